From an optimization exercise on the open Yosys and OpenROAD flow, aimed at small area and a short achievable clock period; shortcuts taken in it are not production practice.
RTL that was checked went through simulation tests only; none was proved equivalent to the original.
The runs stand in the order in which they began. Some may have run side by side, so a run need not build on the results above it, and the first need not be the original design.
Not every run is shown, and edits may drop behaviour that the tests do not exercise.
No functional check of the RTL was part of runs 2, 6 and 8.
Power figures rest on the tool's default switching activity, not on a simulated workload. The flow treats the clock pin as an ideal source, which a real chip does not have.

==> flow/design.v <==
module jmb_fifo # (
  parameter pixel_width = 8,
  parameter sl_width = 512
)
(
  enable,
  clock,
  reset_n,
  in,
  out
);
input wire enable;
input wire [pixel_width-1:0] in;
input wire clock;
input wire reset_n;
output wire [pixel_width-1:0] out;
integer i;
reg [pixel_width-1:0] R[sl_width-1:0];
assign out = R[0];
always @(posedge clock) begin
  if(!reset_n) begin
    for(i = 0; i < sl_width; i = i+1) begin
      R[i] <= 0;
    end
  end
  else if(enable) begin
    for(i = 0; i < sl_width-1; i = i+1) begin
      R[i] <= R[i+1];
    end
    R[sl_width-1] <= in;
  end
  else begin
    for(i = 0; i < sl_width; i = i+1) begin
      R[i] <= R[i];
    end
  end
end
endmodule
module jmb_9x9_window #
(
  parameter integer pixel_width = 8,
  parameter integer image_width = 512
)
(
  enable,
  clock,
  reset_n,
  data,
  w00,  w01,  w02,  w03,  w04,  w05,  w06,  w07,  w08,
  w10,  w11,  w12,  w13,  w14,  w15,  w16,  w17,  w18,
  w20,  w21,  w22,  w23,  w24,  w25,  w26,  w27,  w28,
  w30,  w31,  w32,  w33,  w34,  w35,  w36,  w37,  w38,
  w40,  w41,  w42,  w43,  w44,  w45,  w46,  w47,  w48,
  w50,  w51,  w52,  w53,  w54,  w55,  w56,  w57,  w58,
  w60,  w61,  w62,  w63,  w64,  w65,  w66,  w67,  w68,
  w70,  w71,  w72,  w73,  w74,  w75,  w76,  w77,  w78,
  w80,  w81,  w82,  w83,  w84,  w85,  w86,  w87,  w88
);
input wire enable;
input wire clock;
input wire reset_n;
input wire [pixel_width-1:0] data;
output wire [pixel_width-1:0]  w00,  w01,  w02,  w03,  w04,  w05,  w06,  w07,  w08;
output wire [pixel_width-1:0]  w10,  w11,  w12,  w13,  w14,  w15,  w16,  w17,  w18;
output wire [pixel_width-1:0]  w20,  w21,  w22,  w23,  w24,  w25,  w26,  w27,  w28;
output wire [pixel_width-1:0]  w30,  w31,  w32,  w33,  w34,  w35,  w36,  w37,  w38;
output wire [pixel_width-1:0]  w40,  w41,  w42,  w43,  w44,  w45,  w46,  w47,  w48;
output wire [pixel_width-1:0]  w50,  w51,  w52,  w53,  w54,  w55,  w56,  w57,  w58;
output wire [pixel_width-1:0]  w60,  w61,  w62,  w63,  w64,  w65,  w66,  w67,  w68;
output wire [pixel_width-1:0]  w70,  w71,  w72,  w73,  w74,  w75,  w76,  w77,  w78;
output wire [pixel_width-1:0]  w80,  w81,  w82,  w83,  w84,  w85,  w86,  w87,  w88;
reg [pixel_width-1:0] sl0[0:8];
reg [pixel_width-1:0] sl1[0:8];
reg [pixel_width-1:0] sl2[0:8];
reg [pixel_width-1:0] sl3[0:8];
reg [pixel_width-1:0] sl4[0:8];
reg [pixel_width-1:0] sl5[0:8];
reg [pixel_width-1:0] sl6[0:8];
reg [pixel_width-1:0] sl7[0:8];
reg [pixel_width-1:0] sl8[0:8];
wire [pixel_width-1:0] fifo0_out_w;
wire [pixel_width-1:0] fifo1_out_w;
wire [pixel_width-1:0] fifo2_out_w;
wire [pixel_width-1:0] fifo3_out_w;
wire [pixel_width-1:0] fifo4_out_w;
wire [pixel_width-1:0] fifo5_out_w;
wire [pixel_width-1:0] fifo6_out_w;
wire [pixel_width-1:0] fifo7_out_w;
integer i;
assign w00 = sl0[0];
assign w01 = sl0[1];
assign w02 = sl0[2];
assign w03 = sl0[3];
assign w04 = sl0[4];
assign w05 = sl0[5];
assign w06 = sl0[6];
assign w07 = sl0[7];
assign w08 = sl0[8];
assign w10 = sl1[0];
assign w11 = sl1[1];
assign w12 = sl1[2];
assign w13 = sl1[3];
assign w14 = sl1[4];
assign w15 = sl1[5];
assign w16 = sl1[6];
assign w17 = sl1[7];
assign w18 = sl1[8];
assign w20 = sl2[0];
assign w21 = sl2[1];
assign w22 = sl2[2];
assign w23 = sl2[3];
assign w24 = sl2[4];
assign w25 = sl2[5];
assign w26 = sl2[6];
assign w27 = sl2[7];
assign w28 = sl2[8];
assign w30 = sl3[0];
assign w31 = sl3[1];
assign w32 = sl3[2];
assign w33 = sl3[3];
assign w34 = sl3[4];
assign w35 = sl3[5];
assign w36 = sl3[6];
assign w37 = sl3[7];
assign w38 = sl3[8];
assign w40 = sl4[0];
assign w41 = sl4[1];
assign w42 = sl4[2];
assign w43 = sl4[3];
assign w44 = sl4[4];
assign w45 = sl4[5];
assign w46 = sl4[6];
assign w47 = sl4[7];
assign w48 = sl4[8];
assign w50 = sl5[0];
assign w51 = sl5[1];
assign w52 = sl5[2];
assign w53 = sl5[3];
assign w54 = sl5[4];
assign w55 = sl5[5];
assign w56 = sl5[6];
assign w57 = sl5[7];
assign w58 = sl5[8];
assign w60 = sl6[0];
assign w61 = sl6[1];
assign w62 = sl6[2];
assign w63 = sl6[3];
assign w64 = sl6[4];
assign w65 = sl6[5];
assign w66 = sl6[6];
assign w67 = sl6[7];
assign w68 = sl6[8];
assign w70 = sl7[0];
assign w71 = sl7[1];
assign w72 = sl7[2];
assign w73 = sl7[3];
assign w74 = sl7[4];
assign w75 = sl7[5];
assign w76 = sl7[6];
assign w77 = sl7[7];
assign w78 = sl7[8];
assign w80 = sl8[0];
assign w81 = sl8[1];
assign w82 = sl8[2];
assign w83 = sl8[3];
assign w84 = sl8[4];
assign w85 = sl8[5];
assign w86 = sl8[6];
assign w87 = sl8[7];
assign w88 = sl8[8];
jmb_fifo # (
  pixel_width,
  image_width-9
)fifo0( 
  enable,
  clock,
  reset_n,
  w10,
  fifo0_out_w
);
jmb_fifo # (
  pixel_width,
  image_width-9
)fifo1( 
  enable,
  clock,
  reset_n,
  w20,
  fifo1_out_w
);
jmb_fifo # (
  pixel_width,
  image_width-9
)fifo2( 
  enable,
  clock,
  reset_n,
  w30,
  fifo2_out_w
);
jmb_fifo # (
  pixel_width,
  image_width-9
)fifo3( 
  enable,
  clock,
  reset_n,
  w40,
  fifo3_out_w
);
jmb_fifo # (
  pixel_width,
  image_width-9
)fifo4( 
  enable,
  clock,
  reset_n,
  w50,
  fifo4_out_w
);
jmb_fifo # (
  pixel_width,
  image_width-9
)fifo5( 
  enable,
  clock,
  reset_n,
  w60,
  fifo5_out_w
);
jmb_fifo # (
  pixel_width,
  image_width-9
)fifo6( 
  enable,
  clock,
  reset_n,
  w70,
  fifo6_out_w
);
jmb_fifo # (
  pixel_width,
  image_width-9
)fifo7( 
  enable,
  clock,
  reset_n,
  w80,
  fifo7_out_w
);
always @(posedge clock) begin
  if(!reset_n) begin
    for(i = 0; i < 9; i = i+1) begin
      sl0[i] <= 0;
    end
  end
  else if(enable) begin
    for(i = 0; i < 8; i = i+1) begin
      sl0[i] <= sl0[i+1];
    end
    sl0[8] <= fifo0_out_w;
  end
  else begin 
    for(i = 0; i < 9; i = i+1) begin
      sl0[i] <= sl0[i];
    end
  end
end
always @(posedge clock) begin
  if(!reset_n) begin
    for(i = 0; i < 9; i = i+1) begin
      sl1[i] <= 0;
    end
  end
  else if(enable) begin
    for(i = 0; i < 8; i = i+1) begin
      sl1[i] <= sl1[i+1];
    end
    sl1[8] <= fifo1_out_w;
  end
  else begin 
    for(i = 0; i < 9; i = i+1) begin
      sl1[i] <= sl1[i];
    end
  end
end
always @(posedge clock) begin
  if(!reset_n) begin
    for(i = 0; i < 9; i = i+1) begin
      sl2[i] <= 0;
    end
  end
  else if(enable) begin
    for(i = 0; i < 8; i = i+1) begin
      sl2[i] <= sl2[i+1];
    end
    sl2[8] <= fifo2_out_w;
  end
  else begin 
    for(i = 0; i < 9; i = i+1) begin
      sl2[i] <= sl2[i];
    end
  end
end
always @(posedge clock) begin
  if(!reset_n) begin
    for(i = 0; i < 9; i = i+1) begin
      sl3[i] <= 0;
    end
  end
  else if(enable) begin
    for(i = 0; i < 8; i = i+1) begin
      sl3[i] <= sl3[i+1];
    end
    sl3[8] <= fifo3_out_w;
  end
  else begin 
    for(i = 0; i < 9; i = i+1) begin
      sl3[i] <= sl3[i];
    end
  end
end
always @(posedge clock) begin
  if(!reset_n) begin
    for(i = 0; i < 9; i = i+1) begin
      sl4[i] <= 0;
    end
  end
  else if(enable) begin
    for(i = 0; i < 8; i = i+1) begin
      sl4[i] <= sl4[i+1];
    end
    sl4[8] <= fifo4_out_w;
  end
  else begin 
    for(i = 0; i < 9; i = i+1) begin
      sl4[i] <= sl4[i];
    end
  end
end
always @(posedge clock) begin
  if(!reset_n) begin
    for(i = 0; i < 9; i = i+1) begin
      sl5[i] <= 0;
    end
  end
  else if(enable) begin
    for(i = 0; i < 8; i = i+1) begin
      sl5[i] <= sl5[i+1];
    end
    sl5[8] <= fifo5_out_w;
  end
  else begin 
    for(i = 0; i < 9; i = i+1) begin
      sl5[i] <= sl5[i];
    end
  end
end
always @(posedge clock) begin
  if(!reset_n) begin
    for(i = 0; i < 9; i = i+1) begin
      sl6[i] <= 0;
    end
  end
  else if(enable) begin
    for(i = 0; i < 8; i = i+1) begin
      sl6[i] <= sl6[i+1];
    end
    sl6[8] <= fifo6_out_w;
  end
  else begin 
    for(i = 0; i < 9; i = i+1) begin
      sl6[i] <= sl6[i];
    end
  end
end
always @(posedge clock) begin
  if(!reset_n) begin
    for(i = 0; i < 9; i = i+1) begin
      sl7[i] <= 0;
    end
  end
  else if(enable) begin
    for(i = 0; i < 8; i = i+1) begin
      sl7[i] <= sl7[i+1];
    end
    sl7[8] <= fifo7_out_w;
  end
  else begin 
    for(i = 0; i < 9; i = i+1) begin
      sl7[i] <= sl7[i];
    end
  end
end
always @(posedge clock) begin
  if(!reset_n) begin
    for(i = 0; i < 9; i = i+1) begin
      sl8[i] <= 0;
    end
  end
  else if(enable) begin
    for(i = 0; i < 8; i = i+1) begin
      sl8[i] <= sl8[i+1];
    end
    sl8[8] <= data;
  end
  else begin 
    for(i = 0; i < 9; i = i+1) begin
      sl8[i] <= sl8[i];
    end
  end
end
endmodule
module jmb_9x9_filter #
(
  parameter integer pixel_width = 8,
  parameter integer image_width = 64,
  parameter integer signed A = -40,
  parameter integer signed B = -24,
  parameter integer signed C = -12,
  parameter integer signed D = 0,
  parameter integer signed E = 3,
  parameter integer signed F = 5,
  parameter integer signed G = 5,
  parameter integer signed H = 5,
  parameter integer signed I = 4,
  parameter integer signed J = 2,
  parameter integer signed K = 2,
  parameter integer signed L = 2,
  parameter integer signed M = 1,
  parameter integer signed N = 1,
  parameter integer signed O = 0,
  parameter integer shift = 0,
  parameter integer offset = 128
)
(
  valid_in,
  ready_in,
  clock,
  reset_n,
  data_in,
  valid_out,
  ready_out,
  data_out
);
input wire valid_in;
input wire ready_in;
input wire clock;
input wire reset_n;
input [pixel_width-1:0] data_in;
output wire [pixel_width-1:0] data_out;
output wire valid_out;
output wire ready_out;
wire signed [pixel_width:0]  w00,  w01,  w02,  w03,  w04,  w05,  w06,  w07,  w08;
wire signed [pixel_width:0]  w10,  w11,  w12,  w13,  w14,  w15,  w16,  w17,  w18;
wire signed [pixel_width:0]  w20,  w21,  w22,  w23,  w24,  w25,  w26,  w27,  w28;
wire signed [pixel_width:0]  w30,  w31,  w32,  w33,  w34,  w35,  w36,  w37,  w38;
wire signed [pixel_width:0]  w40,  w41,  w42,  w43,  w44,  w45,  w46,  w47,  w48;
wire signed [pixel_width:0]  w50,  w51,  w52,  w53,  w54,  w55,  w56,  w57,  w58;
wire signed [pixel_width:0]  w60,  w61,  w62,  w63,  w64,  w65,  w66,  w67,  w68;
wire signed [pixel_width:0]  w70,  w71,  w72,  w73,  w74,  w75,  w76,  w77,  w78;
wire signed [pixel_width:0]  w80,  w81,  w82,  w83,  w84,  w85,  w86,  w87,  w88;
wire enable;
reg [pixel_width-1:0] data_out_r;
reg valid_out_r;
reg ready_out_r;
integer signed sum_a;
integer signed sum_b;
integer signed sum_c;
integer signed sum_d;
integer signed sum_e;
integer signed sum_f;
integer signed sum_g;
integer signed sum_h;
integer signed sum_i;
integer signed sum_j;
integer signed sum_k;
integer signed sum_l;
integer signed sum_m;
integer signed sum_n;
integer signed sum_o;
reg signed [63:0] sum_total_1;
reg signed [63:0] sum_total_2;
reg signed [63:0] sum_total_3;
reg signed [63:0] sum_total_4;
reg signed [63:0] sum_total_5;
reg signed [63:0] sum_total_6;
assign data_out = data_out_r;
assign valid_out = valid_out_r;
assign ready_out = ready_out_r;
assign enable = ready_in & valid_in;
assign w00[8] = 1'b0;
assign w01[8] = 1'b0;
assign w02[8] = 1'b0;
assign w03[8] = 1'b0;
assign w04[8] = 1'b0;
assign w05[8] = 1'b0;
assign w06[8] = 1'b0;
assign w07[8] = 1'b0;
assign w08[8] = 1'b0;
assign w10[8] = 1'b0;
assign w11[8] = 1'b0;
assign w12[8] = 1'b0;
assign w13[8] = 1'b0;
assign w14[8] = 1'b0;
assign w15[8] = 1'b0;
assign w16[8] = 1'b0;
assign w17[8] = 1'b0;
assign w18[8] = 1'b0;
assign w20[8] = 1'b0;
assign w21[8] = 1'b0;
assign w22[8] = 1'b0;
assign w23[8] = 1'b0;
assign w24[8] = 1'b0;
assign w25[8] = 1'b0;
assign w26[8] = 1'b0;
assign w27[8] = 1'b0;
assign w28[8] = 1'b0;
assign w30[8] = 1'b0;
assign w31[8] = 1'b0;
assign w32[8] = 1'b0;
assign w33[8] = 1'b0;
assign w34[8] = 1'b0;
assign w35[8] = 1'b0;
assign w36[8] = 1'b0;
assign w37[8] = 1'b0;
assign w38[8] = 1'b0;
assign w40[8] = 1'b0;
assign w41[8] = 1'b0;
assign w42[8] = 1'b0;
assign w43[8] = 1'b0;
assign w44[8] = 1'b0;
assign w45[8] = 1'b0;
assign w46[8] = 1'b0;
assign w47[8] = 1'b0;
assign w48[8] = 1'b0;
assign w50[8] = 1'b0;
assign w51[8] = 1'b0;
assign w52[8] = 1'b0;
assign w53[8] = 1'b0;
assign w54[8] = 1'b0;
assign w55[8] = 1'b0;
assign w56[8] = 1'b0;
assign w57[8] = 1'b0;
assign w58[8] = 1'b0;
assign w60[8] = 1'b0;
assign w61[8] = 1'b0;
assign w62[8] = 1'b0;
assign w63[8] = 1'b0;
assign w64[8] = 1'b0;
assign w65[8] = 1'b0;
assign w66[8] = 1'b0;
assign w67[8] = 1'b0;
assign w68[8] = 1'b0;
assign w70[8] = 1'b0;
assign w71[8] = 1'b0;
assign w72[8] = 1'b0;
assign w73[8] = 1'b0;
assign w74[8] = 1'b0;
assign w75[8] = 1'b0;
assign w76[8] = 1'b0;
assign w77[8] = 1'b0;
assign w78[8] = 1'b0;
assign w80[8] = 1'b0;
assign w81[8] = 1'b0;
assign w82[8] = 1'b0;
assign w83[8] = 1'b0;
assign w84[8] = 1'b0;
assign w85[8] = 1'b0;
assign w86[8] = 1'b0;
assign w87[8] = 1'b0;
assign w88[8] = 1'b0;
jmb_9x9_window #(
  pixel_width,
  image_width
) window (
  enable,
  clock,
  reset_n,
  data_in,
  w00[7:0], w01[7:0], w02[7:0], w03[7:0], w04[7:0], w05[7:0], w06[7:0], w07[7:0], w08[7:0],
  w10[7:0], w11[7:0], w12[7:0], w13[7:0], w14[7:0], w15[7:0], w16[7:0], w17[7:0], w18[7:0],
  w20[7:0], w21[7:0], w22[7:0], w23[7:0], w24[7:0], w25[7:0], w26[7:0], w27[7:0], w28[7:0],
  w30[7:0], w31[7:0], w32[7:0], w33[7:0], w34[7:0], w35[7:0], w36[7:0], w37[7:0], w38[7:0],
  w40[7:0], w41[7:0], w42[7:0], w43[7:0], w44[7:0], w45[7:0], w46[7:0], w47[7:0], w48[7:0],
  w50[7:0], w51[7:0], w52[7:0], w53[7:0], w54[7:0], w55[7:0], w56[7:0], w57[7:0], w58[7:0],
  w60[7:0], w61[7:0], w62[7:0], w63[7:0], w64[7:0], w65[7:0], w66[7:0], w67[7:0], w68[7:0],
  w70[7:0], w71[7:0], w72[7:0], w73[7:0], w74[7:0], w75[7:0], w76[7:0], w77[7:0], w78[7:0],
  w80[7:0], w81[7:0], w82[7:0], w83[7:0], w84[7:0], w85[7:0], w86[7:0], w87[7:0], w88[7:0]
);
always @(posedge clock) begin
  if(!reset_n) begin
    valid_out_r <= 0;
  end
  else begin
    valid_out_r <= valid_in;
  end
end
always @(posedge clock) begin
  if(!reset_n) begin
    ready_out_r <= 0;
  end
  else begin
    ready_out_r <= ready_in;
  end
end
always @(posedge clock) begin
  if(!reset_n) begin
    data_out_r = 0;
    sum_a = 0;
    sum_b = 0;
    sum_c = 0;
    sum_d = 0;
    sum_e = 0;
    sum_f = 0;
    sum_g = 0;
    sum_h = 0;
    sum_i = 0;
    sum_j = 0;
    sum_k = 0;
    sum_l = 0;
    sum_m = 0;
    sum_n = 0;
    sum_o = 0;
    sum_total_1 = 0;
    sum_total_2 = 0;
    sum_total_3 = 0;
    sum_total_4 = 0;
    sum_total_5 = 0;
    sum_total_6 = 0;
  end
  else if(valid_in && ready_in) begin
    sum_a = A*(w44);
    sum_b = B*(w34+w43+w45+w54);
    sum_c = C*(w33+w35+w53+w55);
    sum_d = D*(w24+w42+w46+w64);
    sum_e = E*(w23+w25+w32+w36+w52+w56+w63+w65);
    sum_f = F*(w22+w26+w62+w66);
    sum_g = G*(w14+w41+w47+w74);
    sum_h = H*(w13+w15+w31+w37+w51+w57+w73+w75);
    sum_i = I*(w12+w16+w21+w27+w61+w67+w72+w76);
    sum_j = J*(w11+w17+w71+w77);
    sum_k = K*(w04+w40+w48+w84);
    sum_l = L*(w03+w05+w30+w38+w50+w58+w83+w85);
    sum_m = M*(w02+w06+w20+w28+w60+w68+w82+w86);
    sum_n = N*(w01+w07+w10+w18+w70+w78+w81+w87);
    sum_o = O*(w00+w08+w80+w88);
    sum_total_1 = sum_a+sum_b+sum_c+sum_d;
    sum_total_2 = sum_e+sum_f+sum_g+sum_h;
    sum_total_3 = sum_i+sum_j+sum_k+sum_l;
    sum_total_4 = sum_m+sum_n+sum_o;
    sum_total_5 = sum_total_1+sum_total_2+sum_total_3+sum_total_4;
    sum_total_6 = (sum_total_5 >>> shift) + offset;
    if(sum_total_6[63] == 1'b1) begin
      data_out_r = 8'h0;
    end 
    else if(sum_total_6[62:8] && 1) begin
      data_out_r = 8'hFF;
    end
    else begin
      data_out_r = sum_total_6[7:0];
    end
  end
  else begin
    data_out_r = data_out_r;
  end
end
endmodule
==> flow/run.sh <==
#!/bin/bash
# synth_recipe.tcl (not shown) runs the flow's synth.tcl, then flattens the netlist and writes it again
# the make line also repeats each setting of config.mk as NAME=value (left out here)
make -C /OpenROAD-flow-scripts/flow DESIGN_CONFIG=/design/flow/config.mk WORK_HOME=/design/flow/orfs CLKGATE_MAP_FILE= SYNTH_SCRIPT=/design/flow/synth_recipe.tcl finish
==> flow/config.mk <==
export PLATFORM = sky130hd
export DESIGN_NAME = jmb_9x9_filter
export DESIGN_NICKNAME = jmb_9x9_filter
export VERILOG_FILES = /design/flow/design.v
export SDC_FILE = /design/flow/constraint.sdc
export NUM_CORES = 4
export LEC_CHECK = 0
export CAP_MARGIN = 20
export CORE_MARGIN = 2
export CORE_UTILIZATION = 40
export SLEW_MARGIN = 20
==> flow/constraint.sdc <==
create_clock -name core_clock -period 12.5 [get_ports {clock}]
set_input_delay 2.5000 -clock core_clock [delete_from_list [all_inputs] [get_ports {clock}]]
set_output_delay 2.5000 -clock core_clock [all_outputs]
set_load 0.01 [all_outputs]
==> metrics.md, run 1 <==
| Metric | Value |
|---|---|
| Ports | `22` |
| Post-DR wirelength/cell | `13.4 µm` |
| Die Ht | `659 µm` |
| Clock Skew | `0.0520 ns` |
| FF-to-FF End | `data_out_r[7]` |
| Crit path largest cell delay | `0.64 ns` |
| Final Power | `27.2 mW` |
| Vias post-DR | `120555` |
| Starting Density | `40.2%` |
| M2 GR Usage | `24.7%` |
| P_leak | `63.8 nW` |
| Worst R2R Setup Slack | `0.53 ns` |
| Core area | `0.427 mm²` |
| First-pass DRT Iterations | `8` |
| Slowest CP cell | `or4b_2` |
| Cts hold-fix bufs | `0` |
| Clock tree buffer depth | `4` |
| Register Area | `0.0835 mm²` |
| Worst Path Arrival | `12.80 ns` |
| R2R depth | `38` |
| Initial antenna violation count | `1` |
| Final ANT Viol Nets | `0` |
| Final WL | `339 mm` |
| Most frequent cells in the layout | `8358 x nand2_1, 4170 x dfxtp_1, 4169 x a21boi_0, 672 x inv_1, 534 x fa_1` |
| Die width | `659 µm` |
| Multi-input gate area | `0.0804 mm²` |
| Post-CTS Setup Inserts | `0` |
| Residual DRC count | `0` |
| Tmin final | `11.97 ns` |
| Final worst-path cycle share | `95.7%` |
| Area share of the leading cell type in the synthesized netlist | `48.6%` |
| Slew headroom | `23.3%` |
| Achievable frequency | `83.6 MHz` |
| CTS Buf Count | `435` |
| Crit path max fanout | `8` |
| Met1 Usage GRT | `21.2%` |
| Status | `no timing/DRC/antenna violations` |
| Share of layout cells above drive strength 1 | `4.22%` |
| Initial DRC count | `8015` |
| Post-Synthesis Mean Instance Area | `8.55 µm²` |
| Hold Path Depth | `2` |
| Clk latency of the worst-skew pair | `0.98 ns` |
| Number of vias per cell | `4.77` |
| Primary FF master, synth | `dfxtp_1` |
| Hold Path End | `window.fifo2.R[11][5]` |
| Tot GR Track Use | `15.1%` |
| Max H-tree Level | `5` |
| Final Setup Violations | `0` |
| Setup crit end kind | `register` |
| Largest net degree at the start of global routing | `276` |
| Largest area contributor in the netlist | `dfxtp_1` |
| Fin. Hold Viols | `0` |
| Synthesized instance count | `20082` |
| GRT met3 Usage | `1.82%` |
| Min-delay worst type | `register to register` |
| Commonest non-fill, non-tap cell in the layout | `nand2_1` |
| Peak supply drop | `0.000125 V` |
| Startpoint Class | `register` |
| Ranking of synthesized cells by area | `dfxtp_1 49%, nand2_1 18%, a21boi_0 18%, fa_1 6.2%, clkbuf_1 3.0%` |
| Global route hottest layer | `met2` |
| Port Buffers | `21` |
| Clk slew on worst S/H paths | `0.06 ns` |
| RSZ-0062 raised after global routing | `no` |
| Post-synth EDFFs | `0` |
| Gp weighted congestion | `0.820` |
| Critical path class | `register to register` |
| Global-route wire length before repair | `569 mm` |
| CTS tree | `built` |
| Number of max-slew violations in the final report | `0` |
| Area Overhead vs Synth | `10.6%` |
| Die Area | `0.434 mm²` |
| Dpl hpwl | `200 mm` |
| Maxcap violations | `0` |
| Root Driver | `clkbuf_16` |
| Clk sink count | `4170` |
| Ys Warns | `13` |
| Cts repair resizes | `0` |
| Number of global-route vias before repair | `113255` |
| Pin slew with the least headroom to its limit | `1.15 ns` |
| Post-synth cell types | `53` |
| Reg2reg start | `window.sl5[7][2]` |
| Post-Syn Area | `0.172 mm²` |
| Setup TNS | `0 ns` |
| CP Data Required Time | `13.34 ns` |
| Top cell by count, worst path | `fa_1` |
| Fillers | `42456` |
| PwrDens | `143 mW/mm²` |
| Num rows | `240` |
| Overflow after GRT | `0` |
| Flops & latches, synth | `4170` |
| Asr flop ratio synth | `0%` |
| Hold path startpoint | `window.fifo2.R[12][5]` |
| Seq/Total Area, Yosys | `48.6%` |
| Final layout net count | `20096` |
==> stage by stage <==
stage                     instance area, µm²  std cells  util (%)  setup WS, ns  hold WS, ns
after floorplan                       172000      20082         -          1.44        0.441
after global placement                175000      24499      41.0         0.158        0.446
after detailed placement              175000      24499      41.0         0.304        0.456
after CTS                             190000      25294      44.4         0.295        0.427
after global routing                  190000      25295      44.4       0.00598        0.458
final                                 190000      25296      44.4         0.532        0.420
==> cell type report <==
| class | instances | share of cell area, % |
|---|---|---|
| Clock inverter | 154 | 0.943 |
| Inverter | 672 | 1.33 |
| Timing Repair Buffer | 123 | 0.822 |
| Tap cell | 5687 | 3.75 |
| Antenna cell | 2 | 0.00264 |
| Sequential cell | 4170 | 44.0 |
| Clock buffer | 641 | 6.77 |
| Multi-Input combinational cell | 13847 | 42.4 |
==> cells in the mapped netlist, drive strengths merged (8+ instances only) <==
library cell,instances
nand2,8359
dfxtp,4170
a21boi,4169
clkbuf,1380
inv,672
fa,534
ha,301
a21oi,98
xnor2,72
o21ai,43
nor2,41
xor2,40
o21bai,35
a21o,34
nand2b,17
buf,13
nor2b,10
nand3,9
a2bb2oi,8
==> worst max path at each step <==
| stage | from | depth (start not counted) | to |
|---|---|---|---|
| floorplan | window.sl5[7][2] | 38 | data_out_r[0] |
| global placement | window.sl5[7][2] | 40 | data_out_r[5] |
| detailed placement | window.sl5[7][2] | 40 | data_out_r[0] |
| CTS | window.sl5[7][2] | 40 | data_out_r[7] |
| global route | window.sl5[7][3] | 40 | data_out_r[7] |
| finish | window.sl5[7][2] | 38 | data_out_r[7] |
==> worst max-delay path, delay by kind of cell (launching register included) <==
kind / cells / cell delay (ns)
adders and majority gates: 17 / 7.37
DFF: 1 / 0.35
and+or+nand+nor: 5 / 1.60
xor gates and xnor gates: 2 / 0.63
AOI/OAI and AO/OA: 9 / 1.61
buffers and inverters: 5 / 0.30
==> power breakdown <==
group / internal, mW / switching, mW
sequential: 13.3 / 0.00200
combinational: 0.210 / 0.595
clock: 7.66 / 5.41
total: 21.2 / 6.01
==> cells by family (layout without fill, tap and decap cells) <==
family	after synthesis	after routing	synth area share [%]
xor+xnor	112	112	0.572
mux	5	5	0.0292
buf+inv	2065	1590	4.52
fa+ha+maj	835	835	8.42
simple gates	8470	8470	18.6
flops	4170	4170	48.6
compound gates	4425	4425	19.2
other cells	0	2	0
==> state kept, by name, summed over array words and instances, names as in the netlist, 440 cells and up <==
name / count
window.fifo3.R: 440
window.fifo4.R: 440
window.fifo1.R: 440
window.fifo7.R: 440
window.fifo2.R: 440
window.fifo0.R: 440
window.fifo6.R: 440
window.fifo5.R: 440
==> layer usage <==
layer,vias to the layer above,share of wire [%]
met3,486,2.8
met1,57024,49
met2,886,46
met5,-,0
met4,0,2.1
li1,62159,-
## Run 2: large edit since run 1, in outline
flow/design.v: 668 -> 2673 lines; modules unchanged: 0
  jmb_fifo: edited, 38 -> 16 lines
  jmb_9x9_window: edited, 375 -> 86 lines
  jmb_9x9_filter: edited, 255 -> 2571 lines, shown in part
==> module jmb_fifo as of run 2 <==
module jmb_fifo #(
  parameter integer pixel_width = 8,
  parameter integer depth = 55
) (
  input  wire ld,
  input  wire hd,
  input  wire clock,
  input  wire [pixel_width-1:0] in,
  output wire [pixel_width*depth-1:0] taps
);
  reg [pixel_width*depth-1:0] r;
  wire [pixel_width*depth-1:0] d = {r[pixel_width*(depth-1)-1:0], in};
  always @(posedge clock)
    r <= ({pixel_width*depth{ld}} & d) | ({pixel_width*depth{hd}} & r);
  assign taps = r;
endmodule
==> module jmb_9x9_window as of run 2 <==
module jmb_9x9_window #(
  parameter integer pixel_width = 8
) (
  input  wire ld,
  input  wire hd,
  input  wire clock,
  input  wire [pixel_width-1:0] data,
  output wire [pixel_width*73-1:0] taps
);
  wire [pixel_width*519-1:0] q;
  jmb_fifo #(.pixel_width(pixel_width), .depth(519)) line (
    .ld(ld), .hd(hd), .clock(clock), .in(data), .taps(q));
  assign taps[0*pixel_width +: pixel_width] = q[0*pixel_width +: pixel_width];
  assign taps[1*pixel_width +: pixel_width] = q[1*pixel_width +: pixel_width];
  assign taps[2*pixel_width +: pixel_width] = q[2*pixel_width +: pixel_width];
  assign taps[3*pixel_width +: pixel_width] = q[3*pixel_width +: pixel_width];
  assign taps[4*pixel_width +: pixel_width] = q[4*pixel_width +: pixel_width];
  assign taps[5*pixel_width +: pixel_width] = q[5*pixel_width +: pixel_width];
  assign taps[6*pixel_width +: pixel_width] = q[6*pixel_width +: pixel_width];
  assign taps[7*pixel_width +: pixel_width] = q[63*pixel_width +: pixel_width];
  assign taps[8*pixel_width +: pixel_width] = q[64*pixel_width +: pixel_width];
  assign taps[9*pixel_width +: pixel_width] = q[65*pixel_width +: pixel_width];
  assign taps[10*pixel_width +: pixel_width] = q[66*pixel_width +: pixel_width];
  assign taps[11*pixel_width +: pixel_width] = q[67*pixel_width +: pixel_width];
  assign taps[12*pixel_width +: pixel_width] = q[68*pixel_width +: pixel_width];
  assign taps[13*pixel_width +: pixel_width] = q[69*pixel_width +: pixel_width];
  assign taps[14*pixel_width +: pixel_width] = q[70*pixel_width +: pixel_width];
  assign taps[15*pixel_width +: pixel_width] = q[71*pixel_width +: pixel_width];
  assign taps[16*pixel_width +: pixel_width] = q[127*pixel_width +: pixel_width];
  assign taps[17*pixel_width +: pixel_width] = q[128*pixel_width +: pixel_width];
  assign taps[18*pixel_width +: pixel_width] = q[129*pixel_width +: pixel_width];
  assign taps[19*pixel_width +: pixel_width] = q[130*pixel_width +: pixel_width];
  assign taps[20*pixel_width +: pixel_width] = q[132*pixel_width +: pixel_width];
  assign taps[21*pixel_width +: pixel_width] = q[133*pixel_width +: pixel_width];
  assign taps[22*pixel_width +: pixel_width] = q[134*pixel_width +: pixel_width];
  assign taps[23*pixel_width +: pixel_width] = q[135*pixel_width +: pixel_width];
  assign taps[24*pixel_width +: pixel_width] = q[191*pixel_width +: pixel_width];
  assign taps[25*pixel_width +: pixel_width] = q[192*pixel_width +: pixel_width];
  assign taps[26*pixel_width +: pixel_width] = q[193*pixel_width +: pixel_width];
  assign taps[27*pixel_width +: pixel_width] = q[194*pixel_width +: pixel_width];
  assign taps[28*pixel_width +: pixel_width] = q[195*pixel_width +: pixel_width];
  assign taps[29*pixel_width +: pixel_width] = q[196*pixel_width +: pixel_width];
  assign taps[30*pixel_width +: pixel_width] = q[197*pixel_width +: pixel_width];
  assign taps[31*pixel_width +: pixel_width] = q[198*pixel_width +: pixel_width];
  assign taps[32*pixel_width +: pixel_width] = q[199*pixel_width +: pixel_width];
  assign taps[33*pixel_width +: pixel_width] = q[255*pixel_width +: pixel_width];
  assign taps[34*pixel_width +: pixel_width] = q[256*pixel_width +: pixel_width];
  assign taps[35*pixel_width +: pixel_width] = q[258*pixel_width +: pixel_width];
  assign taps[36*pixel_width +: pixel_width] = q[259*pixel_width +: pixel_width];
  assign taps[37*pixel_width +: pixel_width] = q[260*pixel_width +: pixel_width];
  assign taps[38*pixel_width +: pixel_width] = q[262*pixel_width +: pixel_width];
  assign taps[39*pixel_width +: pixel_width] = q[263*pixel_width +: pixel_width];
  assign taps[40*pixel_width +: pixel_width] = q[319*pixel_width +: pixel_width];
  assign taps[41*pixel_width +: pixel_width] = q[320*pixel_width +: pixel_width];
  assign taps[42*pixel_width +: pixel_width] = q[321*pixel_width +: pixel_width];
  assign taps[43*pixel_width +: pixel_width] = q[322*pixel_width +: pixel_width];
  assign taps[44*pixel_width +: pixel_width] = q[323*pixel_width +: pixel_width];
  assign taps[45*pixel_width +: pixel_width] = q[324*pixel_width +: pixel_width];
  assign taps[46*pixel_width +: pixel_width] = q[325*pixel_width +: pixel_width];
  assign taps[47*pixel_width +: pixel_width] = q[326*pixel_width +: pixel_width];
  assign taps[48*pixel_width +: pixel_width] = q[327*pixel_width +: pixel_width];
  assign taps[49*pixel_width +: pixel_width] = q[383*pixel_width +: pixel_width];
  assign taps[50*pixel_width +: pixel_width] = q[384*pixel_width +: pixel_width];
  assign taps[51*pixel_width +: pixel_width] = q[385*pixel_width +: pixel_width];
  assign taps[52*pixel_width +: pixel_width] = q[386*pixel_width +: pixel_width];
  assign taps[53*pixel_width +: pixel_width] = q[388*pixel_width +: pixel_width];
  assign taps[54*pixel_width +: pixel_width] = q[389*pixel_width +: pixel_width];
  assign taps[55*pixel_width +: pixel_width] = q[390*pixel_width +: pixel_width];
  assign taps[56*pixel_width +: pixel_width] = q[391*pixel_width +: pixel_width];
  assign taps[57*pixel_width +: pixel_width] = q[447*pixel_width +: pixel_width];
  assign taps[58*pixel_width +: pixel_width] = q[448*pixel_width +: pixel_width];
  assign taps[59*pixel_width +: pixel_width] = q[449*pixel_width +: pixel_width];
  assign taps[60*pixel_width +: pixel_width] = q[450*pixel_width +: pixel_width];
  assign taps[61*pixel_width +: pixel_width] = q[451*pixel_width +: pixel_width];
  assign taps[62*pixel_width +: pixel_width] = q[452*pixel_width +: pixel_width];
  assign taps[63*pixel_width +: pixel_width] = q[453*pixel_width +: pixel_width];
  assign taps[64*pixel_width +: pixel_width] = q[454*pixel_width +: pixel_width];
  assign taps[65*pixel_width +: pixel_width] = q[455*pixel_width +: pixel_width];
  assign taps[66*pixel_width +: pixel_width] = q[512*pixel_width +: pixel_width];
  assign taps[67*pixel_width +: pixel_width] = q[513*pixel_width +: pixel_width];
  assign taps[68*pixel_width +: pixel_width] = q[514*pixel_width +: pixel_width];
  assign taps[69*pixel_width +: pixel_width] = q[515*pixel_width +: pixel_width];
  assign taps[70*pixel_width +: pixel_width] = q[516*pixel_width +: pixel_width];
  assign taps[71*pixel_width +: pixel_width] = q[517*pixel_width +: pixel_width];
  assign taps[72*pixel_width +: pixel_width] = q[518*pixel_width +: pixel_width];
endmodule
==> module jmb_9x9_filter, changes in run 2, first 57 of 2823 lines <==
@@ -1,255 +1,2571 @@
-module jmb_9x9_filter #
-(
+module jmb_9x9_filter #(
   parameter integer pixel_width = 8,
-  parameter integer image_width = 64,
-  parameter integer signed A = -40,
-  parameter integer signed B = -24,
-  parameter integer signed C = -12,
-  parameter integer signed D = 0,
-  parameter integer signed E = 3,
-  parameter integer signed F = 5,
-  parameter integer signed G = 5,
-  parameter integer signed H = 5,
-  parameter integer signed I = 4,
-  parameter integer signed J = 2,
-  parameter integer signed K = 2,
-  parameter integer signed L = 2,
-  parameter integer signed M = 1,
-  parameter integer signed N = 1,
-  parameter integer signed O = 0,
-  parameter integer shift = 0,
-  parameter integer offset = 128
-)
-(
-  valid_in,
-  ready_in,
-  clock,
-  reset_n,
-  data_in,
-  valid_out,
-  ready_out,
-  data_out
+  parameter integer image_width = 64
+) (
+  input  wire valid_in,
+  input  wire ready_in,
+  input  wire clock,
+  input  wire reset_n,
+  input  wire [pixel_width-1:0] data_in,
+  output wire valid_out,
+  output wire ready_out,
+  output wire [pixel_width-1:0] data_out
 );
-input wire valid_in;
-input wire ready_in;
-input wire clock;
-input wire reset_n;
-input [pixel_width-1:0] data_in;
-output wire [pixel_width-1:0] data_out;
-output wire valid_out;
-output wire ready_out;
-wire signed [pixel_width:0]  w00,  w01,  w02,  w03,  w04,  w05,  w06,  w07,  w08;
-wire signed [pixel_width:0]  w10,  w11,  w12,  w13,  w14,  w15,  w16,  w17,  w18;
-wire signed [pixel_width:0]  w20,  w21,  w22,  w23,  w24,  w25,  w26,  w27,  w28;
-wire signed [pixel_width:0]  w30,  w31,  w32,  w33,  w34,  w35,  w36,  w37,  w38;
-wire signed [pixel_width:0]  w40,  w41,  w42,  w43,  w44,  w45,  w46,  w47,  w48;
==> run 2 against run 1 <==
Net effect: still clean on timing, DRC and antenna; clock power shrank 4%; total power shrank 1.8%; global-route usage grew 0.26 points; routed wire length decreased by 16%; sequential cell count rose by 48; first-iteration DRC count decreased by 26%; setup slack better by 6.2 ns; non-clock buffer count fell by 35; critical path type unchanged.
==> metrics.md, run 2 <==
| Metric | Value |
|---|---|
| Port Buffers | `21 (unchanged)` |
| Slowest CP cell | `fa_1 (was or4b_2)` |
| Final worst-path cycle share | `45.8% (was 95.7%)` |
| Ys Warns | `2 (was 13)` |
| Global-route wire length before repair | `460 mm (was 569 mm)` |
| Reg2reg start | `window.line.r[2074] (was window.sl5[7][2])` |
| P_leak | `62.6 nW (was 63.8 nW)` |
| PwrDens | `167 mW/mm² (was 143 mW/mm²)` |
| Largest delay share family, worst path | `adder cells (unchanged)` |
| Most instantiated cells after synthesis | `4218 x dfxtp_1, 3964 x a22o_1, 899 x clkbuf_1 (was 8359 x nand2_1, 4170 x dfxtp_1, 4169 x a21boi_0)` |
| Tot GR Track Use | `15.4% (was 15.1%)` |
| Final Core Density | `45.2% (was 44.4%)` |
| Maxcap violations | `0 (unchanged)` |
| Pin slew with the least headroom to its limit | `1.11 ns (was 1.15 ns)` |
| Area Overhead vs Synth | `12.4% (was 10.6%)` |
| Final ANT Viol Nets | `0 (unchanged)` |
| Die width | `599 µm (was 659 µm)` |
| Residual DRC count | `0 (unchanged)` |
| First-pass DRT Iterations | `5 (was 8)` |
| Worst hold slack | `0.418 ns (was 0.420 ns)` |
| Flops & latches, synth | `4218 (was 4170)` |
| Setup TNS | `0 ns (unchanged)` |
| Biggest regs | `window.line.r: 4152 flops, p: 56 flops, data_out_r: 8 flops` |
| Initial antenna violation count | `1 (unchanged)` |
| Number of global-route vias before repair | `83480 (was 113255)` |
| CP bufs+invs | `3 (was 5)` |
| Number of max-slew violations in the final report | `0 (unchanged)` |
| Die Area | `0.359 mm² (was 0.434 mm²)` |
| Ports | `22 (unchanged)` |
| Primary FF master, synth | `dfxtp_1 (unchanged)` |
| Setup crit end kind | `register (unchanged)` |
| Final Setup Violations | `0 (unchanged)` |
| Slew headroom | `25.8% (was 23.3%)` |
| R2R depth | `13 (was 38)` |
| Hold Path End | `window.line.r[689] (was window.fifo2.R[11][5])` |
| Vias post-DR | `83704 (was 120555)` |
| Crit path max fanout | `4 (was 8)` |
| Core area | `0.353 mm² (was 0.427 mm²)` |
| Post-CTS Setup Inserts | `0 (unchanged)` |
| Count leader, synth | `dfxtp_1 (was nand2_1)` |
| Post-Synthesis Mean Instance Area | `12.6 µm² (was 8.55 µm²)` |
| Max reg flops | `4152` |
| CTS tree | `built (unchanged)` |
| Die Ht | `599 µm (was 659 µm)` |
| Share of layout cells above drive strength 1 | `6.92% (was 4.22%)` |
| Most flop-heavy register | `window.line.r` |
| Startpoint Class | `register (unchanged)` |
| Pre-CTS setup slack | `6.38 ns (was 0.304 ns)` |
| Largest net degree at the start of global routing | `253 (was 276)` |
| Status | `no timing/DRC/antenna violations (unchanged)` |
| Worst Path Arrival | `6.52 ns (was 12.80 ns)` |
| Gp weighted congestion | `0.870 (was 0.820)` |
| Critical path class | `register to register (unchanged)` |
| Largest area contributor in the netlist | `dfxtp_1 (unchanged)` |
| Crit path largest cell delay | `0.65 ns (was 0.64 ns)` |
| Min-delay worst type | `register to register (unchanged)` |
| Commonest non-fill, non-tap cell in the layout | `dfxtp_1 (was nand2_1)` |
| Achievable frequency | `175 MHz (was 83.6 MHz)` |
| Asr flop ratio synth | `0% (unchanged)` |
| Final layout net count | `11454 (was 20096)` |
| Seq/Total Area, Yosys | `59.6% (was 48.6%)` |
| Cts repair resizes | `0 (unchanged)` |
| Clk latency of the worst-skew pair | `0.95 ns (was 0.98 ns)` |
| Post-synth EDFFs | `0 (unchanged)` |
| Placed Area | `0.145 mm² (was 0.175 mm²)` |
| Design Area, Final | `0.159 mm² (was 0.190 mm²)` |
| Most frequent cells in the layout | `4218 x dfxtp_1, 3964 x a22o_1, 818 x inv_1, 628 x fa_1, 413 x clkbuf_16 (was 8358 x nand2_1, 4170 x dfxtp_1, 4169 x a21boi_0, 672 x inv_1, 534 x fa_1)` |
| Top cell by count, worst path | `fa_1 (unchanged)` |
| RSZ-0062 raised after global routing | `no (unchanged)` |
| Clk sink count | `4218 (was 4170)` |
| Cts hold-fix bufs | `0 (unchanged)` |
| Post-DR wirelength/cell | `17.9 µm (was 13.4 µm)` |
| FF-to-FF End | `p[40] (was data_out_r[7])` |
| Hold Path Depth | `1 (was 2)` |
| Num rows | `218 (was 240)` |
| Initial DRC count | `5966 (was 8015)` |
| Starting Density | `40.2% (about the same)` |
| Ranking of synthesized cells by area | `dfxtp_1 60%, a22o_1 24%, fa_1 8.9%, clkbuf_1 2.4%, inv_1 2.2% (was dfxtp_1 49%, nand2_1 18%, a21boi_0 18%, fa_1 6.2%, clkbuf_1 3.0%)` |
| Area share of the leading cell type in the synthesized netlist | `59.6% (was 48.6%)` |
| Clock Skew | `0.0625 ns (was 0.0520 ns)` |
| CP Data Required Time | `13.30 ns (was 13.34 ns)` |
| Clock tree buffer depth | `4 (unchanged)` |
| CTS Buf Count | `412 (was 435)` |
| Crit path cell chain | `fa_1, inv_1, fa_1, inv_1, fa_1, fa_1, inv_1, fa_1, fa_1, fa_1, fa_1, fa_1, a22o_1` |
| Overflow after GRT | `0 (unchanged)` |
| Max H-tree Level | `5 (unchanged)` |
| Synthesized instance count | `11224 (was 20082)` |
| Number of vias per cell | `5.28 (was 4.77)` |
| Post-synth cell types | `48 (was 53)` |
| Tmin final | `5.72 ns (was 11.97 ns)` |
| Worst R2R Setup Slack | `6.78 ns (was 0.53 ns)` |
| Clk slew on worst S/H paths | `0.06 ns (about the same)` |
| Hold path startpoint | `window.line.r[681] (was window.fifo2.R[12][5])` |
| Dpl hpwl | `172 mm (was 200 mm)` |
| Peak supply drop | `0.000120 V (was 0.000125 V)` |
| Fin. Hold Viols | `0 (unchanged)` |
| Post-Syn Area | `0.142 mm² (was 0.172 mm²)` |
| Root Driver | `clkbuf_16 (unchanged)` |
| Post-layout worst setup margin | `6.78 ns (was 0.532 ns)` |
| Final WL | `284 mm (was 339 mm)` |
run 2: cell count changes in the layout (fill, tap and decap cells not counted), moves of 35 or more:
| cell | change |
|---|---|
| fa_1 | +94 |
| a21oi_1 | -87 |
| o21bai_1 | -35 |
| dfxtp_1 | +48 |
| a21boi_0 | -4169 |
| ha_1 | -270 |
| inv_1 | +146 |
| xnor2_1 | -56 |
| o21ai_0 | +206 |
| xor2_1 | -38 |
| nand2_1 | -8097 |
| a22o_1 | +3964 |
run 2: cell type report:
cell class,instances,area [µm²]
multi-input combinational,5248,50800
inverter,818,3070
antenna,1,2.50
tap,4730,5920
fill,31408,193000
clock inverter,176,2100
timing repair buffer,88,1100
sequential,4218,84400
clock buffer,585,12000
run 2: worst reg2reg max path, cell delays in order (launching register included):
cell and delay [ns]:
dfxtp_1 0.49, fa_1 0.66, inv_1 0.08, fa_1 0.63
inv_1 0.09, fa_1 0.42, fa_1 0.49, inv_1 0.08
fa_1 0.46, fa_1 0.53, fa_1 0.48, fa_1 0.52
fa_1 0.49, a22o_1 0.20
run 2: worst max path at each step:
| stage | to | slack [ns] | cells after the start | startpoint |
|---|---|---|---|---|
| finish | p[40] | 6.78 | 13 | window.line.r[2074] |
| global route | p[43] | 6.58 | 18 | window.line.r[2611] |
| CTS | p[40] | 6.70 | 13 | window.line.r[2074] |
| detailed placement | data_out_r[3] | 6.38 | 9 | valid_in |
| global placement | data_out_r[0] | 6.37 | 8 | valid_in |
| floorplan | p[36] | 7.32 | 16 | window.line.r[4117] |
run 2: logic make-up (layout without fill, tap and decap cells):
group,after synthesis,count (layout),share of synthesized area [%]
AO/OA/AOI/OAI,4261,4261,25.6
flip-flops,4218,4218,59.6
buffers and inverters,1758,1667,4.65
adder cells (fa/ha/maj),660,660,9.14
AND/OR/NAND/NOR,308,308,0.879
XOR/XNOR,18,18,0.111
multiplexers,1,1,0.00706
other,0,1,0
run 2: per-stage QoR:
| stage | total power [mW] | cells |
|---|---|---|
| after floorplan | 14.2 | 11224 |
| after global placement | 14.4 | 15101 |
| after detailed placement | 14.4 | 15101 |
| after CTS | 27.0 | 15862 |
| after global routing | 27.6 | 15864 |
| final | 26.7 | 15864 |
run 2: metal layers:
layer | GRT usage, % | wire [µm]
met1 | 21.8 | 137000
met2 | 24.3 | 130000
met3 | 2.04 | 9380
met4 | 4.70 | 7710
met5 | 0 | 0
run 2: power by group:
part	internal [mW]	switching [mW]	leakage (nW)
clock	7.34	5.27	6.97
sequential	13.5	0.0165	34.0
combinational	0.0967	0.504	21.7
total	20.9	5.79	62.6
## Run 3: large edit since run 2, in outline
flow/design.v: 2673 -> 4290 lines; modules unchanged: 1
  jmb_9x9_window: edited, 86 -> 85 lines
  jmb_9x9_filter: edited, 2571 -> 4189 lines, shown in part
==> module jmb_9x9_window as of run 3 <==
module jmb_9x9_window #(
  parameter integer pixel_width = 8
) (
  input  wire ld,
  input  wire hd,
  input  wire clock,
  input  wire [pixel_width-1:0] data,
  output wire [pixel_width*72-1:0] taps
);
  wire [pixel_width*518-1:0] q;
  jmb_fifo #(.pixel_width(pixel_width), .depth(518)) line (
    .ld(ld), .hd(hd), .clock(clock), .in(data), .taps(q));
  assign taps[0*pixel_width +: pixel_width] = q[0*pixel_width +: pixel_width];
  assign taps[1*pixel_width +: pixel_width] = q[1*pixel_width +: pixel_width];
  assign taps[2*pixel_width +: pixel_width] = q[2*pixel_width +: pixel_width];
  assign taps[3*pixel_width +: pixel_width] = q[3*pixel_width +: pixel_width];
  assign taps[4*pixel_width +: pixel_width] = q[4*pixel_width +: pixel_width];
  assign taps[5*pixel_width +: pixel_width] = q[5*pixel_width +: pixel_width];
  assign taps[6*pixel_width +: pixel_width] = q[62*pixel_width +: pixel_width];
  assign taps[7*pixel_width +: pixel_width] = q[63*pixel_width +: pixel_width];
  assign taps[8*pixel_width +: pixel_width] = q[64*pixel_width +: pixel_width];
  assign taps[9*pixel_width +: pixel_width] = q[65*pixel_width +: pixel_width];
  assign taps[10*pixel_width +: pixel_width] = q[66*pixel_width +: pixel_width];
  assign taps[11*pixel_width +: pixel_width] = q[67*pixel_width +: pixel_width];
  assign taps[12*pixel_width +: pixel_width] = q[68*pixel_width +: pixel_width];
  assign taps[13*pixel_width +: pixel_width] = q[69*pixel_width +: pixel_width];
  assign taps[14*pixel_width +: pixel_width] = q[70*pixel_width +: pixel_width];
  assign taps[15*pixel_width +: pixel_width] = q[126*pixel_width +: pixel_width];
  assign taps[16*pixel_width +: pixel_width] = q[127*pixel_width +: pixel_width];
  assign taps[17*pixel_width +: pixel_width] = q[128*pixel_width +: pixel_width];
  assign taps[18*pixel_width +: pixel_width] = q[129*pixel_width +: pixel_width];
  assign taps[19*pixel_width +: pixel_width] = q[131*pixel_width +: pixel_width];
  assign taps[20*pixel_width +: pixel_width] = q[132*pixel_width +: pixel_width];
  assign taps[21*pixel_width +: pixel_width] = q[133*pixel_width +: pixel_width];
  assign taps[22*pixel_width +: pixel_width] = q[134*pixel_width +: pixel_width];
  assign taps[23*pixel_width +: pixel_width] = q[190*pixel_width +: pixel_width];
  assign taps[24*pixel_width +: pixel_width] = q[191*pixel_width +: pixel_width];
  assign taps[25*pixel_width +: pixel_width] = q[192*pixel_width +: pixel_width];
  assign taps[26*pixel_width +: pixel_width] = q[193*pixel_width +: pixel_width];
  assign taps[27*pixel_width +: pixel_width] = q[194*pixel_width +: pixel_width];
  assign taps[28*pixel_width +: pixel_width] = q[195*pixel_width +: pixel_width];
  assign taps[29*pixel_width +: pixel_width] = q[196*pixel_width +: pixel_width];
  assign taps[30*pixel_width +: pixel_width] = q[197*pixel_width +: pixel_width];
  assign taps[31*pixel_width +: pixel_width] = q[198*pixel_width +: pixel_width];
  assign taps[32*pixel_width +: pixel_width] = q[254*pixel_width +: pixel_width];
  assign taps[33*pixel_width +: pixel_width] = q[255*pixel_width +: pixel_width];
  assign taps[34*pixel_width +: pixel_width] = q[257*pixel_width +: pixel_width];
  assign taps[35*pixel_width +: pixel_width] = q[258*pixel_width +: pixel_width];
  assign taps[36*pixel_width +: pixel_width] = q[259*pixel_width +: pixel_width];
  assign taps[37*pixel_width +: pixel_width] = q[261*pixel_width +: pixel_width];
  assign taps[38*pixel_width +: pixel_width] = q[262*pixel_width +: pixel_width];
  assign taps[39*pixel_width +: pixel_width] = q[318*pixel_width +: pixel_width];
  assign taps[40*pixel_width +: pixel_width] = q[319*pixel_width +: pixel_width];
  assign taps[41*pixel_width +: pixel_width] = q[320*pixel_width +: pixel_width];
  assign taps[42*pixel_width +: pixel_width] = q[321*pixel_width +: pixel_width];
  assign taps[43*pixel_width +: pixel_width] = q[322*pixel_width +: pixel_width];
  assign taps[44*pixel_width +: pixel_width] = q[323*pixel_width +: pixel_width];
  assign taps[45*pixel_width +: pixel_width] = q[324*pixel_width +: pixel_width];
  assign taps[46*pixel_width +: pixel_width] = q[325*pixel_width +: pixel_width];
  assign taps[47*pixel_width +: pixel_width] = q[326*pixel_width +: pixel_width];
  assign taps[48*pixel_width +: pixel_width] = q[382*pixel_width +: pixel_width];
  assign taps[49*pixel_width +: pixel_width] = q[383*pixel_width +: pixel_width];
  assign taps[50*pixel_width +: pixel_width] = q[384*pixel_width +: pixel_width];
  assign taps[51*pixel_width +: pixel_width] = q[385*pixel_width +: pixel_width];
  assign taps[52*pixel_width +: pixel_width] = q[387*pixel_width +: pixel_width];
  assign taps[53*pixel_width +: pixel_width] = q[388*pixel_width +: pixel_width];
  assign taps[54*pixel_width +: pixel_width] = q[389*pixel_width +: pixel_width];
  assign taps[55*pixel_width +: pixel_width] = q[390*pixel_width +: pixel_width];
  assign taps[56*pixel_width +: pixel_width] = q[446*pixel_width +: pixel_width];
  assign taps[57*pixel_width +: pixel_width] = q[447*pixel_width +: pixel_width];
  assign taps[58*pixel_width +: pixel_width] = q[448*pixel_width +: pixel_width];
  assign taps[59*pixel_width +: pixel_width] = q[449*pixel_width +: pixel_width];
  assign taps[60*pixel_width +: pixel_width] = q[450*pixel_width +: pixel_width];
  assign taps[61*pixel_width +: pixel_width] = q[451*pixel_width +: pixel_width];
  assign taps[62*pixel_width +: pixel_width] = q[452*pixel_width +: pixel_width];
  assign taps[63*pixel_width +: pixel_width] = q[453*pixel_width +: pixel_width];
  assign taps[64*pixel_width +: pixel_width] = q[454*pixel_width +: pixel_width];
  assign taps[65*pixel_width +: pixel_width] = q[511*pixel_width +: pixel_width];
  assign taps[66*pixel_width +: pixel_width] = q[512*pixel_width +: pixel_width];
  assign taps[67*pixel_width +: pixel_width] = q[513*pixel_width +: pixel_width];
  assign taps[68*pixel_width +: pixel_width] = q[514*pixel_width +: pixel_width];
  assign taps[69*pixel_width +: pixel_width] = q[515*pixel_width +: pixel_width];
  assign taps[70*pixel_width +: pixel_width] = q[516*pixel_width +: pixel_width];
  assign taps[71*pixel_width +: pixel_width] = q[517*pixel_width +: pixel_width];
endmodule
==> module jmb_9x9_filter, changes in run 3, first 49 of 6529 lines <==
@@ -21,7 +21,7 @@
   end
   assign valid_out = valid_out_r;
   assign ready_out = ready_out_r;
-  wire [pixel_width*73-1:0] taps;
+  wire [pixel_width*72-1:0] taps;
   jmb_9x9_window #(.pixel_width(pixel_width)) window (
     .ld(ld), .hd(hd), .clock(clock), .data(data_in), .taps(taps));
   wire [7:0] q0 = taps[0*8 +: 8];
@@ -30,7 +30,7 @@
   wire [7:0] q3 = taps[3*8 +: 8];
   wire [7:0] q4 = taps[4*8 +: 8];
   wire [7:0] q5 = taps[5*8 +: 8];
-  wire [7:0] q6 = taps[6*8 +: 8];
+  wire [7:0] q62 = taps[6*8 +: 8];
   wire [7:0] q63 = taps[7*8 +: 8];
   wire [7:0] q64 = taps[8*8 +: 8];
   wire [7:0] q65 = taps[9*8 +: 8];
@@ -39,15 +39,15 @@
   wire [7:0] q68 = taps[12*8 +: 8];
   wire [7:0] q69 = taps[13*8 +: 8];
   wire [7:0] q70 = taps[14*8 +: 8];
-  wire [7:0] q71 = taps[15*8 +: 8];
+  wire [7:0] q126 = taps[15*8 +: 8];
   wire [7:0] q127 = taps[16*8 +: 8];
   wire [7:0] q128 = taps[17*8 +: 8];
   wire [7:0] q129 = taps[18*8 +: 8];
-  wire [7:0] q130 = taps[19*8 +: 8];
+  wire [7:0] q131 = taps[19*8 +: 8];
   wire [7:0] q132 = taps[20*8 +: 8];
   wire [7:0] q133 = taps[21*8 +: 8];
   wire [7:0] q134 = taps[22*8 +: 8];
-  wire [7:0] q135 = taps[23*8 +: 8];
+  wire [7:0] q190 = taps[23*8 +: 8];
   wire [7:0] q191 = taps[24*8 +: 8];
   wire [7:0] q192 = taps[25*8 +: 8];
   wire [7:0] q193 = taps[26*8 +: 8];
@@ -56,14 +56,14 @@
   wire [7:0] q196 = taps[29*8 +: 8];
   wire [7:0] q197 = taps[30*8 +: 8];
   wire [7:0] q198 = taps[31*8 +: 8];
-  wire [7:0] q199 = taps[32*8 +: 8];
+  wire [7:0] q254 = taps[32*8 +: 8];
   wire [7:0] q255 = taps[33*8 +: 8];
-  wire [7:0] q256 = taps[34*8 +: 8];
+  wire [7:0] q257 = taps[34*8 +: 8];
   wire [7:0] q258 = taps[35*8 +: 8];
   wire [7:0] q259 = taps[36*8 +: 8];
-  wire [7:0] q260 = taps[37*8 +: 8];
==> run 3 against run 2 <==
Net effect: highest routed layer unchanged; final area up 0.50%; area after synthesis up 0.80%; first-iteration DRC count up 9.8%; still clean; clock power about the same; via count down 1.0%; sequential share of layout area up 0.55 points.
==> metrics.md, run 3 <==
| Metric | Value |
|---|---|
| Tmin final | `5.72 ns (about the same)` |
| Asr flop ratio synth | `0% (unchanged)` |
| CTS Buf Count | `412 (unchanged)` |
| Final ANT Viol Nets | `0 (unchanged)` |
| Seq/Total Area, Yosys | `60.0% (was 59.6%)` |
| Ports | `22 (unchanged)` |
| Most flop-heavy register | `window.line.r (unchanged)` |
| Commonest non-fill, non-tap cell in the layout | `dfxtp_1 (unchanged)` |
| Die Ht | `602 µm (was 599 µm)` |
| Num rows | `219 (was 218)` |
| Number of vias per cell | `5.28 (about the same)` |
| Final layout net count | `11295 (was 11454)` |
| Hold path startpoint | `window.line.r[2405] (was window.line.r[681])` |
| Post-CTS Setup Inserts | `0 (unchanged)` |
| Tot GR Track Use | `13.8% (was 15.4%)` |
| Gp weighted congestion | `0.822 (was 0.870)` |
| CP startpoint | `reset_n (was window.line.r[2074])` |
| Pin slew with the least headroom to its limit | `1.17 ns (was 1.11 ns)` |
| Die Area | `0.362 mm² (was 0.359 mm²)` |
| Setup TNS | `0 ns (unchanged)` |
| Primary FF master, synth | `dfxtp_1 (unchanged)` |
| Number of max-slew violations in the final report | `0 (unchanged)` |
| Fillers | `31784 (was 31408)` |
| Clk slew on worst S/H paths | `0.06 ns (about the same)` |
| Post-DR wirelength/cell | `16.4 µm (was 17.9 µm)` |
| Maxcap violations | `0 (unchanged)` |
| Final Setup Violations | `0 (unchanged)` |
| First-pass DRT Iterations | `5 (unchanged)` |
| Final Power | `26.7 mW (about the same)` |
| Overflow after GRT | `0 (unchanged)` |
| Peak supply drop | `0.000127 V (was 0.000120 V)` |
| CTS tree | `built (unchanged)` |
| PwrDens | `167 mW/mm² (about the same)` |
| Ys Warns | `2 (unchanged)` |
| Post-layout worst setup margin | `6.78 ns (about the same)` |
| Slew headroom | `22.0% (was 25.8%)` |
| Post-Syn Area | `0.143 mm² (was 0.142 mm²)` |
| Area Overhead vs Synth | `12.1% (was 12.4%)` |
| Largest net degree at the start of global routing | `261 (was 253)` |
| Clock Skew | `0.0569 ns (was 0.0625 ns)` |
| Min-delay worst type | `register to register (unchanged)` |
| Critical path class | `input pin to register (was register to register)` |
| Status | `no timing/DRC/antenna violations (unchanged)` |
| Biggest regs | `window.line.r: 4144 flops, p1: 98 flops, p2: 31 flops (was window.line.r: 4152 flops, p: 56 flops, data_out_r: 8 flops)` |
| Port Buffers | `21 (unchanged)` |
| Share of layout cells above drive strength 1 | `6.46% (was 6.92%)` |
| Initial antenna violation count | `3 (was 1)` |
| Cts repair resizes | `0 (unchanged)` |
| Crit path max fanout | `250 (was 4)` |
| Most instantiated cells after synthesis | `4283 x dfxtp_1, 4040 x a22o_1, 899 x clkbuf_1 (was 4218 x dfxtp_1, 3964 x a22o_1, 899 x clkbuf_1)` |
| Post-synth cell types | `47 (was 48)` |
| Final WL | `257 mm (was 284 mm)` |
| Starting Density | `40.2% (about the same)` |
| RSZ-0062 raised after global routing | `no (unchanged)` |
| Post-synth EDFFs | `0 (unchanged)` |
| Core area | `0.356 mm² (was 0.353 mm²)` |
| Fin. Hold Viols | `0 (unchanged)` |
| P_leak | `60.5 nW (was 62.6 nW)` |
| Final Core Density | `45.0% (was 45.2%)` |
| Die width | `602 µm (was 599 µm)` |
| Max reg flops | `4144 (was 4152)` |
| Most frequent cells in the layout | `4283 x dfxtp_1, 4040 x a22o_1, 640 x fa_1, 557 x inv_1, 419 x clkbuf_16 (was 4218 x dfxtp_1, 3964 x a22o_1, 818 x inv_1, 628 x fa_1, 413 x clkbuf_16)` |
| Global-route wire length before repair | `431 mm (was 460 mm)` |
| Clock tree buffer depth | `4 (unchanged)` |
| Reg2reg start | `window.line.r[3] (was window.line.r[2074])` |
| Residual DRC count | `0 (unchanged)` |
| Root Driver | `clkbuf_16 (unchanged)` |
| Cts hold-fix bufs | `0 (unchanged)` |
| Max H-tree Level | `5 (unchanged)` |
| Final worst-path cycle share | `45.8% (about the same)` |
| Dpl hpwl | `148 mm (was 172 mm)` |
| Synthesized instance count | `11057 (was 11224)` |
| Post-Synthesis Mean Instance Area | `12.9 µm² (was 12.6 µm²)` |
| Hold Path Depth | `1 (unchanged)` |
| Initial DRC count | `6551 (was 5966)` |
| Largest area contributor in the netlist | `dfxtp_1 (unchanged)` |
| Pre-CTS setup slack | `5.97 ns (was 6.38 ns)` |
| Number of global-route vias before repair | `81104 (was 83480)` |
| Worst Path Arrival | `6.56 ns (was 6.52 ns)` |
| Vias post-DR | `82846 (was 83704)` |
| CP Data Required Time | `13.34 ns (was 13.30 ns)` |
| R2R depth | `9 (was 13)` |
| Clk sink count | `4283 (was 4218)` |
| Startpoint Class | `input pin (was register)` |
| Achievable frequency | `175 MHz (about the same)` |
| Setup crit end kind | `register (unchanged)` |
| Area share of the leading cell type in the synthesized netlist | `60.0% (was 59.6%)` |
| Count leader, synth | `dfxtp_1 (unchanged)` |
| Ranking of synthesized cells by area | `dfxtp_1 60%, a22o_1 25%, fa_1 9.0%, clkbuf_1 2.4%, inv_1 1.5% (was dfxtp_1 60%, a22o_1 24%, fa_1 8.9%, clkbuf_1 2.4%, inv_1 2.2%)` |
| Flops & latches, synth | `4283 (was 4218)` |
| Clk latency of the worst-skew pair | `0.95 ns (about the same)` |
-- run 3: cell types whose count changed after synthesis, sizes merged, moves of 7 or more --
cell / change
a32oi: -8
inv: -261
o21ai: -63
fa: +12
ha: +15
a22o: +76
o311ai: +7
nand2: -59
buf: +10
o22ai: +46
a21oi: +10
dfxtp: +65
-- run 3: through the flow --
stage          instances  hold WS, ns  area, µm²
2_1_floorplan      11057        0.425     143000
3_3_place_gp       14936        0.434     146000
3_5_place_dp       14936        0.442     146000
4_1_cts            15682        0.424     160000
5_1_grt            15684        0.460     160000
6_report           15684        0.426     160000
-- run 3: area by class of cell --
class / instances / area [µm²] / area share [%]
Sequential cell: 4283 / 85700 / 53.5
Tap cell: 4751 / 5940 / 3.71
Clock buffer: 629 / 12300 / 7.68
Antenna cell: 1 / 2.50 / 0.00156
Timing Repair Buffer: 79 / 1060 / 0.662
Inverter: 557 / 2090 / 1.31
Clock inverter: 117 / 1520 / 0.948
Multi-Input combinational cell: 5267 / 51500 / 32.2
-- run 3: worst paths after layout --
path	slack (ns)	to
worst max-delay path	6.78	window.line.r[3852]
worst min-delay path	0.43	window.line.r[2413]
worst max register to register	8.37	p1[17]
worst min register to register	0.43	window.line.r[2413]
-- run 3: critical path, cell delays in order --
cell and delay, ns:
clkdlybuf4s50_1 0.67, and2_4 0.73, buf_4 0.58, buf_4 0.69, buf_12 0.71, a22o_1 0.27
-- run 3: metal layers --
layer / GRT usage (%) / part of all wire (%) / vias up
met1: 20.2 / 50 / 41379
met4: 3.81 / 2.4 / 0
met5: 0 / 0 / -
met3: 2.08 / 3.3 / 410
li1: - / - / 40035
met2: 20.9 / 44 / 1022
-- run 3: cells by family (layout without fill, tap and decap cells) --
logic type / Yosys count / after routing / synth area share (%)
fa+ha+maj: 683 / 683 / 9.34
compound gates: 4325 / 4325 / 25.9
mux: 3 / 3 / 0.0219
buf+inv: 1507 / 1382 / 3.97
simple gates: 233 / 233 / 0.648
flops: 4283 / 4283 / 60.0
xor+xnor: 23 / 23 / 0.146
other cells: 0 / 1 / 0
-- run 3: power by group --
group          switching (mW)  leakage (nW)  internal (mW)
Clock                    5.14          6.78           7.33
Combinational           0.470          19.2         0.0904
Sequential             0.0161          34.5           13.7
==> inputs of run 4 (changes only) <==
==> flow/flow/run.sh (new file) <==
#!/bin/bash
# The standard layout, with timing repair aimed at a setup slack of 8.5 ns
# (a 4 ns period) instead of 0; the SDC and everything else stay as they are.
set -euo pipefail
bash standard.sh SETUP_SLACK_MARGIN=8.5 finish > make_finish.log 2>&1
==> flow/standard.sh (new file) <==
#!/bin/bash
# synth_recipe.tcl (not shown) runs the flow's synth.tcl, then flattens the netlist and writes it again
# the make line also repeats each setting of config.mk as NAME=value (left out here)
make -C /OpenROAD-flow-scripts/flow DESIGN_CONFIG=/design/flow/config.mk WORK_HOME=/design/flow/orfs CLKGATE_MAP_FILE= SYNTH_SCRIPT=/design/flow/synth_recipe.tcl "${@:-finish}"
removed: flow/run.sh
==> run 4 against run 3 <==
Net effect: hold slack got worse by 0.012 ns; synthesized cell count unchanged; cell count increased by 0.64%; still clean on timing, DRC and antenna; critical path depth unchanged; combinational power increased by 26%; sequential power about the same; clock power about the same; sequential share of layout area decreased by 0.99 points; routed wire length increased by 11%; first-iteration DRC count decreased by 6.6%; sequential cell count unchanged.
==> metrics.md, run 4 <==
| Metric | Value |
|---|---|
| Post-Synthesis Mean Instance Area | `12.9 µm² (unchanged)` |
| Crit path largest cell delay | `0.68 ns (was 0.73 ns)` |
| Primary FF master, synth | `dfxtp_1 (unchanged)` |
| Achievable frequency | `250 MHz (was 175 MHz)` |
| Final Core Density | `45.9% (was 45.0%)` |
| Crit path max fanout | `108 (was 250)` |
| Tmin final | `4.00 ns (was 5.72 ns)` |
| Clock Skew | `0.0710 ns (was 0.0569 ns)` |
| Final worst-path cycle share | `32.0% (was 45.8%)` |
| Largest delay share family, worst path | `buffers and inverters (unchanged)` |
| Placed Area | `0.146 mm² (about the same)` |
| Pin slew with the least headroom to its limit | `0.982 ns (was 1.17 ns)` |
| Max reg flops | `4144 (unchanged)` |
| Starting Density | `40.2% (unchanged)` |
| Final WL | `286 mm (was 257 mm)` |
| Final Setup Violations | `0 (unchanged)` |
| Clk sink count | `4283 (unchanged)` |
| Clk slew on worst S/H paths | `0.06 ns (about the same)` |
| Post-Synth Simple-Gate Area | `0.648% (unchanged)` |
| Dpl hpwl | `153 mm (was 148 mm)` |
| Biggest regs | `window.line.r: 4144 flops, p1: 98 flops, p2: 31 flops (unchanged)` |
| Port Buffers | `21 (unchanged)` |
| Clock tree buffer depth | `4 (unchanged)` |
| Fin. Hold Viols | `0 (unchanged)` |
| Largest family of logic cells by synthesized area | `compound AO/OA/AOI/OAI gates (unchanged)` |
| Root Driver | `clkbuf_16 (unchanged)` |
| Die width | `602 µm (unchanged)` |
| Tot GR Track Use | `15.3% (was 13.8%)` |
| Crit path cell chain | `clkdlybuf4s50_1, and3_4, buf_4, buf_16, clkbuf_16, a22o_1 (was clkdlybuf4s50_1, and2_4, buf_4, buf_4, buf_12, a22o_1)` |
| First-pass DRT Iterations | `7 (was 5)` |
| Area share of the leading cell type in the synthesized netlist | `60.0% (unchanged)` |
| Adder-Cell Fraction of Synth Area | `9.34% (unchanged)` |
| P_leak | `62.0 nW (was 60.5 nW)` |
| Largest area contributor in the netlist | `dfxtp_1 (unchanged)` |
| Final layout net count | `11385 (was 11295)` |
| RSZ-0062 raised after global routing | `yes (was no)` |
| Residual DRC count | `0 (unchanged)` |
| Clk latency of the worst-skew pair | `0.97 ns (was 0.95 ns)` |
| Most frequent cells in the layout | `4265 x dfxtp_1, 4040 x a22o_1, 606 x fa_1, 553 x inv_1, 427 x clkbuf_16 (was 4283 x dfxtp_1, 4040 x a22o_1, 640 x fa_1, 557 x inv_1, 419 x clkbuf_16)` |
| Die Area | `0.362 mm² (unchanged)` |
| Max H-tree Level | `5 (unchanged)` |
| Worst hold slack | `0.414 ns (was 0.426 ns)` |
| Flops & latches, synth | `4283 (unchanged)` |
| Xor and xnor area share after synthesis | `0.146% (unchanged)` |
| Asr flop ratio synth | `0% (unchanged)` |
| Dpl cells | `14943 (was 14936)` |
| Worst Path Arrival | `4.83 ns (was 6.56 ns)` |
| Initial DRC count | `6118 (was 6551)` |
| CP bufs+invs | `4 (unchanged)` |
| Share of layout cells above drive strength 1 | `8.17% (was 6.46%)` |
| CTS Buf Count | `413 (was 412)` |
| CTS tree | `built (unchanged)` |
| Design Area, Final | `0.163 mm² (was 0.160 mm²)` |
| Die Ht | `602 µm (unchanged)` |
| Peak supply drop | `0.000124 V (was 0.000127 V)` |
| CP Data Required Time | `13.34 ns (about the same)` |
| Post-synth EDFFs | `0 (unchanged)` |
| Setup crit end kind | `register (unchanged)` |
| Most flop-heavy register | `window.line.r (unchanged)` |
| Synthesized instance count | `11057 (unchanged)` |
| Startpoint Class | `input pin (unchanged)` |
| Final ANT Viol Nets | `0 (unchanged)` |
| Min-delay worst type | `register to register (unchanged)` |
| Most instantiated cells after synthesis | `4283 x dfxtp_1, 4040 x a22o_1, 899 x clkbuf_1 (unchanged)` |
| Num rows | `219 (unchanged)` |
| Compound-Gate Fraction of Synth Area | `25.9% (unchanged)` |
| Setup TNS | `0 ns (unchanged)` |
| Number of vias per cell | `5.37 (was 5.28)` |
| Mux share of post-synthesis cell area | `0.0219% (unchanged)` |
| Commonest non-fill, non-tap cell in the layout | `dfxtp_1 (unchanged)` |
| Status | `no timing/DRC/antenna violations (unchanged)` |
| Area Overhead vs Synth | `14.2% (was 12.1%)` |
| Maxcap violations | `0 (unchanged)` |
| Ports | `22 (unchanged)` |
| Initial antenna violation count | `1 (was 3)` |
| Seq/Total Area, Yosys | `60.0% (unchanged)` |
| Number of max-slew violations in the final report | `0 (unchanged)` |
| Post-synth cell types | `47 (unchanged)` |
| Global-route wire length before repair | `471 mm (was 431 mm)` |
| Post-DR wirelength/cell | `18.1 µm (was 16.4 µm)` |
| Count leader, synth | `dfxtp_1 (unchanged)` |
| PwrDens | `167 mW/mm² (about the same)` |
| Gp weighted congestion | `0.838 (was 0.822)` |
| Final std cells w/o fill | `15784 (was 15684)` |
| Vias post-DR | `84783 (was 82846)` |
| Slowest CP cell | `clkdlybuf4s50_1 (was and2_4)` |
| Slew headroom | `34.6% (was 22.0%)` |
| Ys Warns | `2 (unchanged)` |
| Post-Syn Area | `0.143 mm² (unchanged)` |
| Ranking of synthesized cells by area | `dfxtp_1 60%, a22o_1 25%, fa_1 9.0%, clkbuf_1 2.4%, inv_1 1.5% (unchanged)` |
| Largest net degree at the start of global routing | `177 (was 261)` |
| Core area | `0.356 mm² (unchanged)` |
| Critical path class | `input pin to register (unchanged)` |
| Overflow after GRT | `0 (unchanged)` |
| Number of global-route vias before repair | `85500 (was 81104)` |
run 4: kinds of logic after synthesis:
logic type	count (synthesis)
DFF	4283
buffers and inverters	1507
muxes	3
adders and majority gates	683
and+or+nand+nor	233
xor gates and xnor gates	23
AOI/OAI and AO/OA	4325
run 4: worst reg2reg max path, cell delays in order (launching register included):
cell        delay (ns)
dfxtp_1           0.36
clkinvlp_4        0.25
fa_1              0.56
inv_1             0.05
fa_1              0.47
fa_2              0.56
fa_1              0.44
fa_1              0.52
fa_1              0.56
o22ai_1           0.08
run 4: final cells by class:
cell class                 count  area (µm²)
fill                       31536      192000
sequential                  4283       85800
multi-input combinational   5271       51600
clock buffer                 599       12200
tap                         4751        5940
timing repair buffer         164        3550
inverter                     557        2100
clock inverter               157        2070
antenna                        2        5.00
run 4: timing repair:
item	in CTS	in global routing
endpoints found under the setup margin	3730	1146
buffers inserted	16	1
pin swaps	10	26
hold buffers	0	0
resized for setup	191	64
hold endpoints to repair	0	0
cloned	59	7
run 4: metal layers:
| layer | vias to the layer above | part of all wire (%) | track usage, % |
|---|---|---|---|
| li1 | 40310 | - | - |
| met1 | 42887 | 49 | 21.9 |
| met2 | 1131 | 46 | 24.2 |
| met3 | 455 | 3.3 | 2.15 |
| met4 | 0 | 2.5 | 4.27 |
| met5 | - | 0 | 0 |
run 4: stage by stage:
step | power [mW] | setup slack [ns]
3_5_place_dp | 14.6 | 6.37
6_report | 27.2 | 8.50
2_1_floorplan | 14.4 | 8.45
3_3_place_gp | 14.5 | 6.46
4_1_cts | 27.6 | 8.46
5_1_grt | 28.2 | 8.42
run 4: report_power, final:
part | switching [mW] | total (mW) | leakage, nW | internal (mW)
registers | 0.0156 | 13.7 | 34.5 | 13.7
logic | 0.534 | 0.708 | 20.5 | 0.174
clock network | 5.24 | 12.8 | 7.04 | 7.60
total | 5.79 | 27.2 | 62.0 | 21.4
run 4: final timing paths:
| path | depth (start not counted) | slack, ns | to | startpoint |
|---|---|---|---|---|
| setup / recovery | 6 | 8.50 | window.line.r[267] | ready_in |
| hold / removal | 1 | 0.41 | window.line.r[2437] | window.line.r[2429] |
| hold reg to reg | 1 | 0.41 | window.line.r[2437] | window.line.r[2429] |
| setup reg to reg | 9 | 8.52 | p1[36] | window.line.r[2065] |
==> inputs of run 5 (changes only) <==
==> flow/flow/run.sh (replaced) <==
#!/bin/bash
# The standard layout (standard.sh: the standard flow's synthesis and ORFS flow, unchanged
# SDC and floorplan settings) with these make-variable overrides:
#  - timing repair aims at a setup slack of 8.7 ns instead of 0,
#  - port buffers are buf_4 (the default pick is a slow delay cell),
#  - CTS without dummy balancing loads, sinks clustered 30 per leaf buffer
#    within 60 um.
# make's full output goes to make_finish.log, each step's to orfs/logs/.
set -euo pipefail
bash standard.sh \
  SETUP_SLACK_MARGIN=8.7 \
  "BUFFER_PORTS_ARGS=-buffer_cell sky130_fd_sc_hd__buf_4" \
  "CTS_ARGS=-sink_clustering_enable -repair_clock_nets -dont_use_dummy_load -sink_clustering_size 30 -sink_clustering_max_diameter 60" \
  finish > make_finish.log 2>&1
==> run 5 against run 4 <==
Net effect: still clean on timing, DRC and antenna; final area down 5.4%; fmax up 1.3%; clock skew up 0.039 ns; routed wire length down 4.0%; die area unchanged; total power down 20%; area after synthesis unchanged; sequential power about the same.
==> metrics.md, run 5 <==
| Metric | Value |
|---|---|
| Status | `no timing/DRC/antenna violations (unchanged)` |
| Most frequent cells in the layout | `4210 x dfxtp_1, 4040 x a22o_1, 524 x inv_1, 484 x fa_1, 248 x clkbuf_16 (was 4265 x dfxtp_1, 4040 x a22o_1, 606 x fa_1, 553 x inv_1, 427 x clkbuf_16)` |
| Tmin final | `3.94 ns (was 4.00 ns)` |
| Crit path max fanout | `4 (was 108)` |
| Flops & latches, synth | `4283 (unchanged)` |
| Crit path cell chain | `clkinvlp_4, fa_1, inv_2, fa_2, fa_2, fa_2, fa_2, fa_1, o22ai_1 (was clkdlybuf4s50_1, and3_4, buf_4, buf_16, clkbuf_16, a22o_1)` |
| Reg2reg start | `window.line.r[2067] (was window.line.r[2065])` |
| Post-synth cell types | `47 (unchanged)` |
| Fillers | `32100 (was 31536)` |
| Global-route wire length before repair | `446 mm (was 471 mm)` |
| Initial DRC count | `6525 (was 6118)` |
| Final Core Density | `43.4% (was 45.9%)` |
| Num rows | `219 (unchanged)` |
| Most flop-heavy register | `window.line.r (unchanged)` |
| Tot GR Track Use | `14.5% (was 15.3%)` |
| Clock tree buffer depth | `4 (unchanged)` |
| Critical path class | `register to register (was input pin to register)` |
| Dpl hpwl | `156 mm (was 153 mm)` |
| Core area | `0.356 mm² (unchanged)` |
| Clk slew on worst S/H paths | `0.10 ns (was 0.06 ns)` |
| Number of vias per cell | `5.41 (was 5.37)` |
| Final layout net count | `11187 (was 11385)` |
| Sw Share | `21.5% (was 21.3%)` |
| Vias post-DR | `82512 (was 84783)` |
| R2R depth | `9 (unchanged)` |
| Achievable frequency | `254 MHz (was 250 MHz)` |
| First-pass DRT Iterations | `17 (was 7)` |
| Asr flop ratio synth | `0% (unchanged)` |
| Root Driver | `clkbuf_16 (unchanged)` |
| Fin. Hold Viols | `0 (unchanged)` |
| Final Setup Violations | `0 (unchanged)` |
| Count leader, synth | `dfxtp_1 (unchanged)` |
| Final worst-path cycle share | `31.5% (was 32.0%)` |
| Final ANT Viol Nets | `0 (unchanged)` |
| Slowest CP cell | `fa_2 (was clkdlybuf4s50_1)` |
| Clock Skew | `0.110 ns (was 0.0710 ns)` |
| Startpoint Class | `register (was input pin)` |
| Starting Density | `40.2% (unchanged)` |
| Clk sink count | `4283 (unchanged)` |
| Die width | `602 µm (unchanged)` |
| Die Ht | `602 µm (unchanged)` |
| Register Area | `0.0859 mm² (was 0.0858 mm²)` |
| Sequential power share | `62.5% (was 50.2%)` |
| Largest net degree at the start of global routing | `232 (was 177)` |
| Setup TNS | `0 ns (unchanged)` |
| Min-delay worst type | `register to register (unchanged)` |
| PwrDens | `142 mW/mm² (was 167 mW/mm²)` |
| Overflow after GRT | `0 (unchanged)` |
| Max reg flops | `4144 (unchanged)` |
| Hold path startpoint | `window.line.r[3364] (was window.line.r[2429])` |
| Largest area contributor in the netlist | `dfxtp_1 (unchanged)` |
| Max H-tree Level | `4 (was 5)` |
| Post-synth EDFFs | `0 (unchanged)` |
| FF-to-FF End | `p1[36] (unchanged)` |
| Post-DR wirelength/cell | `18.0 µm (was 18.1 µm)` |
| Largest delay share family, worst path | `adder cells (was buffers and inverters)` |
| Port Buffers | `21 (unchanged)` |
| Synthesized instance count | `11057 (unchanged)` |
| Slew headroom | `30.3% (was 34.6%)` |
| Crit path largest cell delay | `0.60 ns (was 0.68 ns)` |
| Primary FF master, synth | `dfxtp_1 (unchanged)` |
| RSZ-0062 raised after global routing | `yes (unchanged)` |
| Switching power | `4.69 mW (was 5.79 mW)` |
| Biggest regs | `window.line.r: 4144 flops, p1: 98 flops, p2: 31 flops (unchanged)` |
| Commonest non-fill, non-tap cell in the layout | `dfxtp_1 (unchanged)` |
| Maxcap violations | `0 (unchanged)` |
| Residual DRC count | `0 (unchanged)` |
| Ranking of synthesized cells by area | `dfxtp_1 60%, a22o_1 25%, fa_1 9.0%, clkbuf_1 2.4%, inv_1 1.5% (unchanged)` |
| Setup crit end kind | `register (unchanged)` |
| Ports | `22 (unchanged)` |
| Worst R2R Setup Slack | `8.56 ns (was 8.52 ns)` |
| Top cell by count, worst path | `fa_2` |
| CP bufs+invs | `2 (was 4)` |
| Die Area | `0.362 mm² (unchanged)` |
| Number of max-slew violations in the final report | `0 (unchanged)` |
| CTS Buf Count | `239 (was 413)` |
| Initial antenna violation count | `1 (unchanged)` |
| Int Pwr | `17.2 mW (was 21.4 mW)` |
| Seq/Total Area, Yosys | `60.0% (unchanged)` |
| Area Overhead vs Synth | `8.05% (was 14.2%)` |
| Peak supply drop | `0.000126 V (was 0.000124 V)` |
| Hold Path Depth | `1 (unchanged)` |
| Pin slew with the least headroom to its limit | `1.05 ns (was 0.982 ns)` |
| Clock network fraction of total power | `34.5% (was 47.2%)` |
| Gp weighted congestion | `0.839 (was 0.838)` |
| Most instantiated cells after synthesis | `4283 x dfxtp_1, 4040 x a22o_1, 899 x clkbuf_1 (unchanged)` |
| Clk latency of the worst-skew pair | `0.94 ns (was 0.97 ns)` |
| Worst Path Arrival | `4.67 ns (was 4.83 ns)` |
| Ys Warns | `2 (unchanged)` |
| P_leak | `57.5 nW (was 62.0 nW)` |
| Post-Synthesis Mean Instance Area | `12.9 µm² (unchanged)` |
| Share of layout cells above drive strength 1 | `6.30% (was 8.17%)` |
| Post-Syn Area | `0.143 mm² (unchanged)` |
| Final Power | `21.9 mW (was 27.2 mW)` |
| Final WL | `275 mm (was 286 mm)` |
| Number of global-route vias before repair | `81002 (was 85500)` |
| Area share of the leading cell type in the synthesized netlist | `60.0% (unchanged)` |
| Hold Path End | `window.line.r[3372] (was window.line.r[2437])` |
| Part of the power in combinational logic | `2.9% (was 2.6%)` |
| CP Data Required Time | `13.23 ns (was 13.34 ns)` |
| CTS tree | `built (unchanged)` |
| Multi-input gate area | `0.0520 mm² (was 0.0516 mm²)` |
## run 5: cell counts after synthesis
No cell type changed its count.
## run 5: what timing repair did
action / in CTS / in global routing
gates resized for setup: 235 / 164
endpoints found under the setup margin: 3700 / 1625
hold buffers: 0 / 0
buffers inserted: 22 / 4
gates cloned: 25 / 9
pin swaps: 89 / 105
## run 5: final cells by class
cell class	instances	share of cell area (%)
flip-flops and latches	4283	55.6
multi-input cells	5271	33.7
clock buffers	239	3.87
well taps	4751	3.85
repair buffers	140	1.65
inverters	557	1.36
diodes	1	0.00162
## run 5: how the worst max path moves through the flow
stage / from / to / slack [ns] / cells after the start
5_1_grt: window.line.r[2067] / p1[36] / 8.46 / 9
3_3_place_gp: ready_in / window.line.r[1040] / 6.83 / 8
4_1_cts: window.line.r[2067] / p1[36] / 8.56 / 9
3_5_place_dp: ready_in / window.line.r[3384] / 6.76 / 7
6_report: window.line.r[2067] / p1[36] / 8.56 / 9
2_1_floorplan: ready_in / p2[27] / 8.57 / 6
## run 5: worst register-to-register path, delay by kind of cell (launching register included)
kind | cells | cell delay [ns]
adder cells (fa/ha/maj) | 6 | 3.13
flip-flops | 1 | 0.35
buffers and inverters | 2 | 0.22
AO/OA/AOI/OAI | 1 | 0.08
## run 5: stage by stage
step                      std cells  instance area, µm²  setup WS, ns  hold slack, ns
after global placement        14942              146000          6.83           0.431
after CTS                     15228              154000          8.56           0.399
after detailed placement      14942              146000          6.76           0.444
after floorplan               11057              143000          8.57           0.425
after global routing          15242              154000          8.46           0.403
final                         15242              154000          8.56           0.403
## run 5: metal layers
layer	vias up	share of wire (%)	global-route usage, %
met3	322	4.0	2.20
li1	39520	-	-
met5	-	0	0
met1	41565	51	21.9
met4	0	2.1	3.22
met2	1105	43	21.7
## run 5: cells by family (layout without fill, tap and decap cells)
| logic type | Yosys count | count (layout) | share of synthesized area, % |
|---|---|---|---|
| adders and majority gates | 683 | 683 | 9.34 |
| and+or+nand+nor | 233 | 237 | 0.648 |
| AOI/OAI and AO/OA | 4325 | 4325 | 25.9 |
| muxes | 3 | 3 | 0.0219 |
| buffers and inverters | 1507 | 936 | 3.97 |
| DFF | 4283 | 4283 | 60.0 |
| xor gates and xnor gates | 23 | 23 | 0.146 |
| other | 0 | 1 | 0 |
## run 5: power groups by stage
stage | Clock (mW) | Sequential [mW] | Combinational [mW]
final | 7.55 | 13.7 | 0.645
after global placement | 0 | 14.0 | 0.554
after floorplan | 0 | 14.0 | 0.456
after CTS | 7.84 | 13.7 | 0.634
after global routing | 8.31 | 13.7 | 0.713
after detailed placement | 0 | 14.0 | 0.566
==> inputs of run 6 (changes only) <==
--- a/flow/design.v
+++ b/flow/design.v
@@ -197,8 +197,8 @@
   wire [7:0] q515 = taps[69*8 +: 8];
   wire [7:0] q516 = taps[70*8 +: 8];
   wire [7:0] q517 = taps[71*8 +: 8];
-  reg [97:0] p1;
-  reg [30:0] p2;
+  reg [138:0] p1;
+  reg [35:0] p2;
   wire n1;
   wire n2;
   wire n3;
@@ -1863,378 +1863,354 @@
   wire s1_x1662;
   wire s1_s1663;
   wire s1_c1664;
-  wire s1_s1665;
-  wire s1_c1666;
-  wire s1_x1667;
-  wire s1_s1668;
-  wire s1_c1669;
-  wire s1_s1670;
-  wire s1_c1671;
-  wire s1_x1672;
-  wire s1_s1673;
-  wire s1_c1674;
-  wire s1_x1675;
-  wire s1_s1676;
-  wire s1_c1677;
-  wire s1_x1678;
-  wire s1_s1679;
-  wire s1_c1680;
-  wire s1_x1681;
-  wire s1_s1682;
-  wire s1_c1683;
-  wire s1_x1684;
-  wire s1_s1685;
-  wire s1_c1686;
-  wire s1_x1687;
-  wire s1_s1688;
-  wire s1_c1689;
-  wire s1_x1690;
-  wire s1_s1691;
-  wire s1_c1692;
-  wire s1_x1693;
-  wire s1_s1694;
-  wire s1_c1695;
-  wire s1_x1696;
-  wire s1_s1697;
-  wire s1_c1698;
-  wire s1_x1699;
-  wire s1_s1700;
-  wire s1_c1701;
-  wire s1_x1702;
-  wire s1_s1703;
-  wire s1_c1704;
-  wire s1_x1705;
-  wire s1_s1706;
-  wire s1_c1707;
-  wire s1_x1708;
-  wire s1_s1709;
-  wire s1_c1710;
-  wire s1_x1711;
-  wire s1_s1712;
-  wire s1_c1713;
-  wire s1_x1714;
-  wire s1_s1715;
-  wire s1_c1716;
-  wire s1_x1717;
-  wire s1_s1718;
-  wire s1_c1719;
-  wire s1_x1720;
-  wire s1_s1721;
-  wire s1_c1722;
-  wire s1_x1723;
-  wire s1_s1724;
-  wire s1_c1725;
-  wire s1_x1726;
-  wire s1_s1727;
-  wire s1_c1728;
-  wire s1_x1729;
-  wire s1_s1730;
-  wire s1_c1731;
-  wire s1_x1732;
-  wire s1_s1733;
-  wire s1_c1734;
-  wire s1_x1735;
-  wire s1_s1736;
-  wire s1_c1737;
-  wire s1_x1738;
-  wire s1_s1739;
-  wire s1_c1740;
-  wire s1_x1741;
-  wire s1_s1742;
-  wire s1_c1743;
-  wire s1_x1744;
-  wire s1_s1745;
-  wire s1_c1746;
-  wire s1_x1747;
-  wire s1_s1748;
-  wire s1_c1749;
-  wire s1_x1750;
-  wire s1_s1751;
-  wire s1_c1752;
-  wire s1_x1753;
-  wire s1_s1754;
-  wire s1_c1755;
-  wire s1_x1756;
-  wire s1_s1757;
-  wire s1_c1758;
-  wire s1_x1759;
-  wire s1_s1760;
-  wire s1_c1761;
-  wire s1_x1762;
-  wire s1_s1763;
-  wire s1_c1764;
-  wire s1_x1765;
-  wire s1_s1766;
-  wire s1_c1767;
-  wire s1_x1768;
-  wire s1_s1769;
-  wire s1_c1770;
-  wire s1_x1771;
-  wire s1_s1772;
-  wire s1_c1773;
-  wire s1_x1774;
-  wire s1_s1775;
-  wire s1_c1776;
-  wire s1_x1777;
-  wire s1_s1778;
-  wire s1_c1779;
-  wire s1_x1780;
-  wire s1_s1781;
-  wire s1_c1782;
-  wire s1_x1783;
-  wire s1_s1784;
-  wire s1_c1785;
-  wire s1_x1786;
-  wire s1_s1787;
-  wire s1_c1788;
-  wire s1_x1789;
-  wire s2_s1790;
-  wire s2_c1791;
-  wire s2_x1792;
-  wire s2_s1793;
-  wire s2_c1794;
-  wire s2_x1795;
-  wire s2_s1796;
-  wire s2_c1797;
-  wire s2_x1798;
-  wire s2_s1799;
-  wire s2_c1800;
-  wire s2_x1801;
-  wire s2_s1802;
-  wire s2_c1803;
-  wire s2_x1804;
-  wire s2_s1805;
-  wire s2_c1806;
-  wire s2_x1807;
-  wire s2_s1808;
-  wire s2_c1809;
-  wire s2_x1810;
-  wire s2_s1811;
-  wire s2_c1812;
-  wire s2_x1813;
-  wire s2_s1814;
-  wire s2_c1815;
-  wire s2_x1816;
-  wire s2_s1817;
-  wire s2_c1818;
-  wire s2_x1819;
-  wire s2_s1820;
-  wire s2_c1821;
-  wire s2_x1822;
-  wire s2_s1823;
-  wire s2_c1824;
-  wire s2_x1825;
-  wire s2_s1826;
-  wire s2_c1827;
-  wire s2_x1828;
-  wire s2_s1829;
-  wire s2_c1830;
-  wire s2_x1831;
-  wire s2_s1832;
-  wire s2_c1833;
-  wire s2_x1834;
-  wire s2_s1835;
-  wire s2_c1836;
-  wire s2_x1837;
-  wire s2_s1838;
-  wire s2_c1839;
-  wire s2_x1840;
-  wire s2_s1841;
-  wire s2_c1842;
-  wire s2_x1843;
-  wire s2_s1844;
-  wire s2_c1845;
-  wire s2_x1846;
-  wire s2_s1847;
-  wire s2_c1848;
-  wire s2_x1849;
-  wire s2_s1850;
-  wire s2_c1851;
-  wire s2_x1852;
-  wire s2_s1853;
-  wire s2_c1854;
-  wire s2_x1855;
-  wire s2_s1856;
-  wire s2_c1857;
-  wire s2_x1858;
-  wire s2_s1859;
-  wire s2_c1860;
-  wire s2_x1861;
-  wire s2_s1862;
-  wire s2_c1863;
-  wire s2_x1864;
-  wire s2_s1865;
-  wire s2_c1866;
-  wire s2_x1867;
-  wire s2_s1868;
-  wire s2_c1869;
-  wire s2_x1870;
-  wire s2_s1871;
-  wire s2_c1872;
-  wire s2_x1873;
-  wire s2_s1874;
-  wire s2_c1875;
-  wire s2_x1876;
-  wire s2_s1877;
-  wire s2_c1878;
-  wire s2_s1879;
-  wire s2_c1880;
-  wire s2_x1881;
-  wire s2_s1882;
-  wire s2_c1883;
-  wire s2_x1884;
-  wire s2_s1885;
-  wire s2_c1886;
-  wire s2_x1887;
-  wire s2_s1888;
-  wire s2_c1889;
-  wire s2_x1890;
-  wire s2_s1891;
-  wire s2_c1892;
-  wire s2_x1893;
-  wire s2_s1894;
-  wire s2_c1895;
-  wire s2_x1896;
-  wire s2_s1897;
-  wire s2_c1898;
-  wire s2_x1899;
-  wire s2_s1900;
-  wire s2_c1901;
-  wire s2_x1902;
-  wire s2_s1903;
-  wire s2_c1904;
-  wire s2_x1905;
-  wire s2_s1906;
-  wire s2_c1907;
-  wire s2_x1908;
-  wire s2_s1909;
-  wire s2_c1910;
-  wire s2_x1911;
-  wire s2_s1912;
-  wire s2_c1913;
-  wire s2_x1914;
-  wire s2_s1915;
-  wire s2_c1916;
-  wire s2_x1917;
-  wire s2_s1918;
-  wire s2_c1919;
-  wire s2_x1920;
-  wire s2_s1921;
-  wire s2_c1922;
-  wire s2_x1923;
-  wire s2_s1924;
-  wire s2_c1925;
-  wire s2_x1926;
-  wire s2_s1927;
-  wire s2_c1928;
-  wire s2_x1929;
-  wire s2_s1930;
-  wire s2_c1931;
-  wire s2_x1932;
-  wire s2_s1933;
-  wire s2_c1934;
-  wire s2_x1935;
-  wire s2_s1936;
-  wire s2_c1937;
-  wire s2_x1938;
-  wire s2_s1939;
-  wire s2_c1940;
-  wire s2_s1941;
-  wire s2_c1942;
-  wire s2_x1943;
-  wire s2_s1944;
-  wire s2_c1945;
-  wire s2_x1946;
-  wire s2_s1947;
-  wire s2_c1948;
-  wire s2_x1949;
-  wire s2_s1950;
-  wire s2_c1951;
-  wire s2_x1952;
-  wire s2_s1953;
-  wire s2_c1954;
-  wire s2_x1955;
-  wire s2_s1956;
-  wire s2_c1957;
-  wire s2_x1958;
-  wire s2_s1959;
-  wire s2_c1960;
-  wire s2_x1961;
-  wire s2_s1962;
-  wire s2_c1963;
-  wire s2_x1964;
-  wire s2_s1965;
-  wire s2_c1966;
-  wire s2_x1967;
-  wire s2_s1968;
-  wire s2_c1969;
-  wire s2_x1970;
-  wire s2_s1971;
-  wire s2_c1972;
-  wire s2_x1973;
-  wire s2_s1974;
-  wire s2_c1975;
-  wire s2_s1976;
-  wire s2_c1977;
-  wire s2_s1978;
-  wire s2_c1979;
-  wire s2_s1980;
-  wire s2_c1981;
-  wire s2_x1982;
-  wire s2_s1983;
-  wire s2_c1984;
-  wire s2_x1985;
-  wire s2_s1986;
-  wire s2_c1987;
-  wire s2_x1988;
-  wire s2_s1989;
-  wire s2_c1990;
-  wire s2_x1991;
-  wire s2_s1992;
-  wire s2_c1993;
-  wire s2_x1994;
-  wire s2_s1995;
-  wire s2_c1996;
-  wire s2_x1997;
-  wire s2_s1998;
-  wire s2_c1999;
-  wire s2_x2000;
-  wire s2_s2001;
-  wire s2_c2002;
-  wire s2_x2003;
-  wire s2_s2004;
-  wire s2_c2005;
-  wire s2_s2006;
-  wire s2_c2007;
-  wire s2_s2008;
-  wire s2_c2009;
-  wire s2_s2010;
-  wire s2_c2011;
-  wire s2_s2012;
-  wire s2_c2013;
-  wire s2_x2014;
-  wire s2_s2015;
-  wire s2_c2016;
-  wire s2_x2017;
-  wire s2_s2018;
-  wire s2_c2019;
-  wire s2_x2020;
-  wire s2_s2021;
-  wire s2_c2022;
-  wire s2_x2023;
-  wire s2_s2024;
-  wire s2_c2025;
-  wire s2_s2026;
-  wire s2_c2027;
-  wire s2_x2028;
-  wire s2_s2029;
-  wire s2_c2030;
-  wire s2_s2031;
-  wire s2_c2032;
-  wire s2_s2033;
-  wire s2_c2034;
-  wire s2_s2035;
-  wire s2_c2036;
+  wire s2_s1665;
+  wire s2_c1666;
+  wire s2_x1667;
+  wire s2_s1668;
+  wire s2_c1669;
+  wire s2_x1670;
+  wire s2_s1671;
+  wire s2_c1672;
+  wire s2_x1673;
+  wire s2_s1674;
+  wire s2_c1675;
+  wire s2_x1676;
+  wire s2_s1677;
+  wire s2_c1678;
+  wire s2_x1679;
+  wire s2_s1680;
+  wire s2_c1681;
+  wire s2_x1682;
+  wire s2_s1683;
+  wire s2_c1684;
+  wire s2_x1685;
+  wire s2_s1686;
+  wire s2_c1687;
+  wire s2_x1688;
+  wire s2_s1689;
+  wire s2_c1690;
+  wire s2_x1691;
+  wire s2_s1692;
+  wire s2_c1693;
+  wire s2_x1694;
+  wire s2_s1695;
+  wire s2_c1696;
+  wire s2_x1697;
+  wire s2_s1698;
+  wire s2_c1699;
+  wire s2_x1700;
+  wire s2_s1701;
+  wire s2_c1702;
+  wire s2_x1703;
+  wire s2_s1704;
+  wire s2_c1705;
+  wire s2_x1706;
+  wire s2_s1707;
+  wire s2_c1708;
+  wire s2_x1709;
+  wire s2_s1710;
+  wire s2_c1711;
+  wire s2_x1712;
+  wire s2_s1713;
+  wire s2_c1714;
+  wire s2_x1715;
+  wire s2_s1716;
+  wire s2_c1717;
+  wire s2_x1718;
+  wire s2_s1719;
+  wire s2_c1720;
+  wire s2_x1721;
+  wire s2_s1722;
+  wire s2_c1723;
+  wire s2_x1724;
+  wire s2_s1725;
+  wire s2_c1726;
+  wire s2_x1727;
+  wire s2_s1728;
+  wire s2_c1729;
+  wire s2_x1730;
+  wire s2_s1731;
+  wire s2_c1732;
+  wire s2_x1733;
+  wire s2_s1734;
+  wire s2_c1735;
+  wire s2_x1736;
+  wire s2_s1737;
+  wire s2_c1738;
+  wire s2_x1739;
+  wire s2_s1740;
+  wire s2_c1741;
+  wire s2_x1742;
+  wire s2_s1743;
+  wire s2_c1744;
+  wire s2_x1745;
+  wire s2_s1746;
+  wire s2_c1747;
+  wire s2_x1748;
+  wire s2_s1749;
+  wire s2_c1750;
+  wire s2_x1751;
+  wire s2_s1752;
+  wire s2_c1753;
+  wire s2_x1754;
+  wire s2_s1755;
+  wire s2_c1756;
+  wire s2_x1757;
+  wire s2_s1758;
+  wire s2_c1759;
+  wire s2_x1760;
+  wire s2_s1761;
+  wire s2_c1762;
+  wire s2_x1763;
+  wire s2_s1764;
+  wire s2_c1765;
+  wire s2_x1766;
+  wire s2_s1767;
+  wire s2_c1768;
+  wire s2_x1769;
+  wire s2_s1770;
+  wire s2_c1771;
+  wire s2_x1772;
+  wire s2_s1773;
+  wire s2_c1774;
+  wire s2_x1775;
+  wire s2_s1776;
+  wire s2_c1777;
+  wire s2_x1778;
+  wire s2_s1779;
+  wire s2_c1780;
+  wire s2_x1781;
+  wire s2_s1782;
+  wire s2_c1783;
+  wire s2_x1784;
+  wire s2_s1785;
+  wire s2_c1786;
+  wire s2_x1787;
+  wire s2_s1788;
+  wire s2_c1789;
+  wire s2_x1790;
+  wire s2_s1791;
+  wire s2_c1792;
+  wire s2_x1793;
+  wire s2_s1794;
+  wire s2_c1795;
+  wire s2_x1796;
+  wire s2_s1797;
+  wire s2_c1798;
+  wire s2_x1799;
+  wire s2_s1800;
+  wire s2_c1801;
+  wire s2_x1802;
+  wire s2_s1803;
+  wire s2_c1804;
+  wire s2_x1805;
+  wire s2_s1806;
+  wire s2_c1807;
+  wire s2_x1808;
+  wire s2_s1809;
+  wire s2_c1810;
+  wire s2_x1811;
+  wire s2_s1812;
+  wire s2_c1813;
+  wire s2_x1814;
+  wire s2_s1815;
+  wire s2_c1816;
+  wire s2_x1817;
+  wire s2_s1818;
+  wire s2_c1819;
+  wire s2_x1820;
+  wire s2_s1821;
+  wire s2_c1822;
+  wire s2_x1823;
+  wire s2_s1824;
+  wire s2_c1825;
+  wire s2_x1826;
+  wire s2_s1827;
+  wire s2_c1828;
+  wire s2_x1829;
+  wire s2_s1830;
+  wire s2_c1831;
+  wire s2_x1832;
+  wire s2_s1833;
+  wire s2_c1834;
+  wire s2_x1835;
+  wire s2_s1836;
+  wire s2_c1837;
+  wire s2_x1838;
+  wire s2_s1839;
+  wire s2_c1840;
+  wire s2_x1841;
+  wire s2_s1842;
+  wire s2_c1843;
+  wire s2_x1844;
+  wire s2_s1845;
+  wire s2_c1846;
+  wire s2_x1847;
+  wire s2_s1848;
+  wire s2_c1849;
+  wire s2_x1850;
+  wire s2_s1851;
+  wire s2_c1852;
+  wire s2_x1853;
+  wire s2_s1854;
+  wire s2_c1855;
+  wire s2_x1856;
+  wire s2_s1857;
+  wire s2_c1858;
+  wire s2_x1859;
+  wire s2_s1860;
+  wire s2_c1861;
+  wire s2_x1862;
+  wire s2_s1863;
+  wire s2_c1864;
+  wire s2_x1865;
+  wire s2_s1866;
+  wire s2_c1867;
+  wire s2_x1868;
+  wire s2_s1869;
+  wire s2_c1870;
+  wire s2_x1871;
+  wire s2_s1872;
+  wire s2_c1873;
+  wire s2_x1874;
+  wire s2_s1875;
+  wire s2_c1876;
+  wire s2_x1877;
+  wire s2_s1878;
+  wire s2_c1879;
+  wire s2_x1880;
+  wire s2_s1881;
+  wire s2_c1882;
+  wire s2_s1883;
+  wire s2_c1884;
+  wire s2_x1885;
+  wire s2_s1886;
+  wire s2_c1887;
+  wire s2_x1888;
+  wire s2_s1889;
+  wire s2_c1890;
+  wire s2_x1891;
+  wire s2_s1892;
+  wire s2_c1893;
+  wire s2_x1894;
+  wire s2_s1895;
+  wire s2_c1896;
+  wire s2_x1897;
+  wire s2_s1898;
+  wire s2_c1899;
+  wire s2_x1900;
+  wire s2_s1901;
+  wire s2_c1902;
+  wire s2_x1903;
+  wire s2_s1904;
+  wire s2_c1905;
+  wire s2_x1906;
+  wire s2_s1907;
+  wire s2_c1908;
+  wire s2_x1909;
+  wire s2_s1910;
+  wire s2_c1911;
+  wire s2_x1912;
+  wire s2_s1913;
+  wire s2_c1914;
+  wire s2_x1915;
+  wire s2_s1916;
+  wire s2_c1917;
+  wire s2_x1918;
+  wire s2_s1919;
+  wire s2_c1920;
+  wire s2_x1921;
+  wire s2_s1922;
+  wire s2_c1923;
+  wire s2_x1924;
+  wire s2_s1925;
+  wire s2_c1926;
+  wire s2_x1927;
+  wire s2_s1928;
+  wire s2_c1929;
+  wire s2_x1930;
+  wire s2_s1931;
+  wire s2_c1932;
+  wire s2_x1933;
+  wire s2_s1934;
+  wire s2_c1935;
+  wire s2_x1936;
+  wire s2_s1937;
+  wire s2_c1938;
+  wire s2_x1939;
+  wire s2_s1940;
+  wire s2_c1941;
+  wire s2_s1942;
+  wire s2_c1943;
+  wire s2_x1944;
+  wire s2_s1945;
+  wire s2_c1946;
+  wire s2_x1947;
+  wire s2_s1948;
+  wire s2_c1949;
+  wire s2_x1950;
+  wire s2_s1951;
+  wire s2_c1952;
+  wire s2_x1953;
+  wire s2_s1954;
+  wire s2_c1955;
+  wire s2_x1956;
+  wire s2_s1957;
+  wire s2_c1958;
+  wire s2_x1959;
+  wire s2_s1960;
+  wire s2_c1961;
+  wire s2_x1962;
+  wire s2_s1963;
+  wire s2_c1964;
+  wire s2_x1965;
+  wire s2_s1966;
+  wire s2_c1967;
+  wire s2_x1968;
+  wire s2_s1969;
+  wire s2_c1970;
+  wire s2_x1971;
+  wire s2_s1972;
+  wire s2_c1973;
+  wire s2_x1974;
+  wire s2_s1975;
+  wire s2_c1976;
+  wire s2_s1977;
+  wire s2_c1978;
+  wire s2_s1979;
+  wire s2_c1980;
+  wire s2_s1981;
+  wire s2_c1982;
+  wire s2_x1983;
+  wire s2_s1984;
+  wire s2_c1985;
+  wire s2_x1986;
+  wire s2_s1987;
+  wire s2_c1988;
+  wire s2_x1989;
+  wire s2_s1990;
+  wire s2_c1991;
+  wire s2_x1992;
+  wire s2_s1993;
+  wire s2_c1994;
+  wire s2_x1995;
+  wire s2_s1996;
+  wire s2_c1997;
+  wire s2_x1998;
+  wire s2_s1999;
+  wire s2_c2000;
+  wire s2_x2001;
+  wire s2_s2002;
+  wire s2_c2003;
+  wire s2_x2004;
+  wire s2_s2005;
+  wire s2_c2006;
+  wire s2_s2007;
+  wire s2_c2008;
+  wire s2_s2009;
+  wire s2_c2010;
+  wire s2_s2011;
+  wire s2_c2012;
   assign n1 = ~q258[0];
   assign n2 = ~q258[1];
   assign n3 = ~q258[2];
@@ -3899,389 +3875,367 @@
   assign s1_c1661 = (s1_s1309 & s1_c1466) | (s1_x1662 & s1_c1469);
   assign s1_s1663 = s1_c1310 ^ s1_c1475;
   assign s1_c1664 = s1_c1310 & s1_c1475;
-  assign s1_x1667 = s1_s1330 ^ s1_c1478;
-  assign s1_s1665 = s1_x1667 ^ s1_s1480;
-  assign s1_c1666 = (s1_s1330 & s1_c1478) | (s1_x1667 & s1_s1480);
-  assign s1_s1668 = s1_s1483 ^ s1_s1486;
-  assign s1_c1669 = s1_s1483 & s1_s1486;
-  assign s1_x1672 = s1_c1481 ^ s1_c1484;
-  assign s1_s1670 = s1_x1672 ^ s1_c1487;
-  assign s1_c1671 = (s1_c1481 & s1_c1484) | (s1_x1672 & s1_c1487);
-  assign s1_x1675 = s1_s1489 ^ s1_s1492;
-  assign s1_s1673 = s1_x1675 ^ s1_s1495;
-  assign s1_c1674 = (s1_s1489 & s1_s1492) | (s1_x1675 & s1_s1495);
-  assign s1_x1678 = s1_s1357 ^ s1_s1360;
-  assign s1_s1676 = s1_x1678 ^ s1_c1490;
-  assign s1_c1677 = (s1_s1357 & s1_s1360) | (s1_x1678 & s1_c1490);
-  assign s1_x1681 = s1_c1493 ^ s1_c1496;
-  assign s1_s1679 = s1_x1681 ^ s1_c1499;
-  assign s1_c1680 = (s1_c1493 & s1_c1496) | (s1_x1681 & s1_c1499);
-  assign s1_x1684 = s1_c1502 ^ s1_s1504;
-  assign s1_s1682 = s1_x1684 ^ s1_s1507;
-  assign s1_c1683 = (s1_c1502 & s1_s1504) | (s1_x1684 & s1_s1507);
-  assign s1_x1687 = s1_s1510 ^ s1_s1513;
-  assign s1_s1685 = s1_x1687 ^ s1_s1516;
-  assign s1_c1686 = (s1_s1510 & s1_s1513) | (s1_x1687 & s1_s1516);
-  assign s1_x1690 = s1_s1375 ^ s1_s1378;
-  assign s1_s1688 = s1_x1690 ^ s1_c1505;
-  assign s1_c1689 = (s1_s1375 & s1_s1378) | (s1_x1690 & s1_c1505);
-  assign s1_x1693 = s1_c1508 ^ s1_c1511;
-  assign s1_s1691 = s1_x1693 ^ s1_c1514;
-  assign s1_c1692 = (s1_c1508 & s1_c1511) | (s1_x1693 & s1_c1514);
-  assign s1_x1696 = s1_c1517 ^ s1_c1520;
-  assign s1_s1694 = s1_x1696 ^ s1_s1522;
-  assign s1_c1695 = (s1_c1517 & s1_c1520) | (s1_x1696 & s1_s1522);
-  assign s1_x1699 = s1_s1525 ^ s1_s1528;
-  assign s1_s1697 = s1_x1699 ^ s1_s1531;
-  assign s1_c1698 = (s1_s1525 & s1_s1528) | (s1_x1699 & s1_s1531);
-  assign s1_x1702 = s1_s1534 ^ s1_s1537;
-  assign s1_s1700 = s1_x1702 ^ s1_s1540;
-  assign s1_c1701 = (s1_s1534 & s1_s1537) | (s1_x1702 & s1_s1540);
-  assign s1_x1705 = s1_c1523 ^ s1_c1526;
-  assign s1_s1703 = s1_x1705 ^ s1_c1529;
-  assign s1_c1704 = (s1_c1523 & s1_c1526) | (s1_x1705 & s1_c1529);
-  assign s1_x1708 = s1_c1532 ^ s1_c1535;
-  assign s1_s1706 = s1_x1708 ^ s1_c1538;
-  assign s1_c1707 = (s1_c1532 & s1_c1535) | (s1_x1708 & s1_c1538);
-  assign s1_x1711 = s1_c1541 ^ s1_s1543;
-  assign s1_s1709 = s1_x1711 ^ s1_s1546;
-  assign s1_c1710 = (s1_c1541 & s1_s1543) | (s1_x1711 & s1_s1546);
-  assign s1_x1714 = s1_s1549 ^ s1_s1552;
-  assign s1_s1712 = s1_x1714 ^ s1_s1555;
-  assign s1_c1713 = (s1_s1549 & s1_s1552) | (s1_x1714 & s1_s1555);
-  assign s1_x1717 = s1_s1558 ^ s1_s1561;
-  assign s1_s1715 = s1_x1717 ^ s1_s1564;
-  assign s1_c1716 = (s1_s1558 & s1_s1561) | (s1_x1717 & s1_s1564);
-  assign s1_x1720 = s1_c1544 ^ s1_c1547;
-  assign s1_s1718 = s1_x1720 ^ s1_c1550;
-  assign s1_c1719 = (s1_c1544 & s1_c1547) | (s1_x1720 & s1_c1550);
-  assign s1_x1723 = s1_c1553 ^ s1_c1556;
-  assign s1_s1721 = s1_x1723 ^ s1_c1559;
-  assign s1_c1722 = (s1_c1553 & s1_c1556) | (s1_x1723 & s1_c1559);
-  assign s1_x1726 = s1_c1562 ^ s1_c1565;
-  assign s1_s1724 = s1_x1726 ^ s1_s1567;
-  assign s1_c1725 = (s1_c1562 & s1_c1565) | (s1_x1726 & s1_s1567);
-  assign s1_x1729 = s1_s1570 ^ s1_s1573;
-  assign s1_s1727 = s1_x1729 ^ s1_s1576;
-  assign s1_c1728 = (s1_s1570 & s1_s1573) | (s1_x1729 & s1_s1576);
-  assign s1_x1732 = s1_s1579 ^ s1_s1582;
-  assign s1_s1730 = s1_x1732 ^ s1_s1585;
-  assign s1_c1731 = (s1_s1579 & s1_s1582) | (s1_x1732 & s1_s1585);
-  assign s1_x1735 = s1_c1568 ^ s1_c1571;
-  assign s1_s1733 = s1_x1735 ^ s1_c1574;
-  assign s1_c1734 = (s1_c1568 & s1_c1571) | (s1_x1735 & s1_c1574);
-  assign s1_x1738 = s1_c1577 ^ s1_c1580;
-  assign s1_s1736 = s1_x1738 ^ s1_c1583;
-  assign s1_c1737 = (s1_c1577 & s1_c1580) | (s1_x1738 & s1_c1583);
-  assign s1_x1741 = s1_c1586 ^ s1_c1589;
-  assign s1_s1739 = s1_x1741 ^ s1_s1591;
-  assign s1_c1740 = (s1_c1586 & s1_c1589) | (s1_x1741 & s1_s1591);
-  assign s1_x1744 = s1_s1594 ^ s1_s1597;
-  assign s1_s1742 = s1_x1744 ^ s1_s1600;
-  assign s1_c1743 = (s1_s1594 & s1_s1597) | (s1_x1744 & s1_s1600);
-  assign s1_x1747 = s1_s1603 ^ s1_s1606;
-  assign s1_s1745 = s1_x1747 ^ s1_s1609;
-  assign s1_c1746 = (s1_s1603 & s1_s1606) | (s1_x1747 & s1_s1609);
-  assign s1_x1750 = s1_s1450 ^ s1_c1592;
-  assign s1_s1748 = s1_x1750 ^ s1_c1595;
-  assign s1_c1749 = (s1_s1450 & s1_c1592) | (s1_x1750 & s1_c1595);
-  assign s1_x1753 = s1_c1598 ^ s1_c1601;
-  assign s1_s1751 = s1_x1753 ^ s1_c1604;
-  assign s1_c1752 = (s1_c1598 & s1_c1601) | (s1_x1753 & s1_c1604);
-  assign s1_x1756 = s1_c1607 ^ s1_c1610;
-  assign s1_s1754 = s1_x1756 ^ s1_c1613;
-  assign s1_c1755 = (s1_c1607 & s1_c1610) | (s1_x1756 & s1_c1613);
-  assign s1_x1759 = s1_s1615 ^ s1_s1618;
-  assign s1_s1757 = s1_x1759 ^ s1_s1621;
-  assign s1_c1758 = (s1_s1615 & s1_s1618) | (s1_x1759 & s1_s1621);
-  assign s1_x1762 = s1_s1624 ^ s1_s1627;
-  assign s1_s1760 = s1_x1762 ^ s1_s1630;
-  assign s1_c1761 = (s1_s1624 & s1_s1627) | (s1_x1762 & s1_s1630);
-  assign s1_x1765 = s1_c1616 ^ s1_c1619;
-  assign s1_s1763 = s1_x1765 ^ s1_c1622;
-  assign s1_c1764 = (s1_c1616 & s1_c1619) | (s1_x1765 & s1_c1622);
-  assign s1_x1768 = s1_c1625 ^ s1_c1628;
-  assign s1_s1766 = s1_x1768 ^ s1_c1631;
-  assign s1_c1767 = (s1_c1625 & s1_c1628) | (s1_x1768 & s1_c1631);
-  assign s1_x1771 = s1_c1634 ^ s1_s1636;
-  assign s1_s1769 = s1_x1771 ^ s1_s1639;
-  assign s1_c1770 = (s1_c1634 & s1_s1636) | (s1_x1771 & s1_s1639);
-  assign s1_x1774 = s1_s1642 ^ s1_s1645;
-  assign s1_s1772 = s1_x1774 ^ s1_s1648;
-  assign s1_c1773 = (s1_s1642 & s1_s1645) | (s1_x1774 & s1_s1648);
-  assign s1_x1777 = s1_s1471 ^ s1_c1637;
-  assign s1_s1775 = s1_x1777 ^ s1_c1640;
-  assign s1_c1776 = (s1_s1471 & s1_c1637) | (s1_x1777 & s1_c1640);
-  assign s1_x1780 = s1_c1643 ^ s1_c1646;
-  assign s1_s1778 = s1_x1780 ^ s1_c1649;
-  assign s1_c1779 = (s1_c1643 & s1_c1646) | (s1_x1780 & s1_c1649);
-  assign s1_x1783 = s1_s1651 ^ s1_s1654;
-  assign s1_s1781 = s1_x1783 ^ s1_s1657;
-  assign s1_c1782 = (s1_s1651 & s1_s1654) | (s1_x1783 & s1_s1657);
-  assign s1_x1786 = s1_c1472 ^ s1_s1474;
-  assign s1_s1784 = s1_x1786 ^ s1_c1652;
-  assign s1_c1785 = (s1_c1472 & s1_s1474) | (s1_x1786 & s1_c1652);
-  assign s1_x1789 = s1_c1655 ^ s1_c1658;
-  assign s1_s1787 = s1_x1789 ^ s1_s1660;
-  assign s1_c1788 = (s1_c1655 & s1_c1658) | (s1_x1789 & s1_s1660);
-  assign s2_x1792 = p1[1] ^ p1[2];
-  assign s2_s1790 = s2_x1792 ^ q0[1];
-  assign s2_c1791 = (p1[1] & p1[2]) | (s2_x1792 & q0[1]);
-  assign s2_x1795 = p1[3] ^ p1[4];
-  assign s2_s1793 = s2_x1795 ^ q0[2];
-  assign s2_c1794 = (p1[3] & p1[4]) | (s2_x1795 & q0[2]);
-  assign s2_x1798 = p1[5] ^ p1[6];
-  assign s2_s1796 = s2_x1798 ^ p1[7];
-  assign s2_c1797 = (p1[5] & p1[6]) | (s2_x1798 & p1[7]);
-  assign s2_x1801 = p1[8] ^ p1[9];
-  assign s2_s1799 = s2_x1801 ^ p1[10];
-  assign s2_c1800 = (p1[8] & p1[9]) | (s2_x1801 & p1[10]);
-  assign s2_x1804 = p1[11] ^ p1[12];
-  assign s2_s1802 = s2_x1804 ^ p1[13];
-  assign s2_c1803 = (p1[11] & p1[12]) | (s2_x1804 & p1[13]);
-  assign s2_x1807 = p1[14] ^ p1[15];
-  assign s2_s1805 = s2_x1807 ^ p1[16];
-  assign s2_c1806 = (p1[14] & p1[15]) | (s2_x1807 & p1[16]);
-  assign s2_x1810 = p1[18] ^ p1[19];
-  assign s2_s1808 = s2_x1810 ^ p1[20];
-  assign s2_c1809 = (p1[18] & p1[19]) | (s2_x1810 & p1[20]);
-  assign s2_x1813 = p1[21] ^ p1[22];
-  assign s2_s1811 = s2_x1813 ^ p1[23];
-  assign s2_c1812 = (p1[21] & p1[22]) | (s2_x1813 & p1[23]);
-  assign s2_x1816 = p1[24] ^ p1[25];
-  assign s2_s1814 = s2_x1816 ^ p1[26];
-  assign s2_c1815 = (p1[24] & p1[25]) | (s2_x1816 & p1[26]);
-  assign s2_x1819 = p1[27] ^ p1[28];
-  assign s2_s1817 = s2_x1819 ^ p1[29];
-  assign s2_c1818 = (p1[27] & p1[28]) | (s2_x1819 & p1[29]);
-  assign s2_x1822 = p1[30] ^ p1[31];
-  assign s2_s1820 = s2_x1822 ^ p1[32];
-  assign s2_c1821 = (p1[30] & p1[31]) | (s2_x1822 & p1[32]);
-  assign s2_x1825 = p1[33] ^ p1[34];
-  assign s2_s1823 = s2_x1825 ^ p1[35];
-  assign s2_c1824 = (p1[33] & p1[34]) | (s2_x1825 & p1[35]);
-  assign s2_x1828 = p1[37] ^ p1[38];
-  assign s2_s1826 = s2_x1828 ^ p1[39];
-  assign s2_c1827 = (p1[37] & p1[38]) | (s2_x1828 & p1[39]);
-  assign s2_x1831 = p1[40] ^ p1[41];
-  assign s2_s1829 = s2_x1831 ^ p1[42];
-  assign s2_c1830 = (p1[40] & p1[41]) | (s2_x1831 & p1[42]);
-  assign s2_x1834 = p1[43] ^ p1[44];
-  assign s2_s1832 = s2_x1834 ^ p1[45];
-  assign s2_c1833 = (p1[43] & p1[44]) | (s2_x1834 & p1[45]);
-  assign s2_x1837 = p1[46] ^ p1[47];
-  assign s2_s1835 = s2_x1837 ^ q0[7];
-  assign s2_c1836 = (p1[46] & p1[47]) | (s2_x1837 & q0[7]);
-  assign s2_x1840 = p1[48] ^ p1[49];
-  assign s2_s1838 = s2_x1840 ^ p1[50];
-  assign s2_c1839 = (p1[48] & p1[49]) | (s2_x1840 & p1[50]);
-  assign s2_x1843 = p1[51] ^ p1[52];
-  assign s2_s1841 = s2_x1843 ^ p1[53];
-  assign s2_c1842 = (p1[51] & p1[52]) | (s2_x1843 & p1[53]);
-  assign s2_x1846 = p1[54] ^ p1[55];
-  assign s2_s1844 = s2_x1846 ^ p1[56];
-  assign s2_c1845 = (p1[54] & p1[55]) | (s2_x1846 & p1[56]);
-  assign s2_x1849 = p1[59] ^ p1[60];
-  assign s2_s1847 = s2_x1849 ^ p1[61];
-  assign s2_c1848 = (p1[59] & p1[60]) | (s2_x1849 & p1[61]);
-  assign s2_x1852 = p1[62] ^ p1[63];
-  assign s2_s1850 = s2_x1852 ^ p1[64];
-  assign s2_c1851 = (p1[62] & p1[63]) | (s2_x1852 & p1[64]);
-  assign s2_x1855 = p1[65] ^ p1[66];
-  assign s2_s1853 = s2_x1855 ^ p1[67];
-  assign s2_c1854 = (p1[65] & p1[66]) | (s2_x1855 & p1[67]);
-  assign s2_x1858 = p1[70] ^ p1[71];
-  assign s2_s1856 = s2_x1858 ^ p1[72];
-  assign s2_c1857 = (p1[70] & p1[71]) | (s2_x1858 & p1[72]);
-  assign s2_x1861 = p1[73] ^ p1[74];
-  assign s2_s1859 = s2_x1861 ^ p1[75];
-  assign s2_c1860 = (p1[73] & p1[74]) | (s2_x1861 & p1[75]);
-  assign s2_x1864 = p1[76] ^ p1[77];
-  assign s2_s1862 = s2_x1864 ^ p1[78];
-  assign s2_c1863 = (p1[76] & p1[77]) | (s2_x1864 & p1[78]);
-  assign s2_x1867 = p1[79] ^ p1[80];
-  assign s2_s1865 = s2_x1867 ^ p1[81];
-  assign s2_c1866 = (p1[79] & p1[80]) | (s2_x1867 & p1[81]);
-  assign s2_x1870 = p1[82] ^ p1[83];
-  assign s2_s1868 = s2_x1870 ^ p1[84];
-  assign s2_c1869 = (p1[82] & p1[83]) | (s2_x1870 & p1[84]);
-  assign s2_x1873 = p1[86] ^ p1[87];
-  assign s2_s1871 = s2_x1873 ^ p1[88];
-  assign s2_c1872 = (p1[86] & p1[87]) | (s2_x1873 & p1[88]);
-  assign s2_x1876 = p1[91] ^ p1[92];
-  assign s2_s1874 = s2_x1876 ^ p1[93];
-  assign s2_c1875 = (p1[91] & p1[92]) | (s2_x1876 & p1[93]);
-  assign s2_s1877 = p1[95] ^ p1[96];
-  assign s2_c1878 = p1[95] & p1[96];
-  assign s2_x1881 = q0[3] ^ s2_c1794;
-  assign s2_s1879 = s2_x1881 ^ s2_s1796;
-  assign s2_c1880 = (q0[3] & s2_c1794) | (s2_x1881 & s2_s1796);
-  assign s2_x1884 = p1[17] ^ q0[4];
-  assign s2_s1882 = s2_x1884 ^ s2_c1797;
-  assign s2_c1883 = (p1[17] & q0[4]) | (s2_x1884 & s2_c1797);
-  assign s2_x1887 = s2_c1800 ^ s2_s1802;
-  assign s2_s1885 = s2_x1887 ^ s2_s1805;
-  assign s2_c1886 = (s2_c1800 & s2_s1802) | (s2_x1887 & s2_s1805);
-  assign s2_x1890 = q0[5] ^ s2_c1803;
-  assign s2_s1888 = s2_x1890 ^ s2_c1806;
-  assign s2_c1889 = (q0[5] & s2_c1803) | (s2_x1890 & s2_c1806);
-  assign s2_x1893 = s2_s1808 ^ s2_s1811;
-  assign s2_s1891 = s2_x1893 ^ s2_s1814;
-  assign s2_c1892 = (s2_s1808 & s2_s1811) | (s2_x1893 & s2_s1814);
-  assign s2_x1896 = p1[36] ^ q0[6];
-  assign s2_s1894 = s2_x1896 ^ s2_c1809;
-  assign s2_c1895 = (p1[36] & q0[6]) | (s2_x1896 & s2_c1809);
-  assign s2_x1899 = s2_c1812 ^ s2_c1815;
-  assign s2_s1897 = s2_x1899 ^ s2_s1817;
-  assign s2_c1898 = (s2_c1812 & s2_c1815) | (s2_x1899 & s2_s1817);
-  assign s2_x1902 = s2_c1818 ^ s2_c1821;
-  assign s2_s1900 = s2_x1902 ^ s2_c1824;
-  assign s2_c1901 = (s2_c1818 & s2_c1821) | (s2_x1902 & s2_c1824);
-  assign s2_x1905 = s2_s1826 ^ s2_s1829;
-  assign s2_s1903 = s2_x1905 ^ s2_s1832;
-  assign s2_c1904 = (s2_s1826 & s2_s1829) | (s2_x1905 & s2_s1832);
-  assign s2_x1908 = p1[57] ^ p1[58];
-  assign s2_s1906 = s2_x1908 ^ s2_c1827;
-  assign s2_c1907 = (p1[57] & p1[58]) | (s2_x1908 & s2_c1827);
-  assign s2_x1911 = s2_c1830 ^ s2_c1833;
-  assign s2_s1909 = s2_x1911 ^ s2_c1836;
-  assign s2_c1910 = (s2_c1830 & s2_c1833) | (s2_x1911 & s2_c1836);
-  assign s2_x1914 = s2_s1838 ^ s2_s1841;
-  assign s2_s1912 = s2_x1914 ^ s2_s1844;
-  assign s2_c1913 = (s2_s1838 & s2_s1841) | (s2_x1914 & s2_s1844);
-  assign s2_x1917 = p1[68] ^ p1[69];
-  assign s2_s1915 = s2_x1917 ^ s2_c1839;
-  assign s2_c1916 = (p1[68] & p1[69]) | (s2_x1917 & s2_c1839);
-  assign s2_x1920 = s2_c1842 ^ s2_c1845;
-  assign s2_s1918 = s2_x1920 ^ s2_s1847;
-  assign s2_c1919 = (s2_c1842 & s2_c1845) | (s2_x1920 & s2_s1847);
-  assign s2_x1923 = s2_c1848 ^ s2_c1851;
-  assign s2_s1921 = s2_x1923 ^ s2_c1854;
-  assign s2_c1922 = (s2_c1848 & s2_c1851) | (s2_x1923 & s2_c1854);
-  assign s2_x1926 = s2_s1856 ^ s2_s1859;
-  assign s2_s1924 = s2_x1926 ^ s2_s1862;
-  assign s2_c1925 = (s2_s1856 & s2_s1859) | (s2_x1926 & s2_s1862);
-  assign s2_x1929 = p1[85] ^ s2_c1857;
-  assign s2_s1927 = s2_x1929 ^ s2_c1860;
-  assign s2_c1928 = (p1[85] & s2_c1857) | (s2_x1929 & s2_c1860);
-  assign s2_x1932 = s2_c1863 ^ s2_s1865;
-  assign s2_s1930 = s2_x1932 ^ s2_s1868;
-  assign s2_c1931 = (s2_c1863 & s2_s1865) | (s2_x1932 & s2_s1868);
-  assign s2_x1935 = p1[89] ^ p1[90];
-  assign s2_s1933 = s2_x1935 ^ s2_c1866;
-  assign s2_c1934 = (p1[89] & p1[90]) | (s2_x1935 & s2_c1866);
-  assign s2_x1938 = p1[94] ^ s2_c1872;
-  assign s2_s1936 = s2_x1938 ^ s2_s1874;
-  assign s2_c1937 = (p1[94] & s2_c1872) | (s2_x1938 & s2_s1874);
-  assign s2_s1939 = s2_c1875 ^ s2_s1877;
-  assign s2_c1940 = s2_c1875 & s2_s1877;
-  assign s2_x1943 = s2_c1880 ^ s2_s1882;
-  assign s2_s1941 = s2_x1943 ^ s2_s1885;
-  assign s2_c1942 = (s2_c1880 & s2_s1882) | (s2_x1943 & s2_s1885);
-  assign s2_x1946 = s2_c1883 ^ s2_c1886;
-  assign s2_s1944 = s2_x1946 ^ s2_s1888;
-  assign s2_c1945 = (s2_c1883 & s2_c1886) | (s2_x1946 & s2_s1888);
-  assign s2_x1949 = s2_s1820 ^ s2_s1823;
-  assign s2_s1947 = s2_x1949 ^ s2_c1889;
-  assign s2_c1948 = (s2_s1820 & s2_s1823) | (s2_x1949 & s2_c1889);
-  assign s2_x1952 = s2_c1892 ^ s2_s1894;
-  assign s2_s1950 = s2_x1952 ^ s2_s1897;
-  assign s2_c1951 = (s2_c1892 & s2_s1894) | (s2_x1952 & s2_s1897);
-  assign s2_x1955 = s2_s1835 ^ s2_c1895;
-  assign s2_s1953 = s2_x1955 ^ s2_c1898;
-  assign s2_c1954 = (s2_s1835 & s2_c1895) | (s2_x1955 & s2_c1898);
-  assign s2_x1958 = s2_c1901 ^ s2_c1904;
-  assign s2_s1956 = s2_x1958 ^ s2_s1906;
-  assign s2_c1957 = (s2_c1901 & s2_c1904) | (s2_x1958 & s2_s1906);
-  assign s2_x1961 = s2_s1850 ^ s2_s1853;
-  assign s2_s1959 = s2_x1961 ^ s2_c1907;
-  assign s2_c1960 = (s2_s1850 & s2_s1853) | (s2_x1961 & s2_c1907);
-  assign s2_x1964 = s2_c1910 ^ s2_c1913;
-  assign s2_s1962 = s2_x1964 ^ s2_s1915;
-  assign s2_c1963 = (s2_c1910 & s2_c1913) | (s2_x1964 & s2_s1915);
-  assign s2_x1967 = s2_c1916 ^ s2_c1919;
-  assign s2_s1965 = s2_x1967 ^ s2_s1921;
-  assign s2_c1966 = (s2_c1916 & s2_c1919) | (s2_x1967 & s2_s1921);
-  assign s2_x1970 = s2_c1922 ^ s2_c1925;
-  assign s2_s1968 = s2_x1970 ^ s2_s1927;
-  assign s2_c1969 = (s2_c1922 & s2_c1925) | (s2_x1970 & s2_s1927);
-  assign s2_x1973 = s2_c1869 ^ s2_s1871;
-  assign s2_s1971 = s2_x1973 ^ s2_c1928;
-  assign s2_c1972 = (s2_c1869 & s2_s1871) | (s2_x1973 & s2_c1928);
-  assign s2_s1974 = s2_c1934 ^ s2_s1936;
-  assign s2_c1975 = s2_c1934 & s2_s1936;
-  assign s2_s1976 = s2_c1937 ^ s2_s1939;
-  assign s2_c1977 = s2_c1937 & s2_s1939;
-  assign s2_s1978 = s2_c1878 ^ s2_c1940;
-  assign s2_c1979 = s2_c1878 & s2_c1940;
-  assign s2_x1982 = s2_s1891 ^ s2_c1942;
-  assign s2_s1980 = s2_x1982 ^ s2_s1944;
-  assign s2_c1981 = (s2_s1891 & s2_c1942) | (s2_x1982 & s2_s1944);
-  assign s2_x1985 = s2_c1945 ^ s2_s1947;
-  assign s2_s1983 = s2_x1985 ^ s2_s1950;
-  assign s2_c1984 = (s2_c1945 & s2_s1947) | (s2_x1985 & s2_s1950);
-  assign s2_x1988 = s2_s1900 ^ s2_s1903;
-  assign s2_s1986 = s2_x1988 ^ s2_c1948;
-  assign s2_c1987 = (s2_s1900 & s2_s1903) | (s2_x1988 & s2_c1948);
-  assign s2_x1991 = s2_s1909 ^ s2_s1912;
-  assign s2_s1989 = s2_x1991 ^ s2_c1954;
-  assign s2_c1990 = (s2_s1909 & s2_s1912) | (s2_x1991 & s2_c1954);
-  assign s2_x1994 = s2_s1918 ^ s2_c1957;
-  assign s2_s1992 = s2_x1994 ^ s2_s1959;
-  assign s2_c1993 = (s2_s1918 & s2_c1957) | (s2_x1994 & s2_s1959);
-  assign s2_x1997 = s2_s1924 ^ s2_c1960;
-  assign s2_s1995 = s2_x1997 ^ s2_c1963;
-  assign s2_c1996 = (s2_s1924 & s2_c1960) | (s2_x1997 & s2_c1963);
-  assign s2_x2000 = s2_s1930 ^ s2_c1966;
-  assign s2_s1998 = s2_x2000 ^ s2_s1968;
-  assign s2_c1999 = (s2_s1930 & s2_c1966) | (s2_x2000 & s2_s1968);
-  assign s2_x2003 = s2_c1931 ^ s2_s1933;
-  assign s2_s2001 = s2_x2003 ^ s2_c1969;
-  assign s2_c2002 = (s2_c1931 & s2_s1933) | (s2_x2003 & s2_c1969);
-  assign s2_s2004 = s2_c1972 ^ s2_s1974;
-  assign s2_c2005 = s2_c1972 & s2_s1974;
-  assign s2_s2006 = s2_c1975 ^ s2_s1976;
-  assign s2_c2007 = s2_c1975 & s2_s1976;
-  assign s2_s2008 = s2_c1977 ^ s2_s1978;
-  assign s2_c2009 = s2_c1977 & s2_s1978;
-  assign s2_s2010 = p1[97] ^ s2_c1979;
-  assign s2_c2011 = p1[97] & s2_c1979;
-  assign s2_x2014 = s2_c1951 ^ s2_s1953;
-  assign s2_s2012 = s2_x2014 ^ s2_c1984;
-  assign s2_c2013 = (s2_c1951 & s2_s1953) | (s2_x2014 & s2_c1984);
-  assign s2_x2017 = s2_s1956 ^ s2_c1987;
-  assign s2_s2015 = s2_x2017 ^ s2_s1989;
-  assign s2_c2016 = (s2_s1956 & s2_c1987) | (s2_x2017 & s2_s1989);
-  assign s2_x2020 = s2_s1962 ^ s2_c1990;
-  assign s2_s2018 = s2_x2020 ^ s2_s1992;
-  assign s2_c2019 = (s2_s1962 & s2_c1990) | (s2_x2020 & s2_s1992);
-  assign s2_x2023 = s2_s1965 ^ s2_c1993;
-  assign s2_s2021 = s2_x2023 ^ s2_s1995;
-  assign s2_c2022 = (s2_s1965 & s2_c1993) | (s2_x2023 & s2_s1995);
-  assign s2_s2024 = s2_c1996 ^ s2_s1998;
-  assign s2_c2025 = s2_c1996 & s2_s1998;
-  assign s2_x2028 = s2_s1971 ^ s2_c1999;
-  assign s2_s2026 = s2_x2028 ^ s2_s2001;
-  assign s2_c2027 = (s2_s1971 & s2_c1999) | (s2_x2028 & s2_s2001);
-  assign s2_s2029 = s2_c2002 ^ s2_s2004;
-  assign s2_c2030 = s2_c2002 & s2_s2004;
-  assign s2_s2031 = s2_c2005 ^ s2_s2006;
-  assign s2_c2032 = s2_c2005 & s2_s2006;
-  assign s2_s2033 = s2_c2007 ^ s2_s2008;
-  assign s2_c2034 = s2_c2007 & s2_s2008;
-  assign s2_s2035 = s2_c2009 ^ s2_s2010;
-  assign s2_c2036 = s2_c2009 & s2_s2010;
-  wire [97:0] p1_d = {1'b1, s1_c1664, 1'b1, s1_c1788, s1_c1785, s1_s1663, s1_c1661, s1_s1787, s1_s1784, s1_c1782, s1_c1779, s1_c1776, s1_s1781, s1_s1778, s1_s1775, s1_c1773, s1_c1770, s1_c1767, s1_c1764, s1_s1772, s1_s1769, s1_s1766, s1_s1763, s1_c1761, s1_c1758, s1_c1755, s1_c1752, s1_c1749, s1_s1760, s1_s1757, s1_s1754, s1_s1751, s1_s1748, s1_c1746, s1_c1743, s1_c1740, s1_c1737, s1_c1734, s1_s1633, s1_s1745, s1_s1742, s1_s1739, s1_s1736, s1_s1733, s1_c1731, s1_c1728, s1_c1725, s1_c1722, s1_c1719, s1_s1612, s1_s1730, s1_s1727, s1_s1724, s1_s1721, s1_s1718, s1_c1716, s1_c1713, s1_c1710, s1_c1707, s1_c1704, s1_s1588, s1_s1715, s1_s1712, s1_s1709, s1_s1706, s1_s1703, s1_c1701, s1_c1698, s1_c1695, s1_c1692, s1_c1689, s1_s1700, s1_s1697, s1_s1694, s1_s1691, s1_s1688, s1_c1686, s1_c1683, s1_c1680, s1_c1677, s1_s1685, s1_s1682, s1_s1679, s1_s1676, s1_c1674, s1_c1671, s1_s1519, s1_s1673, s1_s1670, s1_c1669, s1_c1666, s1_s1501, s1_s1498, s1_s1668, s1_s1665, s1_s1477, s1_s1321, s1_s1312};
-  localparam [97:0] P1_CLR = 98'b00000000000000000000000000000000000000000000000000000000000010000000000000000000000000000000000000;   
+  assign s2_x1667 = p1[1] ^ p1[2];
+  assign s2_s1665 = s2_x1667 ^ q0[1];
+  assign s2_c1666 = (p1[1] & p1[2]) | (s2_x1667 & q0[1]);
+  assign s2_x1670 = p1[3] ^ p1[4];
+  assign s2_s1668 = s2_x1670 ^ p1[5];
+  assign s2_c1669 = (p1[3] & p1[4]) | (s2_x1670 & p1[5]);
+  assign s2_x1673 = p1[6] ^ p1[7];
+  assign s2_s1671 = s2_x1673 ^ q0[2];
+  assign s2_c1672 = (p1[6] & p1[7]) | (s2_x1673 & q0[2]);
+  assign s2_x1676 = p1[8] ^ p1[9];
+  assign s2_s1674 = s2_x1676 ^ p1[10];
+  assign s2_c1675 = (p1[8] & p1[9]) | (s2_x1676 & p1[10]);
+  assign s2_x1679 = p1[11] ^ p1[12];
+  assign s2_s1677 = s2_x1679 ^ p1[13];
+  assign s2_c1678 = (p1[11] & p1[12]) | (s2_x1679 & p1[13]);
+  assign s2_x1682 = p1[14] ^ p1[15];
+  assign s2_s1680 = s2_x1682 ^ q0[3];
+  assign s2_c1681 = (p1[14] & p1[15]) | (s2_x1682 & q0[3]);
+  assign s2_x1685 = p1[16] ^ p1[17];
+  assign s2_s1683 = s2_x1685 ^ p1[18];
+  assign s2_c1684 = (p1[16] & p1[17]) | (s2_x1685 & p1[18]);
+  assign s2_x1688 = p1[19] ^ p1[20];
+  assign s2_s1686 = s2_x1688 ^ p1[21];
+  assign s2_c1687 = (p1[19] & p1[20]) | (s2_x1688 & p1[21]);
+  assign s2_x1691 = p1[22] ^ p1[23];
+  assign s2_s1689 = s2_x1691 ^ p1[24];
+  assign s2_c1690 = (p1[22] & p1[23]) | (s2_x1691 & p1[24]);
+  assign s2_x1694 = p1[25] ^ p1[26];
+  assign s2_s1692 = s2_x1694 ^ p1[27];
+  assign s2_c1693 = (p1[25] & p1[26]) | (s2_x1694 & p1[27]);
+  assign s2_x1697 = p1[29] ^ p1[30];
+  assign s2_s1695 = s2_x1697 ^ p1[31];
+  assign s2_c1696 = (p1[29] & p1[30]) | (s2_x1697 & p1[31]);
+  assign s2_x1700 = p1[32] ^ p1[33];
+  assign s2_s1698 = s2_x1700 ^ p1[34];
+  assign s2_c1699 = (p1[32] & p1[33]) | (s2_x1700 & p1[34]);
+  assign s2_x1703 = p1[35] ^ p1[36];
+  assign s2_s1701 = s2_x1703 ^ p1[37];
+  assign s2_c1702 = (p1[35] & p1[36]) | (s2_x1703 & p1[37]);
+  assign s2_x1706 = p1[38] ^ p1[39];
+  assign s2_s1704 = s2_x1706 ^ p1[40];
+  assign s2_c1705 = (p1[38] & p1[39]) | (s2_x1706 & p1[40]);
+  assign s2_x1709 = p1[41] ^ p1[42];
+  assign s2_s1707 = s2_x1709 ^ p1[43];
+  assign s2_c1708 = (p1[41] & p1[42]) | (s2_x1709 & p1[43]);
+  assign s2_x1712 = p1[44] ^ p1[45];
+  assign s2_s1710 = s2_x1712 ^ p1[46];
+  assign s2_c1711 = (p1[44] & p1[45]) | (s2_x1712 & p1[46]);
+  assign s2_x1715 = p1[47] ^ p1[48];
+  assign s2_s1713 = s2_x1715 ^ p1[49];
+  assign s2_c1714 = (p1[47] & p1[48]) | (s2_x1715 & p1[49]);
+  assign s2_x1718 = p1[50] ^ p1[51];
+  assign s2_s1716 = s2_x1718 ^ p1[52];
+  assign s2_c1717 = (p1[50] & p1[51]) | (s2_x1718 & p1[52]);
+  assign s2_x1721 = p1[53] ^ p1[54];
+  assign s2_s1719 = s2_x1721 ^ p1[55];
+  assign s2_c1720 = (p1[53] & p1[54]) | (s2_x1721 & p1[55]);
+  assign s2_x1724 = p1[56] ^ p1[57];
+  assign s2_s1722 = s2_x1724 ^ p1[58];
+  assign s2_c1723 = (p1[56] & p1[57]) | (s2_x1724 & p1[58]);
+  assign s2_x1727 = p1[59] ^ p1[60];
+  assign s2_s1725 = s2_x1727 ^ p1[61];
+  assign s2_c1726 = (p1[59] & p1[60]) | (s2_x1727 & p1[61]);
+  assign s2_x1730 = p1[62] ^ p1[63];
+  assign s2_s1728 = s2_x1730 ^ p1[64];
+  assign s2_c1729 = (p1[62] & p1[63]) | (s2_x1730 & p1[64]);
+  assign s2_x1733 = p1[65] ^ p1[66];
+  assign s2_s1731 = s2_x1733 ^ p1[67];
+  assign s2_c1732 = (p1[65] & p1[66]) | (s2_x1733 & p1[67]);
+  assign s2_x1736 = p1[68] ^ p1[69];
+  assign s2_s1734 = s2_x1736 ^ p1[70];
+  assign s2_c1735 = (p1[68] & p1[69]) | (s2_x1736 & p1[70]);
+  assign s2_x1739 = p1[71] ^ p1[72];
+  assign s2_s1737 = s2_x1739 ^ p1[73];
+  assign s2_c1738 = (p1[71] & p1[72]) | (s2_x1739 & p1[73]);
+  assign s2_x1742 = p1[75] ^ p1[76];
+  assign s2_s1740 = s2_x1742 ^ p1[77];
+  assign s2_c1741 = (p1[75] & p1[76]) | (s2_x1742 & p1[77]);
+  assign s2_x1745 = p1[78] ^ p1[79];
+  assign s2_s1743 = s2_x1745 ^ p1[80];
+  assign s2_c1744 = (p1[78] & p1[79]) | (s2_x1745 & p1[80]);
+  assign s2_x1748 = p1[81] ^ p1[82];
+  assign s2_s1746 = s2_x1748 ^ p1[83];
+  assign s2_c1747 = (p1[81] & p1[82]) | (s2_x1748 & p1[83]);
+  assign s2_x1751 = p1[84] ^ p1[85];
+  assign s2_s1749 = s2_x1751 ^ p1[86];
+  assign s2_c1750 = (p1[84] & p1[85]) | (s2_x1751 & p1[86]);
+  assign s2_x1754 = p1[87] ^ p1[88];
+  assign s2_s1752 = s2_x1754 ^ p1[89];
+  assign s2_c1753 = (p1[87] & p1[88]) | (s2_x1754 & p1[89]);
+  assign s2_x1757 = p1[91] ^ p1[92];
+  assign s2_s1755 = s2_x1757 ^ p1[93];
+  assign s2_c1756 = (p1[91] & p1[92]) | (s2_x1757 & p1[93]);
+  assign s2_x1760 = p1[94] ^ p1[95];
+  assign s2_s1758 = s2_x1760 ^ p1[96];
+  assign s2_c1759 = (p1[94] & p1[95]) | (s2_x1760 & p1[96]);
+  assign s2_x1763 = p1[97] ^ p1[98];
+  assign s2_s1761 = s2_x1763 ^ p1[99];
+  assign s2_c1762 = (p1[97] & p1[98]) | (s2_x1763 & p1[99]);
+  assign s2_x1766 = p1[100] ^ p1[101];
+  assign s2_s1764 = s2_x1766 ^ p1[102];
+  assign s2_c1765 = (p1[100] & p1[101]) | (s2_x1766 & p1[102]);
+  assign s2_x1769 = p1[103] ^ p1[104];
+  assign s2_s1767 = s2_x1769 ^ p1[105];
+  assign s2_c1768 = (p1[103] & p1[104]) | (s2_x1769 & p1[105]);
+  assign s2_x1772 = p1[107] ^ p1[108];
+  assign s2_s1770 = s2_x1772 ^ p1[109];
+  assign s2_c1771 = (p1[107] & p1[108]) | (s2_x1772 & p1[109]);
+  assign s2_x1775 = p1[110] ^ p1[111];
+  assign s2_s1773 = s2_x1775 ^ p1[112];
+  assign s2_c1774 = (p1[110] & p1[111]) | (s2_x1775 & p1[112]);
+  assign s2_x1778 = p1[113] ^ p1[114];
+  assign s2_s1776 = s2_x1778 ^ p1[115];
+  assign s2_c1777 = (p1[113] & p1[114]) | (s2_x1778 & p1[115]);
+  assign s2_x1781 = p1[116] ^ p1[117];
+  assign s2_s1779 = s2_x1781 ^ p1[118];
+  assign s2_c1780 = (p1[116] & p1[117]) | (s2_x1781 & p1[118]);
+  assign s2_x1784 = p1[119] ^ p1[120];
+  assign s2_s1782 = s2_x1784 ^ p1[121];
+  assign s2_c1783 = (p1[119] & p1[120]) | (s2_x1784 & p1[121]);
+  assign s2_x1787 = p1[122] ^ p1[123];
+  assign s2_s1785 = s2_x1787 ^ p1[124];
+  assign s2_c1786 = (p1[122] & p1[123]) | (s2_x1787 & p1[124]);
+  assign s2_x1790 = p1[125] ^ p1[126];
+  assign s2_s1788 = s2_x1790 ^ p1[127];
+  assign s2_c1789 = (p1[125] & p1[126]) | (s2_x1790 & p1[127]);
+  assign s2_x1793 = p1[128] ^ p1[129];
+  assign s2_s1791 = s2_x1793 ^ p1[130];
+  assign s2_c1792 = (p1[128] & p1[129]) | (s2_x1793 & p1[130]);
+  assign s2_x1796 = p1[131] ^ p1[132];
+  assign s2_s1794 = s2_x1796 ^ p1[133];
+  assign s2_c1795 = (p1[131] & p1[132]) | (s2_x1796 & p1[133]);
+  assign s2_x1799 = s2_c1666 ^ s2_s1668;
+  assign s2_s1797 = s2_x1799 ^ s2_s1671;
+  assign s2_c1798 = (s2_c1666 & s2_s1668) | (s2_x1799 & s2_s1671);
+  assign s2_x1802 = s2_c1669 ^ s2_c1672;
+  assign s2_s1800 = s2_x1802 ^ s2_s1674;
+  assign s2_c1801 = (s2_c1669 & s2_c1672) | (s2_x1802 & s2_s1674);
+  assign s2_x1805 = p1[28] ^ q0[4];
+  assign s2_s1803 = s2_x1805 ^ s2_c1675;
+  assign s2_c1804 = (p1[28] & q0[4]) | (s2_x1805 & s2_c1675);
+  assign s2_x1808 = s2_c1678 ^ s2_c1681;
+  assign s2_s1806 = s2_x1808 ^ s2_s1683;
+  assign s2_c1807 = (s2_c1678 & s2_c1681) | (s2_x1808 & s2_s1683);
+  assign s2_x1811 = s2_s1686 ^ s2_s1689;
+  assign s2_s1809 = s2_x1811 ^ s2_s1692;
+  assign s2_c1810 = (s2_s1686 & s2_s1689) | (s2_x1811 & s2_s1692);
+  assign s2_x1814 = q0[5] ^ s2_c1684;
+  assign s2_s1812 = s2_x1814 ^ s2_c1687;
+  assign s2_c1813 = (q0[5] & s2_c1684) | (s2_x1814 & s2_c1687);
+  assign s2_x1817 = s2_c1690 ^ s2_c1693;
+  assign s2_s1815 = s2_x1817 ^ s2_s1695;
+  assign s2_c1816 = (s2_c1690 & s2_c1693) | (s2_x1817 & s2_s1695);
+  assign s2_x1820 = s2_s1698 ^ s2_s1701;
+  assign s2_s1818 = s2_x1820 ^ s2_s1704;
+  assign s2_c1819 = (s2_s1698 & s2_s1701) | (s2_x1820 & s2_s1704);
+  assign s2_x1823 = q0[6] ^ s2_c1696;
+  assign s2_s1821 = s2_x1823 ^ s2_c1699;
+  assign s2_c1822 = (q0[6] & s2_c1696) | (s2_x1823 & s2_c1699);
+  assign s2_x1826 = s2_c1702 ^ s2_c1705;
+  assign s2_s1824 = s2_x1826 ^ s2_c1708;
+  assign s2_c1825 = (s2_c1702 & s2_c1705) | (s2_x1826 & s2_c1708);
+  assign s2_x1829 = s2_s1710 ^ s2_s1713;
+  assign s2_s1827 = s2_x1829 ^ s2_s1716;
+  assign s2_c1828 = (s2_s1710 & s2_s1713) | (s2_x1829 & s2_s1716);
+  assign s2_x1832 = p1[74] ^ q0[7];
+  assign s2_s1830 = s2_x1832 ^ s2_c1711;
+  assign s2_c1831 = (p1[74] & q0[7]) | (s2_x1832 & s2_c1711);
+  assign s2_x1835 = s2_c1714 ^ s2_c1717;
+  assign s2_s1833 = s2_x1835 ^ s2_c1720;
+  assign s2_c1834 = (s2_c1714 & s2_c1717) | (s2_x1835 & s2_c1720);
+  assign s2_x1838 = s2_c1723 ^ s2_s1725;
+  assign s2_s1836 = s2_x1838 ^ s2_s1728;
+  assign s2_c1837 = (s2_c1723 & s2_s1725) | (s2_x1838 & s2_s1728);
+  assign s2_x1841 = s2_s1731 ^ s2_s1734;
+  assign s2_s1839 = s2_x1841 ^ s2_s1737;
+  assign s2_c1840 = (s2_s1731 & s2_s1734) | (s2_x1841 & s2_s1737);
+  assign s2_x1844 = p1[90] ^ s2_c1726;
+  assign s2_s1842 = s2_x1844 ^ s2_c1729;
+  assign s2_c1843 = (p1[90] & s2_c1726) | (s2_x1844 & s2_c1729);
+  assign s2_x1847 = s2_c1732 ^ s2_c1735;
+  assign s2_s1845 = s2_x1847 ^ s2_c1738;
+  assign s2_c1846 = (s2_c1732 & s2_c1735) | (s2_x1847 & s2_c1738);
+  assign s2_x1850 = s2_s1740 ^ s2_s1743;
+  assign s2_s1848 = s2_x1850 ^ s2_s1746;
+  assign s2_c1849 = (s2_s1740 & s2_s1743) | (s2_x1850 & s2_s1746);
+  assign s2_x1853 = p1[106] ^ s2_c1741;
+  assign s2_s1851 = s2_x1853 ^ s2_c1744;
+  assign s2_c1852 = (p1[106] & s2_c1741) | (s2_x1853 & s2_c1744);
+  assign s2_x1856 = s2_c1747 ^ s2_c1750;
+  assign s2_s1854 = s2_x1856 ^ s2_c1753;
+  assign s2_c1855 = (s2_c1747 & s2_c1750) | (s2_x1856 & s2_c1753);
+  assign s2_x1859 = s2_s1755 ^ s2_s1758;
+  assign s2_s1857 = s2_x1859 ^ s2_s1761;
+  assign s2_c1858 = (s2_s1755 & s2_s1758) | (s2_x1859 & s2_s1761);
+  assign s2_x1862 = s2_c1756 ^ s2_c1759;
+  assign s2_s1860 = s2_x1862 ^ s2_c1762;
+  assign s2_c1861 = (s2_c1756 & s2_c1759) | (s2_x1862 & s2_c1762);
+  assign s2_x1865 = s2_c1765 ^ s2_c1768;
+  assign s2_s1863 = s2_x1865 ^ s2_s1770;
+  assign s2_c1864 = (s2_c1765 & s2_c1768) | (s2_x1865 & s2_s1770);
+  assign s2_x1868 = s2_s1773 ^ s2_s1776;
+  assign s2_s1866 = s2_x1868 ^ s2_s1779;
+  assign s2_c1867 = (s2_s1773 & s2_s1776) | (s2_x1868 & s2_s1779);
+  assign s2_x1871 = s2_c1771 ^ s2_c1774;
+  assign s2_s1869 = s2_x1871 ^ s2_c1777;
+  assign s2_c1870 = (s2_c1771 & s2_c1774) | (s2_x1871 & s2_c1777);
+  assign s2_x1874 = s2_c1780 ^ s2_s1782;
+  assign s2_s1872 = s2_x1874 ^ s2_s1785;
+  assign s2_c1873 = (s2_c1780 & s2_s1782) | (s2_x1874 & s2_s1785);
+  assign s2_x1877 = s2_c1783 ^ s2_c1786;
+  assign s2_s1875 = s2_x1877 ^ s2_c1789;
+  assign s2_c1876 = (s2_c1783 & s2_c1786) | (s2_x1877 & s2_c1789);
+  assign s2_x1880 = p1[134] ^ p1[135];
+  assign s2_s1878 = s2_x1880 ^ s2_c1792;
+  assign s2_c1879 = (p1[134] & p1[135]) | (s2_x1880 & s2_c1792);
+  assign s2_s1881 = p1[136] ^ p1[137];
+  assign s2_c1882 = p1[136] & p1[137];
+  assign s2_x1885 = s2_s1677 ^ s2_s1680;
+  assign s2_s1883 = s2_x1885 ^ s2_c1798;
+  assign s2_c1884 = (s2_s1677 & s2_s1680) | (s2_x1885 & s2_c1798);
+  assign s2_x1888 = s2_c1801 ^ s2_s1803;
+  assign s2_s1886 = s2_x1888 ^ s2_s1806;
+  assign s2_c1887 = (s2_c1801 & s2_s1803) | (s2_x1888 & s2_s1806);
+  assign s2_x1891 = s2_s1707 ^ s2_c1804;
+  assign s2_s1889 = s2_x1891 ^ s2_c1807;
+  assign s2_c1890 = (s2_s1707 & s2_c1804) | (s2_x1891 & s2_c1807);
+  assign s2_x1894 = s2_c1810 ^ s2_s1812;
+  assign s2_s1892 = s2_x1894 ^ s2_s1815;
+  assign s2_c1893 = (s2_c1810 & s2_s1812) | (s2_x1894 & s2_s1815);
+  assign s2_x1897 = s2_s1719 ^ s2_s1722;
+  assign s2_s1895 = s2_x1897 ^ s2_c1813;
+  assign s2_c1896 = (s2_s1719 & s2_s1722) | (s2_x1897 & s2_c1813);
+  assign s2_x1900 = s2_c1816 ^ s2_c1819;
+  assign s2_s1898 = s2_x1900 ^ s2_s1821;
+  assign s2_c1899 = (s2_c1816 & s2_c1819) | (s2_x1900 & s2_s1821);
+  assign s2_x1903 = s2_c1822 ^ s2_c1825;
+  assign s2_s1901 = s2_x1903 ^ s2_c1828;
+  assign s2_c1902 = (s2_c1822 & s2_c1825) | (s2_x1903 & s2_c1828);
+  assign s2_x1906 = s2_s1830 ^ s2_s1833;
+  assign s2_s1904 = s2_x1906 ^ s2_s1836;
+  assign s2_c1905 = (s2_s1830 & s2_s1833) | (s2_x1906 & s2_s1836);
+  assign s2_x1909 = s2_s1749 ^ s2_s1752;
+  assign s2_s1907 = s2_x1909 ^ s2_c1831;
+  assign s2_c1908 = (s2_s1749 & s2_s1752) | (s2_x1909 & s2_c1831);
+  assign s2_x1912 = s2_c1834 ^ s2_c1837;
+  assign s2_s1910 = s2_x1912 ^ s2_c1840;
+  assign s2_c1911 = (s2_c1834 & s2_c1837) | (s2_x1912 & s2_c1840);
+  assign s2_x1915 = s2_s1842 ^ s2_s1845;
+  assign s2_s1913 = s2_x1915 ^ s2_s1848;
+  assign s2_c1914 = (s2_s1842 & s2_s1845) | (s2_x1915 & s2_s1848);
+  assign s2_x1918 = s2_s1764 ^ s2_s1767;
+  assign s2_s1916 = s2_x1918 ^ s2_c1843;
+  assign s2_c1917 = (s2_s1764 & s2_s1767) | (s2_x1918 & s2_c1843);
+  assign s2_x1921 = s2_c1846 ^ s2_c1849;
+  assign s2_s1919 = s2_x1921 ^ s2_s1851;
+  assign s2_c1920 = (s2_c1846 & s2_c1849) | (s2_x1921 & s2_s1851);
+  assign s2_x1924 = s2_c1852 ^ s2_c1855;
+  assign s2_s1922 = s2_x1924 ^ s2_c1858;
+  assign s2_c1923 = (s2_c1852 & s2_c1855) | (s2_x1924 & s2_c1858);
+  assign s2_x1927 = s2_s1860 ^ s2_s1863;
+  assign s2_s1925 = s2_x1927 ^ s2_s1866;
+  assign s2_c1926 = (s2_s1860 & s2_s1863) | (s2_x1927 & s2_s1866);
+  assign s2_x1930 = s2_s1788 ^ s2_c1861;
+  assign s2_s1928 = s2_x1930 ^ s2_c1864;
+  assign s2_c1929 = (s2_s1788 & s2_c1861) | (s2_x1930 & s2_c1864);
+  assign s2_x1933 = s2_c1867 ^ s2_s1869;
+  assign s2_s1931 = s2_x1933 ^ s2_s1872;
+  assign s2_c1932 = (s2_c1867 & s2_s1869) | (s2_x1933 & s2_s1872);
+  assign s2_x1936 = s2_s1791 ^ s2_s1794;
+  assign s2_s1934 = s2_x1936 ^ s2_c1870;
+  assign s2_c1935 = (s2_s1791 & s2_s1794) | (s2_x1936 & s2_c1870);
+  assign s2_x1939 = s2_c1795 ^ s2_c1876;
+  assign s2_s1937 = s2_x1939 ^ s2_s1878;
+  assign s2_c1938 = (s2_c1795 & s2_c1876) | (s2_x1939 & s2_s1878);
+  assign s2_s1940 = s2_s1881 ^ s2_c1879;
+  assign s2_c1941 = s2_s1881 & s2_c1879;
+  assign s2_x1944 = s2_s1809 ^ s2_c1884;
+  assign s2_s1942 = s2_x1944 ^ s2_s1886;
+  assign s2_c1943 = (s2_s1809 & s2_c1884) | (s2_x1944 & s2_s1886);
+  assign s2_x1947 = s2_s1818 ^ s2_c1887;
+  assign s2_s1945 = s2_x1947 ^ s2_s1889;
+  assign s2_c1946 = (s2_s1818 & s2_c1887) | (s2_x1947 & s2_s1889);
+  assign s2_x1950 = s2_s1824 ^ s2_s1827;
+  assign s2_s1948 = s2_x1950 ^ s2_c1890;
+  assign s2_c1949 = (s2_s1824 & s2_s1827) | (s2_x1950 & s2_c1890);
+  assign s2_x1953 = s2_c1893 ^ s2_s1895;
+  assign s2_s1951 = s2_x1953 ^ s2_s1898;
+  assign s2_c1952 = (s2_c1893 & s2_s1895) | (s2_x1953 & s2_s1898);
+  assign s2_x1956 = s2_s1839 ^ s2_c1896;
+  assign s2_s1954 = s2_x1956 ^ s2_c1899;
+  assign s2_c1955 = (s2_s1839 & s2_c1896) | (s2_x1956 & s2_c1899);
+  assign s2_x1959 = s2_c1902 ^ s2_c1905;
+  assign s2_s1957 = s2_x1959 ^ s2_s1907;
+  assign s2_c1958 = (s2_c1902 & s2_c1905) | (s2_x1959 & s2_s1907);
+  assign s2_x1962 = s2_s1854 ^ s2_s1857;
+  assign s2_s1960 = s2_x1962 ^ s2_c1908;
+  assign s2_c1961 = (s2_s1854 & s2_s1857) | (s2_x1962 & s2_c1908);
+  assign s2_x1965 = s2_c1911 ^ s2_c1914;
+  assign s2_s1963 = s2_x1965 ^ s2_s1916;
+  assign s2_c1964 = (s2_c1911 & s2_c1914) | (s2_x1965 & s2_s1916);
+  assign s2_x1968 = s2_c1917 ^ s2_c1920;
+  assign s2_s1966 = s2_x1968 ^ s2_s1922;
+  assign s2_c1967 = (s2_c1917 & s2_c1920) | (s2_x1968 & s2_s1922);
+  assign s2_x1971 = s2_c1923 ^ s2_c1926;
+  assign s2_s1969 = s2_x1971 ^ s2_s1928;
+  assign s2_c1970 = (s2_c1923 & s2_c1926) | (s2_x1971 & s2_s1928);
+  assign s2_x1974 = s2_c1873 ^ s2_s1875;
+  assign s2_s1972 = s2_x1974 ^ s2_c1929;
+  assign s2_c1973 = (s2_c1873 & s2_s1875) | (s2_x1974 & s2_c1929);
+  assign s2_s1975 = s2_c1935 ^ s2_s1937;
+  assign s2_c1976 = s2_c1935 & s2_s1937;
+  assign s2_s1977 = s2_c1938 ^ s2_s1940;
+  assign s2_c1978 = s2_c1938 & s2_s1940;
+  assign s2_s1979 = s2_c1882 ^ s2_c1941;
+  assign s2_c1980 = s2_c1882 & s2_c1941;
+  assign s2_x1983 = s2_s1892 ^ s2_c1943;
+  assign s2_s1981 = s2_x1983 ^ s2_s1945;
+  assign s2_c1982 = (s2_s1892 & s2_c1943) | (s2_x1983 & s2_s1945);
+  assign s2_x1986 = s2_c1946 ^ s2_s1948;
+  assign s2_s1984 = s2_x1986 ^ s2_s1951;
+  assign s2_c1985 = (s2_c1946 & s2_s1948) | (s2_x1986 & s2_s1951);
+  assign s2_x1989 = s2_s1901 ^ s2_s1904;
+  assign s2_s1987 = s2_x1989 ^ s2_c1949;
+  assign s2_c1988 = (s2_s1901 & s2_s1904) | (s2_x1989 & s2_c1949);
+  assign s2_x1992 = s2_s1910 ^ s2_s1913;
+  assign s2_s1990 = s2_x1992 ^ s2_c1955;
+  assign s2_c1991 = (s2_s1910 & s2_s1913) | (s2_x1992 & s2_c1955);
+  assign s2_x1995 = s2_s1919 ^ s2_c1958;
+  assign s2_s1993 = s2_x1995 ^ s2_s1960;
+  assign s2_c1994 = (s2_s1919 & s2_c1958) | (s2_x1995 & s2_s1960);
+  assign s2_x1998 = s2_s1925 ^ s2_c1961;
+  assign s2_s1996 = s2_x1998 ^ s2_c1964;
+  assign s2_c1997 = (s2_s1925 & s2_c1961) | (s2_x1998 & s2_c1964);
+  assign s2_x2001 = s2_s1931 ^ s2_c1967;
+  assign s2_s1999 = s2_x2001 ^ s2_s1969;
+  assign s2_c2000 = (s2_s1931 & s2_c1967) | (s2_x2001 & s2_s1969);
+  assign s2_x2004 = s2_c1932 ^ s2_s1934;
+  assign s2_s2002 = s2_x2004 ^ s2_c1970;
+  assign s2_c2003 = (s2_c1932 & s2_s1934) | (s2_x2004 & s2_c1970);
+  assign s2_s2005 = s2_c1973 ^ s2_s1975;
+  assign s2_c2006 = s2_c1973 & s2_s1975;
+  assign s2_s2007 = s2_c1976 ^ s2_s1977;
+  assign s2_c2008 = s2_c1976 & s2_s1977;
+  assign s2_s2009 = s2_c1978 ^ s2_s1979;
+  assign s2_c2010 = s2_c1978 & s2_s1979;
+  assign s2_s2011 = p1[138] ^ s2_c1980;
+  assign s2_c2012 = p1[138] & s2_c1980;
+  wire [138:0] p1_d = {1'b1, s1_c1664, 1'b1, s1_s1663, s1_c1661, s1_s1660, s1_c1658, s1_c1655, s1_c1652, s1_s1474, s1_c1472, s1_s1657, s1_s1654, s1_s1651, s1_c1649, s1_c1646, s1_c1643, s1_c1640, s1_c1637, s1_s1471, s1_s1648, s1_s1645, s1_s1642, s1_s1639, s1_s1636, s1_c1634, s1_c1631, s1_c1628, s1_c1625, s1_c1622, s1_c1619, s1_c1616, s1_s1633, s1_s1630, s1_s1627, s1_s1624, s1_s1621, s1_s1618, s1_s1615, s1_c1613, s1_c1610, s1_c1607, s1_c1604, s1_c1601, s1_c1598, s1_c1595, s1_c1592, s1_s1450, s1_s1612, s1_s1609, s1_s1606, s1_s1603, s1_s1600, s1_s1597, s1_s1594, s1_s1591, s1_c1589, s1_c1586, s1_c1583, s1_c1580, s1_c1577, s1_c1574, s1_c1571, s1_c1568, s1_s1588, s1_s1585, s1_s1582, s1_s1579, s1_s1576, s1_s1573, s1_s1570, s1_s1567, s1_c1565, s1_c1562, s1_c1559, s1_c1556, s1_c1553, s1_c1550, s1_c1547, s1_c1544, s1_s1564, s1_s1561, s1_s1558, s1_s1555, s1_s1552, s1_s1549, s1_s1546, s1_s1543, s1_c1541, s1_c1538, s1_c1535, s1_c1532, s1_c1529, s1_c1526, s1_c1523, s1_s1540, s1_s1537, s1_s1534, s1_s1531, s1_s1528, s1_s1525, s1_s1522, s1_c1520, s1_c1517, s1_c1514, s1_c1511, s1_c1508, s1_c1505, s1_s1378, s1_s1375, s1_s1519, s1_s1516, s1_s1513, s1_s1510, s1_s1507, s1_s1504, s1_c1502, s1_c1499, s1_c1496, s1_c1493, s1_c1490, s1_s1360, s1_s1357, s1_s1501, s1_s1498, s1_s1495, s1_s1492, s1_s1489, s1_c1487, s1_c1484, s1_c1481, s1_s1486, s1_s1483, s1_s1480, s1_c1478, s1_s1330, s1_s1477, s1_s1321, s1_s1312};
+  localparam [138:0] P1_CLR = 139'b0000000000000000000000000000000000000000000000000000000000000000000000000000000100000000000000000000000000000000000000000000000000000000000;   
   always @(posedge clock)
-    p1 <= ({98{ld}} & p1_d) | ({98{hd}} & p1) | ({98{~reset_n}} & P1_CLR);
-  wire [30:0] p2_d = {s2_s2035, s2_c2034, s2_s2033, s2_c2032, s2_s2031, s2_c2030, s2_s2029, s2_c2027, s2_s2026, s2_c2025, s2_s2024, s2_c2022, s2_s2021, s2_c2019, s2_s2018, s2_c2016, s2_s2015, s2_c2013, s2_s2012, s2_s1986, s2_s1983, s2_c1981, s2_s1980, s2_s1941, s2_s1879, s2_s1799, s2_s1793, s2_c1791, s2_s1790, q0[0], p1[0]};
-  localparam [30:0] P2_CLR = 31'b0000000000000000000100000000000;   
+    p1 <= ({139{ld}} & p1_d) | ({139{hd}} & p1) | ({139{~reset_n}} & P1_CLR);
+  wire [35:0] p2_d = {s2_s2011, s2_c2010, s2_s2009, s2_c2008, s2_s2007, s2_c2006, s2_s2005, s2_c2003, s2_s2002, s2_c2000, s2_s1972, s2_s1999, s2_c1997, s2_s1996, s2_c1994, s2_s1966, s2_s1993, s2_c1991, s2_s1963, s2_s1990, s2_c1988, s2_s1957, s2_s1987, s2_c1985, s2_s1954, s2_c1952, s2_s1984, s2_c1982, s2_s1981, s2_s1942, s2_s1883, s2_s1800, s2_s1797, s2_s1665, q0[0], p1[0]};
+  localparam [35:0] P2_CLR = 36'b000000000000000000000000010000000000;   
   always @(posedge clock)
-    p2 <= ({31{ld}} & p2_d) | ({31{hd}} & p2) | ({31{~reset_n}} & P2_CLR);
-  wire [16:0] row0 = {p2[29], p2[27], p2[25], p2[23], p2[21], p2[19], p2[17], p2[15], p2[13], p2[11], p2[9], p2[8], p2[7], p2[5], p2[3], p2[2], p2[0]};
-  wire [16:0] row1 = {p2[30], p2[28], p2[26], p2[24], p2[22], p2[20], p2[18], p2[16], p2[14], p2[12], p2[10], 1'b0, 1'b0, p2[6], p2[4], 1'b0, p2[1]};
-  wire [16:0] s = row0 + row1;
+    p2 <= ({36{ld}} & p2_d) | ({36{hd}} & p2) | ({36{~reset_n}} & P2_CLR);
+  wire [16:0] row0 = {p2[34], p2[32], p2[30], p2[28], p2[25], p2[23], p2[20], p2[17], p2[14], p2[10], p2[8], p2[7], p2[6], p2[4], p2[3], p2[2], p2[0]};
+  wire [16:0] row1 = {p2[35], p2[33], p2[31], p2[29], p2[26], p2[24], p2[21], p2[18], p2[15], p2[11], p2[9], 1'b0, 1'b0, p2[5], 1'b0, 1'b0, p2[1]};
+  wire [16:0] row2 = {1'b0, 1'b0, 1'b0, 1'b0, p2[27], 1'b0, p2[22], p2[19], p2[16], p2[12], 1'b0, 1'b0, 1'b0, 1'b0, 1'b0, 1'b0, 1'b0};
+  wire [16:0] row3 = {1'b0, 1'b0, 1'b0, 1'b0, 1'b0, 1'b0, 1'b0, 1'b0, 1'b0, p2[13], 1'b0, 1'b0, 1'b0, 1'b0, 1'b0, 1'b0, 1'b0};
+  wire [16:0] s = row0 + row1 + row2 + row3;
   wire [7:0] clamp = s[16] ? 8'd0 : (|s[15:8]) ? 8'd255 : s[7:0];
   reg [7:0] data_out_r;
   always @(posedge clock)
==> run 6 against run 5 <==
Net effect: sequential cell count increased by 46; critical path depth decreased by 3; hold slack got worse by 0.029 ns; sequential power about the same; clock-buffer cell count increased by 44; clock power increased by 11%; routed wire length increased by 4.7%; via count increased by 1.5%; largest cell class unchanged.
==> metrics.md, run 6 <==
| Metric | Value |
|---|---|
| Seq/Total Area, Yosys | `60.0% (about the same)` |
| Slew headroom | `30.9% (was 30.3%)` |
| Worst Path Arrival | `4.71 ns (was 4.67 ns)` |
| Post-DR wirelength/cell | `18.6 µm (was 18.0 µm)` |
| Count leader, synth | `dfxtp_1 (unchanged)` |
| Final WL | `288 mm (was 275 mm)` |
| M2 GR Usage | `23.2% (was 21.7%)` |
| Biggest regs | `window.line.r: 4144 flops, p1: 139 flops, p2: 36 flops (was window.line.r: 4144 flops, p1: 98 flops, p2: 31 flops)` |
| Max H-tree Level | `5 (was 4)` |
| Post-Syn Area | `0.144 mm² (was 0.143 mm²)` |
| Achievable frequency | `257 MHz (was 254 MHz)` |
| GRT met3 Usage | `2.03% (was 2.20%)` |
| Post-synth cell types | `54 (was 47)` |
| Final layout net count | `11369 (was 11187)` |
| Multi-input gate area | `0.0521 mm² (was 0.0520 mm²)` |
| Flops & latches, synth | `4329 (was 4283)` |
| Number of global-route vias before repair | `82792 (was 81002)` |
| RSZ-0062 raised after global routing | `yes (unchanged)` |
| Most flop-heavy register | `window.line.r (unchanged)` |
| Residual DRC count | `0 (unchanged)` |
| Die Area | `0.366 mm² (was 0.362 mm²)` |
| CP Data Required Time | `13.32 ns (was 13.23 ns)` |
| Area share of the leading cell type in the synthesized netlist | `60.0% (about the same)` |
| Root Driver | `clkbuf_16 (unchanged)` |
| CTS Buf Count | `283 (was 239)` |
| Fin. Hold Viols | `0 (unchanged)` |
| Vias post-DR | `83718 (was 82512)` |
| P_leak | `58.5 nW (was 57.5 nW)` |
| Final Setup Violations | `0 (unchanged)` |
| Dpl hpwl | `164 mm (was 156 mm)` |
| Ranking of synthesized cells by area | `dfxtp_1 60%, a22o_1 25%, fa_1 9.0%, clkbuf_1 2.4%, inv_1 1.4% (was dfxtp_1 60%, a22o_1 25%, fa_1 9.0%, clkbuf_1 2.4%, inv_1 1.5%)` |
| Worst hold slack | `0.374 ns (was 0.403 ns)` |
| Initial DRC count | `6346 (was 6525)` |
| Largest area contributor in the netlist | `dfxtp_1 (unchanged)` |
| Number of max-slew violations in the final report | `0 (unchanged)` |
| Max reg flops | `4144 (unchanged)` |
| Crit path max fanout | `237 (was 4)` |
| Min-delay worst type | `register to register (unchanged)` |
| Status | `no timing/DRC/antenna violations (unchanged)` |
| Asr flop ratio synth | `0% (unchanged)` |
| Cts hold-fix bufs | `0 (unchanged)` |
| Final worst-path cycle share | `31.2% (was 31.5%)` |
| Port Buffers | `21 (unchanged)` |
| Initial antenna violation count | `2 (was 1)` |
| Clock tree buffer depth | `4 (unchanged)` |
| Post-Synthesis Mean Instance Area | `12.9 µm² (about the same)` |
| Clk slew on worst S/H paths | `0.10 ns (about the same)` |
| PwrDens | `146 mW/mm² (was 142 mW/mm²)` |
| Core area | `0.359 mm² (was 0.356 mm²)` |
| Tmin final | `3.90 ns (was 3.94 ns)` |
| Tot GR Track Use | `15.2% (was 14.5%)` |
| Overflow after GRT | `0 (unchanged)` |
| Area Overhead vs Synth | `8.58% (was 8.05%)` |
| Ys Warns | `2 (unchanged)` |
| Number of vias per cell | `5.42 (was 5.41)` |
| Global route hottest layer | `met2 (was met1)` |
| Pin slew with the least headroom to its limit | `1.04 ns (was 1.05 ns)` |
| Largest net degree at the start of global routing | `254 (was 232)` |
| Num rows | `220 (was 219)` |
| Gp weighted congestion | `0.846 (was 0.839)` |
| Met1 Usage GRT | `22.5% (was 21.9%)` |
| Clk sink count | `4329 (was 4283)` |
| Final Core Density | `43.6% (was 43.4%)` |
| Register Area | `0.0867 mm² (was 0.0859 mm²)` |
| Fillers | `32362 (was 32100)` |
| Starting Density | `40.2% (about the same)` |
| Post-synth EDFFs | `0 (unchanged)` |
| Primary FF master, synth | `dfxtp_1 (unchanged)` |
| Critical path class | `input pin to register (was register to register)` |
| Global-route wire length before repair | `464 mm (was 446 mm)` |
| Share of layout cells above drive strength 1 | `4.29% (was 6.30%)` |
| Most instantiated cells after synthesis | `4329 x dfxtp_1, 4040 x a22o_1, 941 x clkbuf_1 (was 4283 x dfxtp_1, 4040 x a22o_1, 899 x clkbuf_1)` |
| Clock Skew | `0.104 ns (was 0.110 ns)` |
| First-pass DRT Iterations | `8 (was 17)` |
| Most frequent cells in the layout | `4318 x dfxtp_1, 4040 x a22o_1, 652 x fa_1, 554 x inv_1, 294 x clkbuf_16 (was 4210 x dfxtp_1, 4040 x a22o_1, 524 x inv_1, 484 x fa_1, 248 x clkbuf_16)` |
| Peak supply drop | `0.0000898 V (was 0.000126 V)` |
| Final ANT Viol Nets | `0 (unchanged)` |
| Commonest non-fill, non-tap cell in the layout | `dfxtp_1 (unchanged)` |
| Clk latency of the worst-skew pair | `0.94 ns (about the same)` |
| Final Power | `22.9 mW (was 21.9 mW)` |
| Ports | `22 (unchanged)` |
| Setup crit end kind | `register (unchanged)` |
| CTS tree | `built (unchanged)` |
| Synthesized instance count | `11192 (was 11057)` |
| Die Ht | `605 µm (was 602 µm)` |
| Setup TNS | `0 ns (unchanged)` |
| Die width | `605 µm (was 602 µm)` |
| Maxcap violations | `0 (unchanged)` |
| Startpoint Class | `input pin (was register)` |
-- run 6: cell count changes after synthesis, sizes merged, moves of 12 or more --
cell | previous run | this run
dfxtp | 4283 | 4329
nand2 | 203 | 244
fa | 640 | 652
clkbuf | 899 | 943
o21ai | 186 | 233
buf | 51 | 19
-- run 6: critical path, stage by stage --
cell,delay (ns)
buf_4,0.23
and3_4,0.24
buf_12,0.21
buf_16,0.32
buf_16,0.62
a22o_1,0.25
-- run 6: where the power goes --
group | switching, mW | leakage [nW] | internal [mW]
combinational | 0.560 | 20.1 | 0.178
sequential | 0.0188 | 34.9 | 13.8
clock | 4.36 | 3.49 | 4.02
-- run 6: final timing paths --
kind	startpoint	endpoint	slack, ns	cells after the start
worst max-delay path	valid_in	window.line.r[1375]	8.60	6
worst min-delay path	window.line.r[750]	window.line.r[758]	0.37	1
worst max register to register	window.line.r[6]	p1[58]	8.87	8
worst min register to register	window.line.r[750]	window.line.r[758]	0.37	1
-- run 6: cell families after synthesis --
kind of cell               share of synthesized area [%]
and+or+nand+nor                                    0.776
adders and majority gates                           9.40
xor gates and xnor gates                          0.0667
buffers and inverters                               3.97
muxes                                            0.00693
DFF                                                 60.0
AOI/OAI and AO/OA                                   25.8
-- run 6: stage by stage --
stage / area [µm²] / cells / worst slack [ns]
2_1_floorplan: 145000 / 11192 / 8.59
3_3_place_gp: 148000 / 15088 / 6.67
3_5_place_dp: 148000 / 15088 / 6.61
4_1_cts: 156000 / 15418 / 8.55
5_1_grt: 157000 / 15435 / 8.57
6_report: 157000 / 15435 / 8.60
-- run 6: final cells by class --
class | count | share of cell area [%]
timing repair buffer | 145 | 1.86
antenna | 1 | 0.00160
inverter | 554 | 1.33
sequential | 4329 | 55.3
tap | 4773 | 3.81
multi-input combinational | 5350 | 33.2
clock buffer | 283 | 4.52
-- run 6: repair_timing --
action                      CTS  global route
gates resized for setup     108            33
setup endpoints to repair  3909          2664
gates cloned                 33            11
pin swaps                     3             1
setup buffers                14             5
-- run 6: metal layers --
metal,up-vias,wire (µm)
li1,40001,-
met1,42294,144000
met2,1044,126000
met3,379,10400
met4,0,6950
met5,-,0
==> inputs of run 7 (changes only) <==
==> flow/design.v: back to that of run 3 <==
==> flow/flow/run.sh (replaced) <==
#!/bin/bash
# The standard layout (standard.sh: the standard flow's synthesis and ORFS flow, unchanged
# SDC) with these make-variable overrides:
#  - timing repair aims at a setup slack of 8.8 ns instead of 0,
#  - the buffers ABC put in are removed at floorplan (REMOVE_ABC_BUFFERS)
#    instead of running the pre-placement timing repair,
#  - port buffers are buf_4 (the default pick is a slow delay cell),
#  - CTS without dummy balancing loads, sinks clustered 30 per leaf buffer
#    within 60 um.
# make's full output goes to make_finish.log, each step's to orfs/logs/.
set -euo pipefail
bash standard.sh \
  SETUP_SLACK_MARGIN=8.8 \
  REMOVE_ABC_BUFFERS=1 \
  "BUFFER_PORTS_ARGS=-buffer_cell sky130_fd_sc_hd__buf_4" \
  "CTS_ARGS=-sink_clustering_enable -repair_clock_nets -dont_use_dummy_load -sink_clustering_size 30 -sink_clustering_max_diameter 60" \
  finish > make_finish.log 2>&1
--- a/flow/config.mk
+++ b/flow/config.mk
@@ -7,5 +7,5 @@
 export LEC_CHECK = 0
 export CAP_MARGIN = 20
 export CORE_MARGIN = 2
-export CORE_UTILIZATION = 40
+export CORE_UTILIZATION = 55
 export SLEW_MARGIN = 20
==> run 7 against run 6 <==
Net effect: total power is 4.3% lower; via count is 0.15% lower; die area is 28% lower; core utilization is 16 points higher; fmax is 2.8% lower; global-route usage is 5.5 points higher; area after synthesis is 1.0% lower; clock-buffer cell count is 44 lower; hold slack better by 0.052 ns; clock skew is 0.034 ns lower; non-clock buffer count is 77 higher; still clean; critical endpoint is now p1[36].
==> metrics.md, run 7 <==
| Metric | Value |
|---|---|
| Status | `no timing/DRC/antenna violations (unchanged)` |
| Most instantiated cells after synthesis | `4283 x dfxtp_1, 4040 x a22o_1, 899 x clkbuf_1 (was 4329 x dfxtp_1, 4040 x a22o_1, 941 x clkbuf_1)` |
| Vias post-DR | `83596 (was 83718)` |
| Clk sink count | `4283 (was 4329)` |
| Max H-tree Level | `4 (was 5)` |
| Post-Syn Area | `0.143 mm² (was 0.144 mm²)` |
| Ports | `22 (unchanged)` |
| Final worst-path cycle share | `32.1% (was 31.2%)` |
| Post-Synthesis Mean Instance Area | `12.9 µm² (about the same)` |
| Residual DRC count | `0 (unchanged)` |
| CP bufs+invs | `2 (was 4)` |
| Overflow after GRT | `0 (unchanged)` |
| Die Area | `0.264 mm² (was 0.366 mm²)` |
| Min-delay worst type | `register to register (unchanged)` |
| Hold Path End | `window.line.r[1054] (was window.line.r[758])` |
| Final Power | `21.9 mW (was 22.9 mW)` |
| Worst hold slack | `0.426 ns (was 0.374 ns)` |
| Slowest CP cell | `fa_2 (was buf_16)` |
| Clk slew on worst S/H paths | `0.08 ns (was 0.10 ns)` |
| Tmin final | `4.01 ns (was 3.90 ns)` |
| Asr flop ratio synth | `0% (unchanged)` |
| Reg2reg start | `window.line.r[2065] (was window.line.r[6])` |
| Area share of the leading cell type in the synthesized netlist | `60.0% (about the same)` |
| Peak supply drop | `0.000116 V (was 0.0000898 V)` |
| CP startpoint | `window.line.r[2065] (was valid_in)` |
| Most frequent cells in the layout | `4160 x dfxtp_1, 4040 x a22o_1, 497 x inv_1, 461 x fa_1, 284 x clkbuf_16 (was 4318 x dfxtp_1, 4040 x a22o_1, 652 x fa_1, 554 x inv_1, 294 x clkbuf_16)` |
| Pin slew with the least headroom to its limit | `0.810 ns (was 1.04 ns)` |
| Max reg flops | `4144 (unchanged)` |
| Number of vias per cell | `5.98 (was 5.42)` |
| Hold Path Depth | `2 (was 1)` |
| Post-DR wirelength/cell | `21.0 µm (was 18.6 µm)` |
| Starting Density | `55.2% (was 40.2%)` |
| Critical path class | `register to register (was input pin to register)` |
| Ranking of synthesized cells by area | `dfxtp_1 60%, a22o_1 25%, fa_1 9.0%, clkbuf_1 2.4%, inv_1 1.5% (was dfxtp_1 60%, a22o_1 25%, fa_1 9.0%, clkbuf_1 2.4%, inv_1 1.4%)` |
| Final WL | `294 mm (was 288 mm)` |
| Number of max-slew violations in the final report | `0 (unchanged)` |
| Root Driver | `clkbuf_16 (unchanged)` |
| Post-synth EDFFs | `0 (unchanged)` |
| Final layout net count | `11270 (was 11369)` |
| Top cell by count, worst path | `fa_2 (was buf_16)` |
| Maxcap violations | `0 (unchanged)` |
| Area Overhead vs Synth | `8.20% (was 8.58%)` |
| R2R depth | `9 (was 8)` |
| Startpoint Class | `register (was input pin)` |
| Post-synth cell types | `47 (was 54)` |
| Share of layout cells above drive strength 1 | `8.08% (was 4.29%)` |
| Final ANT Viol Nets | `0 (unchanged)` |
| Global-route wire length before repair | `455 mm (was 464 mm)` |
| Core area | `0.259 mm² (was 0.359 mm²)` |
| CTS Buf Count | `239 (was 283)` |
| Num rows | `187 (was 220)` |
| RSZ-0062 raised after global routing | `yes (unchanged)` |
| Die Ht | `514 µm (was 605 µm)` |
| Largest net degree at the start of global routing | `235 (was 254)` |
| Number of global-route vias before repair | `82059 (was 82792)` |
| CP Data Required Time | `13.25 ns (was 13.32 ns)` |
| Clock Skew | `0.0697 ns (was 0.104 ns)` |
| Initial DRC count | `6417 (was 6346)` |
| Hold path startpoint | `window.line.r[1046] (was window.line.r[750])` |
| Count leader, synth | `dfxtp_1 (unchanged)` |
| Achievable frequency | `249 MHz (was 257 MHz)` |
| Most flop-heavy register | `window.line.r (unchanged)` |
| FF-to-FF End | `p1[36] (was p1[58])` |
| Flops & latches, synth | `4283 (was 4329)` |
| Slew headroom | `46.0% (was 30.9%)` |
| Clock tree buffer depth | `4 (unchanged)` |
| Setup crit end kind | `register (unchanged)` |
| Synthesized instance count | `11057 (was 11192)` |
| Seq/Total Area, Yosys | `60.0% (about the same)` |
| Setup TNS | `0 ns (unchanged)` |
| Final Setup Violations | `0 (unchanged)` |
| Biggest regs | `window.line.r: 4144 flops, p1: 98 flops, p2: 31 flops (was window.line.r: 4144 flops, p1: 139 flops, p2: 36 flops)` |
| Worst R2R Setup Slack | `8.49 ns (was 8.87 ns)` |
| Worst Path Arrival | `4.76 ns (was 4.71 ns)` |
| First-pass DRT Iterations | `5 (was 8)` |
| Crit path largest cell delay | `0.61 ns (was 0.62 ns)` |
| Port Buffers | `21 (unchanged)` |
| Tot GR Track Use | `20.7% (was 15.2%)` |
| Crit path max fanout | `3 (was 237)` |
| Gp weighted congestion | `0.842 (was 0.846)` |
| PwrDens | `142 mW/mm² (was 146 mW/mm²)` |
| Clk latency of the worst-skew pair | `0.92 ns (was 0.94 ns)` |
| Crit path cell chain | `clkinvlp_4, fa_1, inv_2, fa_2, fa_2, fa_2, fa_2, fa_2, o22ai_1 (was buf_4, and3_4, buf_12, buf_16, buf_16, a22o_1)` |
| Commonest non-fill, non-tap cell in the layout | `dfxtp_1 (unchanged)` |
| Fin. Hold Viols | `0 (unchanged)` |
| Ys Warns | `2 (unchanged)` |
| P_leak | `58.4 nW (was 58.5 nW)` |
| Primary FF master, synth | `dfxtp_1 (unchanged)` |
| Die width | `514 µm (was 605 µm)` |
| CTS tree | `built (unchanged)` |
| Dpl hpwl | `160 mm (was 164 mm)` |
| Largest area contributor in the netlist | `dfxtp_1 (unchanged)` |
| Largest delay share family, worst path | `adder cells (was buffers and inverters)` |
| Initial antenna violation count | `4 (was 2)` |
-- run 7: cell count changes after synthesis, moves of 7 or more --
cell	previous run	this run
a22oi_1	7	0
o21ai_0	233	186
xnor2_1	6	13
nor2_1	3	14
dfxtp_1	4329	4283
nand2_1	244	203
clkbuf_1	941	899
fa_1	652	640
buf_1	16	48
-- run 7: layout make-up --
type | count | area, µm²
antenna | 5 | 12.5
clock buffer | 239 | 5980
fill | 20342 | 104000
inverter | 557 | 2110
multi-input combinational | 5272 | 52100
sequential | 4283 | 86000
tap | 3402 | 4260
timing repair buffer | 222 | 4210
-- run 7: worst min-delay path, stage by stage, from the launching register on --
cell	delay, ns
dfxtp_1	0.33
nand2_1	0.05
o21ai_0	0.06
-- run 7: cells by family (layout without fill, tap and decap cells) --
kind of cell             count (synthesis)  in the layout  synth area share [%]
multiplexers                             3              3                0.0219
AND/OR/NAND/NOR                        233            238                 0.648
adder cells (fa/ha/maj)                683            683                  9.34
AO/OA/AOI/OAI                         4325           4325                  25.9
buffers and inverters                 1507           1018                  3.97
flip-flops                            4283           4283                  60.0
other                                    0              5                     0
XOR/XNOR                                23             23                 0.146
-- run 7: layer usage --
layer	global-route usage, %	up-vias	wire, µm
met5	0	-	0
met4	4.85	0	6550
met3	2.13	359	8470
met2	33.5	1051	139000
met1	29.8	42501	140000
li1	-	39685	-
-- run 7: power breakdown --
| part | total, mW | switching (mW) | internal (mW) |
|---|---|---|---|
| clock | 7.55 | 4.18 | 3.38 |
| combinational | 0.727 | 0.546 | 0.181 |
| sequential | 13.7 | 0.0196 | 13.6 |
-- run 7: worst max path at each step --
stage | endpoint | slack [ns] | depth (start not counted)
after floorplan | p1[4] | -65.60 | 3
after global placement | window.line.r[3885] | 6.52 | 7
after detailed placement | window.line.r[3365] | 6.41 | 7
after CTS | data_out[2] | 8.49 | 1
after global routing | p1[36] | 8.43 | 9
final | p1[36] | 8.49 | 9
-- run 7: timing repair --
action / in CTS / in global routing
buffers inserted: 43 / 16
hold buffers: 0 / 0
pin swaps: 194 / 148
gates cloned: 34 / 49
setup endpoints to repair: 3445 / 2882
gates resized for setup: 430 / 180
-- run 7: metrics by stage --
step           setup slack [ns]  utilization [%]  area (µm²)  std cells
2_1_floorplan            -65.60                -      139000      10107
3_3_place_gp               6.52             55.8      145000      13594
3_5_place_dp               6.41             55.8      145000      13594
4_1_cts                    8.49             59.1      153000      13910
5_1_grt                    8.43             59.7      155000      13980
6_report                   8.49             59.7      155000      13980
==> inputs of run 8 (changes only) <==
==> flow/design.v: back to that of run 6 <==
==> run 8 against run 7 <==
Net effect: still clean; setup slack improved by 0.14 ns; clock-buffer cell count down 8; non-clock buffer count fell by 76; total power is 0.21% higher; critical path type is now register to primary output.
==> metrics.md, run 8 <==
| Metric | Value |
|---|---|
| CP startpoint | `data_out_r[2] (was window.line.r[2065])` |
| Clk latency of the worst-skew pair | `0.93 ns (was 0.92 ns)` |
| Ranking of synthesized cells by area | `dfxtp_1 60%, a22o_1 25%, fa_1 9.0%, clkbuf_1 2.4%, inv_1 1.4% (was dfxtp_1 60%, a22o_1 25%, fa_1 9.0%, clkbuf_1 2.4%, inv_1 1.5%)` |
| Die Area | `0.267 mm² (was 0.264 mm²)` |
| Maxcap violations | `0 (unchanged)` |
| Clock tree buffer depth | `4 (unchanged)` |
| Max H-tree Level | `4 (unchanged)` |
| Adder-Cell Fraction of Synth Area | `9.40% (was 9.34%)` |
| Register Area | `0.0867 mm² (was 0.0860 mm²)` |
| Fillers | `20959 (was 20342)` |
| Startpoint Class | `register (unchanged)` |
| Gp weighted congestion | `0.854 (was 0.842)` |
| Mux share of post-synthesis cell area | `0.00693% (was 0.0219%)` |
| Worst Path Arrival | `1.37 ns (was 4.76 ns)` |
| Global route hottest layer | `met2 (unchanged)` |
| Switching power | `4.74 mW (about the same)` |
| Residual DRC count | `0 (unchanged)` |
| Achievable frequency | `258 MHz (was 249 MHz)` |
| Worst R2R Setup Slack | `8.88 ns (was 8.49 ns)` |
| Largest delay share family, worst path | `flip-flops (was adder cells)` |
| Final Power | `22.0 mW (was 21.9 mW)` |
| Setup TNS | `0 ns (unchanged)` |
| Dpl hpwl | `164 mm (was 160 mm)` |
| Final WL | `285 mm (was 294 mm)` |
| Initial antenna violation count | `3 (was 4)` |
| CTS Buf Count | `231 (was 239)` |
| Area share of the leading cell type in the synthesized netlist | `60.0% (about the same)` |
| Crit path largest cell delay | `0.36 ns (was 0.61 ns)` |
| Slowest CP cell | `dfxtp_4 (was fa_2)` |
| Fin. Hold Viols | `0 (unchanged)` |
| Final worst-path cycle share | `31.0% (was 32.1%)` |
| Pin slew with the least headroom to its limit | `0.972 ns (was 0.810 ns)` |
| Peak supply drop | `0.000118 V (was 0.000116 V)` |
| Reg2reg start | `window.line.r[1530] (was window.line.r[2065])` |
| P_leak | `57.8 nW (was 58.4 nW)` |
| GRT met3 Usage | `2.52% (was 2.13%)` |
| Number of global-route vias before repair | `82189 (was 82059)` |
| Count leader, synth | `dfxtp_1 (unchanged)` |
| Status | `no timing/DRC/antenna violations (unchanged)` |
| Synthesized instance count | `11192 (was 11057)` |
| PwrDens | `143 mW/mm² (was 142 mW/mm²)` |
| Clk sink count | `4329 (was 4283)` |
| Int Pwr | `17.3 mW (was 17.2 mW)` |
| FF-to-FF End | `p1[12] (was p1[36])` |
| CP bufs+invs | `1 (was 2)` |
| Xor and xnor area share after synthesis | `0.0667% (was 0.146%)` |
| Commonest non-fill, non-tap cell in the layout | `dfxtp_1 (unchanged)` |
| Largest family of logic cells by synthesized area | `compound AO/OA/AOI/OAI gates (unchanged)` |
| Most flop-heavy register | `window.line.r (unchanged)` |
| Multi-input gate area | `0.0521 mm² (about the same)` |
| Initial DRC count | `5972 (was 6417)` |
| M2 GR Usage | `32.7% (was 33.5%)` |
| Hold Path Depth | `1 (was 2)` |
| Post-DR wirelength/cell | `20.2 µm (was 21.0 µm)` |
| End point of the critical path | `data_out[2] (was p1[36])` |
| Worst path depth | `1 (was 9)` |
| Post-synth cell types | `54 (was 47)` |
| Seq/Total Area, Yosys | `60.0% (about the same)` |
| Port Buffers | `21 (unchanged)` |
| Die Ht | `516 µm (was 514 µm)` |
| Number of max-slew violations in the final report | `0 (unchanged)` |
| Most instantiated cells after synthesis | `4329 x dfxtp_1, 4040 x a22o_1, 941 x clkbuf_1 (was 4283 x dfxtp_1, 4040 x a22o_1, 899 x clkbuf_1)` |
| Final ANT Viol Nets | `0 (unchanged)` |
| Crit path max fanout | `2 (was 3)` |
| Tot GR Track Use | `20.5% (was 20.7%)` |
| Post-synth EDFFs | `0 (unchanged)` |
| Tmin final | `3.87 ns (was 4.01 ns)` |
| CTS tree | `built (unchanged)` |
| Asr flop ratio synth | `0% (unchanged)` |
| RSZ-0062 raised after global routing | `yes (unchanged)` |
| Post-Syn Area | `0.144 mm² (was 0.143 mm²)` |
| Min-delay worst type | `register to register (unchanged)` |
| R2R depth | `8 (was 9)` |
| Post-Synthesis Mean Instance Area | `12.9 µm² (about the same)` |
| Largest net degree at the start of global routing | `251 (was 235)` |
| Critical path class | `register to primary output (was register to register)` |
| Vias post-DR | `83528 (was 83596)` |
| Setup crit end kind | `primary output (was register)` |
| Post-Synth Simple-Gate Area | `0.776% (was 0.648%)` |
| Clock network fraction of total power | `33.8% (was 34.4%)` |
| Most frequent cells in the layout | `4318 x dfxtp_1, 4040 x a22o_1, 652 x fa_1, 554 x inv_1, 249 x clkbuf_16 (was 4160 x dfxtp_1, 4040 x a22o_1, 497 x inv_1, 461 x fa_1, 284 x clkbuf_16)` |
| Clk slew on worst S/H paths | `0.09 ns (was 0.08 ns)` |
| Share of layout cells above drive strength 1 | `3.83% (was 8.08%)` |
| Overflow after GRT | `0 (unchanged)` |
| Slew headroom | `35.2% (was 46.0%)` |
| Number of vias per cell | `5.91 (was 5.98)` |
| Flops & latches, synth | `4329 (was 4283)` |
| Core area | `0.262 mm² (was 0.259 mm²)` |
| Sw Share | `21.6% (about the same)` |
| Primary FF master, synth | `dfxtp_1 (unchanged)` |
| Part of the power in combinational logic | `3.3% (about the same)` |
| Ports | `22 (unchanged)` |
| Max reg flops | `4144 (unchanged)` |
| CP Data Required Time | `10.00 ns (was 13.25 ns)` |
| Num rows | `188 (was 187)` |
| Area Overhead vs Synth | `6.62% (was 8.20%)` |
| Compound-Gate Fraction of Synth Area | `25.8% (was 25.9%)` |
| Largest area contributor in the netlist | `dfxtp_1 (unchanged)` |
| Sequential power share | `62.8% (was 62.3%)` |
| Root Driver | `clkbuf_16 (unchanged)` |
| Clock Skew | `0.104 ns (was 0.0697 ns)` |
| Crit path cell chain | `buf_6 (was clkinvlp_4, fa_1, inv_2, fa_2, fa_2, fa_2, fa_2, fa_2, o22ai_1)` |
| Global-route wire length before repair | `454 mm (was 455 mm)` |
| Final layout net count | `11320 (was 11270)` |
| Met1 Usage GRT | `29.6% (was 29.8%)` |
| Biggest regs | `window.line.r: 4144 flops, p1: 139 flops, p2: 36 flops (was window.line.r: 4144 flops, p1: 98 flops, p2: 31 flops)` |
| First-pass DRT Iterations | `5 (unchanged)` |
| Starting Density | `55.1% (was 55.2%)` |
| Die width | `516 µm (was 514 µm)` |
| Final Setup Violations | `0 (unchanged)` |
| Ys Warns | `2 (unchanged)` |
## run 8: cell count changes after synthesis, sizes merged, moves of 12 or more
cell	delta
o21ai	+47
dfxtp	+46
clkbuf	+44
nand2	+41
buf	-32
fa	+12
## run 8: worst min path at each step
| stage | start | end | slack (ns) |
|---|---|---|---|
| 5_1_grt | window.line.r[3765] | window.line.r[3773] | 0.41 |
| 2_1_floorplan | window.line.r[1040] | window.line.r[1040] | 0.42 |
| 6_report | window.line.r[3765] | window.line.r[3773] | 0.38 |
| 3_5_place_dp | window.line.r[1047] | window.line.r[1055] | 0.44 |
| 3_3_place_gp | window.line.r[1040] | window.line.r[1048] | 0.43 |
| 4_1_cts | window.line.r[3765] | window.line.r[3773] | 0.38 |
## run 8: metal layers
layer	wire (µm)	up-vias
li1	-	39930
met2	132000	955
met3	9250	365
met5	0	-
met1	136000	42278
met4	7090	0
## run 8: timing repair
| item | 4_1_cts | 5_1_grt |
|---|---|---|
| gates cloned | 28 | 19 |
| resized for setup | 94 | 65 |
| pin swaps | 3 | 0 |
| hold buffers | 0 | 0 |
| endpoints found under the setup margin | 3932 | 2169 |
| buffers inserted | 18 | 1 |
## run 8: layout make-up
type | instances | area share, %
Antenna cell | 2 | 0.00325
Clock buffer | 231 | 3.75
Inverter | 554 | 1.35
Multi-Input combinational cell | 5352 | 33.8
Sequential cell | 4329 | 56.3
Tap cell | 3515 | 2.86
Timing Repair Buffer | 146 | 1.91
## run 8: cell families after synthesis
logic type	count (synthesis)
AOI/OAI and AO/OA	4368
DFF	4329
buffers and inverters	1516
adders and majority gates	694
and+or+nand+nor	273
xor gates and xnor gates	11
muxes	1
## run 8: power groups by stage
| stage | Clock, mW | Sequential [mW] | Combinational [mW] |
|---|---|---|---|
| 2_1_floorplan | 0 | 14.1 | 0.530 |
| 3_3_place_gp | 0 | 14.1 | 0.608 |
| 3_5_place_dp | 0 | 14.1 | 0.619 |
| 4_1_cts | 7.72 | 13.8 | 0.709 |
| 5_1_grt | 8.20 | 13.8 | 0.807 |
| 6_report | 7.44 | 13.8 | 0.734 |
## run 8: worst register-to-register path, delay by kind of cell, from the launching register on
family	cells	cell delay, ns
AOI/OAI and AO/OA	1	0.22
adders and majority gates	5	2.75
buffers and inverters	2	0.16
DFF	1	0.36
## run 8: through the flow
stage / cell area, µm² / hold WS, ns / std cells / setup WS, ns / utilization (%)
2_1_floorplan: 141000 / 0.425 / 10230 / -66.74 / -
3_3_place_gp: 146000 / 0.433 / 13830 / 6.74 / 55.8
3_5_place_dp: 146000 / 0.441 / 13830 / 6.68 / 55.8
4_1_cts: 153000 / 0.376 / 14107 / 8.53 / 58.6
5_1_grt: 154000 / 0.415 / 14128 / 8.56 / 58.8
6_report: 154000 / 0.381 / 14129 / 8.63 / 58.8
==> inputs of run 9 (changes only) <==
--- a/flow/design.v
+++ b/flow/design.v
@@ -11,7 +11,7 @@
   reg [pixel_width*depth-1:0] r;
   wire [pixel_width*depth-1:0] d = {r[pixel_width*(depth-1)-1:0], in};
   always @(posedge clock)
-    r <= ({pixel_width*depth{ld}} & d) | ({pixel_width*depth{hd}} & r);
+    r <= ({pixel_width*depth{~ld}} | d) & ({pixel_width*depth{~hd}} | r);
   assign taps = r;
 endmodule
 module jmb_9x9_window #(
@@ -124,81 +124,81 @@
   assign ready_out = ready_out_r;
   wire [pixel_width*72-1:0] taps;
   jmb_9x9_window #(.pixel_width(pixel_width)) window (
-    .ld(ld), .hd(hd), .clock(clock), .data(data_in), .taps(taps));
-  wire [7:0] q0 = taps[0*8 +: 8];
-  wire [7:0] q1 = taps[1*8 +: 8];
-  wire [7:0] q2 = taps[2*8 +: 8];
-  wire [7:0] q3 = taps[3*8 +: 8];
-  wire [7:0] q4 = taps[4*8 +: 8];
-  wire [7:0] q5 = taps[5*8 +: 8];
-  wire [7:0] q62 = taps[6*8 +: 8];
-  wire [7:0] q63 = taps[7*8 +: 8];
-  wire [7:0] q64 = taps[8*8 +: 8];
-  wire [7:0] q65 = taps[9*8 +: 8];
-  wire [7:0] q66 = taps[10*8 +: 8];
-  wire [7:0] q67 = taps[11*8 +: 8];
-  wire [7:0] q68 = taps[12*8 +: 8];
-  wire [7:0] q69 = taps[13*8 +: 8];
-  wire [7:0] q70 = taps[14*8 +: 8];
-  wire [7:0] q126 = taps[15*8 +: 8];
-  wire [7:0] q127 = taps[16*8 +: 8];
-  wire [7:0] q128 = taps[17*8 +: 8];
-  wire [7:0] q129 = taps[18*8 +: 8];
-  wire [7:0] q131 = taps[19*8 +: 8];
-  wire [7:0] q132 = taps[20*8 +: 8];
-  wire [7:0] q133 = taps[21*8 +: 8];
-  wire [7:0] q134 = taps[22*8 +: 8];
-  wire [7:0] q190 = taps[23*8 +: 8];
-  wire [7:0] q191 = taps[24*8 +: 8];
-  wire [7:0] q192 = taps[25*8 +: 8];
-  wire [7:0] q193 = taps[26*8 +: 8];
-  wire [7:0] q194 = taps[27*8 +: 8];
-  wire [7:0] q195 = taps[28*8 +: 8];
-  wire [7:0] q196 = taps[29*8 +: 8];
-  wire [7:0] q197 = taps[30*8 +: 8];
-  wire [7:0] q198 = taps[31*8 +: 8];
-  wire [7:0] q254 = taps[32*8 +: 8];
-  wire [7:0] q255 = taps[33*8 +: 8];
-  wire [7:0] q257 = taps[34*8 +: 8];
-  wire [7:0] q258 = taps[35*8 +: 8];
-  wire [7:0] q259 = taps[36*8 +: 8];
-  wire [7:0] q261 = taps[37*8 +: 8];
-  wire [7:0] q262 = taps[38*8 +: 8];
-  wire [7:0] q318 = taps[39*8 +: 8];
-  wire [7:0] q319 = taps[40*8 +: 8];
-  wire [7:0] q320 = taps[41*8 +: 8];
-  wire [7:0] q321 = taps[42*8 +: 8];
-  wire [7:0] q322 = taps[43*8 +: 8];
-  wire [7:0] q323 = taps[44*8 +: 8];
-  wire [7:0] q324 = taps[45*8 +: 8];
-  wire [7:0] q325 = taps[46*8 +: 8];
-  wire [7:0] q326 = taps[47*8 +: 8];
-  wire [7:0] q382 = taps[48*8 +: 8];
-  wire [7:0] q383 = taps[49*8 +: 8];
-  wire [7:0] q384 = taps[50*8 +: 8];
-  wire [7:0] q385 = taps[51*8 +: 8];
-  wire [7:0] q387 = taps[52*8 +: 8];
-  wire [7:0] q388 = taps[53*8 +: 8];
-  wire [7:0] q389 = taps[54*8 +: 8];
-  wire [7:0] q390 = taps[55*8 +: 8];
-  wire [7:0] q446 = taps[56*8 +: 8];
-  wire [7:0] q447 = taps[57*8 +: 8];
-  wire [7:0] q448 = taps[58*8 +: 8];
-  wire [7:0] q449 = taps[59*8 +: 8];
-  wire [7:0] q450 = taps[60*8 +: 8];
-  wire [7:0] q451 = taps[61*8 +: 8];
-  wire [7:0] q452 = taps[62*8 +: 8];
-  wire [7:0] q453 = taps[63*8 +: 8];
-  wire [7:0] q454 = taps[64*8 +: 8];
-  wire [7:0] q511 = taps[65*8 +: 8];
-  wire [7:0] q512 = taps[66*8 +: 8];
-  wire [7:0] q513 = taps[67*8 +: 8];
-  wire [7:0] q514 = taps[68*8 +: 8];
-  wire [7:0] q515 = taps[69*8 +: 8];
-  wire [7:0] q516 = taps[70*8 +: 8];
-  wire [7:0] q517 = taps[71*8 +: 8];
-  reg [138:0] p1;
-  reg [35:0] p2;
+    .ld(ld), .hd(hd), .clock(clock), .data(~data_in), .taps(taps));
+  wire [7:0] q0 = ~taps[0*8 +: 8];
+  wire [7:0] q1 = ~taps[1*8 +: 8];
+  wire [7:0] q2 = ~taps[2*8 +: 8];
+  wire [7:0] q3 = ~taps[3*8 +: 8];
+  wire [7:0] q4 = ~taps[4*8 +: 8];
+  wire [7:0] q5 = ~taps[5*8 +: 8];
+  wire [7:0] q62 = ~taps[6*8 +: 8];
+  wire [7:0] q63 = ~taps[7*8 +: 8];
+  wire [7:0] q64 = ~taps[8*8 +: 8];
+  wire [7:0] q65 = ~taps[9*8 +: 8];
+  wire [7:0] q66 = ~taps[10*8 +: 8];
+  wire [7:0] q67 = ~taps[11*8 +: 8];
+  wire [7:0] q68 = ~taps[12*8 +: 8];
+  wire [7:0] q69 = ~taps[13*8 +: 8];
+  wire [7:0] q70 = ~taps[14*8 +: 8];
+  wire [7:0] q126 = ~taps[15*8 +: 8];
+  wire [7:0] q127 = ~taps[16*8 +: 8];
+  wire [7:0] q128 = ~taps[17*8 +: 8];
+  wire [7:0] q129 = ~taps[18*8 +: 8];
+  wire [7:0] q131 = ~taps[19*8 +: 8];
+  wire [7:0] q132 = ~taps[20*8 +: 8];
+  wire [7:0] q133 = ~taps[21*8 +: 8];
+  wire [7:0] q134 = ~taps[22*8 +: 8];
+  wire [7:0] q190 = ~taps[23*8 +: 8];
+  wire [7:0] q191 = ~taps[24*8 +: 8];
+  wire [7:0] q192 = ~taps[25*8 +: 8];
+  wire [7:0] q193 = ~taps[26*8 +: 8];
+  wire [7:0] q194 = ~taps[27*8 +: 8];
+  wire [7:0] q195 = ~taps[28*8 +: 8];
+  wire [7:0] q196 = ~taps[29*8 +: 8];
+  wire [7:0] q197 = ~taps[30*8 +: 8];
+  wire [7:0] q198 = ~taps[31*8 +: 8];
+  wire [7:0] q254 = ~taps[32*8 +: 8];
+  wire [7:0] q255 = ~taps[33*8 +: 8];
+  wire [7:0] q257 = ~taps[34*8 +: 8];
+  wire [7:0] q258 = ~taps[35*8 +: 8];
+  wire [7:0] q259 = ~taps[36*8 +: 8];
+  wire [7:0] q261 = ~taps[37*8 +: 8];
+  wire [7:0] q262 = ~taps[38*8 +: 8];
+  wire [7:0] q318 = ~taps[39*8 +: 8];
+  wire [7:0] q319 = ~taps[40*8 +: 8];
+  wire [7:0] q320 = ~taps[41*8 +: 8];
+  wire [7:0] q321 = ~taps[42*8 +: 8];
+  wire [7:0] q322 = ~taps[43*8 +: 8];
+  wire [7:0] q323 = ~taps[44*8 +: 8];
+  wire [7:0] q324 = ~taps[45*8 +: 8];
+  wire [7:0] q325 = ~taps[46*8 +: 8];
+  wire [7:0] q326 = ~taps[47*8 +: 8];
+  wire [7:0] q382 = ~taps[48*8 +: 8];
+  wire [7:0] q383 = ~taps[49*8 +: 8];
+  wire [7:0] q384 = ~taps[50*8 +: 8];
+  wire [7:0] q385 = ~taps[51*8 +: 8];
+  wire [7:0] q387 = ~taps[52*8 +: 8];
+  wire [7:0] q388 = ~taps[53*8 +: 8];
+  wire [7:0] q389 = ~taps[54*8 +: 8];
+  wire [7:0] q390 = ~taps[55*8 +: 8];
+  wire [7:0] q446 = ~taps[56*8 +: 8];
+  wire [7:0] q447 = ~taps[57*8 +: 8];
+  wire [7:0] q448 = ~taps[58*8 +: 8];
+  wire [7:0] q449 = ~taps[59*8 +: 8];
+  wire [7:0] q450 = ~taps[60*8 +: 8];
+  wire [7:0] q451 = ~taps[61*8 +: 8];
+  wire [7:0] q452 = ~taps[62*8 +: 8];
+  wire [7:0] q453 = ~taps[63*8 +: 8];
+  wire [7:0] q454 = ~taps[64*8 +: 8];
+  wire [7:0] q511 = ~taps[65*8 +: 8];
+  wire [7:0] q512 = ~taps[66*8 +: 8];
+  wire [7:0] q513 = ~taps[67*8 +: 8];
+  wire [7:0] q514 = ~taps[68*8 +: 8];
+  wire [7:0] q515 = ~taps[69*8 +: 8];
+  wire [7:0] q516 = ~taps[70*8 +: 8];
+  wire [7:0] q517 = ~taps[71*8 +: 8];
+  reg [97:0] p1;
+  reg [30:0] p2;
   wire n1;
   wire n2;
   wire n3;
@@ -1863,354 +1863,378 @@
   wire s1_x1662;
   wire s1_s1663;
   wire s1_c1664;
-  wire s2_s1665;
-  wire s2_c1666;
-  wire s2_x1667;
-  wire s2_s1668;
-  wire s2_c1669;
-  wire s2_x1670;
-  wire s2_s1671;
-  wire s2_c1672;
-  wire s2_x1673;
-  wire s2_s1674;
-  wire s2_c1675;
-  wire s2_x1676;
-  wire s2_s1677;
-  wire s2_c1678;
-  wire s2_x1679;
-  wire s2_s1680;
-  wire s2_c1681;
-  wire s2_x1682;
-  wire s2_s1683;
-  wire s2_c1684;
-  wire s2_x1685;
-  wire s2_s1686;
-  wire s2_c1687;
-  wire s2_x1688;
-  wire s2_s1689;
-  wire s2_c1690;
-  wire s2_x1691;
-  wire s2_s1692;
-  wire s2_c1693;
-  wire s2_x1694;
-  wire s2_s1695;
-  wire s2_c1696;
-  wire s2_x1697;
-  wire s2_s1698;
-  wire s2_c1699;
-  wire s2_x1700;
-  wire s2_s1701;
-  wire s2_c1702;
-  wire s2_x1703;
-  wire s2_s1704;
-  wire s2_c1705;
-  wire s2_x1706;
-  wire s2_s1707;
-  wire s2_c1708;
-  wire s2_x1709;
-  wire s2_s1710;
-  wire s2_c1711;
-  wire s2_x1712;
-  wire s2_s1713;
-  wire s2_c1714;
-  wire s2_x1715;
-  wire s2_s1716;
-  wire s2_c1717;
-  wire s2_x1718;
-  wire s2_s1719;
-  wire s2_c1720;
-  wire s2_x1721;
-  wire s2_s1722;
-  wire s2_c1723;
-  wire s2_x1724;
-  wire s2_s1725;
-  wire s2_c1726;
-  wire s2_x1727;
-  wire s2_s1728;
-  wire s2_c1729;
-  wire s2_x1730;
-  wire s2_s1731;
-  wire s2_c1732;
-  wire s2_x1733;
-  wire s2_s1734;
-  wire s2_c1735;
-  wire s2_x1736;
-  wire s2_s1737;
-  wire s2_c1738;
-  wire s2_x1739;
-  wire s2_s1740;
-  wire s2_c1741;
-  wire s2_x1742;
-  wire s2_s1743;
-  wire s2_c1744;
-  wire s2_x1745;
-  wire s2_s1746;
-  wire s2_c1747;
-  wire s2_x1748;
-  wire s2_s1749;
-  wire s2_c1750;
-  wire s2_x1751;
-  wire s2_s1752;
-  wire s2_c1753;
-  wire s2_x1754;
-  wire s2_s1755;
-  wire s2_c1756;
-  wire s2_x1757;
-  wire s2_s1758;
-  wire s2_c1759;
-  wire s2_x1760;
-  wire s2_s1761;
-  wire s2_c1762;
-  wire s2_x1763;
-  wire s2_s1764;
-  wire s2_c1765;
-  wire s2_x1766;
-  wire s2_s1767;
-  wire s2_c1768;
-  wire s2_x1769;
-  wire s2_s1770;
-  wire s2_c1771;
-  wire s2_x1772;
-  wire s2_s1773;
-  wire s2_c1774;
-  wire s2_x1775;
-  wire s2_s1776;
-  wire s2_c1777;
-  wire s2_x1778;
-  wire s2_s1779;
-  wire s2_c1780;
-  wire s2_x1781;
-  wire s2_s1782;
-  wire s2_c1783;
-  wire s2_x1784;
-  wire s2_s1785;
-  wire s2_c1786;
-  wire s2_x1787;
-  wire s2_s1788;
-  wire s2_c1789;
-  wire s2_x1790;
-  wire s2_s1791;
-  wire s2_c1792;
-  wire s2_x1793;
-  wire s2_s1794;
-  wire s2_c1795;
-  wire s2_x1796;
-  wire s2_s1797;
-  wire s2_c1798;
-  wire s2_x1799;
-  wire s2_s1800;
-  wire s2_c1801;
-  wire s2_x1802;
-  wire s2_s1803;
-  wire s2_c1804;
-  wire s2_x1805;
-  wire s2_s1806;
-  wire s2_c1807;
-  wire s2_x1808;
-  wire s2_s1809;
-  wire s2_c1810;
-  wire s2_x1811;
-  wire s2_s1812;
-  wire s2_c1813;
-  wire s2_x1814;
-  wire s2_s1815;
-  wire s2_c1816;
-  wire s2_x1817;
-  wire s2_s1818;
-  wire s2_c1819;
-  wire s2_x1820;
-  wire s2_s1821;
-  wire s2_c1822;
-  wire s2_x1823;
-  wire s2_s1824;
-  wire s2_c1825;
-  wire s2_x1826;
-  wire s2_s1827;
-  wire s2_c1828;
-  wire s2_x1829;
-  wire s2_s1830;
-  wire s2_c1831;
-  wire s2_x1832;
-  wire s2_s1833;
-  wire s2_c1834;
-  wire s2_x1835;
-  wire s2_s1836;
-  wire s2_c1837;
-  wire s2_x1838;
-  wire s2_s1839;
-  wire s2_c1840;
-  wire s2_x1841;
-  wire s2_s1842;
-  wire s2_c1843;
-  wire s2_x1844;
-  wire s2_s1845;
-  wire s2_c1846;
-  wire s2_x1847;
-  wire s2_s1848;
-  wire s2_c1849;
-  wire s2_x1850;
-  wire s2_s1851;
-  wire s2_c1852;
-  wire s2_x1853;
-  wire s2_s1854;
-  wire s2_c1855;
-  wire s2_x1856;
-  wire s2_s1857;
-  wire s2_c1858;
-  wire s2_x1859;
-  wire s2_s1860;
-  wire s2_c1861;
-  wire s2_x1862;
-  wire s2_s1863;
-  wire s2_c1864;
-  wire s2_x1865;
-  wire s2_s1866;
-  wire s2_c1867;
-  wire s2_x1868;
-  wire s2_s1869;
-  wire s2_c1870;
-  wire s2_x1871;
-  wire s2_s1872;
-  wire s2_c1873;
-  wire s2_x1874;
-  wire s2_s1875;
-  wire s2_c1876;
-  wire s2_x1877;
-  wire s2_s1878;
-  wire s2_c1879;
-  wire s2_x1880;
-  wire s2_s1881;
-  wire s2_c1882;
-  wire s2_s1883;
-  wire s2_c1884;
-  wire s2_x1885;
-  wire s2_s1886;
-  wire s2_c1887;
-  wire s2_x1888;
-  wire s2_s1889;
-  wire s2_c1890;
-  wire s2_x1891;
-  wire s2_s1892;
-  wire s2_c1893;
-  wire s2_x1894;
-  wire s2_s1895;
-  wire s2_c1896;
-  wire s2_x1897;
-  wire s2_s1898;
-  wire s2_c1899;
-  wire s2_x1900;
-  wire s2_s1901;
-  wire s2_c1902;
-  wire s2_x1903;
-  wire s2_s1904;
-  wire s2_c1905;
-  wire s2_x1906;
-  wire s2_s1907;
-  wire s2_c1908;
-  wire s2_x1909;
-  wire s2_s1910;
-  wire s2_c1911;
-  wire s2_x1912;
-  wire s2_s1913;
-  wire s2_c1914;
-  wire s2_x1915;
-  wire s2_s1916;
-  wire s2_c1917;
-  wire s2_x1918;
-  wire s2_s1919;
-  wire s2_c1920;
-  wire s2_x1921;
-  wire s2_s1922;
-  wire s2_c1923;
-  wire s2_x1924;
-  wire s2_s1925;
-  wire s2_c1926;
-  wire s2_x1927;
-  wire s2_s1928;
-  wire s2_c1929;
-  wire s2_x1930;
-  wire s2_s1931;
-  wire s2_c1932;
-  wire s2_x1933;
-  wire s2_s1934;
-  wire s2_c1935;
-  wire s2_x1936;
-  wire s2_s1937;
-  wire s2_c1938;
-  wire s2_x1939;
-  wire s2_s1940;
-  wire s2_c1941;
-  wire s2_s1942;
-  wire s2_c1943;
-  wire s2_x1944;
-  wire s2_s1945;
-  wire s2_c1946;
-  wire s2_x1947;
-  wire s2_s1948;
-  wire s2_c1949;
-  wire s2_x1950;
-  wire s2_s1951;
-  wire s2_c1952;
-  wire s2_x1953;
-  wire s2_s1954;
-  wire s2_c1955;
-  wire s2_x1956;
-  wire s2_s1957;
-  wire s2_c1958;
-  wire s2_x1959;
-  wire s2_s1960;
-  wire s2_c1961;
-  wire s2_x1962;
-  wire s2_s1963;
-  wire s2_c1964;
-  wire s2_x1965;
-  wire s2_s1966;
-  wire s2_c1967;
-  wire s2_x1968;
-  wire s2_s1969;
-  wire s2_c1970;
-  wire s2_x1971;
-  wire s2_s1972;
-  wire s2_c1973;
-  wire s2_x1974;
-  wire s2_s1975;
-  wire s2_c1976;
-  wire s2_s1977;
-  wire s2_c1978;
-  wire s2_s1979;
-  wire s2_c1980;
-  wire s2_s1981;
-  wire s2_c1982;
-  wire s2_x1983;
-  wire s2_s1984;
-  wire s2_c1985;
-  wire s2_x1986;
-  wire s2_s1987;
-  wire s2_c1988;
-  wire s2_x1989;
-  wire s2_s1990;
-  wire s2_c1991;
-  wire s2_x1992;
-  wire s2_s1993;
-  wire s2_c1994;
-  wire s2_x1995;
-  wire s2_s1996;
-  wire s2_c1997;
-  wire s2_x1998;
-  wire s2_s1999;
-  wire s2_c2000;
-  wire s2_x2001;
-  wire s2_s2002;
-  wire s2_c2003;
-  wire s2_x2004;
-  wire s2_s2005;
-  wire s2_c2006;
-  wire s2_s2007;
-  wire s2_c2008;
-  wire s2_s2009;
-  wire s2_c2010;
-  wire s2_s2011;
-  wire s2_c2012;
+  wire s1_s1665;
+  wire s1_c1666;
+  wire s1_x1667;
+  wire s1_s1668;
+  wire s1_c1669;
+  wire s1_s1670;
+  wire s1_c1671;
+  wire s1_x1672;
+  wire s1_s1673;
+  wire s1_c1674;
+  wire s1_x1675;
+  wire s1_s1676;
+  wire s1_c1677;
+  wire s1_x1678;
+  wire s1_s1679;
+  wire s1_c1680;
+  wire s1_x1681;
+  wire s1_s1682;
+  wire s1_c1683;
+  wire s1_x1684;
+  wire s1_s1685;
+  wire s1_c1686;
+  wire s1_x1687;
+  wire s1_s1688;
+  wire s1_c1689;
+  wire s1_x1690;
+  wire s1_s1691;
+  wire s1_c1692;
+  wire s1_x1693;
+  wire s1_s1694;
+  wire s1_c1695;
+  wire s1_x1696;
+  wire s1_s1697;
+  wire s1_c1698;
+  wire s1_x1699;
+  wire s1_s1700;
+  wire s1_c1701;
+  wire s1_x1702;
+  wire s1_s1703;
+  wire s1_c1704;
+  wire s1_x1705;
+  wire s1_s1706;
+  wire s1_c1707;
+  wire s1_x1708;
+  wire s1_s1709;
+  wire s1_c1710;
+  wire s1_x1711;
+  wire s1_s1712;
+  wire s1_c1713;
+  wire s1_x1714;
+  wire s1_s1715;
+  wire s1_c1716;
+  wire s1_x1717;
+  wire s1_s1718;
+  wire s1_c1719;
+  wire s1_x1720;
+  wire s1_s1721;
+  wire s1_c1722;
+  wire s1_x1723;
+  wire s1_s1724;
+  wire s1_c1725;
+  wire s1_x1726;
+  wire s1_s1727;
+  wire s1_c1728;
+  wire s1_x1729;
+  wire s1_s1730;
+  wire s1_c1731;
+  wire s1_x1732;
+  wire s1_s1733;
+  wire s1_c1734;
+  wire s1_x1735;
+  wire s1_s1736;
+  wire s1_c1737;
+  wire s1_x1738;
+  wire s1_s1739;
+  wire s1_c1740;
+  wire s1_x1741;
+  wire s1_s1742;
+  wire s1_c1743;
+  wire s1_x1744;
+  wire s1_s1745;
+  wire s1_c1746;
+  wire s1_x1747;
+  wire s1_s1748;
+  wire s1_c1749;
+  wire s1_x1750;
+  wire s1_s1751;
+  wire s1_c1752;
+  wire s1_x1753;
+  wire s1_s1754;
+  wire s1_c1755;
+  wire s1_x1756;
+  wire s1_s1757;
+  wire s1_c1758;
+  wire s1_x1759;
+  wire s1_s1760;
+  wire s1_c1761;
+  wire s1_x1762;
+  wire s1_s1763;
+  wire s1_c1764;
+  wire s1_x1765;
+  wire s1_s1766;
+  wire s1_c1767;
+  wire s1_x1768;
+  wire s1_s1769;
+  wire s1_c1770;
+  wire s1_x1771;
+  wire s1_s1772;
+  wire s1_c1773;
+  wire s1_x1774;
+  wire s1_s1775;
+  wire s1_c1776;
+  wire s1_x1777;
+  wire s1_s1778;
+  wire s1_c1779;
+  wire s1_x1780;
+  wire s1_s1781;
+  wire s1_c1782;
+  wire s1_x1783;
+  wire s1_s1784;
+  wire s1_c1785;
+  wire s1_x1786;
+  wire s1_s1787;
+  wire s1_c1788;
+  wire s1_x1789;
+  wire s2_s1790;
+  wire s2_c1791;
+  wire s2_x1792;
+  wire s2_s1793;
+  wire s2_c1794;
+  wire s2_x1795;
+  wire s2_s1796;
+  wire s2_c1797;
+  wire s2_x1798;
+  wire s2_s1799;
+  wire s2_c1800;
+  wire s2_x1801;
+  wire s2_s1802;
+  wire s2_c1803;
+  wire s2_x1804;
+  wire s2_s1805;
+  wire s2_c1806;
+  wire s2_x1807;
+  wire s2_s1808;
+  wire s2_c1809;
+  wire s2_x1810;
+  wire s2_s1811;
+  wire s2_c1812;
+  wire s2_x1813;
+  wire s2_s1814;
+  wire s2_c1815;
+  wire s2_x1816;
+  wire s2_s1817;
+  wire s2_c1818;
+  wire s2_x1819;
+  wire s2_s1820;
+  wire s2_c1821;
+  wire s2_x1822;
+  wire s2_s1823;
+  wire s2_c1824;
+  wire s2_x1825;
+  wire s2_s1826;
+  wire s2_c1827;
+  wire s2_x1828;
+  wire s2_s1829;
+  wire s2_c1830;
+  wire s2_x1831;
+  wire s2_s1832;
+  wire s2_c1833;
+  wire s2_x1834;
+  wire s2_s1835;
+  wire s2_c1836;
+  wire s2_x1837;
+  wire s2_s1838;
+  wire s2_c1839;
+  wire s2_x1840;
+  wire s2_s1841;
+  wire s2_c1842;
+  wire s2_x1843;
+  wire s2_s1844;
+  wire s2_c1845;
+  wire s2_x1846;
+  wire s2_s1847;
+  wire s2_c1848;
+  wire s2_x1849;
+  wire s2_s1850;
+  wire s2_c1851;
+  wire s2_x1852;
+  wire s2_s1853;
+  wire s2_c1854;
+  wire s2_x1855;
+  wire s2_s1856;
+  wire s2_c1857;
+  wire s2_x1858;
+  wire s2_s1859;
+  wire s2_c1860;
+  wire s2_x1861;
+  wire s2_s1862;
+  wire s2_c1863;
+  wire s2_x1864;
+  wire s2_s1865;
+  wire s2_c1866;
+  wire s2_x1867;
+  wire s2_s1868;
+  wire s2_c1869;
+  wire s2_x1870;
+  wire s2_s1871;
+  wire s2_c1872;
+  wire s2_x1873;
+  wire s2_s1874;
+  wire s2_c1875;
+  wire s2_x1876;
+  wire s2_s1877;
+  wire s2_c1878;
+  wire s2_s1879;
+  wire s2_c1880;
+  wire s2_x1881;
+  wire s2_s1882;
+  wire s2_c1883;
+  wire s2_x1884;
+  wire s2_s1885;
+  wire s2_c1886;
+  wire s2_x1887;
+  wire s2_s1888;
+  wire s2_c1889;
+  wire s2_x1890;
+  wire s2_s1891;
+  wire s2_c1892;
+  wire s2_x1893;
+  wire s2_s1894;
+  wire s2_c1895;
+  wire s2_x1896;
+  wire s2_s1897;
+  wire s2_c1898;
+  wire s2_x1899;
+  wire s2_s1900;
+  wire s2_c1901;
+  wire s2_x1902;
+  wire s2_s1903;
+  wire s2_c1904;
+  wire s2_x1905;
+  wire s2_s1906;
+  wire s2_c1907;
+  wire s2_x1908;
+  wire s2_s1909;
+  wire s2_c1910;
+  wire s2_x1911;
+  wire s2_s1912;
+  wire s2_c1913;
+  wire s2_x1914;
+  wire s2_s1915;
+  wire s2_c1916;
+  wire s2_x1917;
+  wire s2_s1918;
+  wire s2_c1919;
+  wire s2_x1920;
+  wire s2_s1921;
+  wire s2_c1922;
+  wire s2_x1923;
+  wire s2_s1924;
+  wire s2_c1925;
+  wire s2_x1926;
+  wire s2_s1927;
+  wire s2_c1928;
+  wire s2_x1929;
+  wire s2_s1930;
+  wire s2_c1931;
+  wire s2_x1932;
+  wire s2_s1933;
+  wire s2_c1934;
+  wire s2_x1935;
+  wire s2_s1936;
+  wire s2_c1937;
+  wire s2_x1938;
+  wire s2_s1939;
+  wire s2_c1940;
+  wire s2_s1941;
+  wire s2_c1942;
+  wire s2_x1943;
+  wire s2_s1944;
+  wire s2_c1945;
+  wire s2_x1946;
+  wire s2_s1947;
+  wire s2_c1948;
+  wire s2_x1949;
+  wire s2_s1950;
+  wire s2_c1951;
+  wire s2_x1952;
+  wire s2_s1953;
+  wire s2_c1954;
+  wire s2_x1955;
+  wire s2_s1956;
+  wire s2_c1957;
+  wire s2_x1958;
+  wire s2_s1959;
+  wire s2_c1960;
+  wire s2_x1961;
+  wire s2_s1962;
+  wire s2_c1963;
+  wire s2_x1964;
+  wire s2_s1965;
+  wire s2_c1966;
+  wire s2_x1967;
+  wire s2_s1968;
+  wire s2_c1969;
+  wire s2_x1970;
+  wire s2_s1971;
+  wire s2_c1972;
+  wire s2_x1973;
+  wire s2_s1974;
+  wire s2_c1975;
+  wire s2_s1976;
+  wire s2_c1977;
+  wire s2_s1978;
+  wire s2_c1979;
+  wire s2_s1980;
+  wire s2_c1981;
+  wire s2_x1982;
+  wire s2_s1983;
+  wire s2_c1984;
+  wire s2_x1985;
+  wire s2_s1986;
+  wire s2_c1987;
+  wire s2_x1988;
+  wire s2_s1989;
+  wire s2_c1990;
+  wire s2_x1991;
+  wire s2_s1992;
+  wire s2_c1993;
+  wire s2_x1994;
+  wire s2_s1995;
+  wire s2_c1996;
+  wire s2_x1997;
+  wire s2_s1998;
+  wire s2_c1999;
+  wire s2_x2000;
+  wire s2_s2001;
+  wire s2_c2002;
+  wire s2_x2003;
+  wire s2_s2004;
+  wire s2_c2005;
+  wire s2_s2006;
+  wire s2_c2007;
+  wire s2_s2008;
+  wire s2_c2009;
+  wire s2_s2010;
+  wire s2_c2011;
+  wire s2_s2012;
+  wire s2_c2013;
+  wire s2_x2014;
+  wire s2_s2015;
+  wire s2_c2016;
+  wire s2_x2017;
+  wire s2_s2018;
+  wire s2_c2019;
+  wire s2_x2020;
+  wire s2_s2021;
+  wire s2_c2022;
+  wire s2_x2023;
+  wire s2_s2024;
+  wire s2_c2025;
+  wire s2_s2026;
+  wire s2_c2027;
+  wire s2_x2028;
+  wire s2_s2029;
+  wire s2_c2030;
+  wire s2_s2031;
+  wire s2_c2032;
+  wire s2_s2033;
+  wire s2_c2034;
+  wire s2_s2035;
+  wire s2_c2036;
   assign n1 = ~q258[0];
   assign n2 = ~q258[1];
   assign n3 = ~q258[2];
@@ -3875,367 +3899,389 @@
   assign s1_c1661 = (s1_s1309 & s1_c1466) | (s1_x1662 & s1_c1469);
   assign s1_s1663 = s1_c1310 ^ s1_c1475;
   assign s1_c1664 = s1_c1310 & s1_c1475;
-  assign s2_x1667 = p1[1] ^ p1[2];
-  assign s2_s1665 = s2_x1667 ^ q0[1];
-  assign s2_c1666 = (p1[1] & p1[2]) | (s2_x1667 & q0[1]);
-  assign s2_x1670 = p1[3] ^ p1[4];
-  assign s2_s1668 = s2_x1670 ^ p1[5];
-  assign s2_c1669 = (p1[3] & p1[4]) | (s2_x1670 & p1[5]);
-  assign s2_x1673 = p1[6] ^ p1[7];
-  assign s2_s1671 = s2_x1673 ^ q0[2];
-  assign s2_c1672 = (p1[6] & p1[7]) | (s2_x1673 & q0[2]);
-  assign s2_x1676 = p1[8] ^ p1[9];
-  assign s2_s1674 = s2_x1676 ^ p1[10];
-  assign s2_c1675 = (p1[8] & p1[9]) | (s2_x1676 & p1[10]);
-  assign s2_x1679 = p1[11] ^ p1[12];
-  assign s2_s1677 = s2_x1679 ^ p1[13];
-  assign s2_c1678 = (p1[11] & p1[12]) | (s2_x1679 & p1[13]);
-  assign s2_x1682 = p1[14] ^ p1[15];
-  assign s2_s1680 = s2_x1682 ^ q0[3];
-  assign s2_c1681 = (p1[14] & p1[15]) | (s2_x1682 & q0[3]);
-  assign s2_x1685 = p1[16] ^ p1[17];
-  assign s2_s1683 = s2_x1685 ^ p1[18];
-  assign s2_c1684 = (p1[16] & p1[17]) | (s2_x1685 & p1[18]);
-  assign s2_x1688 = p1[19] ^ p1[20];
-  assign s2_s1686 = s2_x1688 ^ p1[21];
-  assign s2_c1687 = (p1[19] & p1[20]) | (s2_x1688 & p1[21]);
-  assign s2_x1691 = p1[22] ^ p1[23];
-  assign s2_s1689 = s2_x1691 ^ p1[24];
-  assign s2_c1690 = (p1[22] & p1[23]) | (s2_x1691 & p1[24]);
-  assign s2_x1694 = p1[25] ^ p1[26];
-  assign s2_s1692 = s2_x1694 ^ p1[27];
-  assign s2_c1693 = (p1[25] & p1[26]) | (s2_x1694 & p1[27]);
-  assign s2_x1697 = p1[29] ^ p1[30];
-  assign s2_s1695 = s2_x1697 ^ p1[31];
-  assign s2_c1696 = (p1[29] & p1[30]) | (s2_x1697 & p1[31]);
-  assign s2_x1700 = p1[32] ^ p1[33];
-  assign s2_s1698 = s2_x1700 ^ p1[34];
-  assign s2_c1699 = (p1[32] & p1[33]) | (s2_x1700 & p1[34]);
-  assign s2_x1703 = p1[35] ^ p1[36];
-  assign s2_s1701 = s2_x1703 ^ p1[37];
-  assign s2_c1702 = (p1[35] & p1[36]) | (s2_x1703 & p1[37]);
-  assign s2_x1706 = p1[38] ^ p1[39];
-  assign s2_s1704 = s2_x1706 ^ p1[40];
-  assign s2_c1705 = (p1[38] & p1[39]) | (s2_x1706 & p1[40]);
-  assign s2_x1709 = p1[41] ^ p1[42];
-  assign s2_s1707 = s2_x1709 ^ p1[43];
-  assign s2_c1708 = (p1[41] & p1[42]) | (s2_x1709 & p1[43]);
-  assign s2_x1712 = p1[44] ^ p1[45];
-  assign s2_s1710 = s2_x1712 ^ p1[46];
-  assign s2_c1711 = (p1[44] & p1[45]) | (s2_x1712 & p1[46]);
-  assign s2_x1715 = p1[47] ^ p1[48];
-  assign s2_s1713 = s2_x1715 ^ p1[49];
-  assign s2_c1714 = (p1[47] & p1[48]) | (s2_x1715 & p1[49]);
-  assign s2_x1718 = p1[50] ^ p1[51];
-  assign s2_s1716 = s2_x1718 ^ p1[52];
-  assign s2_c1717 = (p1[50] & p1[51]) | (s2_x1718 & p1[52]);
-  assign s2_x1721 = p1[53] ^ p1[54];
-  assign s2_s1719 = s2_x1721 ^ p1[55];
-  assign s2_c1720 = (p1[53] & p1[54]) | (s2_x1721 & p1[55]);
-  assign s2_x1724 = p1[56] ^ p1[57];
-  assign s2_s1722 = s2_x1724 ^ p1[58];
-  assign s2_c1723 = (p1[56] & p1[57]) | (s2_x1724 & p1[58]);
-  assign s2_x1727 = p1[59] ^ p1[60];
-  assign s2_s1725 = s2_x1727 ^ p1[61];
-  assign s2_c1726 = (p1[59] & p1[60]) | (s2_x1727 & p1[61]);
-  assign s2_x1730 = p1[62] ^ p1[63];
-  assign s2_s1728 = s2_x1730 ^ p1[64];
-  assign s2_c1729 = (p1[62] & p1[63]) | (s2_x1730 & p1[64]);
-  assign s2_x1733 = p1[65] ^ p1[66];
-  assign s2_s1731 = s2_x1733 ^ p1[67];
-  assign s2_c1732 = (p1[65] & p1[66]) | (s2_x1733 & p1[67]);
-  assign s2_x1736 = p1[68] ^ p1[69];
-  assign s2_s1734 = s2_x1736 ^ p1[70];
-  assign s2_c1735 = (p1[68] & p1[69]) | (s2_x1736 & p1[70]);
-  assign s2_x1739 = p1[71] ^ p1[72];
-  assign s2_s1737 = s2_x1739 ^ p1[73];
-  assign s2_c1738 = (p1[71] & p1[72]) | (s2_x1739 & p1[73]);
-  assign s2_x1742 = p1[75] ^ p1[76];
-  assign s2_s1740 = s2_x1742 ^ p1[77];
-  assign s2_c1741 = (p1[75] & p1[76]) | (s2_x1742 & p1[77]);
-  assign s2_x1745 = p1[78] ^ p1[79];
-  assign s2_s1743 = s2_x1745 ^ p1[80];
-  assign s2_c1744 = (p1[78] & p1[79]) | (s2_x1745 & p1[80]);
-  assign s2_x1748 = p1[81] ^ p1[82];
-  assign s2_s1746 = s2_x1748 ^ p1[83];
-  assign s2_c1747 = (p1[81] & p1[82]) | (s2_x1748 & p1[83]);
-  assign s2_x1751 = p1[84] ^ p1[85];
-  assign s2_s1749 = s2_x1751 ^ p1[86];
-  assign s2_c1750 = (p1[84] & p1[85]) | (s2_x1751 & p1[86]);
-  assign s2_x1754 = p1[87] ^ p1[88];
-  assign s2_s1752 = s2_x1754 ^ p1[89];
-  assign s2_c1753 = (p1[87] & p1[88]) | (s2_x1754 & p1[89]);
-  assign s2_x1757 = p1[91] ^ p1[92];
-  assign s2_s1755 = s2_x1757 ^ p1[93];
-  assign s2_c1756 = (p1[91] & p1[92]) | (s2_x1757 & p1[93]);
-  assign s2_x1760 = p1[94] ^ p1[95];
-  assign s2_s1758 = s2_x1760 ^ p1[96];
-  assign s2_c1759 = (p1[94] & p1[95]) | (s2_x1760 & p1[96]);
-  assign s2_x1763 = p1[97] ^ p1[98];
-  assign s2_s1761 = s2_x1763 ^ p1[99];
-  assign s2_c1762 = (p1[97] & p1[98]) | (s2_x1763 & p1[99]);
-  assign s2_x1766 = p1[100] ^ p1[101];
-  assign s2_s1764 = s2_x1766 ^ p1[102];
-  assign s2_c1765 = (p1[100] & p1[101]) | (s2_x1766 & p1[102]);
-  assign s2_x1769 = p1[103] ^ p1[104];
-  assign s2_s1767 = s2_x1769 ^ p1[105];
-  assign s2_c1768 = (p1[103] & p1[104]) | (s2_x1769 & p1[105]);
-  assign s2_x1772 = p1[107] ^ p1[108];
-  assign s2_s1770 = s2_x1772 ^ p1[109];
-  assign s2_c1771 = (p1[107] & p1[108]) | (s2_x1772 & p1[109]);
-  assign s2_x1775 = p1[110] ^ p1[111];
-  assign s2_s1773 = s2_x1775 ^ p1[112];
-  assign s2_c1774 = (p1[110] & p1[111]) | (s2_x1775 & p1[112]);
-  assign s2_x1778 = p1[113] ^ p1[114];
-  assign s2_s1776 = s2_x1778 ^ p1[115];
-  assign s2_c1777 = (p1[113] & p1[114]) | (s2_x1778 & p1[115]);
-  assign s2_x1781 = p1[116] ^ p1[117];
-  assign s2_s1779 = s2_x1781 ^ p1[118];
-  assign s2_c1780 = (p1[116] & p1[117]) | (s2_x1781 & p1[118]);
-  assign s2_x1784 = p1[119] ^ p1[120];
-  assign s2_s1782 = s2_x1784 ^ p1[121];
-  assign s2_c1783 = (p1[119] & p1[120]) | (s2_x1784 & p1[121]);
-  assign s2_x1787 = p1[122] ^ p1[123];
-  assign s2_s1785 = s2_x1787 ^ p1[124];
-  assign s2_c1786 = (p1[122] & p1[123]) | (s2_x1787 & p1[124]);
-  assign s2_x1790 = p1[125] ^ p1[126];
-  assign s2_s1788 = s2_x1790 ^ p1[127];
-  assign s2_c1789 = (p1[125] & p1[126]) | (s2_x1790 & p1[127]);
-  assign s2_x1793 = p1[128] ^ p1[129];
-  assign s2_s1791 = s2_x1793 ^ p1[130];
-  assign s2_c1792 = (p1[128] & p1[129]) | (s2_x1793 & p1[130]);
-  assign s2_x1796 = p1[131] ^ p1[132];
-  assign s2_s1794 = s2_x1796 ^ p1[133];
-  assign s2_c1795 = (p1[131] & p1[132]) | (s2_x1796 & p1[133]);
-  assign s2_x1799 = s2_c1666 ^ s2_s1668;
-  assign s2_s1797 = s2_x1799 ^ s2_s1671;
-  assign s2_c1798 = (s2_c1666 & s2_s1668) | (s2_x1799 & s2_s1671);
-  assign s2_x1802 = s2_c1669 ^ s2_c1672;
-  assign s2_s1800 = s2_x1802 ^ s2_s1674;
-  assign s2_c1801 = (s2_c1669 & s2_c1672) | (s2_x1802 & s2_s1674);
-  assign s2_x1805 = p1[28] ^ q0[4];
-  assign s2_s1803 = s2_x1805 ^ s2_c1675;
-  assign s2_c1804 = (p1[28] & q0[4]) | (s2_x1805 & s2_c1675);
-  assign s2_x1808 = s2_c1678 ^ s2_c1681;
-  assign s2_s1806 = s2_x1808 ^ s2_s1683;
-  assign s2_c1807 = (s2_c1678 & s2_c1681) | (s2_x1808 & s2_s1683);
-  assign s2_x1811 = s2_s1686 ^ s2_s1689;
-  assign s2_s1809 = s2_x1811 ^ s2_s1692;
-  assign s2_c1810 = (s2_s1686 & s2_s1689) | (s2_x1811 & s2_s1692);
-  assign s2_x1814 = q0[5] ^ s2_c1684;
-  assign s2_s1812 = s2_x1814 ^ s2_c1687;
-  assign s2_c1813 = (q0[5] & s2_c1684) | (s2_x1814 & s2_c1687);
-  assign s2_x1817 = s2_c1690 ^ s2_c1693;
-  assign s2_s1815 = s2_x1817 ^ s2_s1695;
-  assign s2_c1816 = (s2_c1690 & s2_c1693) | (s2_x1817 & s2_s1695);
-  assign s2_x1820 = s2_s1698 ^ s2_s1701;
-  assign s2_s1818 = s2_x1820 ^ s2_s1704;
-  assign s2_c1819 = (s2_s1698 & s2_s1701) | (s2_x1820 & s2_s1704);
-  assign s2_x1823 = q0[6] ^ s2_c1696;
-  assign s2_s1821 = s2_x1823 ^ s2_c1699;
-  assign s2_c1822 = (q0[6] & s2_c1696) | (s2_x1823 & s2_c1699);
-  assign s2_x1826 = s2_c1702 ^ s2_c1705;
-  assign s2_s1824 = s2_x1826 ^ s2_c1708;
-  assign s2_c1825 = (s2_c1702 & s2_c1705) | (s2_x1826 & s2_c1708);
-  assign s2_x1829 = s2_s1710 ^ s2_s1713;
-  assign s2_s1827 = s2_x1829 ^ s2_s1716;
-  assign s2_c1828 = (s2_s1710 & s2_s1713) | (s2_x1829 & s2_s1716);
-  assign s2_x1832 = p1[74] ^ q0[7];
-  assign s2_s1830 = s2_x1832 ^ s2_c1711;
-  assign s2_c1831 = (p1[74] & q0[7]) | (s2_x1832 & s2_c1711);
-  assign s2_x1835 = s2_c1714 ^ s2_c1717;
-  assign s2_s1833 = s2_x1835 ^ s2_c1720;
-  assign s2_c1834 = (s2_c1714 & s2_c1717) | (s2_x1835 & s2_c1720);
-  assign s2_x1838 = s2_c1723 ^ s2_s1725;
-  assign s2_s1836 = s2_x1838 ^ s2_s1728;
-  assign s2_c1837 = (s2_c1723 & s2_s1725) | (s2_x1838 & s2_s1728);
-  assign s2_x1841 = s2_s1731 ^ s2_s1734;
-  assign s2_s1839 = s2_x1841 ^ s2_s1737;
-  assign s2_c1840 = (s2_s1731 & s2_s1734) | (s2_x1841 & s2_s1737);
-  assign s2_x1844 = p1[90] ^ s2_c1726;
-  assign s2_s1842 = s2_x1844 ^ s2_c1729;
-  assign s2_c1843 = (p1[90] & s2_c1726) | (s2_x1844 & s2_c1729);
-  assign s2_x1847 = s2_c1732 ^ s2_c1735;
-  assign s2_s1845 = s2_x1847 ^ s2_c1738;
-  assign s2_c1846 = (s2_c1732 & s2_c1735) | (s2_x1847 & s2_c1738);
-  assign s2_x1850 = s2_s1740 ^ s2_s1743;
-  assign s2_s1848 = s2_x1850 ^ s2_s1746;
-  assign s2_c1849 = (s2_s1740 & s2_s1743) | (s2_x1850 & s2_s1746);
-  assign s2_x1853 = p1[106] ^ s2_c1741;
-  assign s2_s1851 = s2_x1853 ^ s2_c1744;
-  assign s2_c1852 = (p1[106] & s2_c1741) | (s2_x1853 & s2_c1744);
-  assign s2_x1856 = s2_c1747 ^ s2_c1750;
-  assign s2_s1854 = s2_x1856 ^ s2_c1753;
-  assign s2_c1855 = (s2_c1747 & s2_c1750) | (s2_x1856 & s2_c1753);
-  assign s2_x1859 = s2_s1755 ^ s2_s1758;
-  assign s2_s1857 = s2_x1859 ^ s2_s1761;
-  assign s2_c1858 = (s2_s1755 & s2_s1758) | (s2_x1859 & s2_s1761);
-  assign s2_x1862 = s2_c1756 ^ s2_c1759;
-  assign s2_s1860 = s2_x1862 ^ s2_c1762;
-  assign s2_c1861 = (s2_c1756 & s2_c1759) | (s2_x1862 & s2_c1762);
-  assign s2_x1865 = s2_c1765 ^ s2_c1768;
-  assign s2_s1863 = s2_x1865 ^ s2_s1770;
-  assign s2_c1864 = (s2_c1765 & s2_c1768) | (s2_x1865 & s2_s1770);
-  assign s2_x1868 = s2_s1773 ^ s2_s1776;
-  assign s2_s1866 = s2_x1868 ^ s2_s1779;
-  assign s2_c1867 = (s2_s1773 & s2_s1776) | (s2_x1868 & s2_s1779);
-  assign s2_x1871 = s2_c1771 ^ s2_c1774;
-  assign s2_s1869 = s2_x1871 ^ s2_c1777;
-  assign s2_c1870 = (s2_c1771 & s2_c1774) | (s2_x1871 & s2_c1777);
-  assign s2_x1874 = s2_c1780 ^ s2_s1782;
-  assign s2_s1872 = s2_x1874 ^ s2_s1785;
-  assign s2_c1873 = (s2_c1780 & s2_s1782) | (s2_x1874 & s2_s1785);
-  assign s2_x1877 = s2_c1783 ^ s2_c1786;
-  assign s2_s1875 = s2_x1877 ^ s2_c1789;
-  assign s2_c1876 = (s2_c1783 & s2_c1786) | (s2_x1877 & s2_c1789);
-  assign s2_x1880 = p1[134] ^ p1[135];
-  assign s2_s1878 = s2_x1880 ^ s2_c1792;
-  assign s2_c1879 = (p1[134] & p1[135]) | (s2_x1880 & s2_c1792);
-  assign s2_s1881 = p1[136] ^ p1[137];
-  assign s2_c1882 = p1[136] & p1[137];
-  assign s2_x1885 = s2_s1677 ^ s2_s1680;
-  assign s2_s1883 = s2_x1885 ^ s2_c1798;
-  assign s2_c1884 = (s2_s1677 & s2_s1680) | (s2_x1885 & s2_c1798);
-  assign s2_x1888 = s2_c1801 ^ s2_s1803;
-  assign s2_s1886 = s2_x1888 ^ s2_s1806;
-  assign s2_c1887 = (s2_c1801 & s2_s1803) | (s2_x1888 & s2_s1806);
-  assign s2_x1891 = s2_s1707 ^ s2_c1804;
-  assign s2_s1889 = s2_x1891 ^ s2_c1807;
-  assign s2_c1890 = (s2_s1707 & s2_c1804) | (s2_x1891 & s2_c1807);
-  assign s2_x1894 = s2_c1810 ^ s2_s1812;
-  assign s2_s1892 = s2_x1894 ^ s2_s1815;
-  assign s2_c1893 = (s2_c1810 & s2_s1812) | (s2_x1894 & s2_s1815);
-  assign s2_x1897 = s2_s1719 ^ s2_s1722;
-  assign s2_s1895 = s2_x1897 ^ s2_c1813;
-  assign s2_c1896 = (s2_s1719 & s2_s1722) | (s2_x1897 & s2_c1813);
-  assign s2_x1900 = s2_c1816 ^ s2_c1819;
-  assign s2_s1898 = s2_x1900 ^ s2_s1821;
-  assign s2_c1899 = (s2_c1816 & s2_c1819) | (s2_x1900 & s2_s1821);
-  assign s2_x1903 = s2_c1822 ^ s2_c1825;
-  assign s2_s1901 = s2_x1903 ^ s2_c1828;
-  assign s2_c1902 = (s2_c1822 & s2_c1825) | (s2_x1903 & s2_c1828);
-  assign s2_x1906 = s2_s1830 ^ s2_s1833;
-  assign s2_s1904 = s2_x1906 ^ s2_s1836;
-  assign s2_c1905 = (s2_s1830 & s2_s1833) | (s2_x1906 & s2_s1836);
-  assign s2_x1909 = s2_s1749 ^ s2_s1752;
-  assign s2_s1907 = s2_x1909 ^ s2_c1831;
-  assign s2_c1908 = (s2_s1749 & s2_s1752) | (s2_x1909 & s2_c1831);
-  assign s2_x1912 = s2_c1834 ^ s2_c1837;
-  assign s2_s1910 = s2_x1912 ^ s2_c1840;
-  assign s2_c1911 = (s2_c1834 & s2_c1837) | (s2_x1912 & s2_c1840);
-  assign s2_x1915 = s2_s1842 ^ s2_s1845;
-  assign s2_s1913 = s2_x1915 ^ s2_s1848;
-  assign s2_c1914 = (s2_s1842 & s2_s1845) | (s2_x1915 & s2_s1848);
-  assign s2_x1918 = s2_s1764 ^ s2_s1767;
-  assign s2_s1916 = s2_x1918 ^ s2_c1843;
-  assign s2_c1917 = (s2_s1764 & s2_s1767) | (s2_x1918 & s2_c1843);
-  assign s2_x1921 = s2_c1846 ^ s2_c1849;
-  assign s2_s1919 = s2_x1921 ^ s2_s1851;
-  assign s2_c1920 = (s2_c1846 & s2_c1849) | (s2_x1921 & s2_s1851);
-  assign s2_x1924 = s2_c1852 ^ s2_c1855;
-  assign s2_s1922 = s2_x1924 ^ s2_c1858;
-  assign s2_c1923 = (s2_c1852 & s2_c1855) | (s2_x1924 & s2_c1858);
-  assign s2_x1927 = s2_s1860 ^ s2_s1863;
-  assign s2_s1925 = s2_x1927 ^ s2_s1866;
-  assign s2_c1926 = (s2_s1860 & s2_s1863) | (s2_x1927 & s2_s1866);
-  assign s2_x1930 = s2_s1788 ^ s2_c1861;
-  assign s2_s1928 = s2_x1930 ^ s2_c1864;
-  assign s2_c1929 = (s2_s1788 & s2_c1861) | (s2_x1930 & s2_c1864);
-  assign s2_x1933 = s2_c1867 ^ s2_s1869;
-  assign s2_s1931 = s2_x1933 ^ s2_s1872;
-  assign s2_c1932 = (s2_c1867 & s2_s1869) | (s2_x1933 & s2_s1872);
-  assign s2_x1936 = s2_s1791 ^ s2_s1794;
-  assign s2_s1934 = s2_x1936 ^ s2_c1870;
-  assign s2_c1935 = (s2_s1791 & s2_s1794) | (s2_x1936 & s2_c1870);
-  assign s2_x1939 = s2_c1795 ^ s2_c1876;
-  assign s2_s1937 = s2_x1939 ^ s2_s1878;
-  assign s2_c1938 = (s2_c1795 & s2_c1876) | (s2_x1939 & s2_s1878);
-  assign s2_s1940 = s2_s1881 ^ s2_c1879;
-  assign s2_c1941 = s2_s1881 & s2_c1879;
-  assign s2_x1944 = s2_s1809 ^ s2_c1884;
-  assign s2_s1942 = s2_x1944 ^ s2_s1886;
-  assign s2_c1943 = (s2_s1809 & s2_c1884) | (s2_x1944 & s2_s1886);
-  assign s2_x1947 = s2_s1818 ^ s2_c1887;
-  assign s2_s1945 = s2_x1947 ^ s2_s1889;
-  assign s2_c1946 = (s2_s1818 & s2_c1887) | (s2_x1947 & s2_s1889);
-  assign s2_x1950 = s2_s1824 ^ s2_s1827;
-  assign s2_s1948 = s2_x1950 ^ s2_c1890;
-  assign s2_c1949 = (s2_s1824 & s2_s1827) | (s2_x1950 & s2_c1890);
-  assign s2_x1953 = s2_c1893 ^ s2_s1895;
-  assign s2_s1951 = s2_x1953 ^ s2_s1898;
-  assign s2_c1952 = (s2_c1893 & s2_s1895) | (s2_x1953 & s2_s1898);
-  assign s2_x1956 = s2_s1839 ^ s2_c1896;
-  assign s2_s1954 = s2_x1956 ^ s2_c1899;
-  assign s2_c1955 = (s2_s1839 & s2_c1896) | (s2_x1956 & s2_c1899);
-  assign s2_x1959 = s2_c1902 ^ s2_c1905;
-  assign s2_s1957 = s2_x1959 ^ s2_s1907;
-  assign s2_c1958 = (s2_c1902 & s2_c1905) | (s2_x1959 & s2_s1907);
-  assign s2_x1962 = s2_s1854 ^ s2_s1857;
-  assign s2_s1960 = s2_x1962 ^ s2_c1908;
-  assign s2_c1961 = (s2_s1854 & s2_s1857) | (s2_x1962 & s2_c1908);
-  assign s2_x1965 = s2_c1911 ^ s2_c1914;
-  assign s2_s1963 = s2_x1965 ^ s2_s1916;
-  assign s2_c1964 = (s2_c1911 & s2_c1914) | (s2_x1965 & s2_s1916);
-  assign s2_x1968 = s2_c1917 ^ s2_c1920;
-  assign s2_s1966 = s2_x1968 ^ s2_s1922;
-  assign s2_c1967 = (s2_c1917 & s2_c1920) | (s2_x1968 & s2_s1922);
-  assign s2_x1971 = s2_c1923 ^ s2_c1926;
-  assign s2_s1969 = s2_x1971 ^ s2_s1928;
-  assign s2_c1970 = (s2_c1923 & s2_c1926) | (s2_x1971 & s2_s1928);
-  assign s2_x1974 = s2_c1873 ^ s2_s1875;
-  assign s2_s1972 = s2_x1974 ^ s2_c1929;
-  assign s2_c1973 = (s2_c1873 & s2_s1875) | (s2_x1974 & s2_c1929);
-  assign s2_s1975 = s2_c1935 ^ s2_s1937;
-  assign s2_c1976 = s2_c1935 & s2_s1937;
-  assign s2_s1977 = s2_c1938 ^ s2_s1940;
-  assign s2_c1978 = s2_c1938 & s2_s1940;
-  assign s2_s1979 = s2_c1882 ^ s2_c1941;
-  assign s2_c1980 = s2_c1882 & s2_c1941;
-  assign s2_x1983 = s2_s1892 ^ s2_c1943;
-  assign s2_s1981 = s2_x1983 ^ s2_s1945;
-  assign s2_c1982 = (s2_s1892 & s2_c1943) | (s2_x1983 & s2_s1945);
-  assign s2_x1986 = s2_c1946 ^ s2_s1948;
-  assign s2_s1984 = s2_x1986 ^ s2_s1951;
-  assign s2_c1985 = (s2_c1946 & s2_s1948) | (s2_x1986 & s2_s1951);
-  assign s2_x1989 = s2_s1901 ^ s2_s1904;
-  assign s2_s1987 = s2_x1989 ^ s2_c1949;
-  assign s2_c1988 = (s2_s1901 & s2_s1904) | (s2_x1989 & s2_c1949);
-  assign s2_x1992 = s2_s1910 ^ s2_s1913;
-  assign s2_s1990 = s2_x1992 ^ s2_c1955;
-  assign s2_c1991 = (s2_s1910 & s2_s1913) | (s2_x1992 & s2_c1955);
-  assign s2_x1995 = s2_s1919 ^ s2_c1958;
-  assign s2_s1993 = s2_x1995 ^ s2_s1960;
-  assign s2_c1994 = (s2_s1919 & s2_c1958) | (s2_x1995 & s2_s1960);
-  assign s2_x1998 = s2_s1925 ^ s2_c1961;
-  assign s2_s1996 = s2_x1998 ^ s2_c1964;
-  assign s2_c1997 = (s2_s1925 & s2_c1961) | (s2_x1998 & s2_c1964);
-  assign s2_x2001 = s2_s1931 ^ s2_c1967;
-  assign s2_s1999 = s2_x2001 ^ s2_s1969;
-  assign s2_c2000 = (s2_s1931 & s2_c1967) | (s2_x2001 & s2_s1969);
-  assign s2_x2004 = s2_c1932 ^ s2_s1934;
-  assign s2_s2002 = s2_x2004 ^ s2_c1970;
-  assign s2_c2003 = (s2_c1932 & s2_s1934) | (s2_x2004 & s2_c1970);
-  assign s2_s2005 = s2_c1973 ^ s2_s1975;
-  assign s2_c2006 = s2_c1973 & s2_s1975;
-  assign s2_s2007 = s2_c1976 ^ s2_s1977;
-  assign s2_c2008 = s2_c1976 & s2_s1977;
-  assign s2_s2009 = s2_c1978 ^ s2_s1979;
-  assign s2_c2010 = s2_c1978 & s2_s1979;
-  assign s2_s2011 = p1[138] ^ s2_c1980;
-  assign s2_c2012 = p1[138] & s2_c1980;
-  wire [138:0] p1_d = {1'b1, s1_c1664, 1'b1, s1_s1663, s1_c1661, s1_s1660, s1_c1658, s1_c1655, s1_c1652, s1_s1474, s1_c1472, s1_s1657, s1_s1654, s1_s1651, s1_c1649, s1_c1646, s1_c1643, s1_c1640, s1_c1637, s1_s1471, s1_s1648, s1_s1645, s1_s1642, s1_s1639, s1_s1636, s1_c1634, s1_c1631, s1_c1628, s1_c1625, s1_c1622, s1_c1619, s1_c1616, s1_s1633, s1_s1630, s1_s1627, s1_s1624, s1_s1621, s1_s1618, s1_s1615, s1_c1613, s1_c1610, s1_c1607, s1_c1604, s1_c1601, s1_c1598, s1_c1595, s1_c1592, s1_s1450, s1_s1612, s1_s1609, s1_s1606, s1_s1603, s1_s1600, s1_s1597, s1_s1594, s1_s1591, s1_c1589, s1_c1586, s1_c1583, s1_c1580, s1_c1577, s1_c1574, s1_c1571, s1_c1568, s1_s1588, s1_s1585, s1_s1582, s1_s1579, s1_s1576, s1_s1573, s1_s1570, s1_s1567, s1_c1565, s1_c1562, s1_c1559, s1_c1556, s1_c1553, s1_c1550, s1_c1547, s1_c1544, s1_s1564, s1_s1561, s1_s1558, s1_s1555, s1_s1552, s1_s1549, s1_s1546, s1_s1543, s1_c1541, s1_c1538, s1_c1535, s1_c1532, s1_c1529, s1_c1526, s1_c1523, s1_s1540, s1_s1537, s1_s1534, s1_s1531, s1_s1528, s1_s1525, s1_s1522, s1_c1520, s1_c1517, s1_c1514, s1_c1511, s1_c1508, s1_c1505, s1_s1378, s1_s1375, s1_s1519, s1_s1516, s1_s1513, s1_s1510, s1_s1507, s1_s1504, s1_c1502, s1_c1499, s1_c1496, s1_c1493, s1_c1490, s1_s1360, s1_s1357, s1_s1501, s1_s1498, s1_s1495, s1_s1492, s1_s1489, s1_c1487, s1_c1484, s1_c1481, s1_s1486, s1_s1483, s1_s1480, s1_c1478, s1_s1330, s1_s1477, s1_s1321, s1_s1312};
-  localparam [138:0] P1_CLR = 139'b0000000000000000000000000000000000000000000000000000000000000000000000000000000100000000000000000000000000000000000000000000000000000000000;   
+  assign s1_x1667 = s1_s1330 ^ s1_c1478;
+  assign s1_s1665 = s1_x1667 ^ s1_s1480;
+  assign s1_c1666 = (s1_s1330 & s1_c1478) | (s1_x1667 & s1_s1480);
+  assign s1_s1668 = s1_s1483 ^ s1_s1486;
+  assign s1_c1669 = s1_s1483 & s1_s1486;
+  assign s1_x1672 = s1_c1481 ^ s1_c1484;
+  assign s1_s1670 = s1_x1672 ^ s1_c1487;
+  assign s1_c1671 = (s1_c1481 & s1_c1484) | (s1_x1672 & s1_c1487);
+  assign s1_x1675 = s1_s1489 ^ s1_s1492;
+  assign s1_s1673 = s1_x1675 ^ s1_s1495;
+  assign s1_c1674 = (s1_s1489 & s1_s1492) | (s1_x1675 & s1_s1495);
+  assign s1_x1678 = s1_s1357 ^ s1_s1360;
+  assign s1_s1676 = s1_x1678 ^ s1_c1490;
+  assign s1_c1677 = (s1_s1357 & s1_s1360) | (s1_x1678 & s1_c1490);
+  assign s1_x1681 = s1_c1493 ^ s1_c1496;
+  assign s1_s1679 = s1_x1681 ^ s1_c1499;
+  assign s1_c1680 = (s1_c1493 & s1_c1496) | (s1_x1681 & s1_c1499);
+  assign s1_x1684 = s1_c1502 ^ s1_s1504;
+  assign s1_s1682 = s1_x1684 ^ s1_s1507;
+  assign s1_c1683 = (s1_c1502 & s1_s1504) | (s1_x1684 & s1_s1507);
+  assign s1_x1687 = s1_s1510 ^ s1_s1513;
+  assign s1_s1685 = s1_x1687 ^ s1_s1516;
+  assign s1_c1686 = (s1_s1510 & s1_s1513) | (s1_x1687 & s1_s1516);
+  assign s1_x1690 = s1_s1375 ^ s1_s1378;
+  assign s1_s1688 = s1_x1690 ^ s1_c1505;
+  assign s1_c1689 = (s1_s1375 & s1_s1378) | (s1_x1690 & s1_c1505);
+  assign s1_x1693 = s1_c1508 ^ s1_c1511;
+  assign s1_s1691 = s1_x1693 ^ s1_c1514;
+  assign s1_c1692 = (s1_c1508 & s1_c1511) | (s1_x1693 & s1_c1514);
+  assign s1_x1696 = s1_c1517 ^ s1_c1520;
+  assign s1_s1694 = s1_x1696 ^ s1_s1522;
+  assign s1_c1695 = (s1_c1517 & s1_c1520) | (s1_x1696 & s1_s1522);
+  assign s1_x1699 = s1_s1525 ^ s1_s1528;
+  assign s1_s1697 = s1_x1699 ^ s1_s1531;
+  assign s1_c1698 = (s1_s1525 & s1_s1528) | (s1_x1699 & s1_s1531);
+  assign s1_x1702 = s1_s1534 ^ s1_s1537;
+  assign s1_s1700 = s1_x1702 ^ s1_s1540;
+  assign s1_c1701 = (s1_s1534 & s1_s1537) | (s1_x1702 & s1_s1540);
+  assign s1_x1705 = s1_c1523 ^ s1_c1526;
+  assign s1_s1703 = s1_x1705 ^ s1_c1529;
+  assign s1_c1704 = (s1_c1523 & s1_c1526) | (s1_x1705 & s1_c1529);
+  assign s1_x1708 = s1_c1532 ^ s1_c1535;
+  assign s1_s1706 = s1_x1708 ^ s1_c1538;
+  assign s1_c1707 = (s1_c1532 & s1_c1535) | (s1_x1708 & s1_c1538);
+  assign s1_x1711 = s1_c1541 ^ s1_s1543;
+  assign s1_s1709 = s1_x1711 ^ s1_s1546;
+  assign s1_c1710 = (s1_c1541 & s1_s1543) | (s1_x1711 & s1_s1546);
+  assign s1_x1714 = s1_s1549 ^ s1_s1552;
+  assign s1_s1712 = s1_x1714 ^ s1_s1555;
+  assign s1_c1713 = (s1_s1549 & s1_s1552) | (s1_x1714 & s1_s1555);
+  assign s1_x1717 = s1_s1558 ^ s1_s1561;
+  assign s1_s1715 = s1_x1717 ^ s1_s1564;
+  assign s1_c1716 = (s1_s1558 & s1_s1561) | (s1_x1717 & s1_s1564);
+  assign s1_x1720 = s1_c1544 ^ s1_c1547;
+  assign s1_s1718 = s1_x1720 ^ s1_c1550;
+  assign s1_c1719 = (s1_c1544 & s1_c1547) | (s1_x1720 & s1_c1550);
+  assign s1_x1723 = s1_c1553 ^ s1_c1556;
+  assign s1_s1721 = s1_x1723 ^ s1_c1559;
+  assign s1_c1722 = (s1_c1553 & s1_c1556) | (s1_x1723 & s1_c1559);
+  assign s1_x1726 = s1_c1562 ^ s1_c1565;
+  assign s1_s1724 = s1_x1726 ^ s1_s1567;
+  assign s1_c1725 = (s1_c1562 & s1_c1565) | (s1_x1726 & s1_s1567);
+  assign s1_x1729 = s1_s1570 ^ s1_s1573;
+  assign s1_s1727 = s1_x1729 ^ s1_s1576;
+  assign s1_c1728 = (s1_s1570 & s1_s1573) | (s1_x1729 & s1_s1576);
+  assign s1_x1732 = s1_s1579 ^ s1_s1582;
+  assign s1_s1730 = s1_x1732 ^ s1_s1585;
+  assign s1_c1731 = (s1_s1579 & s1_s1582) | (s1_x1732 & s1_s1585);
+  assign s1_x1735 = s1_c1568 ^ s1_c1571;
+  assign s1_s1733 = s1_x1735 ^ s1_c1574;
+  assign s1_c1734 = (s1_c1568 & s1_c1571) | (s1_x1735 & s1_c1574);
+  assign s1_x1738 = s1_c1577 ^ s1_c1580;
+  assign s1_s1736 = s1_x1738 ^ s1_c1583;
+  assign s1_c1737 = (s1_c1577 & s1_c1580) | (s1_x1738 & s1_c1583);
+  assign s1_x1741 = s1_c1586 ^ s1_c1589;
+  assign s1_s1739 = s1_x1741 ^ s1_s1591;
+  assign s1_c1740 = (s1_c1586 & s1_c1589) | (s1_x1741 & s1_s1591);
+  assign s1_x1744 = s1_s1594 ^ s1_s1597;
+  assign s1_s1742 = s1_x1744 ^ s1_s1600;
+  assign s1_c1743 = (s1_s1594 & s1_s1597) | (s1_x1744 & s1_s1600);
+  assign s1_x1747 = s1_s1603 ^ s1_s1606;
+  assign s1_s1745 = s1_x1747 ^ s1_s1609;
+  assign s1_c1746 = (s1_s1603 & s1_s1606) | (s1_x1747 & s1_s1609);
+  assign s1_x1750 = s1_s1450 ^ s1_c1592;
+  assign s1_s1748 = s1_x1750 ^ s1_c1595;
+  assign s1_c1749 = (s1_s1450 & s1_c1592) | (s1_x1750 & s1_c1595);
+  assign s1_x1753 = s1_c1598 ^ s1_c1601;
+  assign s1_s1751 = s1_x1753 ^ s1_c1604;
+  assign s1_c1752 = (s1_c1598 & s1_c1601) | (s1_x1753 & s1_c1604);
+  assign s1_x1756 = s1_c1607 ^ s1_c1610;
+  assign s1_s1754 = s1_x1756 ^ s1_c1613;
+  assign s1_c1755 = (s1_c1607 & s1_c1610) | (s1_x1756 & s1_c1613);
+  assign s1_x1759 = s1_s1615 ^ s1_s1618;
+  assign s1_s1757 = s1_x1759 ^ s1_s1621;
+  assign s1_c1758 = (s1_s1615 & s1_s1618) | (s1_x1759 & s1_s1621);
+  assign s1_x1762 = s1_s1624 ^ s1_s1627;
+  assign s1_s1760 = s1_x1762 ^ s1_s1630;
+  assign s1_c1761 = (s1_s1624 & s1_s1627) | (s1_x1762 & s1_s1630);
+  assign s1_x1765 = s1_c1616 ^ s1_c1619;
+  assign s1_s1763 = s1_x1765 ^ s1_c1622;
+  assign s1_c1764 = (s1_c1616 & s1_c1619) | (s1_x1765 & s1_c1622);
+  assign s1_x1768 = s1_c1625 ^ s1_c1628;
+  assign s1_s1766 = s1_x1768 ^ s1_c1631;
+  assign s1_c1767 = (s1_c1625 & s1_c1628) | (s1_x1768 & s1_c1631);
+  assign s1_x1771 = s1_c1634 ^ s1_s1636;
+  assign s1_s1769 = s1_x1771 ^ s1_s1639;
+  assign s1_c1770 = (s1_c1634 & s1_s1636) | (s1_x1771 & s1_s1639);
+  assign s1_x1774 = s1_s1642 ^ s1_s1645;
+  assign s1_s1772 = s1_x1774 ^ s1_s1648;
+  assign s1_c1773 = (s1_s1642 & s1_s1645) | (s1_x1774 & s1_s1648);
+  assign s1_x1777 = s1_s1471 ^ s1_c1637;
+  assign s1_s1775 = s1_x1777 ^ s1_c1640;
+  assign s1_c1776 = (s1_s1471 & s1_c1637) | (s1_x1777 & s1_c1640);
+  assign s1_x1780 = s1_c1643 ^ s1_c1646;
+  assign s1_s1778 = s1_x1780 ^ s1_c1649;
+  assign s1_c1779 = (s1_c1643 & s1_c1646) | (s1_x1780 & s1_c1649);
+  assign s1_x1783 = s1_s1651 ^ s1_s1654;
+  assign s1_s1781 = s1_x1783 ^ s1_s1657;
+  assign s1_c1782 = (s1_s1651 & s1_s1654) | (s1_x1783 & s1_s1657);
+  assign s1_x1786 = s1_c1472 ^ s1_s1474;
+  assign s1_s1784 = s1_x1786 ^ s1_c1652;
+  assign s1_c1785 = (s1_c1472 & s1_s1474) | (s1_x1786 & s1_c1652);
+  assign s1_x1789 = s1_c1655 ^ s1_c1658;
+  assign s1_s1787 = s1_x1789 ^ s1_s1660;
+  assign s1_c1788 = (s1_c1655 & s1_c1658) | (s1_x1789 & s1_s1660);
+  assign s2_x1792 = p1[1] ^ p1[2];
+  assign s2_s1790 = s2_x1792 ^ q0[1];
+  assign s2_c1791 = (p1[1] & p1[2]) | (s2_x1792 & q0[1]);
+  assign s2_x1795 = p1[3] ^ p1[4];
+  assign s2_s1793 = s2_x1795 ^ q0[2];
+  assign s2_c1794 = (p1[3] & p1[4]) | (s2_x1795 & q0[2]);
+  assign s2_x1798 = p1[5] ^ p1[6];
+  assign s2_s1796 = s2_x1798 ^ p1[7];
+  assign s2_c1797 = (p1[5] & p1[6]) | (s2_x1798 & p1[7]);
+  assign s2_x1801 = p1[8] ^ p1[9];
+  assign s2_s1799 = s2_x1801 ^ p1[10];
+  assign s2_c1800 = (p1[8] & p1[9]) | (s2_x1801 & p1[10]);
+  assign s2_x1804 = p1[11] ^ p1[12];
+  assign s2_s1802 = s2_x1804 ^ p1[13];
+  assign s2_c1803 = (p1[11] & p1[12]) | (s2_x1804 & p1[13]);
+  assign s2_x1807 = p1[14] ^ p1[15];
+  assign s2_s1805 = s2_x1807 ^ p1[16];
+  assign s2_c1806 = (p1[14] & p1[15]) | (s2_x1807 & p1[16]);
+  assign s2_x1810 = p1[18] ^ p1[19];
+  assign s2_s1808 = s2_x1810 ^ p1[20];
+  assign s2_c1809 = (p1[18] & p1[19]) | (s2_x1810 & p1[20]);
+  assign s2_x1813 = p1[21] ^ p1[22];
+  assign s2_s1811 = s2_x1813 ^ p1[23];
+  assign s2_c1812 = (p1[21] & p1[22]) | (s2_x1813 & p1[23]);
+  assign s2_x1816 = p1[24] ^ p1[25];
+  assign s2_s1814 = s2_x1816 ^ p1[26];
+  assign s2_c1815 = (p1[24] & p1[25]) | (s2_x1816 & p1[26]);
+  assign s2_x1819 = p1[27] ^ p1[28];
+  assign s2_s1817 = s2_x1819 ^ p1[29];
+  assign s2_c1818 = (p1[27] & p1[28]) | (s2_x1819 & p1[29]);
+  assign s2_x1822 = p1[30] ^ p1[31];
+  assign s2_s1820 = s2_x1822 ^ p1[32];
+  assign s2_c1821 = (p1[30] & p1[31]) | (s2_x1822 & p1[32]);
+  assign s2_x1825 = p1[33] ^ p1[34];
+  assign s2_s1823 = s2_x1825 ^ p1[35];
+  assign s2_c1824 = (p1[33] & p1[34]) | (s2_x1825 & p1[35]);
+  assign s2_x1828 = p1[37] ^ p1[38];
+  assign s2_s1826 = s2_x1828 ^ p1[39];
+  assign s2_c1827 = (p1[37] & p1[38]) | (s2_x1828 & p1[39]);
+  assign s2_x1831 = p1[40] ^ p1[41];
+  assign s2_s1829 = s2_x1831 ^ p1[42];
+  assign s2_c1830 = (p1[40] & p1[41]) | (s2_x1831 & p1[42]);
+  assign s2_x1834 = p1[43] ^ p1[44];
+  assign s2_s1832 = s2_x1834 ^ p1[45];
+  assign s2_c1833 = (p1[43] & p1[44]) | (s2_x1834 & p1[45]);
+  assign s2_x1837 = p1[46] ^ p1[47];
+  assign s2_s1835 = s2_x1837 ^ q0[7];
+  assign s2_c1836 = (p1[46] & p1[47]) | (s2_x1837 & q0[7]);
+  assign s2_x1840 = p1[48] ^ p1[49];
+  assign s2_s1838 = s2_x1840 ^ p1[50];
+  assign s2_c1839 = (p1[48] & p1[49]) | (s2_x1840 & p1[50]);
+  assign s2_x1843 = p1[51] ^ p1[52];
+  assign s2_s1841 = s2_x1843 ^ p1[53];
+  assign s2_c1842 = (p1[51] & p1[52]) | (s2_x1843 & p1[53]);
+  assign s2_x1846 = p1[54] ^ p1[55];
+  assign s2_s1844 = s2_x1846 ^ p1[56];
+  assign s2_c1845 = (p1[54] & p1[55]) | (s2_x1846 & p1[56]);
+  assign s2_x1849 = p1[59] ^ p1[60];
+  assign s2_s1847 = s2_x1849 ^ p1[61];
+  assign s2_c1848 = (p1[59] & p1[60]) | (s2_x1849 & p1[61]);
+  assign s2_x1852 = p1[62] ^ p1[63];
+  assign s2_s1850 = s2_x1852 ^ p1[64];
+  assign s2_c1851 = (p1[62] & p1[63]) | (s2_x1852 & p1[64]);
+  assign s2_x1855 = p1[65] ^ p1[66];
+  assign s2_s1853 = s2_x1855 ^ p1[67];
+  assign s2_c1854 = (p1[65] & p1[66]) | (s2_x1855 & p1[67]);
+  assign s2_x1858 = p1[70] ^ p1[71];
+  assign s2_s1856 = s2_x1858 ^ p1[72];
+  assign s2_c1857 = (p1[70] & p1[71]) | (s2_x1858 & p1[72]);
+  assign s2_x1861 = p1[73] ^ p1[74];
+  assign s2_s1859 = s2_x1861 ^ p1[75];
+  assign s2_c1860 = (p1[73] & p1[74]) | (s2_x1861 & p1[75]);
+  assign s2_x1864 = p1[76] ^ p1[77];
+  assign s2_s1862 = s2_x1864 ^ p1[78];
+  assign s2_c1863 = (p1[76] & p1[77]) | (s2_x1864 & p1[78]);
+  assign s2_x1867 = p1[79] ^ p1[80];
+  assign s2_s1865 = s2_x1867 ^ p1[81];
+  assign s2_c1866 = (p1[79] & p1[80]) | (s2_x1867 & p1[81]);
+  assign s2_x1870 = p1[82] ^ p1[83];
+  assign s2_s1868 = s2_x1870 ^ p1[84];
+  assign s2_c1869 = (p1[82] & p1[83]) | (s2_x1870 & p1[84]);
+  assign s2_x1873 = p1[86] ^ p1[87];
+  assign s2_s1871 = s2_x1873 ^ p1[88];
+  assign s2_c1872 = (p1[86] & p1[87]) | (s2_x1873 & p1[88]);
+  assign s2_x1876 = p1[91] ^ p1[92];
+  assign s2_s1874 = s2_x1876 ^ p1[93];
+  assign s2_c1875 = (p1[91] & p1[92]) | (s2_x1876 & p1[93]);
+  assign s2_s1877 = p1[95] ^ p1[96];
+  assign s2_c1878 = p1[95] & p1[96];
+  assign s2_x1881 = q0[3] ^ s2_c1794;
+  assign s2_s1879 = s2_x1881 ^ s2_s1796;
+  assign s2_c1880 = (q0[3] & s2_c1794) | (s2_x1881 & s2_s1796);
+  assign s2_x1884 = p1[17] ^ q0[4];
+  assign s2_s1882 = s2_x1884 ^ s2_c1797;
+  assign s2_c1883 = (p1[17] & q0[4]) | (s2_x1884 & s2_c1797);
+  assign s2_x1887 = s2_c1800 ^ s2_s1802;
+  assign s2_s1885 = s2_x1887 ^ s2_s1805;
+  assign s2_c1886 = (s2_c1800 & s2_s1802) | (s2_x1887 & s2_s1805);
+  assign s2_x1890 = q0[5] ^ s2_c1803;
+  assign s2_s1888 = s2_x1890 ^ s2_c1806;
+  assign s2_c1889 = (q0[5] & s2_c1803) | (s2_x1890 & s2_c1806);
+  assign s2_x1893 = s2_s1808 ^ s2_s1811;
+  assign s2_s1891 = s2_x1893 ^ s2_s1814;
+  assign s2_c1892 = (s2_s1808 & s2_s1811) | (s2_x1893 & s2_s1814);
+  assign s2_x1896 = p1[36] ^ q0[6];
+  assign s2_s1894 = s2_x1896 ^ s2_c1809;
+  assign s2_c1895 = (p1[36] & q0[6]) | (s2_x1896 & s2_c1809);
+  assign s2_x1899 = s2_c1812 ^ s2_c1815;
+  assign s2_s1897 = s2_x1899 ^ s2_s1817;
+  assign s2_c1898 = (s2_c1812 & s2_c1815) | (s2_x1899 & s2_s1817);
+  assign s2_x1902 = s2_c1818 ^ s2_c1821;
+  assign s2_s1900 = s2_x1902 ^ s2_c1824;
+  assign s2_c1901 = (s2_c1818 & s2_c1821) | (s2_x1902 & s2_c1824);
+  assign s2_x1905 = s2_s1826 ^ s2_s1829;
+  assign s2_s1903 = s2_x1905 ^ s2_s1832;
+  assign s2_c1904 = (s2_s1826 & s2_s1829) | (s2_x1905 & s2_s1832);
+  assign s2_x1908 = p1[57] ^ p1[58];
+  assign s2_s1906 = s2_x1908 ^ s2_c1827;
+  assign s2_c1907 = (p1[57] & p1[58]) | (s2_x1908 & s2_c1827);
+  assign s2_x1911 = s2_c1830 ^ s2_c1833;
+  assign s2_s1909 = s2_x1911 ^ s2_c1836;
+  assign s2_c1910 = (s2_c1830 & s2_c1833) | (s2_x1911 & s2_c1836);
+  assign s2_x1914 = s2_s1838 ^ s2_s1841;
+  assign s2_s1912 = s2_x1914 ^ s2_s1844;
+  assign s2_c1913 = (s2_s1838 & s2_s1841) | (s2_x1914 & s2_s1844);
+  assign s2_x1917 = p1[68] ^ p1[69];
+  assign s2_s1915 = s2_x1917 ^ s2_c1839;
+  assign s2_c1916 = (p1[68] & p1[69]) | (s2_x1917 & s2_c1839);
+  assign s2_x1920 = s2_c1842 ^ s2_c1845;
+  assign s2_s1918 = s2_x1920 ^ s2_s1847;
+  assign s2_c1919 = (s2_c1842 & s2_c1845) | (s2_x1920 & s2_s1847);
+  assign s2_x1923 = s2_c1848 ^ s2_c1851;
+  assign s2_s1921 = s2_x1923 ^ s2_c1854;
+  assign s2_c1922 = (s2_c1848 & s2_c1851) | (s2_x1923 & s2_c1854);
+  assign s2_x1926 = s2_s1856 ^ s2_s1859;
+  assign s2_s1924 = s2_x1926 ^ s2_s1862;
+  assign s2_c1925 = (s2_s1856 & s2_s1859) | (s2_x1926 & s2_s1862);
+  assign s2_x1929 = p1[85] ^ s2_c1857;
+  assign s2_s1927 = s2_x1929 ^ s2_c1860;
+  assign s2_c1928 = (p1[85] & s2_c1857) | (s2_x1929 & s2_c1860);
+  assign s2_x1932 = s2_c1863 ^ s2_s1865;
+  assign s2_s1930 = s2_x1932 ^ s2_s1868;
+  assign s2_c1931 = (s2_c1863 & s2_s1865) | (s2_x1932 & s2_s1868);
+  assign s2_x1935 = p1[89] ^ p1[90];
+  assign s2_s1933 = s2_x1935 ^ s2_c1866;
+  assign s2_c1934 = (p1[89] & p1[90]) | (s2_x1935 & s2_c1866);
+  assign s2_x1938 = p1[94] ^ s2_c1872;
+  assign s2_s1936 = s2_x1938 ^ s2_s1874;
+  assign s2_c1937 = (p1[94] & s2_c1872) | (s2_x1938 & s2_s1874);
+  assign s2_s1939 = s2_c1875 ^ s2_s1877;
+  assign s2_c1940 = s2_c1875 & s2_s1877;
+  assign s2_x1943 = s2_c1880 ^ s2_s1882;
+  assign s2_s1941 = s2_x1943 ^ s2_s1885;
+  assign s2_c1942 = (s2_c1880 & s2_s1882) | (s2_x1943 & s2_s1885);
+  assign s2_x1946 = s2_c1883 ^ s2_c1886;
+  assign s2_s1944 = s2_x1946 ^ s2_s1888;
+  assign s2_c1945 = (s2_c1883 & s2_c1886) | (s2_x1946 & s2_s1888);
+  assign s2_x1949 = s2_s1820 ^ s2_s1823;
+  assign s2_s1947 = s2_x1949 ^ s2_c1889;
+  assign s2_c1948 = (s2_s1820 & s2_s1823) | (s2_x1949 & s2_c1889);
+  assign s2_x1952 = s2_c1892 ^ s2_s1894;
+  assign s2_s1950 = s2_x1952 ^ s2_s1897;
+  assign s2_c1951 = (s2_c1892 & s2_s1894) | (s2_x1952 & s2_s1897);
+  assign s2_x1955 = s2_s1835 ^ s2_c1895;
+  assign s2_s1953 = s2_x1955 ^ s2_c1898;
+  assign s2_c1954 = (s2_s1835 & s2_c1895) | (s2_x1955 & s2_c1898);
+  assign s2_x1958 = s2_c1901 ^ s2_c1904;
+  assign s2_s1956 = s2_x1958 ^ s2_s1906;
+  assign s2_c1957 = (s2_c1901 & s2_c1904) | (s2_x1958 & s2_s1906);
+  assign s2_x1961 = s2_s1850 ^ s2_s1853;
+  assign s2_s1959 = s2_x1961 ^ s2_c1907;
+  assign s2_c1960 = (s2_s1850 & s2_s1853) | (s2_x1961 & s2_c1907);
+  assign s2_x1964 = s2_c1910 ^ s2_c1913;
+  assign s2_s1962 = s2_x1964 ^ s2_s1915;
+  assign s2_c1963 = (s2_c1910 & s2_c1913) | (s2_x1964 & s2_s1915);
+  assign s2_x1967 = s2_c1916 ^ s2_c1919;
+  assign s2_s1965 = s2_x1967 ^ s2_s1921;
+  assign s2_c1966 = (s2_c1916 & s2_c1919) | (s2_x1967 & s2_s1921);
+  assign s2_x1970 = s2_c1922 ^ s2_c1925;
+  assign s2_s1968 = s2_x1970 ^ s2_s1927;
+  assign s2_c1969 = (s2_c1922 & s2_c1925) | (s2_x1970 & s2_s1927);
+  assign s2_x1973 = s2_c1869 ^ s2_s1871;
+  assign s2_s1971 = s2_x1973 ^ s2_c1928;
+  assign s2_c1972 = (s2_c1869 & s2_s1871) | (s2_x1973 & s2_c1928);
+  assign s2_s1974 = s2_c1934 ^ s2_s1936;
+  assign s2_c1975 = s2_c1934 & s2_s1936;
+  assign s2_s1976 = s2_c1937 ^ s2_s1939;
+  assign s2_c1977 = s2_c1937 & s2_s1939;
+  assign s2_s1978 = s2_c1878 ^ s2_c1940;
+  assign s2_c1979 = s2_c1878 & s2_c1940;
+  assign s2_x1982 = s2_s1891 ^ s2_c1942;
+  assign s2_s1980 = s2_x1982 ^ s2_s1944;
+  assign s2_c1981 = (s2_s1891 & s2_c1942) | (s2_x1982 & s2_s1944);
+  assign s2_x1985 = s2_c1945 ^ s2_s1947;
+  assign s2_s1983 = s2_x1985 ^ s2_s1950;
+  assign s2_c1984 = (s2_c1945 & s2_s1947) | (s2_x1985 & s2_s1950);
+  assign s2_x1988 = s2_s1900 ^ s2_s1903;
+  assign s2_s1986 = s2_x1988 ^ s2_c1948;
+  assign s2_c1987 = (s2_s1900 & s2_s1903) | (s2_x1988 & s2_c1948);
+  assign s2_x1991 = s2_s1909 ^ s2_s1912;
+  assign s2_s1989 = s2_x1991 ^ s2_c1954;
+  assign s2_c1990 = (s2_s1909 & s2_s1912) | (s2_x1991 & s2_c1954);
+  assign s2_x1994 = s2_s1918 ^ s2_c1957;
+  assign s2_s1992 = s2_x1994 ^ s2_s1959;
+  assign s2_c1993 = (s2_s1918 & s2_c1957) | (s2_x1994 & s2_s1959);
+  assign s2_x1997 = s2_s1924 ^ s2_c1960;
+  assign s2_s1995 = s2_x1997 ^ s2_c1963;
+  assign s2_c1996 = (s2_s1924 & s2_c1960) | (s2_x1997 & s2_c1963);
+  assign s2_x2000 = s2_s1930 ^ s2_c1966;
+  assign s2_s1998 = s2_x2000 ^ s2_s1968;
+  assign s2_c1999 = (s2_s1930 & s2_c1966) | (s2_x2000 & s2_s1968);
+  assign s2_x2003 = s2_c1931 ^ s2_s1933;
+  assign s2_s2001 = s2_x2003 ^ s2_c1969;
+  assign s2_c2002 = (s2_c1931 & s2_s1933) | (s2_x2003 & s2_c1969);
+  assign s2_s2004 = s2_c1972 ^ s2_s1974;
+  assign s2_c2005 = s2_c1972 & s2_s1974;
+  assign s2_s2006 = s2_c1975 ^ s2_s1976;
+  assign s2_c2007 = s2_c1975 & s2_s1976;
+  assign s2_s2008 = s2_c1977 ^ s2_s1978;
+  assign s2_c2009 = s2_c1977 & s2_s1978;
+  assign s2_s2010 = p1[97] ^ s2_c1979;
+  assign s2_c2011 = p1[97] & s2_c1979;
+  assign s2_x2014 = s2_c1951 ^ s2_s1953;
+  assign s2_s2012 = s2_x2014 ^ s2_c1984;
+  assign s2_c2013 = (s2_c1951 & s2_s1953) | (s2_x2014 & s2_c1984);
+  assign s2_x2017 = s2_s1956 ^ s2_c1987;
+  assign s2_s2015 = s2_x2017 ^ s2_s1989;
+  assign s2_c2016 = (s2_s1956 & s2_c1987) | (s2_x2017 & s2_s1989);
+  assign s2_x2020 = s2_s1962 ^ s2_c1990;
+  assign s2_s2018 = s2_x2020 ^ s2_s1992;
+  assign s2_c2019 = (s2_s1962 & s2_c1990) | (s2_x2020 & s2_s1992);
+  assign s2_x2023 = s2_s1965 ^ s2_c1993;
+  assign s2_s2021 = s2_x2023 ^ s2_s1995;
+  assign s2_c2022 = (s2_s1965 & s2_c1993) | (s2_x2023 & s2_s1995);
+  assign s2_s2024 = s2_c1996 ^ s2_s1998;
+  assign s2_c2025 = s2_c1996 & s2_s1998;
+  assign s2_x2028 = s2_s1971 ^ s2_c1999;
+  assign s2_s2026 = s2_x2028 ^ s2_s2001;
+  assign s2_c2027 = (s2_s1971 & s2_c1999) | (s2_x2028 & s2_s2001);
+  assign s2_s2029 = s2_c2002 ^ s2_s2004;
+  assign s2_c2030 = s2_c2002 & s2_s2004;
+  assign s2_s2031 = s2_c2005 ^ s2_s2006;
+  assign s2_c2032 = s2_c2005 & s2_s2006;
+  assign s2_s2033 = s2_c2007 ^ s2_s2008;
+  assign s2_c2034 = s2_c2007 & s2_s2008;
+  assign s2_s2035 = s2_c2009 ^ s2_s2010;
+  assign s2_c2036 = s2_c2009 & s2_s2010;
+  wire [97:0] p1_d = {1'b1, s1_c1664, 1'b1, s1_c1788, s1_c1785, s1_s1663, s1_c1661, s1_s1787, s1_s1784, s1_c1782, s1_c1779, s1_c1776, s1_s1781, s1_s1778, s1_s1775, s1_c1773, s1_c1770, s1_c1767, s1_c1764, s1_s1772, s1_s1769, s1_s1766, s1_s1763, s1_c1761, s1_c1758, s1_c1755, s1_c1752, s1_c1749, s1_s1760, s1_s1757, s1_s1754, s1_s1751, s1_s1748, s1_c1746, s1_c1743, s1_c1740, s1_c1737, s1_c1734, s1_s1633, s1_s1745, s1_s1742, s1_s1739, s1_s1736, s1_s1733, s1_c1731, s1_c1728, s1_c1725, s1_c1722, s1_c1719, s1_s1612, s1_s1730, s1_s1727, s1_s1724, s1_s1721, s1_s1718, s1_c1716, s1_c1713, s1_c1710, s1_c1707, s1_c1704, s1_s1588, s1_s1715, s1_s1712, s1_s1709, s1_s1706, s1_s1703, s1_c1701, s1_c1698, s1_c1695, s1_c1692, s1_c1689, s1_s1700, s1_s1697, s1_s1694, s1_s1691, s1_s1688, s1_c1686, s1_c1683, s1_c1680, s1_c1677, s1_s1685, s1_s1682, s1_s1679, s1_s1676, s1_c1674, s1_c1671, s1_s1519, s1_s1673, s1_s1670, s1_c1669, s1_c1666, s1_s1501, s1_s1498, s1_s1668, s1_s1665, s1_s1477, s1_s1321, s1_s1312};
+  localparam [97:0] P1_CLR = 98'b00000000000000000000000000000000000000000000000000000000000010000000000000000000000000000000000000;   
   always @(posedge clock)
-    p1 <= ({139{ld}} & p1_d) | ({139{hd}} & p1) | ({139{~reset_n}} & P1_CLR);
-  wire [35:0] p2_d = {s2_s2011, s2_c2010, s2_s2009, s2_c2008, s2_s2007, s2_c2006, s2_s2005, s2_c2003, s2_s2002, s2_c2000, s2_s1972, s2_s1999, s2_c1997, s2_s1996, s2_c1994, s2_s1966, s2_s1993, s2_c1991, s2_s1963, s2_s1990, s2_c1988, s2_s1957, s2_s1987, s2_c1985, s2_s1954, s2_c1952, s2_s1984, s2_c1982, s2_s1981, s2_s1942, s2_s1883, s2_s1800, s2_s1797, s2_s1665, q0[0], p1[0]};
-  localparam [35:0] P2_CLR = 36'b000000000000000000000000010000000000;   
+    p1 <= ({98{ld}} & p1_d) | ({98{hd}} & p1) | ({98{~reset_n}} & P1_CLR);
+  wire [30:0] p2_d = {s2_s2035, s2_c2034, s2_s2033, s2_c2032, s2_s2031, s2_c2030, s2_s2029, s2_c2027, s2_s2026, s2_c2025, s2_s2024, s2_c2022, s2_s2021, s2_c2019, s2_s2018, s2_c2016, s2_s2015, s2_c2013, s2_s2012, s2_s1986, s2_s1983, s2_c1981, s2_s1980, s2_s1941, s2_s1879, s2_s1799, s2_s1793, s2_c1791, s2_s1790, q0[0], p1[0]};
+  localparam [30:0] P2_CLR = 31'b0000000000000000000100000000000;   
   always @(posedge clock)
-    p2 <= ({36{ld}} & p2_d) | ({36{hd}} & p2) | ({36{~reset_n}} & P2_CLR);
-  wire [16:0] row0 = {p2[34], p2[32], p2[30], p2[28], p2[25], p2[23], p2[20], p2[17], p2[14], p2[10], p2[8], p2[7], p2[6], p2[4], p2[3], p2[2], p2[0]};
-  wire [16:0] row1 = {p2[35], p2[33], p2[31], p2[29], p2[26], p2[24], p2[21], p2[18], p2[15], p2[11], p2[9], 1'b0, 1'b0, p2[5], 1'b0, 1'b0, p2[1]};
-  wire [16:0] row2 = {1'b0, 1'b0, 1'b0, 1'b0, p2[27], 1'b0, p2[22], p2[19], p2[16], p2[12], 1'b0, 1'b0, 1'b0, 1'b0, 1'b0, 1'b0, 1'b0};
-  wire [16:0] row3 = {1'b0, 1'b0, 1'b0, 1'b0, 1'b0, 1'b0, 1'b0, 1'b0, 1'b0, p2[13], 1'b0, 1'b0, 1'b0, 1'b0, 1'b0, 1'b0, 1'b0};
-  wire [16:0] s = row0 + row1 + row2 + row3;
+    p2 <= ({31{ld}} & p2_d) | ({31{hd}} & p2) | ({31{~reset_n}} & P2_CLR);
+  wire [16:0] row0 = {p2[29], p2[27], p2[25], p2[23], p2[21], p2[19], p2[17], p2[15], p2[13], p2[11], p2[9], p2[8], p2[7], p2[5], p2[3], p2[2], p2[0]};
+  wire [16:0] row1 = {p2[30], p2[28], p2[26], p2[24], p2[22], p2[20], p2[18], p2[16], p2[14], p2[12], p2[10], 1'b0, 1'b0, p2[6], p2[4], 1'b0, p2[1]};
+  wire [16:0] s = row0 + row1;
   wire [7:0] clamp = s[16] ? 8'd0 : (|s[15:8]) ? 8'd255 : s[7:0];
   reg [7:0] data_out_r;
   always @(posedge clock)
==> flow/flow/run.sh (replaced) <==
#!/bin/bash
# The standard layout (standard.sh: the standard flow's synthesis and ORFS flow, unchanged
# SDC and floorplan settings) with these make-variable overrides:
#  - timing repair aims at a setup slack of 8.7 ns instead of 0,
#  - port buffers are buf_4 (the default pick is a slow delay cell),
#  - CTS without dummy balancing loads, sinks clustered 30 per leaf buffer
#    within 60 um.
# make's full output goes to make_finish.log, each step's to orfs/logs/.
set -euo pipefail
bash standard.sh \
  SETUP_SLACK_MARGIN=8.7 \
  "BUFFER_PORTS_ARGS=-buffer_cell sky130_fd_sc_hd__buf_4" \
  "CTS_ARGS=-sink_clustering_enable -repair_clock_nets -dont_use_dummy_load -sink_clustering_size 30 -sink_clustering_max_diameter 60" \
  finish > make_finish.log 2>&1
--- a/flow/config.mk
+++ b/flow/config.mk
@@ -7,5 +7,5 @@
 export LEC_CHECK = 0
 export CAP_MARGIN = 20
 export CORE_MARGIN = 2
-export CORE_UTILIZATION = 55
+export CORE_UTILIZATION = 40
 export SLEW_MARGIN = 20
==> run 9 against run 8 <==
Net effect: hold slack gained 0.020 ns; fmax shrank 2.1%; critical endpoint is now p1[36]; sequential cell count shrank 46; cell count grew 5.3%; final area is essentially flat; sequential share of layout area shrank 0.54 points; global-route usage shrank 6.0 points.
==> metrics.md, run 9 <==
| Metric | Value |
|---|---|
| Most flop-heavy register | `window.line.r (unchanged)` |
| Peak supply drop | `0.000128 V (was 0.000118 V)` |
| Most instantiated cells after synthesis | `4283 x dfxtp_1, 4096 x o22a_1, 863 x clkbuf_1 (was 4329 x dfxtp_1, 4040 x a22o_1, 941 x clkbuf_1)` |
| Worst Path Arrival | `4.71 ns (was 1.37 ns)` |
| Dpl hpwl | `160 mm (was 164 mm)` |
| Post-DR wirelength/cell | `18.4 µm (was 20.2 µm)` |
| Achievable frequency | `253 MHz (was 258 MHz)` |
| Maxcap violations | `0 (unchanged)` |
| Num rows | `218 (was 188)` |
| Max H-tree Level | `4 (unchanged)` |
| Crit path max fanout | `3 (was 2)` |
| FF-to-FF End | `p1[36] (was p1[12])` |
| Min-delay worst type | `register to register (unchanged)` |
| CTS Buf Count | `243 (was 231)` |
| Status | `no timing/DRC/antenna violations (unchanged)` |
| Share of layout cells above drive strength 1 | `6.62% (was 3.83%)` |
| CTS tree | `built (unchanged)` |
| Primary FF master, synth | `dfxtp_1 (unchanged)` |
| Largest net degree at the start of global routing | `199 (was 251)` |
| Asr flop ratio synth | `0% (unchanged)` |
| Clk latency of the worst-skew pair | `0.93 ns (about the same)` |
| Clock tree buffer depth | `4 (unchanged)` |
| Startpoint Class | `register (unchanged)` |
| Number of vias per cell | `5.45 (was 5.91)` |
| Gp weighted congestion | `0.843 (was 0.854)` |
| Flops & latches, synth | `4283 (was 4329)` |
| Residual DRC count | `0 (unchanged)` |
| Fin. Hold Viols | `0 (unchanged)` |
| Seq/Total Area, Yosys | `60.5% (was 60.0%)` |
| Overflow after GRT | `0 (unchanged)` |
| Largest area contributor in the netlist | `dfxtp_1 (unchanged)` |
| Ys Warns | `2 (unchanged)` |
| Dpl cells | `14537 (was 13830)` |
| Most frequent cells in the layout | `4190 x dfxtp_1, 4096 x o22a_1, 511 x fa_1, 257 x clkbuf_16, 194 x inv_1 (was 4318 x dfxtp_1, 4040 x a22o_1, 652 x fa_1, 554 x inv_1, 249 x clkbuf_16)` |
| Hold Path End | `window.line.r[2337] (was window.line.r[3773])` |
| Vias post-DR | `81093 (was 83528)` |
| Tmin final | `3.95 ns (was 3.87 ns)` |
| Cts hold-fix bufs | `0 (unchanged)` |
| Final Core Density | `43.7% (was 58.8%)` |
| Core area | `0.353 mm² (was 0.262 mm²)` |
| Final std cells w/o fill | `14873 (was 14129)` |
| Tot GR Track Use | `14.6% (was 20.5%)` |
| Final Power | `22.0 mW (about the same)` |
| Final WL | `273 mm (was 285 mm)` |
| Post-Synthesis Mean Instance Area | `13.3 µm² (was 12.9 µm²)` |
| P_leak | `47.4 nW (was 57.8 nW)` |
| Setup TNS | `0 ns (unchanged)` |
| Ranking of synthesized cells by area | `dfxtp_1 61%, o22a_1 25%, fa_1 9.0%, clkbuf_1 2.3%, inv_1 0.55% (was dfxtp_1 60%, a22o_1 25%, fa_1 9.0%, clkbuf_1 2.4%, inv_1 1.4%)` |
| Reg2reg start | `window.line.r[2065] (was window.line.r[1530])` |
| Root Driver | `clkbuf_16 (unchanged)` |
| Hold Path Depth | `1 (unchanged)` |
| Area Overhead vs Synth | `8.68% (was 6.62%)` |
| Register Area | `0.0859 mm² (was 0.0867 mm²)` |
| Fillers | `31728 (was 20959)` |
| Clock Skew | `0.109 ns (was 0.104 ns)` |
| Die Ht | `599 µm (was 516 µm)` |
| Multi-input gate area | `0.0520 mm² (was 0.0521 mm²)` |
| Starting Density | `40.2% (was 55.1%)` |
| R2R depth | `9 (was 8)` |
| Post-Syn Area | `0.142 mm² (was 0.144 mm²)` |
| Number of global-route vias before repair | `80463 (was 82189)` |
| Slew headroom | `35.2% (about the same)` |
| Port Buffers | `21 (unchanged)` |
| Clk sink count | `4283 (was 4329)` |
| Pin slew with the least headroom to its limit | `0.973 ns (was 0.972 ns)` |
| Final ANT Viol Nets | `0 (unchanged)` |
| Number of max-slew violations in the final report | `0 (unchanged)` |
| Hold path startpoint | `window.line.r[2329] (was window.line.r[3765])` |
| Count leader, synth | `dfxtp_1 (unchanged)` |
| Setup crit end kind | `register (was primary output)` |
| Final layout net count | `10839 (was 11320)` |
| Initial DRC count | `5307 (was 5972)` |
| Final Setup Violations | `0 (unchanged)` |
| Worst R2R Setup Slack | `8.55 ns (was 8.88 ns)` |
| Ports | `22 (unchanged)` |
| Global-route wire length before repair | `438 mm (was 454 mm)` |
| First-pass DRT Iterations | `5 (unchanged)` |
| Worst hold slack | `0.402 ns (was 0.381 ns)` |
| Max reg flops | `4144 (unchanged)` |
| Synthesized instance count | `10675 (was 11192)` |
| PwrDens | `143 mW/mm² (about the same)` |
| Clk slew on worst S/H paths | `0.10 ns (was 0.09 ns)` |
| Die width | `599 µm (was 516 µm)` |
| Post-synth cell types | `45 (was 54)` |
| Post-synth EDFFs | `0 (unchanged)` |
| RSZ-0062 raised after global routing | `yes (unchanged)` |
| Biggest regs | `window.line.r: 4144 flops, p1: 98 flops, p2: 31 flops (was window.line.r: 4144 flops, p1: 139 flops, p2: 36 flops)` |
| Initial antenna violation count | `3 (unchanged)` |
| Area share of the leading cell type in the synthesized netlist | `60.5% (was 60.0%)` |
| Final worst-path cycle share | `31.6% (was 31.0%)` |
| CP Data Required Time | `13.26 ns (was 10.00 ns)` |
| Critical path class | `register to register (was register to primary output)` |
| Die Area | `0.359 mm² (was 0.267 mm²)` |
| Commonest non-fill, non-tap cell in the layout | `dfxtp_1 (unchanged)` |
-- run 9: metal layers --
layer / share of wire [%] / vias to the layer above / global-route usage, %
li1: - / 39198 / -
met4: 2.4 / 0 / 3.66
met1: 49 / 40665 / 20.5
met3: 3.5 / 361 / 2.26
met5: 0 / - / 0
met2: 45 / 869 / 23.4
-- run 9: worst max path at each step --
| stage | startpoint | end | slack [ns] | cells after the start |
|---|---|---|---|---|
| 6_report | window.line.r[2065] | p1[36] | 8.55 | 9 |
| 4_1_cts | window.line.r[2065] | p1[36] | 8.49 | 8 |
| 3_5_place_dp | valid_in | window.line.r[2987] | 6.48 | 7 |
| 3_3_place_gp | valid_in | window.line.r[1667] | 6.56 | 7 |
| 5_1_grt | window.line.r[2065] | p1[36] | 8.51 | 8 |
| 2_1_floorplan | ready_in | window.line.r[3116] | 8.63 | 7 |
-- run 9: cell type report --
class,count,share of cell area [%]
flip-flops and latches,4283,55.8
multi-input cells,5238,33.8
clock buffers,243,3.95
well taps,4730,3.84
repair buffers,171,2.13
inverters,207,0.514
diodes,1,0.00162
-- run 9: logic make-up after synthesis --
kind of cell	Yosys count	share of synthesized area, %
DFF	4283	60.5
and+or+nand+nor	197	0.566
adders and majority gates	683	9.42
xor gates and xnor gates	23	0.142
buffers and inverters	1159	3.08
muxes	3	0.0212
AOI/OAI and AO/OA	4327	26.3
-- run 9: metrics by stage --
step	setup WS (ns)	instance area, µm²
6_report	8.55	154000
4_1_cts	8.49	153000
3_3_place_gp	6.56	145000
3_5_place_dp	6.48	145000
5_1_grt	8.51	154000
2_1_floorplan	8.63	142000
-- run 9: critical path, stage by stage (launching register included) --
cell        delay (ns)
dfxtp_2           0.34
clkinvlp_4        0.19
buf_4             0.20
fa_1              0.41
fa_2              0.50
fa_1              0.49
fa_2              0.57
fa_1              0.42
fa_2              0.59
o21ai_0           0.09
-- run 9: power breakdown --
group	switching, mW	internal, mW	total, mW
registers	0.0157	13.7	13.7
clock network	4.16	3.43	7.58
logic	0.532	0.222	0.754
-- run 9: what timing repair did --
item / in CTS / in global routing
buffers inserted: 23 / 13
resized for setup: 275 / 118
setup endpoints to repair: 3579 / 2944
pin swaps: 87 / 89
cloned: 39 / 17
==> inputs of run 10 (changes only) <==
--- a/flow/design.v
+++ b/flow/design.v
@@ -197,8 +197,8 @@
   wire [7:0] q515 = ~taps[69*8 +: 8];
   wire [7:0] q516 = ~taps[70*8 +: 8];
   wire [7:0] q517 = ~taps[71*8 +: 8];
-  reg [97:0] p1;
-  reg [30:0] p2;
+  reg [138:0] p1;
+  reg [35:0] p2;
   wire n1;
   wire n2;
   wire n3;
@@ -1863,378 +1863,354 @@
   wire s1_x1662;
   wire s1_s1663;
   wire s1_c1664;
-  wire s1_s1665;
-  wire s1_c1666;
-  wire s1_x1667;
-  wire s1_s1668;
-  wire s1_c1669;
-  wire s1_s1670;
-  wire s1_c1671;
-  wire s1_x1672;
-  wire s1_s1673;
-  wire s1_c1674;
-  wire s1_x1675;
-  wire s1_s1676;
-  wire s1_c1677;
-  wire s1_x1678;
-  wire s1_s1679;
-  wire s1_c1680;
-  wire s1_x1681;
-  wire s1_s1682;
-  wire s1_c1683;
-  wire s1_x1684;
-  wire s1_s1685;
-  wire s1_c1686;
-  wire s1_x1687;
-  wire s1_s1688;
-  wire s1_c1689;
-  wire s1_x1690;
-  wire s1_s1691;
-  wire s1_c1692;
-  wire s1_x1693;
-  wire s1_s1694;
-  wire s1_c1695;
-  wire s1_x1696;
-  wire s1_s1697;
-  wire s1_c1698;
-  wire s1_x1699;
-  wire s1_s1700;
-  wire s1_c1701;
-  wire s1_x1702;
-  wire s1_s1703;
-  wire s1_c1704;
-  wire s1_x1705;
-  wire s1_s1706;
-  wire s1_c1707;
-  wire s1_x1708;
-  wire s1_s1709;
-  wire s1_c1710;
-  wire s1_x1711;
-  wire s1_s1712;
-  wire s1_c1713;
-  wire s1_x1714;
-  wire s1_s1715;
-  wire s1_c1716;
-  wire s1_x1717;
-  wire s1_s1718;
-  wire s1_c1719;
-  wire s1_x1720;
-  wire s1_s1721;
-  wire s1_c1722;
-  wire s1_x1723;
-  wire s1_s1724;
-  wire s1_c1725;
-  wire s1_x1726;
-  wire s1_s1727;
-  wire s1_c1728;
-  wire s1_x1729;
-  wire s1_s1730;
-  wire s1_c1731;
-  wire s1_x1732;
-  wire s1_s1733;
-  wire s1_c1734;
-  wire s1_x1735;
-  wire s1_s1736;
-  wire s1_c1737;
-  wire s1_x1738;
-  wire s1_s1739;
-  wire s1_c1740;
-  wire s1_x1741;
-  wire s1_s1742;
-  wire s1_c1743;
-  wire s1_x1744;
-  wire s1_s1745;
-  wire s1_c1746;
-  wire s1_x1747;
-  wire s1_s1748;
-  wire s1_c1749;
-  wire s1_x1750;
-  wire s1_s1751;
-  wire s1_c1752;
-  wire s1_x1753;
-  wire s1_s1754;
-  wire s1_c1755;
-  wire s1_x1756;
-  wire s1_s1757;
-  wire s1_c1758;
-  wire s1_x1759;
-  wire s1_s1760;
-  wire s1_c1761;
-  wire s1_x1762;
-  wire s1_s1763;
-  wire s1_c1764;
-  wire s1_x1765;
-  wire s1_s1766;
-  wire s1_c1767;
-  wire s1_x1768;
-  wire s1_s1769;
-  wire s1_c1770;
-  wire s1_x1771;
-  wire s1_s1772;
-  wire s1_c1773;
-  wire s1_x1774;
-  wire s1_s1775;
-  wire s1_c1776;
-  wire s1_x1777;
-  wire s1_s1778;
-  wire s1_c1779;
-  wire s1_x1780;
-  wire s1_s1781;
-  wire s1_c1782;
-  wire s1_x1783;
-  wire s1_s1784;
-  wire s1_c1785;
-  wire s1_x1786;
-  wire s1_s1787;
-  wire s1_c1788;
-  wire s1_x1789;
-  wire s2_s1790;
-  wire s2_c1791;
-  wire s2_x1792;
-  wire s2_s1793;
-  wire s2_c1794;
-  wire s2_x1795;
-  wire s2_s1796;
-  wire s2_c1797;
-  wire s2_x1798;
-  wire s2_s1799;
-  wire s2_c1800;
-  wire s2_x1801;
-  wire s2_s1802;
-  wire s2_c1803;
-  wire s2_x1804;
-  wire s2_s1805;
-  wire s2_c1806;
-  wire s2_x1807;
-  wire s2_s1808;
-  wire s2_c1809;
-  wire s2_x1810;
-  wire s2_s1811;
-  wire s2_c1812;
-  wire s2_x1813;
-  wire s2_s1814;
-  wire s2_c1815;
-  wire s2_x1816;
-  wire s2_s1817;
-  wire s2_c1818;
-  wire s2_x1819;
-  wire s2_s1820;
-  wire s2_c1821;
-  wire s2_x1822;
-  wire s2_s1823;
-  wire s2_c1824;
-  wire s2_x1825;
-  wire s2_s1826;
-  wire s2_c1827;
-  wire s2_x1828;
-  wire s2_s1829;
-  wire s2_c1830;
-  wire s2_x1831;
-  wire s2_s1832;
-  wire s2_c1833;
-  wire s2_x1834;
-  wire s2_s1835;
-  wire s2_c1836;
-  wire s2_x1837;
-  wire s2_s1838;
-  wire s2_c1839;
-  wire s2_x1840;
-  wire s2_s1841;
-  wire s2_c1842;
-  wire s2_x1843;
-  wire s2_s1844;
-  wire s2_c1845;
-  wire s2_x1846;
-  wire s2_s1847;
-  wire s2_c1848;
-  wire s2_x1849;
-  wire s2_s1850;
-  wire s2_c1851;
-  wire s2_x1852;
-  wire s2_s1853;
-  wire s2_c1854;
-  wire s2_x1855;
-  wire s2_s1856;
-  wire s2_c1857;
-  wire s2_x1858;
-  wire s2_s1859;
-  wire s2_c1860;
-  wire s2_x1861;
-  wire s2_s1862;
-  wire s2_c1863;
-  wire s2_x1864;
-  wire s2_s1865;
-  wire s2_c1866;
-  wire s2_x1867;
-  wire s2_s1868;
-  wire s2_c1869;
-  wire s2_x1870;
-  wire s2_s1871;
-  wire s2_c1872;
-  wire s2_x1873;
-  wire s2_s1874;
-  wire s2_c1875;
-  wire s2_x1876;
-  wire s2_s1877;
-  wire s2_c1878;
-  wire s2_s1879;
-  wire s2_c1880;
-  wire s2_x1881;
-  wire s2_s1882;
-  wire s2_c1883;
-  wire s2_x1884;
-  wire s2_s1885;
-  wire s2_c1886;
-  wire s2_x1887;
-  wire s2_s1888;
-  wire s2_c1889;
-  wire s2_x1890;
-  wire s2_s1891;
-  wire s2_c1892;
-  wire s2_x1893;
-  wire s2_s1894;
-  wire s2_c1895;
-  wire s2_x1896;
-  wire s2_s1897;
-  wire s2_c1898;
-  wire s2_x1899;
-  wire s2_s1900;
-  wire s2_c1901;
-  wire s2_x1902;
-  wire s2_s1903;
-  wire s2_c1904;
-  wire s2_x1905;
-  wire s2_s1906;
-  wire s2_c1907;
-  wire s2_x1908;
-  wire s2_s1909;
-  wire s2_c1910;
-  wire s2_x1911;
-  wire s2_s1912;
-  wire s2_c1913;
-  wire s2_x1914;
-  wire s2_s1915;
-  wire s2_c1916;
-  wire s2_x1917;
-  wire s2_s1918;
-  wire s2_c1919;
-  wire s2_x1920;
-  wire s2_s1921;
-  wire s2_c1922;
-  wire s2_x1923;
-  wire s2_s1924;
-  wire s2_c1925;
-  wire s2_x1926;
-  wire s2_s1927;
-  wire s2_c1928;
-  wire s2_x1929;
-  wire s2_s1930;
-  wire s2_c1931;
-  wire s2_x1932;
-  wire s2_s1933;
-  wire s2_c1934;
-  wire s2_x1935;
-  wire s2_s1936;
-  wire s2_c1937;
-  wire s2_x1938;
-  wire s2_s1939;
-  wire s2_c1940;
-  wire s2_s1941;
-  wire s2_c1942;
-  wire s2_x1943;
-  wire s2_s1944;
-  wire s2_c1945;
-  wire s2_x1946;
-  wire s2_s1947;
-  wire s2_c1948;
-  wire s2_x1949;
-  wire s2_s1950;
-  wire s2_c1951;
-  wire s2_x1952;
-  wire s2_s1953;
-  wire s2_c1954;
-  wire s2_x1955;
-  wire s2_s1956;
-  wire s2_c1957;
-  wire s2_x1958;
-  wire s2_s1959;
-  wire s2_c1960;
-  wire s2_x1961;
-  wire s2_s1962;
-  wire s2_c1963;
-  wire s2_x1964;
-  wire s2_s1965;
-  wire s2_c1966;
-  wire s2_x1967;
-  wire s2_s1968;
-  wire s2_c1969;
-  wire s2_x1970;
-  wire s2_s1971;
-  wire s2_c1972;
-  wire s2_x1973;
-  wire s2_s1974;
-  wire s2_c1975;
-  wire s2_s1976;
-  wire s2_c1977;
-  wire s2_s1978;
-  wire s2_c1979;
-  wire s2_s1980;
-  wire s2_c1981;
-  wire s2_x1982;
-  wire s2_s1983;
-  wire s2_c1984;
-  wire s2_x1985;
-  wire s2_s1986;
-  wire s2_c1987;
-  wire s2_x1988;
-  wire s2_s1989;
-  wire s2_c1990;
-  wire s2_x1991;
-  wire s2_s1992;
-  wire s2_c1993;
-  wire s2_x1994;
-  wire s2_s1995;
-  wire s2_c1996;
-  wire s2_x1997;
-  wire s2_s1998;
-  wire s2_c1999;
-  wire s2_x2000;
-  wire s2_s2001;
-  wire s2_c2002;
-  wire s2_x2003;
-  wire s2_s2004;
-  wire s2_c2005;
-  wire s2_s2006;
-  wire s2_c2007;
-  wire s2_s2008;
-  wire s2_c2009;
-  wire s2_s2010;
-  wire s2_c2011;
-  wire s2_s2012;
-  wire s2_c2013;
-  wire s2_x2014;
-  wire s2_s2015;
-  wire s2_c2016;
-  wire s2_x2017;
-  wire s2_s2018;
-  wire s2_c2019;
-  wire s2_x2020;
-  wire s2_s2021;
-  wire s2_c2022;
-  wire s2_x2023;
-  wire s2_s2024;
-  wire s2_c2025;
-  wire s2_s2026;
-  wire s2_c2027;
-  wire s2_x2028;
-  wire s2_s2029;
-  wire s2_c2030;
-  wire s2_s2031;
-  wire s2_c2032;
-  wire s2_s2033;
-  wire s2_c2034;
-  wire s2_s2035;
-  wire s2_c2036;
+  wire s2_s1665;
+  wire s2_c1666;
+  wire s2_x1667;
+  wire s2_s1668;
+  wire s2_c1669;
+  wire s2_x1670;
+  wire s2_s1671;
+  wire s2_c1672;
+  wire s2_x1673;
+  wire s2_s1674;
+  wire s2_c1675;
+  wire s2_x1676;
+  wire s2_s1677;
+  wire s2_c1678;
+  wire s2_x1679;
+  wire s2_s1680;
+  wire s2_c1681;
+  wire s2_x1682;
+  wire s2_s1683;
+  wire s2_c1684;
+  wire s2_x1685;
+  wire s2_s1686;
+  wire s2_c1687;
+  wire s2_x1688;
+  wire s2_s1689;
+  wire s2_c1690;
+  wire s2_x1691;
+  wire s2_s1692;
+  wire s2_c1693;
+  wire s2_x1694;
+  wire s2_s1695;
+  wire s2_c1696;
+  wire s2_x1697;
+  wire s2_s1698;
+  wire s2_c1699;
+  wire s2_x1700;
+  wire s2_s1701;
+  wire s2_c1702;
+  wire s2_x1703;
+  wire s2_s1704;
+  wire s2_c1705;
+  wire s2_x1706;
+  wire s2_s1707;
+  wire s2_c1708;
+  wire s2_x1709;
+  wire s2_s1710;
+  wire s2_c1711;
+  wire s2_x1712;
+  wire s2_s1713;
+  wire s2_c1714;
+  wire s2_x1715;
+  wire s2_s1716;
+  wire s2_c1717;
+  wire s2_x1718;
+  wire s2_s1719;
+  wire s2_c1720;
+  wire s2_x1721;
+  wire s2_s1722;
+  wire s2_c1723;
+  wire s2_x1724;
+  wire s2_s1725;
+  wire s2_c1726;
+  wire s2_x1727;
+  wire s2_s1728;
+  wire s2_c1729;
+  wire s2_x1730;
+  wire s2_s1731;
+  wire s2_c1732;
+  wire s2_x1733;
+  wire s2_s1734;
+  wire s2_c1735;
+  wire s2_x1736;
+  wire s2_s1737;
+  wire s2_c1738;
+  wire s2_x1739;
+  wire s2_s1740;
+  wire s2_c1741;
+  wire s2_x1742;
+  wire s2_s1743;
+  wire s2_c1744;
+  wire s2_x1745;
+  wire s2_s1746;
+  wire s2_c1747;
+  wire s2_x1748;
+  wire s2_s1749;
+  wire s2_c1750;
+  wire s2_x1751;
+  wire s2_s1752;
+  wire s2_c1753;
+  wire s2_x1754;
+  wire s2_s1755;
+  wire s2_c1756;
+  wire s2_x1757;
+  wire s2_s1758;
+  wire s2_c1759;
+  wire s2_x1760;
+  wire s2_s1761;
+  wire s2_c1762;
+  wire s2_x1763;
+  wire s2_s1764;
+  wire s2_c1765;
+  wire s2_x1766;
+  wire s2_s1767;
+  wire s2_c1768;
+  wire s2_x1769;
+  wire s2_s1770;
+  wire s2_c1771;
+  wire s2_x1772;
+  wire s2_s1773;
+  wire s2_c1774;
+  wire s2_x1775;
+  wire s2_s1776;
+  wire s2_c1777;
+  wire s2_x1778;
+  wire s2_s1779;
+  wire s2_c1780;
+  wire s2_x1781;
+  wire s2_s1782;
+  wire s2_c1783;
+  wire s2_x1784;
+  wire s2_s1785;
+  wire s2_c1786;
+  wire s2_x1787;
+  wire s2_s1788;
+  wire s2_c1789;
+  wire s2_x1790;
+  wire s2_s1791;
+  wire s2_c1792;
+  wire s2_x1793;
+  wire s2_s1794;
+  wire s2_c1795;
+  wire s2_x1796;
+  wire s2_s1797;
+  wire s2_c1798;
+  wire s2_x1799;
+  wire s2_s1800;
+  wire s2_c1801;
+  wire s2_x1802;
+  wire s2_s1803;
+  wire s2_c1804;
+  wire s2_x1805;
+  wire s2_s1806;
+  wire s2_c1807;
+  wire s2_x1808;
+  wire s2_s1809;
+  wire s2_c1810;
+  wire s2_x1811;
+  wire s2_s1812;
+  wire s2_c1813;
+  wire s2_x1814;
+  wire s2_s1815;
+  wire s2_c1816;
+  wire s2_x1817;
+  wire s2_s1818;
+  wire s2_c1819;
+  wire s2_x1820;
+  wire s2_s1821;
+  wire s2_c1822;
+  wire s2_x1823;
+  wire s2_s1824;
+  wire s2_c1825;
+  wire s2_x1826;
+  wire s2_s1827;
+  wire s2_c1828;
+  wire s2_x1829;
+  wire s2_s1830;
+  wire s2_c1831;
+  wire s2_x1832;
+  wire s2_s1833;
+  wire s2_c1834;
+  wire s2_x1835;
+  wire s2_s1836;
+  wire s2_c1837;
+  wire s2_x1838;
+  wire s2_s1839;
+  wire s2_c1840;
+  wire s2_x1841;
+  wire s2_s1842;
+  wire s2_c1843;
+  wire s2_x1844;
+  wire s2_s1845;
+  wire s2_c1846;
+  wire s2_x1847;
+  wire s2_s1848;
+  wire s2_c1849;
+  wire s2_x1850;
+  wire s2_s1851;
+  wire s2_c1852;
+  wire s2_x1853;
+  wire s2_s1854;
+  wire s2_c1855;
+  wire s2_x1856;
+  wire s2_s1857;
+  wire s2_c1858;
+  wire s2_x1859;
+  wire s2_s1860;
+  wire s2_c1861;
+  wire s2_x1862;
+  wire s2_s1863;
+  wire s2_c1864;
+  wire s2_x1865;
+  wire s2_s1866;
+  wire s2_c1867;
+  wire s2_x1868;
+  wire s2_s1869;
+  wire s2_c1870;
+  wire s2_x1871;
+  wire s2_s1872;
+  wire s2_c1873;
+  wire s2_x1874;
+  wire s2_s1875;
+  wire s2_c1876;
+  wire s2_x1877;
+  wire s2_s1878;
+  wire s2_c1879;
+  wire s2_x1880;
+  wire s2_s1881;
+  wire s2_c1882;
+  wire s2_s1883;
+  wire s2_c1884;
+  wire s2_x1885;
+  wire s2_s1886;
+  wire s2_c1887;
+  wire s2_x1888;
+  wire s2_s1889;
+  wire s2_c1890;
+  wire s2_x1891;
+  wire s2_s1892;
+  wire s2_c1893;
+  wire s2_x1894;
+  wire s2_s1895;
+  wire s2_c1896;
+  wire s2_x1897;
+  wire s2_s1898;
+  wire s2_c1899;
+  wire s2_x1900;
+  wire s2_s1901;
+  wire s2_c1902;
+  wire s2_x1903;
+  wire s2_s1904;
+  wire s2_c1905;
+  wire s2_x1906;
+  wire s2_s1907;
+  wire s2_c1908;
+  wire s2_x1909;
+  wire s2_s1910;
+  wire s2_c1911;
+  wire s2_x1912;
+  wire s2_s1913;
+  wire s2_c1914;
+  wire s2_x1915;
+  wire s2_s1916;
+  wire s2_c1917;
+  wire s2_x1918;
+  wire s2_s1919;
+  wire s2_c1920;
+  wire s2_x1921;
+  wire s2_s1922;
+  wire s2_c1923;
+  wire s2_x1924;
+  wire s2_s1925;
+  wire s2_c1926;
+  wire s2_x1927;
+  wire s2_s1928;
+  wire s2_c1929;
+  wire s2_x1930;
+  wire s2_s1931;
+  wire s2_c1932;
+  wire s2_x1933;
+  wire s2_s1934;
+  wire s2_c1935;
+  wire s2_x1936;
+  wire s2_s1937;
+  wire s2_c1938;
+  wire s2_x1939;
+  wire s2_s1940;
+  wire s2_c1941;
+  wire s2_s1942;
+  wire s2_c1943;
+  wire s2_x1944;
+  wire s2_s1945;
+  wire s2_c1946;
+  wire s2_x1947;
+  wire s2_s1948;
+  wire s2_c1949;
+  wire s2_x1950;
+  wire s2_s1951;
+  wire s2_c1952;
+  wire s2_x1953;
+  wire s2_s1954;
+  wire s2_c1955;
+  wire s2_x1956;
+  wire s2_s1957;
+  wire s2_c1958;
+  wire s2_x1959;
+  wire s2_s1960;
+  wire s2_c1961;
+  wire s2_x1962;
+  wire s2_s1963;
+  wire s2_c1964;
+  wire s2_x1965;
+  wire s2_s1966;
+  wire s2_c1967;
+  wire s2_x1968;
+  wire s2_s1969;
+  wire s2_c1970;
+  wire s2_x1971;
+  wire s2_s1972;
+  wire s2_c1973;
+  wire s2_x1974;
+  wire s2_s1975;
+  wire s2_c1976;
+  wire s2_s1977;
+  wire s2_c1978;
+  wire s2_s1979;
+  wire s2_c1980;
+  wire s2_s1981;
+  wire s2_c1982;
+  wire s2_x1983;
+  wire s2_s1984;
+  wire s2_c1985;
+  wire s2_x1986;
+  wire s2_s1987;
+  wire s2_c1988;
+  wire s2_x1989;
+  wire s2_s1990;
+  wire s2_c1991;
+  wire s2_x1992;
+  wire s2_s1993;
+  wire s2_c1994;
+  wire s2_x1995;
+  wire s2_s1996;
+  wire s2_c1997;
+  wire s2_x1998;
+  wire s2_s1999;
+  wire s2_c2000;
+  wire s2_x2001;
+  wire s2_s2002;
+  wire s2_c2003;
+  wire s2_x2004;
+  wire s2_s2005;
+  wire s2_c2006;
+  wire s2_s2007;
+  wire s2_c2008;
+  wire s2_s2009;
+  wire s2_c2010;
+  wire s2_s2011;
+  wire s2_c2012;
   assign n1 = ~q258[0];
   assign n2 = ~q258[1];
   assign n3 = ~q258[2];
@@ -3899,389 +3875,367 @@
   assign s1_c1661 = (s1_s1309 & s1_c1466) | (s1_x1662 & s1_c1469);
   assign s1_s1663 = s1_c1310 ^ s1_c1475;
   assign s1_c1664 = s1_c1310 & s1_c1475;
-  assign s1_x1667 = s1_s1330 ^ s1_c1478;
-  assign s1_s1665 = s1_x1667 ^ s1_s1480;
-  assign s1_c1666 = (s1_s1330 & s1_c1478) | (s1_x1667 & s1_s1480);
-  assign s1_s1668 = s1_s1483 ^ s1_s1486;
-  assign s1_c1669 = s1_s1483 & s1_s1486;
-  assign s1_x1672 = s1_c1481 ^ s1_c1484;
-  assign s1_s1670 = s1_x1672 ^ s1_c1487;
-  assign s1_c1671 = (s1_c1481 & s1_c1484) | (s1_x1672 & s1_c1487);
-  assign s1_x1675 = s1_s1489 ^ s1_s1492;
-  assign s1_s1673 = s1_x1675 ^ s1_s1495;
-  assign s1_c1674 = (s1_s1489 & s1_s1492) | (s1_x1675 & s1_s1495);
-  assign s1_x1678 = s1_s1357 ^ s1_s1360;
-  assign s1_s1676 = s1_x1678 ^ s1_c1490;
-  assign s1_c1677 = (s1_s1357 & s1_s1360) | (s1_x1678 & s1_c1490);
-  assign s1_x1681 = s1_c1493 ^ s1_c1496;
-  assign s1_s1679 = s1_x1681 ^ s1_c1499;
-  assign s1_c1680 = (s1_c1493 & s1_c1496) | (s1_x1681 & s1_c1499);
-  assign s1_x1684 = s1_c1502 ^ s1_s1504;
-  assign s1_s1682 = s1_x1684 ^ s1_s1507;
-  assign s1_c1683 = (s1_c1502 & s1_s1504) | (s1_x1684 & s1_s1507);
-  assign s1_x1687 = s1_s1510 ^ s1_s1513;
-  assign s1_s1685 = s1_x1687 ^ s1_s1516;
-  assign s1_c1686 = (s1_s1510 & s1_s1513) | (s1_x1687 & s1_s1516);
-  assign s1_x1690 = s1_s1375 ^ s1_s1378;
-  assign s1_s1688 = s1_x1690 ^ s1_c1505;
-  assign s1_c1689 = (s1_s1375 & s1_s1378) | (s1_x1690 & s1_c1505);
-  assign s1_x1693 = s1_c1508 ^ s1_c1511;
-  assign s1_s1691 = s1_x1693 ^ s1_c1514;
-  assign s1_c1692 = (s1_c1508 & s1_c1511) | (s1_x1693 & s1_c1514);
-  assign s1_x1696 = s1_c1517 ^ s1_c1520;
-  assign s1_s1694 = s1_x1696 ^ s1_s1522;
-  assign s1_c1695 = (s1_c1517 & s1_c1520) | (s1_x1696 & s1_s1522);
-  assign s1_x1699 = s1_s1525 ^ s1_s1528;
-  assign s1_s1697 = s1_x1699 ^ s1_s1531;
-  assign s1_c1698 = (s1_s1525 & s1_s1528) | (s1_x1699 & s1_s1531);
-  assign s1_x1702 = s1_s1534 ^ s1_s1537;
-  assign s1_s1700 = s1_x1702 ^ s1_s1540;
-  assign s1_c1701 = (s1_s1534 & s1_s1537) | (s1_x1702 & s1_s1540);
-  assign s1_x1705 = s1_c1523 ^ s1_c1526;
-  assign s1_s1703 = s1_x1705 ^ s1_c1529;
-  assign s1_c1704 = (s1_c1523 & s1_c1526) | (s1_x1705 & s1_c1529);
-  assign s1_x1708 = s1_c1532 ^ s1_c1535;
-  assign s1_s1706 = s1_x1708 ^ s1_c1538;
-  assign s1_c1707 = (s1_c1532 & s1_c1535) | (s1_x1708 & s1_c1538);
-  assign s1_x1711 = s1_c1541 ^ s1_s1543;
-  assign s1_s1709 = s1_x1711 ^ s1_s1546;
-  assign s1_c1710 = (s1_c1541 & s1_s1543) | (s1_x1711 & s1_s1546);
-  assign s1_x1714 = s1_s1549 ^ s1_s1552;
-  assign s1_s1712 = s1_x1714 ^ s1_s1555;
-  assign s1_c1713 = (s1_s1549 & s1_s1552) | (s1_x1714 & s1_s1555);
-  assign s1_x1717 = s1_s1558 ^ s1_s1561;
-  assign s1_s1715 = s1_x1717 ^ s1_s1564;
-  assign s1_c1716 = (s1_s1558 & s1_s1561) | (s1_x1717 & s1_s1564);
-  assign s1_x1720 = s1_c1544 ^ s1_c1547;
-  assign s1_s1718 = s1_x1720 ^ s1_c1550;
-  assign s1_c1719 = (s1_c1544 & s1_c1547) | (s1_x1720 & s1_c1550);
-  assign s1_x1723 = s1_c1553 ^ s1_c1556;
-  assign s1_s1721 = s1_x1723 ^ s1_c1559;
-  assign s1_c1722 = (s1_c1553 & s1_c1556) | (s1_x1723 & s1_c1559);
-  assign s1_x1726 = s1_c1562 ^ s1_c1565;
-  assign s1_s1724 = s1_x1726 ^ s1_s1567;
-  assign s1_c1725 = (s1_c1562 & s1_c1565) | (s1_x1726 & s1_s1567);
-  assign s1_x1729 = s1_s1570 ^ s1_s1573;
-  assign s1_s1727 = s1_x1729 ^ s1_s1576;
-  assign s1_c1728 = (s1_s1570 & s1_s1573) | (s1_x1729 & s1_s1576);
-  assign s1_x1732 = s1_s1579 ^ s1_s1582;
-  assign s1_s1730 = s1_x1732 ^ s1_s1585;
-  assign s1_c1731 = (s1_s1579 & s1_s1582) | (s1_x1732 & s1_s1585);
-  assign s1_x1735 = s1_c1568 ^ s1_c1571;
-  assign s1_s1733 = s1_x1735 ^ s1_c1574;
-  assign s1_c1734 = (s1_c1568 & s1_c1571) | (s1_x1735 & s1_c1574);
-  assign s1_x1738 = s1_c1577 ^ s1_c1580;
-  assign s1_s1736 = s1_x1738 ^ s1_c1583;
-  assign s1_c1737 = (s1_c1577 & s1_c1580) | (s1_x1738 & s1_c1583);
-  assign s1_x1741 = s1_c1586 ^ s1_c1589;
-  assign s1_s1739 = s1_x1741 ^ s1_s1591;
-  assign s1_c1740 = (s1_c1586 & s1_c1589) | (s1_x1741 & s1_s1591);
-  assign s1_x1744 = s1_s1594 ^ s1_s1597;
-  assign s1_s1742 = s1_x1744 ^ s1_s1600;
-  assign s1_c1743 = (s1_s1594 & s1_s1597) | (s1_x1744 & s1_s1600);
-  assign s1_x1747 = s1_s1603 ^ s1_s1606;
-  assign s1_s1745 = s1_x1747 ^ s1_s1609;
-  assign s1_c1746 = (s1_s1603 & s1_s1606) | (s1_x1747 & s1_s1609);
-  assign s1_x1750 = s1_s1450 ^ s1_c1592;
-  assign s1_s1748 = s1_x1750 ^ s1_c1595;
-  assign s1_c1749 = (s1_s1450 & s1_c1592) | (s1_x1750 & s1_c1595);
-  assign s1_x1753 = s1_c1598 ^ s1_c1601;
-  assign s1_s1751 = s1_x1753 ^ s1_c1604;
-  assign s1_c1752 = (s1_c1598 & s1_c1601) | (s1_x1753 & s1_c1604);
-  assign s1_x1756 = s1_c1607 ^ s1_c1610;
-  assign s1_s1754 = s1_x1756 ^ s1_c1613;
-  assign s1_c1755 = (s1_c1607 & s1_c1610) | (s1_x1756 & s1_c1613);
-  assign s1_x1759 = s1_s1615 ^ s1_s1618;
-  assign s1_s1757 = s1_x1759 ^ s1_s1621;
-  assign s1_c1758 = (s1_s1615 & s1_s1618) | (s1_x1759 & s1_s1621);
-  assign s1_x1762 = s1_s1624 ^ s1_s1627;
-  assign s1_s1760 = s1_x1762 ^ s1_s1630;
-  assign s1_c1761 = (s1_s1624 & s1_s1627) | (s1_x1762 & s1_s1630);
-  assign s1_x1765 = s1_c1616 ^ s1_c1619;
-  assign s1_s1763 = s1_x1765 ^ s1_c1622;
-  assign s1_c1764 = (s1_c1616 & s1_c1619) | (s1_x1765 & s1_c1622);
-  assign s1_x1768 = s1_c1625 ^ s1_c1628;
-  assign s1_s1766 = s1_x1768 ^ s1_c1631;
-  assign s1_c1767 = (s1_c1625 & s1_c1628) | (s1_x1768 & s1_c1631);
-  assign s1_x1771 = s1_c1634 ^ s1_s1636;
-  assign s1_s1769 = s1_x1771 ^ s1_s1639;
-  assign s1_c1770 = (s1_c1634 & s1_s1636) | (s1_x1771 & s1_s1639);
-  assign s1_x1774 = s1_s1642 ^ s1_s1645;
-  assign s1_s1772 = s1_x1774 ^ s1_s1648;
-  assign s1_c1773 = (s1_s1642 & s1_s1645) | (s1_x1774 & s1_s1648);
-  assign s1_x1777 = s1_s1471 ^ s1_c1637;
-  assign s1_s1775 = s1_x1777 ^ s1_c1640;
-  assign s1_c1776 = (s1_s1471 & s1_c1637) | (s1_x1777 & s1_c1640);
-  assign s1_x1780 = s1_c1643 ^ s1_c1646;
-  assign s1_s1778 = s1_x1780 ^ s1_c1649;
-  assign s1_c1779 = (s1_c1643 & s1_c1646) | (s1_x1780 & s1_c1649);
-  assign s1_x1783 = s1_s1651 ^ s1_s1654;
-  assign s1_s1781 = s1_x1783 ^ s1_s1657;
-  assign s1_c1782 = (s1_s1651 & s1_s1654) | (s1_x1783 & s1_s1657);
-  assign s1_x1786 = s1_c1472 ^ s1_s1474;
-  assign s1_s1784 = s1_x1786 ^ s1_c1652;
-  assign s1_c1785 = (s1_c1472 & s1_s1474) | (s1_x1786 & s1_c1652);
-  assign s1_x1789 = s1_c1655 ^ s1_c1658;
-  assign s1_s1787 = s1_x1789 ^ s1_s1660;
-  assign s1_c1788 = (s1_c1655 & s1_c1658) | (s1_x1789 & s1_s1660);
-  assign s2_x1792 = p1[1] ^ p1[2];
-  assign s2_s1790 = s2_x1792 ^ q0[1];
-  assign s2_c1791 = (p1[1] & p1[2]) | (s2_x1792 & q0[1]);
-  assign s2_x1795 = p1[3] ^ p1[4];
-  assign s2_s1793 = s2_x1795 ^ q0[2];
-  assign s2_c1794 = (p1[3] & p1[4]) | (s2_x1795 & q0[2]);
-  assign s2_x1798 = p1[5] ^ p1[6];
-  assign s2_s1796 = s2_x1798 ^ p1[7];
-  assign s2_c1797 = (p1[5] & p1[6]) | (s2_x1798 & p1[7]);
-  assign s2_x1801 = p1[8] ^ p1[9];
-  assign s2_s1799 = s2_x1801 ^ p1[10];
-  assign s2_c1800 = (p1[8] & p1[9]) | (s2_x1801 & p1[10]);
-  assign s2_x1804 = p1[11] ^ p1[12];
-  assign s2_s1802 = s2_x1804 ^ p1[13];
-  assign s2_c1803 = (p1[11] & p1[12]) | (s2_x1804 & p1[13]);
-  assign s2_x1807 = p1[14] ^ p1[15];
-  assign s2_s1805 = s2_x1807 ^ p1[16];
-  assign s2_c1806 = (p1[14] & p1[15]) | (s2_x1807 & p1[16]);
-  assign s2_x1810 = p1[18] ^ p1[19];
-  assign s2_s1808 = s2_x1810 ^ p1[20];
-  assign s2_c1809 = (p1[18] & p1[19]) | (s2_x1810 & p1[20]);
-  assign s2_x1813 = p1[21] ^ p1[22];
-  assign s2_s1811 = s2_x1813 ^ p1[23];
-  assign s2_c1812 = (p1[21] & p1[22]) | (s2_x1813 & p1[23]);
-  assign s2_x1816 = p1[24] ^ p1[25];
-  assign s2_s1814 = s2_x1816 ^ p1[26];
-  assign s2_c1815 = (p1[24] & p1[25]) | (s2_x1816 & p1[26]);
-  assign s2_x1819 = p1[27] ^ p1[28];
-  assign s2_s1817 = s2_x1819 ^ p1[29];
-  assign s2_c1818 = (p1[27] & p1[28]) | (s2_x1819 & p1[29]);
-  assign s2_x1822 = p1[30] ^ p1[31];
-  assign s2_s1820 = s2_x1822 ^ p1[32];
-  assign s2_c1821 = (p1[30] & p1[31]) | (s2_x1822 & p1[32]);
-  assign s2_x1825 = p1[33] ^ p1[34];
-  assign s2_s1823 = s2_x1825 ^ p1[35];
-  assign s2_c1824 = (p1[33] & p1[34]) | (s2_x1825 & p1[35]);
-  assign s2_x1828 = p1[37] ^ p1[38];
-  assign s2_s1826 = s2_x1828 ^ p1[39];
-  assign s2_c1827 = (p1[37] & p1[38]) | (s2_x1828 & p1[39]);
-  assign s2_x1831 = p1[40] ^ p1[41];
-  assign s2_s1829 = s2_x1831 ^ p1[42];
-  assign s2_c1830 = (p1[40] & p1[41]) | (s2_x1831 & p1[42]);
-  assign s2_x1834 = p1[43] ^ p1[44];
-  assign s2_s1832 = s2_x1834 ^ p1[45];
-  assign s2_c1833 = (p1[43] & p1[44]) | (s2_x1834 & p1[45]);
-  assign s2_x1837 = p1[46] ^ p1[47];
-  assign s2_s1835 = s2_x1837 ^ q0[7];
-  assign s2_c1836 = (p1[46] & p1[47]) | (s2_x1837 & q0[7]);
-  assign s2_x1840 = p1[48] ^ p1[49];
-  assign s2_s1838 = s2_x1840 ^ p1[50];
-  assign s2_c1839 = (p1[48] & p1[49]) | (s2_x1840 & p1[50]);
-  assign s2_x1843 = p1[51] ^ p1[52];
-  assign s2_s1841 = s2_x1843 ^ p1[53];
-  assign s2_c1842 = (p1[51] & p1[52]) | (s2_x1843 & p1[53]);
-  assign s2_x1846 = p1[54] ^ p1[55];
-  assign s2_s1844 = s2_x1846 ^ p1[56];
-  assign s2_c1845 = (p1[54] & p1[55]) | (s2_x1846 & p1[56]);
-  assign s2_x1849 = p1[59] ^ p1[60];
-  assign s2_s1847 = s2_x1849 ^ p1[61];
-  assign s2_c1848 = (p1[59] & p1[60]) | (s2_x1849 & p1[61]);
-  assign s2_x1852 = p1[62] ^ p1[63];
-  assign s2_s1850 = s2_x1852 ^ p1[64];
-  assign s2_c1851 = (p1[62] & p1[63]) | (s2_x1852 & p1[64]);
-  assign s2_x1855 = p1[65] ^ p1[66];
-  assign s2_s1853 = s2_x1855 ^ p1[67];
-  assign s2_c1854 = (p1[65] & p1[66]) | (s2_x1855 & p1[67]);
-  assign s2_x1858 = p1[70] ^ p1[71];
-  assign s2_s1856 = s2_x1858 ^ p1[72];
-  assign s2_c1857 = (p1[70] & p1[71]) | (s2_x1858 & p1[72]);
-  assign s2_x1861 = p1[73] ^ p1[74];
-  assign s2_s1859 = s2_x1861 ^ p1[75];
-  assign s2_c1860 = (p1[73] & p1[74]) | (s2_x1861 & p1[75]);
-  assign s2_x1864 = p1[76] ^ p1[77];
-  assign s2_s1862 = s2_x1864 ^ p1[78];
-  assign s2_c1863 = (p1[76] & p1[77]) | (s2_x1864 & p1[78]);
-  assign s2_x1867 = p1[79] ^ p1[80];
-  assign s2_s1865 = s2_x1867 ^ p1[81];
-  assign s2_c1866 = (p1[79] & p1[80]) | (s2_x1867 & p1[81]);
-  assign s2_x1870 = p1[82] ^ p1[83];
-  assign s2_s1868 = s2_x1870 ^ p1[84];
-  assign s2_c1869 = (p1[82] & p1[83]) | (s2_x1870 & p1[84]);
-  assign s2_x1873 = p1[86] ^ p1[87];
-  assign s2_s1871 = s2_x1873 ^ p1[88];
-  assign s2_c1872 = (p1[86] & p1[87]) | (s2_x1873 & p1[88]);
-  assign s2_x1876 = p1[91] ^ p1[92];
-  assign s2_s1874 = s2_x1876 ^ p1[93];
-  assign s2_c1875 = (p1[91] & p1[92]) | (s2_x1876 & p1[93]);
-  assign s2_s1877 = p1[95] ^ p1[96];
-  assign s2_c1878 = p1[95] & p1[96];
-  assign s2_x1881 = q0[3] ^ s2_c1794;
-  assign s2_s1879 = s2_x1881 ^ s2_s1796;
-  assign s2_c1880 = (q0[3] & s2_c1794) | (s2_x1881 & s2_s1796);
-  assign s2_x1884 = p1[17] ^ q0[4];
-  assign s2_s1882 = s2_x1884 ^ s2_c1797;
-  assign s2_c1883 = (p1[17] & q0[4]) | (s2_x1884 & s2_c1797);
-  assign s2_x1887 = s2_c1800 ^ s2_s1802;
-  assign s2_s1885 = s2_x1887 ^ s2_s1805;
-  assign s2_c1886 = (s2_c1800 & s2_s1802) | (s2_x1887 & s2_s1805);
-  assign s2_x1890 = q0[5] ^ s2_c1803;
-  assign s2_s1888 = s2_x1890 ^ s2_c1806;
-  assign s2_c1889 = (q0[5] & s2_c1803) | (s2_x1890 & s2_c1806);
-  assign s2_x1893 = s2_s1808 ^ s2_s1811;
-  assign s2_s1891 = s2_x1893 ^ s2_s1814;
-  assign s2_c1892 = (s2_s1808 & s2_s1811) | (s2_x1893 & s2_s1814);
-  assign s2_x1896 = p1[36] ^ q0[6];
-  assign s2_s1894 = s2_x1896 ^ s2_c1809;
-  assign s2_c1895 = (p1[36] & q0[6]) | (s2_x1896 & s2_c1809);
-  assign s2_x1899 = s2_c1812 ^ s2_c1815;
-  assign s2_s1897 = s2_x1899 ^ s2_s1817;
-  assign s2_c1898 = (s2_c1812 & s2_c1815) | (s2_x1899 & s2_s1817);
-  assign s2_x1902 = s2_c1818 ^ s2_c1821;
-  assign s2_s1900 = s2_x1902 ^ s2_c1824;
-  assign s2_c1901 = (s2_c1818 & s2_c1821) | (s2_x1902 & s2_c1824);
-  assign s2_x1905 = s2_s1826 ^ s2_s1829;
-  assign s2_s1903 = s2_x1905 ^ s2_s1832;
-  assign s2_c1904 = (s2_s1826 & s2_s1829) | (s2_x1905 & s2_s1832);
-  assign s2_x1908 = p1[57] ^ p1[58];
-  assign s2_s1906 = s2_x1908 ^ s2_c1827;
-  assign s2_c1907 = (p1[57] & p1[58]) | (s2_x1908 & s2_c1827);
-  assign s2_x1911 = s2_c1830 ^ s2_c1833;
-  assign s2_s1909 = s2_x1911 ^ s2_c1836;
-  assign s2_c1910 = (s2_c1830 & s2_c1833) | (s2_x1911 & s2_c1836);
-  assign s2_x1914 = s2_s1838 ^ s2_s1841;
-  assign s2_s1912 = s2_x1914 ^ s2_s1844;
-  assign s2_c1913 = (s2_s1838 & s2_s1841) | (s2_x1914 & s2_s1844);
-  assign s2_x1917 = p1[68] ^ p1[69];
-  assign s2_s1915 = s2_x1917 ^ s2_c1839;
-  assign s2_c1916 = (p1[68] & p1[69]) | (s2_x1917 & s2_c1839);
-  assign s2_x1920 = s2_c1842 ^ s2_c1845;
-  assign s2_s1918 = s2_x1920 ^ s2_s1847;
-  assign s2_c1919 = (s2_c1842 & s2_c1845) | (s2_x1920 & s2_s1847);
-  assign s2_x1923 = s2_c1848 ^ s2_c1851;
-  assign s2_s1921 = s2_x1923 ^ s2_c1854;
-  assign s2_c1922 = (s2_c1848 & s2_c1851) | (s2_x1923 & s2_c1854);
-  assign s2_x1926 = s2_s1856 ^ s2_s1859;
-  assign s2_s1924 = s2_x1926 ^ s2_s1862;
-  assign s2_c1925 = (s2_s1856 & s2_s1859) | (s2_x1926 & s2_s1862);
-  assign s2_x1929 = p1[85] ^ s2_c1857;
-  assign s2_s1927 = s2_x1929 ^ s2_c1860;
-  assign s2_c1928 = (p1[85] & s2_c1857) | (s2_x1929 & s2_c1860);
-  assign s2_x1932 = s2_c1863 ^ s2_s1865;
-  assign s2_s1930 = s2_x1932 ^ s2_s1868;
-  assign s2_c1931 = (s2_c1863 & s2_s1865) | (s2_x1932 & s2_s1868);
-  assign s2_x1935 = p1[89] ^ p1[90];
-  assign s2_s1933 = s2_x1935 ^ s2_c1866;
-  assign s2_c1934 = (p1[89] & p1[90]) | (s2_x1935 & s2_c1866);
-  assign s2_x1938 = p1[94] ^ s2_c1872;
-  assign s2_s1936 = s2_x1938 ^ s2_s1874;
-  assign s2_c1937 = (p1[94] & s2_c1872) | (s2_x1938 & s2_s1874);
-  assign s2_s1939 = s2_c1875 ^ s2_s1877;
-  assign s2_c1940 = s2_c1875 & s2_s1877;
-  assign s2_x1943 = s2_c1880 ^ s2_s1882;
-  assign s2_s1941 = s2_x1943 ^ s2_s1885;
-  assign s2_c1942 = (s2_c1880 & s2_s1882) | (s2_x1943 & s2_s1885);
-  assign s2_x1946 = s2_c1883 ^ s2_c1886;
-  assign s2_s1944 = s2_x1946 ^ s2_s1888;
-  assign s2_c1945 = (s2_c1883 & s2_c1886) | (s2_x1946 & s2_s1888);
-  assign s2_x1949 = s2_s1820 ^ s2_s1823;
-  assign s2_s1947 = s2_x1949 ^ s2_c1889;
-  assign s2_c1948 = (s2_s1820 & s2_s1823) | (s2_x1949 & s2_c1889);
-  assign s2_x1952 = s2_c1892 ^ s2_s1894;
-  assign s2_s1950 = s2_x1952 ^ s2_s1897;
-  assign s2_c1951 = (s2_c1892 & s2_s1894) | (s2_x1952 & s2_s1897);
-  assign s2_x1955 = s2_s1835 ^ s2_c1895;
-  assign s2_s1953 = s2_x1955 ^ s2_c1898;
-  assign s2_c1954 = (s2_s1835 & s2_c1895) | (s2_x1955 & s2_c1898);
-  assign s2_x1958 = s2_c1901 ^ s2_c1904;
-  assign s2_s1956 = s2_x1958 ^ s2_s1906;
-  assign s2_c1957 = (s2_c1901 & s2_c1904) | (s2_x1958 & s2_s1906);
-  assign s2_x1961 = s2_s1850 ^ s2_s1853;
-  assign s2_s1959 = s2_x1961 ^ s2_c1907;
-  assign s2_c1960 = (s2_s1850 & s2_s1853) | (s2_x1961 & s2_c1907);
-  assign s2_x1964 = s2_c1910 ^ s2_c1913;
-  assign s2_s1962 = s2_x1964 ^ s2_s1915;
-  assign s2_c1963 = (s2_c1910 & s2_c1913) | (s2_x1964 & s2_s1915);
-  assign s2_x1967 = s2_c1916 ^ s2_c1919;
-  assign s2_s1965 = s2_x1967 ^ s2_s1921;
-  assign s2_c1966 = (s2_c1916 & s2_c1919) | (s2_x1967 & s2_s1921);
-  assign s2_x1970 = s2_c1922 ^ s2_c1925;
-  assign s2_s1968 = s2_x1970 ^ s2_s1927;
-  assign s2_c1969 = (s2_c1922 & s2_c1925) | (s2_x1970 & s2_s1927);
-  assign s2_x1973 = s2_c1869 ^ s2_s1871;
-  assign s2_s1971 = s2_x1973 ^ s2_c1928;
-  assign s2_c1972 = (s2_c1869 & s2_s1871) | (s2_x1973 & s2_c1928);
-  assign s2_s1974 = s2_c1934 ^ s2_s1936;
-  assign s2_c1975 = s2_c1934 & s2_s1936;
-  assign s2_s1976 = s2_c1937 ^ s2_s1939;
-  assign s2_c1977 = s2_c1937 & s2_s1939;
-  assign s2_s1978 = s2_c1878 ^ s2_c1940;
-  assign s2_c1979 = s2_c1878 & s2_c1940;
-  assign s2_x1982 = s2_s1891 ^ s2_c1942;
-  assign s2_s1980 = s2_x1982 ^ s2_s1944;
-  assign s2_c1981 = (s2_s1891 & s2_c1942) | (s2_x1982 & s2_s1944);
-  assign s2_x1985 = s2_c1945 ^ s2_s1947;
-  assign s2_s1983 = s2_x1985 ^ s2_s1950;
-  assign s2_c1984 = (s2_c1945 & s2_s1947) | (s2_x1985 & s2_s1950);
-  assign s2_x1988 = s2_s1900 ^ s2_s1903;
-  assign s2_s1986 = s2_x1988 ^ s2_c1948;
-  assign s2_c1987 = (s2_s1900 & s2_s1903) | (s2_x1988 & s2_c1948);
-  assign s2_x1991 = s2_s1909 ^ s2_s1912;
-  assign s2_s1989 = s2_x1991 ^ s2_c1954;
-  assign s2_c1990 = (s2_s1909 & s2_s1912) | (s2_x1991 & s2_c1954);
-  assign s2_x1994 = s2_s1918 ^ s2_c1957;
-  assign s2_s1992 = s2_x1994 ^ s2_s1959;
-  assign s2_c1993 = (s2_s1918 & s2_c1957) | (s2_x1994 & s2_s1959);
-  assign s2_x1997 = s2_s1924 ^ s2_c1960;
-  assign s2_s1995 = s2_x1997 ^ s2_c1963;
-  assign s2_c1996 = (s2_s1924 & s2_c1960) | (s2_x1997 & s2_c1963);
-  assign s2_x2000 = s2_s1930 ^ s2_c1966;
-  assign s2_s1998 = s2_x2000 ^ s2_s1968;
-  assign s2_c1999 = (s2_s1930 & s2_c1966) | (s2_x2000 & s2_s1968);
-  assign s2_x2003 = s2_c1931 ^ s2_s1933;
-  assign s2_s2001 = s2_x2003 ^ s2_c1969;
-  assign s2_c2002 = (s2_c1931 & s2_s1933) | (s2_x2003 & s2_c1969);
-  assign s2_s2004 = s2_c1972 ^ s2_s1974;
-  assign s2_c2005 = s2_c1972 & s2_s1974;
-  assign s2_s2006 = s2_c1975 ^ s2_s1976;
-  assign s2_c2007 = s2_c1975 & s2_s1976;
-  assign s2_s2008 = s2_c1977 ^ s2_s1978;
-  assign s2_c2009 = s2_c1977 & s2_s1978;
-  assign s2_s2010 = p1[97] ^ s2_c1979;
-  assign s2_c2011 = p1[97] & s2_c1979;
-  assign s2_x2014 = s2_c1951 ^ s2_s1953;
-  assign s2_s2012 = s2_x2014 ^ s2_c1984;
-  assign s2_c2013 = (s2_c1951 & s2_s1953) | (s2_x2014 & s2_c1984);
-  assign s2_x2017 = s2_s1956 ^ s2_c1987;
-  assign s2_s2015 = s2_x2017 ^ s2_s1989;
-  assign s2_c2016 = (s2_s1956 & s2_c1987) | (s2_x2017 & s2_s1989);
-  assign s2_x2020 = s2_s1962 ^ s2_c1990;
-  assign s2_s2018 = s2_x2020 ^ s2_s1992;
-  assign s2_c2019 = (s2_s1962 & s2_c1990) | (s2_x2020 & s2_s1992);
-  assign s2_x2023 = s2_s1965 ^ s2_c1993;
-  assign s2_s2021 = s2_x2023 ^ s2_s1995;
-  assign s2_c2022 = (s2_s1965 & s2_c1993) | (s2_x2023 & s2_s1995);
-  assign s2_s2024 = s2_c1996 ^ s2_s1998;
-  assign s2_c2025 = s2_c1996 & s2_s1998;
-  assign s2_x2028 = s2_s1971 ^ s2_c1999;
-  assign s2_s2026 = s2_x2028 ^ s2_s2001;
-  assign s2_c2027 = (s2_s1971 & s2_c1999) | (s2_x2028 & s2_s2001);
-  assign s2_s2029 = s2_c2002 ^ s2_s2004;
-  assign s2_c2030 = s2_c2002 & s2_s2004;
-  assign s2_s2031 = s2_c2005 ^ s2_s2006;
-  assign s2_c2032 = s2_c2005 & s2_s2006;
-  assign s2_s2033 = s2_c2007 ^ s2_s2008;
-  assign s2_c2034 = s2_c2007 & s2_s2008;
-  assign s2_s2035 = s2_c2009 ^ s2_s2010;
-  assign s2_c2036 = s2_c2009 & s2_s2010;
-  wire [97:0] p1_d = {1'b1, s1_c1664, 1'b1, s1_c1788, s1_c1785, s1_s1663, s1_c1661, s1_s1787, s1_s1784, s1_c1782, s1_c1779, s1_c1776, s1_s1781, s1_s1778, s1_s1775, s1_c1773, s1_c1770, s1_c1767, s1_c1764, s1_s1772, s1_s1769, s1_s1766, s1_s1763, s1_c1761, s1_c1758, s1_c1755, s1_c1752, s1_c1749, s1_s1760, s1_s1757, s1_s1754, s1_s1751, s1_s1748, s1_c1746, s1_c1743, s1_c1740, s1_c1737, s1_c1734, s1_s1633, s1_s1745, s1_s1742, s1_s1739, s1_s1736, s1_s1733, s1_c1731, s1_c1728, s1_c1725, s1_c1722, s1_c1719, s1_s1612, s1_s1730, s1_s1727, s1_s1724, s1_s1721, s1_s1718, s1_c1716, s1_c1713, s1_c1710, s1_c1707, s1_c1704, s1_s1588, s1_s1715, s1_s1712, s1_s1709, s1_s1706, s1_s1703, s1_c1701, s1_c1698, s1_c1695, s1_c1692, s1_c1689, s1_s1700, s1_s1697, s1_s1694, s1_s1691, s1_s1688, s1_c1686, s1_c1683, s1_c1680, s1_c1677, s1_s1685, s1_s1682, s1_s1679, s1_s1676, s1_c1674, s1_c1671, s1_s1519, s1_s1673, s1_s1670, s1_c1669, s1_c1666, s1_s1501, s1_s1498, s1_s1668, s1_s1665, s1_s1477, s1_s1321, s1_s1312};
-  localparam [97:0] P1_CLR = 98'b00000000000000000000000000000000000000000000000000000000000010000000000000000000000000000000000000;   
+  assign s2_x1667 = p1[1] ^ p1[2];
+  assign s2_s1665 = s2_x1667 ^ q0[1];
+  assign s2_c1666 = (p1[1] & p1[2]) | (s2_x1667 & q0[1]);
+  assign s2_x1670 = p1[3] ^ p1[4];
+  assign s2_s1668 = s2_x1670 ^ p1[5];
+  assign s2_c1669 = (p1[3] & p1[4]) | (s2_x1670 & p1[5]);
+  assign s2_x1673 = p1[6] ^ p1[7];
+  assign s2_s1671 = s2_x1673 ^ q0[2];
+  assign s2_c1672 = (p1[6] & p1[7]) | (s2_x1673 & q0[2]);
+  assign s2_x1676 = p1[8] ^ p1[9];
+  assign s2_s1674 = s2_x1676 ^ p1[10];
+  assign s2_c1675 = (p1[8] & p1[9]) | (s2_x1676 & p1[10]);
+  assign s2_x1679 = p1[11] ^ p1[12];
+  assign s2_s1677 = s2_x1679 ^ p1[13];
+  assign s2_c1678 = (p1[11] & p1[12]) | (s2_x1679 & p1[13]);
+  assign s2_x1682 = p1[14] ^ p1[15];
+  assign s2_s1680 = s2_x1682 ^ q0[3];
+  assign s2_c1681 = (p1[14] & p1[15]) | (s2_x1682 & q0[3]);
+  assign s2_x1685 = p1[16] ^ p1[17];
+  assign s2_s1683 = s2_x1685 ^ p1[18];
+  assign s2_c1684 = (p1[16] & p1[17]) | (s2_x1685 & p1[18]);
+  assign s2_x1688 = p1[19] ^ p1[20];
+  assign s2_s1686 = s2_x1688 ^ p1[21];
+  assign s2_c1687 = (p1[19] & p1[20]) | (s2_x1688 & p1[21]);
+  assign s2_x1691 = p1[22] ^ p1[23];
+  assign s2_s1689 = s2_x1691 ^ p1[24];
+  assign s2_c1690 = (p1[22] & p1[23]) | (s2_x1691 & p1[24]);
+  assign s2_x1694 = p1[25] ^ p1[26];
+  assign s2_s1692 = s2_x1694 ^ p1[27];
+  assign s2_c1693 = (p1[25] & p1[26]) | (s2_x1694 & p1[27]);
+  assign s2_x1697 = p1[29] ^ p1[30];
+  assign s2_s1695 = s2_x1697 ^ p1[31];
+  assign s2_c1696 = (p1[29] & p1[30]) | (s2_x1697 & p1[31]);
+  assign s2_x1700 = p1[32] ^ p1[33];
+  assign s2_s1698 = s2_x1700 ^ p1[34];
+  assign s2_c1699 = (p1[32] & p1[33]) | (s2_x1700 & p1[34]);
+  assign s2_x1703 = p1[35] ^ p1[36];
+  assign s2_s1701 = s2_x1703 ^ p1[37];
+  assign s2_c1702 = (p1[35] & p1[36]) | (s2_x1703 & p1[37]);
+  assign s2_x1706 = p1[38] ^ p1[39];
+  assign s2_s1704 = s2_x1706 ^ p1[40];
+  assign s2_c1705 = (p1[38] & p1[39]) | (s2_x1706 & p1[40]);
+  assign s2_x1709 = p1[41] ^ p1[42];
+  assign s2_s1707 = s2_x1709 ^ p1[43];
+  assign s2_c1708 = (p1[41] & p1[42]) | (s2_x1709 & p1[43]);
+  assign s2_x1712 = p1[44] ^ p1[45];
+  assign s2_s1710 = s2_x1712 ^ p1[46];
+  assign s2_c1711 = (p1[44] & p1[45]) | (s2_x1712 & p1[46]);
+  assign s2_x1715 = p1[47] ^ p1[48];
+  assign s2_s1713 = s2_x1715 ^ p1[49];
+  assign s2_c1714 = (p1[47] & p1[48]) | (s2_x1715 & p1[49]);
+  assign s2_x1718 = p1[50] ^ p1[51];
+  assign s2_s1716 = s2_x1718 ^ p1[52];
+  assign s2_c1717 = (p1[50] & p1[51]) | (s2_x1718 & p1[52]);
+  assign s2_x1721 = p1[53] ^ p1[54];
+  assign s2_s1719 = s2_x1721 ^ p1[55];
+  assign s2_c1720 = (p1[53] & p1[54]) | (s2_x1721 & p1[55]);
+  assign s2_x1724 = p1[56] ^ p1[57];
+  assign s2_s1722 = s2_x1724 ^ p1[58];
+  assign s2_c1723 = (p1[56] & p1[57]) | (s2_x1724 & p1[58]);
+  assign s2_x1727 = p1[59] ^ p1[60];
+  assign s2_s1725 = s2_x1727 ^ p1[61];
+  assign s2_c1726 = (p1[59] & p1[60]) | (s2_x1727 & p1[61]);
+  assign s2_x1730 = p1[62] ^ p1[63];
+  assign s2_s1728 = s2_x1730 ^ p1[64];
+  assign s2_c1729 = (p1[62] & p1[63]) | (s2_x1730 & p1[64]);
+  assign s2_x1733 = p1[65] ^ p1[66];
+  assign s2_s1731 = s2_x1733 ^ p1[67];
+  assign s2_c1732 = (p1[65] & p1[66]) | (s2_x1733 & p1[67]);
+  assign s2_x1736 = p1[68] ^ p1[69];
+  assign s2_s1734 = s2_x1736 ^ p1[70];
+  assign s2_c1735 = (p1[68] & p1[69]) | (s2_x1736 & p1[70]);
+  assign s2_x1739 = p1[71] ^ p1[72];
+  assign s2_s1737 = s2_x1739 ^ p1[73];
+  assign s2_c1738 = (p1[71] & p1[72]) | (s2_x1739 & p1[73]);
+  assign s2_x1742 = p1[75] ^ p1[76];
+  assign s2_s1740 = s2_x1742 ^ p1[77];
+  assign s2_c1741 = (p1[75] & p1[76]) | (s2_x1742 & p1[77]);
+  assign s2_x1745 = p1[78] ^ p1[79];
+  assign s2_s1743 = s2_x1745 ^ p1[80];
+  assign s2_c1744 = (p1[78] & p1[79]) | (s2_x1745 & p1[80]);
+  assign s2_x1748 = p1[81] ^ p1[82];
+  assign s2_s1746 = s2_x1748 ^ p1[83];
+  assign s2_c1747 = (p1[81] & p1[82]) | (s2_x1748 & p1[83]);
+  assign s2_x1751 = p1[84] ^ p1[85];
+  assign s2_s1749 = s2_x1751 ^ p1[86];
+  assign s2_c1750 = (p1[84] & p1[85]) | (s2_x1751 & p1[86]);
+  assign s2_x1754 = p1[87] ^ p1[88];
+  assign s2_s1752 = s2_x1754 ^ p1[89];
+  assign s2_c1753 = (p1[87] & p1[88]) | (s2_x1754 & p1[89]);
+  assign s2_x1757 = p1[91] ^ p1[92];
+  assign s2_s1755 = s2_x1757 ^ p1[93];
+  assign s2_c1756 = (p1[91] & p1[92]) | (s2_x1757 & p1[93]);
+  assign s2_x1760 = p1[94] ^ p1[95];
+  assign s2_s1758 = s2_x1760 ^ p1[96];
+  assign s2_c1759 = (p1[94] & p1[95]) | (s2_x1760 & p1[96]);
+  assign s2_x1763 = p1[97] ^ p1[98];
+  assign s2_s1761 = s2_x1763 ^ p1[99];
+  assign s2_c1762 = (p1[97] & p1[98]) | (s2_x1763 & p1[99]);
+  assign s2_x1766 = p1[100] ^ p1[101];
+  assign s2_s1764 = s2_x1766 ^ p1[102];
+  assign s2_c1765 = (p1[100] & p1[101]) | (s2_x1766 & p1[102]);
+  assign s2_x1769 = p1[103] ^ p1[104];
+  assign s2_s1767 = s2_x1769 ^ p1[105];
+  assign s2_c1768 = (p1[103] & p1[104]) | (s2_x1769 & p1[105]);
+  assign s2_x1772 = p1[107] ^ p1[108];
+  assign s2_s1770 = s2_x1772 ^ p1[109];
+  assign s2_c1771 = (p1[107] & p1[108]) | (s2_x1772 & p1[109]);
+  assign s2_x1775 = p1[110] ^ p1[111];
+  assign s2_s1773 = s2_x1775 ^ p1[112];
+  assign s2_c1774 = (p1[110] & p1[111]) | (s2_x1775 & p1[112]);
+  assign s2_x1778 = p1[113] ^ p1[114];
+  assign s2_s1776 = s2_x1778 ^ p1[115];
+  assign s2_c1777 = (p1[113] & p1[114]) | (s2_x1778 & p1[115]);
+  assign s2_x1781 = p1[116] ^ p1[117];
+  assign s2_s1779 = s2_x1781 ^ p1[118];
+  assign s2_c1780 = (p1[116] & p1[117]) | (s2_x1781 & p1[118]);
+  assign s2_x1784 = p1[119] ^ p1[120];
+  assign s2_s1782 = s2_x1784 ^ p1[121];
+  assign s2_c1783 = (p1[119] & p1[120]) | (s2_x1784 & p1[121]);
+  assign s2_x1787 = p1[122] ^ p1[123];
+  assign s2_s1785 = s2_x1787 ^ p1[124];
+  assign s2_c1786 = (p1[122] & p1[123]) | (s2_x1787 & p1[124]);
+  assign s2_x1790 = p1[125] ^ p1[126];
+  assign s2_s1788 = s2_x1790 ^ p1[127];
+  assign s2_c1789 = (p1[125] & p1[126]) | (s2_x1790 & p1[127]);
+  assign s2_x1793 = p1[128] ^ p1[129];
+  assign s2_s1791 = s2_x1793 ^ p1[130];
+  assign s2_c1792 = (p1[128] & p1[129]) | (s2_x1793 & p1[130]);
+  assign s2_x1796 = p1[131] ^ p1[132];
+  assign s2_s1794 = s2_x1796 ^ p1[133];
+  assign s2_c1795 = (p1[131] & p1[132]) | (s2_x1796 & p1[133]);
+  assign s2_x1799 = s2_c1666 ^ s2_s1668;
+  assign s2_s1797 = s2_x1799 ^ s2_s1671;
+  assign s2_c1798 = (s2_c1666 & s2_s1668) | (s2_x1799 & s2_s1671);
+  assign s2_x1802 = s2_c1669 ^ s2_c1672;
+  assign s2_s1800 = s2_x1802 ^ s2_s1674;
+  assign s2_c1801 = (s2_c1669 & s2_c1672) | (s2_x1802 & s2_s1674);
+  assign s2_x1805 = p1[28] ^ q0[4];
+  assign s2_s1803 = s2_x1805 ^ s2_c1675;
+  assign s2_c1804 = (p1[28] & q0[4]) | (s2_x1805 & s2_c1675);
+  assign s2_x1808 = s2_c1678 ^ s2_c1681;
+  assign s2_s1806 = s2_x1808 ^ s2_s1683;
+  assign s2_c1807 = (s2_c1678 & s2_c1681) | (s2_x1808 & s2_s1683);
+  assign s2_x1811 = s2_s1686 ^ s2_s1689;
+  assign s2_s1809 = s2_x1811 ^ s2_s1692;
+  assign s2_c1810 = (s2_s1686 & s2_s1689) | (s2_x1811 & s2_s1692);
+  assign s2_x1814 = q0[5] ^ s2_c1684;
+  assign s2_s1812 = s2_x1814 ^ s2_c1687;
+  assign s2_c1813 = (q0[5] & s2_c1684) | (s2_x1814 & s2_c1687);
+  assign s2_x1817 = s2_c1690 ^ s2_c1693;
+  assign s2_s1815 = s2_x1817 ^ s2_s1695;
+  assign s2_c1816 = (s2_c1690 & s2_c1693) | (s2_x1817 & s2_s1695);
+  assign s2_x1820 = s2_s1698 ^ s2_s1701;
+  assign s2_s1818 = s2_x1820 ^ s2_s1704;
+  assign s2_c1819 = (s2_s1698 & s2_s1701) | (s2_x1820 & s2_s1704);
+  assign s2_x1823 = q0[6] ^ s2_c1696;
+  assign s2_s1821 = s2_x1823 ^ s2_c1699;
+  assign s2_c1822 = (q0[6] & s2_c1696) | (s2_x1823 & s2_c1699);
+  assign s2_x1826 = s2_c1702 ^ s2_c1705;
+  assign s2_s1824 = s2_x1826 ^ s2_c1708;
+  assign s2_c1825 = (s2_c1702 & s2_c1705) | (s2_x1826 & s2_c1708);
+  assign s2_x1829 = s2_s1710 ^ s2_s1713;
+  assign s2_s1827 = s2_x1829 ^ s2_s1716;
+  assign s2_c1828 = (s2_s1710 & s2_s1713) | (s2_x1829 & s2_s1716);
+  assign s2_x1832 = p1[74] ^ q0[7];
+  assign s2_s1830 = s2_x1832 ^ s2_c1711;
+  assign s2_c1831 = (p1[74] & q0[7]) | (s2_x1832 & s2_c1711);
+  assign s2_x1835 = s2_c1714 ^ s2_c1717;
+  assign s2_s1833 = s2_x1835 ^ s2_c1720;
+  assign s2_c1834 = (s2_c1714 & s2_c1717) | (s2_x1835 & s2_c1720);
+  assign s2_x1838 = s2_c1723 ^ s2_s1725;
+  assign s2_s1836 = s2_x1838 ^ s2_s1728;
+  assign s2_c1837 = (s2_c1723 & s2_s1725) | (s2_x1838 & s2_s1728);
+  assign s2_x1841 = s2_s1731 ^ s2_s1734;
+  assign s2_s1839 = s2_x1841 ^ s2_s1737;
+  assign s2_c1840 = (s2_s1731 & s2_s1734) | (s2_x1841 & s2_s1737);
+  assign s2_x1844 = p1[90] ^ s2_c1726;
+  assign s2_s1842 = s2_x1844 ^ s2_c1729;
+  assign s2_c1843 = (p1[90] & s2_c1726) | (s2_x1844 & s2_c1729);
+  assign s2_x1847 = s2_c1732 ^ s2_c1735;
+  assign s2_s1845 = s2_x1847 ^ s2_c1738;
+  assign s2_c1846 = (s2_c1732 & s2_c1735) | (s2_x1847 & s2_c1738);
+  assign s2_x1850 = s2_s1740 ^ s2_s1743;
+  assign s2_s1848 = s2_x1850 ^ s2_s1746;
+  assign s2_c1849 = (s2_s1740 & s2_s1743) | (s2_x1850 & s2_s1746);
+  assign s2_x1853 = p1[106] ^ s2_c1741;
+  assign s2_s1851 = s2_x1853 ^ s2_c1744;
+  assign s2_c1852 = (p1[106] & s2_c1741) | (s2_x1853 & s2_c1744);
+  assign s2_x1856 = s2_c1747 ^ s2_c1750;
+  assign s2_s1854 = s2_x1856 ^ s2_c1753;
+  assign s2_c1855 = (s2_c1747 & s2_c1750) | (s2_x1856 & s2_c1753);
+  assign s2_x1859 = s2_s1755 ^ s2_s1758;
+  assign s2_s1857 = s2_x1859 ^ s2_s1761;
+  assign s2_c1858 = (s2_s1755 & s2_s1758) | (s2_x1859 & s2_s1761);
+  assign s2_x1862 = s2_c1756 ^ s2_c1759;
+  assign s2_s1860 = s2_x1862 ^ s2_c1762;
+  assign s2_c1861 = (s2_c1756 & s2_c1759) | (s2_x1862 & s2_c1762);
+  assign s2_x1865 = s2_c1765 ^ s2_c1768;
+  assign s2_s1863 = s2_x1865 ^ s2_s1770;
+  assign s2_c1864 = (s2_c1765 & s2_c1768) | (s2_x1865 & s2_s1770);
+  assign s2_x1868 = s2_s1773 ^ s2_s1776;
+  assign s2_s1866 = s2_x1868 ^ s2_s1779;
+  assign s2_c1867 = (s2_s1773 & s2_s1776) | (s2_x1868 & s2_s1779);
+  assign s2_x1871 = s2_c1771 ^ s2_c1774;
+  assign s2_s1869 = s2_x1871 ^ s2_c1777;
+  assign s2_c1870 = (s2_c1771 & s2_c1774) | (s2_x1871 & s2_c1777);
+  assign s2_x1874 = s2_c1780 ^ s2_s1782;
+  assign s2_s1872 = s2_x1874 ^ s2_s1785;
+  assign s2_c1873 = (s2_c1780 & s2_s1782) | (s2_x1874 & s2_s1785);
+  assign s2_x1877 = s2_c1783 ^ s2_c1786;
+  assign s2_s1875 = s2_x1877 ^ s2_c1789;
+  assign s2_c1876 = (s2_c1783 & s2_c1786) | (s2_x1877 & s2_c1789);
+  assign s2_x1880 = p1[134] ^ p1[135];
+  assign s2_s1878 = s2_x1880 ^ s2_c1792;
+  assign s2_c1879 = (p1[134] & p1[135]) | (s2_x1880 & s2_c1792);
+  assign s2_s1881 = p1[136] ^ p1[137];
+  assign s2_c1882 = p1[136] & p1[137];
+  assign s2_x1885 = s2_s1677 ^ s2_s1680;
+  assign s2_s1883 = s2_x1885 ^ s2_c1798;
+  assign s2_c1884 = (s2_s1677 & s2_s1680) | (s2_x1885 & s2_c1798);
+  assign s2_x1888 = s2_c1801 ^ s2_s1803;
+  assign s2_s1886 = s2_x1888 ^ s2_s1806;
+  assign s2_c1887 = (s2_c1801 & s2_s1803) | (s2_x1888 & s2_s1806);
+  assign s2_x1891 = s2_s1707 ^ s2_c1804;
+  assign s2_s1889 = s2_x1891 ^ s2_c1807;
+  assign s2_c1890 = (s2_s1707 & s2_c1804) | (s2_x1891 & s2_c1807);
+  assign s2_x1894 = s2_c1810 ^ s2_s1812;
+  assign s2_s1892 = s2_x1894 ^ s2_s1815;
+  assign s2_c1893 = (s2_c1810 & s2_s1812) | (s2_x1894 & s2_s1815);
+  assign s2_x1897 = s2_s1719 ^ s2_s1722;
+  assign s2_s1895 = s2_x1897 ^ s2_c1813;
+  assign s2_c1896 = (s2_s1719 & s2_s1722) | (s2_x1897 & s2_c1813);
+  assign s2_x1900 = s2_c1816 ^ s2_c1819;
+  assign s2_s1898 = s2_x1900 ^ s2_s1821;
+  assign s2_c1899 = (s2_c1816 & s2_c1819) | (s2_x1900 & s2_s1821);
+  assign s2_x1903 = s2_c1822 ^ s2_c1825;
+  assign s2_s1901 = s2_x1903 ^ s2_c1828;
+  assign s2_c1902 = (s2_c1822 & s2_c1825) | (s2_x1903 & s2_c1828);
+  assign s2_x1906 = s2_s1830 ^ s2_s1833;
+  assign s2_s1904 = s2_x1906 ^ s2_s1836;
+  assign s2_c1905 = (s2_s1830 & s2_s1833) | (s2_x1906 & s2_s1836);
+  assign s2_x1909 = s2_s1749 ^ s2_s1752;
+  assign s2_s1907 = s2_x1909 ^ s2_c1831;
+  assign s2_c1908 = (s2_s1749 & s2_s1752) | (s2_x1909 & s2_c1831);
+  assign s2_x1912 = s2_c1834 ^ s2_c1837;
+  assign s2_s1910 = s2_x1912 ^ s2_c1840;
+  assign s2_c1911 = (s2_c1834 & s2_c1837) | (s2_x1912 & s2_c1840);
+  assign s2_x1915 = s2_s1842 ^ s2_s1845;
+  assign s2_s1913 = s2_x1915 ^ s2_s1848;
+  assign s2_c1914 = (s2_s1842 & s2_s1845) | (s2_x1915 & s2_s1848);
+  assign s2_x1918 = s2_s1764 ^ s2_s1767;
+  assign s2_s1916 = s2_x1918 ^ s2_c1843;
+  assign s2_c1917 = (s2_s1764 & s2_s1767) | (s2_x1918 & s2_c1843);
+  assign s2_x1921 = s2_c1846 ^ s2_c1849;
+  assign s2_s1919 = s2_x1921 ^ s2_s1851;
+  assign s2_c1920 = (s2_c1846 & s2_c1849) | (s2_x1921 & s2_s1851);
+  assign s2_x1924 = s2_c1852 ^ s2_c1855;
+  assign s2_s1922 = s2_x1924 ^ s2_c1858;
+  assign s2_c1923 = (s2_c1852 & s2_c1855) | (s2_x1924 & s2_c1858);
+  assign s2_x1927 = s2_s1860 ^ s2_s1863;
+  assign s2_s1925 = s2_x1927 ^ s2_s1866;
+  assign s2_c1926 = (s2_s1860 & s2_s1863) | (s2_x1927 & s2_s1866);
+  assign s2_x1930 = s2_s1788 ^ s2_c1861;
+  assign s2_s1928 = s2_x1930 ^ s2_c1864;
+  assign s2_c1929 = (s2_s1788 & s2_c1861) | (s2_x1930 & s2_c1864);
+  assign s2_x1933 = s2_c1867 ^ s2_s1869;
+  assign s2_s1931 = s2_x1933 ^ s2_s1872;
+  assign s2_c1932 = (s2_c1867 & s2_s1869) | (s2_x1933 & s2_s1872);
+  assign s2_x1936 = s2_s1791 ^ s2_s1794;
+  assign s2_s1934 = s2_x1936 ^ s2_c1870;
+  assign s2_c1935 = (s2_s1791 & s2_s1794) | (s2_x1936 & s2_c1870);
+  assign s2_x1939 = s2_c1795 ^ s2_c1876;
+  assign s2_s1937 = s2_x1939 ^ s2_s1878;
+  assign s2_c1938 = (s2_c1795 & s2_c1876) | (s2_x1939 & s2_s1878);
+  assign s2_s1940 = s2_s1881 ^ s2_c1879;
+  assign s2_c1941 = s2_s1881 & s2_c1879;
+  assign s2_x1944 = s2_s1809 ^ s2_c1884;
+  assign s2_s1942 = s2_x1944 ^ s2_s1886;
+  assign s2_c1943 = (s2_s1809 & s2_c1884) | (s2_x1944 & s2_s1886);
+  assign s2_x1947 = s2_s1818 ^ s2_c1887;
+  assign s2_s1945 = s2_x1947 ^ s2_s1889;
+  assign s2_c1946 = (s2_s1818 & s2_c1887) | (s2_x1947 & s2_s1889);
+  assign s2_x1950 = s2_s1824 ^ s2_s1827;
+  assign s2_s1948 = s2_x1950 ^ s2_c1890;
+  assign s2_c1949 = (s2_s1824 & s2_s1827) | (s2_x1950 & s2_c1890);
+  assign s2_x1953 = s2_c1893 ^ s2_s1895;
+  assign s2_s1951 = s2_x1953 ^ s2_s1898;
+  assign s2_c1952 = (s2_c1893 & s2_s1895) | (s2_x1953 & s2_s1898);
+  assign s2_x1956 = s2_s1839 ^ s2_c1896;
+  assign s2_s1954 = s2_x1956 ^ s2_c1899;
+  assign s2_c1955 = (s2_s1839 & s2_c1896) | (s2_x1956 & s2_c1899);
+  assign s2_x1959 = s2_c1902 ^ s2_c1905;
+  assign s2_s1957 = s2_x1959 ^ s2_s1907;
+  assign s2_c1958 = (s2_c1902 & s2_c1905) | (s2_x1959 & s2_s1907);
+  assign s2_x1962 = s2_s1854 ^ s2_s1857;
+  assign s2_s1960 = s2_x1962 ^ s2_c1908;
+  assign s2_c1961 = (s2_s1854 & s2_s1857) | (s2_x1962 & s2_c1908);
+  assign s2_x1965 = s2_c1911 ^ s2_c1914;
+  assign s2_s1963 = s2_x1965 ^ s2_s1916;
+  assign s2_c1964 = (s2_c1911 & s2_c1914) | (s2_x1965 & s2_s1916);
+  assign s2_x1968 = s2_c1917 ^ s2_c1920;
+  assign s2_s1966 = s2_x1968 ^ s2_s1922;
+  assign s2_c1967 = (s2_c1917 & s2_c1920) | (s2_x1968 & s2_s1922);
+  assign s2_x1971 = s2_c1923 ^ s2_c1926;
+  assign s2_s1969 = s2_x1971 ^ s2_s1928;
+  assign s2_c1970 = (s2_c1923 & s2_c1926) | (s2_x1971 & s2_s1928);
+  assign s2_x1974 = s2_c1873 ^ s2_s1875;
+  assign s2_s1972 = s2_x1974 ^ s2_c1929;
+  assign s2_c1973 = (s2_c1873 & s2_s1875) | (s2_x1974 & s2_c1929);
+  assign s2_s1975 = s2_c1935 ^ s2_s1937;
+  assign s2_c1976 = s2_c1935 & s2_s1937;
+  assign s2_s1977 = s2_c1938 ^ s2_s1940;
+  assign s2_c1978 = s2_c1938 & s2_s1940;
+  assign s2_s1979 = s2_c1882 ^ s2_c1941;
+  assign s2_c1980 = s2_c1882 & s2_c1941;
+  assign s2_x1983 = s2_s1892 ^ s2_c1943;
+  assign s2_s1981 = s2_x1983 ^ s2_s1945;
+  assign s2_c1982 = (s2_s1892 & s2_c1943) | (s2_x1983 & s2_s1945);
+  assign s2_x1986 = s2_c1946 ^ s2_s1948;
+  assign s2_s1984 = s2_x1986 ^ s2_s1951;
+  assign s2_c1985 = (s2_c1946 & s2_s1948) | (s2_x1986 & s2_s1951);
+  assign s2_x1989 = s2_s1901 ^ s2_s1904;
+  assign s2_s1987 = s2_x1989 ^ s2_c1949;
+  assign s2_c1988 = (s2_s1901 & s2_s1904) | (s2_x1989 & s2_c1949);
+  assign s2_x1992 = s2_s1910 ^ s2_s1913;
+  assign s2_s1990 = s2_x1992 ^ s2_c1955;
+  assign s2_c1991 = (s2_s1910 & s2_s1913) | (s2_x1992 & s2_c1955);
+  assign s2_x1995 = s2_s1919 ^ s2_c1958;
+  assign s2_s1993 = s2_x1995 ^ s2_s1960;
+  assign s2_c1994 = (s2_s1919 & s2_c1958) | (s2_x1995 & s2_s1960);
+  assign s2_x1998 = s2_s1925 ^ s2_c1961;
+  assign s2_s1996 = s2_x1998 ^ s2_c1964;
+  assign s2_c1997 = (s2_s1925 & s2_c1961) | (s2_x1998 & s2_c1964);
+  assign s2_x2001 = s2_s1931 ^ s2_c1967;
+  assign s2_s1999 = s2_x2001 ^ s2_s1969;
+  assign s2_c2000 = (s2_s1931 & s2_c1967) | (s2_x2001 & s2_s1969);
+  assign s2_x2004 = s2_c1932 ^ s2_s1934;
+  assign s2_s2002 = s2_x2004 ^ s2_c1970;
+  assign s2_c2003 = (s2_c1932 & s2_s1934) | (s2_x2004 & s2_c1970);
+  assign s2_s2005 = s2_c1973 ^ s2_s1975;
+  assign s2_c2006 = s2_c1973 & s2_s1975;
+  assign s2_s2007 = s2_c1976 ^ s2_s1977;
+  assign s2_c2008 = s2_c1976 & s2_s1977;
+  assign s2_s2009 = s2_c1978 ^ s2_s1979;
+  assign s2_c2010 = s2_c1978 & s2_s1979;
+  assign s2_s2011 = p1[138] ^ s2_c1980;
+  assign s2_c2012 = p1[138] & s2_c1980;
+  wire [138:0] p1_d = {1'b1, s1_c1664, 1'b1, s1_s1663, s1_c1661, s1_s1660, s1_c1658, s1_c1655, s1_c1652, s1_s1474, s1_c1472, s1_s1657, s1_s1654, s1_s1651, s1_c1649, s1_c1646, s1_c1643, s1_c1640, s1_c1637, s1_s1471, s1_s1648, s1_s1645, s1_s1642, s1_s1639, s1_s1636, s1_c1634, s1_c1631, s1_c1628, s1_c1625, s1_c1622, s1_c1619, s1_c1616, s1_s1633, s1_s1630, s1_s1627, s1_s1624, s1_s1621, s1_s1618, s1_s1615, s1_c1613, s1_c1610, s1_c1607, s1_c1604, s1_c1601, s1_c1598, s1_c1595, s1_c1592, s1_s1450, s1_s1612, s1_s1609, s1_s1606, s1_s1603, s1_s1600, s1_s1597, s1_s1594, s1_s1591, s1_c1589, s1_c1586, s1_c1583, s1_c1580, s1_c1577, s1_c1574, s1_c1571, s1_c1568, s1_s1588, s1_s1585, s1_s1582, s1_s1579, s1_s1576, s1_s1573, s1_s1570, s1_s1567, s1_c1565, s1_c1562, s1_c1559, s1_c1556, s1_c1553, s1_c1550, s1_c1547, s1_c1544, s1_s1564, s1_s1561, s1_s1558, s1_s1555, s1_s1552, s1_s1549, s1_s1546, s1_s1543, s1_c1541, s1_c1538, s1_c1535, s1_c1532, s1_c1529, s1_c1526, s1_c1523, s1_s1540, s1_s1537, s1_s1534, s1_s1531, s1_s1528, s1_s1525, s1_s1522, s1_c1520, s1_c1517, s1_c1514, s1_c1511, s1_c1508, s1_c1505, s1_s1378, s1_s1375, s1_s1519, s1_s1516, s1_s1513, s1_s1510, s1_s1507, s1_s1504, s1_c1502, s1_c1499, s1_c1496, s1_c1493, s1_c1490, s1_s1360, s1_s1357, s1_s1501, s1_s1498, s1_s1495, s1_s1492, s1_s1489, s1_c1487, s1_c1484, s1_c1481, s1_s1486, s1_s1483, s1_s1480, s1_c1478, s1_s1330, s1_s1477, s1_s1321, s1_s1312};
+  localparam [138:0] P1_CLR = 139'b0000000000000000000000000000000000000000000000000000000000000000000000000000000100000000000000000000000000000000000000000000000000000000000;   
   always @(posedge clock)
-    p1 <= ({98{ld}} & p1_d) | ({98{hd}} & p1) | ({98{~reset_n}} & P1_CLR);
-  wire [30:0] p2_d = {s2_s2035, s2_c2034, s2_s2033, s2_c2032, s2_s2031, s2_c2030, s2_s2029, s2_c2027, s2_s2026, s2_c2025, s2_s2024, s2_c2022, s2_s2021, s2_c2019, s2_s2018, s2_c2016, s2_s2015, s2_c2013, s2_s2012, s2_s1986, s2_s1983, s2_c1981, s2_s1980, s2_s1941, s2_s1879, s2_s1799, s2_s1793, s2_c1791, s2_s1790, q0[0], p1[0]};
-  localparam [30:0] P2_CLR = 31'b0000000000000000000100000000000;   
+    p1 <= ({139{ld}} & p1_d) | ({139{hd}} & p1) | ({139{~reset_n}} & P1_CLR);
+  wire [35:0] p2_d = {s2_s2011, s2_c2010, s2_s2009, s2_c2008, s2_s2007, s2_c2006, s2_s2005, s2_c2003, s2_s2002, s2_c2000, s2_s1972, s2_s1999, s2_c1997, s2_s1996, s2_c1994, s2_s1966, s2_s1993, s2_c1991, s2_s1963, s2_s1990, s2_c1988, s2_s1957, s2_s1987, s2_c1985, s2_s1954, s2_c1952, s2_s1984, s2_c1982, s2_s1981, s2_s1942, s2_s1883, s2_s1800, s2_s1797, s2_s1665, q0[0], p1[0]};
+  localparam [35:0] P2_CLR = 36'b000000000000000000000000010000000000;   
   always @(posedge clock)
-    p2 <= ({31{ld}} & p2_d) | ({31{hd}} & p2) | ({31{~reset_n}} & P2_CLR);
-  wire [16:0] row0 = {p2[29], p2[27], p2[25], p2[23], p2[21], p2[19], p2[17], p2[15], p2[13], p2[11], p2[9], p2[8], p2[7], p2[5], p2[3], p2[2], p2[0]};
-  wire [16:0] row1 = {p2[30], p2[28], p2[26], p2[24], p2[22], p2[20], p2[18], p2[16], p2[14], p2[12], p2[10], 1'b0, 1'b0, p2[6], p2[4], 1'b0, p2[1]};
-  wire [16:0] s = row0 + row1;
+    p2 <= ({36{ld}} & p2_d) | ({36{hd}} & p2) | ({36{~reset_n}} & P2_CLR);
+  wire [16:0] row0 = {p2[34], p2[32], p2[30], p2[28], p2[25], p2[23], p2[20], p2[17], p2[14], p2[10], p2[8], p2[7], p2[6], p2[4], p2[3], p2[2], p2[0]};
+  wire [16:0] row1 = {p2[35], p2[33], p2[31], p2[29], p2[26], p2[24], p2[21], p2[18], p2[15], p2[11], p2[9], 1'b0, 1'b0, p2[5], 1'b0, 1'b0, p2[1]};
+  wire [16:0] row2 = {1'b0, 1'b0, 1'b0, 1'b0, p2[27], 1'b0, p2[22], p2[19], p2[16], p2[12], 1'b0, 1'b0, 1'b0, 1'b0, 1'b0, 1'b0, 1'b0};
+  wire [16:0] row3 = {1'b0, 1'b0, 1'b0, 1'b0, 1'b0, 1'b0, 1'b0, 1'b0, 1'b0, p2[13], 1'b0, 1'b0, 1'b0, 1'b0, 1'b0, 1'b0, 1'b0};
+  wire [16:0] s = row0 + row1 + row2 + row3;
   wire [7:0] clamp = s[16] ? 8'd0 : (|s[15:8]) ? 8'd255 : s[7:0];
   reg [7:0] data_out_r;
   always @(posedge clock)
==> flow/flow/run.sh (replaced) <==
#!/bin/bash
# The standard layout (standard.sh: the standard flow's synthesis and ORFS flow, unchanged
# SDC) with these make-variable overrides:
#  - timing repair aims at a setup slack of 8.8 ns instead of 0,
#  - the buffers ABC put in are removed at floorplan (REMOVE_ABC_BUFFERS)
#    instead of running the pre-placement timing repair,
#  - port buffers are buf_4 (the default pick is a slow delay cell),
#  - CTS without dummy balancing loads, sinks clustered 30 per leaf buffer
#    within 60 um.
# make's full output goes to make_finish.log, each step's to orfs/logs/.
set -euo pipefail
bash standard.sh \
  SETUP_SLACK_MARGIN=8.8 \
  REMOVE_ABC_BUFFERS=1 \
  "BUFFER_PORTS_ARGS=-buffer_cell sky130_fd_sc_hd__buf_4" \
  "CTS_ARGS=-sink_clustering_enable -repair_clock_nets -dont_use_dummy_load -sink_clustering_size 30 -sink_clustering_max_diameter 60" \
  finish > make_finish.log 2>&1
--- a/flow/config.mk
+++ b/flow/config.mk
@@ -7,5 +7,5 @@
 export LEC_CHECK = 0
 export CAP_MARGIN = 20
 export CORE_MARGIN = 2
-export CORE_UTILIZATION = 40
+export CORE_UTILIZATION = 55
 export SLEW_MARGIN = 20
==> run 10 against run 9 <==
Net effect: final area down 0.93%; first-iteration DRC count fell by 9.2%; routed wire length is 0.74% higher; combinational power rose by 6.0%; global-route usage grew 5.5 points; clock skew down 0.038 ns; via count increased by 0.72%; core utilization increased by 15 points; clock-buffer cell count is 16 lower; register-to-register slack improved by 0.37 ns; critical path depth decreased by 8; sequential cell count up 46; highest routed layer unchanged.
==> metrics.md, run 10 <==
| Metric | Value |
|---|---|
| Status | `no timing/DRC/antenna violations (unchanged)` |
| Final worst-path cycle share | `30.8% (was 31.6%)` |
| Seq/Total Area, Yosys | `60.5% (about the same)` |
| Flops & latches, synth | `4329 (was 4283)` |
| RSZ-0062 raised after global routing | `yes (unchanged)` |
| Final WL | `275 mm (was 273 mm)` |
| Achievable frequency | `259 MHz (was 253 MHz)` |
| Primary FF master, synth | `dfxtp_1 (unchanged)` |
| Clock Skew | `0.0701 ns (was 0.109 ns)` |
| Vias post-DR | `81674 (was 81093)` |
| Core area | `0.259 mm² (was 0.353 mm²)` |
| FF-to-FF End | `p1[58] (was p1[36])` |
| Die Ht | `514 µm (was 599 µm)` |
| Ranking of synthesized cells by area | `dfxtp_1 61%, o22a_1 25%, fa_1 9.1%, clkbuf_1 1.9%, inv_1 0.53% (was dfxtp_1 61%, o22a_1 25%, fa_1 9.0%, clkbuf_1 2.3%, inv_1 0.55%)` |
| Clk sink count | `4329 (was 4283)` |
| Clk slew on worst S/H paths | `0.11 ns (was 0.10 ns)` |
| Startpoint Class | `register (unchanged)` |
| Post-Syn Area | `0.143 mm² (was 0.142 mm²)` |
| Port Buffers | `21 (unchanged)` |
| Post-DR wirelength/cell | `20.2 µm (was 18.4 µm)` |
| Peak supply drop | `0.000155 V (was 0.000128 V)` |
| Design Area, Final | `0.153 mm² (was 0.154 mm²)` |
| Tmin final | `3.85 ns (was 3.95 ns)` |
| Area Overhead vs Synth | `6.55% (was 8.68%)` |
| Die Area | `0.264 mm² (was 0.359 mm²)` |
| Cts hold-fix bufs | `0 (unchanged)` |
| Gp weighted congestion | `0.847 (was 0.843)` |
| End point of the critical path | `data_out[2] (was p1[36])` |
| PwrDens | `144 mW/mm² (was 143 mW/mm²)` |
| Worst path depth | `1 (was 9)` |
| Fin. Hold Viols | `0 (unchanged)` |
| Starting Density | `55.2% (was 40.2%)` |
| Sequential power share | `63.0% (was 62.1%)` |
| Worst Path Arrival | `1.35 ns (was 4.71 ns)` |
| Placed Area | `0.145 mm² (about the same)` |
| Pin slew with the least headroom to its limit | `0.950 ns (was 0.973 ns)` |
| Largest delay share family, worst path | `flip-flops (was adder cells)` |
| Sw Share | `21.4% (about the same)` |
| Reg2reg start | `window.line.r[502] (was window.line.r[2065])` |
| Biggest regs | `window.line.r: 4144 flops, p1: 139 flops, p2: 36 flops (was window.line.r: 4144 flops, p1: 98 flops, p2: 31 flops)` |
| Ys Warns | `2 (unchanged)` |
| Asr flop ratio synth | `0% (unchanged)` |
| Clock network fraction of total power | `33.4% (was 34.5%)` |
| CTS tree | `built (unchanged)` |
| Synthesized instance count | `10801 (was 10675)` |
| Die width | `514 µm (was 599 µm)` |
| Worst R2R Setup Slack | `8.92 ns (was 8.55 ns)` |
| Root Driver | `clkbuf_16 (unchanged)` |
| Clk latency of the worst-skew pair | `0.88 ns (was 0.93 ns)` |
| Post-synth cell types | `46 (was 45)` |
| Critical path class | `register to primary output (was register to register)` |
| Crit path max fanout | `2 (was 3)` |
| Most frequent cells in the layout | `4318 x dfxtp_1, 4106 x o22a_1, 652 x fa_1, 243 x clkbuf_16, 204 x inv_1 (was 4190 x dfxtp_1, 4096 x o22a_1, 511 x fa_1, 257 x clkbuf_16, 194 x inv_1)` |
| Commonest non-fill, non-tap cell in the layout | `dfxtp_1 (unchanged)` |
| First-pass DRT Iterations | `5 (unchanged)` |
| Setup crit end kind | `primary output (was register)` |
| Count leader, synth | `dfxtp_1 (unchanged)` |
| R2R depth | `6 (was 9)` |
| Slew headroom | `36.7% (was 35.2%)` |
| Ports | `22 (unchanged)` |
| Max H-tree Level | `4 (unchanged)` |
| Initial antenna violation count | `6 (was 3)` |
| Most instantiated cells after synthesis | `4329 x dfxtp_1, 4106 x o22a_1, 722 x clkbuf_1 (was 4283 x dfxtp_1, 4096 x o22a_1, 863 x clkbuf_1)` |
| Overflow after GRT | `0 (unchanged)` |
| Number of max-slew violations in the final report | `0 (unchanged)` |
| Area share of the leading cell type in the synthesized netlist | `60.5% (about the same)` |
| Final layout net count | `10921 (was 10839)` |
| CTS Buf Count | `227 (was 243)` |
| Slowest CP cell | `dfxtp_2 (was fa_2)` |
| Min-delay worst type | `register to register (unchanged)` |
| Number of vias per cell | `6.00 (was 5.45)` |
| Tot GR Track Use | `20.1% (was 14.6%)` |
| Max reg flops | `4144 (unchanged)` |
| Int Pwr | `17.2 mW (was 17.3 mW)` |
| Switching power | `4.69 mW (was 4.70 mW)` |
| Largest area contributor in the netlist | `dfxtp_1 (unchanged)` |
| Num rows | `187 (was 218)` |
| Share of layout cells above drive strength 1 | `3.85% (was 6.62%)` |
| CP bufs+invs | `1 (was 2)` |
| Post-synth EDFFs | `0 (unchanged)` |
| Global-route wire length before repair | `440 mm (was 438 mm)` |
| Final Setup Violations | `0 (unchanged)` |
| CP startpoint | `data_out_r[2] (was window.line.r[2065])` |
| P_leak | `47.1 nW (was 47.4 nW)` |
| Largest net degree at the start of global routing | `257 (was 199)` |
| Residual DRC count | `0 (unchanged)` |
| Post-Synthesis Mean Instance Area | `13.3 µm² (about the same)` |
| Crit path cell chain | `buf_6 (was clkinvlp_4, buf_4, fa_1, fa_2, fa_1, fa_2, fa_1, fa_2, o21ai_0)` |
| Final ANT Viol Nets | `0 (unchanged)` |
| Crit path largest cell delay | `0.37 ns (was 0.59 ns)` |
| CP Data Required Time | `10.00 ns (was 13.26 ns)` |
| Setup TNS | `0 ns (unchanged)` |
| Clock tree buffer depth | `3 (was 4)` |
| Number of global-route vias before repair | `80448 (was 80463)` |
| Part of the power in combinational logic | `3.6% (was 3.4%)` |
| Initial DRC count | `4819 (was 5307)` |
| Dpl hpwl | `162 mm (was 160 mm)` |
| Maxcap violations | `0 (unchanged)` |
| Most flop-heavy register | `window.line.r (unchanged)` |
==> run 10: changes by cell type after synthesis, sizes merged, moves of 4 or more <==
cell | previous run | this run
fa | 640 | 652
nor2 | 59 | 47
nor3b | 0 | 5
xor2 | 9 | 2
dfxtp | 4283 | 4329
nand2 | 120 | 169
o21ai | 108 | 157
o22a | 4096 | 4106
a22oi | 7 | 3
a21oi | 66 | 45
xnor2 | 14 | 7
clkbuf | 863 | 722
buf | 89 | 239
o22ai | 10 | 14
==> run 10: power by group through the flow <==
stage	clock [mW]	combinational, mW	sequential, mW
global route	8.05	0.875	13.8
finish	7.32	0.799	13.8
global placement	0	0.674	14.1
detailed placement	0	0.685	14.1
CTS	7.58	0.782	13.8
floorplan	0	0.984	14.1
==> run 10: routing by layer <==
metal	part of all wire, %	vias to the layer above	GRT usage (%)
met1	48	41127	28.1
met3	2.5	311	2.33
met5	0	-	0
met4	1.9	0	4.16
li1	-	39559	-
met2	48	677	33.7
==> run 10: worst register-to-register path, delay by kind of cell (launching register included) <==
kind                       cells  cell delay [ns]
adders and majority gates      5             2.87
AOI/OAI and AO/OA              1             0.07
DFF                            1             0.48
==> run 10: logic make-up after synthesis <==
family,Yosys count,share of synthesized area (%)
XOR/XNOR,9,0.0551
adder cells (fa/ha/maj),694,9.48
AO/OA/AOI/OAI,4358,26.1
AND/OR/NAND/NOR,245,0.696
multiplexers,1,0.00786
buffers and inverters,1165,3.13
flip-flops,4329,60.5
==> run 10: what timing repair did <==
action / CTS / global route
setup buffers: 6 / 0
setup endpoints to repair: 3516 / 1702
pin swaps: 4 / 0
resized for setup: 113 / 24
cloned: 39 / 17
==> run 10: area by class of cell <==
type	count	area, µm²
multi-input combinational	5313	52100
inverter	204	766
clock buffer	227	5680
timing repair buffer	140	3020
fill	20802	107000
sequential	4329	86700
tap	3402	4260
antenna	3	7.51
==> run 10: through the flow <==
| step | hold slack [ns] | power (mW) | std cells | setup slack, ns | util, % |
|---|---|---|---|---|---|
| floorplan | 0.430 | 15.1 | 9840 | -61.94 | - |
| global placement | 0.443 | 14.8 | 13325 | 6.95 | 55.8 |
| detailed placement | 0.450 | 14.8 | 13325 | 6.89 | 55.8 |
| CTS | 0.428 | 22.2 | 13597 | 8.58 | 58.7 |
| global route | 0.427 | 22.8 | 13618 | 8.60 | 58.8 |
| finish | 0.431 | 21.9 | 13618 | 8.65 | 58.8 |
==> run 10: how the worst min path moves through the flow <==
stage | startpoint | to | slack [ns] | depth (start not counted)
after floorplan | p1[0] | p1[0] | 0.43 | 2
after global placement | p1[0] | p1[0] | 0.44 | 2
after detailed placement | p2[6] | p2[6] | 0.45 | 2
after CTS | window.line.r[710] | window.line.r[718] | 0.43 | 1
after global routing | window.line.r[710] | window.line.r[718] | 0.43 | 1
final | window.line.r[710] | window.line.r[718] | 0.43 | 1
==> inputs of run 11 (changes only) <==
--- a/flow/config.mk
+++ b/flow/config.mk
@@ -7,5 +7,5 @@
 export LEC_CHECK = 0
 export CAP_MARGIN = 20
 export CORE_MARGIN = 2
-export CORE_UTILIZATION = 55
+export CORE_UTILIZATION = 65
 export SLEW_MARGIN = 20
==> run 11 against run 10 <==
Net effect: clock power shrank 5.3%; critical path depth did not move; sequential cell count unchanged; highest routed layer unchanged; die area down 15%; still clean on timing, DRC and antenna; setup slack got worse by 0.033 ns; clock skew decreased by 0.0086 ns; cell count is 4.0% lower; core utilization grew 10 points.
==> metrics.md, run 11 <==
| Metric | Value |
|---|---|
| Status | `no timing/DRC/antenna violations (unchanged)` |
| RSZ-0062 raised after global routing | `yes (unchanged)` |
| Share of layout cells above drive strength 1 | `3.77% (was 3.85%)` |
| Clk sink count | `4329 (unchanged)` |
| Num rows | `172 (was 187)` |
| Crit path largest cell delay | `0.40 ns (was 0.37 ns)` |
| Tot GR Track Use | `23.1% (was 20.1%)` |
| Die Ht | `473 µm (was 514 µm)` |
| Pin slew with the least headroom to its limit | `0.912 ns (was 0.950 ns)` |
| Port Buffers | `21 (unchanged)` |
| Vias post-DR | `81896 (was 81674)` |
| CP startpoint | `data_out_r[5] (was data_out_r[2])` |
| Worst path depth | `1 (unchanged)` |
| Min-delay worst type | `register to register (unchanged)` |
| Design Area, Final | `0.152 mm² (was 0.153 mm²)` |
| Die Area | `0.224 mm² (was 0.264 mm²)` |
| Primary FF master, synth | `dfxtp_1 (unchanged)` |
| Most frequent cells in the layout | `4318 x dfxtp_1, 4106 x o22a_1, 652 x fa_1, 223 x clkbuf_16, 204 x inv_1 (was 4318 x dfxtp_1, 4106 x o22a_1, 652 x fa_1, 243 x clkbuf_16, 204 x inv_1)` |
| Number of vias per cell | `6.26 (was 6.00)` |
| PwrDens | `142 mW/mm² (was 144 mW/mm²)` |
| Global-route wire length before repair | `426 mm (was 440 mm)` |
| Post-DR wirelength/cell | `20.4 µm (was 20.2 µm)` |
| Critical path class | `register to primary output (unchanged)` |
| Final layout net count | `10913 (was 10921)` |
| Crit path cell chain | `buf_6 (unchanged)` |
| Max H-tree Level | `4 (unchanged)` |
| Flops & latches, synth | `4329 (unchanged)` |
| CTS Buf Count | `206 (was 227)` |
| Gp weighted congestion | `0.873 (was 0.847)` |
| CTS tree | `built (unchanged)` |
| Initial DRC count | `4997 (was 4819)` |
| Most instantiated cells after synthesis | `4329 x dfxtp_1, 4106 x o22a_1, 722 x clkbuf_1 (unchanged)` |
| Final ANT Viol Nets | `0 (unchanged)` |
| Clock Skew | `0.0616 ns (was 0.0701 ns)` |
| Final worst-path cycle share | `31.1% (was 30.8%)` |
| Peak supply drop | `0.000144 V (was 0.000155 V)` |
| Slew headroom | `39.2% (was 36.7%)` |
| Final WL | `267 mm (was 275 mm)` |
| Worst R2R Setup Slack | `9.00 ns (was 8.92 ns)` |
| Seq/Total Area, Yosys | `60.5% (unchanged)` |
| Reg2reg start | `window.line.r[1075] (was window.line.r[502])` |
| Post-synth cell types | `46 (unchanged)` |
| Ys Warns | `2 (unchanged)` |
| Most flop-heavy register | `window.line.r (unchanged)` |
| Initial antenna violation count | `1 (was 6)` |
| Biggest regs | `window.line.r: 4144 flops, p1: 139 flops, p2: 36 flops (unchanged)` |
| Hold Path Depth | `1 (unchanged)` |
| Ports | `22 (unchanged)` |
| Starting Density | `65.3% (was 55.2%)` |
| Crit path max fanout | `2 (unchanged)` |
| Cts hold-fix bufs | `0 (unchanged)` |
| Area Overhead vs Synth | `6.04% (was 6.55%)` |
| P_leak | `47.2 nW (was 47.1 nW)` |
| Clk latency of the worst-skew pair | `0.87 ns (was 0.88 ns)` |
| CP Data Required Time | `10.00 ns (about the same)` |
| Largest area contributor in the netlist | `dfxtp_1 (unchanged)` |
| Hold path startpoint | `window.line.r[1318] (was window.line.r[710])` |
| Core area | `0.219 mm² (was 0.259 mm²)` |
| Worst hold slack | `0.458 ns (was 0.431 ns)` |
| Largest net degree at the start of global routing | `228 (was 257)` |
| FF-to-FF End | `p1[15] (was p1[58])` |
| Post-Syn Area | `0.143 mm² (unchanged)` |
| Maxcap violations | `0 (unchanged)` |
| Asr flop ratio synth | `0% (unchanged)` |
| Post-synth EDFFs | `0 (unchanged)` |
| R2R depth | `6 (unchanged)` |
| Tmin final | `3.89 ns (was 3.85 ns)` |
| Die width | `473 µm (was 514 µm)` |
| Clock tree buffer depth | `3 (unchanged)` |
| Slowest CP cell | `dfxtp_4 (was dfxtp_2)` |
| Number of max-slew violations in the final report | `0 (unchanged)` |
| Setup TNS | `0 ns (unchanged)` |
| Commonest non-fill, non-tap cell in the layout | `dfxtp_1 (unchanged)` |
| Max reg flops | `4144 (unchanged)` |
| Number of global-route vias before repair | `79926 (was 80448)` |
| Placed Area | `0.144 mm² (was 0.145 mm²)` |
| Count leader, synth | `dfxtp_1 (unchanged)` |
| Startpoint Class | `register (unchanged)` |
| Clk slew on worst S/H paths | `0.10 ns (was 0.11 ns)` |
| Fillers | `15608 (was 20802)` |
| Post-Synthesis Mean Instance Area | `13.3 µm² (unchanged)` |
| Synthesized instance count | `10801 (unchanged)` |
| Root Driver | `clkbuf_16 (unchanged)` |
| Ranking of synthesized cells by area | `dfxtp_1 61%, o22a_1 25%, fa_1 9.1%, clkbuf_1 1.9%, inv_1 0.53% (unchanged)` |
| Fin. Hold Viols | `0 (unchanged)` |
| First-pass DRT Iterations | `5 (unchanged)` |
| Area share of the leading cell type in the synthesized netlist | `60.5% (unchanged)` |
| Worst Path Arrival | `1.39 ns (was 1.35 ns)` |
| Residual DRC count | `0 (unchanged)` |
| Dpl hpwl | `155 mm (was 162 mm)` |
| CP bufs+invs | `1 (unchanged)` |
| Hold Path End | `window.line.r[1326] (was window.line.r[718])` |
| Largest delay share family, worst path | `flip-flops (unchanged)` |
| Final Setup Violations | `0 (unchanged)` |
| Setup crit end kind | `primary output (unchanged)` |
| Overflow after GRT | `0 (unchanged)` |
| Achievable frequency | `257 MHz (was 259 MHz)` |
## run 11: cell counts after synthesis
No cell type changed its count.
## run 11: kinds of logic (layout without fill, tap and decap cells)
kind of cell	count (synthesis)	in the layout	share of synthesized area, %
compound gates	4358	4358	26.1
flops	4329	4329	60.5
buf+inv	1165	564	3.13
fa+ha+maj	694	694	9.48
simple gates	245	250	0.696
xor+xnor	9	9	0.0551
mux	1	1	0.00786
other cells	0	3	0
## run 11: per-layer routing
| layer | routed length [µm] | GRT usage [%] | part of all wire [%] |
|---|---|---|---|
| met4 | 8250 | 6.99 | 3.1 |
| met2 | 128000 | 38.3 | 48 |
| met3 | 7730 | 2.91 | 2.9 |
| met5 | 0 | 0 | 0 |
| met1 | 123000 | 31.7 | 46 |
## run 11: worst reg2reg max path, delay by kind of cell (launching register included)
family,cells,cell delay [ns]
AOI/OAI and AO/OA,1,0.10
DFF,1,0.36
adders and majority gates,5,2.91
## run 11: timing repair
| action | CTS | global route |
|---|---|---|
| setup buffers | 5 | 0 |
| endpoints found under the hold margin | 0 | 0 |
| pin swaps | 3 | 0 |
| resized for setup | 125 | 21 |
| setup endpoints to repair | 4205 | 994 |
| cloned | 53 | 18 |
## run 11: how the worst max path moves through the flow
stage | end | slack [ns]
3_5_place_dp | window.line.r[512] | 6.49
2_1_floorplan | p2[35] | -61.94
6_report | data_out[5] | 8.61
3_3_place_gp | window.line.r[512] | 6.57
4_1_cts | data_out[4] | 8.56
5_1_grt | data_out[4] | 8.56
## run 11: layout make-up
cell class	instances	area (µm²)	share of cell area [%]
diodes	3	7.51	0.00494
clock buffers	206	5150	3.40
inverters	204	766	0.504
multi-input cells	5312	52100	34.3
flip-flops and latches	4329	86700	57.1
well taps	2871	3590	2.37
repair buffers	154	3480	2.29
## run 11: stage by stage
stage / std cells / power, mW / setup slack, ns / util, %
after floorplan: 9840 / 15.1 / -61.94 / -
after global placement: 12794 / 14.8 / 6.57 / 65.7
after detailed placement: 12794 / 14.8 / 6.49 / 65.7
after CTS: 13058 / 21.7 / 8.56 / 69.0
after global routing: 13077 / 22.3 / 8.56 / 69.2
final: 13079 / 21.6 / 8.61 / 69.2
## run 11: power breakdown
part           leakage, nW  internal [mW]  switching (mW)
Combinational         9.56          0.250           0.559
Sequential            35.1           13.8          0.0228
Clock                 2.54           2.93            4.00
Total                 47.2           17.0            4.58
==> inputs of run 12 (changes only) <==
==> flow/flow/run.sh (replaced) <==
#!/bin/bash
# The standard layout (standard.sh: the standard flow's synthesis and ORFS flow, unchanged
# SDC) with these make-variable overrides:
#  - timing repair aims at a setup slack of 9.0 ns instead of 0,
#  - the buffers ABC put in are removed at floorplan (REMOVE_ABC_BUFFERS)
#    instead of running the pre-placement timing repair,
#  - port buffers are buf_4 (the default pick is a slow delay cell),
#  - CTS without dummy balancing loads, sinks clustered 30 per leaf buffer
#    within 60 um.
# make's full output goes to make_finish.log, each step's to orfs/logs/.
set -euo pipefail
bash standard.sh \
  SETUP_SLACK_MARGIN=9.0 \
  REMOVE_ABC_BUFFERS=1 \
  "BUFFER_PORTS_ARGS=-buffer_cell sky130_fd_sc_hd__buf_4" \
  "CTS_ARGS=-sink_clustering_enable -repair_clock_nets -dont_use_dummy_load -sink_clustering_size 30 -sink_clustering_max_diameter 60" \
  finish > make_finish.log 2>&1
==> run 12 against run 11 <==
Net effect: setup slack better by 0.0028 ns; via count increased by 0.65%; core utilization grew 0.46 points; first-iteration DRC count grew 6.1%; clock skew down 0.0015 ns; synthesized cell count unchanged; register-to-register slack gained 0.07 ns; hold slack barely moved; critical path type unchanged; largest power group unchanged.
==> metrics.md, run 12 <==
| Metric | Value |
|---|---|
| Status | `no timing/DRC/antenna violations (unchanged)` |
| R2R depth | `6 (unchanged)` |
| Clk sink count | `4329 (unchanged)` |
| Flops & latches, synth | `4329 (unchanged)` |
| Most instantiated cells after synthesis | `4329 x dfxtp_1, 4106 x o22a_1, 722 x clkbuf_1 (unchanged)` |
| Gp weighted congestion | `0.873 (unchanged)` |
| Startpoint Class | `register (unchanged)` |
| CTS tree | `built (unchanged)` |
| Post-layout worst setup margin | `8.62 ns (was 8.61 ns)` |
| CP bufs+invs | `1 (unchanged)` |
| Post-DR wirelength/cell | `20.9 µm (was 20.4 µm)` |
| Die width | `473 µm (unchanged)` |
| Final ANT Viol Nets | `0 (unchanged)` |
| Post-Syn Area | `0.143 mm² (unchanged)` |
| Sw Share | `21.3% (was 21.2%)` |
| Number of global-route vias before repair | `80875 (was 79926)` |
| Root Driver | `clkbuf_16 (unchanged)` |
| Final Setup Violations | `0 (unchanged)` |
| Port Buffers | `21 (unchanged)` |
| Most flop-heavy register | `window.line.r (unchanged)` |
| CTS Buf Count | `206 (unchanged)` |
| Clock Skew | `0.0601 ns (was 0.0616 ns)` |
| Vias post-DR | `82427 (was 81896)` |
| Sequential power share | `64.0% (was 64.1%)` |
| Max reg flops | `4144 (unchanged)` |
| Initial antenna violation count | `2 (was 1)` |
| Setup crit end kind | `primary output (unchanged)` |
| Tot GR Track Use | `23.8% (was 23.1%)` |
| Ports | `22 (unchanged)` |
| First-pass DRT Iterations | `5 (unchanged)` |
| Largest net degree at the start of global routing | `195 (was 228)` |
| Post-synth cell types | `46 (unchanged)` |
| Biggest regs | `window.line.r: 4144 flops, p1: 139 flops, p2: 36 flops (unchanged)` |
| Share of layout cells above drive strength 1 | `4.25% (was 3.77%)` |
| Worst Path Arrival | `1.38 ns (was 1.39 ns)` |
| Seq/Total Area, Yosys | `60.5% (unchanged)` |
| Ys Warns | `2 (unchanged)` |
| Crit path largest cell delay | `0.40 ns (about the same)` |
| Cts hold-fix bufs | `0 (unchanged)` |
| Ranking of synthesized cells by area | `dfxtp_1 61%, o22a_1 25%, fa_1 9.1%, clkbuf_1 1.9%, inv_1 0.53% (unchanged)` |
| Slowest CP cell | `dfxtp_4 (unchanged)` |
| Setup TNS | `0 ns (unchanged)` |
| Overflow after GRT | `0 (unchanged)` |
| Part of the power in combinational logic | `4.0% (was 3.8%)` |
| Switching power | `4.60 mW (was 4.58 mW)` |
| Die Area | `0.224 mm² (unchanged)` |
| Final worst-path cycle share | `31.1% (about the same)` |
| Fin. Hold Viols | `0 (unchanged)` |
| Slew headroom | `38.5% (was 39.2%)` |
| P_leak | `47.7 nW (was 47.2 nW)` |
| Critical path class | `register to primary output (unchanged)` |
| Maxcap violations | `0 (unchanged)` |
| Achievable frequency | `257 MHz (about the same)` |
| Number of vias per cell | `6.28 (was 6.26)` |
| Most frequent cells in the layout | `4314 x dfxtp_1, 4106 x o22a_1, 647 x fa_1, 224 x clkbuf_16, 202 x inv_1 (was 4318 x dfxtp_1, 4106 x o22a_1, 652 x fa_1, 223 x clkbuf_16, 204 x inv_1)` |
| Primary FF master, synth | `dfxtp_1 (unchanged)` |
| Num rows | `172 (unchanged)` |
| Largest area contributor in the netlist | `dfxtp_1 (unchanged)` |
| Asr flop ratio synth | `0% (unchanged)` |
| Pre-CTS setup slack | `6.49 ns (unchanged)` |
| Starting Density | `65.3% (unchanged)` |
| Core area | `0.219 mm² (unchanged)` |
| Residual DRC count | `0 (unchanged)` |
| Clk latency of the worst-skew pair | `0.86 ns (was 0.87 ns)` |
| Clock network fraction of total power | `32.1% (about the same)` |
| Crit path max fanout | `2 (unchanged)` |
| Area Overhead vs Synth | `6.74% (was 6.04%)` |
| Clock tree buffer depth | `3 (unchanged)` |
| Int Pwr | `17.0 mW (about the same)` |
| Dpl hpwl | `155 mm (unchanged)` |
| Min-delay worst type | `register to register (unchanged)` |
| Max H-tree Level | `4 (unchanged)` |
| Crit path cell chain | `buf_6 (unchanged)` |
| Pin slew with the least headroom to its limit | `0.922 ns (was 0.912 ns)` |
| Area share of the leading cell type in the synthesized netlist | `60.5% (unchanged)` |
| Post-Synthesis Mean Instance Area | `13.3 µm² (unchanged)` |
| CP Data Required Time | `10.00 ns (about the same)` |
| Number of max-slew violations in the final report | `0 (unchanged)` |
| Peak supply drop | `0.000143 V (was 0.000144 V)` |
| Post-synth EDFFs | `0 (unchanged)` |
| Global-route wire length before repair | `436 mm (was 426 mm)` |
| Initial DRC count | `5300 (was 4997)` |
| Die Ht | `473 µm (unchanged)` |
| Final WL | `274 mm (was 267 mm)` |
| Final layout net count | `10951 (was 10913)` |
| PwrDens | `141 mW/mm² (was 142 mW/mm²)` |
| RSZ-0062 raised after global routing | `yes (unchanged)` |
| Tmin final | `3.88 ns (was 3.89 ns)` |
| Largest delay share family, worst path | `flip-flops (unchanged)` |
| Synthesized instance count | `10801 (unchanged)` |
| Hold Path Depth | `1 (unchanged)` |
| Count leader, synth | `dfxtp_1 (unchanged)` |
| Commonest non-fill, non-tap cell in the layout | `dfxtp_1 (unchanged)` |
| Clk slew on worst S/H paths | `0.10 ns (about the same)` |
| Worst path depth | `1 (unchanged)` |
## run 12: cell counts after synthesis
Identical to the previous run, type by type.
## run 12: metrics by stage
step	area, µm²	hold WS (ns)	power (mW)	util, %	cells
2_1_floorplan	139000	0.430	15.1	-	9840
3_3_place_gp	144000	0.438	14.8	65.7	12794
3_5_place_dp	144000	0.451	14.8	65.7	12794
4_1_cts	152000	0.453	21.8	69.4	13085
5_1_grt	153000	0.461	22.4	69.7	13115
6_report	153000	0.458	21.6	69.7	13115
## run 12: cell type report
type | instances | area, µm²
Sequential cell | 4329 | 86700
Tap cell | 2871 | 3590
Fill cell | 15493 | 66500
Antenna cell | 1 | 2.50
Timing Repair Buffer | 191 | 4450
Inverter | 204 | 766
Clock buffer | 206 | 5150
Multi-Input combinational cell | 5313 | 52200
## run 12: routing by layer
metal / up-vias / track usage (%) / part of all wire (%)
li1: 39493 / - / -
met1: 41633 / 32.7 / 46
met2: 921 / 39.6 / 48
met3: 380 / 2.86 / 3.0
met4: 0 / 7.06 / 2.9
met5: - / 0 / 0
## run 12: power groups by stage
| stage | Sequential, mW | Combinational, mW | Clock [mW] |
|---|---|---|---|
| 2_1_floorplan | 14.1 | 0.984 | 0 |
| 3_3_place_gp | 14.1 | 0.660 | 0 |
| 3_5_place_dp | 14.1 | 0.669 | 0 |
| 4_1_cts | 13.8 | 0.840 | 7.13 |
| 5_1_grt | 13.8 | 0.930 | 7.62 |
| 6_report | 13.8 | 0.856 | 6.94 |
## run 12: repair_timing
item / in CTS / in global routing
setup endpoints to repair: 4262 / 2620
gates resized for setup: 162 / 20
gates cloned: 80 / 20
hold endpoints to repair: 0 / 0
pin swaps: 3 / 5
setup buffers: 5 / 9
## run 12: cell families (layout without fill, tap and decap cells)
family | count (synthesis) | count (layout) | synth area share, %
other cells | 0 | 1 | 0
buf+inv | 1165 | 601 | 3.13
mux | 1 | 1 | 0.00786
fa+ha+maj | 694 | 694 | 9.48
compound gates | 4358 | 4358 | 26.1
flops | 4329 | 4329 | 60.5
simple gates | 245 | 251 | 0.696
xor+xnor | 9 | 9 | 0.0551
## run 12: path summary, 6_finish.rpt
check	start	end	slack (ns)
max	data_out_r[0]	data_out[0]	8.62
min	window.line.r[3964]	window.line.r[3972]	0.46
max reg2reg	window.line.r[46]	p1[58]	9.07
min reg2reg	window.line.r[3964]	window.line.r[3972]	0.46
==> inputs of run 13 (changes only) <==
==> flow/flow/run.sh (replaced) <==
#!/bin/bash
# The standard layout (standard.sh: the standard flow's synthesis and ORFS flow, unchanged
# SDC) with these make-variable overrides:
#  - timing repair aims at a setup slack of 8.8 ns instead of 0,
#  - the buffers ABC put in are removed at floorplan (REMOVE_ABC_BUFFERS)
#    instead of running the pre-placement timing repair,
#  - port buffers are buf_4 (the default pick is a slow delay cell),
#  - CTS without dummy balancing loads, sinks clustered 30 per leaf buffer
#    within 80 um.
# make's full output goes to make_finish.log, each step's to orfs/logs/.
set -euo pipefail
bash standard.sh \
  SETUP_SLACK_MARGIN=8.8 \
  REMOVE_ABC_BUFFERS=1 \
  "BUFFER_PORTS_ARGS=-buffer_cell sky130_fd_sc_hd__buf_4" \
  "CTS_ARGS=-sink_clustering_enable -repair_clock_nets -dont_use_dummy_load -sink_clustering_size 30 -sink_clustering_max_diameter 80" \
  finish > make_finish.log 2>&1
==> run 13 against run 12 <==
Net effect: highest routed layer unchanged; core utilization decreased by 0.80 points; clock skew rose by 0.0046 ns; global-route usage is 0.74 points lower; still clean on timing, DRC and antenna; final area decreased by 1.1%; via count shrank 0.74%; hold slack gained 0.0012 ns.
==> metrics.md, run 13 <==
| Metric | Value |
|---|---|
| Share of layout cells above drive strength 1 | `3.48% (was 4.25%)` |
| Achievable frequency | `259 MHz (was 257 MHz)` |
| Largest delay share family, worst path | `flip-flops (unchanged)` |
| Crit path cell chain | `buf_6 (unchanged)` |
| Met2 routed WL | `129 mm (was 132 mm)` |
| Final ANT Viol Nets | `0 (unchanged)` |
| Max H-tree Level | `4 (unchanged)` |
| PwrDens | `139 mW/mm² (was 141 mW/mm²)` |
| Cts hold-fix bufs | `0 (unchanged)` |
| Clock Skew | `0.0647 ns (was 0.0601 ns)` |
| Worst Path Arrival | `1.36 ns (was 1.38 ns)` |
| Starting Density | `65.3% (unchanged)` |
| P_leak | `46.8 nW (was 47.7 nW)` |
| Initial DRC count | `5253 (was 5300)` |
| Hold path startpoint | `window.line.r[2375] (was window.line.r[3964])` |
| Num rows | `172 (unchanged)` |
| Port Buffers | `21 (unchanged)` |
| Ports | `22 (unchanged)` |
| Fillers | `15726 (was 15493)` |
| Ranking of synthesized cells by area | `dfxtp_1 61%, o22a_1 25%, fa_1 9.1%, clkbuf_1 1.9%, inv_1 0.53% (unchanged)` |
| Crit path largest cell delay | `0.40 ns (about the same)` |
| Most flop-heavy register | `window.line.r (unchanged)` |
| Area share of the leading cell type in the synthesized netlist | `60.5% (unchanged)` |
| Biggest regs | `window.line.r: 4144 flops, p1: 139 flops, p2: 36 flops (unchanged)` |
| Number of vias per cell | `6.27 (was 6.28)` |
| Post-synth cell types | `46 (unchanged)` |
| Min-delay worst type | `register to register (unchanged)` |
| Vias post-DR | `81814 (was 82427)` |
| Post-synth EDFFs | `0 (unchanged)` |
| Synthesized instance count | `10801 (unchanged)` |
| RSZ-0062 raised after global routing | `yes (unchanged)` |
| Dpl hpwl | `155 mm (unchanged)` |
| Pre-CTS setup slack | `6.49 ns (unchanged)` |
| Number of global-route vias before repair | `79781 (was 80875)` |
| Ys Warns | `2 (unchanged)` |
| Flops & latches, synth | `4329 (unchanged)` |
| Gp weighted congestion | `0.873 (unchanged)` |
| Final layout net count | `10882 (was 10951)` |
| Core area | `0.219 mm² (unchanged)` |
| Pin slew with the least headroom to its limit | `0.893 ns (was 0.922 ns)` |
| Status | `no timing/DRC/antenna violations (unchanged)` |
| First-pass DRT Iterations | `5 (unchanged)` |
| Number of max-slew violations in the final report | `0 (unchanged)` |
| Tot GR Track Use | `23.0% (was 23.8%)` |
| CTS Buf Count | `171 (was 206)` |
| Largest net degree at the start of global routing | `228 (was 195)` |
| Initial antenna violation count | `1 (was 2)` |
| Register Area | `0.0867 mm² (about the same)` |
| Worst hold slack | `0.459 ns (was 0.458 ns)` |
| Met3 wire length | `7.19 mm (was 8.11 mm)` |
| Die width | `473 µm (unchanged)` |
| Multi-input gate area | `0.0521 mm² (was 0.0522 mm²)` |
| Clk slew on worst S/H paths | `0.10 ns (about the same)` |
| Fin. Hold Viols | `0 (unchanged)` |
| Most frequent cells in the layout | `4318 x dfxtp_1, 4106 x o22a_1, 652 x fa_1, 204 x inv_1, 189 x clkbuf_16 (was 4314 x dfxtp_1, 4106 x o22a_1, 647 x fa_1, 224 x clkbuf_16, 202 x inv_1)` |
| Largest area contributor in the netlist | `dfxtp_1 (unchanged)` |
| Seq/Total Area, Yosys | `60.5% (unchanged)` |
| Asr flop ratio synth | `0% (unchanged)` |
| Post-layout worst setup margin | `8.64 ns (was 8.62 ns)` |
| Area Overhead vs Synth | `5.52% (was 6.74%)` |
| Dpl cells | `12794 (unchanged)` |
| Final std cells w/o fill | `13046 (was 13115)` |
| Clk latency of the worst-skew pair | `0.85 ns (was 0.86 ns)` |
| Highest Signal Layer | `met4 (unchanged)` |
| Max reg flops | `4144 (unchanged)` |
| Peak supply drop | `0.000157 V (was 0.000143 V)` |
| Residual DRC count | `0 (unchanged)` |
| Crit path max fanout | `2 (unchanged)` |
| Die Area | `0.224 mm² (unchanged)` |
| Startpoint Class | `register (unchanged)` |
| Final Setup Violations | `0 (unchanged)` |
| Post-Synthesis Mean Instance Area | `13.3 µm² (unchanged)` |
| Reg2reg start | `window.line.r[3059] (was window.line.r[46])` |
| Slew headroom | `40.4% (was 38.5%)` |
| Clk sink count | `4329 (unchanged)` |
| CP Data Required Time | `10.00 ns (about the same)` |
| Tmin final | `3.86 ns (was 3.88 ns)` |
| Die Ht | `473 µm (unchanged)` |
| Most instantiated cells after synthesis | `4329 x dfxtp_1, 4106 x o22a_1, 722 x clkbuf_1 (unchanged)` |
| CP bufs+invs | `1 (unchanged)` |
| CTS tree | `built (unchanged)` |
| Final WL | `266 mm (was 274 mm)` |
| Setup crit end kind | `primary output (unchanged)` |
| Final Power | `21.0 mW (was 21.6 mW)` |
| Maxcap violations | `0 (unchanged)` |
| Commonest non-fill, non-tap cell in the layout | `dfxtp_1 (unchanged)` |
| Setup TNS | `0 ns (unchanged)` |
| Critical path class | `register to primary output (unchanged)` |
| Post-DR wirelength/cell | `20.4 µm (was 20.9 µm)` |
| Global-route wire length before repair | `426 mm (was 436 mm)` |
| DRT met1 WL | `124 mm (was 126 mm)` |
| Slowest CP cell | `dfxtp_4 (unchanged)` |
| Primary FF master, synth | `dfxtp_1 (unchanged)` |
| Root Driver | `clkbuf_16 (unchanged)` |
| CP startpoint | `data_out_r[0] (unchanged)` |
| Clock tree buffer depth | `3 (unchanged)` |
| Final worst-path cycle share | `30.9% (was 31.1%)` |
| Overflow after GRT | `0 (unchanged)` |
| Post-Syn Area | `0.143 mm² (unchanged)` |
| Count leader, synth | `dfxtp_1 (unchanged)` |
## run 13: metal layers
layer	up-vias	track usage, %
li1	39336	-
met1	41411	31.9
met2	774	38.9
met3	293	2.53
met4	0	5.53
met5	-	0
## run 13: layout make-up
type | count | share of cell area (%)
clock buffer | 171 | 2.83
multi-input combinational | 5312 | 34.5
sequential | 4329 | 57.4
inverter | 204 | 0.507
antenna | 1 | 0.00166
tap | 2871 | 2.38
timing repair buffer | 158 | 2.39
## run 13: final timing paths
path                            cells after the start             endpoint  slack [ns]
worst min register to register                      1  window.line.r[2383]        0.46
worst min-delay path                                1  window.line.r[2383]        0.46
worst max-delay path                                1          data_out[0]        8.64
worst max register to register                      6               p1[15]        8.96
## run 13: cells by family after synthesis
group	share of synthesized area, %
compound gates	26.1
xor+xnor	0.0551
fa+ha+maj	9.48
buf+inv	3.13
flops	60.5
mux	0.00786
simple gates	0.696
## run 13: report_power, final
| group | total [mW] | switching [mW] | internal [mW] |
|---|---|---|---|
| logic | 0.811 | 0.560 | 0.251 |
| registers | 13.8 | 0.0227 | 13.8 |
| clock network | 6.36 | 3.90 | 2.47 |
## run 13: stage by stage
step           cell area (µm²)  utilization, %
6_report                151000            68.9
5_1_grt                 151000            68.9
4_1_cts                 151000            68.7
3_5_place_dp            144000            65.7
3_3_place_gp            144000            65.7
2_1_floorplan           139000               -
## run 13: what timing repair did
item,CTS,global route
setup buffers,5,1
endpoints found under the setup margin,4205,2974
hold endpoints to repair,0,0
resized for setup,125,28
cloned,56,18
pin swaps,3,1
==> inputs of run 14 (changes only) <==
--- a/flow/config.mk
+++ b/flow/config.mk
@@ -7,5 +7,5 @@
 export LEC_CHECK = 0
 export CAP_MARGIN = 20
 export CORE_MARGIN = 2
-export CORE_UTILIZATION = 65
+export CORE_UTILIZATION = 75
 export SLEW_MARGIN = 20
==> run 14 against run 13 <==
Net effect: still clean on timing, DRC and antenna; die area shrank 13%; total power decreased by 0.48%; combinational power fell by 2%; register-to-register slack got worse by 0.03 ns; hold slack got worse by 0.00098 ns; non-clock buffer count decreased by 12; via count up 0.98%; global-route usage up 3.9 points; first-iteration DRC count up 15%; synthesized cell count unchanged; fmax fell by 1.1%; area after synthesis stayed put; critical path type unchanged; critical endpoint is now data_out[4].
==> metrics.md, run 14 <==
| Metric | Value |
|---|---|
| Fin. Hold Viols | `0 (unchanged)` |
| Global route hottest layer | `met2 (unchanged)` |
| Root Driver | `clkbuf_16 (unchanged)` |
| Seq/Total Area, Yosys | `60.5% (unchanged)` |
| Largest area contributor in the netlist | `dfxtp_1 (unchanged)` |
| Most flop-heavy register | `window.line.r (unchanged)` |
| Critical path class | `register to primary output (unchanged)` |
| Starting Density | `75.4% (was 65.3%)` |
| Multi-input gate area | `0.0522 mm² (was 0.0521 mm²)` |
| Setup TNS | `0 ns (unchanged)` |
| Crit path cell chain | `buf_6 (unchanged)` |
| Dpl hpwl | `162 mm (was 155 mm)` |
| Most instantiated cells after synthesis | `4329 x dfxtp_1, 4106 x o22a_1, 722 x clkbuf_1 (unchanged)` |
| Tot GR Track Use | `26.9% (was 23.0%)` |
| Worst Path Arrival | `1.41 ns (was 1.36 ns)` |
| Final ANT Viol Nets | `0 (unchanged)` |
| Pin slew with the least headroom to its limit | `0.952 ns (was 0.893 ns)` |
| Ranking of synthesized cells by area | `dfxtp_1 61%, o22a_1 25%, fa_1 9.1%, clkbuf_1 1.9%, inv_1 0.53% (unchanged)` |
| Die Area | `0.194 mm² (was 0.224 mm²)` |
| Fillers | `11330 (was 15726)` |
| Int Pwr | `16.5 mW (about the same)` |
| Largest net degree at the start of global routing | `134 (was 228)` |
| M2 GR Usage | `46.4% (was 38.9%)` |
| Ys Warns | `2 (unchanged)` |
| Cts hold-fix bufs | `0 (unchanged)` |
| Number of max-slew violations in the final report | `0 (unchanged)` |
| Global-route wire length before repair | `428 mm (was 426 mm)` |
| Most frequent cells in the layout | `4320 x dfxtp_1, 4106 x o22a_1, 652 x fa_1, 204 x inv_1, 188 x clkbuf_16 (was 4318 x dfxtp_1, 4106 x o22a_1, 652 x fa_1, 204 x inv_1, 189 x clkbuf_16)` |
| PwrDens | `139 mW/mm² (about the same)` |
| Register Area | `0.0867 mm² (about the same)` |
| Initial DRC count | `6024 (was 5253)` |
| Status | `no timing/DRC/antenna violations (unchanged)` |
| Largest delay share family, worst path | `flip-flops (unchanged)` |
| Num rows | `160 (was 172)` |
| Switching power | `4.43 mW (was 4.48 mW)` |
| Startpoint Class | `register (unchanged)` |
| Biggest regs | `window.line.r: 4144 flops, p1: 139 flops, p2: 36 flops (unchanged)` |
| Tmin final | `3.91 ns (was 3.86 ns)` |
| Share of layout cells above drive strength 1 | `3.34% (was 3.48%)` |
| CP bufs+invs | `1 (unchanged)` |
| Asr flop ratio synth | `0% (unchanged)` |
| Clock Skew | `0.0756 ns (was 0.0647 ns)` |
| Post-synth cell types | `46 (unchanged)` |
| Gp weighted congestion | `0.926 (was 0.873)` |
| Clock network fraction of total power | `30.0% (was 30.3%)` |
| Maxcap violations | `0 (unchanged)` |
| Final worst-path cycle share | `31.3% (was 30.9%)` |
| Area share of the leading cell type in the synthesized netlist | `60.5% (unchanged)` |
| Sequential power share | `66.2% (was 65.8%)` |
| Slowest CP cell | `dfxtp_4 (unchanged)` |
| Count leader, synth | `dfxtp_1 (unchanged)` |
| Crit path largest cell delay | `0.43 ns (was 0.40 ns)` |
| Area Overhead vs Synth | `4.88% (was 5.52%)` |
| Slew headroom | `36.5% (was 40.4%)` |
| GRT met3 Usage | `3.02% (was 2.53%)` |
| Commonest non-fill, non-tap cell in the layout | `dfxtp_1 (unchanged)` |
| Peak supply drop | `0.000159 V (was 0.000157 V)` |
| Port Buffers | `21 (unchanged)` |
| Post-DR wirelength/cell | `21.6 µm (was 20.4 µm)` |
| Die width | `441 µm (was 473 µm)` |
| Synthesized instance count | `10801 (unchanged)` |
| Flops & latches, synth | `4329 (unchanged)` |
| CP Data Required Time | `10.00 ns (about the same)` |
| First-pass DRT Iterations | `14 (was 5)` |
| Clock tree buffer depth | `3 (unchanged)` |
| Primary FF master, synth | `dfxtp_1 (unchanged)` |
| Achievable frequency | `256 MHz (was 259 MHz)` |
| Max reg flops | `4144 (unchanged)` |
| Setup crit end kind | `primary output (unchanged)` |
| Max H-tree Level | `4 (unchanged)` |
| Ports | `22 (unchanged)` |
| Core area | `0.190 mm² (was 0.219 mm²)` |
| Number of vias per cell | `6.52 (was 6.27)` |
| Met1 Usage GRT | `36.3% (was 31.9%)` |
| Die Ht | `441 µm (was 473 µm)` |
| Part of the power in combinational logic | `3.8% (was 3.9%)` |
| Sw Share | `21.2% (was 21.3%)` |
| Clk sink count | `4329 (unchanged)` |
| Final WL | `274 mm (was 266 mm)` |
| Number of global-route vias before repair | `81112 (was 79781)` |
| Worst hold slack | `0.458 ns (was 0.459 ns)` |
| Residual DRC count | `0 (unchanged)` |
| Clk latency of the worst-skew pair | `0.85 ns (about the same)` |
| Crit path max fanout | `2 (unchanged)` |
| Post-Syn Area | `0.143 mm² (unchanged)` |
| Post-synth EDFFs | `0 (unchanged)` |
| Overflow after GRT | `0 (unchanged)` |
| P_leak | `46.5 nW (was 46.8 nW)` |
| CTS tree | `built (unchanged)` |
| Clk slew on worst S/H paths | `0.10 ns (about the same)` |
| Min-delay worst type | `register to register (unchanged)` |
| Final Power | `20.9 mW (was 21.0 mW)` |
| Final layout net count | `10869 (was 10882)` |
| RSZ-0062 raised after global routing | `yes (unchanged)` |
| Post-Synthesis Mean Instance Area | `13.3 µm² (unchanged)` |
| Final Setup Violations | `0 (unchanged)` |
| Initial antenna violation count | `2 (was 1)` |
| CTS Buf Count | `168 (was 171)` |
| Vias post-DR | `82614 (was 81814)` |
## run 14: stage by stage
step	instances	setup WS, ns	utilization (%)	cell area (µm²)
global placement	12428	6.52	75.6	144000
detailed placement	12428	6.45	75.6	144000
floorplan	9840	-61.94	-	139000
CTS	12639	8.51	78.7	149000
finish	12674	8.59	79.0	150000
global route	12674	8.54	79.0	150000
## run 14: power by group through the flow
stage / combinational (mW) / clock, mW / sequential [mW]
5_1_grt: 0.860 / 6.87 / 13.8
3_3_place_gp: 0.640 / 0 / 14.1
2_1_floorplan: 0.984 / 0 / 14.1
3_5_place_dp: 0.652 / 0 / 14.1
4_1_cts: 0.752 / 6.40 / 13.8
6_report: 0.794 / 6.28 / 13.8
## run 14: worst paths after layout
check / start / end / slack, ns / cells past startpoint
hold / removal: p2[24] / p2[24] / 0.46 / 2
hold reg to reg: p2[24] / p2[24] / 0.46 / 2
setup / recovery: data_out_r[4] / data_out[4] / 8.59 / 1
setup reg to reg: window.line.r[6] / p1[58] / 8.93 / 6
## run 14: cells by family (layout without fill, tap and decap cells)
| logic type | Yosys count | after routing | synth area share [%] |
|---|---|---|---|
| multiplexers | 1 | 1 | 0.00786 |
| AO/OA/AOI/OAI | 4358 | 4358 | 26.1 |
| buffers and inverters | 1165 | 518 | 3.13 |
| XOR/XNOR | 9 | 9 | 0.0551 |
| other | 0 | 2 | 0 |
| flip-flops | 4329 | 4329 | 60.5 |
| AND/OR/NAND/NOR | 245 | 252 | 0.696 |
| adder cells (fa/ha/maj) | 694 | 694 | 9.48 |
## run 14: area by class of cell
cell class                 count  area share (%)
sequential                  4329            57.7
clock buffer                 168            2.80
multi-input combinational   5314            34.7
inverter                     204           0.510
antenna                        2         0.00333
tap                         2511            2.09
timing repair buffer         146            2.13
## run 14: timing repair
action | 4_1_cts | 5_1_grt
setup endpoints to repair | 4028 | 2839
pin swaps | 2 | 4
cloned | 42 | 24
buffers inserted | 1 | 9
gates resized for setup | 122 | 23
## run 14: layer usage
metal	up-vias	wire [µm]	share of wire, %
met5	-	7	0.0026
met4	2	8060	2.9
met3	362	9830	3.6
met2	1193	136000	50
met1	41804	120000	44
li1	39253	-	-
==> inputs of run 15 (changes only) <==
--- a/flow/config.mk
+++ b/flow/config.mk
@@ -7,5 +7,5 @@
 export LEC_CHECK = 0
 export CAP_MARGIN = 20
 export CORE_MARGIN = 2
-export CORE_UTILIZATION = 75
+export CORE_UTILIZATION = 70
 export SLEW_MARGIN = 20
==> run 15 against run 14 <==
Net effect: still clean on timing, DRC and antenna; global-route usage down 2.1 points; cell count up 1.4%; sequential cell count unchanged; combinational power down 2%; non-clock buffer count down 5; critical endpoint is now data_out[0]; largest power group unchanged.
==> metrics.md, run 15 <==
| Metric | Value |
|---|---|
| Ports | `22 (unchanged)` |
| Min-delay worst type | `register to register (unchanged)` |
| Xor and xnor area share after synthesis | `0.0551% (unchanged)` |
| Mux share of post-synthesis cell area | `0.00786% (unchanged)` |
| Num rows | `166 (was 160)` |
| Post-Syn Area | `0.143 mm² (unchanged)` |
| Die Ht | `456 µm (was 441 µm)` |
| Area share of the leading cell type in the synthesized netlist | `60.5% (unchanged)` |
| Area Overhead vs Synth | `4.95% (was 4.88%)` |
| Synthesized instance count | `10801 (unchanged)` |
| Biggest regs | `window.line.r: 4144 flops, p1: 139 flops, p2: 36 flops (unchanged)` |
| Port Buffers | `21 (unchanged)` |
| Ranking of synthesized cells by area | `dfxtp_1 61%, o22a_1 25%, fa_1 9.1%, clkbuf_1 1.9%, inv_1 0.53% (unchanged)` |
| Count leader, synth | `dfxtp_1 (unchanged)` |
| Number of global-route vias before repair | `81098 (was 81112)` |
| Die Area | `0.208 mm² (was 0.194 mm²)` |
| Setup TNS | `0 ns (unchanged)` |
| Commonest non-fill, non-tap cell in the layout | `dfxtp_1 (unchanged)` |
| Clock Skew | `0.0522 ns (was 0.0756 ns)` |
| Vias post-DR | `81639 (was 82614)` |
| Clk latency of the worst-skew pair | `0.83 ns (was 0.85 ns)` |
| Post-Synth Simple-Gate Area | `0.696% (unchanged)` |
| Reg2reg start | `window.line.r[1563] (was window.line.r[6])` |
| Final Setup Violations | `0 (unchanged)` |
| Hold Path End | `p2[8] (was p2[24])` |
| Tot GR Track Use | `24.9% (was 26.9%)` |
| Most instantiated cells after synthesis | `4329 x dfxtp_1, 4106 x o22a_1, 722 x clkbuf_1 (unchanged)` |
| Number of max-slew violations in the final report | `0 (unchanged)` |
| Crit path largest cell delay | `0.37 ns (was 0.43 ns)` |
| Largest area contributor in the netlist | `dfxtp_1 (unchanged)` |
| Clock tree buffer depth | `3 (unchanged)` |
| Hold Path Depth | `2 (unchanged)` |
| FF-to-FF End | `p1[43] (was p1[58])` |
| Peak supply drop | `0.000157 V (was 0.000159 V)` |
| Largest delay share family, worst path | `flip-flops (unchanged)` |
| Hold path startpoint | `p2[8] (was p2[24])` |
| Setup crit end kind | `primary output (unchanged)` |
| Final worst-path cycle share | `30.5% (was 31.3%)` |
| Critical path class | `register to primary output (unchanged)` |
| CTS Buf Count | `169 (was 168)` |
| Clk sink count | `4329 (unchanged)` |
| Crit path cell chain | `buf_6 (unchanged)` |
| Post-synth EDFFs | `0 (unchanged)` |
| Largest net degree at the start of global routing | `246 (was 134)` |
| Max H-tree Level | `4 (unchanged)` |
| Cts hold-fix bufs | `0 (unchanged)` |
| Residual DRC count | `0 (unchanged)` |
| Achievable frequency | `262 MHz (was 256 MHz)` |
| Max reg flops | `4144 (unchanged)` |
| First-pass DRT Iterations | `5 (was 14)` |
| R2R depth | `9 (was 6)` |
| Clk slew on worst S/H paths | `0.08 ns (was 0.10 ns)` |
| Most frequent cells in the layout | `4318 x dfxtp_1, 4106 x o22a_1, 652 x fa_1, 204 x inv_1, 176 x clkbuf_16 (was 4320 x dfxtp_1, 4106 x o22a_1, 652 x fa_1, 204 x inv_1, 188 x clkbuf_16)` |
| Post-Synthesis Mean Instance Area | `13.3 µm² (unchanged)` |
| Starting Density | `70.2% (was 75.4%)` |
| Final Power | `20.9 mW (about the same)` |
| Crit path max fanout | `2 (unchanged)` |
| CP startpoint | `data_out_r[0] (was data_out_r[4])` |
| Core area | `0.204 mm² (was 0.190 mm²)` |
| Slew headroom | `19.0% (was 36.5%)` |
| Global-route wire length before repair | `430 mm (was 428 mm)` |
| Number of vias per cell | `6.36 (was 6.52)` |
| Fin. Hold Viols | `0 (unchanged)` |
| Seq/Total Area, Yosys | `60.5% (unchanged)` |
| Startpoint Class | `register (unchanged)` |
| Compound-Gate Fraction of Synth Area | `26.1% (unchanged)` |
| Gp weighted congestion | `0.865 (was 0.926)` |
| Dpl hpwl | `156 mm (was 162 mm)` |
| Primary FF master, synth | `dfxtp_1 (unchanged)` |
| Slowest CP cell | `dfxtp_2 (was dfxtp_4)` |
| Initial DRC count | `5690 (was 6024)` |
| Flops & latches, synth | `4329 (unchanged)` |
| Die width | `456 µm (was 441 µm)` |
| Worst R2R Setup Slack | `8.95 ns (was 8.93 ns)` |
| Final ANT Viol Nets | `0 (unchanged)` |
| RSZ-0062 raised after global routing | `yes (unchanged)` |
| Ys Warns | `2 (unchanged)` |
| Worst Path Arrival | `1.31 ns (was 1.41 ns)` |
| Post-synth cell types | `46 (unchanged)` |
| Tmin final | `3.81 ns (was 3.91 ns)` |
| Root Driver | `clkbuf_16 (unchanged)` |
| P_leak | `46.5 nW (about the same)` |
| Post-DR wirelength/cell | `20.6 µm (was 21.6 µm)` |
| Initial antenna violation count | `4 (was 2)` |
| Final layout net count | `10863 (was 10869)` |
| PwrDens | `139 mW/mm² (about the same)` |
| Status | `no timing/DRC/antenna violations (unchanged)` |
| CTS tree | `built (unchanged)` |
| Pin slew with the least headroom to its limit | `1.22 ns (was 0.952 ns)` |
| Most flop-heavy register | `window.line.r (unchanged)` |
| CP bufs+invs | `1 (unchanged)` |
| Adder-Cell Fraction of Synth Area | `9.48% (unchanged)` |
| Maxcap violations | `0 (unchanged)` |
| Largest family of logic cells by synthesized area | `compound AO/OA/AOI/OAI gates (unchanged)` |
| Final WL | `265 mm (was 274 mm)` |
| CP Data Required Time | `10.00 ns (about the same)` |
| Share of layout cells above drive strength 1 | `3.30% (was 3.34%)` |
| Asr flop ratio synth | `0% (unchanged)` |
| Overflow after GRT | `0 (unchanged)` |
[run 15: cell types whose count changed in the layout (fill, tap and decap cells not counted), moves of 2 or more]
cell,before,now
buf_12,5,16
buf_16,54,48
buf_6,18,16
bufbuf_16,20,26
clkbuf_16,188,176
dfxtp_1,4320,4318
dfxtp_2,4,11
dfxtp_4,5,0
nand2_4,7,5
[run 15: layout make-up]
cell class                      count  area, µm²
Antenna cell                        3       7.51
Clock buffer                      169       4230
Fill cell                       13761      53700
Inverter                          204        766
Multi-Input combinational cell   5312      52100
Sequential cell                  4329      86700
Tap cell                         2688       3360
Timing Repair Buffer              141       3090
[run 15: kinds of logic after synthesis]
group                    count (synthesis)
AND/OR/NAND/NOR                        245
XOR/XNOR                                 9
AO/OA/AOI/OAI                         4358
multiplexers                             1
buffers and inverters                 1165
adder cells (fa/ha/maj)                694
flip-flops                            4329
[run 15: repair_timing]
| action | in CTS | in global routing |
|---|---|---|
| pin swaps | 3 | 1 |
| endpoints found under the setup margin | 4139 | 62 |
| cloned | 49 | 7 |
| setup buffers | 5 | 1 |
| gates resized for setup | 138 | 4 |
[run 15: stage by stage]
stage	std cells	hold WS (ns)	setup slack (ns)	instance area [µm²]	util (%)
global route	12846	0.478	8.62	150000	73.7
floorplan	9840	0.430	-61.94	139000	-
CTS	12835	0.465	8.63	150000	73.6
detailed placement	12612	0.448	6.66	144000	70.5
finish	12846	0.462	8.69	150000	73.7
global placement	12612	0.443	6.71	144000	70.5
[run 15: worst max path at each step]
stage | to | slack (ns) | cells past startpoint
after CTS | data_out[1] | 8.63 | 1
final | data_out[0] | 8.69 | 1
after detailed placement | window.line.r[1406] | 6.66 | 7
after global routing | data_out[1] | 8.62 | 1
after global placement | window.line.r[1414] | 6.71 | 7
after floorplan | p2[35] | -61.94 | 2
[run 15: per-layer routing]
metal	routed length, µm	share of wire, %	track usage [%]
met5	0	0	0
met2	131000	50	42.7
met4	6610	2.5	6.46
met3	7030	2.7	2.75
met1	120000	45	33.7
[run 15: power breakdown]
group          switching [mW]  internal (mW)
clock network            3.87           2.44
logic                   0.546          0.236
registers              0.0183           13.8

-- afterwards: timing with drivers on the ports --
The results above use ideal ports. As a check the final layouts listed here were re-extracted and re-timed, cells and wires unchanged. Step 1 sets driving cells, clkbuf_16 on the clock port and buf_2 on the other inputs (assumed; they add their load-dependent delay and slew). Step 2, shift: input delay + t, output delay - t, t = (earliest + latest rising clock arrival at the registers) / 2. This alone moves slack from input paths to output paths. Slacks: ideal ports / drivers / drivers and shift; pairs: ideal ports / drivers.
| run | t (ns) | slack for setup (ns) | worst setup path at the end | worst register clock-pin slew, ns | pins driven straight from the clock port |
|---|---|---|---|---|---|
| run 1 | 1.054 | 0.532 / 0.532 / 0.532 | register to register | 0.07 / 0.07 | 1 |
| run 2 | 1.015 | 6.779 / 6.779 / 6.332 | input to register | 0.07 / 0.07 | 1 |
| run 3 | 1.024 | 6.780 / 6.853 / 5.828 | input to register | 0.07 / 0.07 | 1 |
| run 4 | 1.035 | 8.505 / 8.453 / 7.546 | input to register | 0.07 / 0.07 | 1 |
| run 5 | 0.966 | 8.557 / 8.557 / 7.727 | input to register | 0.11 / 0.11 | 1 |
| run 6 | 0.977 | 8.603 / 8.512 / 7.695 | input to register | 0.11 / 0.11 | 1 |
| run 7 | 0.976 | 8.489 / 8.466 / 7.909 | input to register | 0.11 / 0.11 | 1 |
| run 8 | 0.966 | 8.630 / 8.539 / 7.742 | input to register | 0.11 / 0.11 | 1 |
| run 9 | 0.965 | 8.547 / 8.539 / 7.769 | input to register | 0.11 / 0.11 | 1 |
| run 10 | 0.940 | 8.646 / 8.554 / 7.817 | input to register | 0.11 / 0.11 | 1 |
| run 11 | 0.928 | 8.613 / 8.526 / 7.877 | input to register | 0.11 / 0.11 | 1 |
| run 12 | 0.925 | 8.616 / 8.529 / 8.139 | input to register | 0.11 / 0.11 | 1 |
| run 13 | 0.910 | 8.637 / 8.550 / 7.936 | input to register | 0.11 / 0.11 | 1 |
| run 14 | 0.906 | 8.593 / 8.503 / 7.799 | input to register | 0.11 / 0.11 | 1 |
| run 15 | 0.905 | 8.689 / 8.601 / 7.868 | input to register | 0.11 / 0.11 | 1 |
After both steps every run listed still meets setup and hold. For run 4, which loses most, drivers alone change the setup slack by -0.052 ns; drivers and shift together by -0.959 ns.
